This is an optimization exercise on Yosys and OpenROAD, whose aim is small area and a short achievable clock period, not a production implementation.
At most, simulation tests tie the RTL to the original design; equivalence was not proved.
Runs are listed by start time; runs that overlapped did not see each other's results, and the first one shown may already differ from the original design.
Some runs may be left out. An edit can pass the tests and still lose a function that they never use.
Only the layout flow was run in runs 7 to 14, 16, 25 to 28 and 31; the RTL was not checked for function there.
In runs 10 to 14 and 16 to 35 the design's own scripts or RTL, not TritonCTS, make the clock network.
No driver is modelled on the clock port, so clock power and skew are understated where the tree is cut down; a real chip needs a root buffer or a tree.

==> flow/config.mk <==
export PLATFORM = sky130hd
export DESIGN_NAME = syc_FIFO
export DESIGN_NICKNAME = syc_FIFO
export VERILOG_FILES = /design/flow/design.v
export SDC_FILE = /design/flow/constraint.sdc
export NUM_CORES = 4
export LEC_CHECK = 0
export CAP_MARGIN = 20
export CORE_MARGIN = 2
export CORE_UTILIZATION = 40
export SLEW_MARGIN = 20
==> flow/constraint.sdc <==
create_clock -name core_clock -period 3.0 [get_ports {clk}]
set_input_delay 0.6000 -clock core_clock [delete_from_list [all_inputs] [get_ports {clk}]]
set_output_delay 0.6000 -clock core_clock [all_outputs]
set_load 0.01 [all_outputs]
==> flow/design.v <==
module syc_FIFO #(
    parameter DATA_WIDTH = 32,
    parameter DEPTH      = 16
)(
    input                       wr_en,
    input                       rd_en,
    input      [DATA_WIDTH-1:0] wr_data,
    input                       clk,
    input                       rstb,
    output reg [DATA_WIDTH-1:0] rd_data,
    output wire                 full,
    output wire                 empty
);
    localparam ADDR_WIDTH = $clog2(DEPTH);
    localparam PTR_WIDTH  = ADDR_WIDTH + 1;
    reg  [DATA_WIDTH-1:0] memory[DEPTH-1:0];
    reg  [PTR_WIDTH-1:0]  wr_ptr, rd_ptr;
    wire [DATA_WIDTH-1:0] rd_data_from_mem;  
    assign full  = (wr_ptr[ADDR_WIDTH-1:0] == rd_ptr[ADDR_WIDTH-1:0]) &&
                   (wr_ptr[PTR_WIDTH-1]  != rd_ptr[PTR_WIDTH-1]);
    assign empty = (wr_ptr == rd_ptr);
    always @(posedge clk , negedge rstb) begin
        if (!rstb) begin
            wr_ptr <= 0;
        end else begin
            if (wr_en && !full) begin
                memory[wr_ptr[ADDR_WIDTH-1:0]] <= wr_data;  
                wr_ptr <= wr_ptr + 1;
            end
        end
    end
    assign rd_data_from_mem = memory[rd_ptr[ADDR_WIDTH-1:0]];
    always @(posedge clk or negedge rstb) begin
        if (!rstb) begin
            rd_ptr  <= 0;
            rd_data <= 0;
        end else begin
            if (rd_en && !empty) begin
                rd_ptr  <= rd_ptr + 1;
                rd_data <= rd_data_from_mem;
            end
        end
    end
endmodule
==> flow/run.sh <==
#!/bin/bash
# synth_recipe.tcl (not shown) runs the flow's synth.tcl, then flattens the netlist and writes it again
# the make line also repeats each setting of config.mk as NAME=value (left out here)
make -C /OpenROAD-flow-scripts/flow DESIGN_CONFIG=/design/flow/config.mk WORK_HOME=/design/flow/orfs CLKGATE_MAP_FILE= SYNTH_SCRIPT=/design/flow/synth_recipe.tcl finish
==> results.ini, run 1 <==
[floorplan]
die_h_um=236
start_util_pct=40.2
ios=70
fp.dieW_um=236
coreArea_um2=53600
rows=85
die_area_um2=55800

[min_path]
min_path_type=in2async

[place]
place_ws_ns=0.232
gpl.final_weighted_congestion=0.773
portBuffers=69
dpl-instance-area_um2=23500
dpl.hpwl_um=31700

[cells_and_area]
drive_gt1_share_pct=14.2
fin_area_um2=25200
synthToLayoutAreaGrowth_pct=16.7
antenna_cells=0
post-route-util_pct=46.9
layout.nets=1436

[timing]
fin_ws_ns=0.116
maxSlewViolCount=0
max_freq_ghz=0.347
whs_ns=0.124
setup_viol=0
slew_headroom_pct=29.2
rsz0062_at_grt=no
min_period_ns=2.88
tightest_slew_ns=1.06
skew_ns=0.00953
finalCritPeriodShare_pct=96.1
finalHoldViolations=0

[critical_path]
reg2reg_slack_ns=0.20
crit_arrival_ns=2.28
cp.required_ns=2.40
cp_max_fo=5
worstSetupPathType=reg2out
startpoint_type=flip-flop
cp-end-kind=primary output

[routing]
met2WireLength_um=27900
wl_met3_um=4500
met1_length_um=25200
firstDrtPassIters=8
dr.max_layer_used=met4
avgRoutedWirePerCell_um=27.7
viasPerCell=5.93
drc=0
routed_wirelength_um=59100
drtIter0Drc=1433
ant_nets=0
num_vias=12600

[clock_network]
cts_hold_buffers=0
numCtsBuffers=53
cts_buffer_depth=3
cts_sinks=554
cts_tree=done
clk_latency_ns=0.58
cts_root_buffer=clkbuf_16
h-tree-depth=2
clk_pin_slew_ns=0.07

[synth]
async_flop_share_pct=7.58
synth-seq-area-share_pct=76.2
synth_fp_nets=1338
yosys_warnings=2
synth.top_cell.area_share_pct=71.3
synth_area_leaders=edfxtp_1 (71%), dfrtp_1 (4.9%), a221oi_1 (2.2%)
synthCells=1294
yosys.area.top_type=edfxtp_1
synth_edf_count=512
yosys-top-cells-count=edfxtp_1 (512), nand2_1 (62), nor2_1 (58), a22oi_1 (57), a221oi_1 (53)
yosys.cell_count.top_type=edfxtp_1
synth_cell_type_count=70
ys.flop_type=edfxtp_1
synth.avg_cell_area_um2=16.7
ys_ff_latch=554
netlist_area_um2=21600

[status]
status=finished clean

[global_route]
grt_max_degree=91
antenna_found_initial=0
grt_pass1_wl_um=86500
grt_pass1_vias=12500
grt_overflow=0
groute.usage.overall_pct=21.1

[run]
cap_violations=0

==> per-layer routing <==
metal | track usage (%) | up-vias
met5 | 0 | -
li1 | - | 5468
met3 | 3.71 | 94
met4 | 5.93 | 0
met2 | 33.9 | 540
met1 | 29.5 | 6516
==> cell usage in the layout (no fill, tap or decap), types with 10 or more instances in the layout <==
| cell | count |
|---|---|
| edfxtp_1 | 512 |
| clkdlybuf4s50_1 | 68 |
| nand2_1 | 62 |
| nor2_1 | 57 |
| a22oi_1 | 57 |
| clkbuf_16 | 55 |
| a221oi_1 | 53 |
| buf_4 | 48 |
| a21oi_1 | 40 |
| dfrtp_1 | 39 |
| mux2i_1 | 36 |
| a22o_1 | 26 |
| o21ai_0 | 23 |
| buf_12 | 22 |
| o31ai_1 | 20 |
| nand3_1 | 19 |
| o22ai_1 | 19 |
| a211oi_1 | 18 |
| nor3_1 | 15 |
| clkinv_1 | 15 |
| o211ai_1 | 12 |
| inv_1 | 10 |
| a31oi_1 | 10 |
| nor3_2 | 10 |
| clkbuf_1 | 10 |
| clkinv_2 | 10 |
==> through the flow <==
| stage | std cells | setup TNS (ns) |
|---|---|---|
| floorplan | 1294 | -313.94 |
| global placement | 2026 | 0 |
| detailed placement | 2026 | 0 |
| CTS | 2125 | 0 |
| global route | 2129 | 0 |
| finish | 2129 | 0 |
==> area by class of cell <==
class | count | area (µm²)
Multi-Input combinational cell | 632 | 4690
Clock buffer | 65 | 1410
Sequential cell | 554 | 16400
Tap cell | 696 | 871
Inverter | 12 | 45.0
Fill cell | 4573 | 28400
Timing Repair Buffer | 139 | 1490
Clock inverter | 31 | 221
==> cells by family after synthesis <==
family / after synthesis / synth area share, %
AND/OR/NAND/NOR: 206 / 4.57
XOR/XNOR: 14 / 0.568
flip-flops: 554 / 76.2
buffers and inverters: 108 / 3.04
AO/OA/AOI/OAI: 359 / 13.0
adder cells (fa/ha/maj): 8 / 0.464
multiplexers: 45 / 2.24
==> worst paths after layout <==
kind / startpoint / to / depth (start not counted)
hold reg to reg: rd_data[6]$_DFFE_PN0P_ / rd_data[6]$_DFFE_PN0P_ / 2
max in group asynchronous: rstb / rd_ptr[3]$_DFFE_PN0P_ / 2
setup / recovery: rd_ptr[0]$_DFFE_PN0P_ / empty / 4
setup reg to reg: rd_ptr[1]$_DFFE_PN0P_ / rd_data[7]$_DFFE_PN0P_ / 8
min in group core_clock: rd_data[6]$_DFFE_PN0P_ / rd_data[6]$_DFFE_PN0P_ / 2
hold / removal: rstb / wr_ptr[2]$_DFFE_PN0P_ / 2
==> worst max-delay path, stage by stage (launching register included) <==
cell and delay [ns]:
dfrtp_1 0.52, xnor2_2 0.25, nand4_2 0.23, nor2_1 0.15, clkdlybuf4s50_1 0.56
==> timing repair <==
item	CTS	global route
setup buffers	3	4
endpoints found under the setup margin	2	2
gates resized for setup	1	3
pin swaps	1	1
==> flip-flops by register name, indices dropped and copies added (netlist names) <==
signal and flops:
rd_data 32, memory 512, rd_ptr 5, wr_ptr 5
Power of run 1 is not shown: the default activity estimate is doubtful for this run.
==> run 2, diff against run 1 <==
==> flow/design.v (replaced) <==
module syc_FIFO #(
    parameter DATA_WIDTH = 32,
    parameter DEPTH      = 16
)(
    input                       wr_en,
    input                       rd_en,
    input      [DATA_WIDTH-1:0] wr_data,
    input                       clk,
    input                       rstb,
    output reg [DATA_WIDTH-1:0] rd_data,
    output reg                  full,
    output reg                  empty
);
    localparam ADDR_WIDTH = $clog2(DEPTH);
    reg [DATA_WIDTH-1:0] memory [DEPTH-1:0];
    reg [ADDR_WIDTH-1:0] wr_ptr, rd_ptr;
    wire wr = wr_en & ~full;
    wire rd = rd_en & ~empty;
    wire one_word  = (wr_ptr == rd_ptr + 1'b1);
    wire one_free  = (rd_ptr == wr_ptr + 1'b1);
    always @(posedge clk)
        if (wr) memory[wr_ptr] <= wr_data;
    always @(posedge clk or negedge rstb) begin
        if (!rstb) begin
            wr_ptr  <= 0;
            rd_ptr  <= 0;
            rd_data <= 0;
            full    <= 1'b0;
            empty   <= 1'b1;
        end else begin
            if (wr) wr_ptr <= wr_ptr + 1'b1;
            if (rd) begin
                rd_ptr  <= rd_ptr + 1'b1;
                rd_data <= memory[rd_ptr];
            end
            if (wr & ~rd) begin
                empty <= 1'b0;
                full  <= one_free;
            end else if (rd & ~wr) begin
                full  <= 1'b0;
                empty <= one_word;
            end
        end
    end
endmodule
==> run 2 against run 1 <==
Count of clock-buffer cells in the layout is 15 higher. Flip-flop and latch count stayed put. Global-route usage is 4.3 points lower. First-iteration DRC count is 52% lower. Wire length is 22% lower. Synthesized area is 0.81% lower. Cell count is 8.3% lower. Non-clock buffer count is 22 lower. Die area is 0.79% lower. Critical path type unchanged. Critical endpoint unchanged.
==> results.ini, run 2 <==
[cells_and_area]
largest_reg_flops=512  ; unchanged
drive_gt1_share_pct=18.1  ; +3.9 points
synthToLayoutAreaGrowth_pct=16.7  ; about the same
final_cell_mix=edfxtp_1 (512), mux2i_1 (128), clkdlybuf4s50_1 (68)
antenna_cells=0  ; unchanged
layout.nets=1258  ; -12%
final_common_cell=edfxtp_1
fin_area_um2=25000  ; -0.74%

[global_route]
grt_max_degree=57  ; -37%
groute.usage.overall_pct=16.8  ; -4.3 points
grt_overflow=0  ; unchanged
grt_pass1_vias=11000  ; -12%
grt_pass1_wl_um=69300  ; -20%
antenna_found_initial=0  ; unchanged

[place]
gpl.final_weighted_congestion=0.712  ; -7.9%
dpl.hpwl_um=26100  ; -18%
dpl-instance-area_um2=23100  ; -1.3%
portBuffers=69  ; unchanged

[synth]
synth.top_cell.area_share_pct=71.9  ; +0.58 points
async_flop_share_pct=7.58  ; unchanged
yosys_warnings=1  ; -1
synth-seq-area-share_pct=76.8  ; +0.62 points
synth_area_leaders=edfxtp_1 (72%), mux4_2 (6.7%), mux2i_1 (6.0%)
synth_edf_count=512  ; unchanged
ys.flop_type=edfxtp_1
yosys-top-cells-count=edfxtp_1 (512), mux2i_1 (128), mux4_2 (64), o22ai_1 (64)
synth_fp_nets=1148  ; -14%
netlist_area_um2=21400  ; -0.81%
synthCells=1106  ; -15%
yosys.area.top_type=edfxtp_1
synth.avg_cell_area_um2=19.3  ; +16%
ys_ff_latch=554  ; unchanged
synth_cell_type_count=36  ; -49%
yosys.cell_count.top_type=edfxtp_1

[timing]
skew_ns=0.0176  ; +0.00803 ns
tightest_slew_ns=1.01  ; -0.0523 ns
setup_viol=0  ; unchanged
max_freq_ghz=0.426  ; +23%
min_period_ns=2.35  ; -0.535 ns
finalHoldViolations=0  ; unchanged
finalCritPeriodShare_pct=78.3  ; -18 points
slew_headroom_pct=33.0  ; +3.8 points
rsz0062_at_grt=no
whs_ns=0.169  ; +0.0457 ns
maxSlewViolCount=0  ; unchanged
tns_ns=0  ; unchanged

[floorplan]
die_h_um=235  ; -0.40%
fp.dieW_um=235  ; -0.40%
rows=84  ; -1.2%
start_util_pct=40.6  ; +0.31 points
coreArea_um2=52800  ; -1.6%
ios=70  ; unchanged
die_area_um2=55400  ; -0.79%

[min_path]
min_path_type=in2async

[critical_path]
critPathTopFamily=flip-flops
worstSetupPathType=reg2out
slowest_delay_ns=0.60  ; +0.04 ns
path_cells=clkdlybuf4s50_1
cp_slowest_cell=dfstp_2
path_buf_inv=1  ; unchanged
cp_max_fo=3  ; -2
reg2reg_slack_ns=0.72  ; +0.52 ns
startpoint_type=flip-flop
crit_arrival_ns=1.75  ; -0.53 ns
cp-end-kind=primary output
cp.required_ns=2.40  ; about the same

[clock_network]
numCtsBuffers=57  ; +7.5%
cts_resized=0  ; -1
clk_latency_ns=0.61  ; +0.03 ns
cts_setup_buffers=0  ; -3
cts_root_buffer=clkbuf_16
cts_sinks=554  ; unchanged
cts_hold_buffers=0  ; unchanged
clk_pin_slew_ns=0.06  ; about the same
cts_tree=done
h-tree-depth=2  ; unchanged
cts_buffer_depth=3  ; unchanged

[routing]
drtIter0Drc=693  ; -52%
avgRoutedWirePerCell_um=23.5  ; -15%
dr.max_layer_used=met4
ant_nets=0  ; unchanged
num_vias=10500  ; -17%
wl_met3_um=1840  ; -59%
met1_length_um=20000  ; -21%
met2WireLength_um=22900  ; -18%
routed_wirelength_um=45800  ; -22%
drc=0  ; unchanged
firstDrtPassIters=5  ; -3
viasPerCell=5.37  ; -9.4%

[run]
cap_violations=0  ; unchanged

[status]
status=finished clean

run 2: changes by cell type after synthesis, moves of 30 or more:
cell | previous run | this run
o22ai_1 | 19 | 64
nor2_1 | 58 | 3
mux2i_1 | 36 | 128
nor2b_1 | 3 | 33
a22oi_1 | 57 | 0
a21oi_1 | 40 | 0
o21ai_1 | 2 | 33
mux4_2 | 2 | 64
a221oi_1 | 53 | 0
run 2: final timing paths:
check / start / to / cells after the start
max in group asynchronous: rstb / rd_data[21]$_DFFE_PN0P_ / 2
min reg2reg: rd_data[22]$_DFFE_PN0P_ / rd_data[22]$_DFFE_PN0P_ / 2
min in group core_clock: rd_data[22]$_DFFE_PN0P_ / rd_data[22]$_DFFE_PN0P_ / 2
min: rstb / rd_data[25]$_DFFE_PN0P_ / 1
max: empty$_DFFE_PN1P_ / empty / 1
max reg2reg: rd_ptr[0]$_DFFE_PN0P_ / rd_data[22]$_DFFE_PN0P_ / 6
run 2: kinds of logic (layout without fill, tap and decap cells):
family,after synthesis,after routing,synth area share (%)
AOI/OAI and AO/OA,163,163,5.19
xor gates and xnor gates,15,15,0.614
adders and majority gates,6,6,0.351
buffers and inverters,71,229,1.80
DFF,554,554,76.8
muxes,192,192,12.7
and+or+nand+nor,105,105,2.54
run 2: area by class of cell:
class,instances,area [µm²]
flip-flops and latches,554,16400
clock buffers,80,1600
repair buffers,117,1220
inverters,5,18.8
fillers,4429,27800
well taps,688,861
multi-input cells,481,4610
clock inverters,27,233
run 2: metrics by stage:
stage | setup slack, ns | utilization [%] | instances
final | 0.650 | 47.3 | 1952
after global routing | 0.521 | 47.3 | 1952
after detailed placement | 0.278 | 43.9 | 1845
after CTS | 0.607 | 47.3 | 1952
after global placement | 0.292 | 43.9 | 1845
after floorplan | 0.787 | - | 1106
run 2: worst register-to-register path: stages, from the launching register on:
cell and delay [ns]:
dfrtp_4 0.69, buf_12 0.35, buf_4 0.23, mux2i_1 0.20, o22ai_1 0.13, o31ai_1 0.46
o21ai_1 0.10
run 2: layer usage:
| layer | global-route usage, % | vias up |
|---|---|---|
| li1 | - | 4700 |
| met1 | 22.7 | 5477 |
| met2 | 28.2 | 241 |
| met3 | 2.42 | 64 |
| met4 | 5.21 | 0 |
| met5 | 0 | - |
Power of run 2 is not shown: the default activity estimate is doubtful for this run.
==> run 3, diff against run 2 <==
--- a/flow/design.v
+++ b/flow/design.v
@@ -16,8 +16,16 @@
     reg [ADDR_WIDTH-1:0] wr_ptr, rd_ptr;
+    reg [DEPTH-1:0]      rd_sel;             
     wire wr = wr_en & ~full;
     wire rd = rd_en & ~empty;
-    wire one_word  = (wr_ptr == rd_ptr + 1'b1);
-    wire one_free  = (rd_ptr == wr_ptr + 1'b1);
+    wire one_word = (wr_ptr == rd_ptr + 1'b1);
+    wire one_free = (rd_ptr == wr_ptr + 1'b1);
     always @(posedge clk)
         if (wr) memory[wr_ptr] <= wr_data;
+    reg [DATA_WIDTH-1:0] rd_word;
+    integer i;
+    always @* begin
+        rd_word = {DATA_WIDTH{1'b0}};
+        for (i = 0; i < DEPTH; i = i + 1)
+            rd_word = rd_word | (memory[i] & {DATA_WIDTH{rd_sel[i]}});
+    end
     always @(posedge clk or negedge rstb) begin
@@ -26,2 +34,3 @@
             rd_ptr  <= 0;
+            rd_sel  <= 1;
             rd_data <= 0;
@@ -33,3 +42,4 @@
                 rd_ptr  <= rd_ptr + 1'b1;
-                rd_data <= memory[rd_ptr];
+                rd_sel  <= {rd_sel[DEPTH-2:0], rd_sel[DEPTH-1]};
+                rd_data <= rd_word;
             end
==> run 3 against run 2 <==
Fmax rose by 1.8%. Setup slack gained 0.042 ns. Cell area decreased by 3.4%. Cell count down 1.5%. Register-to-register slack improved by 0.24 ns. Die area shrank 2.4%. Critical path type unchanged.
==> results.ini, run 3 <==
[critical_path]
critPathTopFamily=flip-flops
cp-end-kind=primary output
slowest_delay_ns=0.56  ; -0.04 ns
path_buf_inv=1  ; unchanged
cp_max_fo=3  ; unchanged
crit_arrival_ns=1.71  ; -0.04 ns
worstSetupPathType=reg2out
cp.required_ns=2.40  ; about the same
cp_slowest_cell=dfstp_2
path_cells=clkdlybuf4s50_1
startpoint_type=flip-flop

[clock_network]
cts_resized=0  ; unchanged
numCtsBuffers=55  ; -3.5%
cts_buffer_depth=3  ; unchanged
h-tree-depth=2  ; unchanged
cts_sinks=570  ; +2.9%
clk_latency_ns=0.61  ; about the same
cts_tree=done
cts_root_buffer=clkbuf_16
clk_pin_slew_ns=0.06  ; about the same

[synth]
yosys.area.top_type=edfxtp_1
netlist_area_um2=20900  ; -2.5%
synth_area_leaders=edfxtp_1 (74%), dfrtp_1 (6.7%), a22o_1 (5.4%)
synth.avg_cell_area_um2=18.8  ; -2.9%
synth-seq-area-share_pct=80.7  ; +3.9 points
async_flop_share_pct=10.2  ; +2.6 points
synth_cell_type_count=31  ; -14%
synth_edf_count=512  ; unchanged
synth.top_cell.area_share_pct=73.7  ; +1.8 points
synth_fp_nets=1153  ; +0.44%
yosys-top-cells-count=edfxtp_1 (512), a22o_1 (128), a221oi_1 (127), nand2_1 (88), dfrtp_1 (56)
ys_ff_latch=570  ; +2.9%
yosys_warnings=1  ; unchanged
ys.flop_type=edfxtp_1
yosys.cell_count.top_type=edfxtp_1
synthCells=1111  ; +0.45%

[cells_and_area]
synthToLayoutAreaGrowth_pct=15.6
fin_area_um2=24100  ; -3.4%
layout.nets=1237  ; -1.7%
largest_reg_flops=512  ; unchanged
post-route-util_pct=46.9  ; -0.41 points
stdcell_count=1922  ; -1.5%
drive_gt1_share_pct=11.9  ; -6.2 points
final_common_cell=edfxtp_1
n_fill_cell=4257  ; -3.9%
final_cell_mix=edfxtp_1 (512), a22o_1 (128), a221oi_1 (127)

[routing]
routed_wirelength_um=52100  ; +14%
ant_nets=0  ; unchanged
avgRoutedWirePerCell_um=27.1  ; +15%
drc=0  ; unchanged
drtIter0Drc=1130  ; +63%
firstDrtPassIters=7  ; +2
viasPerCell=5.76  ; +7.3%
num_vias=11100  ; +5.6%

[place]
dp.cells=1817  ; -1.5%
dpl-instance-area_um2=22300  ; -3.7%
dpl.hpwl_um=25700  ; -1.7%
gpl.final_weighted_congestion=0.731  ; +2.7%
portBuffers=69  ; unchanged

[global_route]
antenna_found_initial=3  ; +3
grt_pass1_wl_um=75800  ; +9.5%
groute.usage.overall_pct=19.4  ; +2.6 points
grt_max_degree=49  ; -14%
grt_overflow=0  ; unchanged
grt_pass1_vias=11200  ; +1.5%

[floorplan]
fp.dieW_um=232  ; -1.2%
coreArea_um2=51400  ; -2.6%
die_h_um=232  ; -1.2%
ios=70  ; unchanged
die_area_um2=54000  ; -2.4%
rows=83  ; -1.2%
start_util_pct=40.6  ; about the same

[status]
status=finished clean

[timing]
max_freq_ghz=0.433  ; +1.8%
min_period_ns=2.31  ; -0.0417 ns
setup_viol=0  ; unchanged
rsz0062_at_grt=no
maxSlewViolCount=0  ; unchanged
slew_headroom_pct=22.6  ; -10 points
finalHoldViolations=0  ; unchanged
skew_ns=0.0114  ; -0.00620 ns
finalCritPeriodShare_pct=76.9  ; -1.4 points
tightest_slew_ns=1.16  ; +0.155 ns
tns_ns=0  ; unchanged

[run]
cap_violations=0  ; unchanged

[min_path]
min_path_type=reg2reg

## run 3: what timing repair did
action	in CTS	in global routing
hold buffers	1	0
hold endpoints to repair	3	0
endpoints found under the setup margin	0	0
buffers inserted	0	0
## run 3: cells by family (layout without fill, tap and decap cells)
kind of cell / after synthesis / count (layout) / share of synthesized area [%]
AO/OA/AOI/OAI: 291 / 291 / 11.6
XOR/XNOR: 15 / 15 / 0.630
adder cells (fa/ha/maj): 6 / 6 / 0.360
buffers and inverters: 80 / 210 / 2.96
flip-flops: 570 / 570 / 80.7
other: 0 / 1 / 0
AND/OR/NAND/NOR: 149 / 149 / 3.75
## run 3: worst register-to-register path: stages, from the launching register on
cell and delay [ns]:
dfrtp_1 0.71, buf_4 0.38, a22o_1 0.24, a221oi_1 0.27
and4_1 0.25, o21ai_1 0.06
## run 3: routing by layer
| layer | part of all wire, % | vias up | GRT usage, % |
|---|---|---|---|
| li1 | - | 4778 | - |
| met1 | 42 | 5821 | 26.0 |
| met2 | 50 | 402 | 33.0 |
| met3 | 6.7 | 66 | 3.62 |
| met4 | 1.8 | 4 | 4.47 |
| met5 | 0.060 | - | 0 |
## run 3: layout make-up
class                           count  area (µm²)  share of cell area [%]
Sequential cell                   570       16800                    69.8
Multi-Input combinational cell    461        3440                    14.2
Clock buffer                       85        1610                    6.67
Timing Repair Buffer              103        1160                    4.80
Tap cell                          680         851                    3.53
Clock inverter                     18         209                   0.866
Inverter                            4        16.3                  0.0674
Antenna cell                        1        2.50                  0.0104
## run 3: final timing paths
| kind | start | to | slack, ns | depth (start not counted) |
|---|---|---|---|---|
| min in group asynchronous | rstb | rd_data[26]$_DFFE_PN0P_ | 0.54 | 2 |
| max in group asynchronous | rstb | rd_data[11]$_DFFE_PN0P_ | 1.83 | 3 |
| setup / recovery | empty$_DFFE_PN1P_ | empty | 0.69 | 1 |
| setup reg to reg | rd_sel[4]$_DFFE_PN0P_ | rd_data[7]$_DFFE_PN0P_ | 0.96 | 5 |
| hold reg to reg | rd_data[2]$_DFFE_PN0P_ | rd_data[2]$_DFFE_PN0P_ | 0.48 | 2 |
| hold / removal | rd_data[2]$_DFFE_PN0P_ | rd_data[2]$_DFFE_PN0P_ | 0.48 | 2 |
## run 3: metrics by stage
stage                     hold WS, ns  worst slack (ns)
final                           0.483             0.692
after floorplan                 0.304             0.796
after detailed placement        0.477             0.453
after CTS                       0.491             0.649
after global routing            0.508             0.639
after global placement          0.473             0.459
Power of run 3 is not shown: the default activity estimate is doubtful for this run.
==> run 4, diff against run 3 <==
--- a/flow/config.mk
+++ b/flow/config.mk
@@ -10,2 +10,3 @@
 export CORE_UTILIZATION = 40
+export SETUP_SLACK_MARGIN = 1.2
 export SLEW_MARGIN = 20
==> run 4 against run 3 <==
Critical path type unchanged. Still clean. Cell count grew 2.0%. Non-clock buffer count grew 39. Count of clock-buffer cells in the layout is the same. Core utilization increased by 1.0 points. Synthesized cell count stayed put. Synthesized area is the same.
==> results.ini, run 4 <==
[critical_path]
worstSetupPathType=reg2out
startpoint_type=flip-flop
cp.required_ns=2.40  ; about the same
crit_arrival_ns=1.25  ; -0.46 ns
path_depth=1  ; unchanged
critPathTopFamily=flip-flops
cp_max_fo=2  ; -1
slowest_delay_ns=0.55  ; about the same
path_buf_inv=1  ; unchanged
cp_slowest_cell=dfstp_2
ff2ff_path_depth=5  ; unchanged
path_cells=buf_6
cp-end-kind=primary output

[timing]
max_freq_ghz=0.539  ; +24%
tightest_slew_ns=0.888  ; -0.272 ns
fin_ws_ns=1.15  ; +0.453 ns
slew_headroom_pct=40.8  ; +18 points
min_period_ns=1.85  ; -0.453 ns
tns_ns=0  ; unchanged
rsz0062_at_grt=yes
finalCritPeriodShare_pct=61.8  ; -15 points
maxSlewViolCount=0  ; unchanged
setup_viol=0  ; unchanged
skew_ns=0.0110  ; -0.000375 ns
finalHoldViolations=0  ; unchanged

[synth]
synth.avg_cell_area_um2=18.8  ; unchanged
synth_cell_type_count=31  ; unchanged
ys.flop_type=edfxtp_1
yosys.area.top_type=edfxtp_1
yosys_warnings=1  ; unchanged
synth_fp_nets=1153  ; unchanged
yosys-top-cells-count=edfxtp_1 (512), a22o_1 (128), a221oi_1 (127), nand2_1 (88), dfrtp_1 (56)
yosys.cell_count.top_type=edfxtp_1
synthCells=1111  ; unchanged
netlist_area_um2=20900  ; unchanged
synth_area_leaders=edfxtp_1 (74%), dfrtp_1 (6.7%), a22o_1 (5.4%)
synth_edf_count=512  ; unchanged
async_flop_share_pct=10.2  ; unchanged
ys_ff_latch=570  ; unchanged
synth.top_cell.area_share_pct=73.7  ; unchanged
synth-seq-area-share_pct=80.7  ; unchanged

[clock_network]
clk_latency_ns=0.61  ; about the same
numCtsBuffers=56  ; +1.8%
h-tree-depth=2  ; unchanged
cts_sinks=570  ; unchanged
cts_buffer_depth=3  ; unchanged
cts_hold_buffers=0  ; -1
clk_pin_slew_ns=0.06  ; about the same
cts_root_buffer=clkbuf_16
cts_tree=done

[place]
dpl-instance-area_um2=22400  ; +0.39%
portBuffers=69  ; unchanged
place_ws_ns=0.441  ; -0.0118 ns
dpl.hpwl_um=27400  ; +6.8%
gpl.final_weighted_congestion=0.750  ; +2.6%

[cells_and_area]
synthToLayoutAreaGrowth_pct=18.2
fin_area_um2=24700  ; +2.2%
largest_reg_flops=512  ; unchanged
antenna_cells=0  ; -1
final_cell_mix=edfxtp_1 (512), a22o_1 (128), a221oi_1 (121)
final_common_cell=edfxtp_1
layout.nets=1277  ; +3.2%
drive_gt1_share_pct=18.3  ; +6.3 points

[min_path]
min_path_type=in2async

[floorplan]
start_util_pct=40.6  ; unchanged
die_h_um=232  ; unchanged
ios=70  ; unchanged
coreArea_um2=51400  ; unchanged
rows=83  ; unchanged
fp.dieW_um=232  ; unchanged
die_area_um2=54000  ; unchanged

[routing]
drc=0  ; unchanged
firstDrtPassIters=5  ; -2
drtIter0Drc=1093  ; -3.3%
routed_wirelength_um=55000  ; +5.5%
viasPerCell=5.76  ; about the same
avgRoutedWirePerCell_um=28.0  ; +3.4%
ant_nets=0  ; unchanged
num_vias=11300  ; +2.0%

[global_route]
grt_pass1_vias=11300  ; +1.5%
groute.usage.overall_pct=20.1  ; +0.65 points
grt_overflow=0  ; unchanged
grt_pass1_wl_um=78100  ; +2.9%
grt_max_degree=59  ; +20%
antenna_found_initial=0  ; -3

[run]
cap_violations=0  ; unchanged

[status]
status=finished clean

## run 4: cell counts after synthesis
Identical to the previous run, type by type.
## run 4: final cells by class
type	instances	area, µm²
multi-input combinational	461	3540
tap	680	851
fill	4230	26800
clock inverter	19	220
inverter	4	25.0
timing repair buffer	142	1530
sequential	570	16900
clock buffer	85	1620
## run 4: final timing paths
kind | start | end | slack (ns)
setup reg to reg | rd_sel[13]$_DFFE_PN0P_ | rd_data[29]$_DFFE_PN0P_ | 1.19
min in group core_clock | rd_data[5]$_DFFE_PN0P_ | rd_data[5]$_DFFE_PN0P_ | 0.48
hold / removal | rstb | rd_ptr[2]$_DFFE_PN0P_ | 0.12
setup / recovery | empty$_DFFE_PN1P_ | empty | 1.15
hold reg to reg | rd_data[5]$_DFFE_PN0P_ | rd_data[5]$_DFFE_PN0P_ | 0.48
max in group asynchronous | rstb | rd_sel[4]$_DFFE_PN0P_ | 2.20
## run 4: repair_timing
action,CTS,global route
setup endpoints to repair,437,471
gates resized for setup,166,20
pin swaps,2,3
gates cloned,1,5
endpoints found under the hold margin,0,0
setup buffers,23,1
## run 4: through the flow
step	hold WS, ns	std cells	utilization (%)
after global routing	0.188	1961	48.0
after floorplan	0.304	1111	-
after CTS	0.156	1955	47.5
final	0.117	1961	48.0
after detailed placement	0.476	1827	43.5
after global placement	0.468	1827	43.5
## run 4: cell families after synthesis
| kind of cell | Yosys count | synth area share [%] |
|---|---|---|
| AOI/OAI and AO/OA | 291 | 11.6 |
| xor gates and xnor gates | 15 | 0.630 |
| adders and majority gates | 6 | 0.360 |
| buffers and inverters | 80 | 2.96 |
| DFF | 570 | 80.7 |
| and+or+nand+nor | 149 | 3.75 |
## run 4: per-layer routing
layer	wire, µm	GRT usage (%)	share of wire (%)
met5	0	0	0
met1	22900	28.0	42
met4	1320	5.99	2.4
met3	4220	3.10	7.7
met2	26500	32.6	48
Power of run 4 is not shown: the default activity estimate is doubtful for this run.
==> run 5, diff against run 4 <==
--- a/flow/config.mk
+++ b/flow/config.mk
@@ -10,3 +10,3 @@
 export CORE_UTILIZATION = 40
-export SETUP_SLACK_MARGIN = 1.2
+export SETUP_SLACK_MARGIN = 1.6
 export SLEW_MARGIN = 20
==> run 5 against run 4 <==
Still clean on timing, DRC and antenna. Critical path depth is 9 higher. Fmax is 4.6% lower. Synthesized area stayed put. Cell area is 19% higher. First-iteration DRC count is 81% higher. Critical endpoint is now memory[5][25]$_DFFE_PP_. Cell count is 11% higher. Synthesized cell count stayed put. Flip-flop and latch count stayed put.
==> results.ini, run 5 <==
[routing]
ant_nets=0  ; unchanged
routed_wirelength_um=75600  ; +38%
drc=0  ; unchanged
avgRoutedWirePerCell_um=34.6  ; +24%
firstDrtPassIters=6  ; +1
viasPerCell=6.19  ; +7.5%
num_vias=13500  ; +20%
drtIter0Drc=1979  ; +81%

[timing]
maxSlewViolCount=0  ; unchanged
finalCritPeriodShare_pct=64.8  ; +3.0 points
slew_headroom_pct=37.3  ; -3.5 points
max_freq_ghz=0.514  ; -4.6%
min_period_ns=1.94  ; +0.0903 ns
finalHoldViolations=0  ; unchanged
skew_ns=0.0279  ; +0.0169 ns
tightest_slew_ns=0.940  ; +0.0518 ns
rsz0062_at_grt=yes
setup_viol=0  ; unchanged
tns_ns=0  ; unchanged

[place]
portBuffers=69  ; unchanged
dpl.hpwl_um=28300  ; +3.1%
gpl.final_weighted_congestion=0.775  ; +3.3%

[floorplan]
coreArea_um2=51400  ; unchanged
ios=70  ; unchanged
die_h_um=232  ; unchanged
rows=83  ; unchanged
fp.dieW_um=232  ; unchanged
start_util_pct=40.6  ; unchanged
die_area_um2=54000  ; unchanged

[synth]
yosys.cell_count.top_type=edfxtp_1
synth_fp_nets=1153  ; unchanged
synth-seq-area-share_pct=80.7  ; unchanged
synth_xor_area_share_pct=0.630  ; unchanged
async_flop_share_pct=10.2  ; unchanged
yosys-top-cells-count=edfxtp_1 (512), a22o_1 (128), a221oi_1 (127), nand2_1 (88), dfrtp_1 (56)
yosys_warnings=1  ; unchanged
netlist_area_um2=20900  ; unchanged
synthAdderAreaFrac_pct=0.360  ; unchanged
yosys.area.top_type=edfxtp_1
synth_area_leaders=edfxtp_1 (74%), dfrtp_1 (6.7%), a22o_1 (5.4%)
synth_cell_type_count=31  ; unchanged
synth.avg_cell_area_um2=18.8  ; unchanged
ys.flop_type=edfxtp_1
synth.top_cell.area_share_pct=73.7  ; unchanged
synth_compound_area_share_pct=11.6  ; unchanged
ys_ff_latch=570  ; unchanged
synth_simple_gate_area_share_pct=3.75  ; unchanged
muxShareOfSynthArea_pct=0  ; unchanged
synth_top_family_by_area=compound AO/OA/AOI/OAI gates
synthCells=1111  ; unchanged
synth_edf_count=512  ; unchanged

[cells_and_area]
drive_gt1_share_pct=37.9  ; +20 points
largest_reg_flops=512  ; unchanged
final_common_cell=edfxtp_1
final_cell_mix=edfxtp_1 (512), a22o_1 (123), buf_12 (101)
multi_input_area_um2=4270  ; +21%
layout.nets=1497  ; +17%
synthToLayoutAreaGrowth_pct=40.3
ff_latch_area_um2=16900  ; +0.10%
antenna_cells=0  ; unchanged
n_fill_cell=3630  ; -14%

[status]
status=finished clean

[critical_path]
cp_max_fo=7  ; +5
cp.required_ns=3.34  ; +0.94 ns
startpoint_type=flip-flop
critPathTopFamily=buffers and inverters
path_buf_inv=6  ; +5
worstSetupPathType=reg2reg
slowest_delay_ns=0.41  ; -0.14 ns
crit_top_cell=buf_12
cp-end-kind=flip-flop
path_cells=nand2b_4 > buf_12 > clkinv_8 > nand2_4 > nor2_4 > buf_6 > buf_6 > and2_4 > buf_12 > buf_12
crit_arrival_ns=2.29  ; +1.04 ns
cp_slowest_cell=dfrtp_1

[clock_network]
clk_latency_ns=0.63  ; +0.02 ns
cts_tree=done
h-tree-depth=2  ; unchanged
clk_pin_slew_ns=0.06  ; about the same
cts_hold_buffers=0  ; unchanged
cts_sinks=570  ; unchanged
cts_root_buffer=clkbuf_16
cts_buffer_depth=3  ; unchanged
numCtsBuffers=57  ; +1.8%

[global_route]
grt_overflow=0  ; unchanged
antenna_found_initial=0  ; unchanged
grt_pass1_vias=13200  ; +17%
grt_pass1_wl_um=99400  ; +27%
groute.usage.overall_pct=26.3  ; +6.3 points
grt_max_degree=59  ; unchanged

[run]
cap_violations=0  ; unchanged

[min_path]
min_path_type=in2async

==> run 5: layout make-up <==
class                   count  share of cell area [%]
well taps                 680                    2.91
clock inverters            30                   0.987
repair buffers            357                    18.4
multi-input cells         465                    14.6
clock buffers              76                    5.33
inverters                   4                   0.111
flip-flops and latches    570                    57.7
==> run 5: logic make-up after synthesis <==
kind of cell	count (synthesis)
flip-flops	570
XOR/XNOR	15
AND/OR/NAND/NOR	149
adder cells (fa/ha/maj)	6
buffers and inverters	80
AO/OA/AOI/OAI	291
==> run 5: layer usage <==
metal / share of wire [%] / track usage (%) / vias up
met1: 36 / 33.7 / 6896
met4: 6.3 / 13.3 / 0
met3: 11 / 5.88 / 243
li1: - / - / 5341
met2: 47 / 42.3 / 1024
met5: 0 / 0 / -
==> run 5: final timing paths <==
path | slack, ns | from | endpoint | depth (start not counted)
setup / recovery | 1.06 | full$_DFFE_PN0P_ | memory[5][25]$_DFFE_PP_ | 10
min in group core_clock | 0.47 | rd_data[18]$_DFFE_PN0P_ | rd_data[18]$_DFFE_PN0P_ | 2
setup reg to reg | 1.06 | full$_DFFE_PN0P_ | memory[5][25]$_DFFE_PP_ | 10
hold / removal | 0.11 | rstb | rd_data[25]$_DFFE_PN0P_ | 1
max in group asynchronous | 2.18 | rstb | rd_sel[6]$_DFFE_PN0P_ | 1
hold reg to reg | 0.47 | rd_data[18]$_DFFE_PN0P_ | rd_data[18]$_DFFE_PN0P_ | 2
==> run 5: what timing repair did <==
| item | 4_1_cts | 5_1_grt |
|---|---|---|
| pin swaps | 49 | 34 |
| endpoints found under the setup margin | 598 | 600 |
| gates resized for setup | 366 | 72 |
| gates cloned | 42 | 22 |
| setup buffers | 175 | 24 |
==> run 5: through the flow <==
step                      utilization, %  instances  hold WS, ns  setup slack, ns  instance area, µm²
after CTS                           54.9       2136        0.154             1.11               28200
after global routing                57.0       2182        0.185             1.03               29300
after global placement              43.4       1813        0.468            0.487               22300
after detailed placement            43.4       1813        0.477            0.470               22300
final                               57.0       2182        0.106             1.06               29300
after floorplan                        -       1111        0.304             1.15               21000
Power of run 5 is not shown: the default activity estimate is doubtful for this run.
==> run 6, diff against run 5 <==
--- a/flow/config.mk
+++ b/flow/config.mk
@@ -10,3 +10,5 @@
 export CORE_UTILIZATION = 40
-export SETUP_SLACK_MARGIN = 1.6
+export CTS_CLUSTER_DIAMETER = 100
+export CTS_CLUSTER_SIZE = 30
+export SETUP_SLACK_MARGIN = 1.2
 export SLEW_MARGIN = 20
==> run 6 against run 5 <==
First-iteration DRC count down 29%. Via count down 18%. Setup slack better by 0.092 ns. Cell area down 19%. Still clean on timing, DRC and antenna. Die area unchanged. Cell count down 12%. Flip-flop and latch count unchanged. Wire length down 29%.
==> results.ini, run 6 <==
[status]
status=finished clean

[clock_network]
cts_sinks=570  ; unchanged
clk_latency_ns=0.57  ; -0.06 ns
cts_buffer_depth=3  ; unchanged
cts_tree=done
numCtsBuffers=22  ; -61%
clk_pin_slew_ns=0.12  ; +0.06 ns
cts_root_buffer=clkbuf_16
h-tree-depth=1  ; -1

[floorplan]
die_h_um=232  ; unchanged
rows=83  ; unchanged
start_util_pct=40.6  ; unchanged
ios=70  ; unchanged
die_area_um2=54000  ; unchanged
fp.dieW_um=232  ; unchanged
coreArea_um2=51400  ; unchanged

[timing]
rsz0062_at_grt=yes
tns_ns=0  ; unchanged
skew_ns=0.0143  ; -0.0136 ns
min_period_ns=1.85  ; -0.0919 ns
max_freq_ghz=0.540  ; +5.0%
setup_viol=0  ; unchanged
slew_headroom_pct=39.6  ; +2.3 points
finalCritPeriodShare_pct=61.8  ; -3.1 points
finalHoldViolations=0  ; unchanged
maxSlewViolCount=0  ; unchanged
tightest_slew_ns=0.906  ; -0.0339 ns

[routing]
drtIter0Drc=1410  ; -29%
num_vias=11100  ; -18%
ant_nets=0  ; unchanged
routed_wirelength_um=53600  ; -29%
avgRoutedWirePerCell_um=28.0  ; -19%
viasPerCell=5.80  ; -6.3%
drc=0  ; unchanged
firstDrtPassIters=7  ; +1

[cells_and_area]
largest_reg_flops=512  ; unchanged
stdcell_count=1913  ; -12%
antenna_cells=0  ; unchanged
fin_area_um2=23600  ; -19%
drive_gt1_share_pct=16.1  ; -22 points
final_common_cell=edfxtp_1
final_cell_mix=edfxtp_1 (512), a22o_1 (128), a221oi_1 (116)
n_fill_cell=4339  ; +20%
layout.nets=1259  ; -16%
synthToLayoutAreaGrowth_pct=13.2

[synth]
yosys.cell_count.top_type=edfxtp_1
synth_fp_nets=1153  ; unchanged
synth_cell_type_count=31  ; unchanged
synthCells=1111  ; unchanged
yosys-top-cells-count=edfxtp_1 (512), a22o_1 (128), a221oi_1 (127), nand2_1 (88), dfrtp_1 (56)
ys.flop_type=edfxtp_1
synth_edf_count=512  ; unchanged
netlist_area_um2=20900  ; unchanged
yosys.area.top_type=edfxtp_1
synth_area_leaders=edfxtp_1 (74%), dfrtp_1 (6.7%), a22o_1 (5.4%)
synth.top_cell.area_share_pct=73.7  ; unchanged
synth-seq-area-share_pct=80.7  ; unchanged
async_flop_share_pct=10.2  ; unchanged
ys_ff_latch=570  ; unchanged
yosys_warnings=1  ; unchanged
synth.avg_cell_area_um2=18.8  ; unchanged

[global_route]
antenna_found_initial=0  ; unchanged
grt_pass1_wl_um=76500  ; -23%
grt_pass1_vias=10900  ; -18%
grt_overflow=0  ; unchanged
groute.usage.overall_pct=19.5  ; -6.8 points
grt_max_degree=59  ; unchanged

[run]
cap_violations=0  ; unchanged

[critical_path]
startpoint_type=flip-flop
cp_max_fo=20  ; +13
r2r_start=rd_sel[2]$_DFFE_PN0P_
cp.required_ns=3.46  ; +0.12 ns
crit_arrival_ns=2.31  ; +0.02 ns
ff2ff_path_depth=4  ; -6
rr_endpoint=rd_data[2]$_DFFE_PN0P_
worstSetupPathType=reg2reg
reg2reg_slack_ns=1.15  ; +0.09 ns
cp-end-kind=flip-flop

[place]
dp.cells=1827  ; +0.77%
portBuffers=69  ; unchanged
gpl.final_weighted_congestion=0.750  ; -3.2%
dpl-instance-area_um2=22400  ; +0.34%
dpl.hpwl_um=27400  ; -3.0%

[min_path]
min_path_type=in2async

run 6: kinds of logic (layout without fill, tap and decap cells):
logic type,count (synthesis),in the layout,share of synthesized area (%)
flops,570,570,80.7
compound gates,291,291,11.6
simple gates,149,149,3.75
buf+inv,80,202,2.96
xor+xnor,15,15,0.630
fa+ha+maj,6,6,0.360
run 6: routing by layer:
layer  share of wire [%]  track usage [%]  vias to the layer above  wire length [µm]
li1                    -                -                     4784                 -
met1                  43             27.9                     5834             23100
met2                  49             32.6                      419             26100
met3                 6.4             1.90                       55              3450
met4                 1.8             4.07                        0               981
met5                   0                0                        -                 0
run 6: critical path, cell delays in order, from the launching register on:
cell	delay, ns
dfrtp_4	0.67
buf_4	0.27
a221oi_1	0.38
and4_1	0.33
o21ai_1	0.08
run 6: worst max path at each step:
stage	startpoint	to	depth (start not counted)
after floorplan	rd_en	empty$_DFFE_PN1P_	8
after global placement	wr_en	memory[11][12]$_DFFE_PP_	5
after detailed placement	wr_en	memory[11][11]$_DFFE_PP_	5
final	rd_sel[2]$_DFFE_PN0P_	rd_data[2]$_DFFE_PN0P_	4
after global routing	empty$_DFFE_PN1P_	empty	1
after CTS	empty$_DFFE_PN1P_	empty	1
run 6: through the flow:
stage / hold WS [ns] / utilization, % / setup WS, ns
final: 0.142 / 45.9 / 1.15
after CTS: 0.181 / 45.4 / 1.12
after global routing: 0.204 / 45.9 / 1.13
after global placement: 0.468 / 43.5 / 0.459
after detailed placement: 0.476 / 43.5 / 0.441
after floorplan: 0.304 / - / 1.15
run 6: what timing repair did:
action | in CTS | in global routing
gates resized for setup | 158 | 31
setup buffers | 34 | 5
pin swaps | 1 | 4
hold buffers | 0 | 0
setup endpoints to repair | 437 | 388
cloned | 1 | 6
run 6: final cells by class:
cell class,count,area [µm²],area share [%]
Tap cell,680,851,3.60
Clock buffer,40,639,2.71
Multi-Input combinational cell,461,3570,15.1
Timing Repair Buffer,158,1660,7.02
Sequential cell,570,16900,71.4
Inverter,4,25.0,0.106
Power of run 6 is not shown: the default activity estimate is doubtful for this run.
==> run 7, diff against run 6 <==
==> flow/design.v (replaced) <==
module syc_FIFO #(
    parameter DATA_WIDTH = 32,
    parameter DEPTH      = 16
)(
    input                       wr_en,
    input                       rd_en,
    input      [DATA_WIDTH-1:0] wr_data,
    input                       clk,
    input                       rstb,
    output reg [DATA_WIDTH-1:0] rd_data,
    output reg                  full,
    output wire                 empty
);
    reg [DATA_WIDTH-1:0] memory [DEPTH-1:0];
    reg [DEPTH-1:0]      wr_sel, rd_sel;
    reg                  not_empty;
    assign empty = ~not_empty;
    wire wr = wr_en & ~full;
    wire rd = rd_en & not_empty;
    wire [DEPTH-1:0] wr_sel_next = {wr_sel[DEPTH-2:0], wr_sel[DEPTH-1]};
    wire [DEPTH-1:0] rd_sel_next = {rd_sel[DEPTH-2:0], rd_sel[DEPTH-1]};
    wire one_word = |(wr_sel & rd_sel_next);
    wire one_free = |(rd_sel & wr_sel_next);
    integer i;
    always @(posedge clk)
        for (i = 0; i < DEPTH; i = i + 1)
            if (wr & wr_sel[i]) memory[i] <= wr_data;
    reg [DATA_WIDTH-1:0] rd_word;
    always @* begin
        rd_word = {DATA_WIDTH{1'b0}};
        for (i = 0; i < DEPTH; i = i + 1)
            rd_word = rd_word | (memory[i] & {DATA_WIDTH{rd_sel[i]}});
    end
    always @(posedge clk or negedge rstb) begin
        if (!rstb) begin
            wr_sel    <= 1;
            rd_sel    <= 1;
            rd_data   <= 0;
            full      <= 1'b0;
            not_empty <= 1'b0;
        end else begin
            if (wr) wr_sel <= wr_sel_next;
            if (rd) begin
                rd_sel  <= rd_sel_next;
                rd_data <= rd_word;
            end
            if (wr & ~rd) begin
                not_empty <= 1'b1;
                full      <= one_free;
            end else if (rd & ~wr) begin
                full      <= 1'b0;
                not_empty <= ~one_word;
            end
        end
    end
endmodule
==> run 7 against run 6 <==
Die area grew 0.21%. Global-route usage grew 1.5 points. Synthesized cell count shrank 2.8%. Critical endpoint is now memory[7][19]$_DFFE_PP_. Sequential share of layout area shrank 1.1 points. Synthesized area grew 0.21%. Flip-flop and latch count grew 8. Critical path type is now in2reg. Count of clock-buffer cells in the layout shrank 1.
==> results.ini, run 7 <==
[routing]
firstDrtPassIters=5  ; -2
viasPerCell=6.15  ; +6.1%
routed_wirelength_um=60900  ; +14%
ant_nets=0  ; unchanged
avgRoutedWirePerCell_um=32.0  ; +14%
drtIter0Drc=1588  ; +13%
drc=0  ; unchanged
num_vias=11700  ; +5.5%

[global_route]
grt_max_degree=81  ; +37%
groute.usage.overall_pct=21.0  ; +1.5 points
grt_overflow=0  ; unchanged
antenna_found_initial=3  ; +3
grt_pass1_vias=11100  ; +1.9%
grt_pass1_wl_um=81000  ; +5.9%

[critical_path]
cp-end-kind=flip-flop
cp_max_fo=19  ; -5.0%
cp.required_ns=3.23  ; -0.23 ns
cp-startpoint=wr_en
startpoint_type=primary input
ff2ff_path_depth=7  ; +3
crit_arrival_ns=2.16  ; -0.15 ns
worstSetupPathType=in2reg
r2r_start=rd_sel[4]$_DFFE_PN0P_

[floorplan]
die_h_um=233  ; +0.10%
die_area_um2=54100  ; +0.21%
rows=83  ; unchanged
ios=70  ; unchanged
start_util_pct=40.6  ; about the same
fp.dieW_um=233  ; +0.10%
coreArea_um2=51500  ; +0.20%

[synth]
synth.avg_cell_area_um2=19.4  ; +3.1%
synth_area_leaders=edfxtp_1 (74%), dfrtp_1 (7.7%), a22o_1 (5.6%)
async_flop_share_pct=11.4  ; +1.2 points
yosys_warnings=2  ; +1
synth.top_cell.area_share_pct=73.5  ; -0.15 points
yosys-top-cells-count=edfxtp_1 (512), a22o_1 (133), a221oi_1 (132), dfrtp_1 (64), buf_2 (41)
netlist_area_um2=20900  ; +0.21%
yosys.cell_count.top_type=edfxtp_1
synth-seq-area-share_pct=81.4  ; +0.79 points
synth_cell_type_count=26  ; -16%
yosys.area.top_type=edfxtp_1
ys_ff_latch=578  ; +1.4%
synth_fp_nets=1117  ; -3.1%
synthCells=1080  ; -2.8%
synth_edf_count=512  ; unchanged
ys.flop_type=edfxtp_1

[clock_network]
clk_latency_ns=0.60  ; +0.03 ns
cts_hold_buffers=0  ; unchanged
clk_pin_slew_ns=0.11  ; about the same
cts_sinks=578  ; +1.4%
cts_tree=done
cts_buffer_depth=3  ; unchanged
h-tree-depth=1  ; unchanged
cts_root_buffer=clkbuf_16
numCtsBuffers=23  ; +4.5%

[timing]
fin_ws_ns=1.07  ; -0.0799 ns
setup_viol=0  ; unchanged
max_freq_ghz=0.517  ; -4.1%
min_period_ns=1.93  ; +0.0799 ns
tightest_slew_ns=0.770  ; -0.136 ns
rsz0062_at_grt=yes
tns_ns=0  ; unchanged
finalHoldViolations=0  ; unchanged
finalCritPeriodShare_pct=64.4  ; +2.7 points
whs_ns=0.0632  ; -0.0783 ns
skew_ns=0.0347  ; +0.0205 ns
slew_headroom_pct=48.7  ; +9.1 points
maxSlewViolCount=0  ; unchanged

[min_path]
min_path_type=in2async

[cells_and_area]
largest_reg_flops=512  ; unchanged
synthToLayoutAreaGrowth_pct=16.1
final_common_cell=edfxtp_1
layout.nets=1242  ; -1.4%
final_cell_mix=edfxtp_1 (512), a22o_1 (133), a221oi_1 (96)
antenna_cells=0  ; unchanged
drive_gt1_share_pct=22.7  ; +6.5 points

[place]
portBuffers=69  ; unchanged
place_ws_ns=0.481  ; +0.0403 ns
dpl.hpwl_um=27000  ; -1.4%
gpl.final_weighted_congestion=0.759  ; +1.2%

[run]
cap_violations=0  ; unchanged

[status]
status=finished clean

-- run 7: changes by cell type after synthesis, sizes merged, moves of 5 or more --
cell	previous run	this run
a22oi	0	6
dfrtp	56	64
mux2	0	32
nand2	88	33
ha	6	1
buf	67	55
xnor2	11	0
a22o	128	133
clkbuf	9	21
-- run 7: metrics by stage --
stage | utilization (%) | std cells | cell area, µm²
finish | 47.1 | 1902 | 24300
global route | 47.1 | 1902 | 24300
CTS | 45.8 | 1864 | 23600
detailed placement | 43.4 | 1772 | 22300
global placement | 43.4 | 1772 | 22300
floorplan | - | 1080 | 21000
-- run 7: final timing paths --
kind / end / slack [ns]
max in group asynchronous: wr_sel[0]$_DFFE_PN1P_ / 2.24
setup reg to reg: rd_data[21]$_DFFE_PN0P_ / 1.09
setup / recovery: memory[7][19]$_DFFE_PP_ / 1.07
min in group core_clock: rd_data[21]$_DFFE_PN0P_ / 0.49
hold reg to reg: rd_data[21]$_DFFE_PN0P_ / 0.49
hold / removal: wr_sel[13]$_DFFE_PN0P_ / 0.06
-- run 7: critical path, stage by stage --
cell and delay [ns]:
clkdlybuf4s50_1 0.46, nor2b_4 0.22, buf_12 0.20, and2_2 0.64
-- run 7: timing repair --
item,CTS,global route
buffers inserted,48,34
setup endpoints to repair,426,398
resized for setup,159,46
cloned,2,4
pin swaps,3,19
-- run 7: cell type report --
cell class	instances	area, µm²
inverter	1	3.75
timing repair buffer	171	1820
clock inverter	3	32.5
tap	680	851
fill	4388	27200
clock buffer	39	657
multi-input combinational	430	3830
sequential	578	17100
-- run 7: metal layers --
layer | vias to the layer above | track usage [%] | wire, µm
met3 | 83 | 3.33 | 5740
met1 | 6193 | 31.1 | 25600
li1 | 4800 | - | -
met5 | - | 0 | 13
met2 | 628 | 33.0 | 28100
met4 | 2 | 4.42 | 1340
-- run 7: kinds of logic after synthesis --
kind of cell / share of synthesized area [%]
buffers and inverters: 1.97
AOI/OAI and AO/OA: 12.2
DFF: 81.4
adders and majority gates: 0.0598
muxes: 1.72
and+or+nand+nor: 2.56
Power of run 7 is not shown: the default activity estimate is doubtful for this run.
==> run 8, diff against run 7 <==
==> flow/flow/run.sh (new file) <==
#!/bin/bash
# Standard ORFS layout (standard.sh, synthesis unchanged) with port
# buffers of a plain buffer cell instead of the cell buffer_ports picks.
set -uo pipefail
bash standard.sh \
  BUFFER_PORTS_ARGS="-buffer_cell sky130_fd_sc_hd__buf_4" \
  finish > flow_make.log 2>&1
st=$?
exit $st
==> flow/standard.sh (new file) <==
#!/bin/bash
# synth_recipe.tcl (not shown) runs the flow's synth.tcl, then flattens the netlist and writes it again
# the make line also repeats each setting of config.mk as NAME=value (left out here)
make -C /OpenROAD-flow-scripts/flow DESIGN_CONFIG=/design/flow/config.mk WORK_HOME=/design/flow/orfs CLKGATE_MAP_FILE= SYNTH_SCRIPT=/design/flow/synth_recipe.tcl "${@:-finish}"
removed: flow/run.sh
==> run 8 against run 7 <==
Register-to-register slack improved by 0.09 ns. First-iteration DRC count up 1.6%. Critical path depth increased by 1. Synthesized area is the same. Cell count fell by 0.11%. Flip-flop and latch count stayed put. Setup slack better by 0.11 ns. Die area is the same. Synthesized cell count did not move. Critical path type is now reg2reg.
==> results.ini, run 8 <==
[status]
status=finished clean

[routing]
ant_nets=0  ; unchanged
num_vias=11600  ; -0.98%
firstDrtPassIters=6  ; +1
drc=0  ; unchanged
viasPerCell=6.10  ; -0.88%
avgRoutedWirePerCell_um=30.9  ; -3.4%
drtIter0Drc=1613  ; +1.6%
routed_wirelength_um=58700  ; -3.5%

[synth]
synth_edf_count=512  ; unchanged
synth_top_family_by_area=compound AO/OA/AOI/OAI gates
synth_cell_type_count=26  ; unchanged
yosys.cell_count.top_type=edfxtp_1
synth_fp_nets=1117  ; unchanged
yosys.area.top_type=edfxtp_1
yosys_warnings=2  ; unchanged
muxShareOfSynthArea_pct=1.72  ; unchanged
yosys-top-cells-count=edfxtp_1 (512), a22o_1 (133), a221oi_1 (132), dfrtp_1 (64), buf_2 (41)
async_flop_share_pct=11.4  ; unchanged
synth-seq-area-share_pct=81.4  ; unchanged
synthAdderAreaFrac_pct=0.0598  ; unchanged
synth_compound_area_share_pct=12.2  ; unchanged
netlist_area_um2=20900  ; unchanged
synth_xor_area_share_pct=0  ; unchanged
ys_ff_latch=578  ; unchanged
synth_area_leaders=edfxtp_1 (74%), dfrtp_1 (7.7%), a22o_1 (5.6%)
synth.avg_cell_area_um2=19.4  ; unchanged
synth_simple_gate_area_share_pct=2.56  ; unchanged
synthCells=1080  ; unchanged
synth.top_cell.area_share_pct=73.5  ; unchanged
ys.flop_type=edfxtp_1

[cells_and_area]
antenna_cells=0  ; unchanged
stdcell_count=1900  ; -0.11%
fin_area_um2=24200  ; -0.34%
synthToLayoutAreaGrowth_pct=15.7
final_cell_mix=edfxtp_1 (512), a22o_1 (133), a221oi_1 (115)
drive_gt1_share_pct=23.6  ; +0.94 points
ff_latch_area_um2=17100  ; about the same
multi_input_area_um2=3730  ; -2.5%
layout.nets=1240  ; -0.16%
n_fill_cell=4335  ; -1.2%
largest_reg_flops=512  ; unchanged
final_common_cell=edfxtp_1

[critical_path]
worstSetupPathType=reg2reg
ff2ff_path_depth=5  ; -2
cp-end-kind=flip-flop
startpoint_type=flip-flop
cp_max_fo=16  ; -3
cp.required_ns=3.50  ; +0.27 ns
crit_arrival_ns=2.32  ; +0.16 ns

[clock_network]
clk_pin_slew_ns=0.12  ; about the same
cts_root_buffer=clkbuf_16
cts_sinks=578  ; unchanged
h-tree-depth=1  ; unchanged
numCtsBuffers=23  ; unchanged
cts_hold_buffers=0  ; unchanged
cts_tree=done
clk_latency_ns=0.61  ; about the same
cts_buffer_depth=3  ; unchanged

[global_route]
antenna_found_initial=1  ; -2
grt_max_degree=46  ; -43%
grt_pass1_vias=11100  ; -0.40%
grt_overflow=0  ; unchanged
grt_pass1_wl_um=77300  ; -4.6%
groute.usage.overall_pct=19.6  ; -1.4 points

[place]
dpl-instance-area_um2=22200  ; -0.77%
dpl.hpwl_um=26300  ; -2.7%
gpl.final_weighted_congestion=0.751  ; -1.1%
portBuffers=69  ; unchanged
dp.cells=1770  ; -0.11%

[min_path]
min_path_type=in2async

[timing]
min_period_ns=1.82  ; -0.111 ns
tightest_slew_ns=0.725  ; -0.0447 ns
tns_ns=0  ; unchanged
skew_ns=0.0303  ; -0.00448 ns
slew_headroom_pct=51.6  ; +3.0 points
rsz0062_at_grt=yes
maxSlewViolCount=0  ; unchanged
finalCritPeriodShare_pct=60.7  ; -3.7 points
finalHoldViolations=0  ; unchanged
max_freq_ghz=0.549  ; +6.1%
whs_ns=0.0193  ; -0.0439 ns
setup_viol=0  ; unchanged

[run]
cap_violations=0  ; unchanged

[floorplan]
die_h_um=233  ; unchanged
rows=83  ; unchanged
fp.dieW_um=233  ; unchanged
coreArea_um2=51500  ; unchanged
die_area_um2=54100  ; unchanged
ios=70  ; unchanged
start_util_pct=40.6  ; unchanged

## run 8: cell count changes in the layout (fill, tap and decap cells not counted), moves of 8 or more
cell             delta
a221oi_1           +19
a221oi_2           -17
buf_12              +8
buf_2              -33
buf_4              +52
clkdlybuf4s50_1    -34
## run 8: metal layers
metal  global-route usage [%]  vias to the layer above  share of wire [%]
li1                         -                     4805                  -
met1                     28.0                     6093                 42
met2                     32.1                      610                 47
met3                     3.16                       81                9.6
met4                     3.82                        2                1.5
met5                        0                        -              0.022
## run 8: worst max-delay path, stage by stage, from the launching register on
cell and delay (ns):
dfrtp_4 0.61, buf_16 0.21, a22o_1 0.21, a221oi_1 0.29, nand4_1 0.19, a22o_1 0.21
## run 8: area by class of cell
cell class | instances | share of cell area [%]
Clock inverter | 3 | 0.140
Timing Repair Buffer | 163 | 7.67
Inverter | 1 | 0.0155
Tap cell | 680 | 3.52
Clock buffer | 39 | 2.63
Multi-Input combinational cell | 436 | 15.4
Sequential cell | 578 | 70.6
## run 8: cell families after synthesis
group,Yosys count
flops,578
compound gates,306
simple gates,86
buf+inv,77
mux,32
fa+ha+maj,1
## run 8: what timing repair did
item | CTS | global route
pin swaps | 15 | 17
resized for setup | 19 | 31
endpoints found under the setup margin | 480 | 412
cloned | 0 | 11
buffers inserted | 34 | 43
## run 8: final timing paths
path                                         start                 endpoint  slack (ns)
max                          rd_sel[4]$_DFFE_PN0P_         full$_DFFE_PN0P_        1.18
min                                           rstb    rd_sel[2]$_DFFE_PN0P_        0.02
max reg2reg                  rd_sel[4]$_DFFE_PN0P_         full$_DFFE_PN0P_        1.18
min reg2reg                rd_data[22]$_DFFE_PN0P_  rd_data[22]$_DFFE_PN0P_        0.49
max in group asynchronous                     rstb    wr_sel[0]$_DFFE_PN1P_        2.31
min in group core_clock                wr_data[20]  memory[4][20]$_DFFE_PP_        0.29
## run 8: per-stage QoR
step	util [%]	worst slack (ns)
final	47.0	1.18
after global routing	47.0	1.11
after CTS	45.4	1.02
after detailed placement	43.0	0.753
after global placement	43.0	0.734
after floorplan	-	1.22
Power of run 8 is not shown: the default activity estimate is doubtful for this run.
==> run 9, diff against run 8 <==
--- a/flow/design.v
+++ b/flow/design.v
@@ -13,4 +13,6 @@
 );
+    localparam ADDR_WIDTH = $clog2(DEPTH);
     reg [DATA_WIDTH-1:0] memory [DEPTH-1:0];
     reg [DEPTH-1:0]      wr_sel, rd_sel;
+    reg [ADDR_WIDTH-1:0] fill;
     reg                  not_empty;
@@ -19,6 +21,4 @@
     wire rd = rd_en & not_empty;
-    wire [DEPTH-1:0] wr_sel_next = {wr_sel[DEPTH-2:0], wr_sel[DEPTH-1]};
-    wire [DEPTH-1:0] rd_sel_next = {rd_sel[DEPTH-2:0], rd_sel[DEPTH-1]};
-    wire one_word = |(wr_sel & rd_sel_next);
-    wire one_free = |(rd_sel & wr_sel_next);
+    wire one_word = (fill == 1);
+    wire one_free = (fill == DEPTH - 1);
     integer i;
@@ -27,7 +27,7 @@
             if (wr & wr_sel[i]) memory[i] <= wr_data;
-    reg [DATA_WIDTH-1:0] rd_word;
+    reg [DATA_WIDTH-1:0] rd_next;
     always @* begin
-        rd_word = {DATA_WIDTH{1'b0}};
+        rd_next = rd_data & {DATA_WIDTH{~rd}};
         for (i = 0; i < DEPTH; i = i + 1)
-            rd_word = rd_word | (memory[i] & {DATA_WIDTH{rd_sel[i]}});
+            rd_next = rd_next | (memory[i] & {DATA_WIDTH{rd & rd_sel[i]}});
     end
@@ -37,2 +37,3 @@
             rd_sel    <= 1;
+            fill      <= 0;
             rd_data   <= 0;
@@ -41,8 +42,7 @@
         end else begin
-            if (wr) wr_sel <= wr_sel_next;
-            if (rd) begin
-                rd_sel  <= rd_sel_next;
-                rd_data <= rd_word;
-            end
+            rd_data <= rd_next;
+            if (wr) wr_sel <= {wr_sel[DEPTH-2:0], wr_sel[DEPTH-1]};
+            if (rd) rd_sel <= {rd_sel[DEPTH-2:0], rd_sel[DEPTH-1]};
             if (wr & ~rd) begin
+                fill      <= fill + 1'b1;
                 not_empty <= 1'b1;
@@ -50,2 +50,3 @@
             end else if (rd & ~wr) begin
+                fill      <= fill - 1'b1;
                 full      <= 1'b0;
==> run 9 against run 8 <==
Cell area shrank 4.1%. Still clean on timing, DRC and antenna. First-iteration DRC count down 24%. Synthesized cell count increased by 5.1%. Worst hold slack improved by 0.015 ns. Global-route usage is 0.57 points lower. Sequential share of layout area rose by 3.3 points. Clock skew is 0.011 ns lower. Core utilization decreased by 1.8 points. Setup slack gained 0.015 ns. Largest cell class unchanged. Via count down 3.8%. Critical endpoint is now full.
==> results.ini, run 9 <==
[routing]
drc=0  ; unchanged
ant_nets=0  ; unchanged
viasPerCell=5.87  ; -3.8%
routed_wirelength_um=51700  ; -12%
avgRoutedWirePerCell_um=27.2  ; -12%
drtIter0Drc=1225  ; -24%
firstDrtPassIters=7  ; +1
num_vias=11200  ; -3.8%

[timing]
maxSlewViolCount=0  ; unchanged
rsz0062_at_grt=yes
skew_ns=0.0194  ; -0.0109 ns
tns_ns=0  ; unchanged
min_period_ns=1.81  ; -0.0148 ns
max_freq_ghz=0.553  ; +0.82%
finalCritPeriodShare_pct=60.2  ; -0.49 points
setup_viol=0  ; unchanged
tightest_slew_ns=0.614  ; -0.111 ns
slew_headroom_pct=59.0  ; +7.4 points
finalHoldViolations=0  ; unchanged

[clock_network]
clk_latency_ns=0.58  ; -0.03 ns
cts_hold_buffers=0  ; unchanged
cts_sinks=582  ; +0.69%
cts_root_buffer=clkbuf_16
cts_tree=done
clk_pin_slew_ns=0.11  ; about the same
numCtsBuffers=23  ; unchanged
cts_buffer_depth=3  ; unchanged
h-tree-depth=1  ; unchanged

[cells_and_area]
layout.nets=1243  ; +0.24%
synthToLayoutAreaGrowth_pct=11.5
largest_reg_flops=512  ; unchanged
drive_gt1_share_pct=16.8  ; -6.8 points
antenna_cells=0  ; unchanged
final_common_cell=edfxtp_1
final_cell_mix=edfxtp_1 (512), a22oi_1 (152), buf_4 (98)

[synth]
yosys-top-cells-count=edfxtp_1 (512), a22oi_1 (152), dfrtp_1 (68), nand2_1 (51), buf_2 (48)
netlist_area_um2=20800  ; -0.37%
synth-seq-area-share_pct=82.2  ; +0.78 points
synth_fp_nets=1175  ; +5.2%
yosys_warnings=2  ; unchanged
synth.top_cell.area_share_pct=73.8  ; +0.27 points
ys_ff_latch=582  ; +0.69%
yosys.area.top_type=edfxtp_1
ys.flop_type=edfxtp_1
synth_cell_type_count=37  ; +42%
async_flop_share_pct=12.0  ; +0.61 points
synth_edf_count=512  ; unchanged
yosys.cell_count.top_type=edfxtp_1
synth_area_leaders=edfxtp_1 (74%), dfrtp_1 (8.2%), a22oi_1 (5.5%)
synth.avg_cell_area_um2=18.4  ; -5.2%
synthCells=1135  ; +5.1%

[min_path]
min_path_type=in2async

[critical_path]
worstSetupPathType=reg2out
startpoint_type=flip-flop
crit_arrival_ns=1.21  ; -1.11 ns
cp.required_ns=2.40  ; -1.10 ns
cp_slowest_cell=dfrtp_2
critPathTopFamily=flip-flops
slowest_delay_ns=0.48  ; -0.13 ns
cp-end-kind=primary output
cp_max_fo=4  ; -12
path_buf_inv=1  ; unchanged
path_cells=buf_4

[floorplan]
coreArea_um2=51400  ; -0.20%
ios=70  ; unchanged
fp.dieW_um=232  ; -0.18%
die_h_um=232  ; -0.18%
rows=83  ; unchanged
start_util_pct=40.5  ; -0.066 points
die_area_um2=53900  ; -0.36%

[global_route]
groute.usage.overall_pct=19.1  ; -0.57 points
antenna_found_initial=0  ; -1
grt_overflow=0  ; unchanged
grt_pass1_vias=10900  ; -1.3%
grt_pass1_wl_um=75000  ; -2.9%
grt_max_degree=76  ; +65%

[place]
gpl.final_weighted_congestion=0.736  ; -2.0%
portBuffers=69  ; unchanged
dpl.hpwl_um=26800  ; +1.7%

[status]
status=finished clean

[run]
cap_violations=0  ; unchanged

==> run 9: changes by cell type after synthesis, moves of 18 or more <==
| cell | previous run | this run |
|---|---|---|
| o21ai_0 | 31 | 8 |
| a22oi_1 | 6 | 152 |
| a22o_1 | 133 | 26 |
| a221oi_1 | 132 | 26 |
| a222oi_1 | 1 | 28 |
| nand2_1 | 33 | 51 |
| nand3_1 | 1 | 34 |
| and4_1 | 32 | 0 |
| nand4_1 | 2 | 28 |
==> run 9: layout make-up <==
type	instances	area, µm²
inverters	4	17.5
repair buffers	117	1090
clock buffers	40	649
flip-flops and latches	582	17200
fillers	4373	28200
well taps	680	851
multi-input cells	475	3430
clock inverters	2	25.0
==> run 9: path summary, 6_finish.rpt <==
| check | start | to | slack, ns | depth (start not counted) |
|---|---|---|---|---|
| setup / recovery | full$_DFFE_PN0P_ | full | 1.19 | 1 |
| setup reg to reg | not_empty$_DFFE_PN0P_ | fill[3]$_DFFE_PN0P_ | 1.24 | 7 |
| min in group core_clock | wr_data[15] | memory[7][15]$_DFFE_PP_ | 0.32 | 1 |
| max in group asynchronous | rstb | rd_sel[8]$_DFFE_PN0P_ | 2.54 | 2 |
| hold / removal | rstb | rd_data[25]$_DFF_PN0_ | 0.03 | 2 |
| hold reg to reg | memory[10][22]$_DFFE_PP_ | rd_data[22]$_DFF_PN0_ | 0.48 | 2 |
==> run 9: cells by family (layout without fill, tap and decap cells) <==
kind of cell    count (synthesis)  after routing  synth area share [%]
fa+ha+maj                       4              4                 0.240
mux                            17             17                 0.913
xor+xnor                        4              4                 0.168
simple gates                  162            169                  4.04
flops                         582            582                  82.2
compound gates                281            281                  10.5
buf+inv                        85            163                  1.87
==> run 9: stage by stage <==
step / util, % / cell area [µm²] / setup slack (ns) / hold slack, ns / instances
after global placement: 43.4 / 22300 / 0.500 / 0.452 / 1840
after floorplan: - / 20900 / 0.926 / 0.304 / 1135
after CTS: 45.1 / 23200 / 1.11 / 0.0542 / 1895
after global routing: 45.2 / 23200 / 1.14 / 0.0499 / 1900
after detailed placement: 43.4 / 22300 / 0.463 / 0.459 / 1840
final: 45.2 / 23200 / 1.19 / 0.0344 / 1900
==> run 9: timing repair <==
action	4_1_cts	5_1_grt
gates resized for setup	23	6
buffers inserted	6	5
gates cloned	7	0
setup endpoints to repair	558	28
pin swaps	7	3
==> run 9: per-layer routing <==
layer	vias up	global-route usage, %	wire (µm)
met5	-	0	0
met4	0	5.59	1420
met3	66	2.06	3540
met2	473	31.9	25400
met1	5818	26.5	21400
li1	4798	-	-
Power of run 9 is not shown: the default activity estimate is doubtful for this run.
==> run 10, diff against run 9 <==
--- a/flow/design.v
+++ b/flow/design.v
@@ -26,8 +26,8 @@
         for (i = 0; i < DEPTH; i = i + 1)
-            if (wr & wr_sel[i]) memory[i] <= wr_data;
-    reg [DATA_WIDTH-1:0] rd_next;
+            if (wr_en & wr_sel[i]) memory[i] <= wr_data;
+    reg [DATA_WIDTH-1:0] rd_word;
     always @* begin
-        rd_next = rd_data & {DATA_WIDTH{~rd}};
+        rd_word = {DATA_WIDTH{1'b0}};
         for (i = 0; i < DEPTH; i = i + 1)
-            rd_next = rd_next | (memory[i] & {DATA_WIDTH{rd & rd_sel[i]}});
+            rd_word = rd_word | (memory[i] & {DATA_WIDTH{rd_sel[i]}});
     end
@@ -36,3 +36,3 @@
             wr_sel    <= 1;
-            rd_sel    <= 1;
+            rd_sel    <= 0;
             fill      <= 0;
@@ -42,5 +42,15 @@
         end else begin
-            rd_data <= rd_next;
-            if (wr) wr_sel <= {wr_sel[DEPTH-2:0], wr_sel[DEPTH-1]};
-            if (rd) rd_sel <= {rd_sel[DEPTH-2:0], rd_sel[DEPTH-1]};
+            if (rd) rd_data <= rd_word;
+            if (full)
+                wr_sel <= rd ? rd_sel : {DEPTH{1'b0}};
+            else if (wr & ~rd & one_free)
+                wr_sel <= {DEPTH{1'b0}};
+            else if (wr)
+                wr_sel <= {wr_sel[DEPTH-2:0], wr_sel[DEPTH-1]};
+            if (!not_empty)
+                rd_sel <= wr ? wr_sel : {DEPTH{1'b0}};
+            else if (rd & ~wr & one_word)
+                rd_sel <= {DEPTH{1'b0}};
+            else if (rd)
+                rd_sel <= {rd_sel[DEPTH-2:0], rd_sel[DEPTH-1]};
             if (wr & ~rd) begin
==> flow/flow/run.sh (replaced) <==
#!/bin/bash
# Standard ORFS layout (standard.sh, synthesis unchanged) with:
#  - port buffers of a plain buffer cell instead of the one buffer_ports picks;
#  - a hand-built two-level clock tree (flow/pre_cts.tcl, flow/mancts.tcl)
#    in place of TritonCTS's three-level one.
set -uo pipefail
here=$(pwd)
bash standard.sh \
  BUFFER_PORTS_ARGS="-buffer_cell sky130_fd_sc_hd__buf_4" \
  PRE_CTS_TCL="$here/flow/pre_cts.tcl" \
  finish > flow_make.log 2>&1
==> flow/flow/mancts.tcl (new file) <==
# Two-level clock tree built by hand: the clock port drives one root
# clkbuf_16 in the middle of the sinks, which drives one clkbuf_16 per
# cluster of flip-flops (k-means on the flip-flop positions).
proc mancts_build { nclusters {nroots 1} {bufname sky130_fd_sc_hd__clkbuf_16} {rootname sky130_fd_sc_hd__clkbuf_16} } {
  set block [ord::get_db_block]
  set db [ord::get_db]
  set master [$db findMaster $bufname]
  set rmaster [$db findMaster $rootname]
  set clk_net [$block findNet clk]
  set sinks {}
  set xs {}
  set ys {}
  foreach it [$clk_net getITerms] {
    set inst [$it getInst]
    set bb [$inst getBBox]
    lappend sinks $it
    lappend xs [expr {([$bb xMin] + [$bb xMax]) / 2.0}]
    lappend ys [expr {([$bb yMin] + [$bb yMax]) / 2.0}]
  }
  set n [llength $sinks]
  puts "mancts: $n sinks, $nclusters clusters"
  # k-means, seeded on a grid over the sinks' bounding box
  set xmin [tcl::mathfunc::min {*}$xs]; set xmax [tcl::mathfunc::max {*}$xs]
  set ymin [tcl::mathfunc::min {*}$ys]; set ymax [tcl::mathfunc::max {*}$ys]
  set g [expr {int(ceil(sqrt($nclusters)))}]
  set cx {}; set cy {}
  for {set k 0} {$k < $nclusters} {incr k} {
    set i [expr {$k % $g}]; set j [expr {$k / $g}]
    set gy [expr {int(ceil(double($nclusters) / $g))}]
    lappend cx [expr {$xmin + ($i + 0.5) * ($xmax - $xmin) / $g}]
    lappend cy [expr {$ymin + ($j + 0.5) * ($ymax - $ymin) / $gy}]
  }
  set cap [expr {int(ceil(double($n) / $nclusters * 1.15))}]
  for {set iter 0} {$iter < 30} {incr iter} {
    # capacity-limited assignment: nearest centre with room left
    set order {}
    for {set s 0} {$s < $n} {incr s} {
      set best 1e30
      for {set k 0} {$k < $nclusters} {incr k} {
        set d [expr {abs([lindex $xs $s] - [lindex $cx $k]) + abs([lindex $ys $s] - [lindex $cy $k])}]
        if {$d < $best} { set best $d }
      }
      lappend order [list $s $best]
    }
    set order [lsort -real -index 1 $order]
    set cnt [lrepeat $nclusters 0]
    set asg [lrepeat $n 0]
    foreach e $order {
      set s [lindex $e 0]
      set best 1e30; set bk 0
      for {set k 0} {$k < $nclusters} {incr k} {
        if {[lindex $cnt $k] >= $cap} continue
        set d [expr {abs([lindex $xs $s] - [lindex $cx $k]) + abs([lindex $ys $s] - [lindex $cy $k])}]
        if {$d < $best} { set best $d; set bk $k }
      }
      lset asg $s $bk
      lset cnt $bk [expr {[lindex $cnt $bk] + 1}]
    }
    set sx [lrepeat $nclusters 0.0]; set sy [lrepeat $nclusters 0.0]
    for {set s 0} {$s < $n} {incr s} {
      set k [lindex $asg $s]
      lset sx $k [expr {[lindex $sx $k] + [lindex $xs $s]}]
      lset sy $k [expr {[lindex $sy $k] + [lindex $ys $s]}]
    }
    for {set k 0} {$k < $nclusters} {incr k} {
      set c [lindex $cnt $k]
      if {$c > 0} {
        lset cx $k [expr {[lindex $sx $k] / $c}]
        lset cy $k [expr {[lindex $sy $k] / $c}]
      }
    }
  }
  puts "mancts: cluster sizes $cnt"
  # group the leaf buffers into nroots groups, one root buffer each
  set rasg [mancts_kmeans $cx $cy $nroots]
  set leaf_nets {}
  set root_nets {}
  for {set r 0} {$r < $nroots} {incr r} {
    set sx 0.0; set sy 0.0; set c 0
    for {set k 0} {$k < $nclusters} {incr k} {
      if {[lindex $rasg $k] == $r} { set sx [expr {$sx + [lindex $cx $k]}]; set sy [expr {$sy + [lindex $cy $k]}]; incr c }
    }
    set root [odb::dbInst_create $block $rmaster clkbuf_root_$r]
    $root setLocation [expr {int($sx / $c)}] [expr {int($sy / $c)}]
    $root setPlacementStatus PLACED
    set root_net [odb::dbNet_create $block clknet_root_$r]
    $root_net setSigType CLOCK
    [$root findITerm A] connect $clk_net
    [$root findITerm X] connect $root_net
    lappend root_nets $root_net
    puts "mancts: root $r drives $c leaves"
  }
  for {set k 0} {$k < $nclusters} {incr k} {
    set b [odb::dbInst_create $block $master clkbuf_leaf_$k]
    $b setLocation [expr {int([lindex $cx $k])}] [expr {int([lindex $cy $k])}]
    $b setPlacementStatus PLACED
    set ln [odb::dbNet_create $block clknet_leaf_$k]
    $ln setSigType CLOCK
    [$b findITerm A] connect [lindex $root_nets [lindex $rasg $k]]
    [$b findITerm X] connect $ln
    lappend leaf_nets $ln
  }
  for {set s 0} {$s < $n} {incr s} {
    set it [lindex $sinks $s]
    $it disconnect
    $it connect [lindex $leaf_nets [lindex $asg $s]]
  }
}

# plain capacity-limited k-means on points, returns the assignment list
proc mancts_kmeans { xs ys k } {
  set n [llength $xs]
  set cap [expr {int(ceil(double($n) / $k))}]
  set idx [lsort -real -indices $xs]
  set cx {}; set cy {}
  for {set j 0} {$j < $k} {incr j} {
    set p [lindex $idx [expr {int(($j + 0.5) * $n / $k)}]]
    lappend cx [lindex $xs $p]; lappend cy [lindex $ys $p]
  }
  for {set iter 0} {$iter < 20} {incr iter} {
    set cnt [lrepeat $k 0]
    set asg [lrepeat $n 0]
    for {set s 0} {$s < $n} {incr s} {
      set best 1e30; set bk 0
      for {set j 0} {$j < $k} {incr j} {
        if {[lindex $cnt $j] >= $cap} continue
        set d [expr {abs([lindex $xs $s] - [lindex $cx $j]) + abs([lindex $ys $s] - [lindex $cy $j])}]
        if {$d < $best} { set best $d; set bk $j }
      }
      lset asg $s $bk
      lset cnt $bk [expr {[lindex $cnt $bk] + 1}]
    }
    for {set j 0} {$j < $k} {incr j} {
      set sx 0.0; set sy 0.0; set c 0
      for {set s 0} {$s < $n} {incr s} {
        if {[lindex $asg $s] == $j} { set sx [expr {$sx + [lindex $xs $s]}]; set sy [expr {$sy + [lindex $ys $s]}]; incr c }
      }
      if {$c} { lset cx $j [expr {$sx / $c}]; lset cy $j [expr {$sy / $c}] }
    }
  }
  return $asg
}
==> flow/flow/pre_cts.tcl (new file) <==
# Runs before ORFS's CTS step: builds the clock tree by hand (mancts.tcl)
# and stands in for TritonCTS, whose tree has one buffer level more.
source [file join [file dirname [info script]] mancts.tcl]
set nsinks [llength [[[ord::get_db_block] findNet clk] getITerms]]
set nleaves [expr {max(4, int(round($nsinks / 24.0)))}]
mancts_build $nleaves 4
set_propagated_clock [all_clocks]
rename clock_tree_synthesis my_tritoncts_unused
proc clock_tree_synthesis { args } {
  puts "clock tree built by mancts.tcl; clock_tree_synthesis $args not run"
}
--- a/flow/config.mk
+++ b/flow/config.mk
@@ -10,5 +10,3 @@
 export CORE_UTILIZATION = 40
-export CTS_CLUSTER_DIAMETER = 100
-export CTS_CLUSTER_SIZE = 30
-export SETUP_SLACK_MARGIN = 1.2
+export SETUP_SLACK_MARGIN = 1.45
 export SLEW_MARGIN = 20
==> run 10 against run 9 <==
Global-route usage up 1.3 points. Register-to-register slack better by 0.04 ns. Synthesized cell count fell by 0.44%. Core utilization is 1.8 points higher. First-iteration DRC count grew 34%. Die area up 0.98%. Via count rose by 6.3%. Setup slack better by 0.085 ns.
==> results.ini, run 10 <==
[status]
status=finished clean

[routing]
drc=0  ; unchanged
num_vias=11900  ; +6.3%
avgRoutedWirePerCell_um=30.3  ; +11%
firstDrtPassIters=11  ; +4
routed_wirelength_um=58400  ; +13%
drtIter0Drc=1642  ; +34%
viasPerCell=6.15  ; +4.7%
ant_nets=0  ; unchanged

[synth]
synth.top_cell.area_share_pct=73.1  ; -0.72 points
synth_fp_nets=1171  ; -0.34%
yosys.cell_count.top_type=edfxtp_1
yosys_warnings=2  ; unchanged
async_flop_share_pct=12.0  ; unchanged
synth_edf_count=512  ; unchanged
yosys.area.top_type=edfxtp_1
synth-seq-area-share_pct=81.4  ; -0.81 points
synth_cell_type_count=30  ; -19%
synthCells=1130  ; -0.44%
ys.flop_type=edfxtp_1
netlist_area_um2=21000  ; +0.99%
ys_ff_latch=582  ; unchanged
yosys-top-cells-count=edfxtp_1 (512), a221oi_1 (96), a22o_1 (96), dfrtp_1 (69), a22oi_1 (64)
synth.avg_cell_area_um2=18.6  ; +1.4%
synth_area_leaders=edfxtp_1 (73%), dfrtp_1 (8.2%), a221oi_1 (4.0%)

[clock_network]
clk_latency_ns=0.37  ; -0.21 ns
clk_pin_slew_ns=0.10  ; about the same

[timing]
rsz0062_at_grt=yes
setup_viol=0  ; unchanged
finalCritPeriodShare_pct=57.4  ; -2.8 points
tns_ns=0  ; unchanged
slew_headroom_pct=47.5  ; -12 points
tightest_slew_ns=0.787  ; +0.173 ns
max_freq_ghz=0.581  ; +5.0%
maxSlewViolCount=0  ; unchanged
skew_ns=0.0371  ; +0.0178 ns
finalHoldViolations=0  ; unchanged
min_period_ns=1.72  ; -0.0855 ns

[critical_path]
worstSetupPathType=reg2reg
crit_arrival_ns=1.95  ; +0.74 ns
path_depth=7  ; +6
reg2reg_slack_ns=1.28  ; +0.04 ns
critPathTopFamily=simple AND/OR/NAND/NOR gates
slowest_delay_ns=0.40  ; -0.08 ns
cp-end-kind=flip-flop
cp.required_ns=3.23  ; +0.83 ns
path_buf_inv=2  ; +1
cp_slowest_cell=dfrtp_1
cp_max_fo=8  ; +4
startpoint_type=flip-flop
path_cells=nand2b_4 > inv_2 > ha_4 > nand4_1 > nor2b_4 > a222oi_1 > inv_1
r2r_start=full$_DFFE_PN0P_
rr_endpoint=wr_sel[7]$_DFFE_PN0P_
ff2ff_path_depth=7  ; unchanged

[floorplan]
rows=84  ; +1.2%
ios=70  ; unchanged
fp.dieW_um=233  ; +0.49%
die_area_um2=54400  ; +0.98%
die_h_um=233  ; +0.49%
coreArea_um2=52200  ; +1.6%
start_util_pct=40.3  ; -0.25 points

[global_route]
grt_pass1_wl_um=80500  ; +7.2%
groute.usage.overall_pct=20.4  ; +1.3 points
grt_pass1_vias=11400  ; +4.1%
grt_max_degree=65  ; -14%
grt_overflow=0  ; unchanged
antenna_found_initial=2  ; +2

[cells_and_area]
largest_reg_flops=512  ; unchanged
ff_latch_area_um2=17200  ; +0.17%
synthToLayoutAreaGrowth_pct=16.6
final_cell_mix=edfxtp_1 (512), buf_4 (99), a22o_1 (96)
antenna_cells=0  ; unchanged
layout.nets=1285  ; +3.4%
final_common_cell=edfxtp_1
multi_input_area_um2=3780  ; +10%
n_fill_cell=4248  ; -2.9%
drive_gt1_share_pct=22.5  ; +5.7 points

[place]
gpl.final_weighted_congestion=0.753  ; +2.3%
portBuffers=69  ; unchanged
dpl.hpwl_um=26400  ; -1.5%

[run]
cap_violations=0  ; unchanged

[min_path]
min_path_type=in2async

run 10: kinds of logic (layout without fill, tap and decap cells):
| family | after synthesis | after routing | share of synthesized area, % |
|---|---|---|---|
| adders and majority gates | 5 | 5 | 0.297 |
| buffers and inverters | 118 | 229 | 2.38 |
| AOI/OAI and AO/OA | 325 | 325 | 13.3 |
| xor gates and xnor gates | 4 | 4 | 0.167 |
| and+or+nand+nor | 95 | 96 | 2.41 |
| DFF | 582 | 582 | 81.4 |
| muxes | 1 | 1 | 0.0476 |
run 10: worst max path at each step:
stage,from,to,slack [ns]
final,full$_DFFE_PN0P_,wr_sel[7]$_DFFE_PN0P_,1.28
after global routing,full$_DFFE_PN0P_,wr_sel[7]$_DFFE_PN0P_,1.22
after CTS,rd_sel[15]$_DFFE_PN0P_,rd_data[30]$_DFFE_PN0P_,1.28
after detailed placement,wr_en,rd_sel[10]$_DFFE_PN0P_,0.78
after global placement,wr_en,rd_sel[1]$_DFFE_PN0P_,0.84
after floorplan,wr_en,wr_sel[7]$_DFFE_PN0P_,1.18
run 10: timing repair:
item,CTS,global route
setup buffers,36,34
resized for setup,57,49
gates cloned,2,1
hold buffers,0,0
pin swaps,26,45
endpoints found under the setup margin,169,83
run 10: cell type report:
class	count	share of cell area, %
multi-input combinational	431	15.4
timing repair buffer	164	7.62
buffer	28	2.86
sequential	582	70.0
tap	688	3.51
inverter	37	0.566
run 10: layer usage:
metal	share of wire (%)	vias up	GRT usage, %
li1	-	4928	-
met1	42	6291	30.6
met2	47	564	32.3
met3	9.1	76	2.58
met4	2.0	4	3.38
met5	0.038	-	0
run 10: worst reg2reg max path: stages (launching register included):
cell and delay (ns):
dfrtp_1 0.40, nand2b_4 0.16, inv_2 0.06, ha_4 0.13, nand4_1 0.18, nor2b_4 0.24, a222oi_1 0.39, inv_1 0.07
run 10: through the flow:
step | util, % | hold WS, ns | instance area (µm²) | instances | setup WS [ns]
2_1_floorplan | - | 0.304 | 21200 | 1130 | 1.18
3_3_place_gp | 42.9 | 0.496 | 22400 | 1829 | 0.842
3_5_place_dp | 42.9 | 0.494 | 22400 | 1829 | 0.781
4_1_cts | 45.6 | 0.351 | 23800 | 1895 | 1.28
5_1_grt | 47.0 | 0.376 | 24500 | 1930 | 1.22
6_report | 47.0 | 0.328 | 24500 | 1930 | 1.28
Power of run 10 is not shown: the default activity estimate is doubtful for this run.
==> run 11, diff against run 10 <==
--- a/flow/design.v
+++ b/flow/design.v
@@ -26,8 +26,8 @@
         for (i = 0; i < DEPTH; i = i + 1)
-            if (wr_en & wr_sel[i]) memory[i] <= wr_data;
-    reg [DATA_WIDTH-1:0] rd_word;
+            if (wr & wr_sel[i]) memory[i] <= wr_data;
+    reg [DATA_WIDTH-1:0] rd_next;
     always @* begin
-        rd_word = {DATA_WIDTH{1'b0}};
+        rd_next = rd_data & {DATA_WIDTH{~rd}};
         for (i = 0; i < DEPTH; i = i + 1)
-            rd_word = rd_word | (memory[i] & {DATA_WIDTH{rd_sel[i]}});
+            rd_next = rd_next | (memory[i] & {DATA_WIDTH{rd & rd_sel[i]}});
     end
@@ -36,3 +36,3 @@
             wr_sel    <= 1;
-            rd_sel    <= 0;
+            rd_sel    <= 1;
             fill      <= 0;
@@ -42,15 +42,5 @@
         end else begin
-            if (rd) rd_data <= rd_word;
-            if (full)
-                wr_sel <= rd ? rd_sel : {DEPTH{1'b0}};
-            else if (wr & ~rd & one_free)
-                wr_sel <= {DEPTH{1'b0}};
-            else if (wr)
-                wr_sel <= {wr_sel[DEPTH-2:0], wr_sel[DEPTH-1]};
-            if (!not_empty)
-                rd_sel <= wr ? wr_sel : {DEPTH{1'b0}};
-            else if (rd & ~wr & one_word)
-                rd_sel <= {DEPTH{1'b0}};
-            else if (rd)
-                rd_sel <= {rd_sel[DEPTH-2:0], rd_sel[DEPTH-1]};
+            rd_data <= rd_next;
+            if (wr) wr_sel <= {wr_sel[DEPTH-2:0], wr_sel[DEPTH-1]};
+            if (rd) rd_sel <= {rd_sel[DEPTH-2:0], rd_sel[DEPTH-1]};
             if (wr & ~rd) begin
==> run 11 against run 10 <==
Global-route usage up 0.54 points. Via count up 2.7%. Cell area up 3.9%. Setup slack improved by 0.013 ns. Fmax increased by 0.77%. Synthesized area is 0.98% lower. Die area fell by 0.97%. Register-to-register slack hardly changed. Critical path depth shrank 1. Critical path type unchanged. Highest routed layer is now met4.
==> results.ini, run 11 <==
[synth]
yosys-top-cells-count=edfxtp_1 (512), a22oi_1 (152), dfrtp_1 (68), nand2_1 (51), buf_2 (48)
yosys.area.top_type=edfxtp_1
synth_area_leaders=edfxtp_1 (74%), dfrtp_1 (8.2%), a22oi_1 (5.5%)
synth_top_family_by_area=compound AO/OA/AOI/OAI gates
synth_cell_type_count=37  ; +23%
synth_fp_nets=1175  ; +0.34%
netlist_area_um2=20800  ; -0.98%
synth_simple_gate_area_share_pct=4.04  ; +1.6 points
synth_compound_area_share_pct=10.5  ; -2.7 points
synth.top_cell.area_share_pct=73.8  ; +0.72 points
synth.avg_cell_area_um2=18.4  ; -1.4%
yosys_warnings=2  ; unchanged
async_flop_share_pct=12.0  ; unchanged
muxShareOfSynthArea_pct=0.913  ; +0.87 points
ys_ff_latch=582  ; unchanged
synth_xor_area_share_pct=0.168  ; +0.0017 points
yosys.cell_count.top_type=edfxtp_1
synthAdderAreaFrac_pct=0.240  ; -0.057 points
synth_edf_count=512  ; unchanged
ys.flop_type=edfxtp_1
synth-seq-area-share_pct=82.2  ; +0.81 points
synthCells=1135  ; +0.44%

[critical_path]
cp_max_fo=24  ; +16
cp.required_ns=3.25  ; +0.02 ns
cp-end-kind=flip-flop
ff2ff_path_depth=6  ; -1
crit_arrival_ns=1.96  ; about the same
startpoint_type=flip-flop
worstSetupPathType=reg2reg

[timing]
tightest_slew_ns=0.466  ; -0.321 ns
finalHoldViolations=0  ; unchanged
fin_ws_ns=1.29  ; +0.0132 ns
finalCritPeriodShare_pct=56.9  ; -0.44 points
rsz0062_at_grt=yes
min_period_ns=1.71  ; -0.0132 ns
setup_viol=0  ; unchanged
skew_ns=0.0282  ; -0.00899 ns
slew_headroom_pct=69.0  ; +21 points
tns_ns=0  ; unchanged
maxSlewViolCount=0  ; unchanged
max_freq_ghz=0.585  ; +0.77%

[cells_and_area]
final_common_cell=edfxtp_1
stdcell_count=1997  ; +3.5%
ff_latch_area_um2=17200  ; -0.13%
final_cell_mix=edfxtp_1 (512), a22oi_1 (143), buf_4 (116)
synthToLayoutAreaGrowth_pct=22.4
layout.nets=1358  ; +5.7%
drive_gt1_share_pct=27.3  ; +4.7 points
largest_reg_flops=512  ; unchanged
n_fill_cell=4117  ; -3.1%
post-route-util_pct=49.6  ; +2.6 points
multi_input_area_um2=3670  ; -2.8%

[routing]
routed_wirelength_um=62200  ; +6.5%
firstDrtPassIters=7  ; -4
num_vias=12200  ; +2.7%
viasPerCell=6.10  ; -0.77%
drtIter0Drc=1958  ; +19%
ant_nets=0  ; unchanged
avgRoutedWirePerCell_um=31.1  ; +2.9%
drc=0  ; unchanged

[global_route]
groute.usage.overall_pct=20.9  ; +0.54 points
grt_max_degree=58  ; -11%
grt_pass1_vias=11600  ; +2.5%
grt_pass1_wl_um=81600  ; +1.4%
antenna_found_initial=0  ; -2
grt_overflow=0  ; unchanged

[run]
cap_violations=0  ; unchanged

[floorplan]
fp.dieW_um=232  ; -0.48%
rows=83  ; -1.2%
start_util_pct=40.5  ; +0.25 points
die_area_um2=53900  ; -0.97%
coreArea_um2=51400  ; -1.6%
die_h_um=232  ; -0.48%
ios=70  ; unchanged

[clock_network]
clk_latency_ns=0.37  ; about the same
clk_pin_slew_ns=0.09  ; about the same

[place]
dpl.hpwl_um=27700  ; +5.2%
portBuffers=69  ; unchanged
place_ws_ns=0.807  ; +0.0264 ns
dp.cells=1843  ; +0.77%
gpl.final_weighted_congestion=0.748  ; -0.73%

[status]
status=finished clean

[min_path]
min_path_type=in2async

==> run 11: worst paths after layout <==
path                                                from                     to  slack, ns
worst min-delay path                                rstb    fill[0]$_DFFE_PN0P_       0.09
max in group asynchronous                           rstb  rd_sel[9]$_DFFE_PN0P_       2.21
worst max register to register     not_empty$_DFFE_PN0P_  rd_data[27]$_DFF_PN0_       1.29
worst max-delay path               not_empty$_DFFE_PN0P_  rd_data[27]$_DFF_PN0_       1.29
min in group core_clock         memory[10][22]$_DFFE_PP_  rd_data[22]$_DFF_PN0_       0.48
worst min register to register  memory[10][22]$_DFFE_PP_  rd_data[22]$_DFF_PN0_       0.48
==> run 11: cell families after synthesis <==
group,after synthesis
compound gates,281
simple gates,162
mux,17
xor+xnor,4
flops,582
buf+inv,85
fa+ha+maj,4
==> run 11: area by class of cell <==
| class | count | area share (%) |
|---|---|---|
| flip-flops and latches | 582 | 67.3 |
| multi-input cells | 475 | 14.4 |
| repair buffers | 227 | 12.1 |
| well taps | 680 | 3.34 |
| plain buffers | 28 | 2.75 |
| inverters | 4 | 0.0687 |
| diodes | 1 | 0.00981 |
==> run 11: critical path, stage by stage (launching register included) <==
cell and delay [ns]:
dfrtp_2 0.44, and2_4 0.19, inv_4 0.05, buf_4 0.24, a21oi_1 0.22, nand4_1 0.22, o22a_1 0.23
==> run 11: through the flow <==
| stage | area, µm² | hold WS (ns) |
|---|---|---|
| 6_report | 25500 | 0.0921 |
| 5_1_grt | 25500 | 0.103 |
| 4_1_cts | 24500 | 0.0990 |
| 3_5_place_dp | 22300 | 0.456 |
| 3_3_place_gp | 22300 | 0.454 |
| 2_1_floorplan | 20900 | 0.304 |
==> run 11: timing repair <==
item / in CTS / in global routing
pin swaps: 51 / 60
gates cloned: 17 / 21
gates resized for setup: 79 / 74
endpoints found under the hold margin: 0 / 0
setup buffers: 72 / 15
endpoints found under the setup margin: 550 / 473
hold buffers: 0 / 0
==> run 11: routing by layer <==
layer	vias to the layer above	GRT usage, %	share of wire [%]
li1	5019	-	-
met1	6228	29.0	39
met2	779	34.9	47
met3	154	2.27	10
met4	0	6.27	4.5
met5	-	0	0
Power of run 11 is not shown: the default activity estimate is doubtful for this run.
==> run 12, diff against run 11 <==
--- a/flow/design.v
+++ b/flow/design.v
@@ -16,3 +16,3 @@
     reg [DEPTH-1:0]      wr_sel, rd_sel;
-    reg [ADDR_WIDTH-1:0] fill;
+    reg [DEPTH/2-1:0]    fill;
     reg                  not_empty;
@@ -21,4 +21,5 @@
     wire rd = rd_en & not_empty;
-    wire one_word = (fill == 1);
-    wire one_free = (fill == DEPTH - 1);
+    localparam J = DEPTH / 2;
+    wire one_word = fill[0] & ~fill[1];           
+    wire one_free = fill[J-1] & ~fill[J-2];       
     integer i;
@@ -26,8 +27,8 @@
         for (i = 0; i < DEPTH; i = i + 1)
-            if (wr & wr_sel[i]) memory[i] <= wr_data;
-    reg [DATA_WIDTH-1:0] rd_next;
+            if (wr_en & wr_sel[i]) memory[i] <= wr_data;
+    reg [DATA_WIDTH-1:0] rd_word;
     always @* begin
-        rd_next = rd_data & {DATA_WIDTH{~rd}};
+        rd_word = {DATA_WIDTH{1'b0}};
         for (i = 0; i < DEPTH; i = i + 1)
-            rd_next = rd_next | (memory[i] & {DATA_WIDTH{rd & rd_sel[i]}});
+            rd_word = rd_word | (memory[i] & {DATA_WIDTH{rd_sel[i]}});
     end
@@ -36,3 +37,3 @@
             wr_sel    <= 1;
-            rd_sel    <= 1;
+            rd_sel    <= 0;
             fill      <= 0;
@@ -42,7 +43,17 @@
         end else begin
-            rd_data <= rd_next;
-            if (wr) wr_sel <= {wr_sel[DEPTH-2:0], wr_sel[DEPTH-1]};
-            if (rd) rd_sel <= {rd_sel[DEPTH-2:0], rd_sel[DEPTH-1]};
+            if (rd) rd_data <= rd_word;
+            if (full)
+                wr_sel <= rd ? rd_sel : {DEPTH{1'b0}};
+            else if (wr & ~rd & one_free)
+                wr_sel <= {DEPTH{1'b0}};
+            else if (wr)
+                wr_sel <= {wr_sel[DEPTH-2:0], wr_sel[DEPTH-1]};
+            if (!not_empty)
+                rd_sel <= wr ? wr_sel : {DEPTH{1'b0}};
+            else if (rd & ~wr & one_word)
+                rd_sel <= {DEPTH{1'b0}};
+            else if (rd)
+                rd_sel <= {rd_sel[DEPTH-2:0], rd_sel[DEPTH-1]};
             if (wr & ~rd) begin
-                fill      <= fill + 1'b1;
+                fill      <= {fill[J-2:0], ~fill[J-1]};
                 not_empty <= 1'b1;
@@ -50,3 +61,3 @@
             end else if (rd & ~wr) begin
-                fill      <= fill - 1'b1;
+                fill      <= {~fill[0], fill[J-1:1]};
                 full      <= 1'b0;
--- a/flow/config.mk
+++ b/flow/config.mk
@@ -10,3 +10,3 @@
 export CORE_UTILIZATION = 40
-export SETUP_SLACK_MARGIN = 1.45
+export SETUP_SLACK_MARGIN = 1.35
 export SLEW_MARGIN = 20
==> run 12 against run 11 <==
Fmax grew 0.65%. First-iteration DRC count shrank 13%. Synthesized cell count is 0.88% higher. Critical path type unchanged. Wire length down 6.9%. Highest routed layer is now met5. Setup slack improved by 0.011 ns. Critical path depth down 2. Cell area is 4.5% lower.
==> results.ini, run 12 <==
[status]
status=finished clean

[timing]
rsz0062_at_grt=yes
skew_ns=0.0348  ; +0.00664 ns
setup_viol=0  ; unchanged
whs_ns=0.357  ; +0.265 ns
tns_ns=0  ; unchanged
max_freq_ghz=0.589  ; +0.65%
finalCritPeriodShare_pct=56.6  ; -0.37 points
min_period_ns=1.70  ; -0.0110 ns
slew_headroom_pct=38.0  ; -31 points
tightest_slew_ns=0.931  ; +0.465 ns
maxSlewViolCount=0  ; unchanged
finalHoldViolations=0  ; unchanged

[critical_path]
rr_endpoint=rd_data[14]$_DFFE_PN0P_
worstSetupPathType=reg2reg
ff2ff_path_depth=4  ; -2
cp_max_fo=9  ; -63%
r2r_start=rd_sel[1]$_DFFE_PN0P_
cp-end-kind=flip-flop
startpoint_type=flip-flop
crit_arrival_ns=1.90  ; -0.06 ns
reg2reg_slack_ns=1.30  ; about the same
cp.required_ns=3.21  ; -0.04 ns

[clock_network]
clk_latency_ns=0.37  ; about the same
cts_hold_buffers=0  ; unchanged
clk_pin_slew_ns=0.11  ; +0.02 ns

[routing]
ant_nets=0  ; unchanged
drtIter0Drc=1697  ; -13%
drc=0  ; unchanged
routed_wirelength_um=57900  ; -6.9%
viasPerCell=6.16  ; +0.94%
avgRoutedWirePerCell_um=29.9  ; -4.0%
num_vias=11900  ; -2.2%
firstDrtPassIters=10  ; +3

[synth]
netlist_area_um2=21200  ; +1.7%
async_flop_share_pct=12.6  ; +0.60 points
synth_cell_type_count=29  ; -22%
ys_ff_latch=586  ; +0.69%
synth_fp_nets=1183  ; +0.68%
synth_edf_count=512  ; unchanged
synth.top_cell.area_share_pct=72.6  ; -1.2 points
yosys_warnings=2  ; unchanged
ys.flop_type=edfxtp_1
yosys.cell_count.top_type=edfxtp_1
yosys.area.top_type=edfxtp_1
synth_area_leaders=edfxtp_1 (73%), dfrtp_1 (8.6%), a221oi_1 (4.0%)
yosys-top-cells-count=edfxtp_1 (512), a221oi_1 (96), a22o_1 (96), dfrtp_1 (73), a22oi_1 (64)
synthCells=1145  ; +0.88%
synth.avg_cell_area_um2=18.5  ; +0.78%
synth-seq-area-share_pct=81.3  ; -0.88 points

[floorplan]
ios=70  ; unchanged
start_util_pct=40.4  ; -0.14 points
fp.dieW_um=234  ; +0.81%
die_area_um2=54800  ; +1.6%
rows=84  ; +1.2%
die_h_um=234  ; +0.81%
coreArea_um2=52400  ; +2.0%

[cells_and_area]
final_cell_mix=edfxtp_1 (512), buf_4 (120), a22o_1 (96)
largest_reg_flops=512  ; unchanged
synthToLayoutAreaGrowth_pct=15.0
n_fill_cell=4335  ; +5.3%
antenna_cells=0  ; -1
layout.nets=1287  ; -5.2%
final_common_cell=edfxtp_1
drive_gt1_share_pct=21.3  ; -6.0 points

[min_path]
min_path_type=in2async

[global_route]
groute.usage.overall_pct=20.4  ; -0.46 points
grt_pass1_vias=11400  ; -2.0%
grt_overflow=0  ; unchanged
grt_max_degree=65  ; +12%
grt_pass1_wl_um=81500  ; -0.13%
antenna_found_initial=1  ; +1

[place]
gpl.final_weighted_congestion=0.768  ; +2.7%
portBuffers=69  ; unchanged
dpl.hpwl_um=26100  ; -5.9%

[run]
cap_violations=0  ; unchanged

## run 12: cell types whose count changed after synthesis, sizes merged, moves of 18 or more
| cell | previous run | this run |
|---|---|---|
| nand4 | 28 | 0 |
| a22o | 26 | 96 |
| and3 | 13 | 33 |
| a221oi | 26 | 96 |
| nor2 | 9 | 35 |
| nand2 | 51 | 9 |
| nand3 | 34 | 0 |
| inv | 4 | 37 |
| a41oi | 8 | 32 |
| a22oi | 152 | 64 |
| clkbuf | 30 | 48 |
## run 12: logic make-up after synthesis
logic type | share of synthesized area [%]
adders and majority gates | 0.118
buffers and inverters | 2.42
muxes | 0.331
AOI/OAI and AO/OA | 13.4
and+or+nand+nor | 2.39
DFF | 81.3
## run 12: worst max-delay path, cell delays in order, from the launching register on
cell and delay (ns):
dfrtp_4 0.60, buf_6 0.20, a22o_1 0.22, a221oi_1 0.34, a41oi_1 0.17
## run 12: timing repair
item | in CTS | in global routing
gates resized for setup | 23 | 42
setup endpoints to repair | 53 | 58
pin swaps | 3 | 29
buffers inserted | 44 | 19
cloned | 1 | 2
## run 12: worst max path at each step
stage                          startpoint                 endpoint  slack [ns]  cells past startpoint
detailed placement  rd_sel[8]$_DFFE_PN0P_  rd_data[22]$_DFFE_PN0P_        0.89                      4
global route             full$_DFFE_PN0P_    wr_sel[1]$_DFFE_PN0P_        1.21                      7
finish              rd_sel[1]$_DFFE_PN0P_  rd_data[14]$_DFFE_PN0P_        1.30                      4
global placement    rd_sel[8]$_DFFE_PN0P_  rd_data[11]$_DFFE_PN0P_        0.93                      5
floorplan                           wr_en    wr_sel[9]$_DFFE_PN0P_        1.09                     10
CTS                 rd_sel[8]$_DFFE_PN0P_  rd_data[11]$_DFFE_PN0P_        1.31                      5
## run 12: area by class of cell
cell class	count	area (µm²)	area share (%)
inverters	37	139	0.570
multi-input cells	440	3780	15.5
plain buffers	28	701	2.88
repair buffers	156	1580	6.47
well taps	688	861	3.54
flip-flops and latches	586	17300	71.0
## run 12: per-layer routing
layer	track usage [%]	routed length [µm]
met5	0	8
met1	29.9	24400
met4	3.78	1220
met2	33.4	27200
met3	2.36	5020
## run 12: through the flow
step	setup WS, ns	cell area (µm²)	util, %	instances
floorplan	1.09	21300	-	1145
global placement	0.930	22500	42.9	1841
detailed placement	0.891	22500	42.9	1841
CTS	1.31	23800	45.5	1914
global route	1.21	24300	46.4	1935
finish	1.30	24300	46.4	1935
Power of run 12 is not shown: the default activity estimate is doubtful for this run.
==> run 13, diff against run 12 <==
--- a/flow/design.v
+++ b/flow/design.v
@@ -13,6 +13,6 @@
 );
-    localparam ADDR_WIDTH = $clog2(DEPTH);
+    localparam J = DEPTH / 2;
     reg [DATA_WIDTH-1:0] memory [DEPTH-1:0];
     reg [DEPTH-1:0]      wr_sel, rd_sel;
-    reg [DEPTH/2-1:0]    fill;
+    reg [J-1:0]          fill;
     reg                  not_empty;
@@ -21,5 +21,18 @@
     wire rd = rd_en & not_empty;
-    localparam J = DEPTH / 2;
     wire one_word = fill[0] & ~fill[1];           
     wire one_free = fill[J-1] & ~fill[J-2];       
+    wire up   = wr & ~rd;                         
+    wire down = rd & ~wr;                         
+    wire wr_load = full & rd_en;
+    wire wr_step = wr & ~(up & one_free);
+    wire wr_hold = ~wr_load & ~wr;
+    wire rd_load = ~not_empty & wr_en;
+    wire rd_step = rd & ~(down & one_word);
+    wire rd_hold = ~rd_load & ~rd;
+    wire [DEPTH-1:0] wr_sel_next = ({DEPTH{wr_load}} & rd_sel)
+                                 | ({DEPTH{wr_step}} & {wr_sel[DEPTH-2:0], wr_sel[DEPTH-1]})
+                                 | ({DEPTH{wr_hold}} & wr_sel);
+    wire [DEPTH-1:0] rd_sel_next = ({DEPTH{rd_load}} & wr_sel)
+                                 | ({DEPTH{rd_step}} & {rd_sel[DEPTH-2:0], rd_sel[DEPTH-1]})
+                                 | ({DEPTH{rd_hold}} & rd_sel);
     integer i;
@@ -44,15 +57,5 @@
             if (rd) rd_data <= rd_word;
-            if (full)
-                wr_sel <= rd ? rd_sel : {DEPTH{1'b0}};
-            else if (wr & ~rd & one_free)
-                wr_sel <= {DEPTH{1'b0}};
-            else if (wr)
-                wr_sel <= {wr_sel[DEPTH-2:0], wr_sel[DEPTH-1]};
-            if (!not_empty)
-                rd_sel <= wr ? wr_sel : {DEPTH{1'b0}};
-            else if (rd & ~wr & one_word)
-                rd_sel <= {DEPTH{1'b0}};
-            else if (rd)
-                rd_sel <= {rd_sel[DEPTH-2:0], rd_sel[DEPTH-1]};
-            if (wr & ~rd) begin
+            wr_sel <= wr_sel_next;
+            rd_sel <= rd_sel_next;
+            if (up) begin
                 fill      <= {fill[J-2:0], ~fill[J-1]};
@@ -60,3 +63,3 @@
                 full      <= one_free;
-            end else if (rd & ~wr) begin
+            end else if (down) begin
                 fill      <= {~fill[0], fill[J-1:1]};
--- a/flow/config.mk
+++ b/flow/config.mk
@@ -10,3 +10,3 @@
 export CORE_UTILIZATION = 40
-export SETUP_SLACK_MARGIN = 1.35
+export SETUP_SLACK_MARGIN = 1.3
 export SLEW_MARGIN = 20
==> run 13 against run 12 <==
Sequential share of layout area down 0.80 points. Still clean. Via count down 0.40%. Critical path type unchanged. Wire length up 2.7%. Register-to-register slack worse by 0.08 ns. Flip-flop and latch count unchanged. Clock skew up 0.0076 ns. Cell count up 0.36%. Setup slack worse by 0.080 ns. Synthesized area up 0.90%.
==> results.ini, run 13 <==
[critical_path]
cp_max_fo=15  ; +6
cp_slowest_cell=dfrtp_4
ff2ff_path_depth=5  ; +1
cp.required_ns=3.23  ; +0.02 ns
path_cells=buf_12 > a22o_1 > a221oi_1 > and4_1 > o21ai_1
worstSetupPathType=reg2reg
rr_endpoint=rd_data[28]$_DFFE_PN0P_
r2r_start=rd_sel[13]$_DFF_PN0_
slowest_delay_ns=0.61  ; about the same
reg2reg_slack_ns=1.22  ; -0.08 ns
crit_arrival_ns=2.00  ; +0.10 ns
startpoint_type=flip-flop
cp-end-kind=flip-flop

[place]
portBuffers=69  ; unchanged
gpl.final_weighted_congestion=0.761  ; -0.83%
dpl-instance-area_um2=22600  ; +0.59%
dpl.hpwl_um=26400  ; +1.4%

[floorplan]
die_area_um2=55300  ; +0.88%
coreArea_um2=52700  ; +0.40%
start_util_pct=40.6  ; +0.20 points
die_h_um=235  ; +0.44%
ios=70  ; unchanged
rows=84  ; unchanged
fp.dieW_um=235  ; +0.44%

[global_route]
antenna_found_initial=1  ; unchanged
grt_pass1_wl_um=79500  ; -2.4%
grt_max_degree=37  ; -43%
groute.usage.overall_pct=19.4  ; -1.0 points
grt_pass1_vias=11000  ; -3.5%
grt_overflow=0  ; unchanged

[routing]
drc=0  ; unchanged
ant_nets=0  ; unchanged
viasPerCell=6.11  ; -0.76%
num_vias=11900  ; -0.40%
routed_wirelength_um=59500  ; +2.7%
drtIter0Drc=1805  ; +6.4%
firstDrtPassIters=10  ; unchanged
avgRoutedWirePerCell_um=30.6  ; +2.4%

[synth]
synth-seq-area-share_pct=80.6  ; -0.72 points
synth_cell_type_count=30  ; +3.4%
ys.flop_type=edfxtp_1
async_flop_share_pct=12.6  ; unchanged
netlist_area_um2=21400  ; +0.90%
synth_edf_count=512  ; unchanged
synthCells=1146  ; +0.087%
synth_area_leaders=edfxtp_1 (72%), dfrtp_1 (8.5%), a221oi_1 (5.2%)
synth.avg_cell_area_um2=18.6  ; +0.81%
yosys_warnings=2  ; unchanged
yosys.area.top_type=edfxtp_1
ys_ff_latch=586  ; unchanged
synth.top_cell.area_share_pct=72.0  ; -0.65 points
yosys.cell_count.top_type=edfxtp_1
yosys-top-cells-count=edfxtp_1 (512), a221oi_1 (128), a22o_1 (128), dfrtp_1 (73), nand2_1 (41)
synth_fp_nets=1184  ; +0.085%

[cells_and_area]
drive_gt1_share_pct=22.7  ; +1.5 points
largest_reg_flops=512  ; unchanged
fin_area_um2=24600  ; +1.2%
synthToLayoutAreaGrowth_pct=15.3
final_cell_mix=edfxtp_1 (512), a22o_1 (128), buf_4 (116)
final_common_cell=edfxtp_1
layout.nets=1294  ; +0.54%
antenna_cells=0  ; unchanged

[timing]
slew_headroom_pct=50.5  ; +13 points
finalHoldViolations=0  ; unchanged
min_period_ns=1.78  ; +0.0803 ns
finalCritPeriodShare_pct=59.2  ; +2.7 points
tns_ns=0  ; unchanged
maxSlewViolCount=0  ; unchanged
max_freq_ghz=0.563  ; -4.5%
setup_viol=0  ; unchanged
rsz0062_at_grt=yes
skew_ns=0.0424  ; +0.00764 ns
tightest_slew_ns=0.743  ; -0.188 ns

[clock_network]
clk_latency_ns=0.37  ; about the same
clk_pin_slew_ns=0.10  ; about the same

[min_path]
min_path_type=in2async

[status]
status=finished clean

[run]
cap_violations=0  ; unchanged

[run 13: cell types whose count changed after synthesis, sizes merged, moves of 16 or more]
cell	delta
a22oi	-64
and3	-33
o21ai	+33
a221oi	+32
a22o	+32
a41oi	-32
and4	+32
nand2	+32
nor2	-31
buf	+17
clkbuf	-16
[run 13: cells by family (layout without fill, tap and decap cells)]
| logic type | count (synthesis) | count (layout) | synth area share (%) |
|---|---|---|---|
| AO/OA/AOI/OAI | 331 | 331 | 13.0 |
| adder cells (fa/ha/maj) | 2 | 2 | 0.117 |
| buffers and inverters | 121 | 227 | 3.03 |
| flip-flops | 586 | 586 | 80.6 |
| multiplexers | 8 | 8 | 0.375 |
| AND/OR/NAND/NOR | 98 | 100 | 2.83 |
[run 13: worst max-delay path by stage]
stage,startpoint,endpoint,cells after the start
global placement,rd_sel[4]$_DFF_PN0_,rd_data[19]$_DFFE_PN0P_,5
CTS,rd_sel[14]$_DFF_PN0_,rd_data[7]$_DFFE_PN0P_,4
global route,rd_sel[13]$_DFF_PN0_,rd_data[28]$_DFFE_PN0P_,5
floorplan,rd_en,wr_sel[10]$_DFF_PN0_,11
detailed placement,rd_en,wr_sel[5]$_DFF_PN0_,5
finish,rd_sel[13]$_DFF_PN0_,rd_data[28]$_DFFE_PN0P_,5
[run 13: layer usage]
layer / vias up / share of wire [%] / track usage, %
met2: 605 / 48 / 31.5
met1: 6217 / 41 / 28.7
li1: 4970 / - / -
met3: 71 / 8.4 / 1.86
met5: - / 0.022 / 0
met4: 2 / 2.2 / 3.86
[run 13: layout make-up]
cell class	instances	area, µm²
multi-input combinational	441	3870
inverter	37	141
sequential	586	17300
buffer	28	701
timing repair buffer	162	1770
fill	4353	28000
tap	688	861
[run 13: critical path: cells and delay by family (launching register included)]
| kind | cells | cell delay (ns) |
|---|---|---|
| AO/OA/AOI/OAI | 3 | 0.52 |
| flip-flops | 1 | 0.61 |
| buffers and inverters | 1 | 0.22 |
| AND/OR/NAND/NOR | 1 | 0.28 |
[run 13: repair_timing]
action | in CTS | in global routing
buffers inserted | 26 | 39
cloned | 1 | 3
gates resized for setup | 29 | 51
hold buffers | 0 | 0
pin swaps | 6 | 21
endpoints found under the setup margin | 83 | 74
[run 13: metrics by stage]
step | setup slack, ns | hold WS (ns) | cells | util (%)
2_1_floorplan | 0.997 | 0.304 | 1146 | -
3_3_place_gp | 0.792 | 0.470 | 1845 | 43.0
3_5_place_dp | 0.838 | 0.478 | 1845 | 43.0
4_1_cts | 1.23 | 0.238 | 1900 | 45.2
5_1_grt | 1.16 | 0.251 | 1942 | 46.8
6_report | 1.22 | 0.225 | 1942 | 46.8
Power of run 13 is not shown: the default activity estimate is doubtful for this run.
==> run 14, diff against run 13 <==
--- a/flow/config.mk
+++ b/flow/config.mk
@@ -10,3 +10,3 @@
 export CORE_UTILIZATION = 40
-export SETUP_SLACK_MARGIN = 1.3
+export SETUP_SLACK_MARGIN = 1.45
 export SLEW_MARGIN = 20
==> run 14 against run 13 <==
Synthesized cell count unchanged. Sequential share of layout area decreased by 2.0 points. Critical endpoint is now rd_data[30]$_DFFE_PN0P_. Cell count increased by 1.1%. Register-to-register slack better by 0.04 ns. Fmax up 2.1%. Largest cell class unchanged. Via count rose by 2.9%. Still clean on timing, DRC and antenna. Clock skew is 0.0050 ns lower. Critical path depth stayed put. Core utilization up 1.4 points. Cell area grew 3.0%.
==> results.ini, run 14 <==
[routing]
routed_wirelength_um=62700  ; +5.4%
drc=0  ; unchanged
firstDrtPassIters=10  ; unchanged
ant_nets=0  ; unchanged
num_vias=12200  ; +2.9%
viasPerCell=6.22  ; +1.7%
drtIter0Drc=1975  ; +9.4%
avgRoutedWirePerCell_um=31.9  ; +4.2%

[timing]
finalHoldViolations=0  ; unchanged
setup_viol=0  ; unchanged
finalCritPeriodShare_pct=58.1  ; -1.2 points
maxSlewViolCount=0  ; unchanged
max_freq_ghz=0.574  ; +2.1%
rsz0062_at_grt=yes
slew_headroom_pct=45.2  ; -5.2 points
skew_ns=0.0374  ; -0.00503 ns
tns_ns=0  ; unchanged
min_period_ns=1.74  ; -0.0358 ns
tightest_slew_ns=0.821  ; +0.0783 ns
whs_ns=0.320  ; +0.0951 ns
fin_ws_ns=1.26  ; +0.0358 ns

[synth]
synth.top_cell.area_share_pct=72.0  ; unchanged
synth_cell_type_count=30  ; unchanged
synth.avg_cell_area_um2=18.6  ; unchanged
ys_ff_latch=586  ; unchanged
yosys-top-cells-count=edfxtp_1 (512), a221oi_1 (128), a22o_1 (128), dfrtp_1 (73), nand2_1 (41)
yosys_warnings=2  ; unchanged
synth-seq-area-share_pct=80.6  ; unchanged
yosys.area.top_type=edfxtp_1
netlist_area_um2=21400  ; unchanged
yosys.cell_count.top_type=edfxtp_1
synth_edf_count=512  ; unchanged
async_flop_share_pct=12.6  ; unchanged
synth_fp_nets=1184  ; unchanged
synthCells=1146  ; unchanged
synth_area_leaders=edfxtp_1 (72%), dfrtp_1 (8.5%), a221oi_1 (5.2%)
ys.flop_type=edfxtp_1

[global_route]
grt_pass1_vias=11900  ; +8.1%
grt_overflow=0  ; unchanged
groute.usage.overall_pct=21.2  ; +1.8 points
grt_max_degree=55  ; +49%
grt_pass1_wl_um=86000  ; +8.2%
antenna_found_initial=3  ; +2

[critical_path]
rr_endpoint=rd_data[30]$_DFFE_PN0P_
path_cells=buf_4 > a22o_1 > a221oi_1 > and4_4 > o21ai_2
cp_max_fo=6  ; -9
startpoint_type=flip-flop
cp-startpoint=rd_sel[4]$_DFF_PN0_
cp_slowest_cell=dfrtp_4
cp-end-kind=flip-flop
cp.required_ns=3.22  ; about the same
r2r_start=rd_sel[4]$_DFF_PN0_
crit_arrival_ns=1.96  ; -0.04 ns
reg2reg_slack_ns=1.26  ; +0.04 ns
crit_path_end=rd_data[30]$_DFFE_PN0P_
ff2ff_path_depth=5  ; unchanged
slowest_delay_ns=0.57  ; -0.04 ns
worstSetupPathType=reg2reg

[floorplan]
rows=84  ; unchanged
die_area_um2=55300  ; unchanged
die_h_um=235  ; unchanged
coreArea_um2=52700  ; unchanged
ios=70  ; unchanged
fp.dieW_um=235  ; unchanged
start_util_pct=40.6  ; unchanged

[min_path]
min_path_type=in2async

[cells_and_area]
fin_area_um2=25400  ; +3.0%
n_fill_cell=4252  ; -2.3%
largest_reg_flops=512  ; unchanged
final_cell_mix=edfxtp_1 (512), a22o_1 (128), buf_4 (114)
synthToLayoutAreaGrowth_pct=18.7
drive_gt1_share_pct=29.0  ; +6.2 points
final_common_cell=edfxtp_1
layout.nets=1314  ; +1.5%

[place]
portBuffers=69  ; unchanged
place_ws_ns=0.717  ; -0.122 ns
dpl.hpwl_um=25900  ; -2.2%
gpl.final_weighted_congestion=0.731  ; -4.0%
dpl-instance-area_um2=22500  ; -0.61%

[status]
status=finished clean

[clock_network]
cts_hold_buffers=0  ; unchanged
clk_latency_ns=0.38  ; about the same
clk_pin_slew_ns=0.11  ; about the same

[run]
cap_violations=0  ; unchanged

## run 14: worst min-delay path by stage
| stage | cells after the start | startpoint | to |
|---|---|---|---|
| 4_1_cts | 1 | rstb | rd_data[1]$_DFFE_PN0P_ |
| 2_1_floorplan | 0 | rstb | fill[0]$_DFFE_PN0P_ |
| 6_report | 1 | rstb | not_empty$_DFFE_PN0P_ |
| 5_1_grt | 1 | rstb | rd_sel[9]$_DFF_PN0_ |
| 3_3_place_gp | 2 | rd_data[3]$_DFFE_PN0P_ | rd_data[3]$_DFFE_PN0P_ |
| 3_5_place_dp | 2 | rd_data[1]$_DFFE_PN0P_ | rd_data[1]$_DFFE_PN0P_ |
## run 14: stage by stage
stage | util, % | std cells
floorplan | - | 1146
global placement | 42.7 | 1834
global route | 48.2 | 1962
finish | 48.2 | 1964
detailed placement | 42.7 | 1834
CTS | 47.4 | 1939
## run 14: layout make-up
class	instances	area, µm²	share of cell area, %
antenna	2	5.00	0.0197
timing repair buffer	176	2040	8.05
sequential	586	17300	68.2
tap	688	861	3.39
multi-input combinational	447	4320	17.0
buffer	28	701	2.76
inverter	37	144	0.567
## run 14: logic make-up after synthesis
family | after synthesis | share of synthesized area, %
DFF | 586 | 80.6
buffers and inverters | 121 | 3.03
AOI/OAI and AO/OA | 331 | 13.0
adders and majority gates | 2 | 0.117
and+or+nand+nor | 98 | 2.83
muxes | 8 | 0.375
## run 14: routing by layer
metal | vias up | track usage, % | wire, µm
li1 | 5040 | - | -
met1 | 6358 | 30.1 | 25100
met2 | 704 | 34.5 | 29700
met3 | 106 | 3.30 | 6170
met4 | 0 | 5.08 | 1750
met5 | - | 0 | 0
## run 14: what timing repair did
action | CTS | global route
resized for setup | 126 | 47
gates cloned | 7 | 7
buffers inserted | 70 | 16
pin swaps | 56 | 56
setup endpoints to repair | 136 | 244
## run 14: critical path, delay by kind of cell, from the launching register on
family | cells | cell delay, ns
buffers and inverters | 1 | 0.18
AND/OR/NAND/NOR | 1 | 0.29
AO/OA/AOI/OAI | 3 | 0.53
flip-flops | 1 | 0.57
Power of run 14 is not shown: the default activity estimate is doubtful for this run.
==> run 15, diff against run 14 <==
--- a/flow/design.v
+++ b/flow/design.v
@@ -16,2 +16,3 @@
     reg [DEPTH-1:0]      wr_sel, rd_sel;
+    reg [DEPTH-1:0]      rd_sel_hi;          
     reg [J-1:0]          fill;
@@ -37,2 +38,5 @@
                                  | ({DEPTH{rd_hold}} & rd_sel);
+    wire [DEPTH-1:0] rd_sel_hi_next = ({DEPTH{rd_load}} & wr_sel)
+                                    | ({DEPTH{rd_step}} & {rd_sel_hi[DEPTH-2:0], rd_sel_hi[DEPTH-1]})
+                                    | ({DEPTH{rd_hold}} & rd_sel_hi);
     integer i;
@@ -41,2 +45,3 @@
             if (wr_en & wr_sel[i]) memory[i] <= wr_data;
+    localparam LO = DATA_WIDTH / 2;
     reg [DATA_WIDTH-1:0] rd_word;
@@ -45,3 +50,3 @@
         for (i = 0; i < DEPTH; i = i + 1)
-            rd_word = rd_word | (memory[i] & {DATA_WIDTH{rd_sel[i]}});
+            rd_word = rd_word | (memory[i] & {{(DATA_WIDTH-LO){rd_sel_hi[i]}}, {LO{rd_sel[i]}}});
     end
@@ -51,2 +56,3 @@
             rd_sel    <= 0;
+            rd_sel_hi <= 0;
             fill      <= 0;
@@ -59,2 +65,3 @@
             rd_sel <= rd_sel_next;
+            rd_sel_hi <= rd_sel_hi_next;
             if (up) begin
==> flow/flow/run.sh (replaced) <==
#!/bin/bash
# Standard ORFS layout (standard.sh, synthesis unchanged) with port
# buffers of a plain buffer cell instead of the cell buffer_ports picks.
set -uo pipefail
bash standard.sh \
  BUFFER_PORTS_ARGS="-buffer_cell sky130_fd_sc_hd__buf_4" \
  finish > flow_make.log 2>&1
st=$?
exit $st
--- a/flow/config.mk
+++ b/flow/config.mk
@@ -10,3 +10,5 @@
 export CORE_UTILIZATION = 40
-export SETUP_SLACK_MARGIN = 1.45
+export CTS_CLUSTER_DIAMETER = 100
+export CTS_CLUSTER_SIZE = 30
+export SETUP_SLACK_MARGIN = 1.3
 export SLEW_MARGIN = 20
removed: flow/flow/mancts.tcl
removed: flow/flow/pre_cts.tcl
==> run 15 against run 14 <==
First-iteration DRC count down 41%. Die area up 2.4%. Largest cell class unchanged. Synthesized area increased by 2.5%. Core utilization shrank 2.3 points. Critical path depth decreased by 4. Sequential share of layout area rose by 3.4 points. Register-to-register slack gained 0.04 ns. Still clean. Fmax down 2.9%.
==> results.ini, run 15 <==
[timing]
tns_ns=0  ; unchanged
max_freq_ghz=0.557  ; -2.9%
finalCritPeriodShare_pct=59.8  ; +1.7 points
min_period_ns=1.79  ; +0.0523 ns
setup_viol=0  ; unchanged
finalHoldViolations=0  ; unchanged
maxSlewViolCount=0  ; unchanged
slew_headroom_pct=43.3  ; -2.0 points
rsz0062_at_grt=yes
skew_ns=0.0329  ; -0.00451 ns
tightest_slew_ns=0.851  ; +0.0295 ns

[synth]
netlist_area_um2=21900  ; +2.5%
muxShareOfSynthArea_pct=0.371  ; -0.0033 points
synth_top_family_by_area=compound AO/OA/AOI/OAI gates
synth-seq-area-share_pct=80.5  ; -0.10 points
ys_ff_latch=602  ; +2.7%
synthAdderAreaFrac_pct=0.114  ; -0.0028 points
synth_xor_area_share_pct=0  ; unchanged
synth_simple_gate_area_share_pct=2.85  ; +0.018 points
synth_area_leaders=edfxtp_1 (70%), dfrtp_1 (10%), a221oi_1 (3.8%)
yosys_warnings=2  ; unchanged
ys.flop_type=edfxtp_1
synth_compound_area_share_pct=13.6  ; +0.60 points
synth_cell_type_count=31  ; +3.3%
yosys.cell_count.top_type=edfxtp_1
synth_fp_nets=1219  ; +3.0%
synth_edf_count=512  ; unchanged
synth.avg_cell_area_um2=18.5  ; -0.58%
yosys.area.top_type=edfxtp_1
async_flop_share_pct=15.0  ; +2.3 points
synthCells=1181  ; +3.1%
synth.top_cell.area_share_pct=70.2  ; -1.7 points
yosys-top-cells-count=edfxtp_1 (512), a221oi_1 (96), a22o_1 (96), dfrtp_1 (89), a22oi_1 (64)

[routing]
num_vias=11900  ; -2.7%
avgRoutedWirePerCell_um=26.9  ; -16%
viasPerCell=5.97  ; -4.0%
firstDrtPassIters=7  ; -3
ant_nets=0  ; unchanged
routed_wirelength_um=53600  ; -14%
drc=0  ; unchanged
drtIter0Drc=1171  ; -41%

[cells_and_area]
layout.nets=1314  ; unchanged
antenna_cells=0  ; -2
final_common_cell=edfxtp_1
synthToLayoutAreaGrowth_pct=13.0
post-route-util_pct=45.9  ; -2.3 points
final_cell_mix=edfxtp_1 (512), buf_4 (101), a22o_1 (96)
drive_gt1_share_pct=19.4  ; -9.6 points
fin_area_um2=24700  ; -2.5%
largest_reg_flops=512  ; unchanged

[critical_path]
cp_slowest_cell=dfrtp_2
cp.required_ns=2.40  ; -0.82 ns
slowest_delay_ns=0.47  ; -0.10 ns
path_cells=buf_6
critPathTopFamily=flip-flops
worstSetupPathType=reg2out
crit_arrival_ns=1.19  ; -0.77 ns
cp_max_fo=2  ; -4
cp-end-kind=primary output
reg2reg_slack_ns=1.30  ; +0.04 ns
path_buf_inv=1  ; unchanged
startpoint_type=flip-flop

[clock_network]
clk_latency_ns=0.58  ; +0.20 ns
numCtsBuffers=24
h-tree-depth=1
cts_root_buffer=clkbuf_16
cts_buffer_depth=3
cts_tree=done
cts_sinks=602
clk_pin_slew_ns=0.11  ; about the same
cts_hold_buffers=0  ; unchanged

[global_route]
grt_max_degree=60  ; +9.1%
antenna_found_initial=1  ; -2
grt_pass1_wl_um=76600  ; -11%
grt_overflow=0  ; unchanged
grt_pass1_vias=11600  ; -2.8%
groute.usage.overall_pct=18.3  ; -2.9 points

[place]
dpl.hpwl_um=29700  ; +15%
gpl.final_weighted_congestion=0.761  ; +4.2%
portBuffers=69  ; unchanged
dpl-instance-area_um2=23200  ; +3.3%

[floorplan]
rows=85  ; +1.2%
die_h_um=238  ; +1.2%
start_util_pct=40.6  ; about the same
coreArea_um2=53900  ; +2.4%
ios=70  ; unchanged
fp.dieW_um=238  ; +1.2%
die_area_um2=56600  ; +2.4%

[status]
status=finished clean

[min_path]
min_path_type=in2async

[run]
cap_violations=0  ; unchanged

[run 15: final timing paths]
kind	from	endpoint	depth (start not counted)
setup reg to reg	rd_sel[11]$_DFF_PN0_	rd_data[3]$_DFFE_PN0P_	5
min in group core_clock	wr_data[29]	memory[5][29]$_DFFE_PP_	1
max in group asynchronous	rstb	rd_sel_hi[10]$_DFF_PN0_	2
hold / removal	rstb	rd_data[23]$_DFFE_PN0P_	1
setup / recovery	rd_data[13]$_DFFE_PN0P_	rd_data[13]	1
hold reg to reg	fill[3]$_DFFE_PN0P_	fill[3]$_DFFE_PN0P_	2
[run 15: kinds of logic (layout without fill, tap and decap cells)]
logic type / after synthesis / after routing
AOI/OAI and AO/OA: 347 / 348
adders and majority gates: 2 / 2
buffers and inverters: 108 / 219
DFF: 602 / 602
muxes: 8 / 8
and+or+nand+nor: 114 / 115
[run 15: repair_timing]
action	in CTS	in global routing
gates cloned	1	2
pin swaps	2	9
buffers inserted	16	41
gates resized for setup	68	28
endpoints found under the setup margin	102	87
[run 15: per-layer routing]
layer	vias up	wire (µm)	GRT usage, %
li1	5108	-	-
met1	6256	22900	25.1
met2	442	26200	30.5
met3	68	3060	2.42
met4	2	1430	5.77
met5	-	19	0
[run 15: per-stage QoR]
stage          hold slack [ns]  cells  setup slack (ns)
6_report                0.0389   1990              1.21
5_1_grt                 0.0487   1990              1.16
4_1_cts                 0.0309   1947              1.11
3_5_place_dp             0.503   1886             0.811
3_3_place_gp             0.498   1886             0.880
2_1_floorplan            0.304   1181              1.16
[run 15: cell type report]
type	instances	area [µm²]
Clock inverter	2	35.0
Timing Repair Buffer	153	1480
Tap cell	696	871
Timing Repair inverter	1	11.3
Sequential cell	602	17700
Clock buffer	42	689
Inverter	21	108
Fill cell	4581	29200
Multi-Input combinational cell	473	3850
Power of run 15 is not shown: the default activity estimate is doubtful for this run.
==> run 16, diff against run 15 <==
--- a/flow/design.v
+++ b/flow/design.v
@@ -16,3 +16,3 @@
     reg [DEPTH-1:0]      wr_sel, rd_sel;
-    reg [DEPTH-1:0]      rd_sel_hi;          
+    reg [DEPTH-1:0]      rd_mux_lo, rd_mux_hi;
     reg [J-1:0]          fill;
@@ -38,5 +38,2 @@
                                  | ({DEPTH{rd_hold}} & rd_sel);
-    wire [DEPTH-1:0] rd_sel_hi_next = ({DEPTH{rd_load}} & wr_sel)
-                                    | ({DEPTH{rd_step}} & {rd_sel_hi[DEPTH-2:0], rd_sel_hi[DEPTH-1]})
-                                    | ({DEPTH{rd_hold}} & rd_sel_hi);
     integer i;
@@ -50,3 +47,7 @@
         for (i = 0; i < DEPTH; i = i + 1)
-            rd_word = rd_word | (memory[i] & {{(DATA_WIDTH-LO){rd_sel_hi[i]}}, {LO{rd_sel[i]}}});
+            rd_word = rd_word | (memory[i] & {{(DATA_WIDTH-LO){rd_mux_hi[i]}}, {LO{rd_mux_lo[i]}}});
+    end
+    always @(posedge clk) begin
+        rd_mux_lo <= rd_sel_next;
+        rd_mux_hi <= rd_sel_next;
     end
@@ -56,3 +57,2 @@
             rd_sel    <= 0;
-            rd_sel_hi <= 0;
             fill      <= 0;
@@ -65,3 +65,2 @@
             rd_sel <= rd_sel_next;
-            rd_sel_hi <= rd_sel_hi_next;
             if (up) begin
==> flow/flow/run.sh (replaced) <==
#!/bin/bash
# Standard ORFS layout (standard.sh, synthesis unchanged) with:
#  - port buffers of a plain buffer cell instead of the one buffer_ports picks;
#  - a hand-built two-level clock tree (flow/pre_cts.tcl, flow/mancts.tcl)
#    in place of TritonCTS's three-level one.
set -uo pipefail
here=$(pwd)
bash standard.sh \
  BUFFER_PORTS_ARGS="-buffer_cell sky130_fd_sc_hd__buf_4" \
  PRE_CTS_TCL="$here/flow/pre_cts.tcl" \
  finish > flow_make.log 2>&1
==> flow/flow/mancts.tcl: back to that of run 10 <==
==> flow/flow/pre_cts.tcl (new file) <==
# Runs before ORFS's CTS step: builds the clock tree by hand (mancts.tcl)
# and stands in for TritonCTS, whose tree has one buffer level more.
source [file join [file dirname [info script]] mancts.tcl]
set nsinks [llength [[[ord::get_db_block] findNet clk] getITerms]]
set nleaves [expr {max(4, int(round($nsinks / 24.0)))}]
mancts_build $nleaves 4
set_propagated_clock [all_clocks]
rename clock_tree_synthesis my_tritoncts_unused
proc clock_tree_synthesis { args } {
  puts "clock tree built by mancts.tcl; clock_tree_synthesis $args not run"
}
--- a/flow/config.mk
+++ b/flow/config.mk
@@ -10,5 +10,3 @@
 export CORE_UTILIZATION = 40
-export CTS_CLUSTER_DIAMETER = 100
-export CTS_CLUSTER_SIZE = 30
-export SETUP_SLACK_MARGIN = 1.3
+export SETUP_SLACK_MARGIN = 1.35
 export SLEW_MARGIN = 20
==> run 16 against run 15 <==
Highest routed layer unchanged. Wire length increased by 3.2%. Register-to-register slack about the same. Fmax is 5.7% higher. Setup slack better by 0.096 ns. Critical path depth up 6. Clock skew rose by 0.010 ns. Still clean. First-iteration DRC count is 22% higher. Critical endpoint is now wr_sel[15]$_DFF_PN0_. Core utilization is 0.47 points lower. Synthesized area fell by 1.6%. Worst hold slack better by 0.23 ns.
==> results.ini, run 16 <==
[status]
status=finished clean

[global_route]
grt_max_degree=46  ; -23%
grt_overflow=0  ; unchanged
groute.usage.overall_pct=19.1  ; +0.79 points
grt_pass1_wl_um=79000  ; +3.1%
antenna_found_initial=3  ; +2
grt_pass1_vias=11400  ; -1.3%

[timing]
tns_ns=0  ; unchanged
skew_ns=0.0429  ; +0.00999 ns
rsz0062_at_grt=yes
setup_viol=0  ; unchanged
finalHoldViolations=0  ; unchanged
min_period_ns=1.70  ; -0.0964 ns
finalCritPeriodShare_pct=56.6  ; -3.2 points
maxSlewViolCount=0  ; unchanged
max_freq_ghz=0.589  ; +5.7%
tightest_slew_ns=0.687  ; -0.164 ns
slew_headroom_pct=54.2  ; +11 points
whs_ns=0.272  ; +0.233 ns

[cells_and_area]
drive_gt1_share_pct=17.7  ; -1.7 points
largest_reg_flops=512  ; unchanged
synthToLayoutAreaGrowth_pct=12.8
fin_area_um2=24300  ; -1.8%
layout.nets=1284  ; -2.3%
final_cell_mix=edfxtp_1 (512), a22o_1 (128), a221oi_1 (123)
final_common_cell=edfxtp_1

[critical_path]
slowest_delay_ns=0.43  ; -0.04 ns
cp.required_ns=3.21  ; +0.81 ns
cp-startpoint=full$_DFFE_PN0P_
worstSetupPathType=reg2reg
critPathTopFamily=simple AND/OR/NAND/NOR gates
cp_slowest_cell=dfrtp_1
path_cells=nand2b_4 > inv_4 > ha_4 > nand3b_4 > and2_4 > a222oi_1 > inv_1
startpoint_type=flip-flop
crit_arrival_ns=1.91  ; +0.72 ns
cp-end-kind=flip-flop
path_buf_inv=2  ; +1
r2r_start=full$_DFFE_PN0P_
cp_max_fo=8  ; +6

[synth]
synth_area_leaders=edfxtp_1 (71%), dfrtp_1 (8.5%), a221oi_1 (5.2%)
ys_ff_latch=602  ; unchanged
yosys.area.top_type=edfxtp_1
synthCells=1146  ; -3.0%
synth-seq-area-share_pct=81.5  ; +0.97 points
synth.avg_cell_area_um2=18.8  ; +1.4%
yosys_warnings=2  ; unchanged
ys.flop_type=edfxtp_1
synth_fp_nets=1184  ; -2.9%
netlist_area_um2=21500  ; -1.6%
async_flop_share_pct=12.3  ; -2.7 points
synth_edf_count=512  ; unchanged
synth_cell_type_count=30  ; -3.2%
yosys-top-cells-count=edfxtp_1 (512), a221oi_1 (128), a22o_1 (128), dfrtp_1 (73), nand2_1 (41)
synth.top_cell.area_share_pct=71.4  ; +1.2 points
yosys.cell_count.top_type=edfxtp_1

[floorplan]
ios=70  ; unchanged
fp.dieW_um=236  ; -0.81%
rows=85  ; unchanged
coreArea_um2=53500  ; -0.79%
die_area_um2=55700  ; -1.6%
die_h_um=236  ; -0.81%
start_util_pct=40.3  ; -0.35 points

[routing]
routed_wirelength_um=55400  ; +3.2%
drc=0  ; unchanged
viasPerCell=6.01  ; +0.69%
firstDrtPassIters=11  ; +4
avgRoutedWirePerCell_um=28.5  ; +5.9%
drtIter0Drc=1434  ; +22%
num_vias=11700  ; -1.8%
ant_nets=0  ; unchanged

[min_path]
min_path_type=in2async

[clock_network]
clk_pin_slew_ns=0.09  ; -0.02 ns
clk_latency_ns=0.37  ; -0.21 ns
cts_hold_buffers=0  ; unchanged

[place]
portBuffers=69  ; unchanged
dpl-instance-area_um2=23000  ; -0.92%
dpl.hpwl_um=28600  ; -4.0%
gpl.final_weighted_congestion=0.788  ; +3.5%

[run]
cap_violations=0  ; unchanged

[run 16: cell types whose count changed in the layout (fill, tap and decap cells not counted), moves of 17 or more]
cell	delta
and4_1	+30
a22oi_1	-64
nor2_1	-31
dfrtp_2	-21
clkbuf_1	-17
a221oi_1	+29
and3_1	-32
a41oi_1	-31
a221o_1	-32
a22o_1	+32
o21ai_1	+32
nand2_1	+31
buf_6	-30
[run 16: path summary, 6_finish.rpt]
path | to | slack (ns) | cells past startpoint
hold / removal | wr_sel[3]$_DFF_PN0_ | 0.27 | 1
setup reg to reg | wr_sel[15]$_DFF_PN0_ | 1.30 | 7
hold reg to reg | rd_data[27]$_DFFE_PN0P_ | 0.49 | 2
max in group asynchronous | wr_sel[15]$_DFF_PN0_ | 2.08 | 2
setup / recovery | wr_sel[15]$_DFF_PN0_ | 1.30 | 7
min in group core_clock | rd_data[27]$_DFFE_PN0P_ | 0.49 | 2
[run 16: layout make-up]
type | count | area, µm²
fillers | 4540 | 29200
flip-flops and latches | 602 | 17600
multi-input cells | 441 | 3650
repair buffers | 135 | 1290
well taps | 696 | 871
plain buffers | 29 | 726
inverters | 37 | 146
diodes | 1 | 2.50
[run 16: through the flow]
step | utilization (%) | instances | setup WS, ns
6_report | 45.4 | 1941 | 1.30
5_1_grt | 45.4 | 1940 | 1.23
4_1_cts | 44.9 | 1922 | 1.34
3_5_place_dp | 43.0 | 1877 | 0.713
3_3_place_gp | 43.0 | 1877 | 0.785
2_1_floorplan | - | 1146 | 0.994
[run 16: cell families after synthesis]
| kind of cell | share of synthesized area (%) |
|---|---|
| flops | 81.5 |
| fa+ha+maj | 0.116 |
| simple gates | 2.81 |
| mux | 0.372 |
| compound gates | 13.0 |
| buf+inv | 2.26 |
[run 16: repair_timing]
action / 4_1_cts / 5_1_grt
resized for setup: 31 / 16
pin swaps: 7 / 14
setup endpoints to repair: 93 / 80
gates cloned: 2 / 0
setup buffers: 14 / 18
[run 16: layer usage]
layer | vias to the layer above | part of all wire, % | wire length (µm) | track usage (%)
met5 | - | 0.043 | 24 | 0
met4 | 4 | 1.3 | 745 | 2.28
met3 | 52 | 7.4 | 4120 | 2.73
met2 | 473 | 47 | 26200 | 31.8
met1 | 6162 | 44 | 24200 | 27.5
li1 | 4972 | - | - | -
[run 16: worst register-to-register path: stages (launching register included)]
cell and delay, ns:
dfrtp_1 0.43, nand2b_4 0.19, inv_4 0.11, ha_4 0.16, nand3b_4 0.10, and2_4 0.20
a222oi_1 0.32, inv_1 0.07
Power of run 16 is not shown: the default activity estimate is doubtful for this run.
==> run 17, diff against run 16 <==
--- a/flow/design.v
+++ b/flow/design.v
@@ -16,3 +16,3 @@
     reg [DEPTH-1:0]      wr_sel, rd_sel;
-    reg [DEPTH-1:0]      rd_mux_lo, rd_mux_hi;
+    reg [DEPTH-1:0]      rd_sel_hi;          
     reg [J-1:0]          fill;
@@ -38,2 +38,5 @@
                                  | ({DEPTH{rd_hold}} & rd_sel);
+    wire [DEPTH-1:0] rd_sel_hi_next = ({DEPTH{rd_load}} & wr_sel)
+                                    | ({DEPTH{rd_step}} & {rd_sel_hi[DEPTH-2:0], rd_sel_hi[DEPTH-1]})
+                                    | ({DEPTH{rd_hold}} & rd_sel_hi);
     integer i;
@@ -47,7 +50,3 @@
         for (i = 0; i < DEPTH; i = i + 1)
-            rd_word = rd_word | (memory[i] & {{(DATA_WIDTH-LO){rd_mux_hi[i]}}, {LO{rd_mux_lo[i]}}});
-    end
-    always @(posedge clk) begin
-        rd_mux_lo <= rd_sel_next;
-        rd_mux_hi <= rd_sel_next;
+            rd_word = rd_word | (memory[i] & {{(DATA_WIDTH-LO){rd_sel_hi[i]}}, {LO{rd_sel[i]}}});
     end
@@ -57,2 +56,3 @@
             rd_sel    <= 0;
+            rd_sel_hi <= 0;
             fill      <= 0;
@@ -65,2 +65,3 @@
             rd_sel <= rd_sel_next;
+            rd_sel_hi <= rd_sel_hi_next;
             if (up) begin
==> run 17 against run 16 <==
Still clean. Core utilization is essentially flat. Wire length shrank 2.6%. Synthesized cell count grew 3.1%. Fmax grew 1.4%. Die area grew 1.6%. Global-route usage shrank 0.74 points. Via count grew 0.44%. Register-to-register slack gained 0.02 ns. Setup slack gained 0.023 ns.
==> results.ini, run 17 <==
[status]
status=finished clean

[cells_and_area]
final_common_cell=edfxtp_1
final_cell_mix=edfxtp_1 (512), buf_4 (104), a22o_1 (96)
ff_latch_area_um2=17700  ; +0.58%
n_fill_cell=4546  ; +0.13%
multi_input_area_um2=4010  ; +10%
drive_gt1_share_pct=19.1  ; +1.4 points
stdcell_count=1945  ; +0.21%
layout.nets=1289  ; +0.39%
antenna_cells=0  ; -1
largest_reg_flops=512  ; unchanged
post-route-util_pct=45.4  ; +0.048 points
synthToLayoutAreaGrowth_pct=11.9

[floorplan]
fp.dieW_um=238  ; +0.82%
start_util_pct=40.6  ; +0.35 points
die_h_um=238  ; +0.82%
ios=70  ; unchanged
coreArea_um2=53900  ; +0.80%
die_area_um2=56600  ; +1.6%
rows=85  ; unchanged

[place]
gpl.final_weighted_congestion=0.732  ; -7.1%
dpl.hpwl_um=27400  ; -4.0%
portBuffers=69  ; unchanged
dp.cells=1871  ; -0.32%

[synth]
yosys.cell_count.top_type=edfxtp_1
yosys-top-cells-count=edfxtp_1 (512), a221oi_1 (96), a22o_1 (96), dfrtp_1 (89), a22oi_1 (64)
synth_fp_nets=1219  ; +3.0%
synth_edf_count=512  ; unchanged
synth.top_cell.area_share_pct=70.2  ; -1.2 points
synth.avg_cell_area_um2=18.5  ; -1.3%
netlist_area_um2=21900  ; +1.7%
synth-seq-area-share_pct=80.5  ; -0.97 points
ys.flop_type=edfxtp_1
yosys.area.top_type=edfxtp_1
synthCells=1181  ; +3.1%
async_flop_share_pct=15.0  ; +2.7 points
synth_cell_type_count=31  ; +3.3%
ys_ff_latch=602  ; unchanged
synth_area_leaders=edfxtp_1 (70%), dfrtp_1 (10%), a221oi_1 (3.8%)
yosys_warnings=2  ; unchanged

[timing]
tightest_slew_ns=0.792  ; +0.105 ns
min_period_ns=1.67  ; -0.0230 ns
max_freq_ghz=0.597  ; +1.4%
tns_ns=0  ; unchanged
slew_headroom_pct=47.2  ; -7.0 points
whs_ns=0.288  ; +0.0160 ns
finalCritPeriodShare_pct=55.8  ; -0.77 points
rsz0062_at_grt=yes
finalHoldViolations=0  ; unchanged
skew_ns=0.0472  ; +0.00433 ns
maxSlewViolCount=0  ; unchanged
setup_viol=0  ; unchanged

[routing]
avgRoutedWirePerCell_um=27.7  ; -2.8%
viasPerCell=6.02  ; +0.23%
routed_wirelength_um=53900  ; -2.6%
firstDrtPassIters=7  ; -4
drc=0  ; unchanged
num_vias=11700  ; +0.44%
ant_nets=0  ; unchanged
drtIter0Drc=1183  ; -18%

[critical_path]
startpoint_type=flip-flop
cp.required_ns=3.22  ; about the same
worstSetupPathType=reg2reg
slowest_delay_ns=0.57  ; +0.14 ns
crit_arrival_ns=1.90  ; about the same
path_cells=clkbuf_4 > a22o_1 > a221oi_1 > and3_1 > a41oi_1
cp_max_fo=7  ; -1
cp-end-kind=flip-flop
path_depth=5  ; -2
critPathTopFamily=flip-flops
ff2ff_path_depth=5  ; -2
cp_slowest_cell=dfrtp_4
path_buf_inv=1  ; -1

[global_route]
groute.usage.overall_pct=18.3  ; -0.74 points
grt_pass1_vias=11400  ; +0.035%
grt_max_degree=65  ; +41%
antenna_found_initial=1  ; -2
grt_pass1_wl_um=77400  ; -2.0%
grt_overflow=0  ; unchanged

[min_path]
min_path_type=in2async

[clock_network]
clk_latency_ns=0.37  ; about the same
clk_pin_slew_ns=0.09  ; about the same

[run]
cap_violations=0  ; unchanged

[run 17: cell type report]
class,count,area share [%]
Sequential cell,602,72.2
Multi-Input combinational cell,475,16.4
Timing Repair Buffer,122,4.53
Tap cell,696,3.55
Buffer,29,2.96
Inverter,21,0.342
[run 17: path summary, 6_finish.rpt]
kind                                 startpoint                 endpoint  slack, ns
setup / recovery           rd_sel[15]$_DFF_PN0_   rd_data[0]$_DFFE_PN0P_       1.33
hold / removal                             rstb  rd_data[28]$_DFFE_PN0P_       0.29
setup reg to reg           rd_sel[15]$_DFF_PN0_   rd_data[0]$_DFFE_PN0P_       1.33
hold reg to reg             fill[1]$_DFFE_PN0P_      fill[1]$_DFFE_PN0P_       0.51
max in group asynchronous                  rstb      wr_sel[0]$_DFF_PN1_       1.93
min in group core_clock     fill[1]$_DFFE_PN0P_      fill[1]$_DFFE_PN0P_       0.51
[run 17: metal layers]
metal | global-route usage, % | wire length, µm | vias up
met4 | 3.77 | 1080 | 2
met3 | 1.41 | 3240 | 66
li1 | - | - | 5054
met1 | 25.8 | 22900 | 6166
met5 | 0 | 14 | -
met2 | 31.5 | 26700 | 426
[run 17: stage by stage]
stage,cell area (µm²),setup slack [ns]
finish,24500,1.33
global route,24500,1.28
CTS,24200,1.34
detailed placement,23100,0.642
global placement,23100,0.707
floorplan,22000,1.19
[run 17: cells by family (layout without fill, tap and decap cells)]
group | count (synthesis) | count (layout) | share of synthesized area (%)
buffers and inverters | 108 | 172 | 2.51
multiplexers | 8 | 8 | 0.372
AND/OR/NAND/NOR | 114 | 115 | 2.85
AO/OA/AOI/OAI | 347 | 350 | 13.6
adder cells (fa/ha/maj) | 2 | 2 | 0.114
flip-flops | 602 | 602 | 80.5
[run 17: timing repair]
item                       in CTS  in global routing
resized for setup              55                 25
buffers inserted               22                 19
pin swaps                       3                 10
gates cloned                    2                  2
setup endpoints to repair      78                 68
hold buffers                    0                  0
Power of run 17 is not shown: the default activity estimate is doubtful for this run.
==> run 18, diff against run 17 <==
--- a/flow/design.v
+++ b/flow/design.v
@@ -16,3 +16,3 @@
     reg [DEPTH-1:0]      wr_sel, rd_sel;
-    reg [DEPTH-1:0]      rd_sel_hi;          
+    reg [DEPTH-1:0]      rd_mux_lo, rd_mux_hi;
     reg [J-1:0]          fill;
@@ -27,7 +27,7 @@
     wire wr_load = full & rd_en;
-    wire wr_step = wr & ~(up & one_free);
-    wire wr_hold = ~wr_load & ~wr;
+    wire wr_step = wr_en & ~full & (rd_en | ~one_free);
+    wire wr_hold = full ? ~rd_en : ~wr_en;
     wire rd_load = ~not_empty & wr_en;
-    wire rd_step = rd & ~(down & one_word);
-    wire rd_hold = ~rd_load & ~rd;
+    wire rd_step = rd_en & not_empty & (wr_en | ~one_word);
+    wire rd_hold = not_empty ? ~rd_en : ~wr_en;
     wire [DEPTH-1:0] wr_sel_next = ({DEPTH{wr_load}} & rd_sel)
@@ -38,5 +38,2 @@
                                  | ({DEPTH{rd_hold}} & rd_sel);
-    wire [DEPTH-1:0] rd_sel_hi_next = ({DEPTH{rd_load}} & wr_sel)
-                                    | ({DEPTH{rd_step}} & {rd_sel_hi[DEPTH-2:0], rd_sel_hi[DEPTH-1]})
-                                    | ({DEPTH{rd_hold}} & rd_sel_hi);
     integer i;
@@ -50,3 +47,7 @@
         for (i = 0; i < DEPTH; i = i + 1)
-            rd_word = rd_word | (memory[i] & {{(DATA_WIDTH-LO){rd_sel_hi[i]}}, {LO{rd_sel[i]}}});
+            rd_word = rd_word | (memory[i] & {{(DATA_WIDTH-LO){rd_mux_hi[i]}}, {LO{rd_mux_lo[i]}}});
+    end
+    always @(posedge clk) begin
+        rd_mux_lo <= rd_sel_next;
+        rd_mux_hi <= rd_sel_next;
     end
@@ -56,3 +57,2 @@
             rd_sel    <= 0;
-            rd_sel_hi <= 0;
             fill      <= 0;
@@ -65,12 +65,8 @@
             rd_sel <= rd_sel_next;
-            rd_sel_hi <= rd_sel_hi_next;
-            if (up) begin
-                fill      <= {fill[J-2:0], ~fill[J-1]};
-                not_empty <= 1'b1;
-                full      <= one_free;
-            end else if (down) begin
-                fill      <= {~fill[0], fill[J-1:1]};
-                full      <= 1'b0;
-                not_empty <= ~one_word;
-            end
+            full      <= full ? ~rd_en : (wr_en & ~rd_en & one_free);
+            not_empty <= not_empty ? ~(rd_en & ~wr_en & one_word) : wr_en;
+            if (up)
+                fill <= {fill[J-2:0], ~fill[J-1]};
+            else if (down)
+                fill <= {~fill[0], fill[J-1:1]};
         end
==> run 18 against run 17 <==
Fmax grew 2.5%. Clock skew shrank 0.0091 ns. Still clean. Synthesized area shrank 1.8%. Cell count shrank 1.9%. Highest routed layer unchanged. Critical endpoint is now rd_data[20]$_DFFE_PN0P_. Wire length shrank 2.7%.
==> results.ini, run 18 <==
[cells_and_area]
synthToLayoutAreaGrowth_pct=11.8
largest_reg_flops=512  ; unchanged
final_common_cell=edfxtp_1
layout.nets=1260  ; -2.2%
antenna_cells=0  ; unchanged
stdcell_count=1909  ; -1.9%
final_cell_mix=edfxtp_1 (512), a22o_1 (128), a221oi_1 (121)
drive_gt1_share_pct=16.3  ; -2.8 points
fin_area_um2=24000  ; -2.0%

[routing]
ant_nets=0  ; unchanged
num_vias=11400  ; -2.8%
viasPerCell=5.96  ; -0.97%
drtIter0Drc=1340  ; +13%
drc=0  ; unchanged
avgRoutedWirePerCell_um=27.5  ; -0.83%
firstDrtPassIters=7  ; unchanged
routed_wirelength_um=52500  ; -2.7%

[run]
cap_violations=0  ; unchanged

[critical_path]
path_buf_inv=0  ; -1
critPathTopFamily=compound AO/OA/AOI/OAI gates
crit_arrival_ns=1.86  ; -0.04 ns
cp_slowest_cell=dfxtp_4
reg2reg_slack_ns=1.37  ; +0.04 ns
cp-end-kind=flip-flop
cp_max_fo=14  ; +7
slowest_delay_ns=0.44  ; -0.13 ns
worstSetupPathType=reg2reg
startpoint_type=flip-flop
path_cells=a22o_1 > a221oi_1 > and4_1 > o21ai_1
cp.required_ns=3.23  ; about the same

[synth]
synth_area_leaders=edfxtp_1 (72%), dfrtp_1 (8.5%), a221oi_1 (5.2%)
synthCells=1142  ; -3.3%
async_flop_share_pct=12.3  ; -2.7 points
synth_edf_count=512  ; unchanged
ys.flop_type=edfxtp_1
synth-seq-area-share_pct=81.6  ; +1.1 points
synth.top_cell.area_share_pct=71.5  ; +1.3 points
yosys.cell_count.top_type=edfxtp_1
ys_ff_latch=602  ; unchanged
synth_cell_type_count=31  ; unchanged
yosys.area.top_type=edfxtp_1
netlist_area_um2=21500  ; -1.8%
synth_fp_nets=1179  ; -3.3%
yosys-top-cells-count=edfxtp_1 (512), a221oi_1 (128), a22o_1 (128), dfrtp_1 (73), nand2_1 (40)
yosys_warnings=2  ; unchanged
synth.avg_cell_area_um2=18.8  ; +1.5%

[place]
gpl.final_weighted_congestion=0.730  ; -0.26%
dpl.hpwl_um=27200  ; -0.92%
dpl-instance-area_um2=22800  ; -1.0%
dp.cells=1854  ; -0.91%
portBuffers=69  ; unchanged

[status]
status=finished clean

[timing]
rsz0062_at_grt=yes
tns_ns=0  ; unchanged
finalHoldViolations=0  ; unchanged
slew_headroom_pct=53.9  ; +6.6 points
min_period_ns=1.63  ; -0.0411 ns
maxSlewViolCount=0  ; unchanged
max_freq_ghz=0.612  ; +2.5%
tightest_slew_ns=0.692  ; -0.0997 ns
finalCritPeriodShare_pct=54.4  ; -1.4 points
setup_viol=0  ; unchanged
skew_ns=0.0382  ; -0.00905 ns

[floorplan]
fp.dieW_um=236  ; -0.90%
die_h_um=236  ; -0.90%
start_util_pct=40.7  ; +0.055 points
coreArea_um2=52900  ; -2.0%
rows=84  ; -1.2%
die_area_um2=55600  ; -1.8%
ios=70  ; unchanged

[global_route]
antenna_found_initial=2  ; +1
grt_pass1_vias=11200  ; -1.7%
grt_overflow=0  ; unchanged
groute.usage.overall_pct=18.0  ; -0.32 points
grt_max_degree=53  ; -18%
grt_pass1_wl_um=75400  ; -2.6%

[clock_network]
clk_pin_slew_ns=0.10  ; about the same
clk_latency_ns=0.38  ; about the same

[min_path]
min_path_type=in2async

==> run 18: layer usage <==
layer / vias up / GRT usage (%) / wire, µm
met5: - / 0 / 11
met4: 2 / 2.61 / 1000
met3: 55 / 1.72 / 3460
met2: 423 / 31.5 / 25800
met1: 5995 / 25.1 / 22200
li1: 4911 / - / -
==> run 18: path summary, 6_finish.rpt <==
path | to | depth (start not counted) | startpoint
setup / recovery | rd_data[20]$_DFFE_PN0P_ | 4 | rd_mux_hi[2]$_DFF_P_
hold / removal | rd_data[12]$_DFFE_PN0P_ | 1 | rstb
setup reg to reg | rd_data[20]$_DFFE_PN0P_ | 4 | rd_mux_hi[2]$_DFF_P_
hold reg to reg | rd_data[12]$_DFFE_PN0P_ | 2 | rd_data[12]$_DFFE_PN0P_
max in group asynchronous | rd_data[19]$_DFFE_PN0P_ | 2 | rstb
min in group core_clock | rd_data[12]$_DFFE_PN0P_ | 2 | rd_data[12]$_DFFE_PN0P_
==> run 18: repair_timing <==
action | CTS | global route
hold buffers | 0 | 0
setup endpoints to repair | 86 | 108
gates resized for setup | 23 | 15
pin swaps | 1 | 3
buffers inserted | 7 | 19
==> run 18: stage by stage <==
stage	utilization, %	setup WS [ns]	hold WS, ns
floorplan	-	1.29	0.304
global placement	43.2	0.856	0.477
detailed placement	43.2	0.845	0.480
CTS	44.9	1.32	0.291
global route	45.4	1.35	0.332
finish	45.4	1.37	0.284
==> run 18: final cells by class <==
class | count | area [µm²]
fillers | 4454 | 28800
flip-flops and latches | 602 | 17600
multi-input cells | 438 | 3610
repair buffers | 117 | 1080
well taps | 688 | 861
plain buffers | 29 | 726
inverters | 35 | 131
==> run 18: logic make-up after synthesis <==
kind of cell               count (synthesis)  share of synthesized area, %
AOI/OAI and AO/OA                        332                          13.0
adders and majority gates                  1                        0.0582
DFF                                      602                          81.6
and+or+nand+nor                           97                          2.80
muxes                                      8                         0.373
buffers and inverters                    102                          2.12
Power of run 18 is not shown: the default activity estimate is doubtful for this run.
==> run 19, diff against run 18 <==
--- a/flow/flow/run.sh
+++ b/flow/flow/run.sh
@@ -4,3 +4,4 @@
 #  - a hand-built two-level clock tree (flow/pre_cts.tcl, flow/mancts.tcl)
-#    in place of TritonCTS's three-level one.
+#    in place of TritonCTS's three-level one;
+#  - gate sizing not held to cells of the same footprint.
 set -uo pipefail
@@ -10,2 +11,3 @@
   PRE_CTS_TCL="$here/flow/pre_cts.tcl" \
+  MATCH_CELL_FOOTPRINT=0 \
   finish > flow_make.log 2>&1
==> run 19 against run 18 <==
Wire length up 1.2%. Global-route usage up 0.48 points. Core utilization down 0.10 points. Worst hold slack worse by 0.073 ns. Flip-flop and latch count unchanged. Critical path depth down 1. Cell area down 0.23%. Clock skew down 0.013 ns.
==> results.ini, run 19 <==
[timing]
min_period_ns=1.64  ; +0.00703 ns
tns_ns=0  ; unchanged
finalHoldViolations=0  ; unchanged
finalCritPeriodShare_pct=54.7  ; +0.23 points
rsz0062_at_grt=yes
skew_ns=0.0255  ; -0.0127 ns
tightest_slew_ns=0.676  ; -0.0157 ns
setup_viol=0  ; unchanged
maxSlewViolCount=0  ; unchanged
slew_headroom_pct=54.9  ; +1.0 points
max_freq_ghz=0.610  ; -0.43%

[synth]
yosys.cell_count.top_type=edfxtp_1
synthCells=1142  ; unchanged
synth_edf_count=512  ; unchanged
synth.top_cell.area_share_pct=71.5  ; unchanged
synth.avg_cell_area_um2=18.8  ; unchanged
synth_fp_nets=1179  ; unchanged
synth_area_leaders=edfxtp_1 (72%), dfrtp_1 (8.5%), a221oi_1 (5.2%)
synth_cell_type_count=31  ; unchanged
async_flop_share_pct=12.3  ; unchanged
ys.flop_type=edfxtp_1
yosys.area.top_type=edfxtp_1
ys_ff_latch=602  ; unchanged
synth-seq-area-share_pct=81.6  ; unchanged
yosys-top-cells-count=edfxtp_1 (512), a221oi_1 (128), a22o_1 (128), dfrtp_1 (73), nand2_1 (40)
yosys_warnings=2  ; unchanged
netlist_area_um2=21500  ; unchanged

[critical_path]
worstSetupPathType=in2reg
crit_top_cell=buf_4
cp_max_fo=32  ; +18
reg2reg_slack_ns=1.38  ; about the same
cp-end-kind=flip-flop
path_cells=buf_4 > and2_2 > buf_4
startpoint_type=primary input
cp.required_ns=2.99  ; -0.24 ns
slowest_delay_ns=0.53  ; +0.09 ns
crit_arrival_ns=1.63  ; -0.23 ns
critPathTopFamily=buffers and inverters
path_buf_inv=2  ; +2
cp_slowest_cell=buf_4

[cells_and_area]
final_common_cell=edfxtp_1
antenna_cells=0  ; unchanged
layout.nets=1244  ; -1.3%
drive_gt1_share_pct=15.5  ; -0.78 points
fin_area_um2=24000  ; -0.23%
n_fill_cell=4471  ; +0.38%
synthToLayoutAreaGrowth_pct=11.5
largest_reg_flops=512  ; unchanged
final_cell_mix=edfxtp_1 (512), a22o_1 (128), a221oi_1 (115)

[floorplan]
ios=70  ; unchanged
fp.dieW_um=236  ; unchanged
die_area_um2=55600  ; unchanged
die_h_um=236  ; unchanged
rows=84  ; unchanged
coreArea_um2=52900  ; unchanged
start_util_pct=40.7  ; unchanged

[global_route]
antenna_found_initial=1  ; -1
grt_overflow=0  ; unchanged
grt_pass1_vias=11200  ; -0.098%
groute.usage.overall_pct=18.5  ; +0.48 points
grt_pass1_wl_um=77500  ; +2.7%
grt_max_degree=40  ; -25%

[min_path]
min_path_type=in2async

[routing]
routed_wirelength_um=53100  ; +1.2%
ant_nets=0  ; unchanged
firstDrtPassIters=6  ; -1
avgRoutedWirePerCell_um=28.0  ; +2.0%
drtIter0Drc=1331  ; -0.67%
viasPerCell=5.96  ; -0.16%
num_vias=11300  ; -0.99%
drc=0  ; unchanged

[clock_network]
clk_pin_slew_ns=0.09  ; about the same
clk_latency_ns=0.36  ; -0.02 ns
cts_hold_buffers=0  ; unchanged

[run]
cap_violations=0  ; unchanged

[status]
status=finished clean

[place]
dpl.hpwl_um=27300  ; +0.48%
portBuffers=69  ; unchanged
gpl.final_weighted_congestion=0.745  ; +2.1%
dpl-instance-area_um2=22800  ; -0.28%

[run 19: cell counts after synthesis]
Identical to the previous run, type by type.
[run 19: final cells by class]
cell class,instances,area [µm²],area share (%)
multi-input cells,438,3660,15.3
repair buffers,101,981,4.09
well taps,688,861,3.59
flip-flops and latches,602,17600,73.5
inverters,35,131,0.548
plain buffers,29,726,3.03
[run 19: path summary, 6_finish.rpt]
path	startpoint	end	cells after the start
worst max-delay path	wr_en	memory[10][29]$_DFFE_PP_	3
worst min-delay path	rstb	fill[3]$_DFFE_PN0P_	1
max in group asynchronous	rstb	wr_sel[0]$_DFF_PN1_	2
min in group core_clock	rd_data[12]$_DFFE_PN0P_	rd_data[12]$_DFFE_PN0P_	2
worst min register to register	rd_data[12]$_DFFE_PN0P_	rd_data[12]$_DFFE_PN0P_	2
worst max register to register	rd_mux_hi[4]$_DFF_P_	rd_data[28]$_DFFE_PN0P_	4
[run 19: cells by family (layout without fill, tap and decap cells)]
kind of cell	count (synthesis)	count (layout)	synth area share [%]
and+or+nand+nor	97	97	2.80
buffers and inverters	102	165	2.12
adders and majority gates	1	1	0.0582
DFF	602	602	81.6
muxes	8	8	0.373
AOI/OAI and AO/OA	332	332	13.0
[run 19: per-stage QoR]
stage | hold slack, ns | worst slack [ns] | util [%] | std cells
final | 0.211 | 1.36 | 45.3 | 1893
after global routing | 0.265 | 1.33 | 45.3 | 1893
after CTS | 0.249 | 1.36 | 45.0 | 1883
after detailed placement | 0.479 | 0.620 | 43.1 | 1845
after global placement | 0.472 | 0.180 | 43.1 | 1845
after floorplan | 0.304 | 1.29 | - | 1142
[run 19: timing repair]
action / CTS / global route
endpoints found under the hold margin: 0 / 0
pin swaps: 0 / 0
buffers inserted: 9 / 10
endpoints found under the setup margin: 142 / 48
gates resized for setup: 32 / 10
[run 19: routing by layer]
| metal | up-vias | global-route usage (%) | share of wire, % |
|---|---|---|---|
| met5 | - | 0 | 0 |
| met4 | 0 | 3.01 | 1.7 |
| met3 | 49 | 1.74 | 5.7 |
| met2 | 371 | 32.0 | 50 |
| met1 | 5963 | 25.9 | 43 |
| li1 | 4890 | - | - |
Power of run 19 is not shown: the default activity estimate is doubtful for this run.
==> run 20, diff against run 19 <==
--- a/flow/config.mk
+++ b/flow/config.mk
@@ -10,3 +10,3 @@
 export CORE_UTILIZATION = 40
-export SETUP_SLACK_MARGIN = 1.35
+export SETUP_SLACK_MARGIN = 1.55
 export SLEW_MARGIN = 20
==> run 20 against run 19 <==
Cell count up 4.6%. Synthesized cell count unchanged. Core utilization up 2.9 points. Still clean. Register-to-register slack better by 0.03 ns. Worst hold slack better by 0.015 ns. Setup slack better by 0.047 ns.
==> results.ini, run 20 <==
[clock_network]
clk_pin_slew_ns=0.10  ; about the same
clk_latency_ns=0.39  ; +0.03 ns
cts_hold_buffers=0  ; unchanged

[global_route]
grtUsageMet3_pct=2.76  ; +1.0 points
grt.busiest_layer=met2
grt_overflow=0  ; unchanged
grt_pass1_vias=11500  ; +2.9%
groute.usage.overall_pct=19.9  ; +1.4 points
grt_max_degree=46  ; +15%
met1_usage_pct=27.1  ; +1.2 points
use_met2_pct=33.6  ; +1.6 points
antenna_found_initial=0  ; -1
grt_pass1_wl_um=81600  ; +5.3%

[routing]
drc=0  ; unchanged
num_vias=12000  ; +6.2%
avgRoutedWirePerCell_um=30.5  ; +8.9%
ant_nets=0  ; unchanged
routed_wirelength_um=60400  ; +14%
viasPerCell=6.05  ; +1.5%
drtIter0Drc=1384  ; +4.0%
firstDrtPassIters=9  ; +3

[timing]
skew_ns=0.0638  ; +0.0383 ns
min_period_ns=1.59  ; -0.0473 ns
finalHoldViolations=0  ; unchanged
slew_headroom_pct=56.2  ; +1.3 points
rsz0062_at_grt=yes
max_freq_ghz=0.628  ; +3.0%
tightest_slew_ns=0.656  ; -0.0200 ns
setup_viol=0  ; unchanged
maxSlewViolCount=0  ; unchanged
finalCritPeriodShare_pct=53.1  ; -1.6 points
tns_ns=0  ; unchanged
whs_ns=0.226  ; +0.0150 ns

[synth]
synth_top_family_by_area=compound AO/OA/AOI/OAI gates
ys.flop_type=edfxtp_1
ys_ff_latch=602  ; unchanged
netlist_area_um2=21500  ; unchanged
yosys.area.top_type=edfxtp_1
yosys-top-cells-count=edfxtp_1 (512), a221oi_1 (128), a22o_1 (128), dfrtp_1 (73), nand2_1 (40)
synth.avg_cell_area_um2=18.8  ; unchanged
synth_fp_nets=1179  ; unchanged
yosys.cell_count.top_type=edfxtp_1
yosys_warnings=2  ; unchanged
synth_edf_count=512  ; unchanged
synthAdderAreaFrac_pct=0.0582  ; unchanged
synth.top_cell.area_share_pct=71.5  ; unchanged
muxShareOfSynthArea_pct=0.373  ; unchanged
synth-seq-area-share_pct=81.6  ; unchanged
synth_compound_area_share_pct=13.0  ; unchanged
async_flop_share_pct=12.3  ; unchanged
synthCells=1142  ; unchanged
synth_simple_gate_area_share_pct=2.80  ; unchanged
synth_area_leaders=edfxtp_1 (72%), dfrtp_1 (8.5%), a221oi_1 (5.2%)
synth_cell_type_count=31  ; unchanged
synth_xor_area_share_pct=0  ; unchanged

[cells_and_area]
drive_gt1_share_pct=26.3  ; +11 points
n_fill_cell=4315  ; -3.5%
ff_latch_area_um2=17600  ; about the same
antenna_cells=0  ; unchanged
synthToLayoutAreaGrowth_pct=18.7
largest_reg_flops=512  ; unchanged
layout.nets=1331  ; +7.0%
final_common_cell=edfxtp_1
final_cell_mix=edfxtp_1 (512), a22o_1 (128), buf_4 (91)
multi_input_area_um2=4200  ; +15%

[min_path]
min_path_type=in2async

[critical_path]
cp_max_fo=9  ; -72%
cp-end-kind=flip-flop
cp.required_ns=3.24  ; +0.25 ns
slowest_delay_ns=0.45  ; -0.08 ns
worstSetupPathType=reg2reg
path_cells=clkbuf_16 > a22o_1 > a221oi_1 > and4_1 > o21ai_1
startpoint_type=flip-flop
cp_slowest_cell=dfxtp_4
crit_arrival_ns=1.83  ; +0.20 ns

[floorplan]
rows=84  ; unchanged
die_h_um=236  ; unchanged
start_util_pct=40.7  ; unchanged
die_area_um2=55600  ; unchanged
ios=70  ; unchanged
fp.dieW_um=236  ; unchanged
coreArea_um2=52900  ; unchanged

[run]
cap_violations=0  ; unchanged

[place]
gpl.final_weighted_congestion=0.738  ; -1.0%
dpl.hpwl_um=26600  ; -2.5%
portBuffers=69  ; unchanged

[status]
status=finished clean

run 20: cell counts after synthesis:
No cell type changed its count.
run 20: cell families (layout without fill, tap and decap cells):
family / Yosys count / count (layout)
AOI/OAI and AO/OA: 332 / 334
buffers and inverters: 102 / 238
muxes: 8 / 8
adders and majority gates: 1 / 1
and+or+nand+nor: 97 / 109
DFF: 602 / 602
run 20: what timing repair did:
item / 4_1_cts / 5_1_grt
gates cloned: 5 / 11
buffers inserted: 66 / 25
pin swaps: 46 / 52
gates resized for setup: 124 / 55
endpoints found under the setup margin: 506 / 419
run 20: metrics by stage:
stage	utilization (%)	instance area (µm²)	setup slack [ns]	instances
final	48.3	25500	1.41	1980
after global routing	48.3	25500	1.36	1980
after CTS	47.1	24900	1.41	1944
after detailed placement	43.1	22800	0.626	1844
after global placement	43.1	22800	0.194	1844
after floorplan	-	21600	1.39	1142
run 20: cell type report:
cell class	instances	area share (%)
Timing Repair Buffer	174	7.81
Inverter	35	0.515
Buffer	29	2.84
Tap cell	688	3.37
Sequential cell	602	69.0
Multi-Input combinational cell	452	16.4
run 20: critical path, delay by kind of cell (launching register included):
family,cells,cell delay (ns)
DFF,1,0.45
AOI/OAI and AO/OA,3,0.49
and+or+nand+nor,1,0.29
buffers and inverters,1,0.21
run 20: final timing paths:
| path | from | endpoint | slack, ns | cells past startpoint |
|---|---|---|---|---|
| setup / recovery | rd_mux_hi[0]$_DFF_P_ | rd_data[20]$_DFFE_PN0P_ | 1.41 | 5 |
| hold / removal | rstb | rd_sel[15]$_DFF_PN0_ | 0.23 | 1 |
| setup reg to reg | rd_mux_hi[0]$_DFF_P_ | rd_data[20]$_DFFE_PN0P_ | 1.41 | 5 |
| hold reg to reg | rd_data[27]$_DFFE_PN0P_ | rd_data[27]$_DFFE_PN0P_ | 0.51 | 2 |
| max in group asynchronous | rstb | rd_data[6]$_DFFE_PN0P_ | 2.00 | 2 |
| min in group core_clock | rd_data[27]$_DFFE_PN0P_ | rd_data[27]$_DFFE_PN0P_ | 0.51 | 2 |
run 20: per-layer routing:
metal,part of all wire (%),routed length (µm),up-vias
met4,3.1,1870,0
met3,7.7,4670,76
met5,0,0,-
met2,48,29300,499
met1,41,24600,6317
li1,-,-,5080
Power of run 20 is not shown: the default activity estimate is doubtful for this run.
==> run 21, diff against run 20 <==
--- a/flow/config.mk
+++ b/flow/config.mk
@@ -10,3 +10,3 @@
 export CORE_UTILIZATION = 40
-export SETUP_SLACK_MARGIN = 1.55
+export SETUP_SLACK_MARGIN = 1.45
 export SLEW_MARGIN = 20
==> run 21 against run 20 <==
Worst hold slack worse by 0.035 ns. Wire length down 2.5%. Sequential share of layout area rose by 1.4 points. Die area unchanged. Register-to-register slack got worse by 0.06 ns. Setup slack lost 0.064 ns. Critical path depth decreased by 4. Highest routed layer unchanged. Via count fell by 0.22%. Core utilization fell by 0.92 points. Clock skew shrank 0.020 ns. Critical path type unchanged.
==> results.ini, run 21 <==
[status]
status=finished clean

[global_route]
grt_overflow=0  ; unchanged
met1_usage_pct=28.7  ; +1.5 points
grt.busiest_layer=met2
grt_max_degree=42  ; -8.7%
groute.usage.overall_pct=20.2  ; +0.27 points
antenna_found_initial=1  ; +1
grtUsageMet3_pct=2.84  ; +0.082 points
grt_pass1_vias=11600  ; +0.59%
use_met2_pct=33.2  ; -0.46 points
grt_pass1_wl_um=82600  ; +1.3%

[critical_path]
cp_slowest_cell=and2_2
slowest_delay_ns=0.70  ; +0.25 ns
cp_max_fo=16  ; +7
cp-end-kind=flip-flop
crit_arrival_ns=1.66  ; -0.17 ns
path_buf_inv=0  ; -1
cp.required_ns=3.00  ; -0.24 ns
worstSetupPathType=reg2reg
critPathTopFamily=simple AND/OR/NAND/NOR gates
startpoint_type=flip-flop
path_cells=and2_2

[min_path]
min_path_type=in2async

[cells_and_area]
final_cell_mix=edfxtp_1 (512), a22o_1 (127), buf_4 (94)
synthToLayoutAreaGrowth_pct=16.4
multi_input_area_um2=4090  ; -2.4%
n_fill_cell=4437  ; +2.8%
ff_latch_area_um2=17600  ; about the same
drive_gt1_share_pct=23.5  ; -2.8 points
layout.nets=1296  ; -2.6%
largest_reg_flops=512  ; unchanged
final_common_cell=edfxtp_1

[synth]
synth_edf_count=512  ; unchanged
yosys.area.top_type=edfxtp_1
synth-seq-area-share_pct=81.6  ; unchanged
synthCells=1142  ; unchanged
muxShareOfSynthArea_pct=0.373  ; unchanged
async_flop_share_pct=12.3  ; unchanged
synth_compound_area_share_pct=13.0  ; unchanged
synth_simple_gate_area_share_pct=2.80  ; unchanged
synth_xor_area_share_pct=0  ; unchanged
synth.avg_cell_area_um2=18.8  ; unchanged
synth_cell_type_count=31  ; unchanged
yosys_warnings=2  ; unchanged
yosys.cell_count.top_type=edfxtp_1
ys_ff_latch=602  ; unchanged
yosys-top-cells-count=edfxtp_1 (512), a221oi_1 (128), a22o_1 (128), dfrtp_1 (73), nand2_1 (40)
netlist_area_um2=21500  ; unchanged
ys.flop_type=edfxtp_1
synth_fp_nets=1179  ; unchanged
synthAdderAreaFrac_pct=0.0582  ; unchanged
synth_area_leaders=edfxtp_1 (72%), dfrtp_1 (8.5%), a221oi_1 (5.2%)
synth.top_cell.area_share_pct=71.5  ; unchanged
synth_top_family_by_area=compound AO/OA/AOI/OAI gates

[floorplan]
rows=84  ; unchanged
coreArea_um2=52900  ; unchanged
fp.dieW_um=236  ; unchanged
ios=70  ; unchanged
start_util_pct=40.7  ; unchanged
die_h_um=236  ; unchanged
die_area_um2=55600  ; unchanged

[routing]
ant_nets=0  ; unchanged
routed_wirelength_um=58900  ; -2.5%
drc=0  ; unchanged
avgRoutedWirePerCell_um=30.3  ; -0.81%
num_vias=11900  ; -0.22%
viasPerCell=6.14  ; +1.5%
drtIter0Drc=1338  ; -3.3%
firstDrtPassIters=9  ; unchanged

[timing]
rsz0062_at_grt=yes
skew_ns=0.0441  ; -0.0197 ns
slew_headroom_pct=50.2  ; -6.1 points
max_freq_ghz=0.604  ; -3.8%
maxSlewViolCount=0  ; unchanged
tns_ns=0  ; unchanged
setup_viol=0  ; unchanged
tightest_slew_ns=0.747  ; +0.0911 ns
min_period_ns=1.66  ; +0.0637 ns
finalCritPeriodShare_pct=55.2  ; +2.1 points
finalHoldViolations=0  ; unchanged

[place]
gpl.final_weighted_congestion=0.739  ; +0.26%
dpl.hpwl_um=27200  ; +2.1%
portBuffers=69  ; unchanged

[clock_network]
clk_pin_slew_ns=0.10  ; about the same
clk_latency_ns=0.38  ; about the same

[run]
cap_violations=0  ; unchanged

run 21: cell counts after synthesis:
Identical to the previous run, type by type.
run 21: what timing repair did:
item | CTS | global route
resized for setup | 81 | 43
setup buffers | 44 | 15
endpoints found under the setup margin | 178 | 127
pin swaps | 26 | 30
gates cloned | 5 | 6
hold buffers | 0 | 0
run 21: kinds of logic (layout without fill, tap and decap cells):
kind of cell               count (synthesis)  count (layout)
DFF                                      602             602
buffers and inverters                    102             209
AOI/OAI and AO/OA                        332             334
muxes                                      8               8
other                                      0               1
and+or+nand+nor                           97             103
adders and majority gates                  1               1
run 21: layer usage:
metal	up-vias	part of all wire [%]
li1	5008	-
met4	0	2.6
met2	514	48
met1	6344	42
met3	80	7.4
met5	-	0
run 21: final cells by class:
| cell class | instances | share of cell area [%] |
|---|---|---|
| multi-input combinational | 446 | 16.4 |
| antenna | 1 | 0.0100 |
| sequential | 602 | 70.4 |
| timing repair buffer | 145 | 6.40 |
| tap | 688 | 3.44 |
| buffer | 29 | 2.90 |
| inverter | 35 | 0.525 |
run 21: final timing paths:
| check | cells after the start | slack [ns] | start | to |
|---|---|---|---|---|
| min in group core_clock | 2 | 0.49 | rd_data[16]$_DFFE_PN0P_ | rd_data[16]$_DFFE_PN0P_ |
| min | 1 | 0.19 | rstb | rd_sel[13]$_DFF_PN0_ |
| min reg2reg | 2 | 0.49 | rd_data[16]$_DFFE_PN0P_ | rd_data[16]$_DFFE_PN0P_ |
| max | 1 | 1.34 | wr_sel[5]$_DFF_PN0_ | memory[5][5]$_DFFE_PP_ |
| max reg2reg | 1 | 1.34 | wr_sel[5]$_DFF_PN0_ | memory[5][5]$_DFFE_PP_ |
| max in group asynchronous | 2 | 2.13 | rstb | wr_sel[0]$_DFF_PN1_ |
run 21: stage by stage:
step	cells	instance area (µm²)	setup slack (ns)	util, %	hold WS [ns]
2_1_floorplan	1142	21600	1.39	-	0.304
3_3_place_gp	1846	22800	0.854	43.2	0.472
3_5_place_dp	1846	22800	0.820	43.2	0.480
4_1_cts	1924	24600	1.35	46.6	0.215
5_1_grt	1945	25000	1.33	47.3	0.234
6_report	1946	25000	1.34	47.3	0.191
Power of run 21 is not shown: the default activity estimate is doubtful for this run.
==> run 22, diff against run 21 <==
--- a/flow/config.mk
+++ b/flow/config.mk
@@ -10,3 +10,3 @@
 export CORE_UTILIZATION = 40
-export SETUP_SLACK_MARGIN = 1.45
+export SETUP_SLACK_MARGIN = 1.25
 export SLEW_MARGIN = 20
==> run 22 against run 21 <==
Die area stayed put. Critical path depth is 3 higher. Critical endpoint is now rd_data[20]$_DFFE_PN0P_. Via count is 7.0% lower. Cell area is 5.7% lower. Worst hold slack worse by 0.0087 ns. Setup slack worse by 0.023 ns. Synthesized area stayed put. Clock skew is 0.0057 ns higher. Register-to-register slack worse by 0.02 ns. Flip-flop and latch count stayed put.
==> results.ini, run 22 <==
[status]
status=finished clean

[synth]
synth_cell_type_count=31  ; unchanged
synth_fp_nets=1179  ; unchanged
yosys_warnings=2  ; unchanged
yosys.cell_count.top_type=edfxtp_1
synthCells=1142  ; unchanged
synth.avg_cell_area_um2=18.8  ; unchanged
synth_edf_count=512  ; unchanged
async_flop_share_pct=12.3  ; unchanged
synth-seq-area-share_pct=81.6  ; unchanged
yosys-top-cells-count=edfxtp_1 (512), a221oi_1 (128), a22o_1 (128), dfrtp_1 (73), nand2_1 (40)
synth_area_leaders=edfxtp_1 (72%), dfrtp_1 (8.5%), a221oi_1 (5.2%)
ys.flop_type=edfxtp_1
yosys.area.top_type=edfxtp_1
synth.top_cell.area_share_pct=71.5  ; unchanged
netlist_area_um2=21500  ; unchanged
ys_ff_latch=602  ; unchanged

[timing]
maxSlewViolCount=0  ; unchanged
skew_ns=0.0498  ; +0.00566 ns
tns_ns=0  ; unchanged
setup_viol=0  ; unchanged
whs_ns=0.183  ; -0.00865 ns
slew_headroom_pct=54.2  ; +4.0 points
rsz0062_at_grt=no
min_period_ns=1.68  ; +0.0232 ns
fin_ws_ns=1.32  ; -0.0232 ns
tightest_slew_ns=0.687  ; -0.0600 ns
finalCritPeriodShare_pct=56.0  ; +0.77 points
finalHoldViolations=0  ; unchanged
max_freq_ghz=0.595  ; -1.4%

[critical_path]
critPathTopFamily=compound AO/OA/AOI/OAI gates
r2r_start=rd_mux_hi[14]$_DFF_P_
cp_max_fo=32  ; +16
rr_endpoint=rd_data[20]$_DFFE_PN0P_
worstSetupPathType=reg2reg
startpoint_type=flip-flop
path_buf_inv=0  ; unchanged
cp_slowest_cell=dfxtp_4
reg2reg_slack_ns=1.32  ; -0.02 ns
crit_arrival_ns=1.91  ; +0.25 ns
ff2ff_path_depth=4  ; +3
cp-end-kind=flip-flop
path_cells=a22o_1 > a221oi_1 > and4_1 > o21ai_1
slowest_delay_ns=0.51  ; -0.19 ns
cp.required_ns=3.23  ; +0.23 ns

[routing]
drtIter0Drc=1274  ; -4.8%
viasPerCell=5.91  ; -3.8%
avgRoutedWirePerCell_um=27.1  ; -11%
ant_nets=0  ; unchanged
routed_wirelength_um=50900  ; -14%
firstDrtPassIters=7  ; -2
num_vias=11100  ; -7.0%
drc=0  ; unchanged

[global_route]
met1_usage_pct=25.3  ; -3.3 points
grtUsageMet3_pct=2.06  ; -0.78 points
grt_overflow=0  ; unchanged
grt.busiest_layer=met2
grt_max_degree=39  ; -7.1%
antenna_found_initial=0  ; -1
groute.usage.overall_pct=17.8  ; -2.3 points
grt_pass1_wl_um=74700  ; -9.6%
use_met2_pct=30.5  ; -2.7 points
grt_pass1_vias=11000  ; -4.9%

[floorplan]
die_area_um2=55600  ; unchanged
fp.dieW_um=236  ; unchanged
rows=84  ; unchanged
die_h_um=236  ; unchanged
start_util_pct=40.7  ; unchanged
ios=70  ; unchanged
coreArea_um2=52900  ; unchanged

[cells_and_area]
stdcell_count=1881  ; -3.3%
final_common_cell=edfxtp_1
drive_gt1_share_pct=13.6  ; -10 points
synthToLayoutAreaGrowth_pct=9.83
antenna_cells=0  ; -1
largest_reg_flops=512  ; unchanged
layout.nets=1232  ; -4.9%
final_cell_mix=edfxtp_1 (512), a22o_1 (128), a221oi_1 (127)

[clock_network]
clk_latency_ns=0.37  ; about the same
clk_pin_slew_ns=0.10  ; about the same

[place]
dp.cells=1851  ; +0.27%
portBuffers=69  ; unchanged
place_ws_ns=0.826  ; +0.00530 ns
dpl.hpwl_um=26900  ; -0.96%
gpl.final_weighted_congestion=0.773  ; +4.5%

[min_path]
min_path_type=in2async

[run]
cap_violations=0  ; unchanged

run 22: cell types whose count changed in the layout (fill, tap and decap cells not counted), moves of 3 or more:
cell       previous run  this run
buf_4                94        83
and4_4                3         0
buf_16                3         0
and2_4               16        11
a221oi_1             68       127
buf_12               26         2
buf_6                16         3
and4_1               29        32
a221oi_2             58         1
clkbuf_16            32        29
run 22: how the worst max path moves through the flow:
stage          cells after the start                        to                  start  slack (ns)
6_report                           4   rd_data[20]$_DFFE_PN0P_  rd_mux_hi[14]$_DFF_P_        1.32
5_1_grt                            4   rd_data[20]$_DFFE_PN0P_  rd_mux_hi[14]$_DFF_P_        1.27
2_1_floorplan                      8       fill[7]$_DFFE_PN0P_                  rd_en        1.28
3_3_place_gp                       3  memory[14][16]$_DFFE_PP_                  wr_en        0.83
4_1_cts                            4   rd_data[16]$_DFFE_PN0P_  rd_mux_hi[11]$_DFF_P_        1.28
3_5_place_dp                       3  memory[14][14]$_DFFE_PP_                  wr_en        0.83
run 22: repair_timing:
| item | 4_1_cts | 5_1_grt |
|---|---|---|
| pin swaps | 0 | 1 |
| hold buffers | 0 | 0 |
| setup endpoints to repair | 53 | 30 |
| setup buffers | 0 | 1 |
| gates resized for setup | 17 | 9 |
run 22: layout make-up:
cell class / instances / area [µm²]
plain buffers: 29 / 726
fillers: 4491 / 29300
inverters: 35 / 131
multi-input cells: 438 / 3570
flip-flops and latches: 602 / 17600
well taps: 688 / 861
repair buffers: 89 / 712
run 22: through the flow:
stage / cell area (µm²) / utilization (%)
finish: 23600 / 44.7
global route: 23600 / 44.7
CTS: 23600 / 44.6
detailed placement: 22800 / 43.1
global placement: 22800 / 43.1
floorplan: 21500 / -
run 22: logic make-up (layout without fill, tap and decap cells):
group           count (synthesis)  after routing  share of synthesized area (%)
flops                         602            602                           81.6
compound gates                332            332                           13.0
buf+inv                       102            153                           2.12
simple gates                   97             97                           2.80
mux                             8              8                          0.373
fa+ha+maj                       1              1                         0.0582
run 22: metal layers:
metal | vias up | share of wire (%)
met3 | 48 | 6.3
met2 | 386 | 49
met4 | 0 | 1.5
met1 | 5816 | 43
li1 | 4859 | -
met5 | - | 0
Power of run 22 is not shown: the default activity estimate is doubtful for this run.
==> run 23, diff against run 22 <==
--- a/flow/flow/run.sh
+++ b/flow/flow/run.sh
@@ -9,3 +9,3 @@
 bash standard.sh \
-  BUFFER_PORTS_ARGS="-buffer_cell sky130_fd_sc_hd__buf_4" \
+  BUFFER_PORTS_ARGS="-buffer_cell sky130_fd_sc_hd__buf_2" \
   PRE_CTS_TCL="$here/flow/pre_cts.tcl" \
--- a/flow/config.mk
+++ b/flow/config.mk
@@ -10,3 +10,3 @@
 export CORE_UTILIZATION = 40
-export SETUP_SLACK_MARGIN = 1.25
+export SETUP_SLACK_MARGIN = 1.35
 export SLEW_MARGIN = 20
==> run 23 against run 22 <==
Core utilization up 0.21 points. Via count up 1.2%. Register-to-register slack better by 0.05 ns. Cell count up 0.48%. Highest routed layer unchanged. First-iteration DRC count up 11%. Fmax up 3.2%. Worst hold slack worse by 0.0065 ns. Global-route usage about the same. Synthesized area unchanged. Sequential share of layout area down 0.35 points.
==> results.ini, run 23 <==
[place]
portBuffers=69  ; unchanged
gpl.final_weighted_congestion=0.752  ; -2.7%
place_ws_ns=0.740  ; -0.0852 ns
dpl.hpwl_um=28000  ; +4.0%
dpl-instance-area_um2=22700  ; -0.56%

[timing]
slew_headroom_pct=52.9  ; -1.3 points
skew_ns=0.0330  ; -0.0168 ns
tns_ns=0  ; unchanged
tightest_slew_ns=0.706  ; +0.0188 ns
max_freq_ghz=0.614  ; +3.2%
finalCritPeriodShare_pct=54.3  ; -1.7 points
rsz0062_at_grt=yes
setup_viol=0  ; unchanged
maxSlewViolCount=0  ; unchanged
finalHoldViolations=0  ; unchanged
min_period_ns=1.63  ; -0.0521 ns
fin_ws_ns=1.37  ; +0.0521 ns

[critical_path]
r2r_start=rd_mux_hi[0]$_DFF_P_
slowest_delay_ns=0.49  ; -0.02 ns
path_buf_inv=1  ; +1
cp_max_fo=17  ; -47%
worstSetupPathType=reg2reg
crit_arrival_ns=1.88  ; -0.03 ns
cp.required_ns=3.25  ; +0.02 ns
startpoint_type=flip-flop
path_cells=buf_12 > a22o_1 > a221oi_1 > and4_1 > o21ai_1
cp-end-kind=flip-flop
cp-startpoint=rd_mux_hi[0]$_DFF_P_
cp_slowest_cell=dfxtp_4
critPathTopFamily=flip-flops

[cells_and_area]
largest_reg_flops=512  ; unchanged
fin_area_um2=23700  ; +0.48%
final_common_cell=edfxtp_1
final_cell_mix=edfxtp_1 (512), a22o_1 (128), a221oi_1 (114)
antenna_cells=0  ; unchanged
drive_gt1_share_pct=15.5  ; +1.9 points
n_fill_cell=4523  ; +0.71%
synthToLayoutAreaGrowth_pct=10.4
layout.nets=1241  ; +0.73%

[clock_network]
clk_pin_slew_ns=0.11  ; about the same
clk_latency_ns=0.37  ; about the same
cts_hold_buffers=0  ; unchanged

[synth]
synth_fp_nets=1179  ; unchanged
synth_area_leaders=edfxtp_1 (72%), dfrtp_1 (8.5%), a221oi_1 (5.2%)
synthCells=1142  ; unchanged
synth_cell_type_count=31  ; unchanged
yosys_warnings=2  ; unchanged
ys_ff_latch=602  ; unchanged
synth_edf_count=512  ; unchanged
ys.flop_type=edfxtp_1
synth.avg_cell_area_um2=18.8  ; unchanged
yosys.cell_count.top_type=edfxtp_1
async_flop_share_pct=12.3  ; unchanged
netlist_area_um2=21500  ; unchanged
yosys.area.top_type=edfxtp_1
yosys-top-cells-count=edfxtp_1 (512), a221oi_1 (128), a22o_1 (128), dfrtp_1 (73), nand2_1 (40)
synth-seq-area-share_pct=81.6  ; unchanged
synth.top_cell.area_share_pct=71.5  ; unchanged

[routing]
dr.max_layer_used=met4
viasPerCell=5.95  ; +0.69%
num_vias=11200  ; +1.2%
avgRoutedWirePerCell_um=27.5  ; +1.5%
routed_wirelength_um=51900  ; +2.0%
ant_nets=0  ; unchanged
met2WireLength_um=25600  ; +2.4%
drc=0  ; unchanged
met1_length_um=21800  ; -0.16%
firstDrtPassIters=9  ; +2
drtIter0Drc=1409  ; +11%
wl_met3_um=3100  ; -2.9%

[global_route]
grt_overflow=0  ; unchanged
grt_pass1_vias=11300  ; +2.2%
antenna_found_initial=0  ; unchanged
groute.usage.overall_pct=17.9  ; +0.030 points
grt_pass1_wl_um=75100  ; +0.52%
grt_max_degree=49  ; +26%

[status]
status=finished clean

[floorplan]
start_util_pct=40.7  ; unchanged
rows=84  ; unchanged
fp.dieW_um=236  ; unchanged
coreArea_um2=52900  ; unchanged
ios=70  ; unchanged
die_h_um=236  ; unchanged
die_area_um2=55600  ; unchanged

[run]
cap_violations=0  ; unchanged

[min_path]
min_path_type=in2async

## run 23: cell counts after synthesis
No cell type changed its count.
## run 23: layout make-up
class / count / area [µm²] / share of cell area, %
Buffer: 29 / 726 / 3.06
Timing Repair Buffer: 98 / 736 / 3.10
Inverter: 35 / 131 / 0.554
Multi-Input combinational cell: 438 / 3660 / 15.4
Tap cell: 688 / 861 / 3.63
Sequential cell: 602 / 17600 / 74.2
## run 23: worst paths after layout
kind,to,slack (ns),cells past startpoint
min,rd_data[16]$_DFFE_PN0P_,0.18,1
max reg2reg,rd_data[21]$_DFFE_PN0P_,1.37,5
min in group core_clock,rd_data[5]$_DFFE_PN0P_,0.48,2
max in group asynchronous,wr_sel[0]$_DFF_PN1_,2.17,2
max,rd_data[21]$_DFFE_PN0P_,1.37,5
min reg2reg,rd_data[5]$_DFFE_PN0P_,0.48,2
## run 23: metal layers
layer,track usage (%),vias up
li1,-,4877
met3,1.76,83
met2,30.9,392
met1,24.7,5887
met5,0,-
met4,3.74,0
## run 23: logic make-up (layout without fill, tap and decap cells)
family | Yosys count | in the layout | share of synthesized area (%)
adders and majority gates | 1 | 1 | 0.0582
and+or+nand+nor | 97 | 97 | 2.80
muxes | 8 | 8 | 0.373
DFF | 602 | 602 | 81.6
buffers and inverters | 102 | 162 | 2.12
AOI/OAI and AO/OA | 332 | 332 | 13.0
## run 23: repair_timing
action,in CTS,in global routing
gates resized for setup,30,18
setup buffers,5,7
endpoints found under the hold margin,0,0
pin swaps,1,1
endpoints found under the setup margin,424,92
## run 23: metrics by stage
stage	std cells	hold WS [ns]	util [%]
after floorplan	1142	0.304	-
after global placement	1848	0.466	42.8
after detailed placement	1849	0.470	42.9
after CTS	1883	0.194	44.5
after global routing	1890	0.205	44.9
final	1890	0.176	44.9
Power of run 23 is not shown: the default activity estimate is doubtful for this run.
==> run 24, diff against run 23 <==
--- a/flow/config.mk
+++ b/flow/config.mk
@@ -9,3 +9,3 @@
 export CORE_MARGIN = 2
-export CORE_UTILIZATION = 40
+export CORE_UTILIZATION = 50
 export SETUP_SLACK_MARGIN = 1.35
==> run 24 against run 23 <==
Core utilization increased by 11 points. Setup slack better by 0.0074 ns. Wire length decreased by 2.2%. Still clean. Critical path type unchanged. Cell area is 0.67% lower. Flip-flop and latch count stayed put. Via count fell by 0.43%. Fmax grew 0.46%. Die area shrank 20%. Worst hold slack better by 0.022 ns.
==> results.ini, run 24 <==
[floorplan]
die_area_um2=44700  ; -20%
start_util_pct=50.9  ; +10 points
rows=75  ; -11%
die_h_um=211  ; -10%
coreArea_um2=42200  ; -20%
ios=70  ; unchanged
fp.dieW_um=211  ; -10%

[synth]
yosys-top-cells-count=edfxtp_1 (512), a221oi_1 (128), a22o_1 (128), dfrtp_1 (73), nand2_1 (40)
ys_ff_latch=602  ; unchanged
yosys_warnings=2  ; unchanged
synth_cell_type_count=31  ; unchanged
netlist_area_um2=21500  ; unchanged
synth.top_cell.area_share_pct=71.5  ; unchanged
synth.avg_cell_area_um2=18.8  ; unchanged
synthCells=1142  ; unchanged
synth_area_leaders=edfxtp_1 (72%), dfrtp_1 (8.5%), a221oi_1 (5.2%)
yosys.cell_count.top_type=edfxtp_1
ys.flop_type=edfxtp_1
async_flop_share_pct=12.3  ; unchanged
synth_fp_nets=1179  ; unchanged
synth_edf_count=512  ; unchanged
yosys.area.top_type=edfxtp_1
synth-seq-area-share_pct=81.6  ; unchanged

[min_path]
min_path_type=in2async

[critical_path]
startpoint_type=flip-flop
critPathTopFamily=compound AO/OA/AOI/OAI gates
crit_arrival_ns=1.87  ; about the same
cp_slowest_cell=dfxtp_4
cp.required_ns=3.25  ; about the same
slowest_delay_ns=0.45  ; -0.04 ns
cp-end-kind=flip-flop
worstSetupPathType=reg2reg
path_cells=buf_16 > a22o_1 > a221oi_1 > and4_1 > o21ai_1
cp_max_fo=16  ; -1
path_buf_inv=1  ; unchanged

[timing]
maxSlewViolCount=0  ; unchanged
whs_ns=0.198  ; +0.0223 ns
rsz0062_at_grt=yes
skew_ns=0.0418  ; +0.00885 ns
slew_headroom_pct=54.9  ; +2.0 points
tightest_slew_ns=0.677  ; -0.0293 ns
finalCritPeriodShare_pct=54.0  ; -0.25 points
setup_viol=0  ; unchanged
max_freq_ghz=0.617  ; +0.46%
finalHoldViolations=0  ; unchanged
min_period_ns=1.62  ; -0.00740 ns
tns_ns=0  ; unchanged

[routing]
drc=0  ; unchanged
num_vias=11200  ; -0.43%
viasPerCell=6.41  ; +7.8%
avgRoutedWirePerCell_um=29.1  ; +5.9%
ant_nets=0  ; unchanged
firstDrtPassIters=7  ; -2
drtIter0Drc=1424  ; +1.1%
routed_wirelength_um=50800  ; -2.2%

[clock_network]
clk_pin_slew_ns=0.10  ; about the same
clk_latency_ns=0.37  ; about the same

[place]
gpl.final_weighted_congestion=0.737  ; -2.0%
portBuffers=69  ; unchanged
dpl.hpwl_um=25900  ; -7.3%

[cells_and_area]
post-route-util_pct=55.8  ; +11 points
layout.nets=1245  ; +0.32%
largest_reg_flops=512  ; unchanged
final_cell_mix=edfxtp_1 (512), a22o_1 (128), a221oi_1 (121)
final_common_cell=edfxtp_1
synthToLayoutAreaGrowth_pct=9.62
drive_gt1_share_pct=15.1  ; -0.38 points

[global_route]
grt_pass1_wl_um=73400  ; -2.3%
groute.usage.overall_pct=22.3  ; +4.4 points
grt_pass1_vias=11000  ; -2.6%
antenna_found_initial=0  ; unchanged
grt_max_degree=46  ; -6.1%
grt_overflow=0  ; unchanged

[run]
cap_violations=0  ; unchanged

[status]
status=finished clean

[run 24: cell types whose count changed in the layout (fill, tap and decap cells not counted), moves of 2 or more]
cell and change:
dfxtp_4 +2, a221oi_1 +7, a221oi_2 -7, dfxtp_2 -2, buf_6 -2, and2_4 -4
buf_8 +2, buf_4 +2, and2_2 +4
[run 24: worst reg2reg max path, stage by stage (launching register included)]
cell and delay (ns):
dfxtp_4 0.45, buf_16 0.21, a22o_1 0.22, a221oi_1 0.32, and4_1 0.27, o21ai_1 0.06
[run 24: layout make-up]
class                      instances  area (µm²)
timing repair buffer             102         806
antenna                            1        2.50
buffer                            29         726
inverter                          35         131
multi-input combinational        438        3610
tap                              539         674
sequential                       602       17600
fill                            3280       18700
[run 24: worst paths after layout]
check                                              from                       to  slack, ns  depth (start not counted)
worst max-delay path               rd_mux_hi[4]$_DFF_P_   rd_data[3]$_DFFE_PN0P_       1.38                          5
worst min-delay path                               rstb   rd_data[2]$_DFFE_PN0P_       0.20                          1
worst min register to register  rd_data[17]$_DFFE_PN0P_  rd_data[17]$_DFFE_PN0P_       0.48                          2
max in group asynchronous                          rstb      wr_sel[0]$_DFF_PN1_       2.13                          2
min in group core_clock         rd_data[17]$_DFFE_PN0P_  rd_data[17]$_DFFE_PN0P_       0.48                          2
worst max register to register     rd_mux_hi[4]$_DFF_P_   rd_data[3]$_DFFE_PN0P_       1.38                          5
[run 24: layer usage]
metal | part of all wire [%] | track usage [%]
met1 | 43 | 32.1
met2 | 50 | 38.2
met3 | 5.4 | 1.79
met4 | 1.7 | 3.55
met5 | 0 | 0
[run 24: kinds of logic (layout without fill, tap and decap cells)]
kind of cell / after synthesis / count (layout) / synth area share (%)
DFF: 602 / 602 / 81.6
AOI/OAI and AO/OA: 332 / 332 / 13.0
buffers and inverters: 102 / 166 / 2.12
and+or+nand+nor: 97 / 97 / 2.80
muxes: 8 / 8 / 0.373
adders and majority gates: 1 / 1 / 0.0582
other: 0 / 1 / 0
[run 24: through the flow]
| step | instances | instance area (µm²) | worst slack, ns |
|---|---|---|---|
| 6_report | 1746 | 23600 | 1.38 |
| 2_1_floorplan | 1142 | 21600 | 1.29 |
| 5_1_grt | 1745 | 23600 | 1.33 |
| 3_3_place_gp | 1703 | 22500 | 0.716 |
| 3_5_place_dp | 1703 | 22500 | 0.707 |
| 4_1_cts | 1733 | 23300 | 1.31 |
[run 24: repair_timing]
| action | CTS | global route |
|---|---|---|
| hold endpoints to repair | 0 | 0 |
| buffers inserted | 1 | 12 |
| hold buffers | 0 | 0 |
| gates cloned | 0 | 0 |
| setup endpoints to repair | 323 | 112 |
| resized for setup | 24 | 12 |
| pin swaps | 0 | 0 |
Power of run 24 is not shown: the default activity estimate is doubtful for this run.
==> run 25, diff against run 24 <==
==> flow/design.v (replaced) <==
module syc_FIFO #(
    parameter DATA_WIDTH = 32,
    parameter DEPTH      = 16
)(
    input                       wr_en,
    input                       rd_en,
    input      [DATA_WIDTH-1:0] wr_data,
    input                       clk,
    input                       rstb,
    output reg [DATA_WIDTH-1:0] rd_data,
    output reg                  full,
    output wire                 empty
);
    localparam J = DEPTH / 2;
    reg [DATA_WIDTH-1:0] memory [DEPTH-1:0];
    reg [DEPTH-1:0]      wr_sel, rd_sel;
    reg [J-1:0]          fill;
    reg                  not_empty;
    assign empty = ~not_empty;
    wire wr = wr_en & ~full;
    wire rd = rd_en & not_empty;
    wire one_word = fill[0] & ~fill[1];           
    wire one_free = fill[J-1] & ~fill[J-2];       
    wire up   = wr & ~rd;                         
    wire down = rd & ~wr;                         
    integer i;
    always @(posedge clk)
        for (i = 0; i < DEPTH; i = i + 1)
            if (wr & wr_sel[i]) memory[i] <= wr_data;
    reg [DATA_WIDTH-1:0] rd_word;
    always @* begin
        rd_word = {DATA_WIDTH{1'b0}};
        for (i = 0; i < DEPTH; i = i + 1)
            rd_word = rd_word | (memory[i] & {DATA_WIDTH{rd_sel[i]}});
    end
    always @(posedge clk)
        rd_sel <= ({DEPTH{~not_empty}}         & wr_sel)
                | ({DEPTH{not_empty &  rd_en}} & {rd_sel[DEPTH-2:0], rd_sel[DEPTH-1]})
                | ({DEPTH{not_empty & ~rd_en}} & rd_sel);
    always @(posedge clk or negedge rstb) begin
        if (!rstb) begin
            wr_sel    <= 1;
            fill      <= 0;
            rd_data   <= 0;
            full      <= 1'b0;
            not_empty <= 1'b0;
        end else begin
            if (rd) rd_data <= rd_word;
            if (wr) wr_sel <= {wr_sel[DEPTH-2:0], wr_sel[DEPTH-1]};
            full      <= full ? ~rd_en : (wr_en & ~rd_en & one_free);
            not_empty <= not_empty ? ~(rd_en & ~wr_en & one_word) : wr_en;
            if (up)
                fill <= {fill[J-2:0], ~fill[J-1]};
            else if (down)
                fill <= {~fill[0], fill[J-1:1]};
        end
    end
endmodule
--- a/flow/config.mk
+++ b/flow/config.mk
@@ -9,3 +9,3 @@
 export CORE_MARGIN = 2
-export CORE_UTILIZATION = 50
+export CORE_UTILIZATION = 40
 export SETUP_SLACK_MARGIN = 1.35
==> run 25 against run 24 <==
Largest cell class unchanged. Via count increased by 0.63%. First-iteration DRC count decreased by 26%. Critical endpoint is now rd_data[12]$_DFFE_PN0P_. Flip-flop and latch count decreased by 16. Die area increased by 24%. Cell area increased by 3.1%. Still clean. Register-to-register slack about the same. Core utilization decreased by 9.7 points. Critical path depth decreased by 2.
==> results.ini, run 25 <==
[status]
status=finished clean

[global_route]
grt_pass1_vias=11100  ; +0.67%
grt_pass1_wl_um=76800  ; +4.8%
grt_overflow=0  ; unchanged
groute.usage.overall_pct=18.7  ; -3.6 points
grt_max_degree=59  ; +28%
antenna_found_initial=1  ; +1

[timing]
min_period_ns=1.63  ; +0.0129 ns
finalCritPeriodShare_pct=54.5  ; +0.43 points
rsz0062_at_grt=no
skew_ns=0.0361  ; -0.00568 ns
maxSlewViolCount=0  ; unchanged
tns_ns=0  ; unchanged
slew_headroom_pct=37.5  ; -17 points
max_freq_ghz=0.612  ; -0.79%
finalHoldViolations=0  ; unchanged
setup_viol=0  ; unchanged
tightest_slew_ns=0.937  ; +0.260 ns
whs_ns=0.393  ; +0.195 ns

[cells_and_area]
fin_area_um2=24300  ; +3.1%
final_common_cell=edfxtp_1
antenna_cells=0  ; -1
stdcell_count=1938  ; +11%
drive_gt1_share_pct=21.9  ; +6.8 points
largest_reg_flops=512  ; unchanged
synthToLayoutAreaGrowth_pct=13.9
n_fill_cell=4352  ; +33%
final_cell_mix=edfxtp_1 (512), a22o_1 (96), a221oi_1 (74)
layout.nets=1289  ; +3.5%

[routing]
avgRoutedWirePerCell_um=27.7  ; -4.7%
viasPerCell=5.81  ; -9.3%
num_vias=11300  ; +0.63%
drc=0  ; unchanged
wl_met3_um=3470  ; +26%
met1_length_um=21700  ; about the same
routed_wirelength_um=53700  ; +5.8%
ant_nets=0  ; unchanged
drtIter0Drc=1051  ; -26%
firstDrtPassIters=5  ; -2
met2WireLength_um=27000  ; +6.2%
dr.max_layer_used=met5

[synth]
ys_ff_latch=586  ; -2.7%
synth_top_family_by_area=compound AO/OA/AOI/OAI gates
ys.flop_type=edfxtp_1
synth_area_leaders=edfxtp_1 (72%), dfrtp_1 (6.7%), a22o_1 (3.9%)
synth_simple_gate_area_share_pct=2.52  ; -0.28 points
synth.top_cell.area_share_pct=72.1  ; +0.56 points
yosys-top-cells-count=edfxtp_1 (512), a22o_1 (96), a221oi_1 (74), a22oi_1 (64), dfrtp_1 (57)
synth_edf_count=512  ; unchanged
netlist_area_um2=21300  ; -0.77%
synth_compound_area_share_pct=12.7  ; -0.29 points
synthCells=1137  ; -0.44%
synth_fp_nets=1174  ; -0.42%
muxShareOfSynthArea_pct=1.97  ; +1.6 points
synth_xor_area_share_pct=0  ; unchanged
async_flop_share_pct=9.90  ; -2.4 points
yosys.cell_count.top_type=edfxtp_1
synth-seq-area-share_pct=80.4  ; -1.2 points
synth_cell_type_count=26  ; -16%
synth.avg_cell_area_um2=18.8  ; -0.34%
yosys_warnings=2  ; unchanged
yosys.area.top_type=edfxtp_1
synthAdderAreaFrac_pct=0.0587  ; +0.00045 points

[critical_path]
crit_arrival_ns=1.84  ; -0.03 ns
r2r_start=rd_sel[5]$_DFF_P_
cp.required_ns=3.21  ; -0.04 ns
cp_max_fo=34  ; +18
cp-startpoint=rd_sel[5]$_DFF_P_
cp-end-kind=flip-flop
startpoint_type=flip-flop
worstSetupPathType=reg2reg

[floorplan]
start_util_pct=40.5  ; -10 points
coreArea_um2=52700  ; +25%
ios=70  ; unchanged
rows=84  ; +12%
die_h_um=235  ; +11%
fp.dieW_um=235  ; +11%
die_area_um2=55200  ; +24%

[run]
cap_violations=0  ; unchanged

[place]
dpl.hpwl_um=26100  ; +0.52%
gpl.final_weighted_congestion=0.729  ; -1.1%
dpl-instance-area_um2=22200  ; -1.0%
portBuffers=69  ; unchanged
dp.cells=1826  ; +7.2%

[clock_network]
clk_pin_slew_ns=0.09  ; about the same
cts_hold_buffers=0  ; unchanged
clk_latency_ns=0.37  ; about the same

[min_path]
min_path_type=in2async

==> run 25: critical path, cell delays in order, from the launching register on <==
cell and delay (ns):
dfxtp_4 0.52, a22o_1 0.28, a221oi_1 0.46, a41oi_1 0.19
==> run 25: final timing paths <==
check / cells past startpoint / slack [ns] / to
worst min register to register: 2 / 0.52 / fill[5]$_DFFE_PN0P_
worst max register to register: 3 / 1.37 / rd_data[12]$_DFFE_PN0P_
min in group core_clock: 2 / 0.49 / not_empty$_DFF_PN0_
max in group asynchronous: 1 / 1.95 / not_empty$_DFF_PN0_
worst min-delay path: 1 / 0.39 / rd_data[29]$_DFFE_PN0P_
worst max-delay path: 3 / 1.37 / rd_data[12]$_DFFE_PN0P_
==> run 25: metrics by stage <==
stage | setup WS [ns] | utilization (%)
2_1_floorplan | 1.21 | -
3_3_place_gp | 0.767 | 42.2
3_5_place_dp | 0.742 | 42.2
4_1_cts | 1.35 | 46.0
5_1_grt | 1.35 | 46.1
6_report | 1.37 | 46.1
==> run 25: layout make-up <==
cell class / count / area (µm²) / area share [%]
Sequential cell: 586 / 17200 / 70.9
Multi-Input combinational cell: 481 / 3890 / 16.0
Timing Repair Buffer: 151 / 1610 / 6.62
Tap cell: 688 / 861 / 3.55
Buffer: 28 / 701 / 2.89
Inverter: 4 / 15.0 / 0.0618
==> run 25: routing by layer <==
| metal | GRT usage [%] | vias up |
|---|---|---|
| met5 | 0 | - |
| met4 | 4.58 | 2 |
| met3 | 2.49 | 60 |
| met2 | 32.2 | 387 |
| met1 | 25.0 | 5892 |
| li1 | - | 4921 |
==> run 25: repair_timing <==
item	in CTS	in global routing
gates cloned	17	1
resized for setup	37	8
pin swaps	27	1
setup buffers	64	2
setup endpoints to repair	545	299
==> run 25: cells by family (layout without fill, tap and decap cells) <==
logic type,count (synthesis),in the layout
flip-flops,586,586
multiplexers,40,40
adder cells (fa/ha/maj),1,1
buffers and inverters,87,183
AND/OR/NAND/NOR,109,126
AO/OA/AOI/OAI,314,314
Power of run 25 is not shown: the default activity estimate is doubtful for this run.
==> run 26, diff against run 25 <==
--- a/flow/config.mk
+++ b/flow/config.mk
@@ -10,3 +10,3 @@
 export CORE_UTILIZATION = 40
-export SETUP_SLACK_MARGIN = 1.35
+export SETUP_SLACK_MARGIN = 1.42
 export SLEW_MARGIN = 20
==> run 26 against run 25 <==
Core utilization up 0.97 points. Wire length rose by 3.6%. Worst hold slack better by 0.0055 ns. Critical path type is now reg2out.
==> results.ini, run 26 <==
[status]
status=finished clean

[cells_and_area]
stdcell_count=1964  ; +1.3%
antenna_cells=0  ; unchanged
synthToLayoutAreaGrowth_pct=16.3
final_common_cell=edfxtp_1
largest_reg_flops=512  ; unchanged
layout.nets=1315  ; +2.0%
final_cell_mix=edfxtp_1 (512), a22o_1 (96), a221oi_1 (68)
drive_gt1_share_pct=24.0  ; +2.1 points

[synth]
async_flop_share_pct=9.90  ; unchanged
synth.top_cell.area_share_pct=72.1  ; unchanged
yosys_warnings=2  ; unchanged
yosys.cell_count.top_type=edfxtp_1
synthCells=1137  ; unchanged
synth-seq-area-share_pct=80.4  ; unchanged
synth.avg_cell_area_um2=18.8  ; unchanged
yosys.area.top_type=edfxtp_1
yosys-top-cells-count=edfxtp_1 (512), a22o_1 (96), a221oi_1 (74), a22oi_1 (64), dfrtp_1 (57)
synth_fp_nets=1174  ; unchanged
synth_cell_type_count=26  ; unchanged
synth_edf_count=512  ; unchanged
netlist_area_um2=21300  ; unchanged
synth_area_leaders=edfxtp_1 (72%), dfrtp_1 (6.7%), a22o_1 (3.9%)
ys.flop_type=edfxtp_1
ys_ff_latch=586  ; unchanged

[routing]
drtIter0Drc=1102  ; +4.9%
ant_nets=0  ; unchanged
num_vias=11500  ; +2.1%
firstDrtPassIters=5  ; unchanged
routed_wirelength_um=55700  ; +3.6%
drc=0  ; unchanged
viasPerCell=5.86  ; +0.76%
avgRoutedWirePerCell_um=28.3  ; +2.2%

[floorplan]
ios=70  ; unchanged
die_h_um=235  ; unchanged
fp.dieW_um=235  ; unchanged
rows=84  ; unchanged
die_area_um2=55200  ; unchanged
start_util_pct=40.5  ; unchanged
coreArea_um2=52700  ; unchanged

[global_route]
grt_max_degree=59  ; unchanged
grt_overflow=0  ; unchanged
grt_pass1_wl_um=78100  ; +1.6%
antenna_found_initial=1  ; unchanged
groute.usage.overall_pct=19.0  ; +0.34 points
grt_pass1_vias=11200  ; +0.88%

[critical_path]
cp_slowest_cell=dfrtp_2
path_cells=buf_12 > clkinv_4 > buf_6
startpoint_type=flip-flop
cp.required_ns=2.40  ; -0.81 ns
worstSetupPathType=reg2out
cp_max_fo=2  ; -94%
crit_arrival_ns=1.01  ; -0.83 ns
cp-end-kind=primary output
slowest_delay_ns=0.43  ; -0.09 ns

[run]
cap_violations=0  ; unchanged

[timing]
max_freq_ghz=0.621  ; +1.5%
min_period_ns=1.61  ; -0.0239 ns
setup_viol=0  ; unchanged
skew_ns=0.0343  ; -0.00180 ns
finalCritPeriodShare_pct=53.7  ; -0.80 points
slew_headroom_pct=36.4  ; -1.2 points
rsz0062_at_grt=yes
tightest_slew_ns=0.954  ; +0.0174 ns
finalHoldViolations=0  ; unchanged
maxSlewViolCount=0  ; unchanged
tns_ns=0  ; unchanged

[place]
gpl.final_weighted_congestion=0.729  ; unchanged
dp.cells=1826  ; unchanged
portBuffers=69  ; unchanged
dpl.hpwl_um=26100  ; unchanged

[clock_network]
clk_latency_ns=0.37  ; about the same
clk_pin_slew_ns=0.09  ; about the same
cts_hold_buffers=0  ; unchanged

[min_path]
min_path_type=in2async

run 26: cell counts after synthesis:
Identical to the previous run, type by type.
run 26: area by class of cell:
type,instances,area [µm²]
buffer,28,701
fill,4294,27900
inverter,4,20.0
multi-input combinational,481,3930
sequential,586,17200
tap,688,861
timing repair buffer,177,2080
run 26: final timing paths:
path,from,end,slack [ns],depth (start not counted)
max in group asynchronous,rstb,not_empty$_DFF_PN0_,1.93,1
hold reg to reg,fill[5]$_DFFE_PN0P_,fill[5]$_DFFE_PN0P_,0.52,2
setup reg to reg,rd_sel[15]$_DFF_P_,rd_data[4]$_DFFE_PN0P_,1.46,5
hold / removal,rstb,rd_data[24]$_DFFE_PN0P_,0.40,1
min in group core_clock,wr_en,not_empty$_DFF_PN0_,0.51,2
setup / recovery,not_empty$_DFF_PN0_,empty,1.39,3
run 26: kinds of logic (layout without fill, tap and decap cells):
group,after synthesis,after routing,share of synthesized area [%]
compound gates,314,314,12.7
fa+ha+maj,1,1,0.0587
buf+inv,87,209,2.33
flops,586,586,80.4
mux,40,40,1.97
simple gates,109,126,2.52
run 26: repair_timing:
action                                  CTS  global route
resized for setup                        45             9
buffers inserted                         80             9
cloned                                   18             3
endpoints found under the setup margin  547            42
pin swaps                                31             2
run 26: stage by stage:
| step | cell area [µm²] | utilization (%) | hold WS, ns | worst slack [ns] |
|---|---|---|---|---|
| after CTS | 24500 | 46.6 | 0.425 | 1.38 |
| after detailed placement | 22200 | 42.2 | 0.503 | 0.742 |
| after global routing | 24800 | 47.1 | 0.441 | 1.36 |
| after floorplan | 21400 | - | 0.304 | 1.21 |
| final | 24800 | 47.1 | 0.398 | 1.39 |
| after global placement | 22200 | 42.2 | 0.499 | 0.767 |
run 26: critical path: cells and delay by family, from the launching register on:
family                 cells  cell delay [ns]
buffers and inverters      3             0.24
DFF                        1             0.43
run 26: metal layers:
layer  wire length [µm]  track usage, %  vias to the layer above  part of all wire (%)
met5                 10               0                        -                 0.018
met4               1760            4.81                        2                   3.2
met3               3080            1.99                       78                   5.5
met2              27800            32.8                      383                    50
met1              23000            25.8                     6056                    41
li1                   -               -                     4981                     -
Power of run 26 is not shown: the default activity estimate is doubtful for this run.
==> run 27, diff against run 26 <==
--- a/flow/design.v
+++ b/flow/design.v
@@ -16,2 +16,3 @@
     reg [DEPTH-1:0]      wr_sel, rd_sel;
+    reg [DEPTH-1:0]      rd_sel_hi;          
     reg [J-1:0]          fill;
@@ -25,2 +26,17 @@
     wire down = rd & ~wr;                         
+    wire wr_load = full & rd_en;
+    wire wr_step = wr_en & ~full & (rd_en | ~one_free);
+    wire wr_hold = full ? ~rd_en : ~wr_en;
+    wire rd_load = ~not_empty;
+    wire rd_step = not_empty & rd_en;
+    wire rd_hold = not_empty & ~rd_en;
+    wire [DEPTH-1:0] wr_sel_next = ({DEPTH{wr_load}} & rd_sel)
+                                 | ({DEPTH{wr_step}} & {wr_sel[DEPTH-2:0], wr_sel[DEPTH-1]})
+                                 | ({DEPTH{wr_hold}} & wr_sel);
+    wire [DEPTH-1:0] rd_sel_next = ({DEPTH{rd_load}} & wr_sel)
+                                 | ({DEPTH{rd_step}} & {rd_sel[DEPTH-2:0], rd_sel[DEPTH-1]})
+                                 | ({DEPTH{rd_hold}} & rd_sel);
+    wire [DEPTH-1:0] rd_sel_hi_next = ({DEPTH{rd_load}} & wr_sel)
+                                    | ({DEPTH{rd_step}} & {rd_sel_hi[DEPTH-2:0], rd_sel_hi[DEPTH-1]})
+                                    | ({DEPTH{rd_hold}} & rd_sel_hi);
     integer i;
@@ -28,3 +44,4 @@
         for (i = 0; i < DEPTH; i = i + 1)
-            if (wr & wr_sel[i]) memory[i] <= wr_data;
+            if (wr_en & wr_sel[i]) memory[i] <= wr_data;
+    localparam LO = DATA_WIDTH / 2;
     reg [DATA_WIDTH-1:0] rd_word;
@@ -33,8 +50,8 @@
         for (i = 0; i < DEPTH; i = i + 1)
-            rd_word = rd_word | (memory[i] & {DATA_WIDTH{rd_sel[i]}});
+            rd_word = rd_word | (memory[i] & {{(DATA_WIDTH-LO){rd_sel_hi[i]}}, {LO{rd_sel[i]}}});
     end
-    always @(posedge clk)
-        rd_sel <= ({DEPTH{~not_empty}}         & wr_sel)
-                | ({DEPTH{not_empty &  rd_en}} & {rd_sel[DEPTH-2:0], rd_sel[DEPTH-1]})
-                | ({DEPTH{not_empty & ~rd_en}} & rd_sel);
+    always @(posedge clk) begin
+        rd_sel    <= rd_sel_next;
+        rd_sel_hi <= rd_sel_hi_next;
+    end
     always @(posedge clk or negedge rstb) begin
@@ -48,3 +65,3 @@
             if (rd) rd_data <= rd_word;
-            if (wr) wr_sel <= {wr_sel[DEPTH-2:0], wr_sel[DEPTH-1]};
+            wr_sel <= wr_sel_next;
             full      <= full ? ~rd_en : (wr_en & ~rd_en & one_free);
--- a/flow/config.mk
+++ b/flow/config.mk
@@ -10,3 +10,3 @@
 export CORE_UTILIZATION = 40
-export SETUP_SLACK_MARGIN = 1.42
+export SETUP_SLACK_MARGIN = 1.35
 export SLEW_MARGIN = 20
==> run 27 against run 26 <==
Still clean on timing, DRC and antenna. Fmax fell by 3.6%. Worst hold slack got worse by 0.034 ns. Flip-flop and latch count rose by 16. Synthesized cell count rose by 6.3%.
==> results.ini, run 27 <==
[synth]
synth_fp_nets=1246  ; +6.1%
synth_edf_count=512  ; unchanged
synth.avg_cell_area_um2=18.0  ; -3.9%
netlist_area_um2=21800  ; +2.2%
yosys.area.top_type=edfxtp_1
yosys_warnings=2  ; unchanged
synth_area_leaders=edfxtp_1 (71%), dfrtp_1 (6.5%), a221oi_1 (3.9%)
ys.flop_type=edfxtp_1
yosys.cell_count.top_type=edfxtp_1
synthCells=1209  ; +6.3%
ys_ff_latch=602  ; +2.7%
synth_cell_type_count=29  ; +12%
synth-seq-area-share_pct=80.1  ; -0.27 points
yosys-top-cells-count=edfxtp_1 (512), a221oi_1 (96), a22o_1 (96), buf_2 (65), a22oi_1 (64)
async_flop_share_pct=9.63  ; -0.26 points
synth.top_cell.area_share_pct=70.5  ; -1.6 points

[critical_path]
cp-end-kind=primary output
ff2ff_path_depth=3  ; -2
cp-startpoint=not_empty$_DFF_PN0_
startpoint_type=flip-flop
cp_slowest_cell=dfrtp_2
path_cells=inv_4 > buf_4
r2r_start=rd_sel_hi[11]$_DFF_P_
crit_arrival_ns=1.07  ; +0.06 ns
cp.required_ns=2.40  ; about the same
cp_max_fo=5  ; +3
slowest_delay_ns=0.49  ; +0.06 ns
worstSetupPathType=reg2out

[status]
status=finished clean

[cells_and_area]
n_fill_cell=4649  ; +8.3%
drive_gt1_share_pct=14.9  ; -9.1 points
layout.nets=1295  ; -1.5%
final_common_cell=edfxtp_1
largest_reg_flops=512  ; unchanged
final_cell_mix=edfxtp_1 (512), a22o_1 (96), a221oi_1 (94)
synthToLayoutAreaGrowth_pct=8.95

[routing]
viasPerCell=5.98  ; +2.1%
drtIter0Drc=1305  ; +18%
num_vias=11700  ; +1.5%
firstDrtPassIters=10  ; +5
avgRoutedWirePerCell_um=27.5  ; -2.9%
ant_nets=0  ; unchanged
routed_wirelength_um=53700  ; -3.5%
drc=0  ; unchanged

[timing]
whs_ns=0.364  ; -0.0339 ns
rsz0062_at_grt=yes
max_freq_ghz=0.599  ; -3.6%
finalCritPeriodShare_pct=55.6  ; +2.0 points
setup_viol=0  ; unchanged
fin_ws_ns=1.33  ; -0.0596 ns
tns_ns=0  ; unchanged
skew_ns=0.0322  ; -0.00212 ns
tightest_slew_ns=0.921  ; -0.0331 ns
finalHoldViolations=0  ; unchanged
maxSlewViolCount=0  ; unchanged
min_period_ns=1.67  ; +0.0596 ns
slew_headroom_pct=38.6  ; +2.2 points

[floorplan]
start_util_pct=40.5  ; about the same
fp.dieW_um=237  ; +1.1%
coreArea_um2=53800  ; +2.2%
die_h_um=237  ; +1.1%
die_area_um2=56400  ; +2.2%
ios=70  ; unchanged
rows=85  ; +1.2%

[global_route]
grt_overflow=0  ; unchanged
groute.usage.overall_pct=18.5  ; -0.48 points
grt_pass1_vias=11600  ; +3.9%
grt_max_degree=59  ; unchanged
antenna_found_initial=3  ; +2
grt_pass1_wl_um=78000  ; about the same

[place]
place_ws_ns=0.893  ; +0.151 ns
portBuffers=69  ; unchanged
dpl.hpwl_um=29800  ; +14%
gpl.final_weighted_congestion=0.771  ; +5.8%

[clock_network]
clk_latency_ns=0.37  ; about the same
clk_pin_slew_ns=0.10  ; about the same

[min_path]
min_path_type=in2async

[run]
cap_violations=0  ; unchanged

==> run 27: metal layers <==
metal / share of wire (%) / GRT usage [%]
met3: 6.4 / 2.62
met5: 0 / 0
met4: 1.4 / 2.90
met1: 45 / 26.8
met2: 48 / 30.5
==> run 27: worst max-delay path: cells and delay by family (launching register included) <==
kind	cells	cell delay [ns]
buffers and inverters	2	0.23
DFF	1	0.49
==> run 27: area by class of cell <==
type | count | area, µm² | share of cell area, %
Tap cell | 696 | 871 | 3.67
Timing Repair Buffer | 104 | 686 | 2.89
Antenna cell | 1 | 2.50 | 0.0105
Inverter | 20 | 80.1 | 0.337
Sequential cell | 602 | 17500 | 73.7
Buffer | 29 | 726 | 3.06
Multi-Input combinational cell | 501 | 3880 | 16.3
==> run 27: stage by stage <==
| step | util (%) | area (µm²) | std cells |
|---|---|---|---|
| 3_3_place_gp | 42.6 | 22900 | 1919 |
| 6_report | 44.1 | 23700 | 1953 |
| 3_5_place_dp | 42.6 | 22900 | 1919 |
| 5_1_grt | 44.1 | 23700 | 1953 |
| 2_1_floorplan | - | 21900 | 1209 |
| 4_1_cts | 44.0 | 23700 | 1950 |
==> run 27: logic make-up (layout without fill, tap and decap cells) <==
family	count (synthesis)	in the layout	synth area share, %
multiplexers	40	40	1.84
flip-flops	602	602	80.1
AND/OR/NAND/NOR	111	113	2.54
buffers and inverters	108	153	2.44
other	0	1	0
adder cells (fa/ha/maj)	1	1	0.0574
AO/OA/AOI/OAI	347	347	13.0
==> run 27: worst paths after layout <==
kind,end,slack [ns]
min in group core_clock,fill[2]$_DFFE_PN0P_,0.52
max,empty,1.33
min reg2reg,fill[2]$_DFFE_PN0P_,0.52
max reg2reg,rd_data[20]$_DFFE_PN0P_,1.41
min,rd_data[11]$_DFFE_PN0P_,0.36
max in group asynchronous,not_empty$_DFF_PN0_,1.98
==> run 27: what timing repair did <==
item / 4_1_cts / 5_1_grt
setup buffers: 1 / 1
hold buffers: 0 / 0
gates resized for setup: 32 / 9
pin swaps: 2 / 4
endpoints found under the setup margin: 98 / 89
gates cloned: 1 / 1
Power of run 27 is not shown: the default activity estimate is doubtful for this run.
==> run 28, diff against run 27 <==
--- a/flow/design.v
+++ b/flow/design.v
@@ -16,3 +16,2 @@
     reg [DEPTH-1:0]      wr_sel, rd_sel;
-    reg [DEPTH-1:0]      rd_sel_hi;          
     reg [J-1:0]          fill;
@@ -38,5 +37,2 @@
                                  | ({DEPTH{rd_hold}} & rd_sel);
-    wire [DEPTH-1:0] rd_sel_hi_next = ({DEPTH{rd_load}} & wr_sel)
-                                    | ({DEPTH{rd_step}} & {rd_sel_hi[DEPTH-2:0], rd_sel_hi[DEPTH-1]})
-                                    | ({DEPTH{rd_hold}} & rd_sel_hi);
     integer i;
@@ -45,3 +41,2 @@
             if (wr_en & wr_sel[i]) memory[i] <= wr_data;
-    localparam LO = DATA_WIDTH / 2;
     reg [DATA_WIDTH-1:0] rd_word;
@@ -50,8 +45,6 @@
         for (i = 0; i < DEPTH; i = i + 1)
-            rd_word = rd_word | (memory[i] & {{(DATA_WIDTH-LO){rd_sel_hi[i]}}, {LO{rd_sel[i]}}});
+            rd_word = rd_word | (memory[i] & {DATA_WIDTH{rd_sel[i]}});
     end
-    always @(posedge clk) begin
-        rd_sel    <= rd_sel_next;
-        rd_sel_hi <= rd_sel_hi_next;
-    end
+    always @(posedge clk)
+        rd_sel <= rd_sel_next;
     always @(posedge clk or negedge rstb) begin
==> run 28 against run 27 <==
Sequential share of layout area fell by 0.19 points. Register-to-register slack barely moved. Worst hold slack improved by 0.011 ns. Synthesized area fell by 2.1%. Core utilization rose by 0.29 points. Synthesized cell count fell by 4.3%. First-iteration DRC count fell by 18%. Setup slack improved by 0.015 ns. Cell count fell by 2.9%. Clock skew rose by 0.0062 ns. Critical endpoint is now memory[3][11]$_DFFE_PP_.
==> results.ini, run 28 <==
[critical_path]
path_buf_inv=1  ; -1
slowest_delay_ns=0.68  ; +0.19 ns
worstSetupPathType=in2reg
r2r_start=not_empty$_DFF_PN0_
cp_slowest_cell=and2_4
cp.required_ns=2.98  ; +0.58 ns
rr_endpoint=fill[7]$_DFFE_PN0P_
path_cells=buf_2 > and2_4
crit_arrival_ns=1.63  ; +0.56 ns
cp_max_fo=32  ; +27
startpoint_type=primary input
reg2reg_slack_ns=1.42  ; about the same
cp-end-kind=flip-flop
ff2ff_path_depth=8  ; +5
critPathTopFamily=simple AND/OR/NAND/NOR gates

[status]
status=finished clean

[timing]
whs_ns=0.376  ; +0.0115 ns
skew_ns=0.0385  ; +0.00625 ns
maxSlewViolCount=0  ; unchanged
tns_ns=0  ; unchanged
tightest_slew_ns=0.988  ; +0.0667 ns
finalCritPeriodShare_pct=55.2  ; -0.49 points
max_freq_ghz=0.604  ; +0.89%
min_period_ns=1.65  ; -0.0147 ns
slew_headroom_pct=34.1  ; -4.4 points
rsz0062_at_grt=yes
setup_viol=0  ; unchanged
finalHoldViolations=0  ; unchanged

[place]
portBuffers=69  ; unchanged
dpl.hpwl_um=27800  ; -6.9%
gpl.final_weighted_congestion=0.728  ; -5.6%

[synth]
yosys.area.top_type=edfxtp_1
yosys.cell_count.top_type=edfxtp_1
synth_edf_count=512  ; unchanged
yosys_warnings=2  ; unchanged
synth.top_cell.area_share_pct=72.0  ; +1.5 points
synthCells=1157  ; -4.3%
synth-seq-area-share_pct=80.3  ; +0.21 points
ys.flop_type=edfxtp_1
netlist_area_um2=21300  ; -2.1%
synth.avg_cell_area_um2=18.4  ; +2.3%
synth_cell_type_count=29  ; unchanged
async_flop_share_pct=9.90  ; +0.26 points
synth_area_leaders=edfxtp_1 (72%), dfrtp_1 (6.7%), a22o_1 (3.9%)
ys_ff_latch=586  ; -2.7%
synth_fp_nets=1194  ; -4.2%
yosys-top-cells-count=edfxtp_1 (512), a22o_1 (96), a221oi_1 (77), a22oi_1 (64), buf_2 (60)

[cells_and_area]
ff_latch_area_um2=17200  ; -1.8%
post-route-util_pct=44.4  ; +0.29 points
n_fill_cell=4448  ; -4.3%
layout.nets=1247  ; -3.7%
final_common_cell=edfxtp_1
multi_input_area_um2=3760  ; -3.1%
final_cell_mix=edfxtp_1 (512), a22o_1 (96), a221oi_1 (74)
largest_reg_flops=512  ; unchanged
drive_gt1_share_pct=16.5  ; +1.6 points
synthToLayoutAreaGrowth_pct=9.59

[routing]
met1_length_um=22600  ; -5.4%
firstDrtPassIters=11  ; +1
ant_nets=0  ; unchanged
wl_met3_um=3480  ; +1.1%
dr.max_layer_used=met5
num_vias=11300  ; -3.4%
met2WireLength_um=24100  ; -5.7%
viasPerCell=5.95  ; -0.55%
drc=0  ; unchanged
routed_wirelength_um=51400  ; -4.4%
avgRoutedWirePerCell_um=27.1  ; -1.6%
drtIter0Drc=1076  ; -18%

[floorplan]
rows=84  ; -1.2%
die_h_um=235  ; -1.0%
start_util_pct=40.5  ; about the same
ios=70  ; unchanged
coreArea_um2=52700  ; -2.2%
die_area_um2=55200  ; -2.1%
fp.dieW_um=235  ; -1.0%

[global_route]
grt_overflow=0  ; unchanged
grt_max_degree=59  ; unchanged
antenna_found_initial=3  ; unchanged
grt_pass1_vias=11400  ; -1.9%
groute.usage.overall_pct=18.0  ; -0.49 points
grt_pass1_wl_um=75600  ; -3.0%

[clock_network]
cts_hold_buffers=0  ; unchanged
clk_pin_slew_ns=0.08  ; -0.02 ns
clk_latency_ns=0.37  ; about the same

[run]
cap_violations=0  ; unchanged

[min_path]
min_path_type=in2async

==> run 28: layout make-up <==
class / count / share of cell area [%]
diodes: 1 / 0.0107
plain buffers: 28 / 3.00
inverters: 20 / 0.342
multi-input cells: 468 / 16.1
flip-flops and latches: 586 / 73.5
well taps: 688 / 3.68
repair buffers: 106 / 3.39
==> run 28: kinds of logic after synthesis <==
group	Yosys count	share of synthesized area [%]
flip-flops	586	80.3
AND/OR/NAND/NOR	111	2.59
multiplexers	24	1.13
AO/OA/AOI/OAI	331	13.4
buffers and inverters	104	2.43
adder cells (fa/ha/maj)	1	0.0586
==> run 28: worst max-delay path by stage <==
stage	start	end	cells after the start
detailed placement	rd_en	fill[1]$_DFFE_PN0P_	6
finish	wr_en	memory[3][11]$_DFFE_PP_	2
global placement	rd_en	fill[7]$_DFFE_PN0P_	7
global route	wr_en	memory[8][24]$_DFFE_PP_	2
CTS	wr_en	memory[8][24]$_DFFE_PP_	2
floorplan	rd_en	fill[7]$_DFFE_PN0P_	9
==> run 28: timing repair <==
action | CTS | global route
gates resized for setup | 24 | 7
setup endpoints to repair | 129 | 184
setup buffers | 4 | 2
pin swaps | 1 | 6
gates cloned | 2 | 0
==> run 28: stage by stage <==
stage          area [µm²]  worst slack [ns]  std cells
2_1_floorplan       21400              1.34       1157
5_1_grt             23400              1.29       1896
6_report            23400              1.35       1897
3_3_place_gp        22500             0.708       1860
4_1_cts             23400              1.32       1894
3_5_place_dp        22500             0.667       1860
==> run 28: per-layer routing <==
metal / track usage, % / vias up
met2: 29.4 / 397
met5: 0 / -
met4: 3.26 / 6
met1: 26.4 / 5928
li1: - / 4881
met3: 2.17 / 66
Power of run 28 is not shown: the default activity estimate is doubtful for this run.
==> run 29, diff against run 28 <==
--- a/flow/design.v
+++ b/flow/design.v
@@ -16,2 +16,3 @@
     reg [DEPTH-1:0]      wr_sel, rd_sel;
+    reg [DEPTH-1:0]      rd_mux_lo, rd_mux_hi;
     reg [J-1:0]          fill;
@@ -28,5 +29,5 @@
     wire wr_hold = full ? ~rd_en : ~wr_en;
-    wire rd_load = ~not_empty;
-    wire rd_step = not_empty & rd_en;
-    wire rd_hold = not_empty & ~rd_en;
+    wire rd_load = ~not_empty & wr_en;
+    wire rd_step = rd_en & not_empty & (wr_en | ~one_word);
+    wire rd_hold = not_empty ? ~rd_en : ~wr_en;
     wire [DEPTH-1:0] wr_sel_next = ({DEPTH{wr_load}} & rd_sel)
@@ -41,2 +42,3 @@
             if (wr_en & wr_sel[i]) memory[i] <= wr_data;
+    localparam LO = DATA_WIDTH / 2;
     reg [DATA_WIDTH-1:0] rd_word;
@@ -45,6 +47,8 @@
         for (i = 0; i < DEPTH; i = i + 1)
-            rd_word = rd_word | (memory[i] & {DATA_WIDTH{rd_sel[i]}});
+            rd_word = rd_word | (memory[i] & {{(DATA_WIDTH-LO){rd_mux_hi[i]}}, {LO{rd_mux_lo[i]}}});
     end
-    always @(posedge clk)
-        rd_sel <= rd_sel_next;
+    always @(posedge clk) begin
+        rd_mux_lo <= rd_sel_next;
+        rd_mux_hi <= rd_sel_next;
+    end
     always @(posedge clk or negedge rstb) begin
@@ -52,2 +56,3 @@
             wr_sel    <= 1;
+            rd_sel    <= 0;
             fill      <= 0;
@@ -59,2 +64,3 @@
             wr_sel <= wr_sel_next;
+            rd_sel <= rd_sel_next;
             full      <= full ? ~rd_en : (wr_en & ~rd_en & one_free);
--- a/flow/config.mk
+++ b/flow/config.mk
@@ -10,3 +10,3 @@
 export CORE_UTILIZATION = 40
-export SETUP_SLACK_MARGIN = 1.35
+export SETUP_SLACK_MARGIN = 1.4
 export SLEW_MARGIN = 20
==> run 29 against run 28 <==
Core utilization increased by 0.78 points. Critical path type unchanged. Via count decreased by 0.54%. First-iteration DRC count increased by 4.1%. Die area increased by 0.70%.
==> results.ini, run 29 <==
[synth]
synthAdderAreaFrac_pct=0.0582  ; -0.00041 points
ys.flop_type=edfxtp_1
async_flop_share_pct=12.3  ; +2.4 points
ys_ff_latch=602  ; +2.7%
synth_area_leaders=edfxtp_1 (72%), dfrtp_1 (8.5%), a221oi_1 (5.2%)
synth.top_cell.area_share_pct=71.5  ; -0.51 points
synth_edf_count=512  ; unchanged
synth_fp_nets=1179  ; -1.3%
muxShareOfSynthArea_pct=0.373  ; -0.75 points
synth_top_family_by_area=compound AO/OA/AOI/OAI gates
yosys-top-cells-count=edfxtp_1 (512), a221oi_1 (128), a22o_1 (128), dfrtp_1 (73), nand2_1 (40)
yosys.area.top_type=edfxtp_1
synth_cell_type_count=31  ; +6.9%
synth_simple_gate_area_share_pct=2.80  ; +0.21 points
synth_compound_area_share_pct=13.0  ; -0.45 points
synth_xor_area_share_pct=0  ; unchanged
synth.avg_cell_area_um2=18.8  ; +2.0%
yosys.cell_count.top_type=edfxtp_1
yosys_warnings=2  ; unchanged
synthCells=1142  ; -1.3%
netlist_area_um2=21500  ; +0.71%
synth-seq-area-share_pct=81.6  ; +1.3 points

[critical_path]
rr_endpoint=rd_data[6]$_DFFE_PN0P_
ff2ff_path_depth=4  ; -4
cp_max_fo=32  ; unchanged
reg2reg_slack_ns=1.41  ; about the same
crit_path_end=memory[11][8]$_DFFE_PP_
cp.required_ns=2.98  ; about the same
crit_arrival_ns=1.57  ; -0.06 ns
cp-startpoint=wr_en
startpoint_type=primary input
worstSetupPathType=in2reg
r2r_start=rd_mux_hi[0]$_DFF_P_
cp-end-kind=flip-flop

[timing]
finalHoldViolations=0  ; unchanged
tns_ns=0  ; unchanged
setup_viol=0  ; unchanged
skew_ns=0.0506  ; +0.0121 ns
max_freq_ghz=0.627  ; +3.8%
rsz0062_at_grt=yes
finalCritPeriodShare_pct=53.1  ; -2.0 points
whs_ns=0.306  ; -0.0700 ns
maxSlewViolCount=0  ; unchanged
slew_headroom_pct=49.6  ; +15 points
tightest_slew_ns=0.756  ; -0.232 ns
min_period_ns=1.59  ; -0.0605 ns

[place]
portBuffers=69  ; unchanged
dpl-instance-area_um2=22600  ; +0.56%
gpl.final_weighted_congestion=0.749  ; +2.9%
dpl.hpwl_um=26100  ; -6.0%

[global_route]
grt_overflow=0  ; unchanged
grt_max_degree=52  ; -12%
antenna_found_initial=4  ; +1
grt_pass1_wl_um=72900  ; -3.6%
groute.usage.overall_pct=17.2  ; -0.78 points
grt_pass1_vias=11100  ; -2.6%

[floorplan]
rows=84  ; unchanged
die_area_um2=55600  ; +0.70%
die_h_um=236  ; +0.35%
start_util_pct=40.7  ; +0.13 points
fp.dieW_um=236  ; +0.35%
coreArea_um2=52900  ; +0.40%
ios=70  ; unchanged

[routing]
routed_wirelength_um=51700  ; +0.58%
drc=0  ; unchanged
drtIter0Drc=1120  ; +4.1%
avgRoutedWirePerCell_um=27.1  ; +0.16%
ant_nets=0  ; unchanged
num_vias=11200  ; -0.54%
firstDrtPassIters=7  ; -4
viasPerCell=5.89  ; -0.96%

[cells_and_area]
final_common_cell=edfxtp_1
drive_gt1_share_pct=16.0  ; -0.44 points
final_cell_mix=edfxtp_1 (512), a22o_1 (128), a221oi_1 (119)
fin_area_um2=23900  ; +2.2%
layout.nets=1255  ; +0.64%
synthToLayoutAreaGrowth_pct=11.2
largest_reg_flops=512  ; unchanged

[clock_network]
clk_pin_slew_ns=0.09  ; about the same
clk_latency_ns=0.38  ; about the same

[run]
cap_violations=0  ; unchanged

[min_path]
min_path_type=in2async

[status]
status=finished clean

run 29: cell types whose count changed in the layout (fill, tap and decap cells not counted), sizes merged, moves of 16 or more:
cell and change:
o21ai +31, a22oi -64, a41oi -32, and3 -32
mux2i -16, nand2 +33, a222oi +16, dfrtp +16
nor2 -47, and4 +32, a22o +32, a221oi +32
run 29: worst min path at each step:
| stage | from | to | depth (start not counted) |
|---|---|---|---|
| after floorplan | rstb | fill[0]$_DFFE_PN0P_ | 0 |
| after global placement | rd_data[11]$_DFFE_PN0P_ | rd_data[11]$_DFFE_PN0P_ | 2 |
| after detailed placement | rd_data[31]$_DFFE_PN0P_ | rd_data[31]$_DFFE_PN0P_ | 2 |
| after CTS | rstb | rd_data[22]$_DFFE_PN0P_ | 1 |
| after global routing | rstb | rd_sel[9]$_DFF_PN0_ | 1 |
| final | rstb | rd_sel[9]$_DFF_PN0_ | 1 |
run 29: cell families after synthesis:
group | after synthesis
DFF | 602
AOI/OAI and AO/OA | 332
buffers and inverters | 102
and+or+nand+nor | 97
muxes | 8
adders and majority gates | 1
run 29: final cells by class:
cell class,instances,area (µm²)
fillers,4466,29000
flip-flops and latches,602,17600
multi-input cells,440,3640
repair buffers,110,920
well taps,688,861
plain buffers,29,726
inverters,35,131
diodes,1,2.50
run 29: stage by stage:
step | utilization, % | setup WS, ns | std cells
after floorplan | - | 1.30 | 1142
after global placement | 42.8 | 0.812 | 1851
after detailed placement | 42.8 | 0.779 | 1851
after CTS | 44.5 | 1.40 | 1884
after global routing | 45.2 | 1.34 | 1905
final | 45.2 | 1.41 | 1905
run 29: timing repair:
action / CTS / global route
setup buffers: 4 / 18
endpoints found under the setup margin: 479 / 99
resized for setup: 27 / 14
gates cloned: 0 / 2
hold buffers: 0 / 0
pin swaps: 0 / 6
run 29: per-layer routing:
metal  routed length, µm  up-vias  part of all wire [%]  GRT usage (%)
met5                  12        -                 0.023              0
met4                 927        2                   1.8           2.90
met1               22500     5830                    43           24.8
met2               24800      422                    48           29.2
li1                    -     4902                     -              -
met3                3470       61                   6.7           1.58
run 29: worst max-delay path, cell delays in order:
cell,delay [ns]
buf_4,0.27
and2_2,0.20
buf_4,0.46
Power of run 29 is not shown: the default activity estimate is doubtful for this run.
==> run 30, diff against run 29 <==
--- a/flow/config.mk
+++ b/flow/config.mk
@@ -10,3 +10,3 @@
 export CORE_UTILIZATION = 40
-export SETUP_SLACK_MARGIN = 1.4
+export SETUP_SLACK_MARGIN = 1.3
 export SLEW_MARGIN = 20
==> run 30 against run 29 <==
Wire length is 0.65% higher. Flip-flop and latch count stayed put. Core utilization is 0.57 points lower. Die area stayed put.
==> results.ini, run 30 <==
[cells_and_area]
layout.nets=1243  ; -0.96%
final_cell_mix=edfxtp_1 (512), a22o_1 (128), a221oi_1 (120)
drive_gt1_share_pct=15.1  ; -0.92 points
final_common_cell=edfxtp_1
synthToLayoutAreaGrowth_pct=9.75
antenna_cells=0  ; -1
largest_reg_flops=512  ; unchanged
post-route-util_pct=44.6  ; -0.57 points
stdcell_count=1892  ; -0.68%
n_fill_cell=4501  ; +0.78%

[critical_path]
crit_arrival_ns=1.89  ; +0.32 ns
cp_max_fo=14  ; -56%
rr_endpoint=rd_data[7]$_DFFE_PN0P_
cp.required_ns=3.22  ; +0.24 ns
r2r_start=rd_mux_hi[13]$_DFF_P_
startpoint_type=flip-flop
cp-end-kind=flip-flop
cp_slowest_cell=dfxtp_2
path_cells=buf_4 > a22o_1 > a221oi_1 > and4_4 > o21ai_1
cp-startpoint=rd_mux_hi[13]$_DFF_P_
ff2ff_path_depth=5  ; +1
worstSetupPathType=reg2reg
reg2reg_slack_ns=1.33  ; -0.08 ns
slowest_delay_ns=0.42  ; -0.04 ns

[synth]
yosys-top-cells-count=edfxtp_1 (512), a221oi_1 (128), a22o_1 (128), dfrtp_1 (73), nand2_1 (40)
synth_edf_count=512  ; unchanged
synth.top_cell.area_share_pct=71.5  ; unchanged
yosys_warnings=2  ; unchanged
synth-seq-area-share_pct=81.6  ; unchanged
synth.avg_cell_area_um2=18.8  ; unchanged
yosys.cell_count.top_type=edfxtp_1
ys_ff_latch=602  ; unchanged
netlist_area_um2=21500  ; unchanged
synth_area_leaders=edfxtp_1 (72%), dfrtp_1 (8.5%), a221oi_1 (5.2%)
async_flop_share_pct=12.3  ; unchanged
synth_cell_type_count=31  ; unchanged
synth_fp_nets=1179  ; unchanged
yosys.area.top_type=edfxtp_1
synthCells=1142  ; unchanged
ys.flop_type=edfxtp_1

[timing]
slew_headroom_pct=41.2  ; -8.4 points
skew_ns=0.0346  ; -0.0160 ns
maxSlewViolCount=0  ; unchanged
min_period_ns=1.67  ; +0.0771 ns
rsz0062_at_grt=yes
setup_viol=0  ; unchanged
tightest_slew_ns=0.881  ; +0.126 ns
finalHoldViolations=0  ; unchanged
tns_ns=0  ; unchanged
max_freq_ghz=0.598  ; -4.6%
finalCritPeriodShare_pct=55.7  ; +2.6 points

[place]
dp.cells=1860  ; +0.49%
portBuffers=69  ; unchanged
dpl.hpwl_um=28800  ; +10%
gpl.final_weighted_congestion=0.752  ; +0.48%

[floorplan]
start_util_pct=40.7  ; unchanged
fp.dieW_um=236  ; unchanged
die_area_um2=55600  ; unchanged
coreArea_um2=52900  ; unchanged
ios=70  ; unchanged
rows=84  ; unchanged
die_h_um=236  ; unchanged

[routing]
routed_wirelength_um=52000  ; +0.65%
drc=0  ; unchanged
firstDrtPassIters=8  ; +1
wl_met3_um=2980  ; -14%
avgRoutedWirePerCell_um=27.5  ; +1.3%
num_vias=11400  ; +1.3%
viasPerCell=6.01  ; +2.0%
met2WireLength_um=25300  ; +1.8%
ant_nets=0  ; unchanged
met1_length_um=22600  ; +0.81%
dr.max_layer_used=met4
drtIter0Drc=1397  ; +25%

[clock_network]
cts_hold_buffers=0  ; unchanged
clk_latency_ns=0.37  ; about the same
clk_pin_slew_ns=0.10  ; about the same

[global_route]
grt_pass1_vias=11300  ; +2.3%
grt_max_degree=66  ; +27%
groute.usage.overall_pct=18.2  ; +0.96 points
antenna_found_initial=0  ; -4
grt_overflow=0  ; unchanged
grt_pass1_wl_um=76100  ; +4.3%

[min_path]
min_path_type=in2async

[run]
cap_violations=0  ; unchanged

[status]
status=finished clean

[run 30: kinds of logic (layout without fill, tap and decap cells)]
logic type                 Yosys count  in the layout  share of synthesized area (%)
and+or+nand+nor                     97             97                           2.80
adders and majority gates            1              1                         0.0582
DFF                                602            602                           81.6
buffers and inverters              102            164                           2.12
AOI/OAI and AO/OA                  332            332                           13.0
muxes                                8              8                          0.373
[run 30: area by class of cell]
| cell class | instances | area [µm²] | share of cell area [%] |
|---|---|---|---|
| Sequential cell | 602 | 17600 | 74.6 |
| Multi-Input combinational cell | 438 | 3610 | 15.3 |
| Buffer | 29 | 726 | 3.08 |
| Tap cell | 688 | 861 | 3.65 |
| Inverter | 35 | 131 | 0.557 |
| Timing Repair Buffer | 100 | 657 | 2.78 |
[run 30: metrics by stage]
stage / hold WS (ns) / area (µm²) / setup WS (ns)
6_report: 0.368 / 23600 / 1.33
3_5_place_dp: 0.471 / 22700 / 0.763
3_3_place_gp: 0.463 / 22700 / 0.785
5_1_grt: 0.457 / 23600 / 1.29
4_1_cts: 0.417 / 23500 / 1.24
2_1_floorplan: 0.304 / 21500 / 1.29
[run 30: metal layers]
metal | up-vias | track usage, %
li1 | 4881 | -
met1 | 6012 | 26.1
met2 | 403 | 30.8
met3 | 67 | 1.47
met4 | 0 | 3.49
met5 | - | 0
[run 30: how the worst max path moves through the flow]
stage,depth (start not counted),end
floorplan,3,memory[1][0]$_DFFE_PP_
global placement,6,rd_sel[14]$_DFF_PN0_
detailed placement,3,memory[13][2]$_DFFE_PP_
CTS,4,rd_data[13]$_DFFE_PN0P_
global route,5,rd_data[7]$_DFFE_PN0P_
finish,5,rd_data[7]$_DFFE_PN0P_
[run 30: timing repair]
| action | in CTS | in global routing |
|---|---|---|
| setup buffers | 0 | 3 |
| endpoints found under the hold margin | 0 | 0 |
| pin swaps | 0 | 3 |
| gates cloned | 0 | 0 |
| setup endpoints to repair | 175 | 31 |
| resized for setup | 16 | 17 |
[run 30: worst max-delay path: cells and delay by family, from the launching register on]
kind | cells | cell delay (ns)
flops | 1 | 0.42
buf+inv | 1 | 0.25
compound gates | 3 | 0.54
simple gates | 1 | 0.31
Power of run 30 is not shown: the default activity estimate is doubtful for this run.
==> run 31, diff against run 30 <==
--- a/flow/design.v
+++ b/flow/design.v
@@ -13,3 +13,3 @@
 );
-    localparam J = DEPTH / 2;
+    localparam ADDR_WIDTH = $clog2(DEPTH);
     reg [DATA_WIDTH-1:0] memory [DEPTH-1:0];
@@ -17,3 +17,3 @@
     reg [DEPTH-1:0]      rd_mux_lo, rd_mux_hi;
-    reg [J-1:0]          fill;
+    reg [ADDR_WIDTH-1:0] fill;
     reg                  not_empty;
@@ -22,4 +22,4 @@
     wire rd = rd_en & not_empty;
-    wire one_word = fill[0] & ~fill[1];           
-    wire one_free = fill[J-1] & ~fill[J-2];       
+    wire one_word = (fill == 1);
+    wire one_free = (fill == DEPTH - 1);
     wire up   = wr & ~rd;                         
@@ -68,5 +68,5 @@
             if (up)
-                fill <= {fill[J-2:0], ~fill[J-1]};
+                fill <= fill + 1'b1;
             else if (down)
-                fill <= {~fill[0], fill[J-1:1]};
+                fill <= fill - 1'b1;
         end
--- a/flow/config.mk
+++ b/flow/config.mk
@@ -10,3 +10,3 @@
 export CORE_UTILIZATION = 40
-export SETUP_SLACK_MARGIN = 1.3
+export SETUP_SLACK_MARGIN = 1.4
 export SLEW_MARGIN = 20
==> run 31 against run 30 <==
Core utilization is 1.6 points higher. Synthesized cell count is 1.3% lower. Critical path depth is 3 lower. Critical endpoint is now empty.
==> results.ini, run 31 <==
[synth]
synth.avg_cell_area_um2=18.9  ; +0.55%
synth_compound_area_share_pct=13.0  ; -0.028 points
synth_area_leaders=edfxtp_1 (72%), dfrtp_1 (8.1%), a221oi_1 (5.3%)
synth_xor_area_share_pct=0.164  ; +0.16 points
synth-seq-area-share_pct=81.8  ; +0.16 points
muxShareOfSynthArea_pct=0.0469  ; -0.33 points
synth_simple_gate_area_share_pct=2.79  ; -0.014 points
synth_top_family_by_area=compound AO/OA/AOI/OAI gates
yosys_warnings=2  ; unchanged
yosys-top-cells-count=edfxtp_1 (512), a221oi_1 (128), a22o_1 (128), dfrtp_1 (69), inv_1 (35)
synthAdderAreaFrac_pct=0.235  ; +0.18 points
yosys.cell_count.top_type=edfxtp_1
ys_ff_latch=598  ; -0.66%
synth_cell_type_count=35  ; +13%
synth_edf_count=512  ; unchanged
synthCells=1127  ; -1.3%
synth.top_cell.area_share_pct=72.1  ; +0.55 points
ys.flop_type=edfxtp_1
yosys.area.top_type=edfxtp_1
async_flop_share_pct=11.7  ; -0.59 points
synth_fp_nets=1167  ; -1.0%
netlist_area_um2=21300  ; -0.77%

[critical_path]
crit_path_end=empty
worstSetupPathType=reg2out
cp_max_fo=5  ; -9
crit_arrival_ns=1.02  ; -0.87 ns
slowest_delay_ns=0.49  ; +0.07 ns
cp_slowest_cell=dfrtp_2
critPathTopFamily=flip-flops
path_depth=2  ; -3
ff2ff_path_depth=7  ; +2
path_cells=inv_2 > buf_6
cp.required_ns=2.40  ; -0.82 ns
cp-end-kind=primary output
startpoint_type=flip-flop
reg2reg_slack_ns=1.39  ; +0.06 ns
rr_endpoint=rd_sel[3]$_DFF_PN0_
cp-startpoint=not_empty$_DFF_PN0_
path_buf_inv=2  ; +1
r2r_start=fill[1]$_DFFE_PN0P_

[routing]
drtIter0Drc=1309  ; -6.3%
num_vias=11500  ; +0.92%
avgRoutedWirePerCell_um=28.5  ; +3.7%
firstDrtPassIters=6  ; -2
viasPerCell=5.98  ; -0.50%
routed_wirelength_um=54700  ; +5.1%
ant_nets=0  ; unchanged
drc=0  ; unchanged

[cells_and_area]
final_common_cell=edfxtp_1
layout.nets=1272  ; +2.3%
n_fill_cell=4421  ; -1.8%
synthToLayoutAreaGrowth_pct=14.1
drive_gt1_share_pct=21.9  ; +6.8 points
final_cell_mix=edfxtp_1 (512), a22o_1 (128), a221oi_1 (82)
largest_reg_flops=512  ; unchanged

[global_route]
antenna_found_initial=1  ; +1
grt.busiest_layer=met2
groute.usage.overall_pct=18.6  ; +0.36 points
grt_max_degree=71  ; +7.6%
grt_overflow=0  ; unchanged
met1_usage_pct=27.3  ; +1.2 points
use_met2_pct=30.7  ; -0.074 points
grt_pass1_vias=11200  ; -1.3%
grtUsageMet3_pct=2.30  ; +0.83 points
grt_pass1_wl_um=77000  ; +1.2%

[timing]
fin_ws_ns=1.38  ; +0.0475 ns
setup_viol=0  ; unchanged
max_freq_ghz=0.616  ; +2.9%
slew_headroom_pct=50.6  ; +9.4 points
tns_ns=0  ; unchanged
maxSlewViolCount=0  ; unchanged
finalCritPeriodShare_pct=54.1  ; -1.6 points
finalHoldViolations=0  ; unchanged
skew_ns=0.0520  ; +0.0174 ns
tightest_slew_ns=0.741  ; -0.141 ns
rsz0062_at_grt=yes
min_period_ns=1.62  ; -0.0475 ns

[floorplan]
ios=70  ; unchanged
rows=84  ; unchanged
start_util_pct=40.5  ; -0.15 points
die_h_um=235  ; -0.38%
fp.dieW_um=235  ; -0.38%
die_area_um2=55200  ; -0.76%
coreArea_um2=52700  ; -0.40%

[place]
place_ws_ns=0.757  ; -0.00621 ns
portBuffers=69  ; unchanged
gpl.final_weighted_congestion=0.758  ; +0.70%
dpl.hpwl_um=28400  ; -1.7%

[status]
status=finished clean

[min_path]
min_path_type=in2async

[clock_network]
clk_pin_slew_ns=0.10  ; about the same
clk_latency_ns=0.38  ; about the same
cts_hold_buffers=0  ; unchanged

[run]
cap_violations=0  ; unchanged

-- run 31: per-stage QoR --
stage / utilization (%) / area (µm²) / hold slack (ns) / std cells
CTS: 45.2 / 23800 / 0.461 / 1901
finish: 46.2 / 24300 / 0.282 / 1919
floorplan: - / 21400 / 0.304 / 1127
global placement: 42.9 / 22600 / 0.456 / 1848
global route: 46.2 / 24300 / 0.334 / 1918
detailed placement: 42.9 / 22600 / 0.466 / 1848
-- run 31: area by class of cell --
class,count,area [µm²],share of cell area [%]
antenna,1,2.50,0.0103
sequential,598,17500,71.9
buffer,29,726,2.98
timing repair buffer,136,1200,4.93
multi-input combinational,432,3910,16.1
tap,688,861,3.54
inverter,35,131,0.540
-- run 31: how the worst min path moves through the flow --
stage / end / from / slack, ns
after global routing: rd_data[0]$_DFFE_PN0P_ / rstb / 0.33
final: rd_data[0]$_DFFE_PN0P_ / rstb / 0.28
after CTS: rd_data[0]$_DFFE_PN0P_ / rstb / 0.46
after global placement: rd_data[19]$_DFFE_PN0P_ / rd_data[19]$_DFFE_PN0P_ / 0.46
after floorplan: fill[0]$_DFFE_PN0P_ / rstb / 0.30
after detailed placement: rd_data[15]$_DFFE_PN0P_ / rd_data[15]$_DFFE_PN0P_ / 0.47
-- run 31: what timing repair did --
action,CTS,global route
cloned,2,2
buffers inserted,22,15
endpoints found under the setup margin,520,78
pin swaps,12,35
resized for setup,51,49
-- run 31: cell families (layout without fill, tap and decap cells) --
kind of cell / Yosys count / after routing
multiplexers: 1 / 1
XOR/XNOR: 4 / 4
flip-flops: 598 / 598
adder cells (fa/ha/maj): 4 / 4
AO/OA/AOI/OAI: 326 / 327
AND/OR/NAND/NOR: 94 / 96
other: 0 / 1
buffers and inverters: 100 / 200
-- run 31: layer usage --
layer	vias to the layer above	wire length, µm
met2	448	26200
li1	4923	-
met5	-	8
met1	6051	23900
met4	2	701
met3	43	3870
Power of run 31 is not shown: the default activity estimate is doubtful for this run.
==> run 32, diff against run 31 <==
--- a/flow/design.v
+++ b/flow/design.v
@@ -16,3 +16,2 @@
     reg [DEPTH-1:0]      wr_sel, rd_sel;
-    reg [DEPTH-1:0]      rd_mux_lo, rd_mux_hi;
     reg [ADDR_WIDTH-1:0] fill;
@@ -29,5 +28,5 @@
     wire wr_hold = full ? ~rd_en : ~wr_en;
-    wire rd_load = ~not_empty & wr_en;
-    wire rd_step = rd_en & not_empty & (wr_en | ~one_word);
-    wire rd_hold = not_empty ? ~rd_en : ~wr_en;
+    wire rd_load = ~not_empty;
+    wire rd_step = not_empty & rd_en;
+    wire rd_hold = not_empty & ~rd_en;
     wire [DEPTH-1:0] wr_sel_next = ({DEPTH{wr_load}} & rd_sel)
@@ -42,3 +41,2 @@
             if (wr_en & wr_sel[i]) memory[i] <= wr_data;
-    localparam LO = DATA_WIDTH / 2;
     reg [DATA_WIDTH-1:0] rd_word;
@@ -47,8 +45,6 @@
         for (i = 0; i < DEPTH; i = i + 1)
-            rd_word = rd_word | (memory[i] & {{(DATA_WIDTH-LO){rd_mux_hi[i]}}, {LO{rd_mux_lo[i]}}});
+            rd_word = rd_word | (memory[i] & {DATA_WIDTH{rd_sel[i]}});
     end
-    always @(posedge clk) begin
-        rd_mux_lo <= rd_sel_next;
-        rd_mux_hi <= rd_sel_next;
-    end
+    always @(posedge clk)
+        rd_sel <= rd_sel_next;
     always @(posedge clk or negedge rstb) begin
@@ -56,3 +52,2 @@
             wr_sel    <= 1;
-            rd_sel    <= 0;
             fill      <= 0;
@@ -64,3 +59,2 @@
             wr_sel <= wr_sel_next;
-            rd_sel <= rd_sel_next;
             full      <= full ? ~rd_en : (wr_en & ~rd_en & one_free);
==> run 32 against run 31 <==
Still clean on timing, DRC and antenna. Synthesized cell count increased by 1.2%. Critical path depth unchanged. Cell area decreased by 3.9%. Synthesized area decreased by 0.89%. Setup slack improved by 0.012 ns. Largest cell class unchanged.
==> results.ini, run 32 <==
[global_route]
antenna_found_initial=3  ; +2
groute.usage.overall_pct=19.0  ; +0.40 points
grt_overflow=0  ; unchanged
grt_max_degree=65  ; -8.5%
grt_pass1_wl_um=76200  ; -1.0%
grt_pass1_vias=11000  ; -2.1%

[cells_and_area]
layout.nets=1254  ; -1.4%
final_cell_mix=edfxtp_1 (512), a22o_1 (96), a221oi_1 (81)
multi_input_area_um2=3690  ; -5.6%
ff_latch_area_um2=17100  ; -2.4%
drive_gt1_share_pct=17.7  ; -4.1 points
synthToLayoutAreaGrowth_pct=10.6
final_common_cell=edfxtp_1
n_fill_cell=4478  ; +1.3%
largest_reg_flops=512  ; unchanged

[synth]
netlist_area_um2=21100  ; -0.89%
synth-seq-area-share_pct=80.6  ; -1.2 points
yosys-top-cells-count=edfxtp_1 (512), a22o_1 (96), a221oi_1 (91), a22oi_1 (64)
ys.flop_type=edfxtp_1
synth_compound_area_share_pct=13.0  ; +0.052 points
ys_ff_latch=582  ; -2.7%
synth_edf_count=512  ; unchanged
synth_fp_nets=1181  ; +1.2%
yosys.area.top_type=edfxtp_1
synth.top_cell.area_share_pct=72.7  ; +0.65 points
synth_top_family_by_area=compound AO/OA/AOI/OAI gates
synthAdderAreaFrac_pct=0.237  ; +0.0021 points
synth.avg_cell_area_um2=18.5  ; -2.1%
muxShareOfSynthArea_pct=0.805  ; +0.76 points
async_flop_share_pct=9.28  ; -2.4 points
synth_xor_area_share_pct=0.166  ; +0.0015 points
yosys.cell_count.top_type=edfxtp_1
synth_simple_gate_area_share_pct=2.60  ; -0.18 points
synth_cell_type_count=35  ; unchanged
synth_area_leaders=edfxtp_1 (73%), dfrtp_1 (6.3%), a22o_1 (4.0%)
yosys_warnings=2  ; unchanged
synthCells=1141  ; +1.2%

[status]
status=finished clean

[critical_path]
cp-end-kind=primary output
cp_max_fo=4  ; -1
worstSetupPathType=reg2out
crit_arrival_ns=1.01  ; about the same
reg2reg_slack_ns=1.39  ; about the same
cp.required_ns=2.40  ; about the same
r2r_start=not_empty$_DFF_PN0_
startpoint_type=flip-flop
ff2ff_path_depth=7  ; unchanged
rr_endpoint=fill[3]$_DFFE_PN0P_

[floorplan]
fp.dieW_um=234  ; -0.44%
die_area_um2=54700  ; -0.87%
rows=84  ; unchanged
start_util_pct=40.3  ; -0.20 points
coreArea_um2=52400  ; -0.40%
die_h_um=234  ; -0.44%
ios=70  ; unchanged

[timing]
skew_ns=0.0602  ; +0.00815 ns
max_freq_ghz=0.620  ; +0.73%
finalCritPeriodShare_pct=53.7  ; -0.39 points
fin_ws_ns=1.39  ; +0.0118 ns
setup_viol=0  ; unchanged
tightest_slew_ns=0.755  ; +0.0148 ns
min_period_ns=1.61  ; -0.0118 ns
finalHoldViolations=0  ; unchanged
whs_ns=0.234  ; -0.0477 ns
rsz0062_at_grt=yes
tns_ns=0  ; unchanged
slew_headroom_pct=49.6  ; -0.99 points
maxSlewViolCount=0  ; unchanged

[clock_network]
clk_latency_ns=0.38  ; about the same
clk_pin_slew_ns=0.11  ; about the same
cts_hold_buffers=0  ; unchanged

[place]
place_ws_ns=0.787  ; +0.0307 ns
dpl.hpwl_um=28200  ; -0.69%
gpl.final_weighted_congestion=0.755  ; -0.34%
portBuffers=69  ; unchanged

[routing]
firstDrtPassIters=9  ; +3
num_vias=11300  ; -1.5%
ant_nets=0  ; unchanged
drtIter0Drc=1251  ; -4.4%
drc=0  ; unchanged
avgRoutedWirePerCell_um=27.8  ; -2.4%
routed_wirelength_um=52900  ; -3.3%
viasPerCell=5.94  ; -0.58%

[run]
cap_violations=0  ; unchanged

[min_path]
min_path_type=in2async

==> run 32: cell count changes in the layout (fill, tap and decap cells not counted), sizes merged, moves of 32 or more <==
cell / delta
nand2: -34
and3: +32
a22o: -32
a41oi: +32
o21ai: -32
a221oi: -32
a22oi: +64
and4: -32
nor2: +46
==> run 32: metal layers <==
metal	share of wire (%)	GRT usage, %	vias to the layer above
met3	6.7	2.02	56
met4	2.1	3.42	4
met5	0.044	0	-
met2	49	32.4	415
li1	-	-	4854
met1	42	26.7	5964
==> run 32: what timing repair did <==
action,4_1_cts,5_1_grt
gates resized for setup,26,19
endpoints found under the setup margin,233,39
cloned,1,0
pin swaps,2,11
setup buffers,15,4
==> run 32: logic make-up (layout without fill, tap and decap cells) <==
group,after synthesis,in the layout
other cells,0,1
simple gates,107,107
mux,17,17
flops,582,582
xor+xnor,4,4
compound gates,325,325
fa+ha+maj,4,4
buf+inv,102,173
==> run 32: final cells by class <==
| class | instances | share of cell area, % |
|---|---|---|
| tap | 688 | 3.68 |
| buffer | 28 | 3.00 |
| inverter | 20 | 0.342 |
| antenna | 1 | 0.0107 |
| sequential | 582 | 73.1 |
| timing repair buffer | 125 | 4.09 |
| multi-input combinational | 457 | 15.8 |
==> run 32: worst max-delay path, stage by stage, from the launching register on <==
cell and delay (ns):
dfrtp_1 0.41, buf_4 0.15, buf_2 0.13
==> run 32: how the worst max path moves through the flow <==
stage | slack [ns] | to | start
after floorplan | 1.02 | fill[3]$_DFFE_PN0P_ | rd_en
after global placement | 0.83 | memory[11][8]$_DFFE_PP_ | wr_en
after detailed placement | 0.79 | memory[14][8]$_DFFE_PP_ | wr_en
after CTS | 1.25 | rd_data[6]$_DFFE_PN0P_ | rd_sel[15]$_DFF_P_
after global routing | 1.30 | wr_sel[1]$_DFF_PN0_ | fill[1]$_DFFE_PN0P_
final | 1.39 | full | full$_DFF_PN0_
==> run 32: through the flow <==
| step | cells | util (%) | area [µm²] |
|---|---|---|---|
| 5_1_grt | 1901 | 44.6 | 23400 |
| 4_1_cts | 1896 | 44.3 | 23200 |
| 3_5_place_dp | 1852 | 42.6 | 22300 |
| 3_3_place_gp | 1852 | 42.6 | 22300 |
| 2_1_floorplan | 1141 | - | 21200 |
| 6_report | 1901 | 44.6 | 23400 |
Power of run 32 is not shown: the default activity estimate is doubtful for this run.
==> run 33, diff against run 32 <==
--- a/flow/config.mk
+++ b/flow/config.mk
@@ -10,3 +10,3 @@
 export CORE_UTILIZATION = 40
-export SETUP_SLACK_MARGIN = 1.4
+export SETUP_SLACK_MARGIN = 1.45
 export SLEW_MARGIN = 20
==> run 33 against run 32 <==
Via count is 0.43% higher. Die area stayed put. Largest cell class unchanged. Register-to-register slack worse by 0.06 ns. Cell area is 1.3% higher. Synthesized area stayed put. Highest routed layer unchanged. Critical endpoint is now fill[3]$_DFFE_PN0P_. Cell count is 0.95% higher. Critical path depth is 3 higher. First-iteration DRC count is 7.2% lower. Synthesized cell count stayed put. Clock skew is 0.023 ns lower. Flip-flop and latch count stayed put. Sequential share of layout area is 0.89 points lower.
==> results.ini, run 33 <==
[timing]
skew_ns=0.0374  ; -0.0228 ns
maxSlewViolCount=0  ; unchanged
tightest_slew_ns=0.764  ; +0.00822 ns
finalCritPeriodShare_pct=55.7  ; +2.0 points
tns_ns=0  ; unchanged
min_period_ns=1.67  ; +0.0604 ns
fin_ws_ns=1.33  ; -0.0604 ns
slew_headroom_pct=49.1  ; -0.55 points
finalHoldViolations=0  ; unchanged
whs_ns=0.226  ; -0.00776 ns
rsz0062_at_grt=yes
max_freq_ghz=0.598  ; -3.6%
setup_viol=0  ; unchanged

[run]
cap_violations=0  ; unchanged

[place]
portBuffers=69  ; unchanged
dpl-instance-area_um2=22300  ; about the same
dpl.hpwl_um=28400  ; +0.84%
place_ws_ns=0.852  ; +0.0643 ns
gpl.final_weighted_congestion=0.720  ; -4.6%

[floorplan]
die_h_um=234  ; unchanged
start_util_pct=40.3  ; unchanged
coreArea_um2=52400  ; unchanged
rows=84  ; unchanged
ios=70  ; unchanged
fp.dieW_um=234  ; unchanged
die_area_um2=54700  ; unchanged

[routing]
firstDrtPassIters=8  ; -1
routed_wirelength_um=54300  ; +2.7%
drtIter0Drc=1161  ; -7.2%
num_vias=11300  ; +0.43%
viasPerCell=5.91  ; -0.51%
ant_nets=0  ; unchanged
drc=0  ; unchanged
avgRoutedWirePerCell_um=28.3  ; +1.7%

[cells_and_area]
drive_gt1_share_pct=19.8  ; +2.1 points
layout.nets=1273  ; +1.5%
fin_area_um2=23700  ; +1.3%
final_cell_mix=edfxtp_1 (512), a22o_1 (96), a221oi_1 (77)
antenna_cells=0  ; -1
largest_reg_flops=512  ; unchanged
final_common_cell=edfxtp_1
synthToLayoutAreaGrowth_pct=12.0

[synth]
synth_fp_nets=1181  ; unchanged
synth_area_leaders=edfxtp_1 (73%), dfrtp_1 (6.3%), a22o_1 (4.0%)
async_flop_share_pct=9.28  ; unchanged
synth_cell_type_count=35  ; unchanged
synthCells=1141  ; unchanged
synth.top_cell.area_share_pct=72.7  ; unchanged
yosys.cell_count.top_type=edfxtp_1
synth.avg_cell_area_um2=18.5  ; unchanged
ys_ff_latch=582  ; unchanged
yosys_warnings=2  ; unchanged
ys.flop_type=edfxtp_1
yosys-top-cells-count=edfxtp_1 (512), a22o_1 (96), a221oi_1 (91), a22oi_1 (64)
synth_edf_count=512  ; unchanged
yosys.area.top_type=edfxtp_1
netlist_area_um2=21100  ; unchanged
synth-seq-area-share_pct=80.6  ; unchanged

[clock_network]
clk_latency_ns=0.37  ; about the same
clk_pin_slew_ns=0.09  ; -0.02 ns

[critical_path]
cp-end-kind=flip-flop
worstSetupPathType=reg2reg
path_buf_inv=0  ; -2
cp_slowest_cell=or4_4
cp.required_ns=3.27  ; +0.87 ns
path_cells=and2b_2 > ha_4 > or4_4 > a21oi_2 > xor2_1
ff2ff_path_depth=5  ; -2
slowest_delay_ns=0.47  ; +0.06 ns
path_depth=5  ; +3
critPathTopFamily=simple AND/OR/NAND/NOR gates
crit_arrival_ns=1.94  ; +0.93 ns
cp_max_fo=4  ; unchanged
startpoint_type=flip-flop

[min_path]
min_path_type=in2async

[global_route]
grt_overflow=0  ; unchanged
grt_pass1_vias=11300  ; +3.1%
grt_pass1_wl_um=77600  ; +1.9%
grt_max_degree=65  ; unchanged
antenna_found_initial=1  ; -2
groute.usage.overall_pct=19.3  ; +0.36 points

[status]
status=finished clean

-- run 33: changes by cell type in the layout (fill, tap and decap cells not counted), sizes merged --
| cell | change |
|---|---|
| diode | -1 |
| buf | +16 |
| clkinv | -1 |
| inv | +1 |
| and2 | +1 |
| clkbuf | +2 |
-- run 33: through the flow --
step	util, %	instances
after detailed placement	42.6	1852
after floorplan	-	1141
after CTS	44.6	1902
after global placement	42.6	1852
final	45.1	1919
after global routing	45.1	1919
-- run 33: area by class of cell --
| cell class | instances | area [µm²] |
|---|---|---|
| fillers | 4421 | 28800 |
| flip-flops and latches | 582 | 17100 |
| multi-input cells | 458 | 3760 |
| repair buffers | 143 | 1180 |
| well taps | 688 | 861 |
| plain buffers | 28 | 701 |
| inverters | 20 | 75.1 |
-- run 33: cell families (layout without fill, tap and decap cells) --
family                   count (synthesis)  after routing  synth area share, %
buffers and inverters                  102            191                 2.52
AO/OA/AOI/OAI                          325            325                 13.0
flip-flops                             582            582                 80.6
multiplexers                            17             17                0.805
XOR/XNOR                                 4              4                0.166
AND/OR/NAND/NOR                        107            108                 2.60
adder cells (fa/ha/maj)                  4              4                0.237
-- run 33: worst register-to-register path, cell delays in order (launching register included) --
cell	delay, ns
dfrtp_1	0.40
and2b_2	0.26
ha_4	0.16
or4_4	0.47
a21oi_2	0.14
xor2_1	0.16
-- run 33: per-layer routing --
metal	vias to the layer above	wire length, µm	GRT usage, %
li1	4889	-	-
met1	6038	23300	27.5
met2	368	27000	33.4
met3	45	3180	1.59
met4	2	856	2.73
met5	-	8	0
-- run 33: what timing repair did --
action,4_1_cts,5_1_grt
gates cloned,2,2
pin swaps,6,9
hold buffers,0,0
endpoints found under the setup margin,405,72
buffers inserted,20,15
resized for setup,42,26
-- run 33: path summary, 6_finish.rpt --
| kind | startpoint | end | slack (ns) |
|---|---|---|---|
| hold / removal | rstb | rd_data[28]$_DFFE_PN0P_ | 0.23 |
| hold reg to reg | fill[0]$_DFFE_PN0P_ | fill[0]$_DFFE_PN0P_ | 0.53 |
| max in group asynchronous | rstb | wr_sel[0]$_DFF_PN1_ | 2.06 |
| min in group core_clock | fill[0]$_DFFE_PN0P_ | fill[0]$_DFFE_PN0P_ | 0.53 |
| setup reg to reg | full$_DFF_PN0_ | fill[3]$_DFFE_PN0P_ | 1.33 |
| setup / recovery | full$_DFF_PN0_ | fill[3]$_DFFE_PN0P_ | 1.33 |
Power of run 33 is not shown: the default activity estimate is doubtful for this run.
==> run 34, diff against run 33 <==
--- a/flow/config.mk
+++ b/flow/config.mk
@@ -9,4 +9,4 @@
 export CORE_MARGIN = 2
-export CORE_UTILIZATION = 40
-export SETUP_SLACK_MARGIN = 1.45
+export CORE_UTILIZATION = 35
+export SETUP_SLACK_MARGIN = 1.4
 export SLEW_MARGIN = 20
==> run 34 against run 33 <==
Critical path depth decreased by 2. Fmax increased by 1.8%. Via count increased by 2.2%.
==> results.ini, run 34 <==
[critical_path]
startpoint_type=flip-flop
crit_arrival_ns=1.04  ; -0.90 ns
worstSetupPathType=reg2out
cp-end-kind=primary output
cp.required_ns=2.40  ; -0.87 ns
cp_max_fo=3  ; -1
reg2reg_slack_ns=1.38  ; +0.05 ns

[floorplan]
die_h_um=250  ; +6.8%
start_util_pct=35.2  ; -5.1 points
rows=90  ; +7.1%
fp.dieW_um=250  ; +6.8%
die_area_um2=62400  ; +14%
coreArea_um2=60000  ; +14%
ios=70  ; unchanged

[timing]
skew_ns=0.0374  ; +0.0000707 ns
tns_ns=0  ; unchanged
max_freq_ghz=0.609  ; +1.8%
min_period_ns=1.64  ; -0.0301 ns
tightest_slew_ns=0.735  ; -0.0282 ns
setup_viol=0  ; unchanged
maxSlewViolCount=0  ; unchanged
fin_ws_ns=1.36  ; +0.0301 ns
finalHoldViolations=0  ; unchanged
finalCritPeriodShare_pct=54.7  ; -1.0 points
slew_headroom_pct=51.0  ; +1.9 points
rsz0062_at_grt=yes

[routing]
avgRoutedWirePerCell_um=27.4  ; -3.3%
num_vias=11600  ; +2.2%
drc=0  ; unchanged
routed_wirelength_um=55100  ; +1.5%
ant_nets=0  ; unchanged
firstDrtPassIters=6  ; -2
drtIter0Drc=1259  ; +8.4%
viasPerCell=5.76  ; -2.6%

[clock_network]
cts_hold_buffers=0  ; unchanged
clk_pin_slew_ns=0.09  ; about the same
clk_latency_ns=0.37  ; about the same

[place]
dpl.hpwl_um=28600  ; +0.86%
place_ws_ns=0.862  ; +0.0102 ns
gpl.final_weighted_congestion=0.729  ; +1.2%
portBuffers=69  ; unchanged

[synth]
synth_area_leaders=edfxtp_1 (73%), dfrtp_1 (6.3%), a22o_1 (4.0%)
synth_cell_type_count=35  ; unchanged
yosys.area.top_type=edfxtp_1
synth_edf_count=512  ; unchanged
synth.top_cell.area_share_pct=72.7  ; unchanged
async_flop_share_pct=9.28  ; unchanged
synth_fp_nets=1181  ; unchanged
netlist_area_um2=21100  ; unchanged
synth-seq-area-share_pct=80.6  ; unchanged
synthCells=1141  ; unchanged
yosys.cell_count.top_type=edfxtp_1
yosys_warnings=2  ; unchanged
ys.flop_type=edfxtp_1
ys_ff_latch=582  ; unchanged
yosys-top-cells-count=edfxtp_1 (512), a22o_1 (96), a221oi_1 (91), a22oi_1 (64)
synth.avg_cell_area_um2=18.5  ; unchanged

[run]
cap_violations=0  ; unchanged

[global_route]
grt_pass1_vias=11200  ; -0.91%
grt_overflow=0  ; unchanged
antenna_found_initial=5  ; +4
groute.usage.overall_pct=16.8  ; -2.5 points
grt_pass1_wl_um=77700  ; +0.13%
grt_max_degree=65  ; unchanged

[cells_and_area]
final_common_cell=edfxtp_1
synthToLayoutAreaGrowth_pct=12.4
largest_reg_flops=512  ; unchanged
final_cell_mix=edfxtp_1 (512), a22o_1 (96), a221oi_1 (81)
drive_gt1_share_pct=19.0  ; -0.80 points
layout.nets=1272  ; -0.079%

[status]
status=finished clean

[min_path]
min_path_type=in2async

## run 34: cell types whose count changed in the layout (fill, tap and decap cells not counted), moves of 2 or more
cell	before	now
buf_6	7	12
a221oi_2	19	15
and3_1	27	32
a221oi_1	77	81
buf_4	50	46
diode_2	0	2
and3_4	5	0
## run 34: cells by family after synthesis
group	Yosys count	synth area share [%]
AOI/OAI and AO/OA	325	13.0
xor gates and xnor gates	4	0.166
adders and majority gates	4	0.237
buffers and inverters	102	2.52
DFF	582	80.6
muxes	17	0.805
and+or+nand+nor	107	2.60
## run 34: what timing repair did
action | CTS | global route
setup buffers | 16 | 17
resized for setup | 37 | 24
endpoints found under the hold margin | 0 | 0
endpoints found under the setup margin | 221 | 47
cloned | 1 | 1
pin swaps | 2 | 14
## run 34: routing by layer
| metal | GRT usage (%) | vias up | wire (µm) |
|---|---|---|---|
| met2 | 27.8 | 463 | 26400 |
| li1 | - | 4890 | - |
| met3 | 2.05 | 65 | 3530 |
| met5 | 0 | - | 26 |
| met1 | 24.1 | 6169 | 24000 |
| met4 | 2.96 | 4 | 1090 |
## run 34: final timing paths
| kind | start | cells after the start | endpoint |
|---|---|---|---|
| max | not_empty$_DFF_PN0_ | 3 | empty |
| min | rstb | 2 | full$_DFF_PN0_ |
| max reg2reg | full$_DFF_PN0_ | 5 | fill[3]$_DFFE_PN0P_ |
| min reg2reg | wr_sel[3]$_DFF_PN0_ | 2 | wr_sel[4]$_DFF_PN0_ |
| max in group asynchronous | rstb | 2 | wr_sel[0]$_DFF_PN1_ |
| min in group core_clock | rd_en | 2 | full$_DFF_PN0_ |
## run 34: through the flow
stage | hold WS, ns | area, µm² | utilization (%) | std cells
global placement | 0.525 | 22500 | 37.4 | 1949
global route | 0.295 | 23800 | 39.6 | 2014
floorplan | 0.304 | 21200 | - | 1141
detailed placement | 0.513 | 22500 | 37.4 | 1949
finish | 0.270 | 23800 | 39.6 | 2014
CTS | 0.293 | 23500 | 39.2 | 1994
## run 34: cell type report
| class | count | area, µm² |
|---|---|---|
| fill | 5397 | 36300 |
| sequential | 582 | 17100 |
| multi-input combinational | 458 | 3710 |
| timing repair buffer | 142 | 1190 |
| tap | 782 | 978 |
| buffer | 28 | 701 |
| inverter | 20 | 87.6 |
| antenna | 2 | 5.00 |
## run 34: critical path: stages, from the launching register on
cell	delay (ns)
dfrtp_2	0.43
buf_12	0.14
clkinv_8	0.03
buf_6	0.08
Power of run 34 is not shown: the default activity estimate is doubtful for this run.
==> run 35, diff against run 34 <==
--- a/flow/config.mk
+++ b/flow/config.mk
@@ -9,3 +9,3 @@
 export CORE_MARGIN = 2
-export CORE_UTILIZATION = 35
+export CORE_UTILIZATION = 45
 export SETUP_SLACK_MARGIN = 1.4
==> run 35 against run 34 <==
Still clean. Cell count decreased by 9.9%. Synthesized area unchanged. Fmax about the same. Flip-flop and latch count unchanged. Critical path type unchanged.
==> results.ini, run 35 <==
[status]
status=finished clean

[timing]
maxSlewViolCount=0  ; unchanged
setup_viol=0  ; unchanged
rsz0062_at_grt=yes
finalCritPeriodShare_pct=54.8  ; about the same
finalHoldViolations=0  ; unchanged
tightest_slew_ns=0.766  ; +0.0305 ns
min_period_ns=1.64  ; +0.00149 ns
fin_ws_ns=1.36  ; -0.00149 ns
slew_headroom_pct=48.9  ; -2.0 points
skew_ns=0.0471  ; +0.00970 ns
max_freq_ghz=0.608  ; about the same
tns_ns=0  ; unchanged

[synth]
synthCells=1141  ; unchanged
synth_cell_type_count=35  ; unchanged
synth.top_cell.area_share_pct=72.7  ; unchanged
yosys.area.top_type=edfxtp_1
synth_area_leaders=edfxtp_1 (73%), dfrtp_1 (6.3%), a22o_1 (4.0%)
synth-seq-area-share_pct=80.6  ; unchanged
ys.flop_type=edfxtp_1
ys_ff_latch=582  ; unchanged
async_flop_share_pct=9.28  ; unchanged
synth_edf_count=512  ; unchanged
synth_fp_nets=1181  ; unchanged
yosys-top-cells-count=edfxtp_1 (512), a22o_1 (96), a221oi_1 (91), a22oi_1 (64)
synth.avg_cell_area_um2=18.5  ; unchanged
yosys.cell_count.top_type=edfxtp_1
yosys_warnings=2  ; unchanged
netlist_area_um2=21100  ; unchanged

[clock_network]
cts_hold_buffers=0  ; unchanged
clk_pin_slew_ns=0.10  ; about the same
clk_latency_ns=0.38  ; about the same

[global_route]
grt_pass1_wl_um=75600  ; -2.8%
grt_pass1_vias=10900  ; -2.6%
grt_max_degree=65  ; unchanged
grt_overflow=0  ; unchanged
groute.usage.overall_pct=21.4  ; +4.6 points
antenna_found_initial=2  ; -3

[place]
portBuffers=69  ; unchanged
place_ws_ns=0.763  ; -0.0989 ns
gpl.final_weighted_congestion=0.758  ; +3.9%
dpl.hpwl_um=26600  ; -7.1%

[floorplan]
die_area_um2=48700  ; -22%
start_util_pct=45.5  ; +10 points
fp.dieW_um=221  ; -12%
die_h_um=221  ; -12%
coreArea_um2=46500  ; -23%
ios=70  ; unchanged
rows=79  ; -12%

[routing]
drtIter0Drc=1243  ; -1.3%
routed_wirelength_um=52900  ; -3.9%
ant_nets=0  ; unchanged
firstDrtPassIters=6  ; unchanged
num_vias=11300  ; -2.1%
drc=0  ; unchanged
avgRoutedWirePerCell_um=29.2  ; +6.7%
viasPerCell=6.26  ; +8.7%

[critical_path]
cp_max_fo=4  ; +1
reg2reg_slack_ns=1.36  ; -0.02 ns
crit_arrival_ns=1.04  ; about the same
cp-end-kind=primary output
cp.required_ns=2.40  ; about the same
worstSetupPathType=reg2out
startpoint_type=flip-flop

[cells_and_area]
synthToLayoutAreaGrowth_pct=9.77
largest_reg_flops=512  ; unchanged
final_cell_mix=edfxtp_1 (512), a22o_1 (96), a221oi_1 (87)
drive_gt1_share_pct=16.8  ; -2.2 points
layout.nets=1249  ; -1.8%
final_common_cell=edfxtp_1
antenna_cells=0  ; -2

[run]
cap_violations=0  ; unchanged

[min_path]
min_path_type=in2async

run 35: cell types whose count changed in the layout (fill, tap and decap cells not counted), sizes merged:
| cell | delta |
|---|---|
| buf | -23 |
| diode | -2 |
run 35: logic make-up after synthesis:
| logic type | after synthesis | share of synthesized area (%) |
|---|---|---|
| DFF | 582 | 80.6 |
| AOI/OAI and AO/OA | 325 | 13.0 |
| and+or+nand+nor | 107 | 2.60 |
| buffers and inverters | 102 | 2.52 |
| muxes | 17 | 0.805 |
| xor gates and xnor gates | 4 | 0.166 |
| adders and majority gates | 4 | 0.237 |
run 35: critical path, stage by stage, from the launching register on:
cell and delay [ns]:
dfrtp_2 0.43, buf_12 0.13, clkinv_4 0.04, buf_6 0.09
run 35: routing by layer:
metal	track usage, %	up-vias	wire length [µm]
met5	0	-	30
met4	3.82	4	1150
met3	2.09	74	3730
met2	35.2	458	25100
met1	31.6	5969	22900
li1	-	4844	-
run 35: what timing repair did:
item,CTS,global route
setup endpoints to repair,283,44
buffers inserted,9,6
gates cloned,1,1
pin swaps,3,4
gates resized for setup,27,14
run 35: layout make-up:
type / count / area [µm²]
Multi-Input combinational cell: 458 / 3660
Sequential cell: 582 / 17100
Fill cell: 3782 / 23300
Inverter: 20 / 80.1
Tap cell: 607 / 759
Timing Repair Buffer: 119 / 902
Buffer: 28 / 701
run 35: path summary, 6_finish.rpt:
kind                                                end  depth (start not counted)            startpoint
worst max-delay path                              empty                          3   not_empty$_DFF_PN0_
worst min-delay path                wr_sel[6]$_DFF_PN0_                          2                  rstb
worst max register to register  memory[0][23]$_DFFE_PP_                          1   wr_sel[0]$_DFF_PN1_
worst min register to register      wr_sel[0]$_DFF_PN1_                          2  wr_sel[15]$_DFF_PN0_
max in group asynchronous       rd_data[18]$_DFFE_PN0P_                          2                  rstb
min in group core_clock                  full$_DFF_PN0_                          2                 rd_en
run 35: stage by stage:
step	util [%]	instance area (µm²)	hold WS (ns)	instances
2_1_floorplan	-	21200	0.304	1141
3_3_place_gp	47.8	22200	0.511	1769
3_5_place_dp	47.8	22200	0.510	1769
4_1_cts	49.7	23100	0.262	1807
5_1_grt	49.9	23200	0.277	1814
6_report	49.9	23200	0.250	1814
Power of run 35 is not shown: the default activity estimate is doubtful for this run.

-- afterwards: timing with drivers on the ports --
How much do the figures lean on ideal ports? The routed layouts below were timed once more, with nothing changed but the port constraints. Step 1 assumes that a clkbuf_16 drives the clock port and a buf_2 every other input. Step 2, shift: input delay + t, output delay - t, t = (earliest + latest rising clock arrival at the registers) / 2. This alone moves slack from input paths to output paths. Slacks: ideal ports / drivers / drivers and shift; pairs: ideal ports / drivers.
run | t, ns | setup WS [ns] | worst hold slack (ns) | worst setup path at the end | cell pins on the clock port's net
run 1 | 0.630 | 0.116 / 0.063 / 0.204 | 0.124 / 0.121 / 0.480 | register to register | 1
run 2 | 0.653 | 0.650 / 0.593 / 0.329 | 0.169 / 0.141 / 0.483 | input to register | 1
run 3 | 0.657 | 0.692 / 0.637 / 0.450 | 0.483 / 0.483 / 0.483 | input to register | 1
run 4 | 0.657 | 1.145 / 1.090 / 0.654 | 0.117 / 0.087 / 0.475 | input to register | 1
run 5 | 0.676 | 1.055 / 1.055 / 0.440 | 0.106 / 0.072 / 0.471 | input to register | 1
run 6 | 0.613 | 1.147 / 1.114 / 0.646 | 0.142 / 0.114 / 0.488 | input to register | 1
run 7 | 0.639 | 1.067 / 1.090 / 0.456 | 0.063 / 0.035 / 0.485 | input to register | 1
run 8 | 0.647 | 1.178 / 1.143 / 0.951 | 0.019 / -0.009 / 0.491 | input to register | 1
run 9 | 0.625 | 1.193 / 1.140 / 0.988 | 0.034 / 0.007 / 0.476 | input to register | 1
run 10 | 0.479 | 1.279 / 1.165 / 0.935 | 0.328 / 0.221 / 0.514 | input to register | 4
run 11 | 0.475 | 1.292 / 1.276 / 0.907 | 0.092 / -0.003 / 0.472 | input to register | 4
run 12 | 0.468 | 1.303 / 1.277 / 0.959 | 0.357 / 0.279 / 0.524 | input to register | 4
run 13 | 0.465 | 1.223 / 1.223 / 1.001 | 0.225 / 0.139 / 0.490 | input to register | 4
run 14 | 0.479 | 1.258 / 1.239 / 0.963 | 0.320 / 0.226 / 0.487 | input to register | 4
run 15 | 0.625 | 1.206 / 1.149 / 0.955 | 0.039 / 0.010 / 0.524 | input to register | 1
run 16 | 0.472 | 1.302 / 1.220 / 0.961 | 0.272 / 0.174 / 0.491 | input to register | 4
run 17 | 0.465 | 1.325 / 1.290 / 1.006 | 0.288 / 0.197 / 0.515 | input to register | 4
run 18 | 0.478 | 1.366 / 1.279 / 1.013 | 0.284 / 0.188 / 0.492 | input to register | 4
run 19 | 0.467 | 1.359 / 1.329 / 0.978 | 0.211 / 0.129 / 0.491 | input to register | 4
run 20 | 0.478 | 1.407 / 1.300 / 1.142 | 0.226 / 0.125 / 0.515 | input to register | 4
run 21 | 0.484 | 1.343 / 1.298 / 1.013 | 0.191 / 0.090 / 0.488 | input to register | 4
run 22 | 0.478 | 1.320 / 1.246 / 1.019 | 0.183 / 0.095 / 0.488 | input to register | 4
run 23 | 0.477 | 1.372 / 1.269 / 1.052 | 0.176 / 0.085 / 0.480 | input to register | 4
run 24 | 0.469 | 1.379 / 1.286 / 1.085 | 0.198 / 0.107 / 0.480 | input to register | 4
run 25 | 0.474 | 1.366 / 1.261 / 1.088 | 0.393 / 0.291 / 0.519 | input to register | 4
run 26 | 0.473 | 1.390 / 1.266 / 1.135 | 0.398 / 0.297 / 0.517 | input to register | 4
run 27 | 0.465 | 1.331 / 1.221 / 1.029 | 0.364 / 0.292 / 0.525 | input to register | 4
run 28 | 0.464 | 1.345 / 1.266 / 0.947 | 0.376 / 0.294 / 0.527 | input to register | 4
run 29 | 0.461 | 1.406 / 1.324 / 1.040 | 0.306 / 0.221 / 0.483 | input to register | 4
run 30 | 0.475 | 1.329 / 1.254 / 0.978 | 0.368 / 0.276 / 0.483 | input to register | 4
run 31 | 0.472 | 1.376 / 1.255 / 1.061 | 0.282 / 0.199 / 0.479 | input to register | 4
run 32 | 0.458 | 1.388 / 1.284 / 1.031 | 0.234 / 0.162 / 0.529 | input to register | 4
run 33 | 0.460 | 1.328 / 1.247 / 0.966 | 0.226 / 0.144 / 0.532 | input to register | 4
run 34 | 0.465 | 1.358 / 1.240 / 1.011 | 0.270 / 0.177 / 0.529 | input to register | 4
run 35 | 0.463 | 1.356 / 1.247 / 1.006 | 0.250 / 0.161 / 0.550 | input to register | 4
After both steps every run listed still meets setup and hold. For run 5, which loses most, drivers alone change the setup slack by 0.000 ns; drivers and shift together by -0.615 ns.
